Context: an optimization exercise on an open-source flow, tuned for small area. The choices shown serve that exercise and are no tape-out recipe.
Where RTL was checked, it was by simulation tests only, not by an equivalence proof against the original.
Runs are listed by start time; runs that overlapped did not see each other's results, and the first one shown may already differ from the original design.
The series may have gaps, and a smaller design here may also do less where the tests do not look.
Only the layout flow was run in runs 1, 7 and 14; the RTL was not checked for function there.

### flow/run.sh
#!/bin/bash
# synth_recipe.tcl (not shown) runs the flow's synth.tcl, then flattens the netlist and writes it again
# the make line also repeats each setting of config.mk as NAME=value (left out here)
make -C /OpenROAD-flow-scripts/flow DESIGN_CONFIG=/design/flow/config.mk WORK_HOME=/design/flow/orfs CLKGATE_MAP_FILE= SYNTH_SCRIPT=/design/flow/synth_recipe.tcl finish
### flow/config.mk
export PLATFORM = sky130hd
export DESIGN_NAME = EmbeddedReceiver
export DESIGN_NICKNAME = EmbeddedReceiver
export VERILOG_FILES = /design/flow/design.v
export SDC_FILE = /design/flow/constraint.sdc
export NUM_CORES = 4
export LEC_CHECK = 0
export CAP_MARGIN = 20
export CORE_MARGIN = 2
export CORE_UTILIZATION = 40
export SLEW_MARGIN = 20
### flow/constraint.sdc
create_clock -name core_clock -period 8.0 [get_ports {clk_i}]
set_input_delay 1.6000 -clock core_clock [delete_from_list [all_inputs] [get_ports {clk_i}]]
set_output_delay 1.6000 -clock core_clock [all_outputs]
set_load 0.01 [all_outputs]
### flow/design.v
module Decode_3b4b (
      input  [3:0] io_din,
      input   io_comma_in,
      output [2:0] io_dout,
      output  io_error);
  reg [2:0] result;
  reg  error;
  always @ (*) begin
    result = (3'b000);
    error = 1'b0;
    if((! io_comma_in))begin
      case(io_din)
        4'b1011 : begin
          result = (3'b000);
        end
        4'b0100 : begin
          result = (3'b000);
        end
        4'b1001 : begin
          result = (3'b001);
        end
        4'b0101 : begin
          result = (3'b010);
        end
        4'b1100 : begin
          result = (3'b011);
        end
        4'b0011 : begin
          result = (3'b011);
        end
        4'b1101 : begin
          result = (3'b100);
        end
        4'b0010 : begin
          result = (3'b100);
        end
        4'b1010 : begin
          result = (3'b101);
        end
        4'b0110 : begin
          result = (3'b110);
        end
        4'b1110 : begin
          result = (3'b111);
        end
        4'b0001 : begin
          result = (3'b111);
        end
        4'b0111 : begin
          result = (3'b111);
        end
        4'b1000 : begin
          result = (3'b111);
        end
        default : begin
          error = 1'b1;
        end
      endcase
    end else begin
      case(io_din)
        4'b1011 : begin
          result = (3'b000);
        end
        4'b0100 : begin
          result = (3'b000);
        end
        4'b1100 : begin
          result = (3'b011);
        end
        4'b0011 : begin
          result = (3'b011);
        end
        4'b1101 : begin
          result = (3'b100);
        end
        4'b0010 : begin
          result = (3'b100);
        end
        4'b1010 : begin
          result = (3'b101);
        end
        4'b0101 : begin
          result = (3'b101);
        end
        4'b0110 : begin
          result = (3'b110);
        end
        4'b1001 : begin
          result = (3'b110);
        end
        4'b0111 : begin
          result = (3'b111);
        end
        4'b1000 : begin
          result = (3'b111);
        end
        default : begin
          error = 1'b1;
        end
      endcase
    end
  end
  assign io_dout = result;
  assign io_error = error;
endmodule
module Decode_5b6b (
      input  [5:0] io_din,
      output [4:0] io_dout,
      output  io_comma,
      output  io_error);
  reg [4:0] result;
  reg  error;
  reg  comma;
  always @ (*) begin
    result = (5'b00000);
    error = 1'b0;
    comma = 1'b0;
    case(io_din)
      6'b100111 : begin
        result = (5'b00000);
      end
      6'b011000 : begin
        result = (5'b00000);
      end
      6'b011101 : begin
        result = (5'b00001);
      end
      6'b100010 : begin
        result = (5'b00001);
      end
      6'b101101 : begin
        result = (5'b00010);
      end
      6'b010010 : begin
        result = (5'b00010);
      end
      6'b110001 : begin
        result = (5'b00011);
      end
      6'b110101 : begin
        result = (5'b00100);
      end
      6'b001010 : begin
        result = (5'b00100);
      end
      6'b101001 : begin
        result = (5'b00101);
      end
      6'b011001 : begin
        result = (5'b00110);
      end
      6'b111000 : begin
        result = (5'b00111);
      end
      6'b000111 : begin
        result = (5'b00111);
      end
      6'b111001 : begin
        result = (5'b01000);
      end
      6'b000110 : begin
        result = (5'b01000);
      end
      6'b100101 : begin
        result = (5'b01001);
      end
      6'b010101 : begin
        result = (5'b01010);
      end
      6'b110100 : begin
        result = (5'b01011);
      end
      6'b001101 : begin
        result = (5'b01100);
      end
      6'b101100 : begin
        result = (5'b01101);
      end
      6'b011100 : begin
        result = (5'b01110);
      end
      6'b010111 : begin
        result = (5'b01111);
      end
      6'b101000 : begin
        result = (5'b01111);
      end
      6'b011011 : begin
        result = (5'b10000);
      end
      6'b100100 : begin
        result = (5'b10000);
      end
      6'b100011 : begin
        result = (5'b10001);
      end
      6'b010011 : begin
        result = (5'b10010);
      end
      6'b110010 : begin
        result = (5'b10011);
      end
      6'b001011 : begin
        result = (5'b10100);
      end
      6'b101010 : begin
        result = (5'b10101);
      end
      6'b011010 : begin
        result = (5'b10110);
      end
      6'b111010 : begin
        result = (5'b10111);
      end
      6'b000101 : begin
        result = (5'b10111);
      end
      6'b110011 : begin
        result = (5'b11000);
      end
      6'b001100 : begin
        result = (5'b11000);
      end
      6'b100110 : begin
        result = (5'b11001);
      end
      6'b010110 : begin
        result = (5'b11010);
      end
      6'b110110 : begin
        result = (5'b11011);
      end
      6'b001001 : begin
        result = (5'b11011);
      end
      6'b001110 : begin
        result = (5'b11100);
      end
      6'b101110 : begin
        result = (5'b11101);
      end
      6'b010001 : begin
        result = (5'b11101);
      end
      6'b011110 : begin
        result = (5'b11110);
      end
      6'b100001 : begin
        result = (5'b11110);
      end
      6'b101011 : begin
        result = (5'b11111);
      end
      6'b010100 : begin
        result = (5'b11111);
      end
      6'b001111 : begin
        result = (5'b11100);
        comma = 1'b1;
      end
      6'b110000 : begin
        result = (5'b11100);
        comma = 1'b1;
      end
      default : begin
        error = 1'b1;
      end
    endcase
  end
  assign io_dout = result;
  assign io_error = error;
  assign io_comma = comma;
endmodule
module Decode_8b10b (
      input  [9:0] io_din,
      output  io_comma,
      output reg [7:0] io_dout,
      output  io_error);
  wire [3:0] _zz_1_;
  wire [5:0] _zz_2_;
  wire [2:0] decode_3b4b_1__io_dout;
  wire  decode_3b4b_1__io_error;
  wire [4:0] decode_5b6b_1__io_dout;
  wire  decode_5b6b_1__io_comma;
  wire  decode_5b6b_1__io_error;
  Decode_3b4b decode_3b4b_1_ ( 
    .io_din(_zz_1_),
    .io_comma_in(io_comma),
    .io_dout(decode_3b4b_1__io_dout),
    .io_error(decode_3b4b_1__io_error) 
  );
  Decode_5b6b decode_5b6b_1_ ( 
    .io_din(_zz_2_),
    .io_dout(decode_5b6b_1__io_dout),
    .io_comma(decode_5b6b_1__io_comma),
    .io_error(decode_5b6b_1__io_error) 
  );
  assign _zz_2_ = io_din[9 : 4];
  assign io_comma = decode_5b6b_1__io_comma;
  assign _zz_1_ = io_din[3 : 0];
  always @ (*) begin
    io_dout[7 : 5] = decode_3b4b_1__io_dout;
    io_dout[4 : 0] = decode_5b6b_1__io_dout;
  end
  assign io_error = (decode_5b6b_1__io_error || decode_3b4b_1__io_error);
endmodule
module crc_calc #(
  parameter bit [63 : 0] POLY       = 64'h8005,
  parameter int          CRC_SIZE   = 16,
  parameter int          DATA_WIDTH = 8,
  parameter bit [63 : 0] INIT       = 64'h0000,
  parameter int          REF_IN     = 0,
  parameter int          REF_OUT    = 0,
  parameter bit [63 : 0] XOR_OUT    = 64'h0  
)(
  input                       clk_i,
  input                       rst_i,
  input                       soft_reset_i,
  input                       valid_i,
  input  [DATA_WIDTH - 1 : 0] data_i,
  output [CRC_SIZE - 1 : 0]   crc_o
);
logic [CRC_SIZE - 1 : 0] crc;
logic [CRC_SIZE - 1 : 0] crc_next;
logic [CRC_SIZE - 1 : 0] crc_prev;
always_ff @( posedge clk_i )
  if( rst_i )
    crc <= INIT[CRC_SIZE - 1 : 0];
  else
    if( soft_reset_i )
      crc <= INIT[CRC_SIZE - 1 : 0];
    else
      if( valid_i )
        crc <= crc_next;
assign crc_o = crc ^ XOR_OUT[CRC_SIZE - 1 : 0];
generate
  if( REF_OUT == 1 )
    if( REF_IN == 1 )
      begin : ref_out_ref_in
        always_comb
          begin
            crc_next = crc;
            crc_prev = crc;
            for( int i = 0 ; i < DATA_WIDTH; i++ )
              begin
                crc_next[CRC_SIZE - 1] = crc_prev[0] ^ data_i[i];
                for( int j = 1; j < CRC_SIZE; j++ )
                  if( POLY[j] )
                    crc_next[CRC_SIZE - 1 - j] = crc_prev[CRC_SIZE - j] ^ crc_prev[0] ^ data_i[i];
                  else
                    crc_next[CRC_SIZE - 1 - j] = crc_prev[CRC_SIZE - j]; 
                 crc_prev = crc_next;
              end
          end
      end
    else
      begin : ref_out_n_ref_in
        always_comb
          begin
            crc_next = crc;
            crc_prev = crc;
            for( int i = 0; i < DATA_WIDTH; i++ )
              begin
                crc_next[0] = crc_prev[CRC_SIZE - 1] ^ data_i[i];
                for( int j = 1; j < CRC_SIZE; j++ )
                  if( POLY[j] )
                    crc_next[j] = crc_prev[j - 1] ^ crc_prev[CRC_SIZE - 1] ^ data_i[i];
                  else
                    crc_next[j] = crc_prev[j - 1];
                crc_prev = crc_next;
              end
          end
      end
  else
    if( REF_IN == 1 )
      begin : n_ref_out_ref_in
        always_comb
          begin
            crc_next = crc;
            crc_prev = crc;
            for( int i = 0; i < DATA_WIDTH; i ++ )
              begin
                crc_next[CRC_SIZE - 1] = crc_prev[0] ^ data_i[ DATA_WIDTH - 1 - i];
                for( int j = 1; j < CRC_SIZE; j++ )
                  if( POLY[j] )
                    crc_next[CRC_SIZE - 1 - j] = crc_prev[CRC_SIZE - j] ^ crc_prev[0] ^ data_i[DATA_WIDTH - 1 - i];
                  else
                    crc_next[CRC_SIZE - 1 - j] = crc_prev[CRC_SIZE - j];
                crc_prev = crc_next;
              end
          end
      end
    else
      begin : n_ref_out_n_ref_in
        always_comb
          begin
            crc_next = crc;
            crc_prev = crc;
            for( int i = 0; i < DATA_WIDTH; i ++ )
              begin
                crc_next[0] = crc_prev[CRC_SIZE - 1] ^ data_i[DATA_WIDTH - 1 - i];
                for( int j = 1; j < CRC_SIZE; j++ )
                  if( POLY[j] )
                    crc_next[j] = crc_prev[j - 1] ^ crc_prev[CRC_SIZE - 1] ^ data_i[DATA_WIDTH - 1 - i];
                  else
                    crc_next[j] = crc_prev[j - 1];
                crc_prev = crc_next;
              end
          end
      end
endgenerate
endmodule
module AlexanderDetectorSync(
    input  logic clk,
    input  logic reset,      
    input  logic bit_clk,
    input  logic din,        
    output logic early,     
    output logic late,      
    output logic dout       
);
    logic ff1;
    logic ff2;
    logic ff3;
    logic ff4;
    logic bit_clk_delayed;
    logic bit_tick_rise;
    logic bit_tick_fall;
    always_ff @(posedge clk) begin
        if (reset == 1)
            bit_clk_delayed <= 0;
        else
            bit_clk_delayed <= bit_clk;
    end
    assign bit_tick_rise = bit_clk & !bit_clk_delayed;
    assign bit_tick_fall = !bit_clk & bit_clk_delayed;
    always_ff @(posedge clk) begin
        if (reset == 1) begin
            ff1 <= 0;
            ff2 <= 0;
            ff3 <= 0;
            ff4 <= 0;
        end else begin
        if (bit_tick_rise == 1) begin
            ff1 <= din;
            ff2 <= ff1;
            ff4 <= ff3; 
        end
        if (bit_tick_fall == 1)
            ff3 <= din; 
        end
    end
    assign late  = ff2 ^ ff4;
    assign early = ff1 ^ ff4;
    assign dout  = ff2;
endmodule
module CDR_10b_8b #(
    parameter int Ki =     2,
    parameter int Kp =   500,
    parameter int K0 = 335544
)(
    input logic clk,                 
    input logic reset,               
    input logic serial_i,            
    output logic word_tick_o,        
    output logic [7:0] data_o,       
    output logic comma_o,            
    output logic error_o,            
	 output logic sampling_clk_o      
);
    assign sampling_clk_o = sampling_clk;
    logic [1:0] data_sync;
    always_ff @(posedge clk) begin
        data_sync[0] <= serial_i;
        data_sync[1] <= data_sync[0]; 
    end
    logic sampling_clk;
    logic early;
    logic late;
    logic bits;
	 logic phase_det_ref;
    AlexanderDetectorSync alexanderDetector(
        .clk(clk),
        .reset(reset),
        .bit_clk(sampling_clk),
        .din(data_sync[1]),
        .early(early),
        .late(late),
        .dout(bits)
    );
    logic unsigned [23:0] phase;
    logic unsigned [23:0] frequency;
    always_ff @(posedge clk) begin
        if(reset == 1)
            phase <= 0;
        else
            phase <= phase + frequency;
    end
	 logic sampling_tick;
	 assign sampling_clk = phase[23];
    logic signed [23:0] integral_reg;
    always_ff @(posedge clk) begin
        if (reset == 1)
            integral_reg <= 0;
        else begin
            if (early == 1)
                integral_reg <= integral_reg - 24'(Ki);
            else if (late == 1)
                integral_reg <= integral_reg + 24'(Ki);
        end
    end
    always_comb begin
        frequency = unsigned'(24'(K0)+integral_reg);
        if (early == 1)
            frequency = unsigned'(24'(24'(K0) - 24'(Kp) + integral_reg));
        else if (late == 1)
            frequency = unsigned'(24'(24'(K0) + 24'(Kp) + integral_reg));
    end
	 logic sampling_clk_delayed;
	 always_ff @(posedge clk) begin
        if (reset == 1)
            sampling_clk_delayed <= 0;
        else
            sampling_clk_delayed <= sampling_clk;
	 end
	 assign sampling_tick = sampling_clk & (! sampling_clk_delayed);
	 logic [9:0] shift_reg_d, shift_reg_q, result_d, result_q;
	 logic unsigned [3:0] bit_counter_d, bit_counter_q;
	 logic comma_detected;
	 always_ff @(posedge clk) begin
	     if (reset == 1) begin
		      shift_reg_q   <= 'd0;
				result_q      <= 'd0;
				bit_counter_q <= 'd0;
		  end else begin
		      shift_reg_q   <= shift_reg_d;
				bit_counter_q <= bit_counter_d;
				result_q      <= result_d;
		  end
	 end
	 always_comb begin
	     bit_counter_d  = bit_counter_q;
		  result_d       = result_q;
		  shift_reg_d    = shift_reg_q;
		  if (sampling_tick) begin
		      if ((bit_counter_q == 9) | (shift_reg_q == 10'h0f9) | (shift_reg_q == 10'h306)) begin
                bit_counter_d  = 0;
                result_d  = shift_reg_q;
            end else begin
                bit_counter_d  = bit_counter_q + 1;
			   end
				shift_reg_d[9]     = bits;
            shift_reg_d[8:0]   = shift_reg_q[9:1];
		  end
	 end
    logic word_tick_delayed;
    logic word_tick;
    always_ff @(posedge clk) begin
        word_tick_delayed <= (bit_counter_q == 0);
    end
    assign word_tick = (bit_counter_q == 0) & !word_tick_delayed;
    logic error;
    logic comma;
	 logic [7:0] data;
    Decode_8b10b decoder(
      .io_din(result_q),
      .io_comma(comma),
      .io_dout(data),
      .io_error(error)
    );
	 always_ff @(posedge clk) begin
	     word_tick_o <= word_tick;
	     error_o <= error;
		  data_o <= data;
		  comma_o <= comma;
	 end
endmodule
typedef struct packed
{
    logic [  7:0] payload_type;
    logic [127:0] data;
} payload_t;
typedef struct packed
{
    logic unsigned [63:0] pulse_id;
    logic          [63:0] empty;
} pulse_id_t;
typedef struct packed
{
    logic           [ 7:0] board;
    logic           [ 7:0] channel;
    logic           [ 7:0] status;
	 logic unsigned [31:0] delay;
     logic unsigned [31:0] length;
	 logic unsigned [ 7:0] divider;
	 logic unsigned [ 7:0] modulus;
	 logic          [23:0] empty;
} delay_data_t;
typedef struct packed
{
    payload_t    payload;
    logic [15:0] crc;
} frame_t;
module FrameReceiver (
    input logic                         clk,
    input logic                         reset,
    input logic                         word_tick_i,  
    input logic                         comma_i,      
    input logic [7:0]                   data_i,       
    input logic                         error_i,      
    output logic                        frame_tick_o,  
    output logic [136-1:0] payload_o,     
    output logic                        error_o        
);
    logic  input_valid;
    assign input_valid = !comma_i & !error_i;
    frame_t frame;
    localparam NUM_BITS_COUNTER = $clog2(152/8);  
    logic unsigned [NUM_BITS_COUNTER-1:0] byte_counter;
    logic enable_frame_register;          
    logic reset_frame_register;
    logic frame_ready;                    
    always_ff @(posedge clk) begin
        if (reset_frame_register == 1) begin      
            byte_counter <= 0;
        end else if ((enable_frame_register == 1) & (word_tick_i == 1)) begin
            byte_counter <= byte_counter + 1;   
            frame[(152-byte_counter*8-1)-:8] <= data_i;   
        end
    end
    assign frame_ready = (byte_counter >= NUM_BITS_COUNTER'(152/8));
    logic [15:0] crc;
    crc_calc #(
        .POLY(64'h8005),
        .CRC_SIZE(16),
        .DATA_WIDTH(8),
        .INIT(64'h0000),
        .REF_IN(0),
        .REF_OUT(0),
        .XOR_OUT(64'h0)
    ) crc_calculator(
		  .clk_i(clk),
        .rst_i(reset),
        .soft_reset_i(reset_frame_register),
		  .valid_i(enable_frame_register & word_tick_i),
        .data_i(data_i),
        .crc_o(crc)
    );
    logic frame_valid;
    assign frame_valid = (crc == 0);
    payload_t payload_reg;
    logic register_payload;
    always_ff @(posedge clk) begin
        if (register_payload == 1)
            payload_reg <= frame.payload;
        if (reset == 1)
            payload_reg.payload_type <= 8'h00;
    end
    assign payload_o = payload_reg;
    typedef enum logic [2:0] {
        CLEAR,           
        WAIT_FREAME,     
        VALIDATE,        
        ACCEPT,          
        FRAME_TICK,      
        WAIT_COMMA       
    } state_t;
    state_t state_d, state_q;
    always_comb begin
        state_d = state_q;
        case (state_q)
            CLEAR:
                if (input_valid == 1)
                    state_d = WAIT_FREAME;
            WAIT_FREAME: 
                if (frame_ready == 1) 
                    state_d = VALIDATE;
            VALIDATE: 
                if (frame_valid == 1)
                    state_d = ACCEPT;
                else 
                    state_d = CLEAR;
            ACCEPT:
                state_d = FRAME_TICK;
            FRAME_TICK:
                state_d = WAIT_COMMA;
            WAIT_COMMA:
                if (input_valid == 0)
                    state_d = CLEAR;
            default: state_d = CLEAR;
        endcase
    end
    always_ff @(posedge clk) begin
        if (reset == 1)
            state_q <= CLEAR;
        else
            state_q <= state_d;
    end
    assign reset_frame_register  = (state_q == CLEAR) & (input_valid == 0);
    assign enable_frame_register = ((state_q == WAIT_FREAME) | (state_q == CLEAR)) & (input_valid == 1);
    assign frame_tick_o          = (state_q == FRAME_TICK);
    assign register_payload      = (state_q == ACCEPT);
    assign error_o               = (state_q == VALIDATE) & (frame_valid == 0);
endmodule
module LongDivision #(parameter WIDTH=5) (  
    input wire logic clk,               
    input wire logic rst,               
    input wire logic start,             
    output     logic busy,              
    output     logic done,              
    output     logic valid,             
    output     logic dbz,               
    input wire logic [WIDTH-1:0] a,     
    input wire logic [WIDTH-1:0] b,     
    output     logic [WIDTH-1:0] val,   
    output     logic [WIDTH-1:0] rem    
    );
    logic [WIDTH-1:0] b1;              
    logic [WIDTH-1:0] quo, quo_next;   
    logic [WIDTH:0] acc, acc_next;     
    logic [$clog2(WIDTH)-1:0] i;       
    always_comb begin
        if (acc >= {1'b0, b1}) begin
            acc_next = acc - b1;
            {acc_next, quo_next} = {acc_next[WIDTH-1:0], quo, 1'b1};
        end else begin
            {acc_next, quo_next} = {acc, quo} << 1;
        end
    end
    always_ff @(posedge clk) begin
        done <= 0;
        if (start) begin
            valid <= 0;
            i <= 0;
            if (b == 0) begin   
                busy <= 0;
                done <= 1;
                dbz <= 1;
            end else begin
                busy <= 1;
                dbz <= 0;
                b1 <= b;
                {acc, quo} <= {{WIDTH{1'b0}}, a, 1'b0};   
            end
        end else if (busy) begin
            if (7'(i) == 7'(WIDTH-1)) begin   
                busy <= 0;
                done <= 1;
                valid <= 1;
                val <= quo_next;
                rem <= acc_next[WIDTH:1];   
            end else begin   
                i <= i + 1;
                acc <= acc_next;
                quo <= quo_next;
            end
        end
        if (rst) begin
            busy <= 0;
            done <= 0;
            valid <= 0;
            dbz <= 0;
            val <= 0;
            rem <= 0;
        end
    end
endmodule
module Delay(
    input  logic clk_i,      
    input  logic reset_i,    
    input  strobe_i,         
    output strobe_o,         
    input logic unsigned [31:0] delay  
);
    typedef enum logic{
        READY,
        COUNT
    } state_t;
    state_t state_d, state_q;
    logic unsigned [31:0] counter_d, counter_q;
    always_ff @(posedge clk_i) begin
        if (reset_i == 1) begin
            state_q   <= READY;
            counter_q <= 'd0;
        end else begin
            state_q   <= state_d;
            counter_q <= counter_d;
        end
    end
    always_comb begin
        state_d   = state_q;
        counter_d = 'd0;
        case (state_q)
            READY: if (strobe_i == 1) state_d = COUNT;
            COUNT: 
                if (counter_q < delay) begin
                    counter_d = counter_q + 'd1;
                end else begin
                    state_d = READY;
                end
        endcase
    end
    assign strobe_o = (counter_q == delay);
endmodule
module Trigger #(
        parameter int board_number   = 1,        
        parameter int channel_number = 1         
    )(
        input logic                         clk,             
        input logic                         reset,           
        input logic [136-1:0]  payload_i,       
        input logic                         frame_tick_i,    
        output logic                        pulse_o          
    );
    logic trigger;
    payload_t payload;
    assign payload = payload_i;
    delay_data_t delay_data, delay_data_reg;
    assign delay_data = payload.data;
    always_ff @(posedge clk) begin
	     if (reset == 1)
		      delay_data_reg <= '0;
	     else if ((frame_tick_i) & (payload.payload_type == 8'd2))
		      if ((delay_data.board == 8'(unsigned'(board_number))) & (delay_data.channel == 8'(unsigned'(channel_number))))
                delay_data_reg <= delay_data;
    end
    logic unsigned [32-1:0]  delay1,  delay2;
    logic unsigned [32-1:0] length1, length2;
    logic unsigned [8-1:0] modulus;
    logic unsigned [8-1:0] divider;
    logic after_delay1, after_delay2, after_length1, after_length2;
    assign delay1 = (delay_data_reg.delay >> 1) + 32'(delay_data_reg.delay[0]);
    assign delay2 = (delay_data_reg.delay >> 1);
    assign length1 = (delay_data_reg.length >> 1) + 32'(delay_data_reg.length[0]);
    assign length2 = (delay_data_reg.length >> 1);
    assign modulus = delay_data_reg.modulus;
    assign divider = delay_data_reg.divider;
    logic unsigned [63:0] pulse_id;
    assign pulse_id = payload.data[63:0];
    logic pulse_id_tick;
    assign pulse_id_tick = frame_tick_i & (payload.payload_type == 8'h01); 
    logic division_done;
    logic unsigned [63:0] reminder;
    logic unsigned [7:0] reminder_reg;
	 logic unsigned [63:0] pulse_id_reg;
	 logic pulse_id_tick_delayed;
	 always_ff @(posedge clk) begin
        if (pulse_id_tick) pulse_id_reg <= pulse_id + 1;
		  if (reset == 1)
		      pulse_id_tick_delayed <= 1'b0;
		  else
		      pulse_id_tick_delayed <= pulse_id_tick;
    end
    LongDivision #(.WIDTH(64)) division (  
        .clk(clk),
        .rst(reset),             
        .start(pulse_id_tick_delayed),    
        .busy(),                  
        .done(division_done),     
        .valid(),                 
        .dbz(),                   
        .a(pulse_id_reg),             
        .b(64'(divider)),         
        .val(),                   
        .rem(reminder)            
    );
    always_ff @(posedge clk) begin
        if (reset == 1)
            reminder_reg <= 8'd0;
        else if (division_done) reminder_reg <= reminder[7:0];
    end
    assign trigger = pulse_id_tick & (reminder_reg == modulus);
    Delay delay_gen_1(
        .clk_i(clk),
        .reset_i(reset),
        .strobe_i(trigger & delay_data_reg.status[0]),
        .strobe_o(after_delay1),
        .delay(delay1)
    );
    Delay delay_gen_2(
        .clk_i(clk),
        .reset_i(reset),
        .strobe_i(after_delay1),
        .strobe_o(after_delay2),
        .delay(delay2)
    );
    Delay length_gen_1(
        .clk_i(clk),
        .reset_i(reset),
        .strobe_i(after_delay2),
        .strobe_o(after_length1),
        .delay(length1)
    );
    Delay length_gen_2(
        .clk_i(clk),
        .reset_i(reset),
        .strobe_i(after_length1),
        .strobe_o(after_length2),
        .delay(length2)
    );
    always_ff @(posedge clk) begin
        if (reset == 1) begin
            pulse_o <= 0;
        end else begin
            if (after_delay2  == 1) pulse_o <= 1;
            if (after_length2 == 1) pulse_o <= 0;
        end
    end
endmodule
module EmbeddedReceiver #(
        parameter int   board   = 2,        
        parameter int Ki =     2,
        parameter int Kp =   500,
        parameter int K0 = 335544
    )(
        input logic         clk_i,         
        input logic         reset_i,       
        input logic         data_i,        
        output logic        error_o,       
        output logic        trigger_o,     
        output logic [63:0] pulse_id_o     
    );
    logic word_tick;
    logic comma;
    logic frame_tick;
    logic sampling_tick;  
    logic [7:0] data_decoded;
    payload_t payload_frame_receiver;
	 logic error_8b10b;
	 logic error_crc;
    CDR_10b_8b #(
        .Ki(Ki),         
        .Kp(Kp),            
		  .K0(K0)   
    ) cdr_10b_8b (
        .clk(clk_i),                 
        .reset(reset_i),             
        .serial_i(data_i),           
        .word_tick_o(word_tick),     
        .data_o(data_decoded),       
        .comma_o(comma),             
        .error_o(error_8b10b),        
		  .sampling_clk_o (sampling_tick)
    );
    FrameReceiver FrameReceiver (
        .clk(clk_i),
        .reset(reset_i),
        .word_tick_i(word_tick),         
        .comma_i(comma),                 
        .data_i(data_decoded),           
        .error_i(error_8b10b),           
        .frame_tick_o(frame_tick),       
        .payload_o(payload_frame_receiver),             
        .error_o(error_crc)              
    );
    Trigger #(
        .board_number(board),
        .channel_number(1)
    ) trigger_1 (
        .clk(clk_i),
        .reset(reset_i),
        .frame_tick_i(frame_tick),
        .payload_i(payload_frame_receiver),
        .pulse_o(trigger_o)
    );
    payload_t payload_reg;
    always_ff @(posedge clk_i) begin
        if (reset_i == 1)
            payload_reg <= '0;
        else if (payload_frame_receiver.payload_type == 8'h01)
            payload_reg <= payload_frame_receiver;
    end
    assign pulse_id_o = payload_reg.data[63:0];
	 assign error_o = error_8b10b | error_crc;
endmodule
==> results.tsv, run 1 <==
stage	metric	value	unit
timing	Sum Neg Setup Slack	0	ns
timing	Peak Freq	203	MHz
synthesis	Post-Synth Simple-Gate Area	16.1	%
routing	drt wl/cell	16.7	microns
floorplan	I/O pin cnt	69	
clocking	Reg clk slew, reported paths	0.06	ns
floorplan	Rows	121	
timing	RSZ-0062 raised after global routing	false	
timing	max-slew violations	0	
routing	antenna-violating nets left	0	
synthesis	ranking of synthesized cells by area	edfxtp_1 (31%), dfxtp_1 (20%), ha_1 (6.2%)	
clocking	hold_buf cts	0	
grt	largest net degree at the start of global routing	145	
grt	gr ovfl total	0	
finish	Fill cells	10181	
synthesis	Synth Area in XOR/XNOR	7.95	%
routing	via count	29875	
synthesis	Post-Synthesis Cells	4183	
placement	PortBufs	68	
worst_setup_path	crit path DAT	5.34	ns
worst_setup_path	CP max stage cell	or4_1	
floorplan	Initial Util	40.2	%
synthesis	Async SR Flop Fraction	0	%
worst_setup_path	Setup CP Type	reg -> reg	
floorplan	Core ar.	0.108	sq mm
synthesis	Compound-Gate Fraction of Synth Area	7.95	%
placement	dpl hpwl	64000	microns
finish	ANT cells	0	
timing	Slew HR	28.0	%
floorplan	die area	0.111	sq mm
routing	Starting DRT DRC Count	1802	
grt	global-route wire length before repair	155000	microns
routing	Vias/cell	5.24	
timing	Worst Max-Slew Pin Slew	1.08	ns
synthesis	area share of the largest cell type after synthesis	31.1	%
clocking	Root Buffer	clkbuf_16	
run	max_cap viols	0	
synthesis	Seq/Total Area, Yosys	51.3	%
worst_setup_path	Largest stage delay, worst path	0.60	ns
timing	Fin. Hold Viols	0	
synthesis	post-synthesis cell area	0.0435	sq mm
routing	Post-Route WL	95100	microns
synthesis	#FFs+latches synth	890	
synthesis	top cells by count, synth	nor2_1 (476), edfxtp_1 (451), dfxtp_1 (439)	
synthesis	post-synthesis adder-cell area fraction	6.42	%
routing	Residual DRC	0	
worst_setup_path	startpoint types	register	
worst_setup_path	Critical Path End Type	register	
worst_setup_path	crit path cell chain	inv_1 -> ha_1 -> or4_1 -> nand2b_1 -> ha_1 -> nor4b_1 -> nand4_1 -> xor2_1 -> or4_1 -> nor3_1 -> nand2_1 -> mux2_2	
placement	gpl congestion	0.829	
finish	layout cells sized above 1	9.58	%
timing	crit path time final	4.93	ns
synthesis	Post-Synthesis Net Count	4405	
clocking	htree depth	3	
worst_setup_path	Buf/Inv on CP	1	
synthesis	top-count cell post-synth	nor2_1	
finish	nets	4435	
grt	total global-route track usage	16.9	%
grt	initial antenna violation count	1	
min_path	Hold Crit Class	reg -> reg	
synthesis	prevailing post-synth register cell	edfxtp_1	
clocking	CTS tree	done	
clocking	setup bufs post-CTS	0	
routing	drt pass-1 iters	5	
clocking	CTS resizes	0	
finish	Util after Layout	45.0	%
timing	Worst Hold Slack	0.327	ns
timing	Clock Skews	0.0287	ns
worst_setup_path	WP data required	8.41	ns
finish	Syn-to-layout area delta	12.0	%
clocking	number of buffers created by CTS	94	
synthesis	largest family of logic cells by synthesized area	simple AND/OR/NAND/NOR gates	
worst_setup_path	delay-heaviest family, CP	simple AND/OR/NAND/NOR gates	
clocking	Max clock buf depth	3	
worst_setup_path	crit path max fanout	9	
clocking	Clk Latency, worst-skew pair	0.67	ns
synthesis	multiplexer area fraction after synthesis	7.54	%
synthesis	number of synthesized flops with an enable pin	451	
outcome	run status	complete, no violations	
clocking	clock sink count	890	
timing	fin crit share	61.6	%
floorplan	die width	334	microns
floorplan	Die H	334	microns
timing	endpoints failing setup	0	
synthesis	Ys Warns	11	
synthesis	Synth area leader	edfxtp_1	
synthesis	Synth cell types	80	
synthesis	post-synthesis area per instance	10.4	sq um
grt	vias in the first global route	28771	
[cell usage in the layout, fill, tap and decap left out, types with 12 or more instances in the layout]
cell	synthesis	final
a31oi_1	14	14
and2_1	14	14
nor2_1	476	475
o21a_1	18	18
clkinv_2	0	15
buf_4	1	32
a21o_1	62	61
dfxtp_1	439	438
nor2b_1	35	35
inv_1	135	135
clkinv_1	4	17
and3_1	62	62
nor4_1	37	35
nor4b_1	12	12
clkbuf_1	149	20
nand4_1	89	89
o211ai_1	15	15
or3_1	26	25
o21ai_0	98	97
nand2b_1	20	20
clkbuf_16	0	96
a211oi_1	23	23
nor3_1	82	81
a21oi_1	230	230
or4_1	14	14
or2_2	15	15
xor2_1	166	166
nand2_1	435	434
clkdlybuf4s50_1	0	67
nand3_1	142	142
ha_1	216	216
mux2_2	195	195
mux2i_1	104	104
edfxtp_1	451	451
xnor2_1	229	229
o22ai_1	12	12
and4_1	14	14
[cell type report]
type / count / area, sq um / share of cell area, %
clock buffers: 122 / 2550 / 5.23
clock inverters: 53 / 543 / 1.11
inverters: 140 / 533 / 1.09
multi-input cells: 2986 / 20100 / 41.2
flip-flops and latches: 890 / 22300 / 45.8
well taps: 1414 / 1770 / 3.63
repair buffers: 101 / 946 / 1.94
[cells by family after synthesis]
| group | Yosys count |
|---|---|
| compound gates | 562 |
| buf+inv | 307 |
| simple gates | 1504 |
| xor+xnor | 395 |
| flops | 890 |
| mux | 303 |
| fa+ha+maj | 222 |
[metrics by stage]
| step | instance area (sq um) | instances | worst slack, ns |
|---|---|---|---|
| 6_report | 48700 | 5706 | 3.07 |
| 5_1_grt | 48700 | 5706 | 2.79 |
| 4_1_cts | 48700 | 5706 | 3.06 |
| 3_5_place_dp | 45600 | 5531 | 3.09 |
| 3_3_place_gp | 45600 | 5531 | 3.08 |
| 2_1_floorplan | 43500 | 4183 | 2.79 |
[worst paths after layout]
check                           startpoint                 endpoint  slack (ns)  cells past startpoint
min                     cdr_10b_8b.data[3]     cdr_10b_8b.data_o[3]        0.33                      0
max          FrameReceiver.byte_counter[2]  FrameReceiver.frame[44]        3.07                     12
max reg2reg  FrameReceiver.byte_counter[2]  FrameReceiver.frame[44]        3.07                     12
min reg2reg             cdr_10b_8b.data[3]     cdr_10b_8b.data_o[3]        0.33                      0
[routing by layer]
| layer | up-vias | part of all wire [%] | track usage [%] |
|---|---|---|---|
| li1 | 14959 | - | - |
| met4 | 0 | 2.5 | 5.21 |
| met2 | 459 | 47 | 28.0 |
| met1 | 14308 | 47 | 23.0 |
| met3 | 149 | 3.4 | 2.36 |
| met5 | - | 0 | 0 |
Power of run 1 is not shown: the default activity estimate is doubtful for this run.
==> inputs of run 2 (changes only) <==
==> flow/design.v (replaced) <==
module Decode_3b4b (
      input  [3:0] io_din,
      input   io_comma_in,
      output [2:0] io_dout,
      output  io_error);
  reg [2:0] result;
  reg  error;
  always @ (*) begin
    result = (3'b000);
    error = 1'b0;
    if((! io_comma_in))begin
      case(io_din)
        4'b1011 : begin
          result = (3'b000);
        end
        4'b0100 : begin
          result = (3'b000);
        end
        4'b1001 : begin
          result = (3'b001);
        end
        4'b0101 : begin
          result = (3'b010);
        end
        4'b1100 : begin
          result = (3'b011);
        end
        4'b0011 : begin
          result = (3'b011);
        end
        4'b1101 : begin
          result = (3'b100);
        end
        4'b0010 : begin
          result = (3'b100);
        end
        4'b1010 : begin
          result = (3'b101);
        end
        4'b0110 : begin
          result = (3'b110);
        end
        4'b1110 : begin
          result = (3'b111);
        end
        4'b0001 : begin
          result = (3'b111);
        end
        4'b0111 : begin
          result = (3'b111);
        end
        4'b1000 : begin
          result = (3'b111);
        end
        default : begin
          error = 1'b1;
        end
      endcase
    end else begin
      case(io_din)
        4'b1011 : begin
          result = (3'b000);
        end
        4'b0100 : begin
          result = (3'b000);
        end
        4'b1100 : begin
          result = (3'b011);
        end
        4'b0011 : begin
          result = (3'b011);
        end
        4'b1101 : begin
          result = (3'b100);
        end
        4'b0010 : begin
          result = (3'b100);
        end
        4'b1010 : begin
          result = (3'b101);
        end
        4'b0101 : begin
          result = (3'b101);
        end
        4'b0110 : begin
          result = (3'b110);
        end
        4'b1001 : begin
          result = (3'b110);
        end
        4'b0111 : begin
          result = (3'b111);
        end
        4'b1000 : begin
          result = (3'b111);
        end
        default : begin
          error = 1'b1;
        end
      endcase
    end
  end
  assign io_dout = result;
  assign io_error = error;
endmodule
module Decode_5b6b (
      input  [5:0] io_din,
      output [4:0] io_dout,
      output  io_comma,
      output  io_error);
  reg [4:0] result;
  reg  error;
  reg  comma;
  always @ (*) begin
    result = (5'b00000);
    error = 1'b0;
    comma = 1'b0;
    case(io_din)
      6'b100111 : begin
        result = (5'b00000);
      end
      6'b011000 : begin
        result = (5'b00000);
      end
      6'b011101 : begin
        result = (5'b00001);
      end
      6'b100010 : begin
        result = (5'b00001);
      end
      6'b101101 : begin
        result = (5'b00010);
      end
      6'b010010 : begin
        result = (5'b00010);
      end
      6'b110001 : begin
        result = (5'b00011);
      end
      6'b110101 : begin
        result = (5'b00100);
      end
      6'b001010 : begin
        result = (5'b00100);
      end
      6'b101001 : begin
        result = (5'b00101);
      end
      6'b011001 : begin
        result = (5'b00110);
      end
      6'b111000 : begin
        result = (5'b00111);
      end
      6'b000111 : begin
        result = (5'b00111);
      end
      6'b111001 : begin
        result = (5'b01000);
      end
      6'b000110 : begin
        result = (5'b01000);
      end
      6'b100101 : begin
        result = (5'b01001);
      end
      6'b010101 : begin
        result = (5'b01010);
      end
      6'b110100 : begin
        result = (5'b01011);
      end
      6'b001101 : begin
        result = (5'b01100);
      end
      6'b101100 : begin
        result = (5'b01101);
      end
      6'b011100 : begin
        result = (5'b01110);
      end
      6'b010111 : begin
        result = (5'b01111);
      end
      6'b101000 : begin
        result = (5'b01111);
      end
      6'b011011 : begin
        result = (5'b10000);
      end
      6'b100100 : begin
        result = (5'b10000);
      end
      6'b100011 : begin
        result = (5'b10001);
      end
      6'b010011 : begin
        result = (5'b10010);
      end
      6'b110010 : begin
        result = (5'b10011);
      end
      6'b001011 : begin
        result = (5'b10100);
      end
      6'b101010 : begin
        result = (5'b10101);
      end
      6'b011010 : begin
        result = (5'b10110);
      end
      6'b111010 : begin
        result = (5'b10111);
      end
      6'b000101 : begin
        result = (5'b10111);
      end
      6'b110011 : begin
        result = (5'b11000);
      end
      6'b001100 : begin
        result = (5'b11000);
      end
      6'b100110 : begin
        result = (5'b11001);
      end
      6'b010110 : begin
        result = (5'b11010);
      end
      6'b110110 : begin
        result = (5'b11011);
      end
      6'b001001 : begin
        result = (5'b11011);
      end
      6'b001110 : begin
        result = (5'b11100);
      end
      6'b101110 : begin
        result = (5'b11101);
      end
      6'b010001 : begin
        result = (5'b11101);
      end
      6'b011110 : begin
        result = (5'b11110);
      end
      6'b100001 : begin
        result = (5'b11110);
      end
      6'b101011 : begin
        result = (5'b11111);
      end
      6'b010100 : begin
        result = (5'b11111);
      end
      6'b001111 : begin
        result = (5'b11100);
        comma = 1'b1;
      end
      6'b110000 : begin
        result = (5'b11100);
        comma = 1'b1;
      end
      default : begin
        error = 1'b1;
      end
    endcase
  end
  assign io_dout = result;
  assign io_error = error;
  assign io_comma = comma;
endmodule
module Decode_8b10b (
      input  [9:0] io_din,
      output  io_comma,
      output reg [7:0] io_dout,
      output  io_error);
  wire [3:0] _zz_1_;
  wire [5:0] _zz_2_;
  wire [2:0] decode_3b4b_1__io_dout;
  wire  decode_3b4b_1__io_error;
  wire [4:0] decode_5b6b_1__io_dout;
  wire  decode_5b6b_1__io_comma;
  wire  decode_5b6b_1__io_error;
  Decode_3b4b decode_3b4b_1_ ( 
    .io_din(_zz_1_),
    .io_comma_in(io_comma),
    .io_dout(decode_3b4b_1__io_dout),
    .io_error(decode_3b4b_1__io_error) 
  );
  Decode_5b6b decode_5b6b_1_ ( 
    .io_din(_zz_2_),
    .io_dout(decode_5b6b_1__io_dout),
    .io_comma(decode_5b6b_1__io_comma),
    .io_error(decode_5b6b_1__io_error) 
  );
  assign _zz_2_ = io_din[9 : 4];
  assign io_comma = decode_5b6b_1__io_comma;
  assign _zz_1_ = io_din[3 : 0];
  always @ (*) begin
    io_dout[7 : 5] = decode_3b4b_1__io_dout;
    io_dout[4 : 0] = decode_5b6b_1__io_dout;
  end
  assign io_error = (decode_5b6b_1__io_error || decode_3b4b_1__io_error);
endmodule
module Delay #(
    parameter int W = 32
)(
    input  logic         clk_i,
    input  logic         reset_i,
    input  logic         strobe_i,
    output logic         strobe_o,
    input  logic [W-1:0] delay
);
    logic         busy;
    logic [W-1:0] cnt;
    always_ff @(posedge clk_i) begin
        if (reset_i) begin
            busy <= 1'b0;
            cnt  <= '0;
        end else if (!busy) begin
            busy <= strobe_i;
            cnt  <= '0;
        end else if (cnt < delay) begin
            cnt  <= cnt + 1'b1;
        end else begin
            busy <= 1'b0;
            cnt  <= '0;
        end
    end
    assign strobe_o = (cnt == delay);
endmodule
typedef struct packed
{
    logic [  7:0] payload_type;
    logic [127:0] data;
} payload_t;
typedef struct packed
{
    logic unsigned [63:0] pulse_id;
    logic          [63:0] empty;
} pulse_id_t;
typedef struct packed
{
    logic           [ 7:0] board;
    logic           [ 7:0] channel;
    logic           [ 7:0] status;
	 logic unsigned [31:0] delay;
     logic unsigned [31:0] length;
	 logic unsigned [ 7:0] divider;
	 logic unsigned [ 7:0] modulus;
	 logic          [23:0] empty;
} delay_data_t;
typedef struct packed
{
    payload_t    payload;
    logic [15:0] crc;
} frame_t;
module EmbeddedReceiver #(
        parameter int   board   = 2,
        parameter int Ki =     2,
        parameter int Kp =   500,
        parameter int K0 = 335544
    )(
        input  logic        clk_i,
        input  logic        reset_i,
        input  logic        data_i,
        output logic        error_o,
        output logic        trigger_o,
        output logic [63:0] pulse_id_o
    );
    logic [1:0] data_sync;
    always_ff @(posedge clk_i)
        data_sync <= {data_sync[0], data_i};
    logic [23:1] phase;
    logic [23:1] integral;
    logic bit_clk_d, ff1, ff2, ff3, ff4;
    wire bit_clk  = phase[23];
    wire rise     = bit_clk & ~bit_clk_d;
    wire fall     = ~bit_clk & bit_clk_d;
    wire late     = ff2 ^ ff4;
    wire early    = ff1 ^ ff4;
    always_ff @(posedge clk_i) begin
        if (reset_i) begin
            bit_clk_d <= 1'b0;
            ff1 <= 1'b0; ff2 <= 1'b0; ff3 <= 1'b0; ff4 <= 1'b0;
        end else begin
            bit_clk_d <= bit_clk;
            if (rise) begin
                ff1 <= data_sync[1];
                ff2 <= ff1;
                ff4 <= ff3;
            end
            if (fall)
                ff3 <= data_sync[1];
        end
    end
    localparam logic [23:1] C0 = 23'((K0 >> 1));
    localparam logic [23:1] CE = 23'(((K0 - Kp) >> 1));
    localparam logic [23:1] CL = 23'(((K0 + Kp) >> 1));
    logic [23:1] cadd;
    always_comb begin
        cadd = C0;
        if (early)     cadd = CE;
        else if (late) cadd = CL;
    end
    always_ff @(posedge clk_i) begin
        if (reset_i) begin
            phase    <= '0;
            integral <= '0;
        end else begin
            phase <= phase + integral + cadd;
            if (early)     integral <= integral - 23'(Ki >> 1);
            else if (late) integral <= integral + 23'(Ki >> 1);
        end
    end
    logic       tick_d, bit_d;
    always_ff @(posedge clk_i) begin
        tick_d <= rise;
        bit_d  <= ff2;
    end
    logic [9:0] shift_reg, result;
    logic [3:0] bit_cnt;
    always_ff @(posedge clk_i) begin
        if (reset_i) begin
            shift_reg <= '0;
            result    <= '0;
            bit_cnt   <= '0;
        end else if (tick_d) begin
            if ((bit_cnt == 4'd9) | (shift_reg == 10'h0f9) | (shift_reg == 10'h306)) begin
                bit_cnt <= '0;
                result  <= shift_reg;
            end else begin
                bit_cnt <= bit_cnt + 1'b1;
            end
            shift_reg <= {bit_d, shift_reg[9:1]};
        end
    end
    logic wt_d;
    always_ff @(posedge clk_i)
        wt_d <= (bit_cnt == 4'd0);
    wire word_tick = (bit_cnt == 4'd0) & ~wt_d;
    logic [7:0] byte_in;
    logic       comma, dec_err;
    Decode_8b10b decoder (
        .io_din  (result),
        .io_comma(comma),
        .io_dout (byte_in),
        .io_error(dec_err)
    );
    wire input_valid = ~comma & ~dec_err;
    localparam logic [2:0] S_CLEAR = 3'd0, S_WAIT = 3'd1, S_VALID = 3'd2,
                           S_ACCEPT = 3'd3, S_TICK = 3'd4, S_COMMA1 = 3'd5,
                           S_COMMA = 3'd6;
    logic [2:0] state;
    logic [4:0]   byte_cnt;
    logic         is_id;         
    logic         is_cfg;        
    logic         f_status;      
    logic [103:0] f_data;        
    logic [15:0]  crc;
    wire clr_frame = (state == S_CLEAR) & ~input_valid;
    wire wr_frame  = ((state == S_CLEAR) | (state == S_WAIT)) & input_valid & word_tick;
    function automatic logic [15:0] crc_step(input logic [15:0] c, input logic [7:0] d);
        logic [15:0] r;
        r = c;
        for (int k = 7; k >= 0; k--)
            r = {r[14:0], 1'b0} ^ ((r[15] ^ d[k]) ? 16'h8005 : 16'h0000);
        crc_step = r;
    endfunction
    always_ff @(posedge clk_i) begin
        if (clr_frame)
            byte_cnt <= '0;
        else if (wr_frame)
            byte_cnt <= byte_cnt + 1'b1;
    end
    always_ff @(posedge clk_i) begin
        if (wr_frame) begin
            case (byte_cnt)
                5'd0: begin
                    is_id  <= (byte_in == 8'h01);
                    is_cfg <= (byte_in == 8'h02);
                end
                5'd1: is_cfg <= is_cfg & (byte_in == 8'(board));
                5'd2: is_cfg <= is_cfg & (byte_in == 8'd1);
                5'd3: f_status <= byte_in[0];
                default: ;
            endcase
            for (int k = 4; k <= 16; k++)
                if (byte_cnt == 5'(k))
                    f_data[135 - 8*k -: 8] <= byte_in;
        end
    end
    always_ff @(posedge clk_i) begin
        if (reset_i | clr_frame)
            crc <= '0;
        else if (wr_frame)
            crc <= crc_step(crc, byte_in);
    end
    wire crc_ok = (crc == 16'd0);
    always_ff @(posedge clk_i) begin
        if (reset_i)
            state <= S_CLEAR;
        else case (state)
            S_CLEAR:  if (input_valid) state <= S_WAIT;
            S_WAIT:   if (byte_cnt >= 5'd19) state <= S_VALID;
            S_VALID:  state <= crc_ok ? S_ACCEPT : S_CLEAR;
            S_ACCEPT: state <= S_TICK;
            S_TICK:   state <= S_COMMA1;
            S_COMMA1, S_COMMA: state <= input_valid ? S_COMMA : S_CLEAR;
            default:  state <= S_CLEAR;
        endcase
    end
    wire frame_tick = (state == S_TICK);
    wire id_tick    = frame_tick & is_id;
    wire div_start  = (state == S_COMMA1) & is_id;
    assign error_o = dec_err | ((state == S_VALID) & ~crc_ok);
    always_ff @(posedge clk_i) begin
        if (reset_i)
            pulse_id_o <= '0;
        else if (id_tick)
            pulse_id_o <= f_data[63:0];
    end
    logic        status0;
    logic [31:0] dly, len;
    logic [7:0]  divider, modulus;
    always_ff @(posedge clk_i) begin
        if (reset_i) begin
            status0 <= 1'b0;
            dly     <= '0;
            len     <= '0;
            divider <= '0;
            modulus <= '0;
        end else if (frame_tick & is_cfg) begin
            status0 <= f_status;
            dly     <= f_data[103:72];
            len     <= f_data[71:40];
            divider <= f_data[39:32];
            modulus <= f_data[31:24];
        end
    end
    logic       div_busy, div_fin, all_ones;
    logic [5:0] div_idx;             
    logic [8:0] acc;
    logic [7:0] rem_reg;
    wire  [8:0] acc_sub = acc - {1'b0, divider};
    wire        acc_ge  = (acc >= {1'b0, divider});
    wire  [7:0] acc_red = acc_ge ? acc_sub[7:0] : acc[7:0];
    wire        id_bit  = pulse_id_o[div_idx];
    always_ff @(posedge clk_i) begin
        if (reset_i) begin
            div_busy <= 1'b0;
            div_fin  <= 1'b0;
        end else begin
            div_fin <= 1'b0;
            if (div_start) begin
                div_idx  <= 6'd62;
                div_busy <= (divider != 8'd0);
                acc      <= {8'd0, pulse_id_o[63]};
                all_ones <= pulse_id_o[63];
            end else if (div_busy) begin
                div_idx <= div_idx - 1'b1;
                if (div_idx == 6'd63) begin
                    div_busy <= 1'b0;
                    div_fin  <= 1'b1;
                    acc      <= {1'b0, acc_red};
                end else begin
                    acc      <= {acc_red, id_bit};
                    all_ones <= all_ones & id_bit;
                end
            end
        end
    end
    wire [7:0] rem_inc = acc[7:0] + 8'd1;
    always_ff @(posedge clk_i) begin
        if (reset_i)
            rem_reg <= 8'd0;
        else if (div_fin)
            rem_reg <= (all_ones | (rem_inc == divider)) ? 8'd0 : rem_inc;
    end
    wire trigger = id_tick & (rem_reg == modulus) & status0;
    logic after_delay1, after_delay2, after_length1, after_length2;
    Delay #(.W(32)) delay_gen_1 (
        .clk_i(clk_i), .reset_i(reset_i), .strobe_i(trigger),
        .strobe_o(after_delay1), .delay((dly >> 1) + 32'(dly[0])));
    Delay #(.W(31)) delay_gen_2 (
        .clk_i(clk_i), .reset_i(reset_i), .strobe_i(after_delay1),
        .strobe_o(after_delay2), .delay(dly[31:1]));
    Delay #(.W(32)) length_gen_1 (
        .clk_i(clk_i), .reset_i(reset_i), .strobe_i(after_delay2),
        .strobe_o(after_length1), .delay((len >> 1) + 32'(len[0])));
    Delay #(.W(31)) length_gen_2 (
        .clk_i(clk_i), .reset_i(reset_i), .strobe_i(after_length1),
        .strobe_o(after_length2), .delay(len[31:1]));
    always_ff @(posedge clk_i) begin
        if (reset_i)
            trigger_o <= 1'b0;
        else if (after_length2)
            trigger_o <= 1'b0;
        else if (after_delay2)
            trigger_o <= 1'b1;
    end
endmodule
==> results.tsv, run 2 <==
stage	metric	value	unit	change
outcome	run status	complete, no violations		
floorplan	I/O pin cnt	69		unchanged
clocking	Reg clk slew, reported paths	0.06	ns	about the same
worst_setup_path	crit path max fanout	29		+20
finish	max FFs per register	104		
grt	vias in the first global route	20107		-30%
timing	max-slew violations	0		unchanged
routing	Post-Route WL	65600	microns	-31%
grt	global-route wire length before repair	107000	microns	-31%
finish	layout cells sized above 1	5.77	%	-3.8 points
worst_setup_path	Critical Path End	length_gen_1.busy		
worst_setup_path	Setup CP Type	reg -> reg		
worst_setup_path	CP max stage cell	inv_1		
clocking	hold_buf cts	0		unchanged
clocking	CTS tree	done		
timing	endpoints failing setup	0		unchanged
worst_setup_path	Worst R2R End	length_gen_1.busy		
synthesis	#FFs+latches synth	528		-41%
clocking	number of buffers created by CTS	59		-37%
min_path	Hold Crit Class	reg -> reg		
synthesis	area share of the largest cell type after synthesis	29.2	%	-1.9 points
synthesis	Post-Synthesis Cells	3071		-27%
routing	drt wl/cell	16.1	microns	-3.7%
synthesis	Async SR Flop Fraction	0	%	unchanged
finish	most common cell after layout, fill and taps aside	nand2_1		
synthesis	Post-Synthesis Net Count	3304		-25%
routing	antenna-violating nets left	0		unchanged
synthesis	Synth area leader	dfxtp_1		
routing	Vias/cell	5.15		-1.7%
worst_setup_path	crit path cell chain	ha_1 -> ha_1 -> nand2_1 -> nor3_1 -> and3_1 -> nor4b_1 -> nand3_1 -> xnor2_1 -> ha_1 -> nand4_1 -> nor2_1 -> nand2_1 -> o221a_2 -> inv_1 -> o32ai_1		
placement	gpl congestion	0.829		about the same
synthesis	number of synthesized flops with an enable pin	123		-73%
synthesis	prevailing post-synth register cell	dfxtp_1		
routing	drt pass-1 iters	5		unchanged
finish	Syn-to-layout area delta	13.2	%	
floorplan	Core ar.	0.0686	sq mm	-37%
grt	largest net degree at the start of global routing	82		-43%
grt	total global-route track usage	18.4	%	+1.4 points
timing	crit path time final	4.83	ns	-0.0982 ns
clocking	CTS resizes	0		unchanged
synthesis	Seq/Total Area, Yosys	42.6	%	-8.7 points
grt	gr ovfl total	0		unchanged
floorplan	die width	267	microns	-20%
synthesis	Ys Warns	6		-5
finish	Largest Register	f_data		
clocking	Root Buffer	clkbuf_16		
finish	nets	3336		-25%
synthesis	ranking of synthesized cells by area	dfxtp_1 (29%), edfxtp_1 (13%), ha_1 (9.8%)		
finish	commonest non-fill, non-tap cells in the layout	nand2_1 (489), dfxtp_1 (405), nor2_1 (270)		
timing	RSZ-0062 raised after global routing	false		
worst_setup_path	startpoint types	register		
synthesis	top cells by count, synth	nand2_1 (489), dfxtp_1 (405), nor2_1 (271)		
clocking	htree depth	2		-1
run	max_cap viols	0		unchanged
clocking	setup bufs post-CTS	0		unchanged
timing	Sum Neg Setup Slack	0	ns	unchanged
worst_setup_path	Crit path top cell by count	ha_1		
min_path	Worst Hold Depth	0		unchanged
worst_setup_path	CP Launch Point	len[1]		
timing	Worst Max-Slew Pin Slew	1.09	ns	+0.00786 ns
synthesis	top-count cell post-synth	nand2_1		
synthesis	Synth cell types	80		unchanged
worst_setup_path	FF-to-FF path depth	15		+3
placement	PortBufs	68		unchanged
floorplan	Rows	96		-21%
worst_setup_path	Critical Path End Type	register		
clocking	clock sink count	528		-41%
grt	initial antenna violation count	1		unchanged
routing	Starting DRT DRC Count	1418		-21%
routing	Residual DRC	0		unchanged
worst_setup_path	Largest stage delay, worst path	0.69	ns	+0.09 ns
timing	Clock Skews	0.0479	ns	+0.0192 ns
worst_setup_path	crit path DAT	5.32	ns	-0.02 ns
timing	Slew HR	27.2	%	-0.79 points
worst_setup_path	worst reg-to-reg setup slack	3.17	ns	+0.10 ns
timing	Fin. Hold Viols	0		unchanged
routing	via count	21032		-30%
floorplan	Initial Util	40.4	%	+0.27 points
timing	Peak Freq	207	MHz	+2.0%
clocking	Max clock buf depth	3		unchanged
finish	ANT cells	0		unchanged
clocking	Clk Latency, worst-skew pair	0.66	ns	about the same
worst_setup_path	WP data required	8.49	ns	+0.08 ns
synthesis	post-synthesis area per instance	9.03	sq um	-13%
synthesis	post-synthesis cell area	0.0277	sq mm	-36%
worst_setup_path	Reg2Reg Launch Point	len[1]		
floorplan	Die H	267	microns	-20%
timing	fin crit share	60.4	%	-1.2 points
floorplan	die area	0.0714	sq mm	-36%
placement	dpl hpwl	46500	microns	-27%
[run 2: kinds of logic after synthesis]
| family | share of synthesized area (%) |
|---|---|
| AO/OA/AOI/OAI | 11.7 |
| XOR/XNOR | 8.40 |
| adder cells (fa/ha/maj) | 10.7 |
| buffers and inverters | 3.76 |
| flip-flops | 42.6 |
| multiplexers | 3.30 |
| AND/OR/NAND/NOR | 19.6 |
[run 2: layout make-up]
class | count | area (sq um)
inverters | 152 | 571
repair buffers | 89 | 882
fillers | 6680 | 37200
flip-flops and latches | 528 | 11800
multi-input cells | 2273 | 14900
clock inverters | 36 | 435
clock buffers | 76 | 1620
well taps | 931 | 1160
[run 2: how the worst min path moves through the flow]
stage,startpoint,endpoint,slack [ns]
floorplan,data_sync[0],data_sync[1],0.31
global placement,data_sync[0],data_sync[1],0.35
detailed placement,data_sync[0],data_sync[1],0.35
CTS,data_sync[0],data_sync[1],0.36
global route,data_sync[0],data_sync[1],0.36
finish,data_sync[0],data_sync[1],0.36
[run 2: routing by layer]
layer | global-route usage (%) | wire length (microns) | vias to the layer above
met1 | 24.5 | 31100 | 9913
met4 | 5.16 | 1530 | 2
met5 | 0 | 13 | -
met2 | 30.8 | 30500 | 278
met3 | 2.76 | 2430 | 89
li1 | - | - | 10750
[run 2: critical path: cells and delay by family (launching register included)]
family                   cells  cell delay, ns
adder cells (fa/ha/maj)      3            0.69
AND/OR/NAND/NOR              8            2.27
AO/OA/AOI/OAI                2            0.48
XOR/XNOR                     1            0.17
buffers and inverters        1            0.69
flip-flops                   1            0.36
[run 2: per-stage QoR]
stage	cell area, sq um	worst slack, ns	std cells	util (%)	hold slack (ns)
after floorplan	27700	4.00	3071	-	0.310
final	31400	3.17	4085	45.8	0.361
after detailed placement	29300	3.19	3973	42.8	0.349
after CTS	31400	3.15	4085	45.8	0.361
after global routing	31400	2.66	4085	45.8	0.360
after global placement	29300	3.08	3971	42.7	0.355
Power of run 2 is not shown: the default activity estimate is doubtful for this run.
==> inputs of run 3 (changes only) <==
--- a/flow/config.mk
+++ b/flow/config.mk
@@ -5,6 +5,7 @@
 export SDC_FILE = /design/flow/constraint.sdc
 export NUM_CORES = 4
 export LEC_CHECK = 0
+export ABC_AREA = 1
 export CAP_MARGIN = 20
 export CORE_MARGIN = 2
 export CORE_UTILIZATION = 40
==> results.tsv, run 3 <==
stage	metric	value	unit	change
synthesis	multiplexer area fraction after synthesis	0	%	-3.3 points
min_path	Hold Crit Class	reg -> reg		
synthesis	Async SR Flop Fraction	0	%	unchanged
synthesis	Synth Area in XOR/XNOR	4.84	%	-3.6 points
finish	non-filler cells, final	4639		+14%
clocking	setup bufs post-CTS	0		unchanged
grt	largest net degree at the start of global routing	115		+40%
finish	Largest Register	f_data		
timing	Peak Freq	207	MHz	-0.16%
finish	most common cell after layout, fill and taps aside	nand2_1		
finish	nets	3869		+16%
synthesis	post-synthesis adder-cell area fraction	10.4	%	-0.32 points
synthesis	Seq/Total Area, Yosys	41.3	%	-1.3 points
synthesis	top cells by count, synth	nand2_1 (532), nor2_1 (436), inv_1 (421)		
routing	Post-Route WL	71700	microns	+9.3%
synthesis	number of synthesized flops with an enable pin	123		unchanged
floorplan	die width	271	microns	+1.5%
clocking	Max clock buf depth	3		unchanged
clocking	hold_buf cts	0		unchanged
routing	Starting DRT DRC Count	1720		+21%
clocking	clock sink count	528		unchanged
synthesis	ranking of synthesized cells by area	dfxtp_1 (28%), edfxtp_1 (13%), ha_1 (9.5%)		
timing	max-slew violations	0		unchanged
synthesis	#FFs+latches synth	528		unchanged
floorplan	Initial Util	40.2	%	-0.24 points
routing	drt pass-1 iters	7		+2
grt	gr ovfl total	0		unchanged
timing	crit path time final	4.84	ns	+0.00770 ns
timing	Clock Skews	0.0645	ns	+0.0166 ns
grt	global-route wire length before repair	117000	microns	+9.9%
clocking	CTS tree	done		
worst_setup_path	Setup CP Type	reg -> reg		
run	max_cap viols	0		unchanged
clocking	number of buffers created by CTS	60		+1.7%
worst_setup_path	crit path max fanout	24		-17%
grt	initial antenna violation count	1		unchanged
placement	PortBufs	68		unchanged
synthesis	Post-Synthesis Net Count	3817		+16%
timing	fin crit share	60.5	%	+0.096 points
worst_setup_path	startpoint types	register		
timing	Worst Max-Slew Pin Slew	1.07	ns	-0.0209 ns
routing	antenna-violating nets left	0		unchanged
synthesis	largest family of logic cells by synthesized area	simple AND/OR/NAND/NOR gates		
finish	Util after Layout	45.5	%	-0.30 points
placement	gpl congestion	0.889		+7.3%
clocking	Root Buffer	clkbuf_16		
placement	dpl hpwl	51100	microns	+9.9%
timing	Fin. Hold Viols	0		unchanged
clocking	Reg clk slew, reported paths	0.06	ns	about the same
worst_setup_path	Critical Path End Type	register		
synthesis	Ys Warns	6		unchanged
timing	Slew HR	28.4	%	+1.1 points
floorplan	I/O pin cnt	69		unchanged
grt	total global-route track usage	19.3	%	+0.91 points
worst_setup_path	crit path DAT	5.38	ns	+0.06 ns
synthesis	Post-Synthesis Cells	3584		+17%
synthesis	Post-Synth Simple-Gate Area	22.7	%	+3.2 points
routing	Vias/cell	5.08		-1.3%
routing	via count	23577		+12%
finish	layout cells sized above 1	6.40	%	+0.63 points
synthesis	post-synthesis area per instance	7.97	sq um	-12%
routing	Residual DRC	0		unchanged
placement	placed insts	4524		+14%
timing	endpoints failing setup	0		unchanged
timing	RSZ-0062 raised after global routing	false		
synthesis	area share of the largest cell type after synthesis	28.4	%	-0.88 points
floorplan	die area	0.0736	sq mm	+3.0%
worst_setup_path	WP data required	8.54	ns	+0.05 ns
finish	max FFs per register	104		unchanged
timing	final worst setup slack	3.16	ns	-0.00770 ns
finish	commonest non-fill, non-tap cells in the layout	nand2_1 (531), nor2_1 (435), inv_1 (420)		
synthesis	Compound-Gate Fraction of Synth Area	13.5	%	+1.8 points
synthesis	top-count cell post-synth	nand2_1		
placement	setup slack at placement	3.19	ns	+0.00387 ns
outcome	run status	complete, no violations		
finish	Fill cells	7104		+6.3%
clocking	CTS resizes	0		unchanged
synthesis	prevailing post-synth register cell	dfxtp_1		
clocking	htree depth	2		unchanged
synthesis	Synth area leader	dfxtp_1		
finish	Syn-to-layout area delta	13.1	%	about the same
grt	vias in the first global route	22172		+10%
floorplan	Die H	271	microns	+1.5%
synthesis	post-synthesis cell area	0.0286	sq mm	+3.1%
floorplan	Core ar.	0.0711	sq mm	+3.7%
timing	Sum Neg Setup Slack	0	ns	unchanged
floorplan	Rows	98		+2.1%
clocking	Clk Latency, worst-skew pair	0.67	ns	about the same
synthesis	Synth cell types	71		-11%
routing	drt wl/cell	15.5	microns	-3.7%
## run 3: cell types whose count changed in the layout (fill, tap and decap cells not counted), moves of 26 or more
cell / change
nand2_1: +42
xnor2_1: -133
a21o_1: -55
and3_1: -34
o21ai_0: +241
nor2b_1: -26
inv_1: +270
nand3_1: +56
nor2_1: +165
mux2i_1: -26
nor4_1: +28
## run 3: cell families after synthesis
logic type | after synthesis
buffers and inverters | 538
adders and majority gates | 230
xor gates and xnor gates | 158
DFF | 528
and+or+nand+nor | 1420
AOI/OAI and AO/OA | 710
## run 3: path summary, 6_finish.rpt
path	from	end	slack (ns)	cells after the start
setup / recovery	ff1	phase[22]	3.16	23
hold / removal	data_sync[0]	data_sync[1]	0.33	0
setup reg to reg	ff1	phase[22]	3.16	23
hold reg to reg	data_sync[0]	data_sync[1]	0.33	0
## run 3: metal layers
layer | share of wire, % | up-vias | global-route usage, %
met4 | 2.3 | 0 | 5.28
met5 | 0 | - | 0
met2 | 44 | 449 | 30.4
met3 | 4.6 | 104 | 2.64
li1 | - | 12129 | -
met1 | 49 | 10895 | 27.6
## run 3: layout make-up
class                      count  area [sq um]  area share, %
clock inverter                41           460           1.42
multi-input combinational   2518         14800           45.6
inverter                     437          1650           5.09
antenna                        2          5.00         0.0155
tap                          950          1190           3.68
sequential                   528         11800           36.5
timing repair buffer          91           861           2.66
clock buffer                  72          1620           5.00
## run 3: worst max-delay path, cell delays in order, from the launching register on
cell and delay (ns):
dfxtp_1 0.33, xnor2_1 0.48, inv_1 0.57, nor2_1 0.28, buf_4 0.29, inv_1 0.08
fa_1 0.49, ha_1 0.16, inv_1 0.05, fa_1 0.40, nor2_1 0.14, nor2_1 0.05
o21bai_1 0.11, inv_1 0.10, nor3_1 0.13, nor2_1 0.09, o21ai_1 0.22, a21boi_0 0.19
o21ai_1 0.25, nand2_1 0.08, nand2_1 0.08, nand2_1 0.05, nand2_1 0.05, nor2_1 0.05
## run 3: stage by stage
step	hold WS, ns	instance area (sq um)
after CTS	0.330	32300
after detailed placement	0.316	30200
after global routing	0.331	32300
final	0.329	32300
after floorplan	0.310	28600
after global placement	0.320	30200
Power of run 3 is not shown: the default activity estimate is doubtful for this run.
==> inputs of run 4 (changes only) <==
==> flow/config.mk (replaced) <==
export PLATFORM = sky130hd
export DESIGN_NAME = EmbeddedReceiver
export DESIGN_NICKNAME = EmbeddedReceiver
export VERILOG_FILES = /design/flow/design.v
export SDC_FILE = /design/flow/constraint.sdc
export NUM_CORES = 4
export LEC_CHECK = 0
export CAP_MARGIN = 0
export CORE_MARGIN = 2
export CORE_UTILIZATION = 60
export PLACE_DENSITY = 0.75
export SLEW_MARGIN = 0
==> results.tsv, run 4 <==
stage	metric	value	unit	change
timing	Slew HR	23.5	%	-4.9 points
finish	max FFs per register	104		unchanged
synthesis	Seq/Total Area, Yosys	42.6	%	+1.3 points
timing	Sum Neg Setup Slack	0	ns	unchanged
timing	crit path time final	5.03	ns	+0.194 ns
timing	Clock Skews	0.0141	ns	-0.0504 ns
grt	vias in the first global route	21204		-4.4%
synthesis	Synth area leader	dfxtp_1		
finish	commonest non-fill, non-tap cells in the layout	nand2_1 (489), dfxtp_1 (405), nor2_1 (270)		
worst_setup_path	WP data required	8.42	ns	-0.12 ns
clocking	CTS tree	done		
grt	initial antenna violation count	0		-1
routing	drt wl/cell	17.8	microns	+15%
placement	PortBufs	68		unchanged
timing	max-slew violations	0		unchanged
finish	Syn-to-layout area delta	11.2	%	
floorplan	Initial Util	61.0	%	+21 points
timing	endpoints failing setup	0		unchanged
run	max_cap viols	0		unchanged
synthesis	Post-Synthesis Cells	3071		-14%
finish	ANT cells	0		-2
timing	fin crit share	62.9	%	+2.4 points
grt	gr ovfl total	0		unchanged
worst_setup_path	Buf/Inv on CP	0		-5
routing	Post-Route WL	66600	microns	-7.2%
synthesis	ranking of synthesized cells by area	dfxtp_1 (29%), edfxtp_1 (13%), ha_1 (9.8%)		
finish	nets	3327		-14%
timing	Fin. Hold Viols	0		unchanged
synthesis	Post-Synthesis Net Count	3304		-13%
clocking	Max clock buf depth	3		unchanged
clocking	hold_buf cts	0		unchanged
min_path	Hold Crit Class	reg -> reg		
routing	antenna-violating nets left	0		unchanged
worst_setup_path	startpoint types	register		
synthesis	number of synthesized flops with an enable pin	123		unchanged
outcome	run status	complete, no violations		
synthesis	top cells by count, synth	nand2_1 (489), dfxtp_1 (405), nor2_1 (271)		
clocking	Reg clk slew, reported paths	0.06	ns	about the same
floorplan	die width	219	microns	-19%
floorplan	I/O pin cnt	69		unchanged
clocking	number of buffers created by CTS	55		-8.3%
worst_setup_path	crit path DAT	5.46	ns	+0.08 ns
timing	Worst Max-Slew Pin Slew	1.15	ns	+0.0816 ns
worst_setup_path	crit path cell chain	ha_1 -> ha_1 -> nand2_1 -> nor3_1 -> and3_1 -> nor4b_1 -> nand3_1 -> xnor2_1 -> ha_1 -> nand4_1 -> nor2_1 -> nand2_1 -> nor3_1 -> o21a_1 -> o32ai_1		
routing	Residual DRC	0		unchanged
placement	dpl hpwl	46900	microns	-8.2%
synthesis	post-synthesis cell area	0.0277	sq mm	-3.0%
worst_setup_path	CP max stage cell	o21a_1		
synthesis	Async SR Flop Fraction	0	%	unchanged
worst_setup_path	Crit path top cell by count	ha_1		
routing	Vias/cell	5.87		+15%
synthesis	post-synthesis area per instance	9.03	sq um	+13%
worst_setup_path	crit path max fanout	33		+38%
finish	Largest Register	f_data		
clocking	setup bufs post-CTS	0		unchanged
clocking	clock sink count	528		unchanged
worst_setup_path	Setup CP Type	reg -> reg		
synthesis	#FFs+latches synth	528		unchanged
timing	RSZ-0062 raised after global routing	false		
synthesis	Synth cell types	80		+13%
floorplan	Rows	78		-20%
grt	global-route wire length before repair	108000	microns	-8.1%
worst_setup_path	Largest stage delay, worst path	0.95	ns	+0.38 ns
routing	via count	21959		-6.9%
synthesis	top-count cell post-synth	nand2_1		
synthesis	Ys Warns	6		unchanged
placement	gpl congestion	0.914		+2.8%
floorplan	Core ar.	0.0455	sq mm	-36%
finish	most common cell after layout, fill and taps aside	nand2_1		
routing	Starting DRT DRC Count	2067		+20%
timing	Peak Freq	199	MHz	-3.9%
synthesis	area share of the largest cell type after synthesis	29.2	%	+0.88 points
clocking	CTS resizes	0		unchanged
worst_setup_path	Critical Path End Type	register		
clocking	htree depth	2		unchanged
grt	total global-route track usage	27.7	%	+8.4 points
worst_setup_path	delay-heaviest family, CP	simple AND/OR/NAND/NOR gates		
clocking	Clk Latency, worst-skew pair	0.61	ns	-0.06 ns
routing	drt pass-1 iters	5		-2
floorplan	die area	0.0479	sq mm	-35%
synthesis	prevailing post-synth register cell	dfxtp_1		
timing	Worst Hold Slack	0.328	ns	-0.000262 ns
clocking	Root Buffer	clkbuf_16		
floorplan	Die H	219	microns	-19%
finish	layout cells sized above 1	5.51	%	-0.89 points
grt	largest net degree at the start of global routing	131		+14%
[run 4: cell count changes after synthesis, sizes merged, moves of 56 or more]
cell   delta
nand2    -56
nor2    -181
o21ai   -257
inv     -281
nand3    -68
xnor2   +133
[run 4: layer usage]
layer / routed length (microns) / vias up / GRT usage [%]
met3: 3810 / 139 / 4.13
met1: 29800 / 10508 / 36.8
met5: 0 / - / 0
met2: 31100 / 588 / 46.0
li1: - / 10724 / -
met4: 1870 / 0 / 9.50
[run 4: area by class of cell]
| class | instances | area, sq um |
|---|---|---|
| sequential | 528 | 11800 |
| clock buffer | 64 | 1460 |
| tap | 600 | 751 |
| inverter | 152 | 571 |
| clock inverter | 40 | 526 |
| multi-input combinational | 2273 | 14900 |
| fill | 3618 | 14600 |
| timing repair buffer | 84 | 817 |
[run 4: stage by stage]
stage	setup WS, ns	util (%)	std cells	cell area [sq um]
after floorplan	4.00	-	3071	27700
after global placement	3.34	63.4	3637	28800
after detailed placement	3.06	63.4	3637	28800
after CTS	2.98	67.8	3741	30800
after global routing	2.60	67.8	3741	30800
final	2.97	67.8	3741	30800
[run 4: worst register-to-register path: cells and delay by family, from the launching register on]
| family | cells | cell delay, ns |
|---|---|---|
| flops | 1 | 0.35 |
| compound gates | 2 | 1.15 |
| xor+xnor | 1 | 0.17 |
| simple gates | 9 | 2.48 |
| fa+ha+maj | 3 | 0.69 |
[run 4: logic make-up after synthesis]
| logic type | count (synthesis) | synth area share [%] |
|---|---|---|
| flops | 528 | 42.6 |
| xor+xnor | 266 | 8.40 |
| simple gates | 1193 | 19.6 |
| buf+inv | 270 | 3.76 |
| fa+ha+maj | 230 | 10.7 |
| mux | 62 | 3.30 |
| compound gates | 522 | 11.7 |
[run 4: worst paths after layout]
path / slack [ns] / start / cells after the start / end
max: 2.97 / len[1] / 15 / length_gen_1.busy
min: 0.33 / data_sync[0] / 0 / data_sync[1]
max reg2reg: 2.97 / len[1] / 15 / length_gen_1.busy
min reg2reg: 0.33 / data_sync[0] / 0 / data_sync[1]
Power of run 4 is not shown: the default activity estimate is doubtful for this run.
==> inputs of run 5 (changes only) <==
==> flow/config.mk (replaced) <==
export PLATFORM = sky130hd
export DESIGN_NAME = EmbeddedReceiver
export DESIGN_NICKNAME = EmbeddedReceiver
export VERILOG_FILES = /design/flow/design.v
export SDC_FILE = /design/flow/constraint.sdc
export NUM_CORES = 4
export LEC_CHECK = 0
export CAP_MARGIN = 20
export CORE_MARGIN = 2
export CORE_UTILIZATION = 40
export CTS_BUF_LIST = sky130_fd_sc_hd__clkbuf_16
export CTS_CLUSTER_DIAMETER = 100
export CTS_CLUSTER_SIZE = 30
export SLEW_MARGIN = 20
==> results.tsv, run 5 <==
stage	metric	value	unit	change
outcome	run status	complete, no violations		
synthesis	number of synthesized flops with an enable pin	123		unchanged
placement	dpl hpwl	46500	microns	-0.87%
worst_setup_path	Critical Path End Type	register		
worst_setup_path	CP max stage cell	nor3_1		
timing	Slew HR	23.8	%	+0.34 points
synthesis	top-count cell post-synth	nand2_1		
synthesis	top cells by count, synth	nand2_1 (489), dfxtp_1 (405), nor2_1 (271)		
floorplan	die width	267	microns	+22%
timing	endpoints failing setup	0		unchanged
floorplan	Core ar.	0.0686	sq mm	+51%
finish	layout cells sized above 1	4.04	%	-1.5 points
finish	max FFs per register	104		unchanged
timing	Worst Max-Slew Pin Slew	1.14	ns	-0.00935 ns
routing	Residual DRC	0		unchanged
floorplan	I/O pin cnt	69		unchanged
routing	antenna-violating nets left	0		unchanged
finish	Largest Register	f_data		
synthesis	Synth area leader	dfxtp_1		
finish	commonest non-fill, non-tap cells in the layout	nand2_1 (489), dfxtp_1 (405), nor2_1 (270)		
routing	drt wl/cell	16.1	microns	-9.5%
routing	Post-Route WL	64800	microns	-2.6%
synthesis	Synth Area in XOR/XNOR	8.40	%	unchanged
finish	ANT cells	0		unchanged
routing	drt pass-1 iters	5		unchanged
timing	crit path time final	4.82	ns	-0.219 ns
placement	gpl congestion	0.829		-9.4%
timing	RSZ-0062 raised after global routing	false		
timing	Clock Skews	0.0610	ns	+0.0469 ns
synthesis	Post-Synthesis Net Count	3304		unchanged
synthesis	Post-Synth Simple-Gate Area	19.6	%	unchanged
clocking	hold_buf cts	0		unchanged
finish	Fill cells	6763		+87%
clocking	Clk Latency, worst-skew pair	0.64	ns	+0.03 ns
run	max_cap viols	0		unchanged
finish	most common cell after layout, fill and taps aside	nand2_1		
worst_setup_path	crit path DAT	5.30	ns	-0.16 ns
synthesis	post-synthesis area per instance	9.03	sq um	unchanged
min_path	Hold Crit Class	reg -> reg		
synthesis	Seq/Total Area, Yosys	42.6	%	unchanged
clocking	Max clock buf depth	3		unchanged
finish	Syn-to-layout area delta	9.18	%	
grt	vias in the first global route	19671		-7.2%
clocking	CTS tree	done		
grt	total global-route track usage	18.0	%	-9.7 points
grt	gr ovfl total	0		unchanged
worst_setup_path	crit path cell chain	ha_1 -> ha_1 -> nand2_1 -> nor3_1 -> and3_1 -> nor4b_1 -> nand3_1 -> xnor2_1 -> ha_1 -> nand4_1 -> nor2_1 -> nand4_1 -> nor4_1 -> o21ai_0 -> o211ai_1 -> buf_4 -> nor2_1		
synthesis	post-synthesis adder-cell area fraction	10.7	%	unchanged
clocking	Reg clk slew, reported paths	0.10	ns	+0.04 ns
timing	max-slew violations	0		unchanged
clocking	number of buffers created by CTS	27		-51%
floorplan	Die H	267	microns	+22%
synthesis	area share of the largest cell type after synthesis	29.2	%	unchanged
routing	Starting DRT DRC Count	1361		-34%
timing	Peak Freq	208	MHz	+4.5%
floorplan	Rows	96		+23%
floorplan	Initial Util	40.4	%	-21 points
timing	fin crit share	60.2	%	-2.7 points
synthesis	ranking of synthesized cells by area	dfxtp_1 (29%), edfxtp_1 (13%), ha_1 (9.8%)		
floorplan	die area	0.0714	sq mm	+49%
synthesis	prevailing post-synth register cell	dfxtp_1		
finish	nets	3304		-0.69%
clocking	clock sink count	528		unchanged
clocking	setup bufs post-CTS	0		unchanged
synthesis	Post-Synthesis Cells	3071		unchanged
grt	initial antenna violation count	1		+1
synthesis	Ys Warns	6		unchanged
synthesis	#FFs+latches synth	528		unchanged
worst_setup_path	Crit path top cell by count	ha_1		
routing	via count	20805		-5.3%
synthesis	Synth cell types	80		unchanged
timing	Sum Neg Setup Slack	0	ns	unchanged
placement	PortBufs	68		unchanged
synthesis	largest family of logic cells by synthesized area	simple AND/OR/NAND/NOR gates		
synthesis	Compound-Gate Fraction of Synth Area	11.7	%	unchanged
worst_setup_path	crit path max fanout	32		-3.0%
worst_setup_path	Setup CP Type	reg -> reg		
worst_setup_path	Largest stage delay, worst path	0.70	ns	-0.25 ns
synthesis	post-synthesis cell area	0.0277	sq mm	unchanged
synthesis	Async SR Flop Fraction	0	%	unchanged
timing	Fin. Hold Viols	0		unchanged
clocking	htree depth	1		-1
grt	global-route wire length before repair	105000	microns	-2.5%
worst_setup_path	startpoint types	register		
worst_setup_path	WP data required	8.48	ns	+0.06 ns
routing	Vias/cell	5.17		-12%
grt	largest net degree at the start of global routing	82		-37%
synthesis	multiplexer area fraction after synthesis	3.30	%	unchanged
clocking	Root Buffer	clkbuf_16		
clocking	CTS resizes	0		unchanged
-- run 5: cell counts after synthesis --
Identical to the previous run, type by type.
-- run 5: metal layers --
layer | up-vias | global-route usage, % | wire length, microns
met3 | 78 | 2.04 | 2380
li1 | 10649 | - | -
met5 | - | 0 | 13
met1 | 9769 | 24.3 | 30900
met4 | 2 | 4.48 | 1490
met2 | 307 | 30.6 | 30100
-- run 5: cell type report --
cell class | instances | area [sq um] | area share (%)
Sequential cell | 528 | 11800 | 39.0
Clock inverter | 23 | 263 | 0.868
Timing Repair Buffer | 89 | 882 | 2.91
Clock buffer | 27 | 676 | 2.23
Inverter | 152 | 571 | 1.88
Tap cell | 931 | 1160 | 3.85
Multi-Input combinational cell | 2273 | 14900 | 49.3
-- run 5: kinds of logic (layout without fill, tap and decap cells) --
| kind of cell | after synthesis | count (layout) |
|---|---|---|
| xor gates and xnor gates | 266 | 266 |
| DFF | 528 | 528 |
| adders and majority gates | 230 | 230 |
| and+or+nand+nor | 1193 | 1193 |
| muxes | 62 | 62 |
| buffers and inverters | 270 | 291 |
| AOI/OAI and AO/OA | 522 | 522 |
-- run 5: path summary, 6_finish.rpt --
| check | depth (start not counted) | startpoint | slack [ns] | endpoint |
|---|---|---|---|---|
| worst min register to register | 0 | data_sync[0] | 0.37 | data_sync[1] |
| worst max register to register | 17 | dly[1] | 3.18 | delay_gen_1.cnt[6] |
| worst min-delay path | 0 | data_sync[0] | 0.37 | data_sync[1] |
| worst max-delay path | 17 | dly[1] | 3.18 | delay_gen_1.cnt[6] |
-- run 5: worst max-delay path: cells and delay by family (launching register included) --
family | cells | cell delay [ns]
simple gates | 10 | 2.75
fa+ha+maj | 3 | 0.69
buf+inv | 1 | 0.40
flops | 1 | 0.38
compound gates | 2 | 0.33
xor+xnor | 1 | 0.16
-- run 5: through the flow --
stage               cell area, sq um  utilization, %  hold slack (ns)  instances  setup slack [ns]
floorplan                      27700               -            0.310       3071              4.00
global placement               29300            42.7            0.355       3971              3.08
detailed placement             29300            42.8            0.349       3973              3.19
CTS                            30300            44.1            0.367       4023              3.15
global route                   30300            44.1            0.368       4023              2.65
finish                         30300            44.1            0.368       4023              3.18
Power of run 5 is not shown: the default activity estimate is doubtful for this run.
==> inputs of run 6 (changes only) <==
--- a/flow/config.mk
+++ b/flow/config.mk
@@ -8,7 +8,7 @@
 export CAP_MARGIN = 20
 export CORE_MARGIN = 2
 export CORE_UTILIZATION = 40
-export CTS_BUF_LIST = sky130_fd_sc_hd__clkbuf_16
-export CTS_CLUSTER_DIAMETER = 100
-export CTS_CLUSTER_SIZE = 30
+export CTS_BUF_LIST = sky130_fd_sc_hd__clkbuf_8
+export CTS_CLUSTER_DIAMETER = 50
+export CTS_CLUSTER_SIZE = 12
 export SLEW_MARGIN = 20
==> results.tsv, run 6 <==
stage	metric	value	unit	change
finish	Syn-to-layout area delta	11.1	%	
worst_setup_path	Crit path top cell by count	ha_1		
grt	global-route wire length before repair	106000	microns	+1.4%
clocking	Root Buffer	clkbuf_8		
routing	drt pass-1 iters	5		unchanged
worst_setup_path	Critical Path End	length_gen_1.busy		
finish	most common cell after layout, fill and taps aside	nand2_1		
synthesis	#FFs+latches synth	528		unchanged
floorplan	Initial Util	40.4	%	unchanged
grt	total global-route track usage	18.4	%	+0.42 points
clocking	Max clock buf depth	3		unchanged
synthesis	Async SR Flop Fraction	0	%	unchanged
synthesis	Post-Synthesis Cells	3071		unchanged
synthesis	prevailing post-synth register cell	dfxtp_1		
clocking	hold_buf cts	0		unchanged
synthesis	Synth area leader	dfxtp_1		
finish	layout cells sized above 1	5.97	%	+1.9 points
worst_setup_path	CP Launch Point	len[1]		
floorplan	die area	0.0714	sq mm	unchanged
timing	Clock Skews	0.0504	ns	-0.0107 ns
worst_setup_path	Worst R2R End	length_gen_1.busy		
placement	dpl hpwl	46500	microns	unchanged
timing	Peak Freq	207	MHz	-0.23%
placement	PortBufs	68		unchanged
routing	Residual DRC	0		unchanged
routing	Post-Route WL	65500	microns	+1.1%
finish	Multi-input gate area	0.0149	sq mm	unchanged
placement	gpl congestion	0.829		unchanged
worst_setup_path	FF-to-FF path depth	15		-2
synthesis	number of synthesized flops with an enable pin	123		unchanged
timing	RSZ-0062 raised after global routing	false		
clocking	CTS resizes	0		unchanged
synthesis	post-synthesis area per instance	9.03	sq um	unchanged
worst_setup_path	Critical Path End Type	register		
finish	commonest non-fill, non-tap cells in the layout	nand2_1 (489), dfxtp_1 (405), nor2_1 (270)		
worst_setup_path	crit path cell chain	ha_1 -> ha_1 -> nand2_1 -> nor3_1 -> and3_1 -> nor4b_1 -> nand3_1 -> xnor2_1 -> ha_1 -> nand4_1 -> nor2_1 -> nand2_1 -> o221a_2 -> inv_1 -> o32ai_1		
synthesis	Post-Synthesis Net Count	3304		unchanged
finish	max FFs per register	104		unchanged
finish	Largest Register	f_data		
clocking	setup bufs post-CTS	0		unchanged
worst_setup_path	WP data required	8.50	ns	+0.02 ns
synthesis	post-synthesis cell area	0.0277	sq mm	unchanged
timing	fin crit share	60.3	%	+0.14 points
finish	nets	3346		+1.3%
worst_setup_path	Buf/Inv on CP	1		unchanged
finish	Fill cells	6731		-0.47%
synthesis	Synth cell types	80		unchanged
worst_setup_path	CP max stage cell	inv_1		
worst_setup_path	Setup CP Type	reg -> reg		
timing	Fin. Hold Viols	0		unchanged
worst_setup_path	Reg2Reg Launch Point	len[1]		
grt	vias in the first global route	20046		+1.9%
finish	non-filler cells, final	4099		+1.9%
routing	Starting DRT DRC Count	1404		+3.2%
placement	placed insts	3973		unchanged
min_path	Hold Crit Class	reg -> reg		
grt	gr ovfl total	0		unchanged
worst_setup_path	Largest stage delay, worst path	0.70	ns	about the same
worst_setup_path	delay-heaviest family, CP	simple AND/OR/NAND/NOR gates		
worst_setup_path	startpoint types	register		
worst_setup_path	Critical Path Stages	15		-2
floorplan	die width	267	microns	unchanged
timing	endpoints failing setup	0		unchanged
timing	crit path time final	4.83	ns	+0.0114 ns
worst_setup_path	worst reg-to-reg setup slack	3.17	ns	about the same
synthesis	top-count cell post-synth	nand2_1		
routing	Vias/cell	5.14		-0.54%
routing	drt wl/cell	16.0	microns	-0.74%
floorplan	Rows	96		unchanged
floorplan	I/O pin cnt	69		unchanged
clocking	Clk Latency, worst-skew pair	0.65	ns	about the same
worst_setup_path	crit path DAT	5.32	ns	+0.02 ns
synthesis	ranking of synthesized cells by area	dfxtp_1 (29%), edfxtp_1 (13%), ha_1 (9.8%)		
finish	register cell area after layout	0.0118	sq mm	unchanged
grt	largest net degree at the start of global routing	82		unchanged
clocking	number of buffers created by CTS	69		+160%
timing	Sum Neg Setup Slack	0	ns	unchanged
clocking	clock sink count	528		unchanged
synthesis	Ys Warns	6		unchanged
timing	Worst Max-Slew Pin Slew	1.14	ns	-0.00269 ns
grt	initial antenna violation count	2		+1
clocking	htree depth	3		+2
synthesis	Seq/Total Area, Yosys	42.6	%	unchanged
outcome	run status	complete, no violations		
clocking	CTS tree	done		
floorplan	Core ar.	0.0686	sq mm	unchanged
finish	design area	0.0308	sq mm	+1.8%
synthesis	area share of the largest cell type after synthesis	29.2	%	unchanged
worst_setup_path	crit path max fanout	29		-9.4%
timing	max-slew violations	0		unchanged
clocking	Reg clk slew, reported paths	0.08	ns	-0.02 ns
floorplan	Die H	267	microns	unchanged
run	max_cap viols	0		unchanged
routing	via count	21083		+1.3%
timing	Slew HR	24.0	%	+0.18 points
placement	placed instance area	0.0293	sq mm	unchanged
routing	antenna-violating nets left	0		unchanged
synthesis	top cells by count, synth	nand2_1 (489), dfxtp_1 (405), nor2_1 (271)		
-- run 6: area by class of cell --
type                            count  share of cell area, %
Timing Repair Buffer               89                   2.86
Sequential cell                   528                   38.3
Antenna cell                        1                0.00812
Inverter                          152                   1.85
Clock buffer                       73                   3.26
Tap cell                          931                   3.78
Multi-Input combinational cell   2273                   48.4
Clock inverter                     52                   1.53
-- run 6: stage by stage --
stage                     hold WS (ns)  setup WS, ns  util [%]
after floorplan                  0.310          4.00         -
after global placement           0.355          3.08      42.7
after detailed placement         0.349          3.19      42.8
after CTS                        0.371          3.15      44.9
after global routing             0.364          2.66      44.9
final                            0.364          3.17      44.9
-- run 6: kinds of logic (layout without fill, tap and decap cells) --
group                      after synthesis  in the layout  synth area share [%]
AOI/OAI and AO/OA                      522            522                  11.7
buffers and inverters                  270            366                  3.76
and+or+nand+nor                       1193           1193                  19.6
other                                    0              1                     0
muxes                                   62             62                  3.30
DFF                                    528            528                  42.6
adders and majority gates              230            230                  10.7
xor gates and xnor gates               266            266                  8.40
-- run 6: per-layer routing --
layer / vias up / part of all wire [%] / track usage (%)
met5: - / 0.020 / 0
met4: 2 / 2.5 / 6.00
met3: 101 / 3.7 / 2.72
met2: 296 / 46 / 30.5
met1: 9924 / 48 / 24.6
li1: 10760 / - / -
-- run 6: how the worst min path moves through the flow --
stage	depth (start not counted)	slack, ns	endpoint	from
finish	0	0.36	data_sync[1]	data_sync[0]
global route	0	0.36	data_sync[1]	data_sync[0]
CTS	0	0.37	data_sync[1]	data_sync[0]
detailed placement	0	0.35	data_sync[1]	data_sync[0]
global placement	0	0.35	data_sync[1]	data_sync[0]
floorplan	0	0.31	data_sync[1]	data_sync[0]
-- run 6: worst reg2reg max path, cell delays in order (launching register included) --
cell and delay (ns):
dfxtp_1 0.36, ha_1 0.19, ha_1 0.21, nand2_1 0.09
nor3_1 0.66, and3_1 0.33, nor4b_1 0.59, nand3_1 0.20
xnor2_1 0.16, ha_1 0.29, nand4_1 0.13, nor2_1 0.16
nand2_1 0.10, o221a_2 0.28, inv_1 0.70, o32ai_1 0.20
Power of run 6 is not shown: the default activity estimate is doubtful for this run.
==> inputs of run 7 (changes only) <==
--- a/flow/design.v
+++ b/flow/design.v
@@ -304,85 +304,31 @@
   end
   assign io_error = (decode_5b6b_1__io_error || decode_3b4b_1__io_error);
 endmodule
-module Delay #(
-    parameter int W = 32
+module CDR_10b_8b #(
+    parameter int Ki =     2,
+    parameter int Kp =   500,
+    parameter int K0 = 335544
 )(
-    input  logic         clk_i,
-    input  logic         reset_i,
-    input  logic         strobe_i,
-    output logic         strobe_o,
-    input  logic [W-1:0] delay
+    input  logic       clk,
+    input  logic       reset,
+    input  logic       serial_i,
+    output logic       word_tick_o,
+    output logic [7:0] data_o,
+    output logic       comma_o,
+    output logic       error_o
 );
-    logic         busy;
-    logic [W-1:0] cnt;
-    always_ff @(posedge clk_i) begin
-        if (reset_i) begin
-            busy <= 1'b0;
-            cnt  <= '0;
-        end else if (!busy) begin
-            busy <= strobe_i;
-            cnt  <= '0;
-        end else if (cnt < delay) begin
-            cnt  <= cnt + 1'b1;
-        end else begin
-            busy <= 1'b0;
-            cnt  <= '0;
-        end
-    end
-    assign strobe_o = (cnt == delay);
-endmodule
-typedef struct packed
-{
-    logic [  7:0] payload_type;
-    logic [127:0] data;
-} payload_t;
-typedef struct packed
-{
-    logic unsigned [63:0] pulse_id;
-    logic          [63:0] empty;
-} pulse_id_t;
-typedef struct packed
-{
-    logic           [ 7:0] board;
-    logic           [ 7:0] channel;
-    logic           [ 7:0] status;
-	 logic unsigned [31:0] delay;
-     logic unsigned [31:0] length;
-	 logic unsigned [ 7:0] divider;
-	 logic unsigned [ 7:0] modulus;
-	 logic          [23:0] empty;
-} delay_data_t;
-typedef struct packed
-{
-    payload_t    payload;
-    logic [15:0] crc;
-} frame_t;
-module EmbeddedReceiver #(
-        parameter int   board   = 2,
-        parameter int Ki =     2,
-        parameter int Kp =   500,
-        parameter int K0 = 335544
-    )(
-        input  logic        clk_i,
-        input  logic        reset_i,
-        input  logic        data_i,
-        output logic        error_o,
-        output logic        trigger_o,
-        output logic [63:0] pulse_id_o
-    );
     logic [1:0] data_sync;
-    always_ff @(posedge clk_i)
-        data_sync <= {data_sync[0], data_i};
+    always_ff @(posedge clk)
+        data_sync <= {data_sync[0], serial_i};
     logic [23:1] phase;
-    logic [23:1] integral;
     logic bit_clk_d, ff1, ff2, ff3, ff4;
-    wire bit_clk  = phase[23];
-    wire rise     = bit_clk & ~bit_clk_d;
-    wire fall     = ~bit_clk & bit_clk_d;
-    wire late     = ff2 ^ ff4;
-    wire early    = ff1 ^ ff4;
-    always_ff @(posedge clk_i) begin
-        if (reset_i) begin
+    wire bit_clk = phase[23];
+    wire rise    = bit_clk & ~bit_clk_d;
+    wire fall    = ~bit_clk & bit_clk_d;
+    wire late    = ff2 ^ ff4;
+    wire early   = ff1 ^ ff4;
+    always_ff @(posedge clk) begin
+        if (reset) begin
             bit_clk_d <= 1'b0;
             ff1 <= 1'b0; ff2 <= 1'b0; ff3 <= 1'b0; ff4 <= 1'b0;
         end else begin
@@ -396,34 +342,50 @@
                 ff3 <= data_sync[1];
         end
     end
-    localparam logic [23:1] C0 = 23'((K0 >> 1));
-    localparam logic [23:1] CE = 23'(((K0 - Kp) >> 1));
-    localparam logic [23:1] CL = 23'(((K0 + Kp) >> 1));
-    logic [23:1] cadd;
+    logic [23:1] freq;
+    wire [1:0] s_now  = early ? 2'b11 : late ? 2'b01 : 2'b00;
+    wire early_nx = rise ? (data_sync[1] ^ ff3) : early;
+    wire late_nx  = rise ? (ff1 ^ ff3) : late;
+    wire [1:0] s_nx   = early_nx ? 2'b11 : late_nx ? 2'b01 : 2'b00;
+    localparam int KPH = Kp / 2;
+    localparam int KIH = Ki / 2;
+    logic signed [11:0] delta;
     always_comb begin
-        cadd = C0;
-        if (early)     cadd = CE;
-        else if (late) cadd = CL;
+        delta = 12'sd0;
+        case (s_now)
+            2'b11: delta = -12'(KIH);
+            2'b01: delta = 12'(KIH);
+            default: ;
+        endcase
+        case (s_nx)
+            2'b11: delta = delta - 12'(KPH);
+            2'b01: delta = delta + 12'(KPH);
+            default: ;
+        endcase
+        case (s_now)
+            2'b11: delta = delta + 12'(KPH);
+            2'b01: delta = delta - 12'(KPH);
+            default: ;
+        endcase
     end
-    always_ff @(posedge clk_i) begin
-        if (reset_i) begin
-            phase    <= '0;
-            integral <= '0;
+    always_ff @(posedge clk) begin
+        if (reset) begin
+            phase <= '0;
+            freq  <= 23'(K0 >> 1);
         end else begin
-            phase <= phase + integral + cadd;
-            if (early)     integral <= integral - 23'(Ki >> 1);
-            else if (late) integral <= integral + 23'(Ki >> 1);
+            phase <= phase + freq;
+            freq  <= freq + {{11{delta[11]}}, delta};
         end
     end
-    logic       tick_d, bit_d;
-    always_ff @(posedge clk_i) begin
+    logic tick_d, bit_d;
+    always_ff @(posedge clk) begin
         tick_d <= rise;
         bit_d  <= ff2;
     end
     logic [9:0] shift_reg, result;
     logic [3:0] bit_cnt;
-    always_ff @(posedge clk_i) begin
-        if (reset_i) begin
+    always_ff @(posedge clk) begin
+        if (reset) begin
             shift_reg <= '0;
             result    <= '0;
             bit_cnt   <= '0;
@@ -438,30 +400,42 @@
         end
     end
     logic wt_d;
-    always_ff @(posedge clk_i)
+    always_ff @(posedge clk)
         wt_d <= (bit_cnt == 4'd0);
-    wire word_tick = (bit_cnt == 4'd0) & ~wt_d;
-    logic [7:0] byte_in;
-    logic       comma, dec_err;
+    assign word_tick_o = (bit_cnt == 4'd0) & ~wt_d;
     Decode_8b10b decoder (
         .io_din  (result),
-        .io_comma(comma),
-        .io_dout (byte_in),
-        .io_error(dec_err)
+        .io_comma(comma_o),
+        .io_dout (data_o),
+        .io_error(error_o)
     );
-    wire input_valid = ~comma & ~dec_err;
+endmodule
+module FrameReceiver #(
+    parameter int board = 2
+)(
+    input  logic         clk,
+    input  logic         reset,
+    input  logic         word_tick_i,
+    input  logic         comma_i,
+    input  logic [7:0]   data_i,
+    input  logic         error_i,
+    output logic         frame_tick_o,    
+    output logic         tick_d_o,        
+    output logic         is_id_o,         
+    output logic         is_cfg_o,        
+    output logic         status_o,        
+    output logic [103:0] data_o,          
+    output logic         error_o          
+);
+    wire input_valid = ~comma_i & ~error_i;
     localparam logic [2:0] S_CLEAR = 3'd0, S_WAIT = 3'd1, S_VALID = 3'd2,
                            S_ACCEPT = 3'd3, S_TICK = 3'd4, S_COMMA1 = 3'd5,
                            S_COMMA = 3'd6;
-    logic [2:0] state;
-    logic [4:0]   byte_cnt;
-    logic         is_id;         
-    logic         is_cfg;        
-    logic         f_status;      
-    logic [103:0] f_data;        
-    logic [15:0]  crc;
+    logic [2:0]  state;
+    logic [4:0]  byte_cnt;
+    logic [15:0] crc;
     wire clr_frame = (state == S_CLEAR) & ~input_valid;
-    wire wr_frame  = ((state == S_CLEAR) | (state == S_WAIT)) & input_valid & word_tick;
+    wire wr_frame  = ((state == S_CLEAR) | (state == S_WAIT)) & input_valid & word_tick_i;
     function automatic logic [15:0] crc_step(input logic [15:0] c, input logic [7:0] d);
         logic [15:0] r;
         r = c;
@@ -469,38 +443,43 @@
             r = {r[14:0], 1'b0} ^ ((r[15] ^ d[k]) ? 16'h8005 : 16'h0000);
         crc_step = r;
     endfunction
-    always_ff @(posedge clk_i) begin
+    always_ff @(posedge clk) begin
         if (clr_frame)
             byte_cnt <= '0;
         else if (wr_frame)
             byte_cnt <= byte_cnt + 1'b1;
     end
-    always_ff @(posedge clk_i) begin
-        if (wr_frame) begin
+    wire [7:0] wr_byte = reset ? 8'd0 : data_i;
+    always_ff @(posedge clk) begin
+        if (reset)
+            status_o <= 1'b0;
+        else if (wr_frame) begin
             case (byte_cnt)
                 5'd0: begin
-                    is_id  <= (byte_in == 8'h01);
-                    is_cfg <= (byte_in == 8'h02);
+                    is_id_o  <= (data_i == 8'h01);
+                    is_cfg_o <= (data_i == 8'h02);
                 end
-                5'd1: is_cfg <= is_cfg & (byte_in == 8'(board));
-                5'd2: is_cfg <= is_cfg & (byte_in == 8'd1);
-                5'd3: f_status <= byte_in[0];
+                5'd1: is_cfg_o <= is_cfg_o & (data_i == 8'(board));
+                5'd2: is_cfg_o <= is_cfg_o & (data_i == 8'd1);
+                5'd3: status_o <= data_i[0];
                 default: ;
             endcase
-            for (int k = 4; k <= 16; k++)
-                if (byte_cnt == 5'(k))
-                    f_data[135 - 8*k -: 8] <= byte_in;
         end
     end
-    always_ff @(posedge clk_i) begin
-        if (reset_i | clr_frame)
+    always_ff @(posedge clk) begin
+        for (int k = 4; k <= 16; k++)
+            if (reset | (wr_frame & (byte_cnt == 5'(k))))
+                data_o[135 - 8*k -: 8] <= wr_byte;
+    end
+    always_ff @(posedge clk) begin
+        if (clr_frame)           
             crc <= '0;
         else if (wr_frame)
-            crc <= crc_step(crc, byte_in);
+            crc <= crc_step(crc, data_i);
     end
     wire crc_ok = (crc == 16'd0);
-    always_ff @(posedge clk_i) begin
-        if (reset_i)
+    always_ff @(posedge clk) begin
+        if (reset)
             state <= S_CLEAR;
         else case (state)
             S_CLEAR:  if (input_valid) state <= S_WAIT;
@@ -512,59 +491,42 @@
             default:  state <= S_CLEAR;
         endcase
     end
-    wire frame_tick = (state == S_TICK);
-    wire id_tick    = frame_tick & is_id;
-    wire div_start  = (state == S_COMMA1) & is_id;
-    assign error_o = dec_err | ((state == S_VALID) & ~crc_ok);
-    always_ff @(posedge clk_i) begin
-        if (reset_i)
-            pulse_id_o <= '0;
-        else if (id_tick)
-            pulse_id_o <= f_data[63:0];
-    end
-    logic        status0;
-    logic [31:0] dly, len;
-    logic [7:0]  divider, modulus;
-    always_ff @(posedge clk_i) begin
-        if (reset_i) begin
-            status0 <= 1'b0;
-            dly     <= '0;
-            len     <= '0;
-            divider <= '0;
-            modulus <= '0;
-        end else if (frame_tick & is_cfg) begin
-            status0 <= f_status;
-            dly     <= f_data[103:72];
-            len     <= f_data[71:40];
-            divider <= f_data[39:32];
-            modulus <= f_data[31:24];
-        end
-    end
-    logic       div_busy, div_fin, all_ones;
-    logic [5:0] div_idx;             
+    assign frame_tick_o = (state == S_TICK);
+    assign tick_d_o     = (state == S_COMMA1);
+    assign error_o      = (state == S_VALID) & ~crc_ok;
+endmodule
+module LongDivision (
+    input  logic        clk,
+    input  logic        rst,
+    input  logic        start,
+    input  logic [63:0] id,
+    input  logic [7:0]  divider,
+    output logic [7:0]  rem_o
+);
+    logic       busy, fin, all_ones;
+    logic [5:0] idx;                 
     logic [8:0] acc;
-    logic [7:0] rem_reg;
     wire  [8:0] acc_sub = acc - {1'b0, divider};
     wire        acc_ge  = (acc >= {1'b0, divider});
     wire  [7:0] acc_red = acc_ge ? acc_sub[7:0] : acc[7:0];
-    wire        id_bit  = pulse_id_o[div_idx];
-    always_ff @(posedge clk_i) begin
-        if (reset_i) begin
-            div_busy <= 1'b0;
-            div_fin  <= 1'b0;
+    wire        id_bit  = id[idx];
+    always_ff @(posedge clk) begin
+        if (rst) begin
+            busy <= 1'b0;
+            fin  <= 1'b0;
         end else begin
-            div_fin <= 1'b0;
-            if (div_start) begin
-                div_idx  <= 6'd62;
-                div_busy <= (divider != 8'd0);
-                acc      <= {8'd0, pulse_id_o[63]};
-                all_ones <= pulse_id_o[63];
-            end else if (div_busy) begin
-                div_idx <= div_idx - 1'b1;
-                if (div_idx == 6'd63) begin
-                    div_busy <= 1'b0;
-                    div_fin  <= 1'b1;
-                    acc      <= {1'b0, acc_red};
+            fin <= 1'b0;
+            if (start) begin
+                idx      <= 6'd62;
+                busy     <= (divider != 8'd0);
+                acc      <= {8'd0, id[63]};
+                all_ones <= id[63];
+            end else if (busy) begin
+                idx <= idx - 1'b1;
+                if (idx == 6'd63) begin
+                    busy <= 1'b0;
+                    fin  <= 1'b1;
+                    acc  <= {1'b0, acc_red};
                 end else begin
                     acc      <= {acc_red, id_bit};
                     all_ones <= all_ones & id_bit;
@@ -573,32 +535,153 @@
         end
     end
     wire [7:0] rem_inc = acc[7:0] + 8'd1;
+    always_ff @(posedge clk) begin
+        if (rst)
+            rem_o <= 8'd0;
+        else if (fin)
+            rem_o <= (all_ones | (rem_inc == divider)) ? 8'd0 : rem_inc;
+    end
+endmodule
+module Delay #(
+    parameter int W = 32
+)(
+    input  logic         clk_i,
+    input  logic         reset_i,
+    input  logic         strobe_i,
+    output logic         strobe_o,
+    input  logic [W-1:0] delay
+);
+    logic         busy;
+    logic [W-1:0] cnt;
     always_ff @(posedge clk_i) begin
-        if (reset_i)
-            rem_reg <= 8'd0;
-        else if (div_fin)
-            rem_reg <= (all_ones | (rem_inc == divider)) ? 8'd0 : rem_inc;
+        if (reset_i) begin
+            busy <= 1'b0;
+            cnt  <= '0;
+        end else if (!busy) begin
+            busy <= strobe_i;
+            cnt  <= '0;
+        end else if (cnt < delay) begin
+            cnt  <= cnt + 1'b1;
+        end else begin
+            busy <= 1'b0;
+            cnt  <= '0;
+        end
     end
-    wire trigger = id_tick & (rem_reg == modulus) & status0;
+    assign strobe_o = (cnt == delay);
+endmodule
+module Trigger (
+    input  logic         clk,
+    input  logic         reset,
+    input  logic         frame_tick_i,
+    input  logic         tick_d_i,
+    input  logic         is_id_i,
+    input  logic         is_cfg_i,
+    input  logic         status_i,
+    input  logic [103:0] data_i,
+    input  logic [63:0]  id_i,           
+    output logic         pulse_o
+);
+    logic        status0;
+    logic [31:0] dly, len;
+    logic [7:0]  divider, modulus;
+    always_ff @(posedge clk) begin
+        if (reset | (frame_tick_i & is_cfg_i)) begin
+            status0 <= status_i;
+            dly     <= data_i[103:72];
+            len     <= data_i[71:40];
+            divider <= data_i[39:32];
+            modulus <= data_i[31:24];
+        end
+    end
+    logic [7:0] rem;
+    LongDivision division (
+        .clk(clk), .rst(reset), .start(tick_d_i & is_id_i),
+        .id(id_i), .divider(divider), .rem_o(rem));
+    wire trigger = frame_tick_i & is_id_i & (rem == modulus) & status0;
     logic after_delay1, after_delay2, after_length1, after_length2;
     Delay #(.W(32)) delay_gen_1 (
-        .clk_i(clk_i), .reset_i(reset_i), .strobe_i(trigger),
+        .clk_i(clk), .reset_i(reset), .strobe_i(trigger),
         .strobe_o(after_delay1), .delay((dly >> 1) + 32'(dly[0])));
     Delay #(.W(31)) delay_gen_2 (
-        .clk_i(clk_i), .reset_i(reset_i), .strobe_i(after_delay1),
+        .clk_i(clk), .reset_i(reset), .strobe_i(after_delay1),
         .strobe_o(after_delay2), .delay(dly[31:1]));
     Delay #(.W(32)) length_gen_1 (
-        .clk_i(clk_i), .reset_i(reset_i), .strobe_i(after_delay2),
+        .clk_i(clk), .reset_i(reset), .strobe_i(after_delay2),
         .strobe_o(after_length1), .delay((len >> 1) + 32'(len[0])));
     Delay #(.W(31)) length_gen_2 (
-        .clk_i(clk_i), .reset_i(reset_i), .strobe_i(after_length1),
+        .clk_i(clk), .reset_i(reset), .strobe_i(after_length1),
         .strobe_o(after_length2), .delay(len[31:1]));
-    always_ff @(posedge clk_i) begin
-        if (reset_i)
-            trigger_o <= 1'b0;
+    always_ff @(posedge clk) begin
+        if (reset)
+            pulse_o <= 1'b0;
         else if (after_length2)
-            trigger_o <= 1'b0;
+            pulse_o <= 1'b0;
         else if (after_delay2)
-            trigger_o <= 1'b1;
+            pulse_o <= 1'b1;
     end
 endmodule
+typedef struct packed
+{
+    logic [  7:0] payload_type;
+    logic [127:0] data;
+} payload_t;
+typedef struct packed
+{
+    logic unsigned [63:0] pulse_id;
+    logic          [63:0] empty;
+} pulse_id_t;
+typedef struct packed
+{
+    logic           [ 7:0] board;
+    logic           [ 7:0] channel;
+    logic           [ 7:0] status;
+	 logic unsigned [31:0] delay;
+     logic unsigned [31:0] length;
+	 logic unsigned [ 7:0] divider;
+	 logic unsigned [ 7:0] modulus;
+	 logic          [23:0] empty;
+} delay_data_t;
+typedef struct packed
+{
+    payload_t    payload;
+    logic [15:0] crc;
+} frame_t;
+module EmbeddedReceiver #(
+        parameter int   board   = 2,
+        parameter int Ki =     2,
+        parameter int Kp =   500,
+        parameter int K0 = 335544
+    )(
+        input  logic        clk_i,
+        input  logic        reset_i,
+        input  logic        data_i,
+        output logic        error_o,
+        output logic        trigger_o,
+        output logic [63:0] pulse_id_o
+    );
+    logic         word_tick, comma, error_8b10b;
+    logic [7:0]   data_decoded;
+    CDR_10b_8b #(.Ki(Ki), .Kp(Kp), .K0(K0)) cdr_10b_8b (
+        .clk(clk_i), .reset(reset_i), .serial_i(data_i),
+        .word_tick_o(word_tick), .data_o(data_decoded),
+        .comma_o(comma), .error_o(error_8b10b));
+    logic         frame_tick, tick_d, is_id, is_cfg, status, error_crc;
+    logic [103:0] frame_data;
+    FrameReceiver #(.board(board)) frame_receiver (
+        .clk(clk_i), .reset(reset_i),
+        .word_tick_i(word_tick), .comma_i(comma), .data_i(data_decoded),
+        .error_i(error_8b10b),
+        .frame_tick_o(frame_tick), .tick_d_o(tick_d), .is_id_o(is_id),
+        .is_cfg_o(is_cfg), .status_o(status), .data_o(frame_data),
+        .error_o(error_crc));
+    always_ff @(posedge clk_i) begin
+        if (reset_i | (frame_tick & is_id))
+            pulse_id_o <= frame_data[63:0];
+    end
+    Trigger trigger_1 (
+        .clk(clk_i), .reset(reset_i),
+        .frame_tick_i(frame_tick), .tick_d_i(tick_d), .is_id_i(is_id),
+        .is_cfg_i(is_cfg), .status_i(status), .data_i(frame_data),
+        .id_i(pulse_id_o), .pulse_o(trigger_o));
+    assign error_o = error_8b10b | error_crc;
+endmodule
==> flow/flow/run.sh (new file) <==
#!/bin/bash
set -euo pipefail
export BUFFER_PORTS_ARGS="-buffer_cell sky130_fd_sc_hd__buf_1"
export CTS_ARGS="-sink_clustering_enable -repair_clock_nets -dont_use_dummy_load -sink_clustering_size 30 -sink_clustering_max_diameter 100 -buf_list sky130_fd_sc_hd__clkbuf_16"
bash standard.sh > standard.log 2>&1
==> flow/standard.sh (new file) <==
#!/bin/bash
# synth_recipe.tcl (not shown) runs the flow's synth.tcl, then flattens the netlist and writes it again
# the make line also repeats each setting of config.mk as NAME=value (left out here)
make -C /OpenROAD-flow-scripts/flow DESIGN_CONFIG=/design/flow/config.mk WORK_HOME=/design/flow/orfs CLKGATE_MAP_FILE= SYNTH_SCRIPT=/design/flow/synth_recipe.tcl "${@:-finish}"
--- a/flow/config.mk
+++ b/flow/config.mk
@@ -8,7 +8,7 @@
 export CAP_MARGIN = 20
 export CORE_MARGIN = 2
 export CORE_UTILIZATION = 40
-export CTS_BUF_LIST = sky130_fd_sc_hd__clkbuf_8
-export CTS_CLUSTER_DIAMETER = 50
-export CTS_CLUSTER_SIZE = 12
+export CTS_BUF_LIST = sky130_fd_sc_hd__clkbuf_16
+export CTS_CLUSTER_DIAMETER = 100
+export CTS_CLUSTER_SIZE = 30
 export SLEW_MARGIN = 20
removed: flow/run.sh
==> results.tsv, run 7 <==
stage	metric	value	unit	change
synthesis	Seq/Total Area, Yosys	48.9	%	+6.4 points
outcome	run status	complete, no violations		
synthesis	Post-Synthesis Cells	2589		-16%
placement	placed instance area	0.0283	sq mm	-3.4%
synthesis	Compound-Gate Fraction of Synth Area	9.52	%	-2.1 points
synthesis	post-synthesis area per instance	10.5	sq um	+16%
floorplan	die area	0.0698	sq mm	-2.3%
timing	Peak Freq	214	MHz	+3.3%
worst_setup_path	WP data required	8.42	ns	-0.08 ns
routing	Vias/cell	5.42		+5.3%
timing	Sum Neg Setup Slack	0	ns	unchanged
synthesis	post-synthesis cell area	0.0271	sq mm	-2.4%
timing	Worst Max-Slew Pin Slew	1.09	ns	-0.0509 ns
clocking	Reg clk slew, reported paths	0.11	ns	+0.03 ns
grt	global-route wire length before repair	97300	microns	-8.4%
floorplan	Rows	95		-1.0%
synthesis	post-synthesis adder-cell area fraction	9.96	%	-0.77 points
routing	Starting DRT DRC Count	1299		-7.5%
timing	RSZ-0062 raised after global routing	false		
finish	Syn-to-layout area delta	6.87	%	
synthesis	Ys Warns	10		+4
clocking	CTS tree	done		
floorplan	Die H	264	microns	-1.2%
timing	final worst setup slack	3.33	ns	+0.152 ns
synthesis	#FFs+latches synth	528		unchanged
worst_setup_path	crit path DAT	5.10	ns	-0.22 ns
placement	dpl hpwl	44100	microns	-5.2%
clocking	hold_buf cts	0		unchanged
timing	crit path time final	4.67	ns	-0.152 ns
placement	gpl congestion	0.892		+7.7%
finish	commonest non-fill, non-tap cells in the layout	nor2_1 (287), edfxtp_1 (267), dfxtp_1 (261)		
synthesis	largest family of logic cells by synthesized area	simple AND/OR/NAND/NOR gates		
routing	Post-Route WL	60000	microns	-8.4%
synthesis	number of synthesized flops with an enable pin	267		+120%
synthesis	Synth cell types	79		-1.3%
finish	nets	2844		-15%
grt	largest net degree at the start of global routing	82		unchanged
floorplan	die width	264	microns	-1.2%
grt	gr ovfl total	0		unchanged
synthesis	top cells by count, synth	nor2_1 (288), edfxtp_1 (267), dfxtp_1 (261)		
finish	most common cell after layout, fill and taps aside	nor2_1		
timing	endpoints failing setup	0		unchanged
synthesis	Post-Synth Simple-Gate Area	16.5	%	-3.1 points
finish	Largest Register	frame_receiver.data_o		
synthesis	Synth Area in XOR/XNOR	8.96	%	+0.56 points
synthesis	area share of the largest cell type after synthesis	29.6	%	+0.38 points
floorplan	Initial Util	40.4	%	-0.053 points
floorplan	Core ar.	0.0670	sq mm	-2.3%
routing	antenna-violating nets left	0		unchanged
synthesis	Async SR Flop Fraction	0	%	unchanged
synthesis	ranking of synthesized cells by area	edfxtp_1 (30%), dfxtp_1 (19%), ha_1 (9.7%)		
run	max_cap viols	0		unchanged
timing	Fin. Hold Viols	0		unchanged
timing	fin crit share	58.4	%	-1.9 points
routing	via count	18952		-10%
clocking	Root Buffer	clkbuf_16		
clocking	clock sink count	528		unchanged
min_path	min-delay src	cdr_10b_8b.data_sync[0]		
routing	Residual DRC	0		unchanged
worst_setup_path	startpoint types	register		
placement	PortBufs	68		unchanged
timing	Slew HR	26.9	%	+2.9 points
clocking	Clk Latency, worst-skew pair	0.60	ns	-0.05 ns
timing	Clock Skews	0.0567	ns	+0.00634 ns
worst_setup_path	crit path max fanout	14		-52%
synthesis	top-count cell post-synth	nor2_1		
timing	max-slew violations	0		unchanged
finish	design area	0.0289	sq mm	-6.1%
worst_setup_path	CP Launch Point	cdr_10b_8b.ff1		
grt	total global-route track usage	17.0	%	-1.4 points
synthesis	Post-Synthesis Net Count	2805		-15%
synthesis	multiplexer area fraction after synthesis	3.31	%	+0.011 points
clocking	htree depth	1		-2
worst_setup_path	Setup CP Type	reg -> reg		
synthesis	Synth area leader	edfxtp_1		
finish	layout cells sized above 1	3.96	%	-2.0 points
synthesis	prevailing post-synth register cell	edfxtp_1		
clocking	CTS resizes	0		unchanged
clocking	Max clock buf depth	3		unchanged
routing	drt wl/cell	17.2	microns	+7.3%
grt	vias in the first global route	18406		-8.2%
clocking	number of buffers created by CTS	23		-67%
routing	drt pass-1 iters	5		unchanged
worst_setup_path	Reg2Reg Launch Point	cdr_10b_8b.ff1		
min_path	Hold Crit Class	reg -> reg		
finish	max FFs per register	104		unchanged
finish	ANT cells	0		-1
grt	initial antenna violation count	0		-2
clocking	setup bufs post-CTS	0		unchanged
worst_setup_path	Critical Path End Type	register		
placement	setup slack at placement	3.05	ns	-0.138 ns
floorplan	I/O pin cnt	69		unchanged
[run 7: cell types whose count changed in the layout (fill, tap and decap cells not counted), moves of 45 or more]
cell | previous run | this run
nand2_1 | 489 | 186
a21oi_1 | 257 | 106
dfxtp_1 | 405 | 261
edfxtp_1 | 123 | 267
clkbuf_8 | 74 | 0
buf_1 | 0 | 67
clkdlybuf4s50_1 | 67 | 0
inv_1 | 164 | 119
[run 7: logic make-up after synthesis]
family	Yosys count
adders and majority gates	213
DFF	528
muxes	60
xor gates and xnor gates	277
buffers and inverters	196
AOI/OAI and AO/OA	393
and+or+nand+nor	922
[run 7: path summary, 6_finish.rpt]
path         slack (ns)                      end  cells after the start
max reg2reg        3.33      cdr_10b_8b.freq[23]                     15
min                0.33  cdr_10b_8b.data_sync[1]                      0
max                3.33      cdr_10b_8b.freq[23]                     15
min reg2reg        0.33  cdr_10b_8b.data_sync[1]                      0
[run 7: through the flow]
step	util [%]	instances	hold WS, ns
floorplan	-	2589	0.310
global placement	42.3	3476	0.332
detailed placement	42.3	3476	0.333
CTS	43.1	3499	0.340
global route	43.1	3499	0.347
finish	43.1	3499	0.334
[run 7: cell type report]
class | instances | area [sq um]
inverters | 120 | 455
repair buffers | 90 | 424
fillers | 6377 | 38100
flip-flops and latches | 528 | 13200
multi-input cells | 1865 | 13100
well taps | 873 | 1090
clock buffers | 23 | 576
[run 7: critical path: stages (launching register included)]
cell      delay [ns]
dfxtp_1         0.63
mux2i_1         0.52
inv_1           0.09
ha_1            0.35
inv_1           0.07
nor2_1          0.16
o21ai_0         0.17
a21oi_2         0.57
ha_1            0.43
o211a_1         0.16
a221oi_1        0.37
o21ai_0         0.20
a211o_1         0.32
o31ai_1         0.27
xor2_1          0.17
nor2_1          0.05
[run 7: metal layers]
metal | share of wire [%] | routed length [microns] | global-route usage (%)
met5 | 0 | 0 | 0
met4 | 2.3 | 1380 | 3.90
met3 | 4.2 | 2540 | 2.34
met2 | 47 | 28400 | 28.8
met1 | 46 | 27700 | 23.0
Power of run 7 is not shown: the default activity estimate is doubtful for this run.
==> inputs of run 8 (changes only) <==
--- a/flow/design.v
+++ b/flow/design.v
@@ -343,38 +343,36 @@
         end
     end
     logic [23:1] freq;
-    wire [1:0] s_now  = early ? 2'b11 : late ? 2'b01 : 2'b00;
+    wire s_e  = early;
+    wire s_l  = ~early & late;
     wire early_nx = rise ? (data_sync[1] ^ ff3) : early;
     wire late_nx  = rise ? (ff1 ^ ff3) : late;
-    wire [1:0] s_nx   = early_nx ? 2'b11 : late_nx ? 2'b01 : 2'b00;
-    localparam int KPH = Kp / 2;
-    localparam int KIH = Ki / 2;
-    logic signed [11:0] delta;
+    wire n_e  = early_nx;
+    wire n_l  = ~early_nx & late_nx;
+    localparam logic [23:1] KIH = 23'd1;      
+    localparam logic [23:1] KPH = 23'd250;    
+    localparam logic [23:1] F0  = 23'd167772;  
+    logic [23:1] delta;
     always_comb begin
-        delta = 12'sd0;
-        case (s_now)
-            2'b11: delta = -12'(KIH);
-            2'b01: delta = 12'(KIH);
-            default: ;
-        endcase
-        case (s_nx)
-            2'b11: delta = delta - 12'(KPH);
-            2'b01: delta = delta + 12'(KPH);
-            default: ;
-        endcase
-        case (s_now)
-            2'b11: delta = delta + 12'(KPH);
-            2'b01: delta = delta - 12'(KPH);
-            default: ;
+        case ({s_e, s_l, n_e, n_l})
+            4'b0001: delta = KPH;                         
+            4'b0010: delta = 23'd0 - KPH;                 
+            4'b0101: delta = KIH;                         
+            4'b0100: delta = KIH - KPH;                   
+            4'b0110: delta = KIH - KPH - KPH;             
+            4'b1010: delta = 23'd0 - KIH;                 
+            4'b1000: delta = KPH - KIH;                   
+            4'b1001: delta = KPH + KPH - KIH;             
+            default: delta = 23'd0;
         endcase
     end
     always_ff @(posedge clk) begin
         if (reset) begin
             phase <= '0;
-            freq  <= 23'(K0 >> 1);
+            freq  <= F0;
         end else begin
             phase <= phase + freq;
-            freq  <= freq + {{11{delta[11]}}, delta};
+            freq  <= freq + delta;
         end
     end
     logic tick_d, bit_d;
==> flow/run.sh (new file) <==
#!/bin/bash
# synth_recipe.tcl (not shown) runs the flow's synth.tcl, then flattens the netlist and writes it again
# the make line also repeats each setting of config.mk as NAME=value (left out here)
make -C /OpenROAD-flow-scripts/flow DESIGN_CONFIG=/design/flow/config.mk WORK_HOME=/design/flow/orfs CLKGATE_MAP_FILE= SYNTH_SCRIPT=/design/flow/synth_recipe.tcl finish
removed: flow/flow/run.sh
removed: flow/standard.sh
==> results.tsv, run 8 <==
stage	metric	value	unit	change
outcome	run status	complete, no violations		
clocking	htree depth	1		unchanged
min_path	Hold Crit Class	reg -> reg		
placement	setup slack at placement	3.40	ns	+0.352 ns
worst_setup_path	startpoint types	register		
synthesis	post-synthesis cell area	0.0270	sq mm	-0.28%
clocking	clock sink count	528		unchanged
clocking	CTS resizes	0		unchanged
timing	crit path time final	4.17	ns	-0.506 ns
routing	Residual DRC	0		unchanged
placement	PortBufs	68		unchanged
routing	antenna-violating nets left	0		unchanged
routing	Starting DRT DRC Count	1241		-4.5%
worst_setup_path	CP max stage cell	clkdlybuf4s50_1		
timing	endpoints failing setup	0		unchanged
grt	total global-route track usage	17.8	%	+0.82 points
min_path	Worst Hold Depth	0		unchanged
routing	drt wl/cell	17.9	microns	+4.2%
clocking	number of buffers created by CTS	27		+17%
worst_setup_path	Setup CP Type	reg -> out		
run	max_cap viols	0		unchanged
synthesis	top-count cell post-synth	nor2_1		
timing	Sum Neg Setup Slack	0	ns	unchanged
grt	initial antenna violation count	0		unchanged
worst_setup_path	Critical Path End Type	output port		
synthesis	post-synthesis adder-cell area fraction	9.82	%	-0.14 points
synthesis	Compound-Gate Fraction of Synth Area	9.12	%	-0.40 points
worst_setup_path	Largest stage delay, worst path	0.55	ns	-0.08 ns
synthesis	ranking of synthesized cells by area	edfxtp_1 (30%), dfxtp_1 (19%), ha_1 (9.6%)		
synthesis	Post-Synthesis Cells	2586		-0.12%
clocking	Clk Latency, worst-skew pair	0.62	ns	+0.02 ns
synthesis	Seq/Total Area, Yosys	49.1	%	+0.14 points
floorplan	die area	0.0696	sq mm	-0.28%
synthesis	largest family of logic cells by synthesized area	simple AND/OR/NAND/NOR gates		
synthesis	Async SR Flop Fraction	0	%	unchanged
worst_setup_path	Buf/Inv on CP	1		-1
timing	Peak Freq	240	MHz	+12%
grt	vias in the first global route	18394		-0.065%
routing	Vias/cell	5.35		-1.2%
grt	largest net degree at the start of global routing	86		+4.9%
synthesis	Synth Area in XOR/XNOR	8.89	%	-0.077 points
timing	Worst Max-Slew Pin Slew	1.05	ns	-0.0399 ns
finish	Multi-input gate area	0.0130	sq mm	-0.87%
routing	drt pass-1 iters	8		+3
min_path	Worst Hold Path EP	cdr_10b_8b.data_sync[1]		
finish	most common cell after layout, fill and taps aside	nor2_1		
finish	nets	2844		unchanged
timing	final worst setup slack	3.83	ns	+0.506 ns
floorplan	Initial Util	40.3	%	-0.11 points
timing	Slew HR	28.3	%	+1.5 points
worst_setup_path	WP data required	6.40	ns	-2.02 ns
worst_setup_path	crit path DAT	2.57	ns	-2.53 ns
synthesis	#FFs+latches synth	528		unchanged
finish	register cell area after layout	0.0132	sq mm	unchanged
min_path	min-delay src	cdr_10b_8b.data_sync[0]		
clocking	Reg clk slew, reported paths	0.11	ns	about the same
worst_setup_path	worst reg-to-reg setup slack	3.89	ns	+0.56 ns
floorplan	I/O pin cnt	69		unchanged
clocking	setup bufs post-CTS	0		unchanged
synthesis	area share of the largest cell type after synthesis	29.7	%	+0.084 points
synthesis	Ys Warns	10		unchanged
worst_setup_path	FF-to-FF path depth	17		+2
finish	layout cells sized above 1	4.15	%	+0.19 points
clocking	Max clock buf depth	3		unchanged
synthesis	Synth cell types	89		+13%
floorplan	Core ar.	0.0670	sq mm	unchanged
timing	RSZ-0062 raised after global routing	false		
synthesis	number of synthesized flops with an enable pin	267		unchanged
finish	max FFs per register	104		unchanged
synthesis	multiplexer area fraction after synthesis	3.23	%	-0.083 points
synthesis	Post-Synthesis Net Count	2799		-0.21%
clocking	CTS tree	done		
grt	global-route wire length before repair	101000	microns	+3.6%
placement	gpl congestion	0.857		-3.9%
synthesis	prevailing post-synth register cell	edfxtp_1		
routing	via count	18849		-0.54%
finish	commonest non-fill, non-tap cells in the layout	nor2_1 (282), edfxtp_1 (267), dfxtp_1 (261)		
clocking	Root Buffer	clkbuf_16		
worst_setup_path	crit path cell chain	nor4_1 -> nand4_1 -> a311o_1 -> clkdlybuf4s50_1		
synthesis	Synth area leader	edfxtp_1		
worst_setup_path	Worst R2R End	trigger_1.delay_gen_1.cnt[18]		
timing	Clock Skews	0.0344	ns	-0.0223 ns
grt	gr ovfl total	0		unchanged
floorplan	Die H	264	microns	-0.14%
finish	Syn-to-layout area delta	9.92	%	
routing	Post-Route WL	63000	microns	+4.9%
timing	Fin. Hold Viols	0		unchanged
placement	dpl hpwl	45900	microns	+4.1%
synthesis	post-synthesis area per instance	10.4	sq um	-0.17%
finish	Fill cells	6235		-2.2%
worst_setup_path	Reg2Reg Launch Point	trigger_1.dly[7]		
timing	max-slew violations	0		unchanged
worst_setup_path	crit path max fanout	3		-11
clocking	hold_buf cts	0		unchanged
synthesis	top cells by count, synth	nor2_1 (282), edfxtp_1 (267), dfxtp_1 (261)		
finish	Largest Register	frame_receiver.data_o		
synthesis	Post-Synth Simple-Gate Area	16.9	%	+0.43 points
floorplan	Rows	95		unchanged
timing	fin crit share	52.1	%	-6.3 points
finish	ANT cells	0		unchanged
floorplan	die width	264	microns	-0.14%
worst_setup_path	delay-heaviest family, CP	simple AND/OR/NAND/NOR gates		
## run 8: cell types whose count changed after synthesis, sizes merged, moves of 11 or more
cell and delta:
nor3 -16, nand2 +14, nand4 +18, a21oi +19, xnor2 -13, and3 -11
nor2b -11, a211oi -12, o21a -15
## run 8: worst max-delay path by stage
stage / start / end / cells past startpoint
after global placement: reset_i / frame_receiver.data_i[2] / 11
after global routing: trigger_1.dly[7] / trigger_1.delay_gen_1.cnt[9] / 17
after CTS: frame_receiver.crc[15] / error_o / 4
after floorplan: reset_i / trigger_1.divider[0] / 5
after detailed placement: reset_i / frame_receiver.data_i[2] / 11
final: frame_receiver.crc[15] / error_o / 4
## run 8: stage by stage
| step | cells | instance area (sq um) | hold WS (ns) | util, % |
|---|---|---|---|---|
| finish | 3523 | 29700 | 0.347 | 44.3 |
| detailed placement | 3473 | 28700 | 0.329 | 42.7 |
| floorplan | 2586 | 27000 | 0.310 | - |
| global route | 3523 | 29700 | 0.358 | 44.3 |
| CTS | 3521 | 29600 | 0.353 | 44.2 |
| global placement | 3473 | 28700 | 0.331 | 42.7 |
## run 8: cells by family after synthesis
| kind of cell | count (synthesis) |
|---|---|
| DFF | 528 |
| adders and majority gates | 210 |
| buffers and inverters | 200 |
| xor gates and xnor gates | 273 |
| AOI/OAI and AO/OA | 383 |
| muxes | 53 |
| and+or+nand+nor | 939 |
## run 8: metal layers
layer  vias up  global-route usage, %  share of wire, %
li1       9377                      -                 -
met1      9099                   25.2                48
met2       310                   29.8                47
met3        63                   1.62               3.4
met4         0                   3.52               1.6
met5         -                      0                 0
## run 8: cell type report
type | instances | share of cell area [%]
multi-input cells | 1858 | 43.9
inverters | 121 | 1.55
clock buffers | 28 | 2.36
clock inverters | 20 | 0.860
well taps | 873 | 3.68
flip-flops and latches | 528 | 44.6
repair buffers | 95 | 3.02
Power of run 8 is not shown: the default activity estimate is doubtful for this run.
==> inputs of run 9 (changes only) <==
--- a/flow/design.v
+++ b/flow/design.v
@@ -1,308 +1,23 @@
-module Decode_3b4b (
-      input  [3:0] io_din,
-      input   io_comma_in,
-      output [2:0] io_dout,
-      output  io_error);
-  reg [2:0] result;
-  reg  error;
-  always @ (*) begin
-    result = (3'b000);
-    error = 1'b0;
-    if((! io_comma_in))begin
-      case(io_din)
-        4'b1011 : begin
-          result = (3'b000);
-        end
-        4'b0100 : begin
-          result = (3'b000);
-        end
-        4'b1001 : begin
-          result = (3'b001);
-        end
-        4'b0101 : begin
-          result = (3'b010);
-        end
-        4'b1100 : begin
-          result = (3'b011);
-        end
-        4'b0011 : begin
-          result = (3'b011);
-        end
-        4'b1101 : begin
-          result = (3'b100);
-        end
-        4'b0010 : begin
-          result = (3'b100);
-        end
-        4'b1010 : begin
-          result = (3'b101);
-        end
-        4'b0110 : begin
-          result = (3'b110);
-        end
-        4'b1110 : begin
-          result = (3'b111);
-        end
-        4'b0001 : begin
-          result = (3'b111);
-        end
-        4'b0111 : begin
-          result = (3'b111);
-        end
-        4'b1000 : begin
-          result = (3'b111);
-        end
-        default : begin
-          error = 1'b1;
-        end
-      endcase
-    end else begin
-      case(io_din)
-        4'b1011 : begin
-          result = (3'b000);
-        end
-        4'b0100 : begin
-          result = (3'b000);
-        end
-        4'b1100 : begin
-          result = (3'b011);
-        end
-        4'b0011 : begin
-          result = (3'b011);
-        end
-        4'b1101 : begin
-          result = (3'b100);
-        end
-        4'b0010 : begin
-          result = (3'b100);
-        end
-        4'b1010 : begin
-          result = (3'b101);
-        end
-        4'b0101 : begin
-          result = (3'b101);
-        end
-        4'b0110 : begin
-          result = (3'b110);
-        end
-        4'b1001 : begin
-          result = (3'b110);
-        end
-        4'b0111 : begin
-          result = (3'b111);
-        end
-        4'b1000 : begin
-          result = (3'b111);
-        end
-        default : begin
-          error = 1'b1;
-        end
-      endcase
-    end
-  end
-  assign io_dout = result;
-  assign io_error = error;
-endmodule
-module Decode_5b6b (
-      input  [5:0] io_din,
-      output [4:0] io_dout,
-      output  io_comma,
-      output  io_error);
-  reg [4:0] result;
-  reg  error;
-  reg  comma;
-  always @ (*) begin
-    result = (5'b00000);
-    error = 1'b0;
-    comma = 1'b0;
-    case(io_din)
-      6'b100111 : begin
-        result = (5'b00000);
-      end
-      6'b011000 : begin
-        result = (5'b00000);
-      end
-      6'b011101 : begin
-        result = (5'b00001);
-      end
-      6'b100010 : begin
-        result = (5'b00001);
-      end
-      6'b101101 : begin
-        result = (5'b00010);
-      end
-      6'b010010 : begin
-        result = (5'b00010);
-      end
-      6'b110001 : begin
-        result = (5'b00011);
-      end
-      6'b110101 : begin
-        result = (5'b00100);
-      end
-      6'b001010 : begin
-        result = (5'b00100);
-      end
-      6'b101001 : begin
-        result = (5'b00101);
-      end
-      6'b011001 : begin
-        result = (5'b00110);
-      end
-      6'b111000 : begin
-        result = (5'b00111);
-      end
-      6'b000111 : begin
-        result = (5'b00111);
-      end
-      6'b111001 : begin
-        result = (5'b01000);
-      end
-      6'b000110 : begin
-        result = (5'b01000);
-      end
-      6'b100101 : begin
-        result = (5'b01001);
-      end
-      6'b010101 : begin
-        result = (5'b01010);
-      end
-      6'b110100 : begin
-        result = (5'b01011);
-      end
-      6'b001101 : begin
-        result = (5'b01100);
-      end
-      6'b101100 : begin
-        result = (5'b01101);
-      end
-      6'b011100 : begin
-        result = (5'b01110);
-      end
-      6'b010111 : begin
-        result = (5'b01111);
-      end
-      6'b101000 : begin
-        result = (5'b01111);
-      end
-      6'b011011 : begin
-        result = (5'b10000);
-      end
-      6'b100100 : begin
-        result = (5'b10000);
-      end
-      6'b100011 : begin
-        result = (5'b10001);
-      end
-      6'b010011 : begin
-        result = (5'b10010);
-      end
-      6'b110010 : begin
-        result = (5'b10011);
-      end
-      6'b001011 : begin
-        result = (5'b10100);
-      end
-      6'b101010 : begin
-        result = (5'b10101);
-      end
-      6'b011010 : begin
-        result = (5'b10110);
-      end
-      6'b111010 : begin
-        result = (5'b10111);
-      end
-      6'b000101 : begin
-        result = (5'b10111);
-      end
-      6'b110011 : begin
-        result = (5'b11000);
-      end
-      6'b001100 : begin
-        result = (5'b11000);
-      end
-      6'b100110 : begin
-        result = (5'b11001);
-      end
-      6'b010110 : begin
-        result = (5'b11010);
-      end
-      6'b110110 : begin
-        result = (5'b11011);
-      end
-      6'b001001 : begin
-        result = (5'b11011);
-      end
-      6'b001110 : begin
-        result = (5'b11100);
-      end
-      6'b101110 : begin
-        result = (5'b11101);
-      end
-      6'b010001 : begin
-        result = (5'b11101);
-      end
-      6'b011110 : begin
-        result = (5'b11110);
-      end
-      6'b100001 : begin
-        result = (5'b11110);
-      end
-      6'b101011 : begin
-        result = (5'b11111);
-      end
-      6'b010100 : begin
-        result = (5'b11111);
-      end
-      6'b001111 : begin
-        result = (5'b11100);
-        comma = 1'b1;
-      end
-      6'b110000 : begin
-        result = (5'b11100);
-        comma = 1'b1;
-      end
-      default : begin
-        error = 1'b1;
-      end
-    endcase
-  end
-  assign io_dout = result;
-  assign io_error = error;
-  assign io_comma = comma;
-endmodule
 module Decode_8b10b (
-      input  [9:0] io_din,
-      output  io_comma,
-      output reg [7:0] io_dout,
-      output  io_error);
-  wire [3:0] _zz_1_;
-  wire [5:0] _zz_2_;
-  wire [2:0] decode_3b4b_1__io_dout;
-  wire  decode_3b4b_1__io_error;
-  wire [4:0] decode_5b6b_1__io_dout;
-  wire  decode_5b6b_1__io_comma;
-  wire  decode_5b6b_1__io_error;
-  Decode_3b4b decode_3b4b_1_ ( 
-    .io_din(_zz_1_),
-    .io_comma_in(io_comma),
-    .io_dout(decode_3b4b_1__io_dout),
-    .io_error(decode_3b4b_1__io_error) 
-  );
-  Decode_5b6b decode_5b6b_1_ ( 
-    .io_din(_zz_2_),
-    .io_dout(decode_5b6b_1__io_dout),
-    .io_comma(decode_5b6b_1__io_comma),
-    .io_error(decode_5b6b_1__io_error) 
-  );
-  assign _zz_2_ = io_din[9 : 4];
-  assign io_comma = decode_5b6b_1__io_comma;
-  assign _zz_1_ = io_din[3 : 0];
-  always @ (*) begin
-    io_dout[7 : 5] = decode_3b4b_1__io_dout;
-    io_dout[4 : 0] = decode_5b6b_1__io_dout;
-  end
-  assign io_error = (decode_5b6b_1__io_error || decode_3b4b_1__io_error);
+    input  [9:0] io_din,
+    output       io_comma,
+    output [7:0] io_dout,
+    output       io_error);
+  wire [5:0] d6 = io_din[9:4];
+  wire [3:0] d4 = io_din[3:0];
+  wire k = (d6 == 6'b001111) | (d6 == 6'b110000);
+  assign io_comma = k;
+  wire e5 = (~d6[2] & ~d6[3] & ~d6[4] & ~d6[5]) | (~d6[0] & ~d6[1] & ~d6[2] & ~d6[3] & ~d6[4]) | (~d6[0] & ~d6[1] & ~d6[3] & ~d6[4] & ~d6[5]) | (~d6[0] & ~d6[1] & ~d6[2] & ~d6[4] & ~d6[5]) | (d6[0] & d6[1] & d6[2] & d6[3] & d6[4]) | (d6[0] & d6[1] & d6[2] & d6[3] & d6[5]) | (~d6[0] & ~d6[1] & ~d6[2] & ~d6[3] & ~d6[5]) | (d6[0] & d6[1] & d6[2] & d6[4] & d6[5]) | (d6[0] & d6[1] & d6[3] & d6[4] & d6[5]) | (d6[2] & d6[3] & d6[4] & d6[5]);
+  wire e3 = (~d4[0] & ~d4[1] & ~d4[2] & ~d4[3]) | (~d4[1] & ~d4[2] & ~d4[3] & k) | (d4[1] & d4[2] & d4[3] & k) | (d4[0] & d4[1] & d4[2] & d4[3]);
+  assign io_error = e5 | e3;
+  assign io_dout[0] = d6[2] ^ ((d6[0] & ~d6[1] & ~d6[3] & d6[4]) | (~d6[0] & d6[1] & d6[2] & ~d6[5]) | (~d6[0] & ~d6[1] & ~d6[3] & ~d6[4]) | (~d6[0] & ~d6[2] & d6[5]) | (d6[0] & ~d6[1] & d6[3] & ~d6[4]) | (d6[0] & d6[1] & ~d6[4] & d6[5]) | (~d6[0] & d6[2] & d6[3] & ~d6[5]));
+  assign io_dout[1] = d6[5] ^ ~((~d6[0] & ~d6[4] & ~d6[5]) | (~d6[1] & ~d6[2] & ~d6[3]) | (~d6[0] & ~d6[1] & ~d6[2]) | (d6[0] & d6[1] & d6[3]) | (d6[0] & d6[2] & d6[3]) | (~d6[0] & d6[4] & d6[5]));
+  assign io_dout[2] = d6[5] ^ ~((~d6[1] & ~d6[2] & ~d6[4]) | (d6[0] & ~d6[1] & d6[2] & d6[4]) | (~d6[0] & d6[1] & ~d6[3] & ~d6[5]) | (~d6[0] & ~d6[1] & ~d6[2]) | (d6[1] & d6[3] & d6[5]) | (~d6[0] & ~d6[1] & d6[3] & ~d6[4]) | (d6[0] & d6[1] & ~d6[2] & d6[4] & ~d6[5]));
+  assign io_dout[3] = d6[4] ^ ((d6[0] & ~d6[1] & ~d6[3] & d6[5]) | (~d6[0] & d6[1] & d6[2] & ~d6[4]) | (d6[0] & d6[1] & d6[3] & d6[5]) | (~d6[0] & ~d6[2] & d6[4]) | (d6[0] & ~d6[1] & d6[3] & ~d6[5]) | (~d6[0] & ~d6[1] & d6[3] & ~d6[4]) | (d6[1] & ~d6[2] & d6[4] & ~d6[5]));
+  assign io_dout[4] = d6[1] ^ ~((d6[0] & d6[2] & d6[3]) | (d6[1] & d6[2] & d6[3]) | (d6[0] & d6[1] & ~d6[2]) | (d6[0] & ~d6[1] & d6[2] & d6[4]) | (d6[0] & ~d6[1] & d6[2] & d6[5]) | (d6[3] & d6[4]) | (~d6[0] & d6[1] & d6[2] & d6[5]) | (d6[3] & d6[5]) | (d6[4] & d6[5]) | (~d6[0] & d6[1] & d6[2] & d6[4]));
+  assign io_dout[5] = ((~d4[1] & ~d4[2]) | (~d4[0] & d4[3]) | (d4[0] & d4[1] & ~d4[3]));
+  assign io_dout[6] = ((d4[0] & ~d4[3]) | (d4[1] & d4[2]) | (~d4[0] & ~d4[1] & d4[3]));
+  assign io_dout[7] = d4[2] ^ ((~d4[1] & ~d4[3]) | (~d4[0] & ~d4[2]) | (~d4[0] & ~d4[1]));
 endmodule
 module CDR_10b_8b #(
     parameter int Ki =     2,
==> flow/flow/run.sh (new file) <==
#!/bin/bash
set -euo pipefail
rm -rf scripts_own
cp -r "$FLOW_HOME/scripts" scripts_own
cp flow/abc_map.script scripts_own/abc_speed.script
export BUFFER_PORTS_ARGS="-buffer_cell sky130_fd_sc_hd__buf_1"
export CTS_ARGS="-sink_clustering_enable -repair_clock_nets -dont_use_dummy_load -sink_clustering_size 30 -sink_clustering_max_diameter 100 -buf_list sky130_fd_sc_hd__clkbuf_16"
bash standard.sh SCRIPTS_DIR="$PWD/scripts_own" finish > standard.log 2>&1
==> flow/flow/abc_map.script (new file) <==
strash
dch
amap
topo
stime -c
==> flow/standard.sh (new file) <==
#!/bin/bash
# synth_recipe.tcl (not shown) runs the flow's synth.tcl, then flattens the netlist and writes it again
# the make line also repeats each setting of config.mk as NAME=value (left out here)
make -C /OpenROAD-flow-scripts/flow DESIGN_CONFIG=/design/flow/config.mk WORK_HOME=/design/flow/orfs CLKGATE_MAP_FILE= SYNTH_SCRIPT=/design/flow/synth_recipe.tcl "${@:-finish}"
removed: flow/run.sh
==> results.tsv, run 9 <==
stage	metric	value	unit	change
synthesis	Post-Synthesis Net Count	2689		-3.9%
worst_setup_path	Largest stage delay, worst path	0.43	ns	-0.12 ns
synthesis	Post-Synth Simple-Gate Area	14.4	%	-2.5 points
clocking	CTS tree	done		
timing	Peak Freq	139	MHz	-42%
finish	ANT cells	0		unchanged
synthesis	#FFs+latches synth	513		-2.8%
worst_setup_path	Crit path top cell by count	clkinv_1		
worst_setup_path	Setup CP Type	reg -> reg		
synthesis	Ys Warns	7		-3
timing	Slew HR	23.8	%	-4.5 points
routing	drt wl/cell	17.2	microns	-3.7%
worst_setup_path	worst reg-to-reg setup slack	0.81	ns	-3.08 ns
synthesis	Post-Synthesis Cells	2486		-3.9%
finish	max FFs per register	104		unchanged
synthesis	Async SR Flop Fraction	0	%	unchanged
placement	PortBufs	68		unchanged
clocking	hold_buf cts	0		unchanged
finish	Largest Register	frame_receiver.data_o		
finish	Fill cells	5654		-9.3%
worst_setup_path	Critical Path End Type	register		
timing	Worst Max-Slew Pin Slew	1.14	ns	+0.0961 ns
run	max_cap viols	0		unchanged
timing	crit path time final	7.19	ns	+3.02 ns
min_path	Hold Crit Class	reg -> reg		
finish	nets	2804		-1.4%
synthesis	Compound-Gate Fraction of Synth Area	17.6	%	+8.4 points
grt	largest net degree at the start of global routing	82		-4.7%
floorplan	Initial Util	40.6	%	+0.32 points
timing	max-slew violations	0		unchanged
placement	dpl hpwl	42800	microns	-6.8%
finish	Syn-to-layout area delta	8.52	%	
routing	Vias/cell	5.57		+4.1%
grt	initial antenna violation count	2		+2
clocking	number of buffers created by CTS	24		-11%
clocking	Max clock buf depth	3		unchanged
clocking	Root Buffer	clkbuf_16		
synthesis	post-synthesis adder-cell area fraction	10.3	%	+0.47 points
clocking	clock sink count	513		-2.8%
worst_setup_path	CP max stage cell	or3_1		
clocking	htree depth	1		unchanged
worst_setup_path	startpoint types	register		
synthesis	multiplexer area fraction after synthesis	0	%	-3.2 points
grt	gr ovfl total	0		unchanged
synthesis	area share of the largest cell type after synthesis	32.7	%	+3.0 points
synthesis	largest family of logic cells by synthesized area	compound AO/OA/AOI/OAI gates		
timing	endpoints failing setup	0		unchanged
placement	setup slack at placement	0.130	ns	-3.27 ns
synthesis	top cells by count, synth	clkinv_1 (318), nor2_1 (314), edfxtp_1 (267)		
finish	most common cell after layout, fill and taps aside	clkinv_1		
grt	total global-route track usage	18.2	%	+0.35 points
grt	vias in the first global route	17837		-3.0%
timing	Clock Skews	0.0696	ns	+0.0351 ns
timing	final worst setup slack	0.809	ns	-3.02 ns
routing	Residual DRC	0		unchanged
floorplan	Core ar.	0.0605	sq mm	-9.8%
routing	antenna-violating nets left	0		unchanged
floorplan	Die H	252	microns	-4.6%
floorplan	die area	0.0633	sq mm	-8.9%
finish	Util after Layout	44.0	%	-0.22 points
synthesis	prevailing post-synth register cell	edfxtp_1		
synthesis	Seq/Total Area, Yosys	52.7	%	+3.7 points
routing	drt pass-1 iters	5		-3
outcome	run status	complete, no violations		
floorplan	Rows	90		-5.3%
synthesis	ranking of synthesized cells by area	edfxtp_1 (33%), dfxtp_1 (20%), ha_1 (10%)		
synthesis	post-synthesis cell area	0.0245	sq mm	-9.1%
synthesis	top-count cell post-synth	clkinv_1		
timing	Fin. Hold Viols	0		unchanged
worst_setup_path	WP data required	8.42	ns	+2.02 ns
grt	global-route wire length before repair	93200	microns	-7.5%
clocking	Reg clk slew, reported paths	0.11	ns	about the same
synthesis	post-synthesis area per instance	9.87	sq um	-5.4%
finish	commonest non-fill, non-tap cells in the layout	clkinv_1 (317), nor2_1 (309), edfxtp_1 (267)		
synthesis	Synth area leader	edfxtp_1		
synthesis	Synth Area in XOR/XNOR	0.107	%	-8.8 points
timing	fin crit share	89.9	%	+38 points
floorplan	I/O pin cnt	69		unchanged
synthesis	number of synthesized flops with an enable pin	267		unchanged
floorplan	die width	252	microns	-4.6%
worst_setup_path	crit path DAT	7.61	ns	+5.04 ns
routing	via count	18822		-0.14%
placement	gpl congestion	0.854		-0.40%
worst_setup_path	crit path max fanout	14		+11
clocking	Clk Latency, worst-skew pair	0.60	ns	-0.02 ns
routing	Post-Route WL	58200	microns	-7.6%
finish	layout cells sized above 1	2.23	%	-1.9 points
synthesis	Synth cell types	49		-45%
routing	Starting DRT DRC Count	1132		-8.8%
timing	Sum Neg Setup Slack	0	ns	unchanged
[run 9: logic make-up after synthesis]
logic type / after synthesis
compound gates: 662
xor+xnor: 3
fa+ha+maj: 200
buf+inv: 318
flops: 513
simple gates: 790
[run 9: critical path, delay by kind of cell, from the launching register on]
family / cells / cell delay [ns]
buf+inv: 13 / 1.81
compound gates: 2 / 0.16
simple gates: 19 / 4.08
flops: 1 / 0.36
fa+ha+maj: 3 / 0.63
[run 9: what timing repair did]
| action | in CTS | in global routing |
|---|---|---|
| buffers inserted | 0 | 2 |
| hold endpoints to repair | 0 | 0 |
| gates resized for setup | 0 | 7 |
| setup endpoints to repair | 0 | 30 |
[run 9: cell type report]
class,instances,area (sq um),share of cell area (%)
flip-flops and latches,513,12900,48.6
repair buffers,88,429,1.61
repair inverters,1,7.51,0.0282
clock buffers,24,601,2.26
inverters,318,1200,4.50
well taps,782,978,3.67
multi-input cells,1655,10500,39.3
[run 9: metrics by stage]
stage / hold slack (ns) / area (sq um) / instances
after global placement: 0.317 / 25900 / 3353
after floorplan: 0.310 / 24500 / 2486
after CTS: 0.344 / 26500 / 3377
final: 0.340 / 26600 / 3381
after global routing: 0.348 / 26600 / 3381
after detailed placement: 0.316 / 25900 / 3353
[run 9: layer usage]
| layer | vias up | track usage (%) | wire (microns) |
|---|---|---|---|
| li1 | 9470 | - | - |
| met1 | 8884 | 24.9 | 27000 |
| met2 | 403 | 31.0 | 27300 |
| met3 | 65 | 1.89 | 2650 |
| met4 | 0 | 3.93 | 1210 |
| met5 | - | 0 | 0 |
[run 9: worst paths after layout]
| kind | from | end | cells past startpoint |
|---|---|---|---|
| min | cdr_10b_8b.data_sync[0] | cdr_10b_8b.data_sync[1] | 0 |
| max | trigger_1.dly[1] | trigger_1.delay_gen_1.cnt[29] | 37 |
| max reg2reg | trigger_1.dly[1] | trigger_1.delay_gen_1.cnt[29] | 37 |
| min reg2reg | cdr_10b_8b.data_sync[0] | cdr_10b_8b.data_sync[1] | 0 |
Power of run 9 is not shown: the default activity estimate is doubtful for this run.
==> inputs of run 10 (changes only) <==
==> flow/run.sh (new file) <==
#!/bin/bash
# synth_recipe.tcl (not shown) runs the flow's synth.tcl, then flattens the netlist and writes it again
# the make line also repeats each setting of config.mk as NAME=value (left out here)
make -C /OpenROAD-flow-scripts/flow DESIGN_CONFIG=/design/flow/config.mk WORK_HOME=/design/flow/orfs CLKGATE_MAP_FILE= SYNTH_SCRIPT=/design/flow/synth_recipe.tcl finish
removed: flow/flow/run.sh
removed: flow/flow/abc_map.script
removed: flow/standard.sh
==> results.tsv, run 10 <==
stage	metric	value	unit	change
timing	max-slew violations	0		unchanged
routing	Residual DRC	0		unchanged
synthesis	Synth area leader	edfxtp_1		
clocking	Root Buffer	clkbuf_16		
worst_setup_path	Buf/Inv on CP	1		-12
worst_setup_path	CP max stage cell	dfxtp_1		
routing	Starting DRT DRC Count	1102		-2.7%
worst_setup_path	worst reg-to-reg setup slack	3.35	ns	+2.54 ns
placement	gpl congestion	0.849		-0.56%
clocking	Reg clk slew, reported paths	0.11	ns	about the same
grt	gr ovfl total	0		unchanged
synthesis	top cells by count, synth	nor2_1 (319), edfxtp_1 (267), dfxtp_1 (246)		
floorplan	die area	0.0667	sq mm	+5.3%
finish	layout cells sized above 1	3.94	%	+1.7 points
synthesis	Seq/Total Area, Yosys	50.1	%	-2.7 points
clocking	CTS tree	done		
floorplan	Core ar.	0.0642	sq mm	+6.2%
worst_setup_path	crit path max fanout	19		+5
finish	Syn-to-layout area delta	9.69	%	
clocking	hold_buf cts	0		unchanged
worst_setup_path	FF-to-FF path depth	17		-54%
floorplan	Initial Util	40.2	%	-0.33 points
finish	register cell area after layout	0.0129	sq mm	unchanged
timing	Fin. Hold Viols	0		unchanged
timing	crit path time final	4.67	ns	-2.52 ns
floorplan	I/O pin cnt	69		unchanged
routing	Post-Route WL	57900	microns	-0.52%
floorplan	die width	258	microns	+2.6%
finish	commonest non-fill, non-tap cells in the layout	nor2_1 (314), edfxtp_1 (267), dfxtp_1 (246)		
grt	vias in the first global route	17432		-2.3%
timing	Clock Skews	0.0287	ns	-0.0408 ns
worst_setup_path	startpoint types	register		
worst_setup_path	Reg2Reg Launch Point	trigger_1.len[8]		
synthesis	post-synthesis cell area	0.0259	sq mm	+5.4%
finish	max FFs per register	104		unchanged
clocking	Clk Latency, worst-skew pair	0.60	ns	about the same
worst_setup_path	WP data required	6.40	ns	-2.02 ns
routing	drt pass-1 iters	6		+1
synthesis	top-count cell post-synth	nor2_1		
timing	Peak Freq	214	MHz	+54%
worst_setup_path	Worst R2R End	trigger_1.length_gen_1.busy		
synthesis	ranking of synthesized cells by area	edfxtp_1 (31%), dfxtp_1 (19%), ha_1 (9.5%)		
synthesis	number of synthesized flops with an enable pin	267		unchanged
min_path	min-delay src	cdr_10b_8b.data_sync[0]		
routing	drt wl/cell	17.2	microns	-0.10%
min_path	Worst Hold Path EP	cdr_10b_8b.data_sync[1]		
synthesis	#FFs+latches synth	513		unchanged
min_path	Worst Hold Depth	0		unchanged
finish	ANT cells	0		unchanged
timing	RSZ-0062 raised after global routing	false		
routing	Vias/cell	5.28		-5.2%
clocking	number of buffers created by CTS	26		+8.3%
finish	Largest Register	frame_receiver.data_o		
finish	Fill cells	6032		+6.7%
outcome	run status	complete, no violations		
routing	antenna-violating nets left	0		unchanged
finish	nets	2695		-3.9%
timing	fin crit share	58.4	%	-31 points
clocking	htree depth	1		unchanged
worst_setup_path	Critical Path End Type	output port		
synthesis	Ys Warns	7		unchanged
placement	dpl hpwl	42000	microns	-1.8%
synthesis	Async SR Flop Fraction	0	%	unchanged
clocking	CTS resizes	0		unchanged
routing	via count	17762		-5.6%
finish	most common cell after layout, fill and taps aside	nor2_1		
grt	largest net degree at the start of global routing	82		unchanged
finish	Multi-input gate area	0.0122	sq mm	+17%
worst_setup_path	Largest stage delay, worst path	0.73	ns	+0.30 ns
timing	Sum Neg Setup Slack	0	ns	unchanged
worst_setup_path	Setup CP Type	reg -> out		
clocking	clock sink count	513		unchanged
synthesis	prevailing post-synth register cell	edfxtp_1		
timing	Slew HR	29.3	%	+5.4 points
synthesis	Synth cell types	80		+63%
grt	global-route wire length before repair	93200	microns	about the same
timing	endpoints failing setup	0		unchanged
worst_setup_path	crit path DAT	3.07	ns	-4.54 ns
synthesis	area share of the largest cell type after synthesis	31.0	%	-1.7 points
floorplan	Die H	258	microns	+2.6%
run	max_cap viols	0		unchanged
timing	Worst Max-Slew Pin Slew	1.06	ns	-0.0848 ns
synthesis	Post-Synthesis Cells	2457		-1.2%
min_path	Hold Crit Class	reg -> reg		
placement	PortBufs	68		unchanged
worst_setup_path	Crit path top cell by count	o21ai_0		
grt	initial antenna violation count	0		-2
grt	total global-route track usage	17.2	%	-0.96 points
synthesis	post-synthesis area per instance	10.5	sq um	+6.6%
worst_setup_path	crit path cell chain	o21ai_0 -> a311o_1 -> o21ai_0 -> o2111ai_1 -> or2_2 -> clkdlybuf4s50_1		
worst_setup_path	delay-heaviest family, CP	compound AO/OA/AOI/OAI gates		
clocking	Max clock buf depth	3		unchanged
synthesis	Post-Synthesis Net Count	2660		-1.1%
clocking	setup bufs post-CTS	0		unchanged
floorplan	Rows	93		+3.3%
==> run 10: layer usage <==
metal,wire (microns),vias to the layer above,GRT usage [%]
met3,1820,61,1.78
met1,27400,8648,23.7
li1,-,8809,-
met2,27600,244,29.5
met4,1060,0,3.31
met5,0,-,0
==> run 10: layout make-up <==
| cell class | count | area share, % |
|---|---|---|
| multi-input cells | 1751 | 43.0 |
| flip-flops and latches | 513 | 45.6 |
| inverters | 120 | 1.59 |
| repair buffers | 80 | 2.71 |
| clock inverters | 21 | 0.878 |
| clock buffers | 27 | 2.38 |
| well taps | 855 | 3.77 |
==> run 10: logic make-up after synthesis <==
group	Yosys count	synth area share, %
simple gates	864	16.0
flops	513	50.1
compound gates	357	9.08
xor+xnor	270	9.32
fa+ha+maj	201	9.81
buf+inv	193	3.03
mux	59	2.68
==> run 10: worst max-delay path by stage <==
stage                                    start                           to  slack, ns  cells past startpoint
final                     cdr_10b_8b.result[7]                      error_o       3.33                      6
after global placement        trigger_1.len[8]  trigger_1.length_gen_1.busy       3.43                     17
after detailed placement      trigger_1.len[8]  trigger_1.length_gen_1.busy       3.34                     17
after global routing          trigger_1.len[1]  trigger_1.length_gen_1.busy       2.93                     18
after floorplan                        reset_i         trigger_1.divider[0]       3.51                      4
after CTS                     trigger_1.len[8]  trigger_1.length_gen_1.busy       3.32                     17
==> run 10: through the flow <==
step | worst slack (ns) | utilization (%) | cells | cell area (sq um) | hold slack (ns)
after detailed placement | 3.34 | 42.7 | 3319 | 27400 | 0.319
after CTS | 3.32 | 44.1 | 3367 | 28300 | 0.347
final | 3.33 | 44.1 | 3367 | 28400 | 0.340
after global routing | 2.93 | 44.1 | 3367 | 28400 | 0.348
after global placement | 3.43 | 42.7 | 3319 | 27400 | 0.316
after floorplan | 3.51 | - | 2457 | 25900 | 0.310
Power of run 10 is not shown: the default activity estimate is doubtful for this run.
==> inputs of run 11 (changes only) <==
--- a/flow/design.v
+++ b/flow/design.v
@@ -81,13 +81,21 @@
             default: delta = 23'd0;
         endcase
     end
+    function automatic logic [22:0] radd(input logic [22:0] a, input logic [22:0] b);
+        logic c;
+        c = 1'b0;
+        for (int i = 0; i < 23; i++) begin
+            radd[i] = a[i] ^ b[i] ^ c;
+            c = (a[i] & b[i]) | (c & (a[i] ^ b[i]));
+        end
+    endfunction
     always_ff @(posedge clk) begin
         if (reset) begin
             phase <= '0;
             freq  <= F0;
         end else begin
-            phase <= phase + freq;
-            freq  <= freq + delta;
+            phase <= radd(phase, freq);
+            freq  <= radd(freq, delta);
         end
     end
     logic tick_d, bit_d;
@@ -219,8 +227,19 @@
     logic       busy, fin, all_ones;
     logic [5:0] idx;                 
     logic [8:0] acc;
-    wire  [8:0] acc_sub = acc - {1'b0, divider};
-    wire        acc_ge  = (acc >= {1'b0, divider});
+    logic [8:0] acc_sub;
+    logic       acc_ge;
+    always_comb begin
+        logic c;
+        c = 1'b1;
+        for (int i = 0; i < 9; i++) begin
+            logic b;
+            b = (i < 8) ? ~divider[i] : 1'b1;
+            acc_sub[i] = acc[i] ^ b ^ c;
+            c = (acc[i] & b) | (c & (acc[i] ^ b));
+        end
+        acc_ge = c;
+    end
     wire  [7:0] acc_red = acc_ge ? acc_sub[7:0] : acc[7:0];
     wire        id_bit  = id[idx];
     always_ff @(posedge clk) begin
==> flow/flow/run.sh (new file) <==
#!/bin/bash
set -euo pipefail
rm -rf scripts_own
cp -r "$FLOW_HOME/scripts" scripts_own
cp flow/abc_map.script scripts_own/abc_speed.script
export BUFFER_PORTS_ARGS="-buffer_cell sky130_fd_sc_hd__buf_1"
export CTS_ARGS="-sink_clustering_enable -repair_clock_nets -dont_use_dummy_load -sink_clustering_size 30 -sink_clustering_max_diameter 100 -buf_list sky130_fd_sc_hd__clkbuf_16"
bash standard.sh SCRIPTS_DIR="$PWD/scripts_own" finish > standard.log 2>&1
==> flow/flow/abc_map.script (new file) <==
strash
&get -n
&deepsyn -T 60
&put
dch
amap
topo
stime -c
==> flow/standard.sh (new file) <==
#!/bin/bash
# synth_recipe.tcl (not shown) runs the flow's synth.tcl, then flattens the netlist and writes it again
# the make line also repeats each setting of config.mk as NAME=value (left out here)
make -C /OpenROAD-flow-scripts/flow DESIGN_CONFIG=/design/flow/config.mk WORK_HOME=/design/flow/orfs CLKGATE_MAP_FILE= SYNTH_SCRIPT=/design/flow/synth_recipe.tcl "${@:-finish}"
removed: flow/run.sh
==> results.tsv, run 11 <==
stage	metric	value	unit	change
worst_setup_path	Buf/Inv on CP	2		+1
synthesis	Compound-Gate Fraction of Synth Area	13.7	%	+4.6 points
synthesis	number of synthesized flops with an enable pin	267		unchanged
worst_setup_path	Critical Path End Type	register		
synthesis	multiplexer area fraction after synthesis	0	%	-2.7 points
timing	max-slew violations	0		unchanged
clocking	clock sink count	513		unchanged
placement	dpl hpwl	39800	microns	-5.2%
worst_setup_path	startpoint types	register		
clocking	Reg clk slew, reported paths	0.10	ns	about the same
routing	Post-Route WL	54100	microns	-6.5%
timing	Peak Freq	111	MHz	-48%
clocking	htree depth	1		unchanged
clocking	Root Buffer	clkbuf_16		
synthesis	area share of the largest cell type after synthesis	33.9	%	+2.9 points
synthesis	post-synthesis adder-cell area fraction	12.0	%	+2.2 points
synthesis	largest family of logic cells by synthesized area	simple AND/OR/NAND/NOR gates		
grt	gr ovfl total	0		unchanged
timing	Fin. Hold Viols	0		unchanged
floorplan	I/O pin cnt	69		unchanged
synthesis	post-synthesis area per instance	10.2	sq um	-3.0%
worst_setup_path	WP data required	8.43	ns	+2.03 ns
outcome	run status	complete, but fails checks		
routing	antenna-violating nets left	0		unchanged
finish	max FFs per register	104		unchanged
synthesis	Synth Area in XOR/XNOR	0	%	-9.3 points
synthesis	#FFs+latches synth	513		unchanged
routing	drt wl/cell	16.6	microns	-3.5%
routing	drt pass-1 iters	5		-1
timing	final worst setup slack	-1.04	ns	-4.37 ns
routing	Vias/cell	5.24		-0.58%
timing	RSZ-0062 raised after global routing	true		
clocking	Clk Latency, worst-skew pair	0.58	ns	-0.02 ns
synthesis	Synth cell types	48		-40%
synthesis	Synth area leader	edfxtp_1		
finish	Multi-input gate area	0.00985	sq mm	-19%
outcome	SO Viols	setup timing		
finish	Fill cells	5464		-9.4%
floorplan	Rows	89		-4.3%
grt	total global-route track usage	17.8	%	+0.60 points
synthesis	prevailing post-synth register cell	edfxtp_1		
finish	commonest non-fill, non-tap cells in the layout	clkinv_1 (338), nor2_1 (309), edfxtp_1 (267)		
timing	Slew HR	28.7	%	-0.57 points
finish	most common cell after layout, fill and taps aside	clkinv_1		
routing	Starting DRT DRC Count	967		-12%
floorplan	die width	247	microns	-4.3%
synthesis	Post-Synthesis Net Count	2515		-5.5%
timing	fin crit share	113	%	+55 points
worst_setup_path	Crit path top cell by count	fa_2		
placement	setup slack at placement	-1.05	ns	-4.39 ns
run	max_cap viols	0		unchanged
clocking	hold_buf cts	0		unchanged
synthesis	Async SR Flop Fraction	0	%	unchanged
synthesis	Post-Synthesis Cells	2315		-5.8%
synthesis	top cells by count, synth	clkinv_1 (349), nor2_1 (315), edfxtp_1 (267)		
grt	global-route wire length before repair	86300	microns	-7.4%
placement	placed insts	3234		-2.6%
floorplan	Core ar.	0.0587	sq mm	-8.6%
grt	initial antenna violation count	0		unchanged
floorplan	Die H	247	microns	-4.3%
worst_setup_path	Largest stage delay, worst path	0.37	ns	-0.36 ns
synthesis	Seq/Total Area, Yosys	54.8	%	+4.7 points
worst_setup_path	CP max stage cell	fa_2		
finish	nets	2692		-0.11%
placement	gpl congestion	0.855		+0.74%
finish	layout cells sized above 1	9.40	%	+5.5 points
finish	Syn-to-layout area delta	12.5	%	
timing	crit path time final	9.04	ns	+4.37 ns
timing	endpoints failing setup	6		+6
clocking	number of buffers created by CTS	23		-12%
min_path	Hold Crit Class	reg -> reg		
placement	PortBufs	68		unchanged
synthesis	ranking of synthesized cells by area	edfxtp_1 (34%), dfxtp_1 (21%), ha_1 (7.8%)		
synthesis	post-synthesis cell area	0.0236	sq mm	-8.6%
finish	Largest Register	frame_receiver.data_o		
routing	Residual DRC	0		unchanged
worst_setup_path	crit path DAT	9.48	ns	+6.41 ns
worst_setup_path	delay-heaviest family, CP	adder cells		
worst_setup_path	crit path max fanout	3		-16
grt	vias in the first global route	16587		-4.8%
synthesis	top-count cell post-synth	clkinv_1		
synthesis	Post-Synth Simple-Gate Area	14.0	%	-2.0 points
finish	ANT cells	0		unchanged
finish	non-filler cells, final	3263		-3.1%
finish	register cell area after layout	0.0130	sq mm	about the same
floorplan	die area	0.0610	sq mm	-8.5%
clocking	CTS tree	done		
worst_setup_path	Setup CP Type	reg -> reg		
grt	largest net degree at the start of global routing	54		-34%
routing	via count	17113		-3.7%
clocking	Max clock buf depth	3		unchanged
synthesis	Ys Warns	7		unchanged
floorplan	Initial Util	40.3	%	about the same
timing	Clock Skews	0.0429	ns	+0.0141 ns
timing	Worst Max-Slew Pin Slew	1.04	ns	-0.0137 ns
run 11: cell count changes after synthesis, moves of 50 or more:
cell,change
a211oi_1,+65
a21o_1,-57
clkinv_1,+346
inv_1,-117
mux2i_1,-50
nand3_1,-62
nor3_1,+54
o21ai_0,+54
o22ai_1,+121
xnor2_1,-150
xor2_1,-115
run 11: path summary, 6_finish.rpt:
check                                              from                       to  slack, ns  depth (start not counted)
worst max-delay path               cdr_10b_8b.phase[23]      cdr_10b_8b.freq[23]      -1.04                         33
worst min-delay path            cdr_10b_8b.data_sync[0]  cdr_10b_8b.data_sync[1]       0.35                          0
worst max register to register     cdr_10b_8b.phase[23]      cdr_10b_8b.freq[23]      -1.04                         33
worst min register to register  cdr_10b_8b.data_sync[0]  cdr_10b_8b.data_sync[1]       0.35                          0
run 11: cell type report:
type | instances | share of cell area, %
clock buffers | 23 | 2.17
repair buffers | 152 | 3.43
flip-flops and latches | 513 | 48.7
inverters | 349 | 5.00
well taps | 773 | 3.64
multi-input cells | 1453 | 37.0
run 11: per-layer routing:
metal	routed length, microns	GRT usage (%)	vias up	share of wire, %
met5	0	0	-	0
met4	1120	3.97	0	2.1
met3	2100	1.83	58	3.9
met2	25800	30.6	306	48
met1	25100	24.1	8115	46
li1	-	-	8634	-
run 11: stage by stage:
stage / utilization [%] / hold WS (ns) / TNS, ns / area, sq um
after floorplan: - / 0.310 / -1.81 / 23800
after global placement: 43.7 / 0.338 / -2.86 / 25700
after detailed placement: 43.7 / 0.346 / -10.28 / 25700
after CTS: 44.9 / 0.354 / -3.08 / 26400
after global routing: 45.3 / 0.357 / -4.80 / 26600
final: 45.3 / 0.349 / -3.02 / 26600
run 11: logic make-up after synthesis:
logic type,count (synthesis)
compound gates,508
fa+ha+maj,197
simple gates,748
buf+inv,349
flops,513
run 11: what timing repair did:
item | CTS | global route
gates cloned | 0 | 0
hold endpoints to repair | 0 | 0
endpoints found under the setup margin | 72 | 75
gates resized for setup | 23 | 43
pin swaps | 4 | 4
buffers inserted | 4 | 2
Power of run 11 is not shown: the default activity estimate is doubtful for this run.
==> inputs of run 12 (changes only) <==
==> flow/flow/run.sh (replaced) <==
#!/bin/bash
set -euo pipefail
rm -rf scripts_own
cp -r "$FLOW_HOME/scripts" scripts_own
cp flow/abc_map.script scripts_own/abc_speed.script
export BUFFER_PORTS_ARGS="-buffer_cell sky130_fd_sc_hd__buf_1"
export CTS_ARGS="-sink_clustering_enable -repair_clock_nets -dont_use_dummy_load -sink_clustering_size 40 -sink_clustering_max_diameter 60 -buf_list sky130_fd_sc_hd__clkbuf_16"
bash standard.sh SCRIPTS_DIR="$PWD/scripts_own" finish > standard.log 2>&1
==> flow/flow/abc_map.script (replaced) <==
strash
dch
amap
topo
stime -c
==> results.tsv, run 12 <==
stage	metric	value	unit	change
grt	largest net degree at the start of global routing	82		+52%
routing	Vias/cell	5.42		+3.4%
grt	GRT busiest layer	met2		
finish	nets	2631		-2.3%
finish	Syn-to-layout area delta	11.8	%	
routing	via count	17356		+1.4%
synthesis	top-count cell post-synth	clkinv_1		
finish	commonest non-fill, non-tap cells in the layout	clkinv_1 (279), nor2_1 (272), edfxtp_1 (267)		
synthesis	#FFs+latches synth	513		unchanged
finish	Util after Layout	45.2	%	-0.15 points
synthesis	ranking of synthesized cells by area	edfxtp_1 (34%), dfxtp_1 (21%), ha_1 (7.8%)		
floorplan	die area	0.0614	sq mm	+0.69%
timing	final worst setup slack	-0.883	ns	+0.161 ns
clocking	Root Buffer	clkbuf_16		
worst_setup_path	WP data required	8.41	ns	-0.02 ns
worst_setup_path	startpoint types	register		
synthesis	post-synthesis cell area	0.0238	sq mm	+0.69%
placement	PortBufs	68		unchanged
grt	met3 GRT Util	3.14	%	+1.3 points
timing	crit path time final	8.88	ns	-0.161 ns
worst_setup_path	crit path DAT	9.29	ns	-0.19 ns
routing	Post-Route WL	54700	microns	+0.98%
finish	max FFs per register	104		unchanged
timing	RSZ-0062 raised after global routing	true		
grt	GR Util met2	30.5	%	-0.19 points
finish	most common cell after layout, fill and taps aside	clkinv_1		
timing	Fin. Hold Viols	0		unchanged
synthesis	Ys Warns	7		unchanged
placement	dpl hpwl	39700	microns	-0.12%
run	max_cap viols	0		unchanged
grt	vias in the first global route	16687		+0.60%
floorplan	Initial Util	40.4	%	+0.13 points
routing	antenna-violating nets left	0		unchanged
grt	met1 GRT Util	23.6	%	-0.49 points
placement	setup slack at placement	-0.946	ns	+0.108 ns
grt	total global-route track usage	18.0	%	+0.22 points
outcome	SO Viols	setup timing		
clocking	htree depth	2		+1
synthesis	Post-Synthesis Cells	2282		-1.4%
timing	Slew HR	29.2	%	+0.53 points
timing	Worst Max-Slew Pin Slew	1.06	ns	+0.0178 ns
floorplan	I/O pin cnt	69		unchanged
timing	Peak Freq	113	MHz	+1.8%
synthesis	prevailing post-synth register cell	edfxtp_1		
clocking	hold_buf cts	0		unchanged
clocking	Clk Latency, worst-skew pair	0.60	ns	+0.02 ns
routing	Residual DRC	0		unchanged
placement	gpl congestion	0.861		+0.64%
floorplan	Core ar.	0.0589	sq mm	+0.38%
worst_setup_path	Crit path top cell by count	fa_2		
worst_setup_path	crit path max fanout	5		+2
grt	gr ovfl total	0		unchanged
synthesis	post-synthesis area per instance	10.4	sq um	+2.1%
synthesis	Async SR Flop Fraction	0	%	unchanged
synthesis	top cells by count, synth	clkinv_1 (290), nor2_1 (283), edfxtp_1 (267)		
synthesis	Synth cell types	53		+10%
routing	drt pass-1 iters	5		unchanged
timing	fin crit share	111	%	-2.0 points
finish	layout cells sized above 1	7.04	%	-2.4 points
synthesis	Seq/Total Area, Yosys	54.4	%	-0.38 points
clocking	CTS tree	done		
timing	max-slew violations	0		unchanged
worst_setup_path	Largest stage delay, worst path	0.36	ns	about the same
clocking	number of buffers created by CTS	37		+61%
timing	Sum Neg Setup Slack	-2.25	ns	+0.769 ns
clocking	Reg clk slew, reported paths	0.06	ns	-0.04 ns
finish	ANT cells	0		unchanged
worst_setup_path	Setup CP Type	reg -> reg		
clocking	Max clock buf depth	3		unchanged
clocking	clock sink count	513		unchanged
floorplan	Rows	89		unchanged
synthesis	Synth area leader	edfxtp_1		
worst_setup_path	Critical Path End Type	register		
routing	drt wl/cell	17.1	microns	+2.9%
synthesis	area share of the largest cell type after synthesis	33.7	%	-0.23 points
grt	global-route wire length before repair	87400	microns	+1.3%
grt	initial antenna violation count	1		+1
outcome	run status	complete, but fails checks		
min_path	Hold Crit Class	reg -> reg		
worst_setup_path	CP max stage cell	fa_2		
floorplan	Die H	248	microns	+0.34%
finish	Largest Register	frame_receiver.data_o		
timing	Clock Skews	0.0691	ns	+0.0262 ns
synthesis	Post-Synthesis Net Count	2482		-1.3%
routing	Starting DRT DRC Count	1037		+7.2%
timing	endpoints failing setup	6		unchanged
floorplan	die width	248	microns	+0.34%
synthesis	number of synthesized flops with an enable pin	267		unchanged
run 12: what timing repair did:
action,in CTS,in global routing
setup buffers,6,1
gates cloned,0,0
gates resized for setup,15,20
pin swaps,1,3
endpoints found under the setup margin,6,61
run 12: through the flow:
stage / std cells / cell area [sq um] / hold slack [ns]
6_report: 3202 / 26600 / 0.329
5_1_grt: 3202 / 26600 / 0.347
4_1_cts: 3200 / 26500 / 0.333
3_5_place_dp: 3157 / 25500 / 0.318
3_3_place_gp: 3157 / 25500 / 0.327
2_1_floorplan: 2282 / 24000 / 0.310
run 12: routing by layer:
layer	vias up	wire length (microns)	part of all wire (%)
met3	84	3100	5.7
met2	376	26200	48
li1	8664	-	-
met4	0	1490	2.7
met1	8232	23900	44
met5	-	0	0
run 12: critical path, delay by kind of cell (launching register included):
| family | cells | cell delay, ns |
|---|---|---|
| AND/OR/NAND/NOR | 3 | 0.35 |
| buffers and inverters | 2 | 0.15 |
| adder cells (fa/ha/maj) | 21 | 7.32 |
| flip-flops | 1 | 0.35 |
| AO/OA/AOI/OAI | 5 | 0.58 |
run 12: final timing paths:
| path | slack, ns | end | startpoint | cells past startpoint |
|---|---|---|---|---|
| worst max-delay path | -0.88 | cdr_10b_8b.freq[23] | cdr_10b_8b.phase[23] | 31 |
| worst min-delay path | 0.33 | cdr_10b_8b.data_sync[1] | cdr_10b_8b.data_sync[0] | 0 |
| worst max register to register | -0.88 | cdr_10b_8b.freq[23] | cdr_10b_8b.phase[23] | 31 |
| worst min register to register | 0.33 | cdr_10b_8b.data_sync[1] | cdr_10b_8b.data_sync[0] | 0 |
run 12: area by class of cell:
class | instances | area [sq um]
Multi-Input combinational cell | 1479 | 10000
Inverter | 290 | 1110
Timing Repair Buffer | 110 | 589
Fill cell | 5458 | 32300
Tap cell | 773 | 967
Sequential cell | 513 | 13000
Clock buffer | 37 | 926
run 12: cell families (layout without fill, tap and decap cells):
kind of cell | count (synthesis) | in the layout | share of synthesized area [%]
AOI/OAI and AO/OA | 534 | 534 | 14.8
buffers and inverters | 290 | 437 | 4.58
DFF | 513 | 513 | 54.4
and+or+nand+nor | 745 | 745 | 14.2
xor gates and xnor gates | 3 | 3 | 0.110
adders and majority gates | 197 | 197 | 11.9
Power of run 12 is not shown: the default activity estimate is doubtful for this run.
==> inputs of run 13 (changes only) <==
==> flow/flow/run.sh (replaced) <==
#!/bin/bash
set -euo pipefail
rm -rf scripts_own
cp -r "$FLOW_HOME/scripts" scripts_own
cp flow/abc_map.script scripts_own/abc_speed.script
export BUFFER_PORTS_ARGS="-buffer_cell sky130_fd_sc_hd__buf_1"
export CTS_ARGS="-sink_clustering_enable -repair_clock_nets -dont_use_dummy_load -sink_clustering_size 30 -sink_clustering_max_diameter 100 -buf_list sky130_fd_sc_hd__clkbuf_16"
bash standard.sh SCRIPTS_DIR="$PWD/scripts_own" finish > standard.log 2>&1
==> results.tsv, run 13 <==
stage	metric	value	unit	change
clocking	number of buffers created by CTS	23		-38%
clocking	Max clock buf depth	3		unchanged
routing	Residual DRC	0		unchanged
worst_setup_path	crit path DAT	9.36	ns	+0.07 ns
outcome	run status	complete, but fails checks		
synthesis	area share of the largest cell type after synthesis	33.7	%	unchanged
finish	Multi-input gate area	0.0100	sq mm	about the same
finish	most common cell after layout, fill and taps aside	clkinv_1		
worst_setup_path	crit path max fanout	5		unchanged
outcome	SO Viols	setup timing		
synthesis	number of synthesized flops with an enable pin	267		unchanged
worst_setup_path	Critical Path End	cdr_10b_8b.freq[23]		
grt	gr ovfl total	0		unchanged
timing	Clock Skews	0.0759	ns	+0.00681 ns
synthesis	Synth cell types	53		unchanged
synthesis	ranking of synthesized cells by area	edfxtp_1 (34%), dfxtp_1 (21%), ha_1 (7.8%)		
worst_setup_path	Buf/Inv on CP	2		unchanged
worst_setup_path	delay-heaviest family, CP	adder cells		
worst_setup_path	Worst R2R End	cdr_10b_8b.freq[23]		
placement	placed insts	3157		unchanged
finish	Util after Layout	44.6	%	-0.53 points
worst_setup_path	Critical Path End Type	register		
worst_setup_path	worst reg-to-reg setup slack	-0.89	ns	about the same
placement	dpl hpwl	39700	microns	unchanged
routing	Post-Route WL	54300	microns	-0.55%
floorplan	Die H	248	microns	unchanged
timing	Slew HR	28.1	%	-1.1 points
finish	nets	2623		-0.30%
finish	commonest non-fill, non-tap cells in the layout	clkinv_1 (281), nor2_1 (272), edfxtp_1 (267)		
finish	Largest Register	frame_receiver.data_o		
clocking	CTS tree	done		
synthesis	Async SR Flop Fraction	0	%	unchanged
floorplan	Rows	89		unchanged
synthesis	top-count cell post-synth	clkinv_1		
finish	non-filler cells, final	3194		-0.25%
synthesis	prevailing post-synth register cell	edfxtp_1		
synthesis	top cells by count, synth	clkinv_1 (290), nor2_1 (283), edfxtp_1 (267)		
routing	Vias/cell	5.41		-0.26%
finish	Fill cells	5463		+0.092%
clocking	Root Buffer	clkbuf_16		
worst_setup_path	Critical Path Stages	31		unchanged
synthesis	Ys Warns	7		unchanged
routing	via count	17267		-0.51%
worst_setup_path	FF-to-FF path depth	31		unchanged
min_path	Hold Crit Class	reg -> reg		
placement	PortBufs	68		unchanged
routing	Starting DRT DRC Count	1074		+3.6%
timing	endpoints failing setup	6		unchanged
grt	total global-route track usage	17.7	%	-0.32 points
worst_setup_path	CP max stage cell	dfxtp_2		
timing	final worst setup slack	-0.892	ns	-0.00962 ns
worst_setup_path	CP Launch Point	cdr_10b_8b.phase[23]		
finish	register cell area after layout	0.0130	sq mm	about the same
synthesis	Post-Synthesis Net Count	2482		unchanged
timing	crit path time final	8.89	ns	+0.00962 ns
finish	max FFs per register	104		unchanged
routing	drt pass-1 iters	5		unchanged
clocking	Reg clk slew, reported paths	0.12	ns	+0.06 ns
routing	drt wl/cell	17.0	microns	-0.30%
synthesis	Seq/Total Area, Yosys	54.4	%	unchanged
synthesis	#FFs+latches synth	513		unchanged
floorplan	Initial Util	40.4	%	unchanged
synthesis	post-synthesis area per instance	10.4	sq um	unchanged
worst_setup_path	Setup CP Type	reg -> reg		
placement	gpl congestion	0.861		unchanged
grt	vias in the first global route	16648		-0.23%
clocking	clock sink count	513		unchanged
clocking	Clk Latency, worst-skew pair	0.58	ns	-0.02 ns
floorplan	die width	248	microns	unchanged
worst_setup_path	startpoint types	register		
floorplan	die area	0.0614	sq mm	unchanged
worst_setup_path	Largest stage delay, worst path	0.38	ns	+0.02 ns
timing	RSZ-0062 raised after global routing	true		
routing	antenna-violating nets left	0		unchanged
synthesis	Synth area leader	edfxtp_1		
finish	Syn-to-layout area delta	10.5	%	
timing	fin crit share	111	%	+0.12 points
grt	initial antenna violation count	1		unchanged
synthesis	post-synthesis cell area	0.0238	sq mm	unchanged
timing	max-slew violations	0		unchanged
clocking	htree depth	1		-1
timing	Peak Freq	112	MHz	-0.11%
grt	largest net degree at the start of global routing	82		unchanged
floorplan	Core ar.	0.0589	sq mm	unchanged
finish	layout cells sized above 1	6.73	%	-0.31 points
finish	design area	0.0263	sq mm	-1.2%
worst_setup_path	Reg2Reg Launch Point	cdr_10b_8b.phase[23]		
timing	Fin. Hold Viols	0		unchanged
floorplan	I/O pin cnt	69		unchanged
placement	placed instance area	0.0255	sq mm	unchanged
finish	ANT cells	0		unchanged
worst_setup_path	WP data required	8.47	ns	+0.06 ns
grt	global-route wire length before repair	86700	microns	-0.81%
timing	Worst Max-Slew Pin Slew	1.08	ns	+0.0145 ns
worst_setup_path	Crit path top cell by count	fa_2		
run	max_cap viols	0		unchanged
synthesis	Post-Synthesis Cells	2282		unchanged
## run 13: cell counts after synthesis
Identical to the previous run, type by type.
## run 13: logic make-up after synthesis
logic type,count (synthesis),share of synthesized area [%]
adder cells (fa/ha/maj),197,11.9
XOR/XNOR,3,0.110
flip-flops,513,54.4
buffers and inverters,290,4.58
AND/OR/NAND/NOR,745,14.2
AO/OA/AOI/OAI,534,14.8
## run 13: worst min-delay path by stage
| stage | cells past startpoint | to | from | slack (ns) |
|---|---|---|---|---|
| finish | 0 | cdr_10b_8b.data_sync[1] | cdr_10b_8b.data_sync[0] | 0.33 |
| global route | 0 | cdr_10b_8b.data_sync[1] | cdr_10b_8b.data_sync[0] | 0.35 |
| CTS | 0 | cdr_10b_8b.data_sync[1] | cdr_10b_8b.data_sync[0] | 0.34 |
| detailed placement | 0 | cdr_10b_8b.data_sync[1] | cdr_10b_8b.data_sync[0] | 0.32 |
| global placement | 0 | cdr_10b_8b.data_sync[1] | cdr_10b_8b.data_sync[0] | 0.33 |
| floorplan | 0 | cdr_10b_8b.data_sync[1] | cdr_10b_8b.data_sync[0] | 0.31 |
## run 13: area by class of cell
| type | instances | share of cell area, % |
|---|---|---|
| multi-input cells | 1479 | 38.2 |
| clock buffers | 23 | 2.19 |
| well taps | 773 | 3.68 |
| repair buffers | 116 | 2.38 |
| flip-flops and latches | 513 | 49.3 |
| inverters | 290 | 4.23 |
## run 13: per-stage QoR
step | setup slack, ns | hold slack, ns | TNS [ns]
3_3_place_gp | -0.901 | 0.327 | -2.49
2_1_floorplan | -0.698 | 0.310 | -1.53
6_report | -0.892 | 0.334 | -2.41
3_5_place_dp | -0.946 | 0.318 | -2.78
4_1_cts | -0.885 | 0.345 | -2.44
5_1_grt | -1.21 | 0.349 | -4.00
## run 13: per-layer routing
metal | wire (microns) | vias to the layer above | track usage (%) | share of wire [%]
li1 | - | 8632 | - | -
met1 | 24000 | 8197 | 23.5 | 44
met2 | 26200 | 357 | 30.4 | 48
met3 | 2620 | 81 | 2.08 | 4.8
met4 | 1600 | 0 | 4.93 | 3.0
met5 | 0 | - | 0 | 0
## run 13: timing repair
action / in CTS / in global routing
hold buffers: 0 / 0
gates resized for setup: 14 / 18
pin swaps: 2 / 2
setup endpoints to repair: 6 / 48
setup buffers: 8 / 6
Power of run 13 is not shown: the default activity estimate is doubtful for this run.
==> inputs of run 14 (changes only) <==
--- a/flow/design.v
+++ b/flow/design.v
@@ -35,9 +35,11 @@
     logic [1:0] data_sync;
     always_ff @(posedge clk)
         data_sync <= {data_sync[0], serial_i};
-    logic [23:1] phase;
+    logic [23:13] phase_hi;
+    logic [12:1]  phase_lo;
+    logic         phase_c;
     logic bit_clk_d, ff1, ff2, ff3, ff4;
-    wire bit_clk = phase[23];
+    wire bit_clk = phase_hi[23] ^ (phase_c & (&phase_hi[22:13]));
     wire rise    = bit_clk & ~bit_clk_d;
     wire fall    = ~bit_clk & bit_clk_d;
     wire late    = ff2 ^ ff4;
@@ -81,21 +83,46 @@
             default: delta = 23'd0;
         endcase
     end
-    function automatic logic [22:0] radd(input logic [22:0] a, input logic [22:0] b);
+    function automatic logic [12:0] radd12(input logic [11:0] a, input logic [11:0] b);
         logic c;
         c = 1'b0;
-        for (int i = 0; i < 23; i++) begin
-            radd[i] = a[i] ^ b[i] ^ c;
+        for (int i = 0; i < 12; i++) begin
+            radd12[i] = a[i] ^ b[i] ^ c;
             c = (a[i] & b[i]) | (c & (a[i] ^ b[i]));
         end
+        radd12[12] = c;
     endfunction
+    function automatic logic [10:0] radd10(input logic [9:0] a, input logic [9:0] b);
+        logic c;
+        c = 1'b0;
+        for (int i = 0; i < 10; i++) begin
+            radd10[i] = a[i] ^ b[i] ^ c;
+            c = (a[i] & b[i]) | (c & (a[i] ^ b[i]));
+        end
+        radd10[10] = c;
+    endfunction
+    function automatic logic [10:0] radd11(input logic [10:0] a, input logic [10:0] b, input logic ci);
+        logic c;
+        c = ci;
+        for (int i = 0; i < 11; i++) begin
+            radd11[i] = a[i] ^ b[i] ^ c;
+            c = (a[i] & b[i]) | (c & (a[i] ^ b[i]));
+        end
+    endfunction
+    logic       fcarry;
+    logic [9:0] flo_nx;
+    assign {fcarry, flo_nx} = radd10(freq[10:1], delta[10:1]);
     always_ff @(posedge clk) begin
         if (reset) begin
-            phase <= '0;
-            freq  <= F0;
+            phase_hi <= '0;
+            phase_lo <= '0;
+            phase_c  <= 1'b0;
+            freq     <= F0;
         end else begin
-            phase <= radd(phase, freq);
-            freq  <= radd(freq, delta);
+            {phase_c, phase_lo} <= radd12(phase_lo, freq[12:1]);
+            phase_hi <= radd11(phase_hi, freq[23:13], phase_c);
+            freq[10:1]  <= flo_nx;
+            freq[23:11] <= freq[23:11] + {13{delta[23]}} + {12'd0, fcarry};
         end
     end
     logic tick_d, bit_d;
==> results.tsv, run 14 <==
stage	metric	value	unit	change
outcome	run status	complete, no violations		
routing	Vias/cell	5.43		+0.40%
finish	Largest Register	frame_receiver.data_o		
clocking	clock sink count	514		+0.19%
run	max_cap viols	0		unchanged
clocking	number of buffers created by CTS	22		-4.3%
synthesis	area share of the largest cell type after synthesis	33.2	%	-0.47 points
placement	gpl congestion	0.839		-2.5%
timing	crit path time final	7.51	ns	-1.38 ns
synthesis	Seq/Total Area, Yosys	53.7	%	-0.67 points
timing	Fin. Hold Viols	0		unchanged
routing	Starting DRT DRC Count	1245		+16%
synthesis	top-count cell post-synth	nor2_1		
timing	max-slew violations	0		unchanged
placement	dpl hpwl	41300	microns	+3.9%
finish	ANT cells	0		unchanged
finish	commonest non-fill, non-tap cells in the layout	nor2_1 (331), clkinv_1 (287), edfxtp_1 (267)		
finish	most common cell after layout, fill and taps aside	nor2_1		
synthesis	post-synthesis area per instance	10.2	sq um	-2.3%
timing	Sum Neg Setup Slack	0	ns	+2.41 ns
clocking	Max clock buf depth	3		unchanged
clocking	htree depth	1		unchanged
synthesis	Post-Synthesis Cells	2368		+3.8%
routing	Max Used Layer	met4		
floorplan	Core ar.	0.0600	sq mm	+1.9%
routing	drt wl/cell	17.2	microns	+0.92%
routing	drt pass-1 iters	5		unchanged
worst_setup_path	crit path max fanout	6		+1
timing	Clock Skews	0.0692	ns	-0.00674 ns
timing	RSZ-0062 raised after global routing	false		
synthesis	prevailing post-synth register cell	edfxtp_1		
floorplan	die width	250	microns	+0.69%
clocking	Reg clk slew, reported paths	0.11	ns	about the same
worst_setup_path	Critical Path End Type	register		
finish	Fill cells	5655		+3.5%
clocking	Clk Latency, worst-skew pair	0.59	ns	about the same
synthesis	top cells by count, synth	nor2_1 (333), clkinv_1 (289), edfxtp_1 (267)		
clocking	CTS tree	done		
timing	fin crit share	93.9	%	-17 points
grt	largest net degree at the start of global routing	82		unchanged
worst_setup_path	CP max stage cell	fa_1		
timing	endpoints failing setup	0		-6
worst_setup_path	WP data required	8.43	ns	-0.04 ns
timing	Worst Hold Slack	0.344	ns	+0.00953 ns
worst_setup_path	startpoint types	register		
finish	nets	2684		+2.3%
synthesis	number of synthesized flops with an enable pin	267		unchanged
synthesis	Synth cell types	53		unchanged
routing	Residual DRC	0		unchanged
finish	max FFs per register	104		unchanged
synthesis	post-synthesis cell area	0.0241	sq mm	+1.4%
grt	total global-route track usage	17.7	%	about the same
worst_setup_path	Setup CP Type	reg -> reg		
timing	Worst Max-Slew Pin Slew	1.03	ns	-0.0443 ns
routing	routed wl met3	2310	microns	-12%
synthesis	Synth area leader	edfxtp_1		
clocking	hold_buf cts	0		unchanged
floorplan	die area	0.0623	sq mm	+1.4%
synthesis	Async SR Flop Fraction	0	%	unchanged
timing	Slew HR	31.3	%	+3.2 points
synthesis	ranking of synthesized cells by area	edfxtp_1 (33%), dfxtp_1 (20%), ha_1 (8.2%)		
worst_setup_path	crit path DAT	7.94	ns	-1.42 ns
grt	gr ovfl total	0		unchanged
routing	Post-Route WL	56000	microns	+3.1%
floorplan	Die H	250	microns	+0.69%
routing	via count	17711		+2.6%
routing	antenna-violating nets left	0		unchanged
finish	Util after Layout	43.6	%	-1.0 points
clocking	Root Buffer	clkbuf_16		
grt	initial antenna violation count	0		-1
placement	PortBufs	68		unchanged
timing	Peak Freq	133	MHz	+18%
synthesis	Ys Warns	7		unchanged
worst_setup_path	Crit path top cell by count	nor2_1		
grt	global-route wire length before repair	89400	microns	+3.2%
floorplan	I/O pin cnt	69		unchanged
routing	Met1 Wirelength	26600	microns	+11%
floorplan	Initial Util	40.2	%	-0.19 points
synthesis	Post-Synthesis Net Count	2569		+3.5%
grt	vias in the first global route	16809		+0.97%
synthesis	#FFs+latches synth	514		+0.19%
finish	Syn-to-layout area delta	8.52	%	
min_path	Hold Crit Class	reg -> reg		
routing	met2 wire len	25800	microns	-1.3%
worst_setup_path	Largest stage delay, worst path	0.40	ns	+0.02 ns
floorplan	Rows	90		+1.1%
finish	layout cells sized above 1	2.86	%	-3.9 points
[run 14: repair_timing]
action | in CTS | in global routing
setup buffers | 0 | 6
resized for setup | 0 | 24
setup endpoints to repair | 0 | 32
[run 14: area by class of cell]
type | count | area [sq um] | area share [%]
Clock buffer | 22 | 551 | 2.10
Inverter | 289 | 1080 | 4.14
Multi-Input combinational cell | 1565 | 10200 | 38.8
Sequential cell | 514 | 13000 | 49.5
Tap cell | 782 | 978 | 3.74
Timing Repair Buffer | 91 | 432 | 1.65
[run 14: worst max-delay path, delay by kind of cell (launching register included)]
kind            cells  cell delay (ns)
compound gates      6             0.95
xor+xnor            1             0.19
fa+ha+maj          11             3.57
buf+inv             2             0.17
flops               1             0.36
simple gates       21             2.12
[run 14: through the flow]
| step | std cells | area (sq um) | setup WS (ns) |
|---|---|---|---|
| finish | 3263 | 26200 | 0.489 |
| global route | 3263 | 26200 | 0.0114 |
| CTS | 3257 | 26100 | 0.0176 |
| detailed placement | 3235 | 25500 | 0.0276 |
| global placement | 3235 | 25500 | 0.216 |
| floorplan | 2368 | 24100 | 0.294 |
[run 14: path summary, 6_finish.rpt]
path / start / slack (ns) / cells after the start / to
hold reg to reg: cdr_10b_8b.data_sync[0] / 0.34 / 0 / cdr_10b_8b.data_sync[1]
hold / removal: cdr_10b_8b.data_sync[0] / 0.34 / 0 / cdr_10b_8b.data_sync[1]
setup reg to reg: cdr_10b_8b.phase_c / 0.49 / 41 / cdr_10b_8b.freq[23]
setup / recovery: cdr_10b_8b.phase_c / 0.49 / 41 / cdr_10b_8b.freq[23]
[run 14: layer usage]
| layer | up-vias | track usage (%) |
|---|---|---|
| met5 | - | 0 |
| met4 | 0 | 4.08 |
| met3 | 67 | 1.91 |
| met2 | 331 | 29.5 |
| met1 | 8405 | 24.8 |
| li1 | 8908 | - |
[run 14: kinds of logic after synthesis]
family | synth area share [%]
buffers and inverters | 4.50
adders and majority gates | 11.5
xor gates and xnor gates | 0.182
AOI/OAI and AO/OA | 14.6
and+or+nand+nor | 15.5
DFF | 53.7
Power of run 14 is not shown: the default activity estimate is doubtful for this run.
==> inputs of run 15 (changes only) <==
--- a/flow/design.v
+++ b/flow/design.v
@@ -313,18 +313,16 @@
     logic         busy;
     logic [W-1:0] cnt;
     always_ff @(posedge clk_i) begin
-        if (reset_i) begin
+        if (reset_i)
             busy <= 1'b0;
-            cnt  <= '0;
-        end else if (!busy) begin
+        else if (!busy)
             busy <= strobe_i;
-            cnt  <= '0;
-        end else if (cnt < delay) begin
-            cnt  <= cnt + 1'b1;
-        end else begin
+        else if (!(cnt < delay))
             busy <= 1'b0;
-            cnt  <= '0;
-        end
+        if (busy & (cnt < delay))
+            cnt <= cnt + 1'b1;
+        else
+            cnt <= '0;
     end
     assign strobe_o = (cnt == delay);
 endmodule
==> results.tsv, run 15 <==
stage	metric	value	unit	change
finish	nets	2666		-0.67%
grt	global-route wire length before repair	89500	microns	+0.10%
clocking	CTS tree	done		
finish	layout cells sized above 1	3.13	%	+0.26 points
floorplan	Rows	89		-1.1%
floorplan	die width	249	microns	-0.14%
grt	largest net degree at the start of global routing	69		-16%
worst_setup_path	WP data required	8.41	ns	-0.02 ns
floorplan	Initial Util	40.6	%	+0.41 points
timing	Worst Hold Slack	0.348	ns	+0.00383 ns
clocking	clock sink count	514		unchanged
worst_setup_path	Buf/Inv on CP	2		unchanged
synthesis	ranking of synthesized cells by area	edfxtp_1 (33%), dfxtp_1 (21%), ha_1 (8.3%)		
synthesis	top cells by count, synth	nor2_1 (321), clkinv_1 (299), edfxtp_1 (267)		
timing	Peak Freq	135	MHz	+1.6%
worst_setup_path	CP max stage cell	fa_1		
clocking	Clk Latency, worst-skew pair	0.60	ns	about the same
timing	Fin. Hold Viols	0		unchanged
clocking	hold_buf cts	0		unchanged
worst_setup_path	Critical Path End Type	register		
synthesis	Compound-Gate Fraction of Synth Area	14.6	%	+0.020 points
timing	Worst Max-Slew Pin Slew	1.10	ns	+0.0680 ns
timing	endpoints failing setup	0		unchanged
routing	drt wl/cell	17.4	microns	+1.1%
min_path	Hold Crit Class	reg -> reg		
synthesis	top-count cell post-synth	nor2_1		
timing	max-slew violations	0		unchanged
finish	Multi-input gate area	0.0101	sq mm	-1.0%
placement	dpl hpwl	41400	microns	+0.15%
clocking	Max clock buf depth	3		unchanged
finish	most common cell after layout, fill and taps aside	nor2_1		
finish	design area	0.0262	sq mm	about the same
routing	drt pass-1 iters	5		unchanged
synthesis	Ys Warns	7		unchanged
synthesis	Synth area leader	edfxtp_1		
floorplan	Die H	249	microns	-0.14%
synthesis	Post-Synthesis Net Count	2551		-0.70%
routing	via count	17594		-0.66%
synthesis	Post-Synthesis Cells	2350		-0.76%
synthesis	multiplexer area fraction after synthesis	0	%	unchanged
synthesis	Async SR Flop Fraction	0	%	unchanged
worst_setup_path	startpoint types	register		
outcome	run status	complete, no violations		
timing	crit path time final	7.39	ns	-0.118 ns
worst_setup_path	Setup CP Type	reg -> reg		
synthesis	Seq/Total Area, Yosys	53.9	%	+0.15 points
finish	max FFs per register	104		unchanged
worst_setup_path	crit path DAT	7.80	ns	-0.14 ns
finish	commonest non-fill, non-tap cells in the layout	nor2_1 (313), clkinv_1 (297), edfxtp_1 (267)		
run	max_cap viols	0		unchanged
worst_setup_path	delay-heaviest family, CP	adder cells		
synthesis	area share of the largest cell type after synthesis	33.3	%	+0.093 points
clocking	Root Buffer	clkbuf_16		
clocking	htree depth	1		unchanged
synthesis	largest family of logic cells by synthesized area	simple AND/OR/NAND/NOR gates		
worst_setup_path	Largest stage delay, worst path	0.41	ns	about the same
placement	PortBufs	68		unchanged
synthesis	post-synthesis area per instance	10.2	sq um	+0.48%
routing	Starting DRT DRC Count	1071		-14%
worst_setup_path	Crit path top cell by count	nor2_1		
synthesis	prevailing post-synth register cell	edfxtp_1		
routing	Vias/cell	5.44		+0.17%
clocking	number of buffers created by CTS	25		+14%
finish	Fill cells	5611		-0.78%
synthesis	Post-Synth Simple-Gate Area	15.0	%	-0.45 points
placement	placed instance area	0.0254	sq mm	-0.28%
placement	gpl congestion	0.848		+1.0%
routing	antenna-violating nets left	0		unchanged
floorplan	die area	0.0621	sq mm	-0.28%
synthesis	number of synthesized flops with an enable pin	267		unchanged
worst_setup_path	crit path max fanout	7		+1
clocking	Reg clk slew, reported paths	0.11	ns	about the same
timing	fin crit share	92.4	%	-1.5 points
floorplan	Core ar.	0.0592	sq mm	-1.3%
finish	ANT cells	0		unchanged
routing	Post-Route WL	56200	microns	+0.29%
timing	Clock Skews	0.0638	ns	-0.00543 ns
routing	Residual DRC	0		unchanged
timing	Sum Neg Setup Slack	0	ns	unchanged
finish	Largest Register	frame_receiver.data_o		
timing	Slew HR	26.7	%	-4.6 points
grt	gr ovfl total	0		unchanged
synthesis	post-synthesis adder-cell area fraction	11.5	%	+0.032 points
finish	register cell area after layout	0.0130	sq mm	about the same
synthesis	#FFs+latches synth	514		unchanged
timing	RSZ-0062 raised after global routing	false		
floorplan	I/O pin cnt	69		unchanged
grt	initial antenna violation count	0		unchanged
synthesis	Synth cell types	53		unchanged
grt	vias in the first global route	17011		+1.2%
finish	Syn-to-layout area delta	8.73	%	
grt	total global-route track usage	17.8	%	+0.16 points
synthesis	post-synthesis cell area	0.0241	sq mm	-0.28%
synthesis	Synth Area in XOR/XNOR	0.255	%	+0.073 points
==> run 15: layer usage <==
layer / share of wire, % / GRT usage [%]
met4: 2.7 / 4.72
met1: 46 / 24.5
met5: 0 / 0
met2: 47 / 30.1
met3: 4.0 / 1.97
==> run 15: layout make-up <==
type | count | share of cell area (%)
repair buffers | 87 | 1.54
repair inverters | 1 | 0.0287
inverters | 299 | 4.31
multi-input cells | 1537 | 38.4
flip-flops and latches | 514 | 49.6
well taps | 773 | 3.70
clock buffers | 25 | 2.39
==> run 15: cells by family after synthesis <==
| logic type | Yosys count |
|---|---|
| DFF | 514 |
| and+or+nand+nor | 797 |
| adders and majority gates | 198 |
| buffers and inverters | 299 |
| AOI/OAI and AO/OA | 535 |
| xor gates and xnor gates | 7 |
==> run 15: worst paths after layout <==
| kind | start | endpoint | slack (ns) | depth (start not counted) |
|---|---|---|---|---|
| hold / removal | cdr_10b_8b.data_sync[0] | cdr_10b_8b.data_sync[1] | 0.35 | 0 |
| hold reg to reg | cdr_10b_8b.data_sync[0] | cdr_10b_8b.data_sync[1] | 0.35 | 0 |
| setup reg to reg | cdr_10b_8b.phase_hi[21] | cdr_10b_8b.freq[23] | 0.61 | 41 |
| setup / recovery | cdr_10b_8b.phase_hi[21] | cdr_10b_8b.freq[23] | 0.61 | 41 |
==> run 15: metrics by stage <==
stage | worst slack (ns) | util (%) | std cells
6_report | 0.607 | 44.1 | 3236
5_1_grt | 0.000514 | 44.1 | 3236
4_1_cts | 0.323 | 44.0 | 3233
3_5_place_dp | 0.367 | 42.9 | 3208
3_3_place_gp | 0.470 | 42.9 | 3208
2_1_floorplan | 0.190 | - | 2350
==> run 15: repair_timing <==
action	CTS	global route
buffers inserted	0	2
resized for setup	0	23
setup endpoints to repair	0	32
Power of run 15 is not shown: the default activity estimate is doubtful for this run.
==> inputs of run 16 (changes only) <==
==> flow/flow/abc_map.script (replaced) <==
strash
&get -n
&deepsyn -T 60
&put
dch
amap
topo
stime -c
==> results.tsv, run 16 <==
stage	metric	value	unit	change
outcome	run status	complete, no violations		
routing	routed wl met3	3360	microns	+49%
synthesis	number of synthesized flops with an enable pin	267		unchanged
clocking	Clk Latency, worst-skew pair	0.58	ns	-0.02 ns
timing	Fin. Hold Viols	0		unchanged
grt	global-route wire length before repair	89800	microns	+0.39%
worst_setup_path	startpoint types	register		
timing	Clock Skews	0.0642	ns	+0.000469 ns
routing	Max Used Layer	met4		
clocking	Root Buffer	clkbuf_16		
routing	met2 wire len	25500	microns	-2.9%
finish	Largest Register	frame_receiver.data_o		
routing	drt wl/cell	17.8	microns	+2.7%
synthesis	Async SR Flop Fraction	0	%	unchanged
clocking	htree depth	1		unchanged
placement	gpl congestion	0.853		+0.57%
worst_setup_path	Critical Path End Type	register		
synthesis	#FFs+latches synth	514		unchanged
grt	initial antenna violation count	0		unchanged
synthesis	ranking of synthesized cells by area	edfxtp_1 (34%), dfxtp_1 (21%), ha_1 (8.4%)		
timing	crit path time final	7.46	ns	+0.0655 ns
clocking	CTS tree	done		
worst_setup_path	WP data required	8.46	ns	+0.05 ns
routing	Residual DRC	0		unchanged
synthesis	Compound-Gate Fraction of Synth Area	14.0	%	-0.61 points
synthesis	Post-Synth Simple-Gate Area	14.5	%	-0.50 points
finish	Syn-to-layout area delta	9.98	%	
routing	via count	17350		-1.4%
worst_setup_path	Largest stage delay, worst path	0.43	ns	+0.02 ns
clocking	clock sink count	514		unchanged
clocking	number of buffers created by CTS	23		-8.0%
worst_setup_path	worst reg-to-reg setup slack	0.54	ns	-0.07 ns
timing	max-slew violations	0		unchanged
finish	Fill cells	5442		-3.0%
clocking	Max clock buf depth	3		unchanged
synthesis	post-synthesis area per instance	10.2	sq um	-0.38%
timing	endpoints failing setup	0		unchanged
clocking	hold_buf cts	0		unchanged
synthesis	post-synthesis adder-cell area fraction	11.6	%	+0.12 points
synthesis	Post-Synthesis Net Count	2536		-0.59%
synthesis	Synth Area in XOR/XNOR	0.0368	%	-0.22 points
worst_setup_path	crit path max fanout	5		-2
finish	ANT cells	0		unchanged
floorplan	Initial Util	40.4	%	-0.18 points
timing	Peak Freq	134	MHz	-0.88%
synthesis	Seq/Total Area, Yosys	54.4	%	+0.55 points
min_path	Hold Crit Class	reg -> reg		
floorplan	die width	248	microns	-0.50%
clocking	Reg clk slew, reported paths	0.12	ns	about the same
grt	largest net degree at the start of global routing	82		+19%
synthesis	top cells by count, synth	clkinv_1 (338), nor2_1 (307), edfxtp_1 (267)		
synthesis	Synth area leader	edfxtp_1		
synthesis	top-count cell post-synth	clkinv_1		
routing	Post-Route WL	57600	microns	+2.4%
grt	gr ovfl total	0		unchanged
floorplan	I/O pin cnt	69		unchanged
grt	total global-route track usage	18.6	%	+0.76 points
run	max_cap viols	0		unchanged
grt	vias in the first global route	16376		-3.7%
timing	fin crit share	93.2	%	+0.82 points
finish	commonest non-fill, non-tap cells in the layout	clkinv_1 (338), nor2_1 (305), edfxtp_1 (267)		
synthesis	post-synthesis cell area	0.0238	sq mm	-1.0%
finish	most common cell after layout, fill and taps aside	clkinv_1		
placement	dpl hpwl	42900	microns	+3.7%
routing	antenna-violating nets left	0		unchanged
finish	max FFs per register	104		unchanged
floorplan	die area	0.0615	sq mm	-1.0%
routing	Starting DRT DRC Count	1308		+22%
synthesis	multiplexer area fraction after synthesis	0	%	unchanged
placement	placed instance area	0.0253	sq mm	-0.58%
synthesis	Post-Synthesis Cells	2335		-0.64%
finish	nets	2659		-0.26%
floorplan	Rows	89		unchanged
synthesis	Ys Warns	7		unchanged
worst_setup_path	Crit path top cell by count	fa_1		
placement	PortBufs	68		unchanged
floorplan	Die H	248	microns	-0.50%
synthesis	largest family of logic cells by synthesized area	simple AND/OR/NAND/NOR gates		
synthesis	Synth cell types	49		-7.5%
finish	design area	0.0262	sq mm	+0.12%
worst_setup_path	crit path DAT	7.92	ns	+0.12 ns
routing	drt pass-1 iters	5		unchanged
worst_setup_path	CP max stage cell	o41a_1		
timing	Worst Max-Slew Pin Slew	1.18	ns	+0.0811 ns
timing	Slew HR	21.1	%	-5.6 points
routing	Vias/cell	5.37		-1.2%
routing	Met1 Wirelength	27400	microns	+4.7%
finish	layout cells sized above 1	4.93	%	+1.8 points
synthesis	area share of the largest cell type after synthesis	33.7	%	+0.34 points
worst_setup_path	Setup CP Type	reg -> reg		
floorplan	Core ar.	0.0589	sq mm	-0.56%
synthesis	prevailing post-synth register cell	edfxtp_1		
run 16: worst max-delay path: cells and delay by family (launching register included):
kind / cells / cell delay (ns)
adder cells (fa/ha/maj): 11 / 3.72
AND/OR/NAND/NOR: 15 / 1.53
AO/OA/AOI/OAI: 9 / 1.44
flip-flops: 1 / 0.36
buffers and inverters: 3 / 0.29
run 16: metrics by stage:
stage | std cells | TNS [ns] | hold WS, ns | setup WS, ns | utilization (%)
after floorplan | 2335 | 0 | 0.310 | 0.682 | -
after global placement | 3203 | 0 | 0.321 | 0.0967 | 42.9
after detailed placement | 3204 | -0.626 | 0.325 | -0.0883 | 42.9
after CTS | 3227 | 0 | 0.348 | 0.0126 | 44.0
after global routing | 3229 | -0.422 | 0.344 | -0.0640 | 44.5
final | 3229 | 0 | 0.351 | 0.541 | 44.5
run 16: cell type report:
cell class / count / area (sq um) / area share, %
sequential: 514 / 13000 / 49.5
multi-input combinational: 1483 / 9890 / 37.8
inverter: 338 / 1270 / 4.84
tap: 773 / 967 / 3.69
clock buffer: 23 / 576 / 2.20
timing repair buffer: 98 / 508 / 1.94
run 16: repair_timing:
item / CTS / global route
resized for setup: 4 / 62
setup endpoints to repair: 44 / 72
buffers inserted: 0 / 2
pin swaps: 0 / 4
run 16: cells by family (layout without fill, tap and decap cells):
group | count (synthesis) | count (layout)
buf+inv | 338 | 459
flops | 514 | 514
xor+xnor | 1 | 1
compound gates | 512 | 512
fa+ha+maj | 198 | 198
simple gates | 772 | 772
run 16: metal layers:
| metal | global-route usage (%) | vias to the layer above |
|---|---|---|
| met2 | 29.3 | 448 |
| met1 | 26.9 | 8196 |
| met3 | 2.93 | 67 |
| met5 | 0 | - |
| met4 | 4.26 | 0 |
| li1 | - | 8639 |
run 16: final timing paths:
path / from / to / cells after the start
hold reg to reg: cdr_10b_8b.data_sync[0] / cdr_10b_8b.data_sync[1] / 0
setup reg to reg: cdr_10b_8b.phase_hi[21] / cdr_10b_8b.freq[23] / 38
hold / removal: cdr_10b_8b.data_sync[0] / cdr_10b_8b.data_sync[1] / 0
setup / recovery: cdr_10b_8b.phase_hi[21] / cdr_10b_8b.freq[23] / 38
Power of run 16 is not shown: the default activity estimate is doubtful for this run.
==> inputs of run 17 (changes only) <==
==> flow/flow/run.sh (replaced) <==
#!/bin/bash
set -euo pipefail
rm -rf scripts_own
cp -r "$FLOW_HOME/scripts" scripts_own
cp flow/abc_map.script scripts_own/abc_speed.script
export BUFFER_PORTS_ARGS="-buffer_cell sky130_fd_sc_hd__buf_1"
export CTS_ARGS="-sink_clustering_enable -repair_clock_nets -dont_use_dummy_load -sink_clustering_size 40 -sink_clustering_max_diameter 70 -buf_list sky130_fd_sc_hd__clkbuf_16"
bash standard.sh SCRIPTS_DIR="$PWD/scripts_own" finish > standard.log 2>&1
==> flow/flow/abc_map.script (replaced) <==
strash
dch
amap
topo
stime -c
==> results.tsv, run 17 <==
stage	metric	value	unit	change
clocking	CTS tree	done		
synthesis	prevailing post-synth register cell	edfxtp_1		
grt	global-route wire length before repair	90000	microns	+0.13%
finish	most common cell after layout, fill and taps aside	nor2_1		
synthesis	ranking of synthesized cells by area	edfxtp_1 (33%), dfxtp_1 (21%), ha_1 (8.3%)		
grt	gr ovfl total	0		unchanged
finish	ANT cells	0		unchanged
timing	RSZ-0062 raised after global routing	false		
timing	crit path time final	7.38	ns	-0.0803 ns
timing	Worst Max-Slew Pin Slew	1.14	ns	-0.0356 ns
finish	Largest Register	frame_receiver.data_o		
synthesis	#FFs+latches synth	514		unchanged
worst_setup_path	WP data required	8.42	ns	-0.04 ns
floorplan	I/O pin cnt	69		unchanged
grt	initial antenna violation count	0		unchanged
synthesis	Post-Synthesis Net Count	2551		+0.59%
floorplan	Die H	249	microns	+0.50%
worst_setup_path	crit path max fanout	7		+2
clocking	clock sink count	514		unchanged
finish	Syn-to-layout area delta	9.84	%	
timing	fin crit share	92.2	%	-1.0 points
grt	largest net degree at the start of global routing	69		-16%
worst_setup_path	CP max stage cell	fa_1		
finish	nets	2676		+0.64%
placement	PortBufs	68		unchanged
timing	endpoints failing setup	0		unchanged
grt	total global-route track usage	18.1	%	-0.47 points
clocking	htree depth	2		+1
routing	drt wl/cell	17.5	microns	-2.0%
routing	Post-Route WL	56700	microns	-1.5%
timing	Clock Skews	0.0847	ns	+0.0205 ns
timing	Sum Neg Setup Slack	0	ns	unchanged
synthesis	post-synthesis area per instance	10.2	sq um	+0.38%
placement	dpl hpwl	41400	microns	-3.5%
synthesis	Synth area leader	edfxtp_1		
routing	Starting DRT DRC Count	1054		-19%
floorplan	die width	249	microns	+0.50%
worst_setup_path	Crit path top cell by count	nor2_1		
clocking	Root Buffer	clkbuf_16		
routing	via count	17763		+2.4%
timing	Slew HR	23.6	%	+2.6 points
worst_setup_path	Critical Path End Type	register		
clocking	Max clock buf depth	3		unchanged
worst_setup_path	Largest stage delay, worst path	0.41	ns	-0.02 ns
timing	max-slew violations	0		unchanged
synthesis	top-count cell post-synth	nor2_1		
timing	Peak Freq	136	MHz	+1.1%
min_path	Hold Crit Class	reg -> reg		
worst_setup_path	Setup CP Type	reg -> reg		
routing	antenna-violating nets left	0		unchanged
synthesis	Ys Warns	7		unchanged
finish	commonest non-fill, non-tap cells in the layout	nor2_1 (312), clkinv_1 (297), edfxtp_1 (267)		
routing	Residual DRC	0		unchanged
worst_setup_path	startpoint types	register		
outcome	run status	complete, no violations		
synthesis	Synth cell types	53		+8.2%
clocking	Clk Latency, worst-skew pair	0.59	ns	about the same
finish	max FFs per register	104		unchanged
placement	gpl congestion	0.848		-0.56%
synthesis	number of synthesized flops with an enable pin	267		unchanged
synthesis	top cells by count, synth	nor2_1 (321), clkinv_1 (299), edfxtp_1 (267)		
finish	layout cells sized above 1	3.64	%	-1.3 points
synthesis	post-synthesis cell area	0.0241	sq mm	+1.0%
clocking	number of buffers created by CTS	36		+57%
synthesis	Async SR Flop Fraction	0	%	unchanged
clocking	Reg clk slew, reported paths	0.08	ns	-0.04 ns
run	max_cap viols	0		unchanged
worst_setup_path	worst reg-to-reg setup slack	0.62	ns	+0.08 ns
routing	Vias/cell	5.47		+1.8%
floorplan	die area	0.0621	sq mm	+1.0%
floorplan	Initial Util	40.6	%	+0.18 points
synthesis	area share of the largest cell type after synthesis	33.3	%	-0.34 points
grt	vias in the first global route	17134		+4.6%
routing	drt pass-1 iters	5		unchanged
floorplan	Core ar.	0.0592	sq mm	+0.57%
floorplan	Rows	89		unchanged
timing	Fin. Hold Viols	0		unchanged
clocking	hold_buf cts	0		unchanged
synthesis	Seq/Total Area, Yosys	53.9	%	-0.55 points
synthesis	Post-Synthesis Cells	2350		+0.64%
worst_setup_path	crit path DAT	7.80	ns	-0.12 ns
-- run 17: cell types whose count changed after synthesis, moves of 18 or more --
cell      change
a21oi_1      +75
nand3_1      +24
nand4_1      +18
a22oi_1      +42
o22ai_1      -65
clkinv_1     -39
o21ai_0      -29
-- run 17: per-stage QoR --
stage          std cells  utilization, %  hold WS [ns]  setup slack (ns)  area (sq um)
2_1_floorplan       2350               -         0.310             0.190         24100
3_3_place_gp        3208            42.9         0.320             0.470         25400
3_5_place_dp        3208            42.9         0.324             0.367         25400
4_1_cts             3244            44.5         0.340             0.324         26300
5_1_grt             3246            44.6         0.351            0.0253         26400
6_report            3246            44.6         0.336             0.622         26400
-- run 17: worst paths after layout --
path              depth (start not counted)               startpoint                      end
setup / recovery                         41  cdr_10b_8b.phase_hi[21]      cdr_10b_8b.freq[23]
hold / removal                            0  cdr_10b_8b.data_sync[0]  cdr_10b_8b.data_sync[1]
setup reg to reg                         41  cdr_10b_8b.phase_hi[21]      cdr_10b_8b.freq[23]
hold reg to reg                           0  cdr_10b_8b.data_sync[0]  cdr_10b_8b.data_sync[1]
-- run 17: per-layer routing --
layer  global-route usage, %  wire length [microns]  vias up
met5                       0                      0        -
met3                    2.79                   2860       92
met1                    24.5                  25900     8419
met4                    5.61                   1600        0
li1                        -                      -     8844
met2                    30.0                  26300      408
-- run 17: timing repair --
item                                    in CTS  in global routing
setup buffers                                0                  1
endpoints found under the setup margin       0                 32
resized for setup                            0                 26
-- run 17: logic make-up after synthesis --
group / after synthesis / synth area share (%)
compound gates: 535 / 14.6
flops: 514 / 53.9
fa+ha+maj: 198 / 11.5
simple gates: 797 / 15.0
buf+inv: 299 / 4.67
xor+xnor: 7 / 0.255
-- run 17: layout make-up --
type / instances / area (sq um)
fill: 5574 / 32800
timing repair buffer: 86 / 395
clock buffer: 36 / 901
inverter: 299 / 1130
timing repair inverter: 1 / 7.51
sequential: 514 / 13000
tap: 773 / 967
multi-input combinational: 1537 / 10100
-- run 17: worst max-delay path, delay by kind of cell, from the launching register on --
kind	cells	cell delay (ns)
XOR/XNOR	1	0.12
AO/OA/AOI/OAI	7	0.87
buffers and inverters	2	0.21
AND/OR/NAND/NOR	20	2.16
adder cells (fa/ha/maj)	11	3.53
flip-flops	1	0.35
Power of run 17 is not shown: the default activity estimate is doubtful for this run.
==> inputs of run 18 (changes only) <==
==> flow/flow/run.sh (replaced) <==
#!/bin/bash
set -euo pipefail
rm -rf scripts_own
cp -r "$FLOW_HOME/scripts" scripts_own
cp flow/abc_map.script scripts_own/abc_speed.script
export BUFFER_PORTS_ARGS="-buffer_cell sky130_fd_sc_hd__buf_1"
export CTS_ARGS="-sink_clustering_enable -repair_clock_nets -dont_use_dummy_load -sink_clustering_size 30 -sink_clustering_max_diameter 100 -buf_list sky130_fd_sc_hd__clkbuf_16"
bash standard.sh SCRIPTS_DIR="$PWD/scripts_own" finish > standard.log 2>&1
==> flow/config.mk (replaced) <==
export PLATFORM = sky130hd
export DESIGN_NAME = EmbeddedReceiver
export DESIGN_NICKNAME = EmbeddedReceiver
export VERILOG_FILES = /design/flow/design.v
export SDC_FILE = /design/flow/constraint.sdc
export NUM_CORES = 4
export LEC_CHECK = 0
export CAP_MARGIN = 0
export CORE_MARGIN = 2
export CORE_UTILIZATION = 70
export PLACE_DENSITY = 0.8
export SLEW_MARGIN = 0
==> results.tsv, run 18 <==
stage	metric	value	unit	change
finish	layout cells sized above 1	3.33	%	-0.31 points
floorplan	Die H	189	microns	-24%
timing	crit path time final	7.78	ns	+0.406 ns
synthesis	Post-Synthesis Cells	2350		unchanged
synthesis	Seq/Total Area, Yosys	53.9	%	unchanged
grt	initial antenna violation count	0		unchanged
routing	via count	18086		+1.8%
synthesis	prevailing post-synth register cell	edfxtp_1		
placement	placed insts	2874		-10%
routing	Starting DRT DRC Count	1558		+48%
worst_setup_path	Buf/Inv on CP	2		unchanged
finish	Largest Register	frame_receiver.data_o		
timing	Worst Hold Slack	0.341	ns	+0.00519 ns
synthesis	#FFs+latches synth	514		unchanged
timing	final worst setup slack	0.216	ns	-0.406 ns
finish	commonest non-fill, non-tap cells in the layout	nor2_1 (312), clkinv_1 (297), edfxtp_1 (267)		
floorplan	die width	189	microns	-24%
synthesis	post-synthesis cell area	0.0241	sq mm	unchanged
worst_setup_path	startpoint types	register		
timing	max-slew violations	0		unchanged
synthesis	top cells by count, synth	nor2_1 (321), clkinv_1 (299), edfxtp_1 (267)		
clocking	Root Buffer	clkbuf_16		
placement	setup slack at placement	0.0140	ns	-0.353 ns
outcome	run status	complete, no violations		
synthesis	Ys Warns	7		unchanged
floorplan	Initial Util	71.4	%	+31 points
clocking	Max clock buf depth	3		unchanged
synthesis	Synth cell types	53		unchanged
synthesis	area share of the largest cell type after synthesis	33.3	%	unchanged
finish	max FFs per register	104		unchanged
routing	antenna-violating nets left	0		unchanged
synthesis	number of synthesized flops with an enable pin	267		unchanged
floorplan	Core ar.	0.0337	sq mm	-43%
grt	gr ovfl total	0		unchanged
clocking	CTS tree	done		
worst_setup_path	delay-heaviest family, CP	adder cells		
clocking	Clk Latency, worst-skew pair	0.57	ns	-0.02 ns
clocking	htree depth	1		-1
worst_setup_path	Crit path top cell by count	nor2_1		
routing	Residual DRC	0		unchanged
timing	endpoints failing setup	0		unchanged
worst_setup_path	CP max stage cell	fa_1		
synthesis	Synth area leader	edfxtp_1		
finish	Util after Layout	76.3	%	+32 points
finish	most common cell after layout, fill and taps aside	nor2_1		
finish	ANT cells	0		unchanged
floorplan	Rows	67		-25%
clocking	number of buffers created by CTS	21		-42%
timing	Worst Max-Slew Pin Slew	1.12	ns	-0.0210 ns
routing	Post-Route WL	53700	microns	-5.2%
synthesis	ranking of synthesized cells by area	edfxtp_1 (33%), dfxtp_1 (21%), ha_1 (8.3%)		
run	max_cap viols	0		unchanged
worst_setup_path	crit path max fanout	5		-2
floorplan	I/O pin cnt	69		unchanged
placement	dpl hpwl	38300	microns	-7.5%
finish	nets	2664		-0.45%
placement	PortBufs	68		unchanged
worst_setup_path	Largest stage delay, worst path	0.41	ns	about the same
timing	Peak Freq	128	MHz	-5.2%
clocking	clock sink count	514		unchanged
synthesis	Post-Synthesis Net Count	2551		unchanged
worst_setup_path	crit path DAT	8.20	ns	+0.40 ns
timing	Clock Skews	0.0691	ns	-0.0156 ns
clocking	hold_buf cts	0		unchanged
timing	fin crit share	97.3	%	+5.1 points
clocking	Reg clk slew, reported paths	0.11	ns	+0.03 ns
floorplan	die area	0.0359	sq mm	-42%
synthesis	Async SR Flop Fraction	0	%	unchanged
min_path	Hold Crit Class	reg -> reg		
worst_setup_path	WP data required	8.42	ns	about the same
placement	gpl congestion	0.891		+5.0%
timing	Slew HR	25.0	%	+1.4 points
synthesis	top-count cell post-synth	nor2_1		
grt	vias in the first global route	17239		+0.61%
grt	largest net degree at the start of global routing	84		+22%
finish	non-filler cells, final	2909		-10%
routing	drt wl/cell	18.5	microns	+5.8%
finish	Syn-to-layout area delta	6.96	%	
worst_setup_path	FF-to-FF path depth	40		-2.4%
grt	global-route wire length before repair	85500	microns	-5.0%
worst_setup_path	Setup CP Type	reg -> reg		
routing	drt pass-1 iters	5		unchanged
grt	total global-route track usage	29.6	%	+11 points
worst_setup_path	Critical Path Stages	40		-2.4%
worst_setup_path	Critical Path End Type	register		
synthesis	post-synthesis area per instance	10.2	sq um	unchanged
timing	Fin. Hold Viols	0		unchanged
min_path	Worst Hold Depth	0		unchanged
routing	Vias/cell	6.22		+14%
run 18: final cells by class:
type                       count  area [sq um]
inverter                     299          1130
clock buffer                  21           526
timing repair buffer          89           439
sequential                   514         13000
multi-input combinational   1537         10100
timing repair inverter         1          7.51
tap                          448           561
fill                        2254          7970
run 18: final timing paths:
path                                               from                 endpoint  slack (ns)
worst max-delay path            cdr_10b_8b.phase_hi[21]      cdr_10b_8b.freq[23]        0.22
worst max register to register  cdr_10b_8b.phase_hi[21]      cdr_10b_8b.freq[23]        0.22
worst min-delay path            cdr_10b_8b.data_sync[0]  cdr_10b_8b.data_sync[1]        0.34
worst min register to register  cdr_10b_8b.data_sync[0]  cdr_10b_8b.data_sync[1]        0.34
run 18: per-stage QoR:
stage / setup TNS [ns] / area, sq um
finish: 0 / 25700
CTS: 0 / 25500
global route: -0.154 / 25700
global placement: 0 / 25000
detailed placement: 0 / 25000
floorplan: 0 / 24100
run 18: timing repair:
| action | 4_1_cts | 5_1_grt |
|---|---|---|
| buffers inserted | 0 | 13 |
| pin swaps | 0 | 9 |
| endpoints found under the setup margin | 1 | 58 |
| gates cloned | 0 | 1 |
| gates resized for setup | 1 | 30 |
run 18: kinds of logic (layout without fill, tap and decap cells):
family,after synthesis,count (layout),synth area share (%)
AOI/OAI and AO/OA,535,535,14.6
buffers and inverters,299,410,4.67
adders and majority gates,198,198,11.5
and+or+nand+nor,797,797,15.0
DFF,514,514,53.9
xor gates and xnor gates,7,7,0.255
run 18: routing by layer:
layer,GRT usage [%],vias up,share of wire [%]
met4,8.56,0,3.1
met2,50.4,574,48
met5,0,-,0
met1,40.7,8605,43
met3,3.00,124,5.7
li1,-,8783,-
Power of run 18 is not shown: the default activity estimate is doubtful for this run.
==> inputs of run 19 (changes only) <==
--- a/flow/config.mk
+++ b/flow/config.mk
@@ -7,6 +7,6 @@
 export LEC_CHECK = 0
 export CAP_MARGIN = 0
 export CORE_MARGIN = 2
-export CORE_UTILIZATION = 70
-export PLACE_DENSITY = 0.8
+export CORE_UTILIZATION = 75
+export PLACE_DENSITY = 0.85
 export SLEW_MARGIN = 0
==> results.tsv, run 19 <==
stage	metric	value	unit	change
grt	GRT busiest layer	met2		
routing	Vias/cell	6.42		+3.2%
floorplan	Core ar.	0.0316	sq mm	-6.4%
routing	drt pass-1 iters	6		+1
synthesis	post-synthesis cell area	0.0241	sq mm	unchanged
synthesis	multiplexer area fraction after synthesis	0	%	unchanged
synthesis	Seq/Total Area, Yosys	53.9	%	unchanged
min_path	Worst Hold Depth	0		unchanged
timing	Fin. Hold Viols	0		unchanged
finish	Syn-to-layout area delta	6.38	%	
worst_setup_path	FF-to-FF path depth	41		+2.5%
synthesis	Ys Warns	7		unchanged
synthesis	post-synthesis area per instance	10.2	sq um	unchanged
synthesis	Post-Synth Simple-Gate Area	15.0	%	unchanged
grt	met3 GRT Util	3.24	%	+0.23 points
grt	GR Util met2	55.2	%	+4.7 points
routing	drt wl/cell	18.7	microns	+1.3%
synthesis	top cells by count, synth	nor2_1 (321), clkinv_1 (299), edfxtp_1 (267)		
synthesis	prevailing post-synth register cell	edfxtp_1		
routing	via count	18329		+1.3%
synthesis	number of synthesized flops with an enable pin	267		unchanged
worst_setup_path	startpoint types	register		
grt	gr ovfl total	0		unchanged
floorplan	die area	0.0335	sq mm	-6.5%
placement	gpl congestion	0.899		+0.92%
routing	Post-Route WL	53500	microns	-0.51%
finish	Fill cells	1867		-17%
finish	Largest Register	frame_receiver.data_o		
synthesis	Synth cell types	53		unchanged
routing	Starting DRT DRC Count	1800		+16%
grt	met1 GRT Util	43.1	%	+2.4 points
worst_setup_path	Setup CP Type	reg -> reg		
worst_setup_path	Crit path top cell by count	nor2_1		
clocking	clock sink count	514		unchanged
floorplan	Initial Util	76.2	%	+4.9 points
floorplan	Rows	65		-3.0%
min_path	Worst Hold Path EP	cdr_10b_8b.data_sync[1]		
synthesis	area share of the largest cell type after synthesis	33.3	%	unchanged
synthesis	top-count cell post-synth	nor2_1		
grt	largest net degree at the start of global routing	84		unchanged
worst_setup_path	Largest stage delay, worst path	0.41	ns	about the same
timing	Peak Freq	132	MHz	+2.7%
min_path	min-delay src	cdr_10b_8b.data_sync[0]		
grt	total global-route track usage	32.0	%	+2.4 points
synthesis	#FFs+latches synth	514		unchanged
floorplan	I/O pin cnt	69		unchanged
placement	PortBufs	68		unchanged
synthesis	Synth area leader	edfxtp_1		
worst_setup_path	CP max stage cell	fa_1		
timing	max-slew violations	0		unchanged
grt	vias in the first global route	17561		+1.9%
worst_setup_path	worst reg-to-reg setup slack	0.42	ns	+0.21 ns
synthesis	ranking of synthesized cells by area	edfxtp_1 (33%), dfxtp_1 (21%), ha_1 (8.3%)		
synthesis	Compound-Gate Fraction of Synth Area	14.6	%	unchanged
placement	setup slack at placement	0.373	ns	+0.359 ns
timing	final worst setup slack	0.421	ns	+0.206 ns
synthesis	Post-Synthesis Cells	2350		unchanged
grt	global-route wire length before repair	86200	microns	+0.89%
routing	Residual DRC	0		unchanged
worst_setup_path	crit path max fanout	7		+2
synthesis	largest family of logic cells by synthesized area	simple AND/OR/NAND/NOR gates		
floorplan	Die H	183	microns	-3.3%
clocking	CTS tree	done		
outcome	run status	complete, no violations		
placement	dpl hpwl	38700	microns	+1.0%
synthesis	Synth Area in XOR/XNOR	0.255	%	unchanged
worst_setup_path	WP data required	8.39	ns	-0.03 ns
grt	initial antenna violation count	0		unchanged
worst_setup_path	Worst R2R End	cdr_10b_8b.freq[23]		
routing	antenna-violating nets left	0		unchanged
finish	most common cell after layout, fill and taps aside	nor2_1		
timing	fin crit share	94.7	%	-2.6 points
min_path	Hold Crit Class	reg -> reg		
clocking	Max clock buf depth	3		unchanged
clocking	number of buffers created by CTS	21		unchanged
timing	Sum Neg Setup Slack	0	ns	unchanged
timing	Clock Skews	0.0604	ns	-0.00872 ns
clocking	Clk Latency, worst-skew pair	0.57	ns	about the same
finish	ANT cells	0		unchanged
clocking	Reg clk slew, reported paths	0.11	ns	about the same
timing	Slew HR	18.6	%	-6.5 points
worst_setup_path	crit path DAT	7.97	ns	-0.23 ns
worst_setup_path	Reg2Reg Launch Point	cdr_10b_8b.phase_hi[17]		
finish	register cell area after layout	0.0130	sq mm	about the same
timing	crit path time final	7.58	ns	-0.206 ns
clocking	htree depth	1		unchanged
synthesis	post-synthesis adder-cell area fraction	11.5	%	unchanged
worst_setup_path	Critical Path End Type	register		
timing	Worst Max-Slew Pin Slew	1.21	ns	+0.0856 ns
clocking	hold_buf cts	0		unchanged
timing	endpoints failing setup	0		unchanged
finish	Util after Layout	81.1	%	+4.7 points
finish	commonest non-fill, non-tap cells in the layout	nor2_1 (314), clkinv_1 (297), edfxtp_1 (267)		
synthesis	Async SR Flop Fraction	0	%	unchanged
finish	layout cells sized above 1	2.77	%	-0.56 points
finish	Multi-input gate area	0.0101	sq mm	-0.25%
floorplan	die width	183	microns	-3.3%
synthesis	Post-Synthesis Net Count	2551		unchanged
run	max_cap viols	0		unchanged
finish	nets	2658		-0.23%
clocking	Root Buffer	clkbuf_16		
finish	max FFs per register	104		unchanged
run 19: cell counts after synthesis:
Identical to the previous run, type by type.
run 19: worst max-delay path by stage:
stage	endpoint	start	depth (start not counted)
final	cdr_10b_8b.freq[23]	cdr_10b_8b.phase_hi[17]	41
after global routing	cdr_10b_8b.freq[23]	cdr_10b_8b.phase_hi[17]	41
after CTS	trigger_1.delay_gen_1.cnt[3]	trigger_1.dly[1]	32
after detailed placement	cdr_10b_8b.freq[23]	cdr_10b_8b.phase_hi[15]	40
after global placement	cdr_10b_8b.freq[23]	cdr_10b_8b.phase_hi[15]	40
after floorplan	trigger_1.length_gen_1.busy	trigger_1.len[1]	33
run 19: cells by family after synthesis:
logic type      after synthesis
simple gates                797
compound gates              535
flops                       514
buf+inv                     299
fa+ha+maj                   198
xor+xnor                      7
run 19: stage by stage:
stage / area [sq um] / hold slack, ns / cells
global placement: 24900 / 0.329 / 2831
global route: 25600 / 0.353 / 2857
CTS: 25500 / 0.351 / 2852
floorplan: 24100 / 0.310 / 2350
finish: 25600 / 0.349 / 2857
detailed placement: 24900 / 0.322 / 2831
run 19: cell type report:
class                      count  share of cell area, %
tap                          402                   1.97
timing repair buffer          83                   1.52
sequential                   514                   50.7
inverter                     299                   4.40
multi-input combinational   1537                   39.3
clock buffer                  21                   2.05
timing repair inverter         1                 0.0293
run 19: critical path: cells and delay by family, from the launching register on:
family / cells / cell delay [ns]
DFF: 1 / 0.36
xor gates and xnor gates: 1 / 0.12
adders and majority gates: 11 / 3.68
buffers and inverters: 2 / 0.21
AOI/OAI and AO/OA: 7 / 0.85
and+or+nand+nor: 20 / 2.22
run 19: repair_timing:
action	CTS	global route
setup buffers	0	4
gates resized for setup	0	26
endpoints found under the setup margin	0	61
run 19: per-layer routing:
layer / vias to the layer above / wire [microns]
li1: 8774 / -
met1: 8690 / 22200
met2: 732 / 26200
met3: 133 / 3540
met4: 0 / 1580
met5: - / 0
Power of run 19 is not shown: the default activity estimate is doubtful for this run.
==> inputs of run 20 (changes only) <==
--- a/flow/config.mk
+++ b/flow/config.mk
@@ -7,6 +7,6 @@
 export LEC_CHECK = 0
 export CAP_MARGIN = 0
 export CORE_MARGIN = 2
-export CORE_UTILIZATION = 75
-export PLACE_DENSITY = 0.85
+export CORE_UTILIZATION = 60
+export PLACE_DENSITY = 0.7
 export SLEW_MARGIN = 0
==> results.tsv, run 20 <==
stage	metric	value	unit	change
clocking	hold_buf cts	0		unchanged
worst_setup_path	Crit path top cell by count	nor2_1		
placement	PortBufs	68		unchanged
floorplan	Initial Util	60.7	%	-16 points
finish	Largest Register	frame_receiver.data_o		
timing	fin crit share	93.4	%	-1.3 points
outcome	run status	complete, no violations		
worst_setup_path	Critical Path End Type	register		
grt	vias in the first global route	16414		-6.5%
finish	layout cells sized above 1	1.92	%	-0.85 points
synthesis	post-synthesis cell area	0.0241	sq mm	unchanged
routing	Residual DRC	0		unchanged
clocking	Max clock buf depth	3		unchanged
routing	Starting DRT DRC Count	1357		-25%
clocking	Clk Latency, worst-skew pair	0.58	ns	about the same
worst_setup_path	WP data required	8.43	ns	+0.04 ns
synthesis	#FFs+latches synth	514		unchanged
synthesis	Synth cell types	53		unchanged
finish	design area	0.0256	sq mm	+0.18%
synthesis	Synth area leader	edfxtp_1		
grt	total global-route track usage	25.1	%	-6.8 points
grt	largest net degree at the start of global routing	68		-19%
floorplan	Core ar.	0.0396	sq mm	+26%
worst_setup_path	Largest stage delay, worst path	0.41	ns	about the same
finish	max FFs per register	104		unchanged
worst_setup_path	CP max stage cell	fa_1		
timing	crit path time final	7.48	ns	-0.103 ns
floorplan	Die H	204	microns	+12%
worst_setup_path	Setup CP Type	reg -> reg		
synthesis	ranking of synthesized cells by area	edfxtp_1 (33%), dfxtp_1 (21%), ha_1 (8.3%)		
finish	most common cell after layout, fill and taps aside	nor2_1		
run	max_cap viols	0		unchanged
timing	Peak Freq	134	MHz	+1.4%
worst_setup_path	startpoint types	register		
timing	final worst setup slack	0.525	ns	+0.103 ns
timing	Clock Skews	0.0455	ns	-0.0149 ns
placement	setup slack at placement	0.418	ns	+0.0457 ns
synthesis	Post-Synthesis Net Count	2551		unchanged
timing	Sum Neg Setup Slack	0	ns	unchanged
min_path	Worst Hold Depth	0		unchanged
routing	drt wl/cell	17.4	microns	-7.0%
synthesis	Seq/Total Area, Yosys	53.9	%	unchanged
clocking	htree depth	1		unchanged
clocking	CTS tree	done		
clocking	Root Buffer	clkbuf_16		
worst_setup_path	crit path max fanout	7		unchanged
synthesis	top-count cell post-synth	nor2_1		
finish	commonest non-fill, non-tap cells in the layout	nor2_1 (317), clkinv_1 (297), edfxtp_1 (267)		
synthesis	prevailing post-synth register cell	edfxtp_1		
clocking	clock sink count	514		unchanged
min_path	Hold Crit Class	reg -> reg		
timing	max-slew violations	0		unchanged
worst_setup_path	FF-to-FF path depth	41		unchanged
timing	Worst Max-Slew Pin Slew	1.14	ns	-0.0657 ns
timing	Slew HR	23.6	%	+5.0 points
grt	gr ovfl total	0		unchanged
synthesis	Ys Warns	7		unchanged
floorplan	Rows	73		+12%
routing	antenna-violating nets left	0		unchanged
grt	global-route wire length before repair	83900	microns	-2.7%
floorplan	I/O pin cnt	69		unchanged
synthesis	top cells by count, synth	nor2_1 (321), clkinv_1 (299), edfxtp_1 (267)		
synthesis	area share of the largest cell type after synthesis	33.3	%	unchanged
floorplan	die area	0.0417	sq mm	+24%
timing	Worst Hold Slack	0.372	ns	+0.0227 ns
clocking	setup bufs post-CTS	0		unchanged
timing	Fin. Hold Viols	0		unchanged
placement	gpl congestion	0.925		+2.9%
clocking	Reg clk slew, reported paths	0.11	ns	about the same
timing	endpoints failing setup	0		unchanged
finish	ANT cells	0		unchanged
synthesis	post-synthesis area per instance	10.2	sq um	unchanged
synthesis	Post-Synthesis Cells	2350		unchanged
routing	Vias/cell	5.87		-8.4%
routing	drt pass-1 iters	5		-1
finish	Syn-to-layout area delta	6.56	%	
worst_setup_path	crit path DAT	7.91	ns	-0.06 ns
timing	RSZ-0062 raised after global routing	true		
placement	dpl hpwl	38100	microns	-1.4%
routing	Post-Route WL	51800	microns	-3.1%
synthesis	number of synthesized flops with an enable pin	267		unchanged
grt	initial antenna violation count	0		unchanged
placement	placed instance area	0.0251	sq mm	+0.64%
synthesis	Async SR Flop Fraction	0	%	unchanged
finish	nets	2654		-0.15%
clocking	number of buffers created by CTS	21		unchanged
routing	via count	17481		-4.6%
floorplan	die width	204	microns	+12%
==> run 20: cell families after synthesis <==
group           Yosys count  synth area share, %
buf+inv                 299                 4.67
xor+xnor                  7                0.255
flops                   514                 53.9
compound gates          535                 14.6
fa+ha+maj               198                 11.5
simple gates            797                 15.0
==> run 20: worst paths after layout <==
path,start,endpoint,slack [ns]
worst min-delay path,cdr_10b_8b.data_sync[0],cdr_10b_8b.data_sync[1],0.37
worst min register to register,cdr_10b_8b.data_sync[0],cdr_10b_8b.data_sync[1],0.37
worst max register to register,cdr_10b_8b.phase_hi[16],cdr_10b_8b.freq[23],0.52
worst max-delay path,cdr_10b_8b.phase_hi[16],cdr_10b_8b.freq[23],0.52
==> run 20: critical path, delay by kind of cell (launching register included) <==
| kind | cells | cell delay [ns] |
|---|---|---|
| DFF | 1 | 0.38 |
| buffers and inverters | 2 | 0.23 |
| xor gates and xnor gates | 1 | 0.11 |
| AOI/OAI and AO/OA | 7 | 0.84 |
| and+or+nand+nor | 20 | 2.10 |
| adders and majority gates | 11 | 3.68 |
==> run 20: per-stage QoR <==
step / std cells / util, %
3_3_place_gp: 2955 / 63.3
4_1_cts: 2976 / 64.6
2_1_floorplan: 2350 / -
5_1_grt: 2976 / 64.7
3_5_place_dp: 2955 / 63.3
6_report: 2976 / 64.7
==> run 20: area by class of cell <==
cell class / count / area [sq um]
Fill cell: 3213 / 14000
Sequential cell: 514 / 13000
Multi-Input combinational cell: 1537 / 10000
Inverter: 299 / 1130
Tap cell: 525 / 657
Clock buffer: 21 / 526
Timing Repair Buffer: 80 / 347
==> run 20: layer usage <==
metal	part of all wire, %	vias to the layer above	global-route usage (%)	wire [microns]
met3	5.0	80	2.93	2580
li1	-	8787	-	-
met1	46	8236	35.5	23700
met4	2.6	0	6.60	1340
met5	0	-	0	0
met2	47	378	41.4	24200
==> run 20: what timing repair did <==
| item | CTS | global route |
|---|---|---|
| gates resized for setup | 0 | 6 |
| hold endpoints to repair | 0 | 0 |
| endpoints found under the setup margin | 0 | 64 |
Power of run 20 is not shown: the default activity estimate is doubtful for this run.
==> inputs of run 21 (changes only) <==
==> flow/flow/run.sh (replaced) <==
#!/bin/bash
set -euo pipefail
rm -rf scripts_own
cp -r "$FLOW_HOME/scripts" scripts_own
cp flow/abc_map.script scripts_own/abc_speed.script
export BUFFER_PORTS_ARGS="-buffer_cell sky130_fd_sc_hd__buf_1"
export CTS_ARGS="-sink_clustering_enable -repair_clock_nets -dont_use_dummy_load -sink_clustering_size 35 -sink_clustering_max_diameter 80 -buf_list sky130_fd_sc_hd__clkbuf_16"
bash standard.sh SCRIPTS_DIR="$PWD/scripts_own" finish > standard.log 2>&1
==> results.tsv, run 21 <==
stage	metric	value	unit	change
timing	RSZ-0062 raised after global routing	true		
synthesis	top-count cell post-synth	nor2_1		
grt	total global-route track usage	25.1	%	-0.065 points
worst_setup_path	crit path max fanout	7		unchanged
synthesis	Seq/Total Area, Yosys	53.9	%	unchanged
timing	Worst Max-Slew Pin Slew	1.15	ns	+0.00856 ns
clocking	Root Buffer	clkbuf_16		
synthesis	Post-Synthesis Net Count	2551		unchanged
timing	Slew HR	23.0	%	-0.57 points
synthesis	area share of the largest cell type after synthesis	33.3	%	unchanged
grt	initial antenna violation count	0		unchanged
worst_setup_path	startpoint types	register		
floorplan	die area	0.0417	sq mm	unchanged
min_path	Hold Crit Class	reg -> reg		
clocking	Max clock buf depth	3		unchanged
synthesis	post-synthesis cell area	0.0241	sq mm	unchanged
min_path	Worst Hold Depth	0		unchanged
placement	dpl hpwl	38100	microns	unchanged
clocking	clock sink count	514		unchanged
finish	Multi-input gate area	0.0100	sq mm	about the same
finish	Fill cells	3192		-0.65%
synthesis	top cells by count, synth	nor2_1 (321), clkinv_1 (299), edfxtp_1 (267)		
finish	register cell area after layout	0.0130	sq mm	unchanged
grt	vias in the first global route	16484		+0.43%
synthesis	prevailing post-synth register cell	edfxtp_1		
placement	gpl congestion	0.925		unchanged
grt	global-route wire length before repair	83700	microns	-0.26%
run	max_cap viols	0		unchanged
finish	ANT cells	0		unchanged
clocking	number of buffers created by CTS	25		+19%
worst_setup_path	Critical Path End Type	register		
timing	endpoints failing setup	0		unchanged
floorplan	Initial Util	60.7	%	unchanged
floorplan	Die H	204	microns	unchanged
routing	Vias/cell	5.87		about the same
worst_setup_path	Crit path top cell by count	nor2_1		
worst_setup_path	FF-to-FF path depth	41		unchanged
worst_setup_path	worst reg-to-reg setup slack	0.52	ns	about the same
synthesis	Ys Warns	7		unchanged
finish	most common cell after layout, fill and taps aside	nor2_1		
finish	nets	2658		+0.15%
synthesis	post-synthesis area per instance	10.2	sq um	unchanged
timing	fin crit share	93.5	%	about the same
outcome	run status	complete, no violations		
synthesis	Async SR Flop Fraction	0	%	unchanged
timing	max-slew violations	0		unchanged
finish	design area	0.0257	sq mm	+0.42%
worst_setup_path	WP data required	8.44	ns	about the same
grt	gr ovfl total	0		unchanged
routing	antenna-violating nets left	0		unchanged
timing	Peak Freq	134	MHz	about the same
grt	largest net degree at the start of global routing	68		unchanged
synthesis	Post-Synthesis Cells	2350		unchanged
synthesis	ranking of synthesized cells by area	edfxtp_1 (33%), dfxtp_1 (21%), ha_1 (8.3%)		
floorplan	I/O pin cnt	69		unchanged
routing	drt wl/cell	17.4	microns	+0.12%
routing	Post-Route WL	51900	microns	+0.26%
floorplan	Core ar.	0.0396	sq mm	unchanged
routing	drt pass-1 iters	5		unchanged
clocking	Reg clk slew, reported paths	0.09	ns	-0.02 ns
synthesis	Synth area leader	edfxtp_1		
placement	PortBufs	68		unchanged
worst_setup_path	Largest stage delay, worst path	0.41	ns	about the same
floorplan	Rows	73		unchanged
finish	max FFs per register	104		unchanged
timing	Fin. Hold Viols	0		unchanged
synthesis	#FFs+latches synth	514		unchanged
finish	Largest Register	frame_receiver.data_o		
clocking	setup bufs post-CTS	0		unchanged
worst_setup_path	crit path DAT	7.92	ns	about the same
clocking	Clk Latency, worst-skew pair	0.60	ns	+0.02 ns
synthesis	number of synthesized flops with an enable pin	267		unchanged
clocking	CTS tree	done		
finish	Syn-to-layout area delta	7.02	%	
routing	via count	17494		+0.074%
routing	Starting DRT DRC Count	1277		-5.9%
clocking	htree depth	1		unchanged
placement	placed instance area	0.0251	sq mm	unchanged
worst_setup_path	Setup CP Type	reg -> reg		
timing	Clock Skews	0.0779	ns	+0.0324 ns
worst_setup_path	CP max stage cell	fa_1		
finish	layout cells sized above 1	2.12	%	+0.20 points
timing	crit path time final	7.48	ns	+0.00683 ns
synthesis	Synth cell types	53		unchanged
routing	Residual DRC	0		unchanged
floorplan	die width	204	microns	unchanged
finish	commonest non-fill, non-tap cells in the layout	nor2_1 (317), clkinv_1 (297), edfxtp_1 (267)		
[run 21: cell counts after synthesis]
No cell type changed its count.
[run 21: cell families after synthesis]
family,count (synthesis),synth area share [%]
AND/OR/NAND/NOR,797,15.0
AO/OA/AOI/OAI,535,14.6
flip-flops,514,53.9
buffers and inverters,299,4.67
adder cells (fa/ha/maj),198,11.5
XOR/XNOR,7,0.255
[run 21: routing by layer]
metal / vias up / routed length (microns) / global-route usage, %
met5: - / 0 / 0
met2: 401 / 24000 / 41.3
met4: 0 / 1410 / 7.12
met1: 8229 / 23700 / 35.2
li1: 8781 / - / -
met3: 83 / 2860 / 2.97
[run 21: what timing repair did]
action                                  CTS  global route
resized for setup                         0             8
hold buffers                              0             0
endpoints found under the setup margin    0            65
[run 21: worst paths after layout]
check | startpoint | to
setup / recovery | cdr_10b_8b.phase_hi[16] | cdr_10b_8b.freq[23]
hold / removal | cdr_10b_8b.data_sync[0] | cdr_10b_8b.data_sync[1]
setup reg to reg | cdr_10b_8b.phase_hi[16] | cdr_10b_8b.freq[23]
hold reg to reg | cdr_10b_8b.data_sync[0] | cdr_10b_8b.data_sync[1]
[run 21: metrics by stage]
step | hold WS [ns] | instances | setup WS [ns] | utilization (%) | setup TNS, ns
CTS | 0.377 | 2980 | 0.396 | 64.9 | 0
detailed placement | 0.366 | 2955 | 0.418 | 63.3 | 0
finish | 0.372 | 2980 | 0.518 | 64.9 | 0
global placement | 0.356 | 2955 | 0.692 | 63.3 | 0
floorplan | 0.310 | 2350 | 0.190 | - | 0
global route | 0.373 | 2980 | -0.115 | 64.9 | -0.115
[run 21: critical path: cells and delay by family (launching register included)]
family                     cells  cell delay (ns)
DFF                            1             0.37
adders and majority gates     11             3.69
and+or+nand+nor               20             2.11
AOI/OAI and AO/OA              7             0.84
xor gates and xnor gates       1             0.11
buffers and inverters          2             0.23
[run 21: final cells by class]
cell class	count	area share (%)
clock buffer	25	2.43
inverter	299	4.37
multi-input combinational	1537	38.9
sequential	514	50.4
tap	525	2.55
timing repair buffer	80	1.36
Power of run 21 is not shown: the default activity estimate is doubtful for this run.
==> inputs of run 22 (changes only) <==
==> flow/flow/run.sh (replaced) <==
#!/bin/bash
set -euo pipefail
rm -rf scripts_own
cp -r "$FLOW_HOME/scripts" scripts_own
cp flow/abc_map.script scripts_own/abc_speed.script
export BUFFER_PORTS_ARGS="-buffer_cell sky130_fd_sc_hd__buf_1"
export CTS_ARGS="-sink_clustering_enable -repair_clock_nets -dont_use_dummy_load -sink_clustering_size 30 -sink_clustering_max_diameter 150 -buf_list sky130_fd_sc_hd__clkbuf_16"
bash standard.sh SCRIPTS_DIR="$PWD/scripts_own" finish > standard.log 2>&1
==> results.tsv, run 22 <==
stage	metric	value	unit	change
clocking	Root Buffer	clkbuf_16		
clocking	Reg clk slew, reported paths	0.11	ns	+0.02 ns
clocking	number of buffers created by CTS	21		-16%
grt	gr ovfl total	0		unchanged
finish	Multi-input gate area	0.0100	sq mm	about the same
routing	Post-Route WL	51900	microns	-0.14%
worst_setup_path	Crit path top cell by count	nor2_1		
synthesis	Synth cell types	53		unchanged
outcome	run status	complete, no violations		
synthesis	Async SR Flop Fraction	0	%	unchanged
finish	most common cell after layout, fill and taps aside	nor2_1		
timing	Fin. Hold Viols	0		unchanged
clocking	Max clock buf depth	3		unchanged
worst_setup_path	Setup CP Type	reg -> reg		
timing	Clock Skews	0.0647	ns	-0.0132 ns
clocking	htree depth	1		unchanged
finish	nets	2654		-0.15%
finish	max FFs per register	104		unchanged
grt	initial antenna violation count	0		unchanged
finish	Fill cells	3215		+0.72%
timing	fin crit share	93.7	%	+0.21 points
synthesis	Post-Synthesis Net Count	2551		unchanged
timing	RSZ-0062 raised after global routing	true		
worst_setup_path	Critical Path End Type	register		
synthesis	Seq/Total Area, Yosys	53.9	%	unchanged
finish	layout cells sized above 1	1.92	%	-0.20 points
finish	Largest Register	frame_receiver.data_o		
placement	dpl hpwl	38100	microns	unchanged
timing	Sum Neg Setup Slack	0	ns	unchanged
synthesis	ranking of synthesized cells by area	edfxtp_1 (33%), dfxtp_1 (21%), ha_1 (8.3%)		
synthesis	top cells by count, synth	nor2_1 (321), clkinv_1 (299), edfxtp_1 (267)		
finish	Syn-to-layout area delta	6.56	%	
floorplan	Die H	204	microns	unchanged
synthesis	area share of the largest cell type after synthesis	33.3	%	unchanged
synthesis	post-synthesis cell area	0.0241	sq mm	unchanged
timing	Worst Max-Slew Pin Slew	1.16	ns	+0.00446 ns
timing	crit path time final	7.50	ns	+0.0167 ns
finish	design area	0.0256	sq mm	-0.42%
routing	antenna-violating nets left	0		unchanged
grt	vias in the first global route	16521		+0.22%
synthesis	top-count cell post-synth	nor2_1		
min_path	min-delay src	cdr_10b_8b.data_sync[0]		
worst_setup_path	WP data required	8.41	ns	-0.03 ns
timing	Slew HR	22.7	%	-0.30 points
clocking	Clk Latency, worst-skew pair	0.56	ns	-0.04 ns
floorplan	Initial Util	60.7	%	unchanged
worst_setup_path	CP Launch Point	cdr_10b_8b.phase_hi[15]		
floorplan	die width	204	microns	unchanged
synthesis	number of synthesized flops with an enable pin	267		unchanged
floorplan	I/O pin cnt	69		unchanged
min_path	Hold Crit Class	reg -> reg		
timing	final worst setup slack	0.501	ns	-0.0167 ns
floorplan	Core ar.	0.0396	sq mm	unchanged
routing	Residual DRC	0		unchanged
synthesis	Synth area leader	edfxtp_1		
routing	Vias/cell	5.90		+0.45%
worst_setup_path	Reg2Reg Launch Point	cdr_10b_8b.phase_hi[15]		
worst_setup_path	crit path max fanout	7		unchanged
grt	global-route wire length before repair	83500	microns	-0.18%
finish	commonest non-fill, non-tap cells in the layout	nor2_1 (317), clkinv_1 (297), edfxtp_1 (267)		
synthesis	Post-Synthesis Cells	2350		unchanged
synthesis	post-synthesis area per instance	10.2	sq um	unchanged
grt	largest net degree at the start of global routing	68		unchanged
timing	endpoints failing setup	0		unchanged
worst_setup_path	Largest stage delay, worst path	0.41	ns	about the same
timing	Peak Freq	133	MHz	-0.22%
synthesis	#FFs+latches synth	514		unchanged
grt	total global-route track usage	25.0	%	-0.039 points
clocking	CTS tree	done		
synthesis	Ys Warns	7		unchanged
timing	max-slew violations	0		unchanged
floorplan	die area	0.0417	sq mm	unchanged
synthesis	prevailing post-synth register cell	edfxtp_1		
clocking	clock sink count	514		unchanged
placement	setup slack at placement	0.418	ns	unchanged
timing	Worst Hold Slack	0.378	ns	+0.00561 ns
routing	via count	17549		+0.31%
routing	drt wl/cell	17.4	microns	about the same
routing	drt pass-1 iters	5		unchanged
routing	Starting DRT DRC Count	1274		-0.23%
finish	ANT cells	0		unchanged
clocking	setup bufs post-CTS	0		unchanged
finish	register cell area after layout	0.0130	sq mm	unchanged
worst_setup_path	CP max stage cell	fa_1		
placement	placed instance area	0.0251	sq mm	unchanged
worst_setup_path	crit path DAT	7.91	ns	about the same
run	max_cap viols	0		unchanged
placement	PortBufs	68		unchanged
placement	gpl congestion	0.925		unchanged
worst_setup_path	startpoint types	register		
floorplan	Rows	73		unchanged
[run 22: cell counts after synthesis]
Identical to the previous run, type by type.
[run 22: worst max-delay path: cells and delay by family, from the launching register on]
family	cells	cell delay [ns]
buffers and inverters	2	0.23
and+or+nand+nor	20	2.10
adders and majority gates	11	3.68
xor gates and xnor gates	1	0.11
AOI/OAI and AO/OA	7	0.85
DFF	1	0.39
[run 22: cell type report]
type / count / area share [%]
Timing Repair Buffer: 80 / 1.35
Clock buffer: 21 / 2.05
Sequential cell: 514 / 50.6
Multi-Input combinational cell: 1537 / 39.1
Inverter: 299 / 4.39
Tap cell: 525 / 2.56
[run 22: logic make-up (layout without fill, tap and decap cells)]
kind of cell / count (synthesis) / in the layout / synth area share, %
adder cells (fa/ha/maj): 198 / 198 / 11.5
flip-flops: 514 / 514 / 53.9
AO/OA/AOI/OAI: 535 / 535 / 14.6
AND/OR/NAND/NOR: 797 / 797 / 15.0
buffers and inverters: 299 / 400 / 4.67
XOR/XNOR: 7 / 7 / 0.255
[run 22: per-layer routing]
metal  vias up  global-route usage, %  share of wire [%]
met2       434                   41.5                 47
met1      8241                   34.9                 45
met4         0                   7.04                2.8
met5         -                      0                  0
li1       8777                      -                  -
met3        97                   2.92                5.4
[run 22: metrics by stage]
step / utilization (%) / std cells
detailed placement: 63.3 / 2955
global placement: 63.3 / 2955
finish: 64.7 / 2976
global route: 64.7 / 2976
floorplan: - / 2350
CTS: 64.6 / 2976
[run 22: what timing repair did]
item	in CTS	in global routing
endpoints found under the setup margin	0	64
resized for setup	0	6
hold buffers	0	0
[run 22: final timing paths]
path	to	slack [ns]	depth (start not counted)
min	cdr_10b_8b.data_sync[1]	0.38	0
max reg2reg	cdr_10b_8b.freq[23]	0.50	41
min reg2reg	cdr_10b_8b.data_sync[1]	0.38	0
max	cdr_10b_8b.freq[23]	0.50	41
Power of run 22 is not shown: the default activity estimate is doubtful for this run.
==> inputs of run 23 (changes only) <==
==> flow/run.sh (new file) <==
#!/bin/bash
# synth_recipe.tcl (not shown) runs the flow's synth.tcl, then flattens the netlist and writes it again
# the make line also repeats each setting of config.mk as NAME=value (left out here)
make -C /OpenROAD-flow-scripts/flow DESIGN_CONFIG=/design/flow/config.mk WORK_HOME=/design/flow/orfs CLKGATE_MAP_FILE= SYNTH_SCRIPT=/design/flow/synth_recipe.tcl finish
--- a/flow/config.mk
+++ b/flow/config.mk
@@ -8,5 +8,8 @@
 export CAP_MARGIN = 0
 export CORE_MARGIN = 2
 export CORE_UTILIZATION = 60
+export CTS_BUF_LIST = sky130_fd_sc_hd__clkbuf_16
+export CTS_CLUSTER_DIAMETER = 100
+export CTS_CLUSTER_SIZE = 30
 export PLACE_DENSITY = 0.7
 export SLEW_MARGIN = 0
removed: flow/flow/run.sh
removed: flow/flow/abc_map.script
removed: flow/standard.sh
==> results.tsv, run 23 <==
stage	metric	value	unit	change
outcome	run status	complete, no violations		
synthesis	Post-Synthesis Cells	2346		-0.17%
worst_setup_path	WP data required	8.45	ns	+0.04 ns
finish	Fill cells	3220		+0.16%
finish	Multi-input gate area	0.0118	sq mm	+17%
synthesis	post-synthesis area per instance	10.9	sq um	+6.3%
floorplan	die area	0.0442	sq mm	+6.0%
clocking	clock sink count	514		unchanged
worst_setup_path	crit path max fanout	11		+4
placement	gpl congestion	0.880		-4.8%
synthesis	#FFs+latches synth	514		unchanged
grt	largest net degree at the start of global routing	99		+46%
synthesis	area share of the largest cell type after synthesis	31.4	%	-1.9 points
timing	Peak Freq	141	MHz	+5.5%
finish	nets	2570		-3.2%
clocking	Max clock buf depth	3		unchanged
grt	total global-route track usage	24.4	%	-0.66 points
clocking	CTS resizes	0		unchanged
grt	global-route wire length before repair	86300	microns	+3.4%
grt	vias in the first global route	16288		-1.4%
routing	drt pass-1 iters	5		unchanged
finish	layout cells sized above 1	4.36	%	+2.4 points
floorplan	Rows	75		+2.7%
clocking	CTS tree	done		
synthesis	Ys Warns	7		unchanged
clocking	htree depth	1		unchanged
floorplan	Initial Util	60.8	%	+0.17 points
synthesis	number of synthesized flops with an enable pin	267		unchanged
finish	ANT cells	0		unchanged
finish	Syn-to-layout area delta	7.11	%	
clocking	Reg clk slew, reported paths	0.11	ns	about the same
finish	max FFs per register	104		unchanged
finish	most common cell after layout, fill and taps aside	edfxtp_1		
synthesis	top-count cell post-synth	edfxtp_1		
clocking	hold_buf cts	0		unchanged
worst_setup_path	Crit path top cell by count	fa_1		
routing	Post-Route WL	53400	microns	+2.9%
timing	RSZ-0062 raised after global routing	false		
worst_setup_path	crit path DAT	7.55	ns	-0.36 ns
worst_setup_path	Setup CP Type	reg -> reg		
synthesis	Post-Synthesis Net Count	2547		-0.16%
timing	Clock Skews	0.0269	ns	-0.0378 ns
min_path	Hold Crit Class	reg -> reg		
synthesis	prevailing post-synth register cell	edfxtp_1		
floorplan	Die H	210	microns	+3.0%
synthesis	Synth cell types	77		+45%
timing	Sum Neg Setup Slack	0	ns	unchanged
timing	Worst Max-Slew Pin Slew	1.16	ns	+0.00341 ns
synthesis	ranking of synthesized cells by area	edfxtp_1 (31%), dfxtp_1 (19%), ha_1 (7.8%)		
timing	crit path time final	7.11	ns	-0.391 ns
synthesis	Async SR Flop Fraction	0	%	unchanged
worst_setup_path	Critical Path End Type	register		
placement	PortBufs	68		unchanged
floorplan	I/O pin cnt	69		unchanged
worst_setup_path	CP max stage cell	nor2_1		
worst_setup_path	worst reg-to-reg setup slack	0.89	ns	+0.39 ns
floorplan	die width	210	microns	+3.0%
run	max_cap viols	0		unchanged
finish	non-filler cells, final	2922		-1.8%
timing	fin crit share	88.8	%	-4.9 points
placement	placed insts	2885		-2.4%
finish	commonest non-fill, non-tap cells in the layout	edfxtp_1 (267), dfxtp_1 (247), nor2_1 (222)		
worst_setup_path	Largest stage delay, worst path	0.55	ns	+0.14 ns
synthesis	post-synthesis cell area	0.0255	sq mm	+6.1%
finish	register cell area after layout	0.0130	sq mm	unchanged
worst_setup_path	startpoint types	register		
finish	Largest Register	frame_receiver.data_o		
clocking	Root Buffer	clkbuf_16		
grt	gr ovfl total	0		unchanged
clocking	setup bufs post-CTS	0		unchanged
routing	Residual DRC	0		unchanged
synthesis	top cells by count, synth	edfxtp_1 (267), dfxtp_1 (247), nor2_1 (225)		
timing	endpoints failing setup	0		unchanged
timing	Slew HR	22.7	%	-0.041 points
clocking	number of buffers created by CTS	21		unchanged
synthesis	Synth area leader	edfxtp_1		
grt	initial antenna violation count	0		unchanged
synthesis	Seq/Total Area, Yosys	50.8	%	-3.1 points
routing	via count	16980		-3.2%
routing	antenna-violating nets left	0		unchanged
routing	drt wl/cell	18.3	microns	+4.8%
placement	dpl hpwl	38400	microns	+0.71%
timing	max-slew violations	0		unchanged
timing	Fin. Hold Viols	0		unchanged
clocking	Clk Latency, worst-skew pair	0.59	ns	+0.03 ns
routing	Vias/cell	5.81		-1.5%
routing	Starting DRT DRC Count	1539		+21%
floorplan	Core ar.	0.0419	sq mm	+5.8%
-- run 23: worst paths after layout --
kind,startpoint,to,depth (start not counted)
worst max-delay path,cdr_10b_8b.phase_hi[18],cdr_10b_8b.freq[23],28
worst max register to register,cdr_10b_8b.phase_hi[18],cdr_10b_8b.freq[23],28
worst min-delay path,cdr_10b_8b.data_sync[0],cdr_10b_8b.data_sync[1],0
worst min register to register,cdr_10b_8b.data_sync[0],cdr_10b_8b.data_sync[1],0
-- run 23: through the flow --
stage	worst slack, ns	utilization (%)	hold WS (ns)	cell area [sq um]
2_1_floorplan	1.60	-	0.310	25500
3_3_place_gp	1.00	63.7	0.360	26700
3_5_place_dp	0.904	63.7	0.365	26700
4_1_cts	0.894	65.2	0.382	27300
5_1_grt	0.315	65.2	0.389	27300
6_report	0.893	65.2	0.380	27300
-- run 23: metal layers --
| metal | routed length (microns) | part of all wire, % | global-route usage, % |
|---|---|---|---|
| met4 | 943 | 1.8 | 4.62 |
| met1 | 25100 | 47 | 35.7 |
| met2 | 24600 | 46 | 39.2 |
| met5 | 0 | 0 | 0 |
| met3 | 2710 | 5.1 | 3.41 |
-- run 23: logic make-up after synthesis --
kind of cell             Yosys count  synth area share, %
adder cells (fa/ha/maj)          200                 10.9
AND/OR/NAND/NOR                  840                 16.4
multiplexers                      49                 2.95
AO/OA/AOI/OAI                    275                 6.86
buffers and inverters            220                 3.42
flip-flops                       514                 50.8
XOR/XNOR                         248                 8.68
-- run 23: worst max-delay path, delay by kind of cell, from the launching register on --
family	cells	cell delay, ns
xor+xnor	2	0.31
compound gates	10	1.48
fa+ha+maj	11	3.75
simple gates	4	0.98
buf+inv	1	0.08
flops	1	0.40
-- run 23: final cells by class --
type,instances,area share (%)
Sequential cell,514,47.4
Multi-Input combinational cell,1612,43.0
Timing Repair Buffer,87,3.00
Tap cell,539,2.47
Clock buffer,21,1.92
Inverter,133,1.83
Clock inverter,16,0.389
Power of run 23 is not shown: the default activity estimate is doubtful for this run.
==> inputs of run 24 (changes only) <==
==> flow/flow/run.sh (new file) <==
#!/bin/bash
set -euo pipefail
rm -rf scripts_own
cp -r "$FLOW_HOME/scripts" scripts_own
cp flow/abc_map.script scripts_own/abc_speed.script
export BUFFER_PORTS_ARGS="-buffer_cell sky130_fd_sc_hd__buf_1"
export CTS_ARGS="-sink_clustering_enable -repair_clock_nets -dont_use_dummy_load -sink_clustering_size 30 -sink_clustering_max_diameter 100 -buf_list sky130_fd_sc_hd__clkbuf_16"
bash standard.sh SCRIPTS_DIR="$PWD/scripts_own" finish > standard.log 2>&1
==> flow/flow/abc_map.script (new file) <==
strash
&get -n
&deepsyn -T 60
&put
dch
amap
topo
stime -c
==> flow/standard.sh (new file) <==
#!/bin/bash
# synth_recipe.tcl (not shown) runs the flow's synth.tcl, then flattens the netlist and writes it again
# the make line also repeats each setting of config.mk as NAME=value (left out here)
make -C /OpenROAD-flow-scripts/flow DESIGN_CONFIG=/design/flow/config.mk WORK_HOME=/design/flow/orfs CLKGATE_MAP_FILE= SYNTH_SCRIPT=/design/flow/synth_recipe.tcl "${@:-finish}"
--- a/flow/config.mk
+++ b/flow/config.mk
@@ -8,8 +8,5 @@
 export CAP_MARGIN = 0
 export CORE_MARGIN = 2
 export CORE_UTILIZATION = 60
-export CTS_BUF_LIST = sky130_fd_sc_hd__clkbuf_16
-export CTS_CLUSTER_DIAMETER = 100
-export CTS_CLUSTER_SIZE = 30
 export PLACE_DENSITY = 0.7
 export SLEW_MARGIN = 0
removed: flow/run.sh
==> results.tsv, run 24 <==
stage	metric	value	unit	change
timing	Sum Neg Setup Slack	0	ns	unchanged
run	max_cap viols	0		unchanged
routing	drt pass-1 iters	7		+2
timing	Fin. Hold Viols	0		unchanged
finish	most common cell after layout, fill and taps aside	clkinv_1		
clocking	setup bufs post-CTS	0		unchanged
worst_setup_path	startpoint types	register		
timing	max-slew violations	0		unchanged
synthesis	Post-Synth Simple-Gate Area	14.5	%	-1.9 points
worst_setup_path	WP data required	8.50	ns	+0.05 ns
worst_setup_path	crit path max fanout	6		-5
synthesis	Compound-Gate Fraction of Synth Area	14.0	%	+7.2 points
finish	ANT cells	0		unchanged
synthesis	Synth Area in XOR/XNOR	0.0369	%	-8.6 points
floorplan	die area	0.0412	sq mm	-6.8%
clocking	Reg clk slew, reported paths	0.11	ns	about the same
outcome	run status	complete, no violations		
synthesis	top-count cell post-synth	nor2_1		
clocking	htree depth	1		unchanged
finish	layout cells sized above 1	4.46	%	+0.096 points
timing	endpoints failing setup	0		unchanged
synthesis	post-synthesis cell area	0.0238	sq mm	-6.9%
finish	Largest Register	frame_receiver.data_o		
grt	largest net degree at the start of global routing	82		-17%
routing	antenna-violating nets left	0		unchanged
clocking	Root Buffer	clkbuf_16		
timing	fin crit share	93.1	%	+4.2 points
worst_setup_path	Largest stage delay, worst path	0.44	ns	-0.11 ns
synthesis	Synth area leader	edfxtp_1		
worst_setup_path	Crit path top cell by count	fa_1		
clocking	number of buffers created by CTS	21		unchanged
synthesis	ranking of synthesized cells by area	edfxtp_1 (34%), dfxtp_1 (21%), ha_1 (8.4%)		
routing	drt wl/cell	18.4	microns	+0.95%
min_path	min-delay src	cdr_10b_8b.data_sync[0]		
finish	Syn-to-layout area delta	8.08	%	
worst_setup_path	Worst R2R End	cdr_10b_8b.freq[23]		
worst_setup_path	FF-to-FF path depth	37		+32%
min_path	Worst Hold Depth	0		unchanged
synthesis	post-synthesis area per instance	10.2	sq um	-6.5%
timing	Worst Max-Slew Pin Slew	1.20	ns	+0.0435 ns
synthesis	Synth cell types	52		-32%
floorplan	Die H	203	microns	-3.5%
grt	GRT busiest layer	met2		
synthesis	prevailing post-synth register cell	edfxtp_1		
routing	Residual DRC	0		unchanged
synthesis	Seq/Total Area, Yosys	54.6	%	+3.8 points
synthesis	post-synthesis adder-cell area fraction	11.7	%	+0.73 points
floorplan	I/O pin cnt	69		unchanged
clocking	Clk Latency, worst-skew pair	0.58	ns	about the same
worst_setup_path	CP Launch Point	cdr_10b_8b.phase_hi[17]		
synthesis	Post-Synthesis Cells	2335		-0.47%
grt	global-route wire length before repair	87300	microns	+1.1%
clocking	CTS tree	done		
worst_setup_path	crit path DAT	7.95	ns	+0.40 ns
synthesis	#FFs+latches synth	514		unchanged
finish	commonest non-fill, non-tap cells in the layout	clkinv_1 (329), nor2_1 (328), edfxtp_1 (267)		
placement	PortBufs	68		unchanged
finish	Util after Layout	66.1	%	+0.95 points
clocking	Max clock buf depth	3		unchanged
floorplan	Rows	72		-4.0%
synthesis	Async SR Flop Fraction	0	%	unchanged
worst_setup_path	Setup CP Type	reg -> reg		
placement	dpl hpwl	40800	microns	+6.3%
routing	Starting DRT DRC Count	1381		-10%
worst_setup_path	worst reg-to-reg setup slack	0.55	ns	-0.34 ns
floorplan	Core ar.	0.0388	sq mm	-7.4%
grt	gr ovfl total	0		unchanged
timing	Peak Freq	134	MHz	-4.5%
timing	Clock Skews	0.0575	ns	+0.0306 ns
synthesis	Ys Warns	7		unchanged
synthesis	top cells by count, synth	nor2_1 (334), clkinv_1 (333), edfxtp_1 (267)		
clocking	clock sink count	514		unchanged
grt	met1 GRT Util	39.1	%	+3.4 points
grt	initial antenna violation count	0		unchanged
placement	placed insts	2941		+1.9%
finish	max FFs per register	104		unchanged
floorplan	Initial Util	61.2	%	+0.33 points
routing	via count	17397		+2.5%
synthesis	Post-Synthesis Net Count	2536		-0.43%
floorplan	die width	203	microns	-3.5%
grt	met3 GRT Util	3.61	%	+0.20 points
worst_setup_path	Critical Path End Type	register		
worst_setup_path	Reg2Reg Launch Point	cdr_10b_8b.phase_hi[17]		
grt	GR Util met2	43.0	%	+3.8 points
finish	non-filler cells, final	2962		+1.4%
finish	nets	2647		+3.0%
routing	Post-Route WL	54600	microns	+2.3%
min_path	Worst Hold Path EP	cdr_10b_8b.data_sync[1]		
grt	total global-route track usage	26.7	%	+2.3 points
synthesis	multiplexer area fraction after synthesis	0	%	-3.0 points
timing	Worst Hold Slack	0.379	ns	-0.000348 ns
synthesis	number of synthesized flops with an enable pin	267		unchanged
synthesis	largest family of logic cells by synthesized area	simple AND/OR/NAND/NOR gates		
routing	Vias/cell	5.87		+1.1%
timing	Slew HR	18.9	%	-3.7 points
grt	vias in the first global route	16754		+2.9%
synthesis	area share of the largest cell type after synthesis	33.8	%	+2.3 points
timing	crit path time final	7.45	ns	+0.338 ns
clocking	hold_buf cts	0		unchanged
placement	gpl congestion	0.870		-1.2%
worst_setup_path	CP max stage cell	fa_1		
min_path	Hold Crit Class	reg -> reg		
-- run 24: cell count changes in the layout (fill, tap and decap cells not counted), moves of 42 or more --
| cell | before | now |
|---|---|---|
| a211oi_1 | 14 | 81 |
| buf_1 | 0 | 67 |
| clkdlybuf4s50_1 | 67 | 0 |
| clkinv_1 | 0 | 329 |
| inv_1 | 142 | 0 |
| nand3_1 | 105 | 23 |
| nor2_1 | 222 | 328 |
| nor3_2 | 0 | 42 |
| o21ai_0 | 54 | 105 |
| o22ai_1 | 4 | 133 |
| xnor2_1 | 158 | 0 |
| xor2_1 | 86 | 1 |
-- run 24: how the worst max path moves through the flow --
stage | end | slack [ns] | depth (start not counted)
3_5_place_dp | trigger_1.length_gen_1.cnt[9] | -0.15 | 44
5_1_grt | trigger_1.length_gen_1.cnt[17] | -0.08 | 38
2_1_floorplan | trigger_1.delay_gen_1.cnt[30] | 0.48 | 41
6_report | cdr_10b_8b.freq[23] | 0.55 | 37
3_3_place_gp | trigger_1.length_gen_1.cnt[31] | 0.23 | 44
4_1_cts | trigger_1.length_gen_1.cnt[9] | 0.02 | 44
-- run 24: per-stage QoR --
step,area [sq um],setup slack [ns]
2_1_floorplan,23800,0.484
3_3_place_gp,24900,0.227
3_5_place_dp,24900,-0.151
4_1_cts,25400,0.0249
5_1_grt,25700,-0.0816
6_report,25700,0.555
-- run 24: repair_timing --
action	4_1_cts	5_1_grt
pin swaps	0	5
endpoints found under the setup margin	53	73
gates resized for setup	6	59
-- run 24: layout make-up --
| cell class | instances | area (sq um) |
|---|---|---|
| multi-input combinational | 1488 | 9880 |
| sequential | 514 | 13000 |
| tap | 518 | 648 |
| inverter | 333 | 1250 |
| clock buffer | 21 | 526 |
| fill | 3016 | 13200 |
| timing repair buffer | 88 | 410 |
-- run 24: layer usage --
metal / share of wire [%] / vias to the layer above / wire length, microns
met5: 0 / - / 0
met4: 1.6 / 0 / 901
met3: 6.5 / 62 / 3530
met2: 46 / 453 / 24900
met1: 46 / 8286 / 25300
li1: - / 8596 / -
-- run 24: cell families after synthesis --
kind of cell	after synthesis
AND/OR/NAND/NOR	776
adder cells (fa/ha/maj)	198
buffers and inverters	333
flip-flops	514
XOR/XNOR	1
AO/OA/AOI/OAI	513
-- run 24: worst max-delay path, delay by kind of cell, from the launching register on --
kind / cells / cell delay, ns
DFF: 1 / 0.38
buffers and inverters: 2 / 0.19
and+or+nand+nor: 16 / 1.84
adders and majority gates: 11 / 3.79
AOI/OAI and AO/OA: 8 / 1.19
Power of run 24 is not shown: the default activity estimate is doubtful for this run.
==> inputs of run 25 (changes only) <==
==> flow/flow/abc_map.script (replaced) <==
strash
ifraig
dc2
dch -f
amap -m
topo
stime -c
==> results.tsv, run 25 <==
stage	metric	value	unit	change
synthesis	Post-Synth Simple-Gate Area	14.9	%	+0.42 points
worst_setup_path	Largest stage delay, worst path	0.41	ns	-0.03 ns
timing	crit path time final	7.41	ns	-0.0346 ns
synthesis	number of synthesized flops with an enable pin	267		unchanged
clocking	CTS tree	done		
synthesis	area share of the largest cell type after synthesis	33.3	%	-0.44 points
finish	commonest non-fill, non-tap cells in the layout	clkinv_1 (325), nor2_1 (314), edfxtp_1 (267)		
finish	register cell area after layout	0.0130	sq mm	about the same
finish	ANT cells	0		unchanged
worst_setup_path	worst reg-to-reg setup slack	0.59	ns	+0.03 ns
routing	Starting DRT DRC Count	1755		+27%
clocking	Root Buffer	clkbuf_16		
worst_setup_path	Reg2Reg Launch Point	cdr_10b_8b.phase_hi[22]		
synthesis	Async SR Flop Fraction	0	%	unchanged
synthesis	Ys Warns	7		unchanged
synthesis	top-count cell post-synth	clkinv_1		
grt	largest net degree at the start of global routing	82		unchanged
clocking	htree depth	1		unchanged
clocking	Max clock buf depth	3		unchanged
synthesis	Synth cell types	48		-7.7%
clocking	Clk Latency, worst-skew pair	0.58	ns	about the same
synthesis	largest family of logic cells by synthesized area	simple AND/OR/NAND/NOR gates		
synthesis	Synth Area in XOR/XNOR	0	%	-0.037 points
grt	total global-route track usage	26.3	%	-0.43 points
timing	Worst Max-Slew Pin Slew	1.16	ns	-0.0417 ns
worst_setup_path	WP data required	8.45	ns	-0.05 ns
finish	Largest Register	frame_receiver.data_o		
routing	Vias/cell	5.91		+0.64%
synthesis	post-synthesis adder-cell area fraction	11.5	%	-0.15 points
clocking	clock sink count	514		unchanged
floorplan	Rows	73		+1.4%
synthesis	#FFs+latches synth	514		unchanged
synthesis	Compound-Gate Fraction of Synth Area	14.6	%	+0.63 points
synthesis	post-synthesis cell area	0.0241	sq mm	+1.3%
synthesis	ranking of synthesized cells by area	edfxtp_1 (33%), dfxtp_1 (21%), ha_1 (8.3%)		
synthesis	multiplexer area fraction after synthesis	0	%	unchanged
synthesis	post-synthesis area per instance	10.1	sq um	-0.36%
routing	antenna-violating nets left	0		unchanged
timing	Slew HR	22.6	%	+3.6 points
clocking	Reg clk slew, reported paths	0.11	ns	about the same
worst_setup_path	startpoint types	register		
synthesis	Post-Synthesis Cells	2374		+1.7%
floorplan	I/O pin cnt	69		unchanged
finish	Multi-input gate area	0.0100	sq mm	+1.4%
grt	vias in the first global route	16993		+1.4%
finish	Fill cells	3217		+6.7%
min_path	Hold Crit Class	reg -> reg		
finish	Syn-to-layout area delta	7.14	%	
outcome	run status	complete, no violations		
finish	layout cells sized above 1	3.19	%	-1.3 points
worst_setup_path	CP Launch Point	cdr_10b_8b.phase_hi[22]		
finish	nets	2682		+1.3%
floorplan	die area	0.0417	sq mm	+1.3%
worst_setup_path	crit path DAT	7.86	ns	-0.09 ns
synthesis	prevailing post-synth register cell	edfxtp_1		
placement	dpl hpwl	39300	microns	-3.6%
timing	Fin. Hold Viols	0		unchanged
routing	via count	17757		+2.1%
worst_setup_path	Setup CP Type	reg -> reg		
routing	drt pass-1 iters	5		-2
synthesis	Synth area leader	edfxtp_1		
min_path	Worst Hold Depth	0		unchanged
placement	gpl congestion	0.895		+2.9%
timing	fin crit share	92.6	%	-0.43 points
routing	Post-Route WL	53500	microns	-2.0%
synthesis	top cells by count, synth	clkinv_1 (327), nor2_1 (323), edfxtp_1 (267)		
floorplan	Die H	204	microns	+0.64%
synthesis	Post-Synthesis Net Count	2575		+1.5%
worst_setup_path	Critical Path End Type	register		
grt	gr ovfl total	0		unchanged
synthesis	Seq/Total Area, Yosys	53.9	%	-0.70 points
run	max_cap viols	0		unchanged
clocking	number of buffers created by CTS	21		unchanged
floorplan	Core ar.	0.0396	sq mm	+2.1%
floorplan	Initial Util	60.7	%	-0.47 points
worst_setup_path	Crit path top cell by count	nor2_1		
routing	drt wl/cell	17.8	microns	-3.3%
timing	Clock Skews	0.0545	ns	-0.00299 ns
grt	initial antenna violation count	1		+1
worst_setup_path	crit path max fanout	6		unchanged
timing	max-slew violations	0		unchanged
worst_setup_path	CP max stage cell	fa_1		
floorplan	die width	204	microns	+0.64%
grt	global-route wire length before repair	87300	microns	about the same
worst_setup_path	FF-to-FF path depth	41		+11%
placement	PortBufs	68		unchanged
min_path	min-delay src	cdr_10b_8b.data_sync[0]		
finish	most common cell after layout, fill and taps aside	clkinv_1		
routing	Residual DRC	0		unchanged
timing	Peak Freq	135	MHz	+0.47%
timing	endpoints failing setup	0		unchanged
finish	max FFs per register	104		unchanged
timing	Sum Neg Setup Slack	0	ns	unchanged
-- run 25: changes by cell type after synthesis, moves of 10 or more --
cell / change
a211oi_1: +11
a21oi_1: +51
a221oi_1: +26
a22oi_1: +21
and3_1: -13
nand2_1: -10
nand3_1: +37
nor2_1: -11
nor2b_1: -14
nor3_1: +11
o21a_1: -14
o21ai_0: -12
o22a_1: +10
o22ai_1: -54
-- run 25: final timing paths --
kind	endpoint
worst max-delay path	cdr_10b_8b.freq[23]
worst max register to register	cdr_10b_8b.freq[23]
worst min register to register	cdr_10b_8b.data_sync[1]
worst min-delay path	cdr_10b_8b.data_sync[1]
-- run 25: cell families after synthesis --
kind of cell | count (synthesis)
buffers and inverters | 327
adder cells (fa/ha/maj) | 198
flip-flops | 514
AND/OR/NAND/NOR | 796
AO/OA/AOI/OAI | 539
-- run 25: metal layers --
layer | global-route usage, % | vias up | wire (microns)
met5 | 0 | - | 12
met2 | 43.3 | 441 | 24800
met3 | 3.40 | 79 | 2870
met1 | 37.1 | 8424 | 24500
met4 | 6.50 | 2 | 1360
li1 | - | 8811 | -
-- run 25: what timing repair did --
action | in CTS | in global routing
hold buffers | 0 | 0
gates resized for setup | 0 | 33
endpoints found under the setup margin | 0 | 72
buffers inserted | 0 | 4
-- run 25: metrics by stage --
stage | std cells | cell area (sq um) | util [%] | hold slack (ns) | setup WS [ns]
global route | 3004 | 25800 | 65.0 | 0.376 | -0.0175
CTS | 3000 | 25600 | 64.7 | 0.366 | 0.0387
finish | 3004 | 25800 | 65.0 | 0.367 | 0.589
detailed placement | 2979 | 25100 | 63.4 | 0.347 | 0.0921
global placement | 2979 | 25100 | 63.4 | 0.354 | 0.352
floorplan | 2374 | 24100 | - | 0.310 | 0.191
-- run 25: final cells by class --
class / count / area share (%)
Clock buffer: 21 / 2.04
Multi-Input combinational cell: 1533 / 38.9
Sequential cell: 514 / 50.3
Tap cell: 525 / 2.55
Timing Repair Buffer: 84 / 1.50
Inverter: 327 / 4.76
-- run 25: worst max-delay path: cells and delay by family, from the launching register on --
kind / cells / cell delay, ns
adders and majority gates: 11 / 3.61
and+or+nand+nor: 16 / 1.71
AOI/OAI and AO/OA: 10 / 1.19
DFF: 1 / 0.37
buffers and inverters: 4 / 0.37
Power of run 25 is not shown: the default activity estimate is doubtful for this run.
==> inputs of run 26 (changes only) <==
==> flow/flow/abc_map.script (replaced) <==
strash
dc2
dc2
dch -f
amap
topo
stime -c
==> results.tsv, run 26 <==
stage	metric	value	unit	change
grt	total global-route track usage	26.0	%	-0.33 points
worst_setup_path	CP max stage cell	fa_1		
synthesis	prevailing post-synth register cell	edfxtp_1		
floorplan	Die H	204	microns	-0.28%
finish	layout cells sized above 1	5.36	%	+2.2 points
synthesis	Seq/Total Area, Yosys	54.2	%	+0.30 points
timing	max-slew violations	0		unchanged
placement	placed instance area	0.0251	sq mm	+0.12%
clocking	number of buffers created by CTS	21		unchanged
grt	vias in the first global route	16916		-0.45%
timing	endpoints failing setup	0		unchanged
routing	Starting DRT DRC Count	1143		-35%
finish	Largest Register	frame_receiver.data_o		
placement	gpl congestion	0.899		+0.49%
synthesis	area share of the largest cell type after synthesis	33.5	%	+0.19 points
grt	met1 GRT Util	34.7	%	-2.4 points
clocking	htree depth	1		unchanged
grt	largest net degree at the start of global routing	69		-16%
floorplan	Core ar.	0.0395	sq mm	-0.23%
synthesis	Async SR Flop Fraction	0	%	unchanged
finish	commonest non-fill, non-tap cells in the layout	nor2_1 (336), clkinv_1 (302), edfxtp_1 (267)		
run	max_cap viols	0		unchanged
clocking	Root Buffer	clkbuf_16		
clocking	hold_buf cts	0		unchanged
grt	gr ovfl total	0		unchanged
synthesis	top-count cell post-synth	nor2_1		
timing	Clock Skews	0.0265	ns	-0.0280 ns
grt	global-route wire length before repair	85800	microns	-1.6%
worst_setup_path	Largest stage delay, worst path	0.40	ns	about the same
clocking	Max clock buf depth	3		unchanged
timing	Peak Freq	133	MHz	-1.7%
finish	Syn-to-layout area delta	8.79	%	
finish	max FFs per register	104		unchanged
floorplan	Initial Util	60.5	%	-0.20 points
worst_setup_path	Critical Path End Type	register		
clocking	Clk Latency, worst-skew pair	0.56	ns	-0.02 ns
finish	most common cell after layout, fill and taps aside	nor2_1		
clocking	clock sink count	514		unchanged
routing	drt pass-1 iters	5		unchanged
grt	initial antenna violation count	0		-1
placement	dpl hpwl	39400	microns	+0.25%
synthesis	post-synthesis area per instance	10.2	sq um	+0.24%
floorplan	I/O pin cnt	69		unchanged
routing	Post-Route WL	53600	microns	+0.10%
timing	Slew HR	23.3	%	+0.72 points
placement	PortBufs	68		unchanged
routing	Vias/cell	5.86		-0.87%
worst_setup_path	crit path DAT	7.95	ns	+0.09 ns
routing	drt wl/cell	17.8	microns	about the same
finish	design area	0.0260	sq mm	+0.97%
floorplan	Rows	73		unchanged
finish	ANT cells	0		unchanged
synthesis	Ys Warns	7		unchanged
synthesis	Synth cell types	49		+2.1%
routing	antenna-violating nets left	0		unchanged
worst_setup_path	WP data required	8.41	ns	-0.04 ns
outcome	run status	complete, no violations		
worst_setup_path	Setup CP Type	reg -> reg		
routing	Residual DRC	0		unchanged
timing	Fin. Hold Viols	0		unchanged
synthesis	top cells by count, synth	nor2_1 (344), clkinv_1 (307), edfxtp_1 (267)		
synthesis	number of synthesized flops with an enable pin	267		unchanged
synthesis	Synth area leader	edfxtp_1		
synthesis	#FFs+latches synth	514		unchanged
timing	crit path time final	7.54	ns	+0.129 ns
synthesis	post-synthesis cell area	0.0239	sq mm	-0.56%
finish	non-filler cells, final	3005		+0.033%
timing	Worst Hold Slack	0.342	ns	-0.0250 ns
finish	nets	2683		+0.037%
clocking	Reg clk slew, reported paths	0.11	ns	about the same
clocking	CTS tree	done		
placement	placed insts	2980		+0.034%
grt	GR Util met2	44.8	%	+1.5 points
finish	Fill cells	3156		-1.9%
timing	fin crit share	94.2	%	+1.6 points
synthesis	Post-Synthesis Cells	2355		-0.80%
grt	met3 GRT Util	3.55	%	+0.15 points
routing	via count	17608		-0.84%
grt	GRT busiest layer	met2		
floorplan	die area	0.0415	sq mm	-0.55%
synthesis	Post-Synthesis Net Count	2556		-0.74%
synthesis	ranking of synthesized cells by area	edfxtp_1 (34%), dfxtp_1 (21%), ha_1 (8.3%)		
worst_setup_path	startpoint types	register		
timing	Worst Max-Slew Pin Slew	1.14	ns	-0.0204 ns
min_path	Hold Crit Class	reg -> reg		
floorplan	die width	204	microns	-0.28%
worst_setup_path	crit path max fanout	5		-1
==> run 26: changes by cell type in the layout (fill, tap and decap cells not counted), sizes merged, moves of 9 or more <==
cell / previous run / this run
a22oi: 25 / 12
a21oi: 127 / 137
nand3: 60 / 47
buf: 84 / 104
clkinv: 325 / 304
o22a: 11 / 0
nand4: 35 / 20
nor3: 110 / 101
o32ai: 3 / 13
o21a: 10 / 30
a211oi: 92 / 83
a221oi: 29 / 13
and3: 5 / 28
nor2: 323 / 344
==> run 26: path summary, 6_finish.rpt <==
path / startpoint / end / slack, ns / cells after the start
worst min-delay path: cdr_10b_8b.data_sync[0] / cdr_10b_8b.data_sync[1] / 0.34 / 0
worst min register to register: cdr_10b_8b.data_sync[0] / cdr_10b_8b.data_sync[1] / 0.34 / 0
worst max-delay path: cdr_10b_8b.phase_hi[17] / cdr_10b_8b.freq[23] / 0.46 / 39
worst max register to register: cdr_10b_8b.phase_hi[17] / cdr_10b_8b.freq[23] / 0.46 / 39
==> run 26: layout make-up <==
| cell class | instances | area (sq um) | area share (%) |
|---|---|---|---|
| Tap cell | 525 | 657 | 2.52 |
| Timing Repair Buffer | 104 | 539 | 2.07 |
| Clock buffer | 21 | 526 | 2.02 |
| Inverter | 307 | 1150 | 4.44 |
| Sequential cell | 514 | 13000 | 49.8 |
| Multi-Input combinational cell | 1534 | 10200 | 39.1 |
==> run 26: critical path, delay by kind of cell, from the launching register on <==
family                     cells  cell delay (ns)
buffers and inverters          2             0.14
and+or+nand+nor               17             1.95
AOI/OAI and AO/OA              9             1.33
DFF                            1             0.36
adders and majority gates     11             3.64
==> run 26: repair_timing <==
item | 4_1_cts | 5_1_grt
setup endpoints to repair | 40 | 72
resized for setup | 14 | 62
pin swaps | 0 | 13
buffers inserted | 0 | 4
==> run 26: cells by family (layout without fill, tap and decap cells) <==
| kind of cell | after synthesis | count (layout) | share of synthesized area [%] |
|---|---|---|---|
| AO/OA/AOI/OAI | 534 | 534 | 14.4 |
| AND/OR/NAND/NOR | 800 | 800 | 15.0 |
| adder cells (fa/ha/maj) | 198 | 198 | 11.6 |
| XOR/XNOR | 2 | 2 | 0.0732 |
| flip-flops | 514 | 514 | 54.2 |
| buffers and inverters | 307 | 432 | 4.82 |
==> run 26: metal layers <==
metal  vias up  part of all wire [%]
met5         -                     0
met4         0                   2.4
met3        75                   5.9
met2       402                    48
met1      8371                    44
li1       8760                     -
==> run 26: stage by stage <==
step	setup TNS, ns	setup WS (ns)	util (%)
after floorplan	0	0.302	-
after global placement	-0.555	-0.118	63.6
after detailed placement	-10.96	-0.495	63.6
after CTS	0	0.0176	65.1
after global routing	-5.31	-0.235	65.8
final	0	0.460	65.8
Power of run 26 is not shown: the default activity estimate is doubtful for this run.
==> inputs of run 27 (changes only) <==
==> flow/flow/abc_map.script (replaced) <==
strash
dch
amap
topo
stime -c
--- a/flow/config.mk
+++ b/flow/config.mk
@@ -8,5 +8,6 @@
 export CAP_MARGIN = 0
 export CORE_MARGIN = 2
 export CORE_UTILIZATION = 60
+export GPL_TIMING_DRIVEN = 0
 export PLACE_DENSITY = 0.7
 export SLEW_MARGIN = 0
==> results.tsv, run 27 <==
stage	metric	value	unit	change
finish	most common cell after layout, fill and taps aside	nor2_1		
grt	initial antenna violation count	0		unchanged
placement	gpl congestion	0.918		+2.1%
worst_setup_path	crit path DAT	7.85	ns	-0.10 ns
routing	Post-Route WL	51000	microns	-4.9%
clocking	Clk Latency, worst-skew pair	0.57	ns	about the same
floorplan	die width	204	microns	+0.25%
synthesis	ranking of synthesized cells by area	edfxtp_1 (33%), dfxtp_1 (21%), ha_1 (8.3%)		
clocking	Root Buffer	clkbuf_16		
floorplan	Core ar.	0.0396	sq mm	+0.23%
timing	crit path time final	7.43	ns	-0.114 ns
worst_setup_path	WP data required	8.42	ns	about the same
worst_setup_path	Setup CP Type	reg -> reg		
grt	global-route wire length before repair	81500	microns	-5.0%
placement	PortBufs	68		unchanged
timing	Worst Hold Slack	0.358	ns	+0.0160 ns
grt	gr ovfl total	0		unchanged
routing	antenna-violating nets left	0		unchanged
floorplan	Initial Util	60.7	%	+0.17 points
routing	Starting DRT DRC Count	1343		+17%
synthesis	post-synthesis area per instance	10.2	sq um	+0.73%
timing	Slew HR	7.55	%	-16 points
finish	commonest non-fill, non-tap cells in the layout	nor2_1 (312), clkinv_1 (296), edfxtp_1 (267)		
worst_setup_path	CP max stage cell	fa_1		
synthesis	area share of the largest cell type after synthesis	33.3	%	-0.17 points
min_path	Hold Crit Class	reg -> reg		
floorplan	die area	0.0417	sq mm	+0.51%
synthesis	number of synthesized flops with an enable pin	267		unchanged
run	max_cap viols	0		unchanged
synthesis	Synth cell types	53		+8.2%
timing	Worst Max-Slew Pin Slew	1.38	ns	+0.241 ns
clocking	htree depth	1		unchanged
clocking	Max clock buf depth	3		unchanged
worst_setup_path	Critical Path End Type	register		
routing	Vias/cell	5.89		+0.43%
finish	ANT cells	0		unchanged
synthesis	Ys Warns	7		unchanged
clocking	Reg clk slew, reported paths	0.11	ns	about the same
finish	layout cells sized above 1	3.25	%	-2.1 points
synthesis	#FFs+latches synth	514		unchanged
timing	Fin. Hold Viols	0		unchanged
clocking	number of buffers created by CTS	21		unchanged
timing	endpoints failing setup	0		unchanged
worst_setup_path	Largest stage delay, worst path	0.41	ns	about the same
finish	nets	2662		-0.78%
timing	max-slew violations	0		unchanged
finish	Largest Register	frame_receiver.data_o		
placement	dpl hpwl	37200	microns	-5.7%
synthesis	top-count cell post-synth	nor2_1		
timing	Clock Skews	0.0443	ns	+0.0177 ns
grt	largest net degree at the start of global routing	65		-5.8%
synthesis	Post-Synthesis Cells	2350		-0.21%
synthesis	Post-Synthesis Net Count	2551		-0.20%
routing	drt wl/cell	17.1	microns	-4.2%
worst_setup_path	crit path max fanout	6		+1
finish	max FFs per register	104		unchanged
clocking	CTS tree	done		
grt	total global-route track usage	24.3	%	-1.6 points
finish	Syn-to-layout area delta	7.72	%	
floorplan	Rows	73		unchanged
grt	vias in the first global route	16178		-4.4%
timing	fin crit share	92.8	%	-1.4 points
routing	drt pass-1 iters	5		unchanged
routing	Residual DRC	0		unchanged
clocking	clock sink count	514		unchanged
routing	via count	17561		-0.27%
synthesis	Async SR Flop Fraction	0	%	unchanged
synthesis	post-synthesis cell area	0.0241	sq mm	+0.52%
outcome	run status	complete, no violations		
synthesis	prevailing post-synth register cell	edfxtp_1		
floorplan	I/O pin cnt	69		unchanged
worst_setup_path	Crit path top cell by count	nor2_1		
synthesis	top cells by count, synth	nor2_1 (321), clkinv_1 (299), edfxtp_1 (267)		
timing	Peak Freq	135	MHz	+1.5%
finish	Fill cells	3121		-1.1%
worst_setup_path	startpoint types	register		
synthesis	Synth area leader	edfxtp_1		
synthesis	Seq/Total Area, Yosys	53.9	%	-0.28 points
floorplan	Die H	204	microns	+0.25%
==> run 27: cell count changes in the layout (fill, tap and decap cells not counted), moves of 8 or more <==
cell	before	now
o22ai_1	83	63
a31oi_1	5	13
o32ai_1	11	3
and3_1	28	18
buf_4	35	10
o21a_1	30	5
nor3_1	58	101
a221oi_1	13	22
o21ai_0	90	77
nand4_1	20	39
a22oi_1	12	42
nor2_1	336	312
nor3_2	39	1
==> run 27: per-stage QoR <==
stage	setup TNS, ns	instance area [sq um]	setup WS [ns]	util, %	cells
2_1_floorplan	0	24100	0.190	-	2350
3_3_place_gp	-672.41	25000	-5.39	63.0	2943
3_5_place_dp	-0.337	25100	-0.324	63.4	2950
4_1_cts	0	25700	0.0405	64.8	2971
5_1_grt	-0.0139	25900	-0.0139	65.4	2984
6_report	0	25900	0.574	65.4	2984
==> run 27: cell families (layout without fill, tap and decap cells) <==
family          after synthesis  in the layout  share of synthesized area, %
fa+ha+maj                   198            198                          11.5
simple gates                797            797                          15.0
flops                       514            514                          53.9
xor+xnor                      7              7                         0.255
buf+inv                     299            408                          4.67
compound gates              535            535                          14.6
==> run 27: worst paths after layout <==
path / slack (ns) / endpoint / from / cells after the start
worst max register to register: 0.57 / cdr_10b_8b.freq[23] / cdr_10b_8b.phase_hi[16] / 41
worst min register to register: 0.36 / cdr_10b_8b.data_sync[1] / cdr_10b_8b.data_sync[0] / 0
worst max-delay path: 0.57 / cdr_10b_8b.freq[23] / cdr_10b_8b.phase_hi[16] / 41
worst min-delay path: 0.36 / cdr_10b_8b.data_sync[1] / cdr_10b_8b.data_sync[0] / 0
==> run 27: area by class of cell <==
class                   instances  area, sq um  area share [%]
clock buffers                  21          526            2.03
multi-input cells            1537        10100            39.0
repair buffers                 87          512            1.97
well taps                     525          657            2.54
inverters                     299         1130            4.35
repair inverters                1         7.51          0.0290
flip-flops and latches        514        13000            50.1
==> run 27: worst max-delay path: cells and delay by family, from the launching register on <==
| family | cells | cell delay, ns |
|---|---|---|
| AOI/OAI and AO/OA | 7 | 0.85 |
| xor gates and xnor gates | 1 | 0.18 |
| adders and majority gates | 11 | 3.60 |
| buffers and inverters | 2 | 0.18 |
| DFF | 1 | 0.36 |
| and+or+nand+nor | 20 | 2.11 |
==> run 27: timing repair <==
item                       CTS  global route
setup endpoints to repair    2            58
gates resized for setup      2            30
hold buffers                 0             0
gates cloned                 0             1
buffers inserted             0            12
pin swaps                    0             9
==> run 27: metal layers <==
metal  up-vias  routed length (microns)  track usage, %  part of all wire [%]
met4         0                     1060            5.02                   2.1
met5         -                        0               0                     0
met3        73                     2530            2.38                   5.0
li1       8818                        -               -                     -
met2       378                    24200            41.0                    48
met1      8292                    23200            34.5                    45
Power of run 27 is not shown: the default activity estimate is doubtful for this run.

==> afterwards: timing with drivers on the ports <==
How much do the figures lean on ideal ports? The routed layouts below were timed once more, with nothing changed but the port constraints. Step 1 sets driving cells, clkbuf_16 on the clock port and buf_2 on the other inputs (assumed; they add their load-dependent delay and slew). Step 2 also shifts input and output timing later by t, the mid clock arrival at the registers, as if the neighbouring blocks saw the same clock. Slacks: no drivers / after step 1 / after step 2; pairs: no drivers / after step 1.
run | t, ns | setup WS [ns] | latest minus earliest clock arrival (ns) | worst slew at a driven data input, ns
run 1 | 0.724 | 3.069 / 3.069 / 3.069 | 0.030 / 0.029 | 0.05
run 2 | 0.701 | 3.168 / 3.168 / 3.168 | 0.052 / 0.052 | 0.04
run 3 | 0.701 | 3.160 / 3.160 / 3.160 | 0.068 / 0.069 | 0.05
run 4 | 0.669 | 2.966 / 2.966 / 2.966 | 0.015 / 0.015 | 0.04
run 5 | 0.675 | 3.185 / 3.185 / 3.185 | 0.062 / 0.061 | 0.04
run 6 | 0.693 | 3.173 / 3.173 / 3.173 | 0.061 / 0.061 | 0.04
run 7 | 0.631 | 3.326 / 3.326 / 3.326 | 0.059 / 0.059 | 0.03
run 8 | 0.661 | 3.832 / 3.775 / 3.352 | 0.037 / 0.037 | 0.04
run 9 | 0.626 | 0.809 / 0.809 / 0.809 | 0.073 / 0.074 | 0.03
run 10 | 0.645 | 3.326 / 3.263 / 3.348 | 0.028 / 0.029 | 0.04
run 11 | 0.619 | -1.043 / -1.043 / -1.043 | 0.044 / 0.044 | 0.03
run 12 | 0.621 | -0.883 / -0.883 / -0.883 | 0.070 / 0.069 | 0.03
run 13 | 0.600 | -0.892 / -0.892 / -0.892 | 0.077 / 0.077 | 0.03
run 14 | 0.614 | 0.489 / 0.489 / 0.489 | 0.070 / 0.070 | 0.03
run 15 | 0.631 | 0.607 / 0.607 / 0.607 | 0.070 / 0.069 | 0.03
run 16 | 0.609 | 0.541 / 0.541 / 0.541 | 0.066 / 0.065 | 0.03
run 17 | 0.611 | 0.622 / 0.622 / 0.622 | 0.090 / 0.090 | 0.03
run 18 | 0.592 | 0.216 / 0.216 / 0.216 | 0.070 / 0.069 | 0.06
run 19 | 0.599 | 0.421 / 0.421 / 0.421 | 0.068 / 0.068 | 0.03
run 20 | 0.611 | 0.525 / 0.525 / 0.525 | 0.047 / 0.047 | 0.06
run 21 | 0.621 | 0.518 / 0.518 / 0.518 | 0.078 / 0.078 | 0.06
run 22 | 0.591 | 0.501 / 0.501 / 0.501 | 0.072 / 0.072 | 0.06
run 23 | 0.631 | 0.893 / 0.893 / 0.893 | 0.028 / 0.029 | 0.03
run 24 | 0.609 | 0.555 / 0.555 / 0.555 | 0.059 / 0.059 | 0.05
run 25 | 0.603 | 0.589 / 0.589 / 0.589 | 0.054 / 0.055 | 0.03
run 26 | 0.599 | 0.460 / 0.460 / 0.460 | 0.027 / 0.027 | 0.04
run 27 | 0.602 | 0.574 / 0.574 / 0.574 | 0.045 / 0.044 | 0.03
The setup slack of run 8, which loses most, moves by -0.057 ns with the drivers and by -0.480 ns with both steps.
